From an optimization exercise on the open Yosys and OpenROAD flow, aimed at small area, a short achievable clock period and few clock cycles per item; shortcuts taken in it are not production practice. RTL that was checked went through simulation tests only; none was proved equivalent to the original. Runs are listed by start time; runs that overlapped did not see each other's results, and the first one shown may already differ from the original design. Not every run is shown, and edits may drop behaviour that the tests do not exercise. For runs 6 and 7, only the layout was checked, not whether the RTL still works.

<file path="flow/config.mk">
export PLATFORM = sky130hd
export DESIGN_NAME = ascon_p_serial_multiround
export DESIGN_NICKNAME = ascon_p_serial_multiround
export VERILOG_FILES = /design/flow/design.v
export SDC_FILE = /design/flow/constraint.sdc
export NUM_CORES = 4
export LEC_CHECK = 0
export CAP_MARGIN = 20
export CORE_MARGIN = 2
export CORE_UTILIZATION = 40
export SLEW_MARGIN = 20
</file>
<file path="flow/design.v">
`timescale 1ns / 1ps
module rotr
    #(parameter BW = 64)
    (
        input [BW - 1:0] val,     
        input [5:0] n_1,          
        input [5:0] n_2,          
        output [BW - 1:0] out
    );
    assign out = ((val >> n_1) | (val << (BW - n_1))) ^ ((val >> n_2) | (val << (BW - n_2)));
endmodule
`timescale 1ns / 1ps
module round_counter (
    input clk,               
    input load,              
    input inc,               
    output reg [3:0] dout,   
    output reg done          
);
    always @(posedge clk) begin
        if (load) begin
            dout <= 0;        
            done <= 0;
        end
        else if (inc && !done) begin
            dout <= dout + 1;        
            if (dout == 4'd11)       
                done <= 1;
        end
    end
endmodule
`timescale 1ns / 1ps
module ascon_p_serial_multiround     
     #(parameter BW = 64) (
         input clk,
         input rstn,
         input en,                        
         input en_inc,                    
         input [2:0] slice_idx,           
         input [BW-1:0] slice_in,         
         output reg [BW-1:0] slice_out,   
         output done                      
     );
    reg [BW-1:0] state [0:4];
    wire [3:0] round;
    wire [BW*5 - 1:0] next_state_w;
    always @(posedge clk or negedge rstn) begin
        if (!rstn) begin
            state[0] <= 0; state[1] <= 0; state[2] <= 0;
            state[3] <= 0; state[4] <= 0;
        end else if (en) begin
            state[slice_idx] <= slice_in;
        end 
        else if (en_inc && !done) begin
            {state[0], state[1], state[2], state[3], state[4]} <= next_state_w;
        end
    end
    wire [BW-1:0] s_rc0, s_rc1, s_rc2, s_rc3, s_rc4;
    wire [BW-1:0] s_p1_0, s_p1_1, s_p1_2, s_p1_3, s_p1_4;
    wire [BW-1:0] t0, t1, t2, t3, t4;
    wire [BW-1:0] s_p2_0, s_p2_1, s_p2_2, s_p2_3, s_p2_4;
    wire [BW-1:0] s_sub_0, s_sub_1, s_sub_2, s_sub_3, s_sub_4;
    wire [BW-1:0] s_q0, s_q1, s_q2, s_q3, s_q4;
    wire [BW-1:0] s_ld_0, s_ld_1, s_ld_2, s_ld_3, s_ld_4;
    assign s_rc0 = state[0];
    assign s_rc1 = state[1];
    assign s_rc2 = state[2] ^ {{56'd0}, (8'd240 - 8'd15 * round)};  
    assign s_rc3 = state[3];
    assign s_rc4 = state[4];
    assign s_p1_0 = s_rc0 ^ s_rc4;
    assign s_p1_4 = s_rc4 ^ s_rc3;
    assign s_p1_2 = s_rc2 ^ s_rc1;
    assign s_p1_1 = s_rc1;
    assign s_p1_3 = s_rc3;
    assign t0 = (~s_p1_0) & s_p1_1;
    assign t1 = (~s_p1_1) & s_p1_2;
    assign t2 = (~s_p1_2) & s_p1_3;
    assign t3 = (~s_p1_3) & s_p1_4;
    assign t4 = (~s_p1_4) & s_p1_0;
    assign s_p2_0 = s_p1_0 ^ t1;
    assign s_p2_1 = s_p1_1 ^ t2;
    assign s_p2_2 = s_p1_2 ^ t3;
    assign s_p2_3 = s_p1_3 ^ t4;
    assign s_p2_4 = s_p1_4 ^ t0;
    assign s_sub_1 = s_p2_1 ^ s_p2_0;
    assign s_sub_0 = s_p2_0 ^ s_p2_4;
    assign s_sub_3 = s_p2_3 ^ s_p2_2;
    assign s_sub_2 = s_p2_2 ^ {BW{1'b1}};
    assign s_sub_4 = s_p2_4;
    assign s_ld_0 = s_sub_0 ^ s_q0;
    assign s_ld_1 = s_sub_1 ^ s_q1;
    assign s_ld_2 = s_sub_2 ^ s_q2;
    assign s_ld_3 = s_sub_3 ^ s_q3;
    assign s_ld_4 = s_sub_4 ^ s_q4;
    assign next_state_w = {s_ld_0, s_ld_1, s_ld_2, s_ld_3, s_ld_4};
    reg [BW-1:0] tmp_out;
    always @(*) begin
        case (slice_idx)
            3'd0: tmp_out = state[0];
            3'd1: tmp_out = state[1];
            3'd2: tmp_out = state[2];
            3'd3: tmp_out = state[3];
            3'd4: tmp_out = state[4];
            default: tmp_out = 0;
        endcase
    end
    always @(posedge clk or negedge rstn) begin
        if (!rstn)
            slice_out <= 'd0;
        else 
            slice_out <= tmp_out;
    end
    round_counter round_ctr (
        .clk(clk),
        .load(!rstn || en),    
        .inc(en_inc),
        .dout(round),
        .done(done)
    );
    rotr ROT0(.val(s_sub_0), .n_1(19), .n_2(28), .out(s_q0));
    rotr ROT1(.val(s_sub_1), .n_1(61), .n_2(39), .out(s_q1));
    rotr ROT2(.val(s_sub_2), .n_1(1),  .n_2(6),  .out(s_q2));
    rotr ROT3(.val(s_sub_3), .n_1(10), .n_2(17), .out(s_q3));
    rotr ROT4(.val(s_sub_4), .n_1(7),  .n_2(41), .out(s_q4));
endmodule
</file>
<file path="flow/run.sh">
#!/bin/bash
# synth_recipe.tcl (not shown) runs the flow's synth.tcl, then flattens the netlist and writes it again
# the make line also repeats each setting of config.mk as NAME=value (left out here)
make -C /OpenROAD-flow-scripts/flow DESIGN_CONFIG=/design/flow/config.mk WORK_HOME=/design/flow/orfs CLKGATE_MAP_FILE= SYNTH_SCRIPT=/design/flow/synth_recipe.tcl finish
</file>
<file path="flow/constraint.sdc">
create_clock -name core_clock -period 4.2 [get_ports {clk}]
set_input_delay 0.8400 -clock core_clock [delete_from_list [all_inputs] [get_ports {clk}]]
set_output_delay 0.8400 -clock core_clock [all_outputs]
set_load 0.01 [all_outputs]
</file>
==> impl_metrics.env, run 1 <==
export IMPL_tritoncts_clock_tree="built"
export IMPL_hpwl_after_detailed_placement_um=111000
export IMPL_cts_root_to_sink_buffers=3
export IMPL_drt_iter0_markers=3613
export IMPL_ant_nets=0
export IMPL_layout_min_cycle_time_ns=4.04
export IMPL_start_kind="register"
export IMPL_grt_remaining_overflow=0
export IMPL_placement_rows=104
export IMPL_drt_pass1_iterations=6
export IMPL_skew_ns=0.0292
export IMPL_yosys_most_used_dff="dfrtp_1"
export IMPL_die_height_um=290
export IMPL_routed_wl_um=146000
export IMPL_first_global_vias=27079
export IMPL_routedWlPerCell_um=29.4
export IMPL_layout_cells_most_common="xnor2_1"
export IMPL_io_pins=136
export IMPL_ys_seq_elements=389
export IMPL_worst_path_max_fanout=5
export IMPL_final_design_area_no_fill_sq_um=37900
export IMPL_yosysSeqAreaShare_pct=29.8
export IMPL_fillerInstances=7830
export IMPL_synth_cell_area_sq_um=32600
export IMPL_timing_max_slew_rel_slack_pct=15.7
export IMPL_final_hold_viol_count=0
export IMPL_postSynth_asyncResetShare_pct=98.7
export IMPL_syn_mean_instance_area_sq_um=8.82
export IMPL_worst_path_stages=17
export IMPL_worst_pin_slew_ns=1.26
export IMPL_yosysUniqueCellTypes=45
export IMPL_crit_path_top_delay_cell="fa_1"
export IMPL_worstHoldPathType="input port to asynchronous set/reset pin"
export IMPL_cts_htree_levels=2
export IMPL_critical_path_n_buffers_inverters=3
export IMPL_cpPeakStageDelay_ns=0.51
export IMPL_clock_insertion_delay_worst_skew_ns=0.63
export IMPL_worst_r2r_startpoint="round_ctr.dout[1]"
export IMPL_die_footprint_sq_um=83900
export IMPL_timing_final_max_slew_violations=0
export IMPL_floorplan_initialDensity_pct=40.4
export IMPL_synth_fp_nets=3919
export IMPL_core_sq_um=80700
export IMPL_min_period_over_period_pct=96.1
export IMPL_placed_cell_area_sq_um=36100
export IMPL_fin_nets=4090
export IMPL_first_pass_grt_wire_length_um=205000
export IMPL_postLayoutCoreUtil_pct=47.0
export IMPL_endpoint_kind="register"
export IMPL_final_cell_mix="xnor2_1 (849), dfrtp_1 (384), nand2_1 (377), xor2_1 (298), o21ai_0 (287)"
export IMPL_run_status="finished clean"
export IMPL_layout_cells_non_filler=4967
export IMPL_worst_r2r_cell_count=17
export IMPL_cts_made_buffers=51
export IMPL_grtUsageTotal_pct=34.4
export IMPL_path_clk_slew_ns=0.06
export IMPL_crit_path_frequent_cell="ha_1"
export IMPL_register_area_sq_um=9720
export IMPL_required_ns=4.69
export IMPL_fp_dieW_um=290
export IMPL_setup_ws_ns=0.165
export IMPL_layout_drive_gt1_share_pct=7.24
export IMPL_dp_cells=4874
export IMPL_post_route_drc_count=0
export IMPL_final_setup_viol_count=0
export IMPL_cts_root_buf="clkbuf_16"
export IMPL_antenna_found_initial=2
export IMPL_io_buffers=135
export IMPL_pin_count_of_the_biggest_net_entering_global_routing=126
export IMPL_critical_path_class="register to register"
export IMPL_cap_violations=0
export IMPL_multi_input_area_sq_um=21800
export IMPL_clock_sinks=389
export IMPL_routed_via_density=5.79
export IMPL_kind_of_cell_with_the_highest_combined_delay_on_the_critical_path="adder cells"
export IMPL_antenna_cells_inserted=0
export IMPL_area_growth_syn_to_layout_pct=16.1
export IMPL_yosysWarningCount=13
export IMPL_via_count=28749
export IMPL_post_place_ws_ns=-0.0702
export IMPL_globalplace_congestion=1.09
export IMPL_critPathArrivalTime_ns=4.53
export IMPL_postSynthCellCount=3699
export IMPL_timing_reg2reg_setup_slack_ns=0.16
export IMPL_max_freq_ghz=0.248
export IMPL_synth_enable_flop_cells=0
export IMPL_regToRegEndpoint="state[3][53]"
export IMPL_timing_critical_path_cells="buf_4 -> ha_1 -> fa_1 -> inv_1 -> ha_1 -> fa_1 -> a21o_1 -> a21oi_1 -> xnor2_1 -> ha_1 -> xnor2_2 -> xnor2_2 -> buf_4 -> xor2_1 -> xnor2_1 -> o21ai_0 -> o21ai_0"
per-stage QoR:
step	hold WS, ns	setup TNS [ns]
floorplan	0.490	0
global placement	0.508	-0.0882
detailed placement	0.515	-0.178
CTS	0.236	0
global route	0.251	-0.140
finish	0.206	0
worst max path at each step:
stage                      startpoint      endpoint  slack, ns
floorplan           round_ctr.dout[2]  state[3][53]       0.03
global placement    round_ctr.dout[2]  state[3][53]      -0.05
detailed placement  round_ctr.dout[2]  state[3][53]      -0.07
CTS                 round_ctr.dout[2]  state[3][51]       0.04
global route        round_ctr.dout[1]   state[3][6]      -0.04
finish              round_ctr.dout[1]  state[3][53]       0.16
synthesized netlist by cell type (2+ instances only):
cell,n,area [sq um]
a31oi_1,24,150
a21oi_1,134,671
mux2i_1,103,1030
o211ai_1,164,1230
xor2_1,301,2640
o21a_1,128,961
fa_1,5,100
ha_1,144,1800
nand2_1,378,1420
buf_1,25,93.8
dfxtp_1,5,100
xnor2_2,8,130
nor2_1,176,661
buf_2,27,135
nor3b_1,3,22.5
a21boi_0,9,67.6
nor2b_1,4,25.0
a21o_1,2,15.0
dfrtp_1,384,9610
o21ai_0,293,1470
o22ai_1,64,400
a22oi_1,63,473
maj3_1,12,120
or3_1,2,12.5
clkbuf_1,121,454
nand3_1,2,10.0
nand2b_1,84,526
inv_1,157,589
nand3b_1,2,15.0
xnor2_1,856,7500
o221ai_1,5,43.8
worst register-to-register path, cell delays in order (launching register included):
cell	delay, ns
dfxtp_2	0.32
buf_4	0.15
ha_1	0.31
fa_1	0.51
inv_1	0.04
ha_1	0.20
fa_1	0.47
a21o_1	0.20
a21oi_1	0.17
xnor2_1	0.16
ha_1	0.29
xnor2_2	0.26
xnor2_2	0.08
buf_4	0.17
xor2_1	0.17
xnor2_1	0.17
o21ai_0	0.16
o21ai_0	0.09
routing by layer:
| metal | wire length [um] | track usage, % |
|---|---|---|
| met1 | 59800 | 46.7 |
| met5 | 16 | 0 |
| met2 | 61000 | 50.5 |
| met4 | 10400 | 20.7 |
| met3 | 14700 | 6.99 |
cell families (layout without fill, tap and decap cells):
kind of cell	count (synthesis)	after routing	share of synthesized area, %
XOR/XNOR	1167	1167	31.6
AO/OA/AOI/OAI	894	894	17.0
AND/OR/NAND/NOR	654	654	8.31
flip-flops	389	389	29.8
buffers and inverters	330	538	3.90
adder cells (fa/ha/maj)	161	161	6.20
multiplexers	104	104	3.23
flip-flops by register name (all words and copies together) (netlist names):
signal	count
state	320
slice_out	64
round_ctr.dout	4
round_ctr.done	1
final cells by class:
| cell class | count | share of cell area [%] |
|---|---|---|
| tap | 1060 | 3.50 |
| timing repair buffer | 291 | 7.22 |
| clock buffer | 74 | 3.97 |
| inverter | 157 | 1.56 |
| multi-input combinational | 2980 | 57.7 |
| sequential | 389 | 25.6 |
| clock inverter | 16 | 0.442 |
what timing repair did:
item,4_1_cts,5_1_grt
hold buffers,0,0
setup buffers,0,3
pin swaps,0,7
endpoints found under the setup margin,4,29
resized for setup,2,22
Testbench counts, summed over its fixed seeds: cycles 6,576, items 384.
Power of run 1 is not shown: default switching activity piles up to over one toggle a cycle in this logic, so the estimate is an artifact.
==> run 2: changes to the inputs <==
==> flow/design.v (replaced) <==
`timescale 1ns / 1ps
module rotr
    #(parameter BW = 64)
    (
        input [BW - 1:0] val,     
        input [5:0] n_1,          
        input [5:0] n_2,          
        output [BW - 1:0] out
    );
    assign out = ((val >> n_1) | (val << (BW - n_1))) ^ ((val >> n_2) | (val << (BW - n_2)));
endmodule
`timescale 1ns / 1ps
module round_counter (
    input            clk,
    input            rstn,
    input            en,       
    input            inc,      
    output reg [3:0] dout,     
    output reg       done,     
    output           adv       
);
    assign adv = rstn & ~en & inc & ~done;
    always @(posedge clk) begin
        if (!rstn || en) begin
            dout <= 4'd0;
            done <= 1'b0;
        end else if (inc && !done) begin
            dout <= dout + 4'd1;
            if (dout == 4'd11)
                done <= 1'b1;
        end
    end
endmodule
`timescale 1ns / 1ps
module ascon_p_serial_multiround     
     #(parameter BW = 64) (
         input clk,
         input rstn,
         input en,                        
         input en_inc,                    
         input [2:0] slice_idx,           
         input [BW-1:0] slice_in,         
         output reg [BW-1:0] slice_out,   
         output done                      
     );
    reg  [BW-1:0] x0, x1, x2, x3, x4;
    wire [3:0]    round;
    wire          adv;
    round_counter round_ctr (
        .clk(clk), .rstn(rstn), .en(en), .inc(en_inc),
        .dout(round), .done(done), .adv(adv)
    );
    wire [BW-1:0] a2 = x2 ^ {56'd0, ~round, round};    
    wire [BW-1:0] b0 = x0 ^ x4;
    wire [BW-1:0] b1 = x1;
    wire [BW-1:0] b2 = a2 ^ x1;
    wire [BW-1:0] b3 = x3;
    wire [BW-1:0] b4 = x4 ^ x3;
    wire [BW-1:0] c0 = b0 ^ (~b1 & b2);
    wire [BW-1:0] c1 = b1 ^ (~b2 & b3);
    wire [BW-1:0] c2 = b2 ^ (~b3 & b4);
    wire [BW-1:0] c3 = b3 ^ (~b4 & b0);
    wire [BW-1:0] c4 = b4 ^ (~b0 & b1);
    wire [BW-1:0] d0 = c0 ^ c4;
    wire [BW-1:0] d1 = c1 ^ c0;
    wire [BW-1:0] d2 = ~c2;
    wire [BW-1:0] d3 = c3 ^ c2;
    wire [BW-1:0] d4 = c4;
    wire [BW-1:0] q0, q1, q2, q3, q4;
    rotr ROT0(.val(d0), .n_1(6'd19), .n_2(6'd28), .out(q0));
    rotr ROT1(.val(d1), .n_1(6'd61), .n_2(6'd39), .out(q1));
    rotr ROT2(.val(d2), .n_1(6'd1),  .n_2(6'd6),  .out(q2));
    rotr ROT3(.val(d3), .n_1(6'd10), .n_2(6'd17), .out(q3));
    rotr ROT4(.val(d4), .n_1(6'd7),  .n_2(6'd41), .out(q4));
    wire [BW-1:0] r0 = d0 ^ q0;
    wire [BW-1:0] r1 = d1 ^ q1;
    wire [BW-1:0] r2 = d2 ^ q2;
    wire [BW-1:0] r3 = d3 ^ q3;
    wire [BW-1:0] r4 = d4 ^ q4;
    wire ld0 = rstn & en & (slice_idx == 3'd0);
    wire ld1 = rstn & en & (slice_idx == 3'd1);
    wire ld2 = rstn & en & (slice_idx == 3'd2);
    wire ld3 = rstn & en & (slice_idx == 3'd3);
    wire ld4 = rstn & en & (slice_idx == 3'd4);
    wire h0  = rstn & ~ld0 & ~adv;
    wire h1  = rstn & ~ld1 & ~adv;
    wire h2  = rstn & ~ld2 & ~adv;
    wire h3  = rstn & ~ld3 & ~adv;
    wire h4  = rstn & ~ld4 & ~adv;
    always @(posedge clk) begin
        x0 <= ({BW{ld0}} & slice_in) | ({BW{adv}} & r0) | ({BW{h0}} & x0);
        x1 <= ({BW{ld1}} & slice_in) | ({BW{adv}} & r1) | ({BW{h1}} & x1);
        x2 <= ({BW{ld2}} & slice_in) | ({BW{adv}} & r2) | ({BW{h2}} & x2);
        x3 <= ({BW{ld3}} & slice_in) | ({BW{adv}} & r3) | ({BW{h3}} & x3);
        x4 <= ({BW{ld4}} & slice_in) | ({BW{adv}} & r4) | ({BW{h4}} & x4);
    end
    wire s0 = (slice_idx == 3'd0);
    wire s1 = (slice_idx == 3'd1);
    wire s2 = (slice_idx == 3'd2);
    wire s3 = (slice_idx == 3'd3);
    wire s4 = (slice_idx == 3'd4);
    always @(posedge clk)
        slice_out <= ({BW{s0}} & x0) | ({BW{s1}} & x1) | ({BW{s2}} & x2)
                   | ({BW{s3}} & x3) | ({BW{s4}} & x4);
endmodule
==> run 2 against run 1 <==
Worst setup slack improved by 1.0 ns. Clock-buffer cell count is 1 higher. Still clean. Non-clock buffer count decreased by 69. Synthesized area decreased by 5.5%. Synthesized cell count is 19% lower. Register-to-register slack improved by 1.0 ns. Global-route usage up 3.4 points. Die area is 5.4% lower.
==> impl_metrics.env, run 2 <==
export IMPL_cts_root_to_sink_buffers=3
export IMPL_synth_fp_nets=3183
export IMPL_via_count=26008
export IMPL_cts_setup_buffers=0
export IMPL_path_clk_slew_ns=0.06
export IMPL_die_height_um=282
export IMPL_min_delay_path_depth=2
export IMPL_skew_ns=0.0154
export IMPL_required_ns=4.74
export IMPL_yosysWarningCount=2
export IMPL_fin_nets=3313
export IMPL_ys_seq_elements=389
export IMPL_antenna_found_initial=11
export IMPL_setup_repair_after_global_routing_missed_its_margin="no"
export IMPL_synth_cell_area_sq_um=30800
export IMPL_worst_pin_slew_ns=1.33
export IMPL_core_sq_um=76100
export IMPL_io_buffers=135
export IMPL_layout_cells_most_common="xnor2_1"
export IMPL_post_synth_top_area_fraction_pct=25.3
export IMPL_finalSetupTns_ns=0
export IMPL_cap_violations=0
export IMPL_postSynthCellCount=2983
export IMPL_global_route_usage_met2_pct=55.8
export IMPL_endpoint_kind="register"
export IMPL_routedWlPerCell_um=36.3
export IMPL_synth_enable_flop_cells=0
export IMPL_synthTopCellsByArea="dfxtp_1 (25%), xnor3_1 (18%), xnor2_1 (13%)"
export IMPL_cts_made_buffers=51
export IMPL_run_status="finished clean"
export IMPL_yosys_cell_count_top_type="xnor2_1"
export IMPL_placement_rows=101
export IMPL_kind_of_cell_with_the_highest_combined_delay_on_the_critical_path="XOR/XNOR gates"
export IMPL_floorplan_initialDensity_pct=40.5
export IMPL_routed_wl_um=152000
export IMPL_timing_hold_worst_start="round_ctr.done"
export IMPL_crit_path_top_delay_cell="xnor2_1"
export IMPL_cts_resized=0
export IMPL_grt_remaining_overflow=0
export IMPL_regToRegEndpoint="x3[13]"
export IMPL_routed_via_density=6.22
export IMPL_max_freq_ghz=0.330
export IMPL_busiest_layer="met2"
export IMPL_post_place_ws_ns=0.639
export IMPL_syn_mean_instance_area_sq_um=10.3
export IMPL_critical_path_n_buffers_inverters=1
export IMPL_first_global_vias=24694
export IMPL_yosysSeqAreaShare_pct=25.3
export IMPL_groute_layer_met1_usage_pct=50.7
export IMPL_pin_count_of_the_biggest_net_entering_global_routing=116
export IMPL_cts_root_buf="clkbuf_16"
export IMPL_use_met3_pct=7.57
export IMPL_timing_final_max_slew_violations=0
export IMPL_fp_dieW_um=282
export IMPL_clock_insertion_delay_worst_skew_ns=0.62
export IMPL_drt_pass1_iterations=5
export IMPL_start_kind="register"
export IMPL_layout_drive_gt1_share_pct=11.4
export IMPL_grtUsageTotal_pct=37.9
export IMPL_timing_critical_path_cells="inv_1 -> ha_1 -> xnor2_1 -> xnor2_1 -> xnor3_1 -> o21ai_1"
export IMPL_hold_buffers=0
export IMPL_worst_r2r_cell_count=6
export IMPL_worstHoldPathType="register to register"
export IMPL_final_hold_viol_count=0
export IMPL_setup_ws_ns=1.17
export IMPL_worst_r2r_startpoint="x1[13]"
export IMPL_layout_cells_non_filler=4183
export IMPL_dp_cells=4090
export IMPL_critPathArrivalTime_ns=3.58
export IMPL_final_cell_mix="xnor2_1 (440), dfxtp_1 (389), a22oi_1 (314), o21ai_1 (292), xnor3_1 (250)"
export IMPL_yosys_most_used_dff="dfxtp_1"
export IMPL_post_route_drc_count=0
export IMPL_cts_htree_levels=2
export IMPL_drt_iter0_markers=3699
export IMPL_ant_nets=0
export IMPL_critical_path_class="register to register"
export IMPL_min_period_over_period_pct=72.3
export IMPL_final_setup_viol_count=0
export IMPL_timing_max_slew_rel_slack_pct=10.4
export IMPL_die_footprint_sq_um=79300
export IMPL_layout_min_cycle_time_ns=3.03
export IMPL_globalplace_congestion=1.04
export IMPL_synth_largest_area_cell="dfxtp_1"
export IMPL_timing_reg2reg_setup_slack_ns=1.17
export IMPL_hpwl_after_detailed_placement_um=113000
export IMPL_tritoncts_clock_tree="built"
export IMPL_clock_sinks=389
export IMPL_worst_path_max_fanout=5
export IMPL_postSynth_asyncResetShare_pct=0
export IMPL_crit_path_frequent_cell="xnor2_1"
export IMPL_yosysUniqueCellTypes=40
export IMPL_area_growth_syn_to_layout_pct=15.3
export IMPL_synth_top_cells_by_count="xnor2_1 (447), dfxtp_1 (389), a22oi_1 (314)"
export IMPL_io_pins=136
export IMPL_first_pass_grt_wire_length_um=206000
export IMPL_hold_path_endpoint="round_ctr.done"
export IMPL_cpPeakStageDelay_ns=1.07
-- run 2: cell count changes after synthesis, sizes merged, moves of 58 or more --
cell | previous run | this run
a221o | 0 | 69
nand2 | 378 | 170
o211ai | 164 | 0
xnor3 | 1 | 250
o21ai | 295 | 353
xor2 | 302 | 104
nand2b | 84 | 4
nor2 | 176 | 56
xnor2 | 864 | 547
dfxtp | 5 | 389
a21oi | 135 | 22
a22oi | 63 | 314
o21a | 128 | 0
dfrtp | 384 | 0
-- run 2: worst min-delay path, cell delays in order, from the launching register on --
cell and delay [ns]:
dfxtp_1 0.36, a41oi_1 0.06, nor2_1 0.08
-- run 2: final cells by class --
cell class	count	area, sq um
clock buffers	75	1500
diodes	4	10.0
well taps	1030	1290
repair buffers	222	2180
inverters	193	724
multi-input cells	2256	21900
flip-flops and latches	389	7790
fillers	7134	40500
clock inverters	14	129
-- run 2: through the flow --
stage | hold WS [ns] | utilization, % | instance area, sq um
after floorplan | 0.490 | - | 30800
after global placement | 0.499 | 44.6 | 33900
after detailed placement | 0.521 | 44.6 | 33900
after CTS | 0.540 | 46.7 | 35500
after global routing | 0.565 | 46.7 | 35600
final | 0.537 | 46.8 | 35600
-- run 2: how the worst max path moves through the flow --
| stage | startpoint | endpoint | slack, ns | depth (start not counted) |
|---|---|---|---|---|
| global placement | rstn | x0[63] | 0.71 | 7 |
| CTS | rstn | x0[50] | 1.28 | 7 |
| floorplan | slice_idx[2] | slice_out[57] | 1.91 | 6 |
| finish | x1[13] | x3[13] | 1.17 | 6 |
| global route | rstn | x0[62] | 1.14 | 7 |
| detailed placement | en | x0[50] | 0.64 | 7 |
-- run 2: routing by layer --
metal  vias to the layer above  part of all wire, %
li1                      10916                    -
met1                     13079                   40
met2                      1647                   42
met3                       362                   10
met4                         4                  7.3
met5                         -                0.018
-- run 2: logic make-up (layout without fill, tap and decap cells) --
kind of cell | count (synthesis) | count (layout) | synth area share (%)
XOR/XNOR | 907 | 907 | 39.8
buffers and inverters | 338 | 504 | 4.16
AO/OA/AOI/OAI | 825 | 825 | 17.7
adder cells (fa/ha/maj) | 193 | 193 | 7.43
flip-flops | 389 | 389 | 25.3
multiplexers | 69 | 69 | 2.24
AND/OR/NAND/NOR | 262 | 262 | 3.40
other | 0 | 4 | 0
Testbench counts for the RTL of run 2, summed over its fixed seeds: cycles 6,576, items 384.
Power of run 2 is left out for the same reason.
==> run 3: changes to the inputs <==
--- a/flow/config.mk
+++ b/flow/config.mk
@@ -10,2 +10,3 @@
 export CORE_UTILIZATION = 40
+export SETUP_SLACK_MARGIN = 1.5
 export SLEW_MARGIN = 20
==> run 3 against run 2 <==
Hold slack barely moved. Non-clock buffer count up 1. Still clean on timing, DRC and antenna. Final cell count about the same. Worst setup slack improved by 0.26 ns. Maximum frequency increased by 9.6%. Register-to-register slack better by 0.26 ns.
==> impl_metrics.env, run 3 <==
export IMPL_run_status="finished clean"
export IMPL_routed_wl_um=153000
export IMPL_routed_via_density=6.23
export IMPL_placement_rows=101
export IMPL_io_buffers=135
export IMPL_ys_seq_elements=389
export IMPL_cts_root_to_sink_buffers=3
export IMPL_synth_enable_flop_cells=0
export IMPL_skew_ns=0.0195
export IMPL_setup_ws_ns=1.43
export IMPL_yosysUniqueCellTypes=40
export IMPL_cap_violations=0
export IMPL_ant_nets=0
export IMPL_grtUsageTotal_pct=38.1
export IMPL_post_synth_top_area_fraction_pct=25.3
export IMPL_layout_min_cycle_time_ns=2.77
export IMPL_antenna_found_initial=14
export IMPL_layout_drive_gt1_share_pct=12.6
export IMPL_worst_r2r_cell_count=6
export IMPL_yosys_cell_count_top_type="xnor2_1"
export IMPL_post_place_ws_ns=0.639
export IMPL_critical_path_class="register to register"
export IMPL_required_ns=4.75
export IMPL_crit_path_top_delay_cell="xnor2_1"
export IMPL_hold_path_endpoint="round_ctr.done"
export IMPL_critical_path_n_buffers_inverters=0
export IMPL_drt_iter0_markers=3790
export IMPL_yosysSeqAreaShare_pct=25.3
export IMPL_cts_root_buf="clkbuf_16"
export IMPL_tritoncts_clock_tree="built"
export IMPL_post_route_drc_count=0
export IMPL_critPathArrivalTime_ns=3.32
export IMPL_crit_path_frequent_cell="xnor2_1"
export IMPL_path_clk_slew_ns=0.06
export IMPL_drt_pass1_iterations=6
export IMPL_area_growth_syn_to_layout_pct=16.5
export IMPL_core_sq_um=76100
export IMPL_yosys_most_used_dff="dfxtp_1"
export IMPL_postLayoutCoreUtil_pct=47.2
export IMPL_timing_critical_path_cells="xnor2_1 -> ha_1 -> xnor2_2 -> xnor2_1 -> xnor3_1 -> o21ai_1"
export IMPL_timing_max_slew_rel_slack_pct=13.5
export IMPL_endpoint_kind="register"
export IMPL_first_global_vias=24753
export IMPL_first_pass_grt_wire_length_um=207000
export IMPL_clock_insertion_delay_worst_skew_ns=0.62
export IMPL_max_freq_ghz=0.361
export IMPL_floorplan_initialDensity_pct=40.5
export IMPL_cts_made_buffers=51
export IMPL_timing_reg2reg_setup_slack_ns=1.43
export IMPL_clock_sinks=389
export IMPL_synthTopCellsByArea="dfxtp_1 (25%), xnor3_1 (18%), xnor2_1 (13%)"
export IMPL_worst_path_stages=6
export IMPL_pin_count_of_the_biggest_net_entering_global_routing=116
export IMPL_synth_fp_nets=3183
export IMPL_min_period_over_period_pct=65.9
export IMPL_cpPeakStageDelay_ns=0.82
export IMPL_hpwl_after_detailed_placement_um=113000
export IMPL_fp_dieW_um=282
export IMPL_fillerInstances=7108
export IMPL_worst_path_max_fanout=4
export IMPL_postSynth_asyncResetShare_pct=0
export IMPL_worst_r2r_startpoint="round_ctr.dout[3]"
export IMPL_fin_nets=3315
export IMPL_via_count=26082
export IMPL_final_hold_viol_count=0
export IMPL_worstHoldPathType="register to register"
export IMPL_worst_pin_slew_ns=1.29
export IMPL_postSynthCellCount=2983
export IMPL_kind_of_cell_with_the_highest_combined_delay_on_the_critical_path="XOR/XNOR gates"
export IMPL_synth_largest_area_cell="dfxtp_1"
export IMPL_setup_repair_after_global_routing_missed_its_margin="no"
export IMPL_cts_htree_levels=2
export IMPL_die_footprint_sq_um=79300
export IMPL_layout_cells_most_common="xnor2_1"
export IMPL_timing_final_max_slew_violations=0
export IMPL_final_setup_viol_count=0
export IMPL_routedWlPerCell_um=36.5
export IMPL_yosysWarningCount=2
export IMPL_start_kind="register"
export IMPL_globalplace_congestion=1.04
export IMPL_hold_buffers=0
export IMPL_finalSetupTns_ns=0
export IMPL_syn_mean_instance_area_sq_um=10.3
export IMPL_grt_remaining_overflow=0
export IMPL_regToRegEndpoint="x3[54]"
export IMPL_synth_cell_area_sq_um=30800
export IMPL_io_pins=136
export IMPL_final_cell_mix="xnor2_1 (405), dfxtp_1 (389), a22oi_1 (314), o21ai_1 (292), xnor3_1 (250)"
export IMPL_min_delay_path_depth=2
export IMPL_synth_top_cells_by_count="xnor2_1 (447), dfxtp_1 (389), a22oi_1 (314)"
export IMPL_die_height_um=282
export IMPL_timing_hold_worst_start="round_ctr.done"
## run 3: cell counts after synthesis
Identical to the previous run, type by type.
## run 3: metal layers
metal | track usage (%) | up-vias | wire length, um
met2 | 55.8 | 1668 | 64400
met3 | 7.52 | 373 | 15900
li1 | - | 10932 | -
met4 | 24.2 | 14 | 11000
met5 | 0 | - | 99
met1 | 51.3 | 13095 | 61200
## run 3: cells by family after synthesis
logic type / Yosys count / share of synthesized area, %
muxes: 69 / 2.24
buffers and inverters: 338 / 4.16
and+or+nand+nor: 262 / 3.40
AOI/OAI and AO/OA: 825 / 17.7
DFF: 389 / 25.3
xor gates and xnor gates: 907 / 39.8
adders and majority gates: 193 / 7.43
## run 3: worst max path at each step
stage / slack, ns / start / endpoint
detailed placement: 0.64 / en / x0[50]
floorplan: 1.91 / slice_idx[2] / slice_out[57]
global placement: 0.71 / rstn / x0[63]
global route: 1.51 / x1[39] / x3[22]
CTS: 1.47 / en_inc / x4[44]
finish: 1.43 / round_ctr.dout[3] / x3[54]
## run 3: area by class of cell
| class | count | area [sq um] | area share (%) |
|---|---|---|---|
| Clock buffer | 75 | 1500 | 4.17 |
| Sequential cell | 389 | 7790 | 21.7 |
| Antenna cell | 6 | 15.0 | 0.0418 |
| Clock inverter | 14 | 129 | 0.359 |
| Timing Repair Buffer | 223 | 2210 | 6.16 |
| Multi-Input combinational cell | 2257 | 22300 | 62.0 |
| Tap cell | 1030 | 1290 | 3.59 |
| Inverter | 193 | 724 | 2.02 |
## run 3: repair_timing
item | in CTS | in global routing
gates cloned | 1 | 0
setup buffers | 0 | 1
pin swaps | 1 | 1
gates resized for setup | 22 | 26
endpoints found under the setup margin | 97 | 162
## run 3: per-stage QoR
step | std cells | hold WS (ns) | cell area (sq um)
after global placement | 4089 | 0.499 | 33900
after global routing | 4182 | 0.564 | 35900
after CTS | 4180 | 0.540 | 35700
final | 4187 | 0.536 | 35900
after floorplan | 2983 | 0.490 | 30800
after detailed placement | 4090 | 0.521 | 33900
## run 3: worst register-to-register path, stage by stage (launching register included)
cell and delay [ns]:
dfxtp_1 0.46, xnor2_1 0.19, ha_1 0.30, xnor2_2 0.24
xnor2_1 0.82, xnor3_1 0.57, o21ai_1 0.12
Power of run 3 is left out for the same reason.
==> run 4: changes to the inputs <==
--- a/flow/config.mk
+++ b/flow/config.mk
@@ -10,3 +10,3 @@
 export CORE_UTILIZATION = 40
-export SETUP_SLACK_MARGIN = 1.5
+export SETUP_SLACK_MARGIN = 2.2
 export SLEW_MARGIN = 20
==> run 4 against run 3 <==
Critical path depth stayed put. Clock-buffer cell count increased by 7. Critical endpoint is now x0[8]. Highest routed layer unchanged. Sequential cell count unchanged. Final cell count is 9.0% higher. Via count is 9.0% higher. Worst setup slack better by 0.65 ns. Register-to-register slack better by 0.65 ns.
==> impl_metrics.env, run 4 <==
export IMPL_final_hold_viol_count=0
export IMPL_worst_path_max_fanout=5
export IMPL_pin_count_of_the_biggest_net_entering_global_routing=83
export IMPL_io_buffers=135
export IMPL_start_kind="register"
export IMPL_syn_mean_instance_area_sq_um=10.3
export IMPL_timing_max_slew_rel_slack_pct=49.6
export IMPL_cts_made_buffers=50
export IMPL_clock_insertion_delay_worst_skew_ns=0.63
export IMPL_synth_compound_area_share_pct=17.7
export IMPL_required_ns=4.75
export IMPL_postSynthCellCount=2983
export IMPL_routed_via_density=6.23
export IMPL_io_pins=136
export IMPL_worst_r2r_cell_count=6
export IMPL_synth_adder_area_share_pct=7.43
export IMPL_via_count=28428
export IMPL_cts_htree_levels=2
export IMPL_cap_violations=0
export IMPL_grt_remaining_overflow=0
export IMPL_main_combinational_cell_family_by_area_after_synthesis="XOR/XNOR gates"
export IMPL_worstHoldPathType="register to register"
export IMPL_antenna_found_initial=9
export IMPL_yosysWarningCount=2
export IMPL_skew_ns=0.0150
export IMPL_synth_fp_nets=3183
export IMPL_run_status="finished clean"
export IMPL_setup_repair_after_global_routing_missed_its_margin="yes"
export IMPL_synthTopCellsByArea="dfxtp_1 (25%), xnor3_1 (18%), xnor2_1 (13%)"
export IMPL_die_height_um=282
export IMPL_layout_cells_most_common="buf_4"
export IMPL_routed_wl_um=163000
export IMPL_fin_nets=3692
export IMPL_post_route_drc_count=0
export IMPL_layout_drive_gt1_share_pct=42.4
export IMPL_min_period_over_period_pct=50.5
export IMPL_path_clk_slew_ns=0.06
export IMPL_area_growth_syn_to_layout_pct=48.7
export IMPL_clock_sinks=389
export IMPL_grtUsageTotal_pct=40.2
export IMPL_synth_mux_area_share_pct=2.24
export IMPL_synth_cell_area_sq_um=30800
export IMPL_post_synth_and_or_nand_nor_area_fraction_pct=3.40
export IMPL_synth_largest_area_cell="dfxtp_1"
export IMPL_worst_pin_slew_ns=0.756
export IMPL_drt_pass1_iterations=8
export IMPL_yosysSeqAreaShare_pct=25.3
export IMPL_finalSetupTns_ns=0
export IMPL_endpoint_kind="register"
export IMPL_hpwl_after_detailed_placement_um=112000
export IMPL_tritoncts_clock_tree="built"
export IMPL_synth_top_cells_by_count="xnor2_1 (447), dfxtp_1 (389), a22oi_1 (314)"
export IMPL_fillerInstances=6045
export IMPL_post_synth_top_area_fraction_pct=25.3
export IMPL_ys_seq_elements=389
export IMPL_yosys_area_share_xor_xnor_pct=39.8
export IMPL_layout_min_cycle_time_ns=2.12
export IMPL_first_pass_grt_wire_length_um=219000
export IMPL_cts_root_buf="clkbuf_16"
export IMPL_core_sq_um=76100
export IMPL_synth_enable_flop_cells=0
export IMPL_timing_final_max_slew_violations=0
export IMPL_critical_path_class="register to register"
export IMPL_globalplace_congestion=1.05
export IMPL_final_cell_mix="buf_4 (324), a22oi_1 (311), o21ai_1 (292), xnor2_1 (231), xnor3_1 (211)"
export IMPL_hold_buffers=0
export IMPL_fp_dieW_um=282
export IMPL_routedWlPerCell_um=35.7
export IMPL_die_footprint_sq_um=79300
export IMPL_final_setup_viol_count=0
export IMPL_yosysUniqueCellTypes=40
export IMPL_drt_iter0_markers=3728
export IMPL_postSynth_asyncResetShare_pct=0
export IMPL_critPathArrivalTime_ns=2.67
export IMPL_first_global_vias=26792
export IMPL_min_delay_path_depth=2
export IMPL_yosys_most_used_dff="dfxtp_1"
export IMPL_ant_nets=0
export IMPL_yosys_cell_count_top_type="xnor2_1"
export IMPL_max_freq_ghz=0.471
export IMPL_cts_root_to_sink_buffers=3
export IMPL_placement_rows=101
export IMPL_floorplan_initialDensity_pct=40.5
==> run 4: cell count changes in the layout (fill, tap and decap cells not counted), moves of 85 or more <==
| cell | previous run | this run |
|---|---|---|
| buf_4 | 70 | 324 |
| dfxtp_1 | 389 | 178 |
| xnor2_1 | 405 | 231 |
| dfxtp_2 | 0 | 164 |
| xnor2_4 | 5 | 169 |
| ha_1 | 129 | 17 |
| ha_4 | 0 | 96 |
| xor2_1 | 97 | 12 |
==> run 4: cell families (layout without fill, tap and decap cells) <==
logic type	after synthesis	in the layout
compound gates	825	825
xor+xnor	907	907
buf+inv	338	885
mux	69	69
fa+ha+maj	193	193
simple gates	262	263
other cells	0	1
flops	389	389
==> run 4: per-layer routing <==
layer / track usage [%] / share of wire [%] / vias up / wire length (um)
met5: 0 / 0.045 / - / 73
met4: 25.4 / 8.6 / 12 / 14000
met3: 8.78 / 12 / 561 / 18900
met2: 60.6 / 43 / 2022 / 69600
met1: 52.3 / 37 / 14182 / 60500
li1: - / - / 11651 / -
==> run 4: what timing repair did <==
action / CTS / global route
resized for setup: 917 / 376
endpoints found under the setup margin: 449 / 273
pin swaps: 272 / 195
buffers inserted: 281 / 106
cloned: 5 / 1
==> run 4: cell type report <==
cell class                      instances  area, sq um  share of cell area [%]
Multi-Input combinational cell       2257        27900                    60.9
Sequential cell                       389         8170                    17.8
Timing Repair Buffer                  601         6120                    13.3
Clock buffer                           82         1550                    3.37
Tap cell                             1030         1290                    2.81
Inverter                              193          729                    1.59
Clock inverter                          9         73.8                   0.161
Antenna cell                            1         2.50                 0.00546
==> run 4: worst max-delay path, cell delays in order, from the launching register on <==
cell and delay (ns):
dfxtp_1 0.43, ha_1 0.31, xor2_1 0.24, xnor2_1 0.18, buf_6 0.17, xnor3_2 0.54
o21ai_1 0.18
==> run 4: per-stage QoR <==
step                utilization (%)  area [sq um]  hold slack (ns)  std cells  worst slack [ns]
finish                         60.3         45900            0.509       4562              2.08
global route                   60.3         45900            0.536       4562              2.01
CTS                            57.0         43300            0.520       4454              2.12
detailed placement             44.7         34000            0.517       4077              1.02
global placement               44.7         34000            0.500       4076              1.07
floorplan                         -         31100            0.490       2983              2.10
==> run 4: worst paths after layout <==
check / from / end / slack (ns)
setup / recovery: x4[8] / x0[8] / 2.08
hold / removal: x3[6] / x3[6] / 0.51
setup reg to reg: x4[8] / x0[8] / 2.08
hold reg to reg: x3[6] / x3[6] / 0.51
Power of run 4 is left out for the same reason.
==> run 5: changes to the inputs <==
--- a/flow/config.mk
+++ b/flow/config.mk
@@ -9,4 +9,4 @@
 export CORE_MARGIN = 2
-export CORE_UTILIZATION = 40
-export SETUP_SLACK_MARGIN = 2.2
+export CORE_UTILIZATION = 70
+export SETUP_SLACK_MARGIN = 2.3
 export SLEW_MARGIN = 20
==> run 5 against run 4 <==
The run now fails in 4_1_cts. Synthesized area unchanged. Synthesized cell count stayed put.
==> impl_metrics.env, run 5 <==
export IMPL_postSynthCellCount=2983
export IMPL_postSynth_asyncResetShare_pct=0
export IMPL_yosysUniqueCellTypes=40
export IMPL_cts_resized=1209
export IMPL_clock_sinks=389
export IMPL_yosys_cell_count_top_type="xnor2_1"
export IMPL_globalplace_congestion=1.25
export IMPL_syn_mean_instance_area_sq_um=10.3
export IMPL_io_pins=136
export IMPL_post_synth_top_area_fraction_pct=25.3
export IMPL_io_buffers=135
export IMPL_yosysSeqAreaShare_pct=25.3
export IMPL_synth_largest_area_cell="dfxtp_1"
export IMPL_yosysWarningCount=2
export IMPL_error_message="[ERROR DPL-0038] Utilization greater than 100%, impossible to legalize"
export IMPL_placement_rows=76
export IMPL_cts_root_buf="clkbuf_16"
export IMPL_floorplan_initialDensity_pct=71.3
export IMPL_synth_enable_flop_cells=0
export IMPL_synth_cell_area_sq_um=30800
export IMPL_cts_made_buffers=45
export IMPL_placed_cell_area_sq_um=33800
export IMPL_cts_root_to_sink_buffers=3
export IMPL_synth_top_cells_by_count="xnor2_1 (447), dfxtp_1 (389), a22oi_1 (314)"
export IMPL_hold_buffers=0
export IMPL_cts_setup_buffers=347
export IMPL_fp_dieW_um=214
export IMPL_flow_stopped_at="4_1_cts"
export IMPL_cts_htree_levels=2
export IMPL_hpwl_after_detailed_placement_um=95800
export IMPL_die_height_um=214
export IMPL_ys_seq_elements=389
export IMPL_run_status="stopped before the end"
export IMPL_synth_fp_nets=3183
export IMPL_yosys_most_used_dff="dfxtp_1"
export IMPL_synthTopCellsByArea="dfxtp_1 (25%), xnor3_1 (18%), xnor2_1 (13%)"
## run 5: worst max-delay path by stage
stage / endpoint / slack [ns] / startpoint / cells past startpoint
after floorplan: x2[13] / 2.18 / slice_idx[2] / 7
after global placement: slice_out[55] / 0.93 / slice_idx[1] / 6
after detailed placement: slice_out[52] / 0.92 / slice_idx[1] / 6
## run 5: per-stage QoR
step	utilization, %	cells	worst slack [ns]
3_3_place_gp	78.1	3608	0.927
2_1_floorplan	-	2983	2.18
3_5_place_dp	78.1	3608	0.921
## run 5: logic make-up after synthesis
family | count (synthesis) | share of synthesized area (%)
xor+xnor | 907 | 39.8
compound gates | 825 | 17.7
flops | 389 | 25.3
buf+inv | 338 | 4.16
simple gates | 262 | 3.40
fa+ha+maj | 193 | 7.43
mux | 69 | 2.24
==> run 6: changes to the inputs <==
==> flow/design.v (replaced) <==
`timescale 1ns / 1ps
module rotr
    #(parameter BW = 64)
    (
        input [BW - 1:0] val,     
        input [5:0] n_1,          
        input [5:0] n_2,          
        output [BW - 1:0] out
    );
    assign out = ((val >> n_1) | (val << (BW - n_1))) ^ ((val >> n_2) | (val << (BW - n_2)));
endmodule
module ascon_xor (input a, input b, output y);
    assign y = a ^ b;
endmodule
module ascon_xnor (input a, input b, output y);
    assign y = ~(a ^ b);
endmodule
module ascon_orn (input a, input b, output y);
    assign y = a | ~b;
endmodule
module ascon_nxt (input ld, input d, input h, input q, input advn, input rn, output n);
    assign n = ~((advn | rn) & ~((ld & d) | (h & q)));
endmodule
module ascon_rd (input [4:0] s, input [4:0] x, output y);
    assign y = |(s & x);
endmodule
`timescale 1ns / 1ps
module round_counter (
    input            clk,
    input            rstn,
    input            en,       
    input            inc,      
    output reg [3:0] dout,     
    output reg       done,     
    output           adv       
);
    assign adv = rstn & ~en & inc & ~done;
    always @(posedge clk) begin
        if (!rstn || en) begin
            dout <= 4'd0;
            done <= 1'b0;
        end else if (inc && !done) begin
            dout <= dout + 4'd1;
            if (dout == 4'd11)
                done <= 1'b1;
        end
    end
endmodule
`timescale 1ns / 1ps
module ascon_p_serial_multiround     
     #(parameter BW = 64) (
         input clk,
         input rstn,
         input en,                        
         input en_inc,                    
         input [2:0] slice_idx,           
         input [BW-1:0] slice_in,         
         output reg [BW-1:0] slice_out,   
         output done                      
     );
    reg  [BW-1:0] x0, x1, x2, x3, x4;
    wire [3:0]    round;
    wire          adv;
    round_counter round_ctr (
        .clk(clk), .rstn(rstn), .en(en), .inc(en_inc),
        .dout(round), .done(done), .adv(adv)
    );
    wire [7:0] rc = {~round, round};
    wire [BW-1:0] b0, b2, b4;             
    wire [BW-1:0] t0, t1, t2, t3, t4;     
    wire [BW-1:0] c0, c1, c3, c4;         
    wire [BW-1:0] d0, d1, d2, d3;         
    wire [BW-1:0] d4 = c4;
    genvar i;
    generate
        for (i = 0; i < BW; i = i + 1) begin : g_sbox
            ascon_xor XB0(.a(x0[i]), .b(x4[i]), .y(b0[i]));
            ascon_xor XB4(.a(x4[i]), .b(x3[i]), .y(b4[i]));
            if (i < 8) begin : g_rc
                wire x2c;
                ascon_xor XRC(.a(x2[i]), .b(rc[i]), .y(x2c));
                ascon_xor XB2(.a(x2c), .b(x1[i]), .y(b2[i]));
            end else begin : g_norc
                ascon_xor XB2(.a(x2[i]), .b(x1[i]), .y(b2[i]));
            end
            ascon_orn A0(.a(x1[i]), .b(b2[i]), .y(t0[i]));
            ascon_orn A1(.a(b2[i]), .b(x3[i]), .y(t1[i]));
            ascon_orn A2(.a(x3[i]), .b(b4[i]), .y(t2[i]));
            ascon_orn A3(.a(b4[i]), .b(b0[i]), .y(t3[i]));
            ascon_orn A4(.a(b0[i]), .b(x1[i]), .y(t4[i]));
            ascon_xnor XC0(.a(b0[i]), .b(t0[i]), .y(c0[i]));
            ascon_xnor XC1(.a(x1[i]), .b(t1[i]), .y(c1[i]));
            ascon_xor  XC2(.a(b2[i]), .b(t2[i]), .y(d2[i]));
            ascon_xnor XC3(.a(x3[i]), .b(t3[i]), .y(c3[i]));
            ascon_xnor XC4(.a(b4[i]), .b(t4[i]), .y(c4[i]));
            ascon_xor  XD0(.a(c0[i]), .b(c4[i]), .y(d0[i]));
            ascon_xor  XD1(.a(c1[i]), .b(c0[i]), .y(d1[i]));
            ascon_xnor XD3(.a(c3[i]), .b(d2[i]), .y(d3[i]));    
        end
    endgenerate
    wire ld0 = rstn & en & (slice_idx == 3'd0);
    wire ld1 = rstn & en & (slice_idx == 3'd1);
    wire ld2 = rstn & en & (slice_idx == 3'd2);
    wire ld3 = rstn & en & (slice_idx == 3'd3);
    wire ld4 = rstn & en & (slice_idx == 3'd4);
    wire h0  = rstn & ~ld0 & ~adv;
    wire h1  = rstn & ~ld1 & ~adv;
    wire h2  = rstn & ~ld2 & ~adv;
    wire h3  = rstn & ~ld3 & ~adv;
    wire h4  = rstn & ~ld4 & ~adv;
    wire advn = ~adv;
    wire [BW-1:0] n0, n1, n2, n3, n4;
    generate
        for (i = 0; i < BW; i = i + 1) begin : g_lin
            wire p0, p1, p2, p3, p4;      
            wire r0, r1, r2, r3, r4;      
            ascon_xor  P0(.a(d0[(i+19)%64]), .b(d0[(i+28)%64]), .y(p0));
            ascon_xor  P1(.a(d1[(i+61)%64]), .b(d1[(i+39)%64]), .y(p1));
            ascon_xor  P2(.a(d2[(i+1)%64]),  .b(d2[(i+6)%64]),  .y(p2));
            ascon_xor  P3(.a(d3[(i+10)%64]), .b(d3[(i+17)%64]), .y(p3));
            ascon_xor  P4(.a(d4[(i+7)%64]),  .b(d4[(i+41)%64]), .y(p4));
            ascon_xnor R0(.a(p0), .b(d0[i]), .y(r0));
            ascon_xnor R1(.a(p1), .b(d1[i]), .y(r1));
            ascon_xnor R2(.a(p2), .b(d2[i]), .y(r2));
            ascon_xnor R3(.a(p3), .b(d3[i]), .y(r3));
            ascon_xnor R4(.a(p4), .b(d4[i]), .y(r4));
            ascon_nxt  N0(.ld(ld0), .d(slice_in[i]), .h(h0), .q(x0[i]), .advn(advn), .rn(r0), .n(n0[i]));
            ascon_nxt  N1(.ld(ld1), .d(slice_in[i]), .h(h1), .q(x1[i]), .advn(advn), .rn(r1), .n(n1[i]));
            ascon_nxt  N2(.ld(ld2), .d(slice_in[i]), .h(h2), .q(x2[i]), .advn(advn), .rn(r2), .n(n2[i]));
            ascon_nxt  N3(.ld(ld3), .d(slice_in[i]), .h(h3), .q(x3[i]), .advn(advn), .rn(r3), .n(n3[i]));
            ascon_nxt  N4(.ld(ld4), .d(slice_in[i]), .h(h4), .q(x4[i]), .advn(advn), .rn(r4), .n(n4[i]));
        end
    endgenerate
    always @(posedge clk) begin
        x0 <= n0; x1 <= n1; x2 <= n2; x3 <= n3; x4 <= n4;
    end
    wire [4:0] sel;
    assign sel[0] = (slice_idx == 3'd0);
    assign sel[1] = (slice_idx == 3'd1);
    assign sel[2] = (slice_idx == 3'd2);
    assign sel[3] = (slice_idx == 3'd3);
    assign sel[4] = (slice_idx == 3'd4);
    wire [BW-1:0] rd;
    generate
        for (i = 0; i < BW; i = i + 1) begin : g_rd
            ascon_rd RD(.s(sel), .x({x4[i], x3[i], x2[i], x1[i], x0[i]}), .y(rd[i]));
        end
    endgenerate
    always @(posedge clk)
        slice_out <= rd;
endmodule
--- a/flow/config.mk
+++ b/flow/config.mk
@@ -9,4 +9,6 @@
 export CORE_MARGIN = 2
-export CORE_UTILIZATION = 70
-export SETUP_SLACK_MARGIN = 2.3
+export CORE_UTILIZATION = 50
+export SETUP_SLACK_MARGIN = 1.8
 export SLEW_MARGIN = 20
+export SYNTH_HIERARCHICAL = 1
+export SYNTH_MINIMUM_KEEP_SIZE = 0
==> run 6 against run 5 <==
Synthesized cell count shrank 1.4%. Synthesized area shrank 12%. The run now finishes clean.
==> impl_metrics.env, run 6 <==
export IMPL_timing_max_slew_rel_slack_pct=44.7
export IMPL_fp_dieW_um=238
export IMPL_layout_cells_most_common="xnor2_1"
export IMPL_tritoncts_clock_tree="built"
export IMPL_cap_violations=0
export IMPL_endpoint_kind="register"
export IMPL_setup_ws_ns=1.64
export IMPL_io_pins=136
export IMPL_postLayoutCoreUtil_pct=69.6
export IMPL_yosysUniqueCellTypes=26
export IMPL_fin_nets=3378
export IMPL_min_period_over_period_pct=60.9
export IMPL_routed_via_density=6.33
export IMPL_skew_ns=0.0203
export IMPL_post_place_ws_ns=0.899
export IMPL_postSynth_asyncResetShare_pct=0
export IMPL_yosys_most_used_dff="dfxtp_1"
export IMPL_grtUsageTotal_pct=43.2
export IMPL_hold_buffers=0
export IMPL_worstHoldPathType="register to register"
export IMPL_die_height_um=238
export IMPL_synth_largest_area_cell="dfxtp_1"
export IMPL_critPathArrivalTime_ns=3.02
export IMPL_worst_path_max_fanout=6
export IMPL_core_sq_um=53900
export IMPL_final_setup_viol_count=0
export IMPL_post_synth_top_area_fraction_pct=28.5
export IMPL_worst_pin_slew_ns=0.830
export IMPL_die_footprint_sq_um=56400
export IMPL_via_count=25552
export IMPL_max_freq_ghz=0.391
export IMPL_setup_repair_after_global_routing_missed_its_margin="yes"
export IMPL_synthTopCellsByArea="dfxtp_1 (29%), xor2_1 (23%), xnor2_1 (21%)"
export IMPL_io_buffers=135
export IMPL_final_hold_viol_count=0
export IMPL_layout_min_cycle_time_ns=2.56
export IMPL_cts_htree_levels=2
export IMPL_ant_nets=0
export IMPL_routedWlPerCell_um=31.5
export IMPL_ys_seq_elements=389
export IMPL_clock_sinks=389
export IMPL_grt_remaining_overflow=0
export IMPL_hpwl_after_detailed_placement_um=86100
export IMPL_placement_rows=85
export IMPL_yosys_cell_count_top_type="xor2_1"
export IMPL_run_status="finished clean"
export IMPL_cts_root_to_sink_buffers=3
export IMPL_drt_pass1_iterations=10
export IMPL_synth_cell_area_sq_um=27300
export IMPL_final_hold_worst_slack_ns=0.528
export IMPL_final_cell_mix="xnor2_1 (488), xor2_1 (448), a22oi_1 (384), dfxtp_1 (380), nand2b_1 (322)"
export IMPL_floorplan_initialDensity_pct=50.6
export IMPL_first_pass_grt_wire_length_um=175000
export IMPL_antenna_found_initial=3
export IMPL_syn_mean_instance_area_sq_um=9.28
export IMPL_pin_count_of_the_biggest_net_entering_global_routing=147
export IMPL_synth_enable_flop_cells=0
export IMPL_path_clk_slew_ns=0.06
export IMPL_routed_wl_um=127000
export IMPL_yosysWarningCount=8
export IMPL_clock_insertion_delay_worst_skew_ns=0.61
export IMPL_drt_iter0_markers=3796
export IMPL_cts_made_buffers=47
export IMPL_globalplace_congestion=1.03
export IMPL_dp_cells=3877
export IMPL_layout_cells_non_filler=4038
export IMPL_synth_fp_nets=3013
export IMPL_post_route_drc_count=0
export IMPL_required_ns=4.66
export IMPL_area_growth_syn_to_layout_pct=37.6
export IMPL_yosysSeqAreaShare_pct=28.5
export IMPL_first_global_vias=23981
export IMPL_timing_final_max_slew_violations=0
export IMPL_critical_path_class="register to register"
export IMPL_start_kind="register"
export IMPL_synth_top_cells_by_count="xor2_1 (713), xnor2_1 (641), dfxtp_1 (389)"
export IMPL_cts_root_buf="clkbuf_16"
export IMPL_layout_drive_gt1_share_pct=21.0
export IMPL_postSynthCellCount=2941
[run 6: cell types whose count changed after synthesis, moves of 69 or more]
cell,before,now
xor2_1,100,713
nand2b_1,4,324
xnor3_1,250,0
xnor2_1,447,641
inv_1,162,7
ha_1,129,1
clkbuf_1,115,0
nand2_1,170,64
xnor2_2,99,0
a22oi_1,314,384
a221o_1,69,0
[run 6: cells by family after synthesis]
kind of cell,share of synthesized area [%]
xor gates and xnor gates,43.5
AOI/OAI and AO/OA,19.0
and+or+nand+nor,8.83
DFF,28.5
buffers and inverters,0.115
muxes,0.0367
adders and majority gates,0.0459
[run 6: timing repair]
item / CTS / global route
resized for setup: 258 / 302
gates cloned: 1 / 0
hold endpoints to repair: 0 / 0
endpoints found under the setup margin: 356 / 242
pin swaps: 27 / 45
buffers inserted: 43 / 32
[run 6: per-stage QoR]
step | cell area, sq um | TNS [ns]
floorplan | 27400 | -79.80
global placement | 30700 | 0
detailed placement | 30700 | 0
CTS | 34700 | 0
global route | 37500 | 0
finish | 37500 | 0
[run 6: area by class of cell]
cell class	count	area, sq um
Sequential cell	389	7810
Tap cell	696	871
Clock buffer	78	1480
Multi-Input combinational cell	2544	24100
Antenna cell	1	2.50
Timing Repair Buffer	317	3210
Clock inverter	6	80.1
Fill cell	4215	16400
Inverter	7	30.0
[run 6: critical path, stage by stage (launching register included)]
cell	delay [ns]
dfxtp_1	0.47
xor2_2	0.30
nand2b_1	0.21
xnor2_4	0.35
xor2_4	0.46
xor2_1	0.20
xnor2_2	0.31
o21ai_1	0.11
[run 6: final timing paths]
path,from,endpoint,slack (ns),cells past startpoint
worst max register to register,x1[13],x0[58],1.64,7
worst min-delay path,round_ctr.done,round_ctr.done,0.53,2
worst min register to register,round_ctr.done,round_ctr.done,0.53,2
worst max-delay path,x1[13],x0[58],1.64,7
[run 6: modules after synthesis (local to each module, per instance)]
module,flip-flops and latches,cell area [sq um]
ascon_p_serial_multiround,384,7850
round_counter,5,220
ascon_rd,0,21.3
ascon_nxt,0,12.5
ascon_xnor,0,8.76
ascon_xor,0,8.76
ascon_orn,0,6.26
[run 6: routing by layer]
layer | vias to the layer above | part of all wire (%) | track usage [%]
li1 | 10802 | - | -
met1 | 12534 | 37 | 57.7
met2 | 1804 | 41 | 62.1
met3 | 412 | 14 | 9.75
met4 | 0 | 8.4 | 29.6
met5 | - | 0 | 0
Power of run 6 is left out for the same reason.
==> run 7: changes to the inputs <==
--- a/flow/config.mk
+++ b/flow/config.mk
@@ -9,4 +9,3 @@
 export CORE_MARGIN = 2
-export CORE_UTILIZATION = 50
-export SETUP_SLACK_MARGIN = 1.8
+export CORE_UTILIZATION = 60
 export SLEW_MARGIN = 20
==> run 7 against run 6 <==
Critical path depth is the same. Sequential cell count did not move. Sequential share of layout area grew 3.4 points. Cell area is 14% lower. Die area fell by 16%. Hold slack gained 0.0057 ns. Synthesized area did not move. First-iteration DRC count increased by 15%. Critical path type unchanged. Highest routed layer is now met5.
==> impl_metrics.env, run 7 <==
export IMPL_final_hold_worst_slack_ns=0.534
export IMPL_cts_root_to_sink_buffers=3
export IMPL_pin_count_of_the_biggest_net_entering_global_routing=86
export IMPL_synth_top_cells_by_count="xor2_1 (713), xnor2_1 (641), dfxtp_1 (389)"
export IMPL_timing_reg2reg_setup_slack_ns=0.99
export IMPL_yosys_most_used_dff="dfxtp_1"
export IMPL_die_height_um=217
export IMPL_final_cell_mix="xor2_1 (713), xnor2_1 (639), dfxtp_1 (389), a22oi_1 (384), nand2b_1 (323)"
export IMPL_cts_htree_levels=2
export IMPL_register_area_sq_um=7790
export IMPL_critical_path_class="register to register"
export IMPL_synth_cell_area_sq_um=27300
export IMPL_hpwl_after_detailed_placement_um=85600
export IMPL_via_count=25675
export IMPL_min_delay_path_depth=2
export IMPL_path_clk_slew_ns=0.06
export IMPL_layout_cells_non_filler=3859
export IMPL_die_footprint_sq_um=47200
export IMPL_finalSetupTns_ns=0
export IMPL_worst_r2r_cell_count=7
export IMPL_routed_wl_um=119000
export IMPL_hold_path_endpoint="slice_out[13]"
export IMPL_io_buffers=135
export IMPL_yosysSeqAreaShare_pct=28.5
export IMPL_max_freq_ghz=0.311
export IMPL_drt_iter0_markers=4357
export IMPL_required_ns=4.67
export IMPL_dp_cells=3770
export IMPL_fin_nets=3291
export IMPL_routed_via_density=6.65
export IMPL_io_pins=136
export IMPL_fp_dieW_um=217
export IMPL_grtUsageTotal_pct=49.2
export IMPL_postSynth_asyncResetShare_pct=0
export IMPL_layout_drive_gt1_share_pct=6.14
export IMPL_final_setup_viol_count=0
export IMPL_hold_buffers=0
export IMPL_worst_r2r_startpoint="x4[3]"
export IMPL_synthTopCellsByArea="dfxtp_1 (29%), xor2_1 (23%), xnor2_1 (21%)"
export IMPL_postSynthCellCount=2941
export IMPL_synth_enable_flop_cells=0
export IMPL_worst_pin_slew_ns=1.25
export IMPL_placement_rows=78
export IMPL_drt_pass1_iterations=9
export IMPL_tritoncts_clock_tree="built"
export IMPL_critPathArrivalTime_ns=3.69
export IMPL_worstHoldPathType="register to register"
export IMPL_yosysUniqueCellTypes=26
export IMPL_worst_path_max_fanout=4
export IMPL_antenna_found_initial=3
export IMPL_ant_nets=0
export IMPL_cts_made_buffers=47
export IMPL_synth_largest_area_cell="dfxtp_1"
export IMPL_globalplace_congestion=1.10
export IMPL_cts_resized=0
export IMPL_start_kind="register"
export IMPL_first_global_vias=24248
export IMPL_yosys_cell_count_top_type="xor2_1"
export IMPL_clock_sinks=389
export IMPL_first_pass_grt_wire_length_um=169000
export IMPL_ys_seq_elements=389
export IMPL_final_hold_viol_count=0
export IMPL_yosysWarningCount=8
export IMPL_postLayoutCoreUtil_pct=71.4
export IMPL_cts_setup_buffers=0
export IMPL_skew_ns=0.0236
export IMPL_cap_violations=0
export IMPL_area_growth_syn_to_layout_pct=18.0
export IMPL_synth_fp_nets=3013
export IMPL_post_synth_top_area_fraction_pct=28.5
export IMPL_grt_remaining_overflow=0
export IMPL_timing_final_max_slew_violations=0
export IMPL_cts_root_buf="clkbuf_16"
export IMPL_clock_insertion_delay_worst_skew_ns=0.61
export IMPL_post_route_drc_count=0
export IMPL_routedWlPerCell_um=31.0
export IMPL_layout_cells_most_common="xor2_1"
export IMPL_setup_repair_after_global_routing_missed_its_margin="no"
export IMPL_layout_min_cycle_time_ns=3.21
export IMPL_min_period_over_period_pct=76.5
export IMPL_timing_hold_worst_start="x2[13]"
export IMPL_core_sq_um=45100
export IMPL_multi_input_area_sq_um=19600
export IMPL_regToRegEndpoint="x0[39]"
export IMPL_fillerInstances=3592
export IMPL_syn_mean_instance_area_sq_um=9.28
export IMPL_timing_max_slew_rel_slack_pct=16.1
export IMPL_run_status="finished clean"
export IMPL_floorplan_initialDensity_pct=60.5
export IMPL_endpoint_kind="register"
[run 7: cell counts after synthesis]
Identical to the previous run, type by type.
[run 7: logic make-up (layout without fill, tap and decap cells)]
group	after synthesis	in the layout	share of synthesized area, %
simple gates	412	412	8.83
fa+ha+maj	1	1	0.0459
flops	389	389	28.5
other cells	0	2	0
compound gates	776	776	19.0
buf+inv	8	324	0.115
mux	1	1	0.0367
xor+xnor	1354	1354	43.5
[run 7: worst max path at each step]
stage,to,startpoint,slack (ns),cells past startpoint
after global placement,x4[56],en,0.83,8
after global routing,x1[10],round_ctr.dout[3],0.98,9
after CTS,x0[39],x4[3],1.17,7
after detailed placement,x4[39],en,0.76,8
final,x0[39],x4[3],0.99,7
after floorplan,x0[0],en,-0.25,4
[run 7: per-module statistics from Yosys (local to each module, per instance)]
module	cells	flops+latches
ascon_rd	3	0
round_counter	23	5
ascon_p_serial_multiround	414	384
ascon_nxt	2	0
ascon_orn	1	0
ascon_xnor	1	0
ascon_xor	1	0
[run 7: worst max-delay path, cell delays in order (launching register included)]
cell      delay (ns)
dfxtp_1         0.43
xor2_1          0.15
nand2b_1        0.18
xnor2_1         0.69
xor2_1          0.77
xor2_1          0.21
xnor2_1         0.53
o21ai_1         0.12
[run 7: metal layers]
layer	global-route usage, %	up-vias	part of all wire (%)
met5	0	-	0.011
li1	-	10852	-
met4	34.4	2	8.9
met1	62.8	12219	36
met2	70.7	2080	40
met3	15.1	522	14
[run 7: area by class of cell]
class	instances	share of cell area (%)
clock inverter	24	0.944
clock buffer	63	4.22
multi-input combinational	2544	61.0
timing repair buffer	230	7.23
antenna	2	0.0155
tap	600	2.33
sequential	389	24.2
inverter	7	0.0933
[run 7: stage by stage]
stage | setup WS, ns | cell area (sq um)
6_report | 0.986 | 32200
5_1_grt | 0.984 | 32200
4_1_cts | 1.17 | 32200
3_5_place_dp | 0.764 | 30500
3_3_place_gp | 0.827 | 30500
2_1_floorplan | -0.249 | 27300
Power of run 7 is left out for the same reason.
==> run 8: changes to the inputs <==
--- a/flow/design.v
+++ b/flow/design.v
@@ -20,2 +20,17 @@
 endmodule
+module ascon_or (input a, input b, output y);
+    assign y = a | b;
+endmodule
+module ascon_muxi (input s, input a, input b, output y);
+    assign y = ~(s ? a : b);
+endmodule
+module ascon_c1 (input x1, input x2, input x3, output y);
+    assign y = x1 ? ~(x3 & x2) : (x3 & ~x2);
+endmodule
+module ascon_c1i (input x1, input x2n, input x3, output y);
+    assign y = x1 ? ~(x3 & ~x2n) : (x3 & x2n);
+endmodule
+module ascon_c3 (input x0, input x3, input x4, output y);
+    assign y = (x3 & x0) | (x3 & ~x4) | (x0 & ~x4);
+endmodule
 module ascon_nxt (input ld, input d, input h, input q, input advn, input rn, output n);
@@ -34,5 +49,7 @@
     output reg       done,     
-    output           adv       
+    output           adv,      
+    output     [3:0] knext     
 );
-    assign adv = rstn & ~en & inc & ~done;
+    assign adv   = rstn & ~en & inc & ~done;
+    assign knext = (dout == 4'd11) ? 4'd0 : dout + 4'd1;
     always @(posedge clk) begin
@@ -62,2 +79,3 @@
     wire [3:0]    round;
+    wire [3:0]    knext;
     wire          adv;
@@ -65,10 +83,6 @@
         .clk(clk), .rstn(rstn), .en(en), .inc(en_inc),
-        .dout(round), .done(done), .adv(adv)
+        .dout(round), .done(done), .adv(adv), .knext(knext)
     );
-    wire [7:0] rc = {~round, round};
-    wire [BW-1:0] b0, b2, b4;             
-    wire [BW-1:0] t0, t1, t2, t3, t4;     
-    wire [BW-1:0] c0, c1, c3, c4;         
-    wire [BW-1:0] d0, d1, d2, d3;         
-    wire [BW-1:0] d4 = c4;
+    wire [7:0] kadd = {knext, knext};     
+    wire [BW-1:0] d0, d1, d2, d3, d4n;    
     genvar i;
@@ -76,24 +90,24 @@
         for (i = 0; i < BW; i = i + 1) begin : g_sbox
-            ascon_xor XB0(.a(x0[i]), .b(x4[i]), .y(b0[i]));
-            ascon_xor XB4(.a(x4[i]), .b(x3[i]), .y(b4[i]));
-            if (i < 8) begin : g_rc
-                wire x2c;
-                ascon_xor XRC(.a(x2[i]), .b(rc[i]), .y(x2c));
-                ascon_xor XB2(.a(x2c), .b(x1[i]), .y(b2[i]));
-            end else begin : g_norc
-                ascon_xor XB2(.a(x2[i]), .b(x1[i]), .y(b2[i]));
+            wire b0, b2, t0n, t2n, c0, c1, c2n, c3, e4, b4;
+            ascon_xor  XB0(.a(x0[i]), .b(x4[i]), .y(b0));
+            ascon_orn  T2 (.a(x3[i]), .b(x4[i]), .y(t2n));           
+            if (i >= 4 && i < 8) begin : g_inv
+                ascon_xnor XB2(.a(x2[i]), .b(x1[i]), .y(b2));
+                ascon_or   T0 (.a(x1[i]), .b(x2[i]), .y(t0n));       
+                ascon_c1i  C1 (.x1(x1[i]), .x2n(x2[i]), .x3(x3[i]), .y(c1));
+            end else begin : g_pos
+                ascon_xor  XB2(.a(x2[i]), .b(x1[i]), .y(b2));
+                ascon_orn  T0 (.a(x1[i]), .b(x2[i]), .y(t0n));       
+                ascon_c1   C1 (.x1(x1[i]), .x2(x2[i]), .x3(x3[i]), .y(c1));
             end
-            ascon_orn A0(.a(x1[i]), .b(b2[i]), .y(t0[i]));
-            ascon_orn A1(.a(b2[i]), .b(x3[i]), .y(t1[i]));
-            ascon_orn A2(.a(x3[i]), .b(b4[i]), .y(t2[i]));
-            ascon_orn A3(.a(b4[i]), .b(b0[i]), .y(t3[i]));
-            ascon_orn A4(.a(b0[i]), .b(x1[i]), .y(t4[i]));
-            ascon_xnor XC0(.a(b0[i]), .b(t0[i]), .y(c0[i]));
-            ascon_xnor XC1(.a(x1[i]), .b(t1[i]), .y(c1[i]));
-            ascon_xor  XC2(.a(b2[i]), .b(t2[i]), .y(d2[i]));
-            ascon_xnor XC3(.a(x3[i]), .b(t3[i]), .y(c3[i]));
-            ascon_xnor XC4(.a(b4[i]), .b(t4[i]), .y(c4[i]));
-            ascon_xor  XD0(.a(c0[i]), .b(c4[i]), .y(d0[i]));
-            ascon_xor  XD1(.a(c1[i]), .b(c0[i]), .y(d1[i]));
-            ascon_xnor XD3(.a(c3[i]), .b(d2[i]), .y(d3[i]));    
+            ascon_xnor XC0(.a(b0), .b(t0n), .y(c0));                 
+            ascon_xor  XC2(.a(b2), .b(t2n), .y(c2n));                
+            ascon_c3   C3 (.x0(x0[i]), .x3(x3[i]), .x4(x4[i]), .y(c3));
+            ascon_xnor XE4(.a(x3[i]), .b(x0[i]), .y(e4));
+            ascon_xor  XB4(.a(x4[i]), .b(x3[i]), .y(b4));
+            ascon_muxi C4 (.s(x1[i]), .a(e4), .b(b4), .y(d4n[i]));   
+            ascon_xnor XD0(.a(c0), .b(d4n[i]), .y(d0[i]));           
+            ascon_xor  XD1(.a(c1), .b(c0), .y(d1[i]));               
+            ascon_xnor XD3(.a(c3), .b(c2n), .y(d3[i]));              
+            assign d2[i] = c2n;                                      
         end
@@ -116,12 +130,18 @@
             wire r0, r1, r2, r3, r4;      
-            ascon_xor  P0(.a(d0[(i+19)%64]), .b(d0[(i+28)%64]), .y(p0));
-            ascon_xor  P1(.a(d1[(i+61)%64]), .b(d1[(i+39)%64]), .y(p1));
-            ascon_xor  P2(.a(d2[(i+1)%64]),  .b(d2[(i+6)%64]),  .y(p2));
-            ascon_xor  P3(.a(d3[(i+10)%64]), .b(d3[(i+17)%64]), .y(p3));
-            ascon_xor  P4(.a(d4[(i+7)%64]),  .b(d4[(i+41)%64]), .y(p4));
-            ascon_xnor R0(.a(p0), .b(d0[i]), .y(r0));
-            ascon_xnor R1(.a(p1), .b(d1[i]), .y(r1));
-            ascon_xnor R2(.a(p2), .b(d2[i]), .y(r2));
-            ascon_xnor R3(.a(p3), .b(d3[i]), .y(r3));
-            ascon_xnor R4(.a(p4), .b(d4[i]), .y(r4));
+            wire e2;
+            ascon_xor  P0(.a(d0[(i+19)%64]),  .b(d0[(i+28)%64]),  .y(p0));
+            ascon_xor  P1(.a(d1[(i+61)%64]),  .b(d1[(i+39)%64]),  .y(p1));
+            ascon_xor  P2(.a(d2[(i+1)%64]),   .b(d2[(i+6)%64]),   .y(p2));
+            ascon_xor  P3(.a(d3[(i+10)%64]),  .b(d3[(i+17)%64]),  .y(p3));
+            ascon_xor  P4(.a(d4n[(i+7)%64]),  .b(d4n[(i+41)%64]), .y(p4));
+            ascon_xnor R0(.a(p0), .b(d0[i]),  .y(r0));
+            ascon_xnor R1(.a(p1), .b(d1[i]),  .y(r1));
+            if (i < 8) begin : g_rc
+                ascon_xor  K2(.a(d2[i]), .b(kadd[i]), .y(e2));
+            end else begin : g_norc
+                assign e2 = d2[i];
+            end
+            ascon_xnor R2(.a(p2), .b(e2),     .y(r2));
+            ascon_xnor R3(.a(p3), .b(d3[i]),  .y(r3));
+            ascon_xor  R4(.a(p4), .b(d4n[i]), .y(r4));              
             ascon_nxt  N0(.ld(ld0), .d(slice_in[i]), .h(h0), .q(x0[i]), .advn(advn), .rn(r0), .n(n0[i]));
==> run 8 against run 7 <==
Maximum frequency is 2.4% higher. Via count is 1.2% lower. Sequential cell count unchanged. Final cell count down 0.75%. Clock skew shrank 0.0036 ns. Utilization shrank 0.49 points. Global-route usage is 0.37 points lower. Synthesized area grew 0.93%. Sequential share of layout area barely moved. Worst setup slack better by 0.076 ns.
==> impl_metrics.env, run 8 <==
export IMPL_io_buffers=135
export IMPL_cts_root_buf="clkbuf_16"
export IMPL_min_delay_path_depth=2
export IMPL_hold_buffers=0
export IMPL_layout_cells_most_common="xor2_1"
export IMPL_required_ns=4.65
export IMPL_syn_mean_instance_area_sq_um=9.36
export IMPL_synth_cell_area_sq_um=27500
export IMPL_drt_pass1_iterations=9
export IMPL_tritoncts_clock_tree="built"
export IMPL_area_growth_syn_to_layout_pct=16.9
export IMPL_min_period_over_period_pct=74.7
export IMPL_routedWlPerCell_um=31.0
export IMPL_max_freq_ghz=0.319
export IMPL_synth_top_cells_by_count="xor2_1 (710), xnor2_1 (517), dfxtp_1 (389)"
export IMPL_layout_drive_gt1_share_pct=7.43
export IMPL_clock_insertion_delay_worst_skew_ns=0.60
export IMPL_floorplan_initialDensity_pct=60.7
export IMPL_cts_root_to_sink_buffers=3
export IMPL_synth_enable_flop_cells=0
export IMPL_synth_largest_area_cell="dfxtp_1"
export IMPL_final_setup_viol_count=0
export IMPL_ys_seq_elements=389
export IMPL_worst_path_max_fanout=7
export IMPL_layout_min_cycle_time_ns=3.14
export IMPL_first_global_vias=23656
export IMPL_cts_resized=0
export IMPL_grt_remaining_overflow=0
export IMPL_start_kind="register"
export IMPL_antenna_found_initial=0
export IMPL_path_clk_slew_ns=0.06
export IMPL_regToRegEndpoint="x0[32]"
export IMPL_cts_htree_levels=2
export IMPL_timing_hold_worst_start="round_ctr.done"
export IMPL_ant_nets=0
export IMPL_postSynth_asyncResetShare_pct=0
export IMPL_yosysWarningCount=8
export IMPL_critical_path_class="register to register"
export IMPL_timing_final_max_slew_violations=0
export IMPL_fin_nets=3267
export IMPL_antenna_cells_inserted=0
export IMPL_worst_r2r_startpoint="x3[60]"
export IMPL_worst_r2r_cell_count=6
export IMPL_cts_setup_buffers=0
export IMPL_hold_path_endpoint="round_ctr.done"
export IMPL_skew_ns=0.0200
export IMPL_routed_via_density=6.62
export IMPL_die_height_um=218
export IMPL_globalplace_congestion=1.08
export IMPL_cts_made_buffers=47
export IMPL_post_route_drc_count=0
export IMPL_final_hold_worst_slack_ns=0.550
export IMPL_grtUsageTotal_pct=48.9
export IMPL_yosys_cell_count_top_type="xor2_1"
export IMPL_first_pass_grt_wire_length_um=169000
export IMPL_fp_dieW_um=218
export IMPL_hpwl_after_detailed_placement_um=84300
export IMPL_yosys_most_used_dff="dfxtp_1"
export IMPL_cap_violations=0
export IMPL_final_hold_viol_count=0
export IMPL_io_pins=136
export IMPL_yosysUniqueCellTypes=37
export IMPL_yosysSeqAreaShare_pct=28.3
export IMPL_fillerInstances=3655
export IMPL_clock_sinks=389
export IMPL_final_cell_mix="xor2_1 (709), xnor2_1 (516), dfxtp_1 (389), a22oi_1 (384), o21ai_1 (320)"
export IMPL_worst_pin_slew_ns=1.26
export IMPL_synth_fp_nets=3015
export IMPL_routed_wl_um=119000
export IMPL_pin_count_of_the_biggest_net_entering_global_routing=65
export IMPL_critPathArrivalTime_ns=3.59
export IMPL_core_sq_um=45400
export IMPL_worstHoldPathType="register to register"
export IMPL_post_synth_top_area_fraction_pct=28.3
export IMPL_postSynthCellCount=2943
export IMPL_endpoint_kind="register"
export IMPL_setup_repair_after_global_routing_missed_its_margin="no"
export IMPL_timing_max_slew_rel_slack_pct=15.4
export IMPL_timing_reg2reg_setup_slack_ns=1.06
export IMPL_synthTopCellsByArea="dfxtp_1 (28%), xor2_1 (23%), xnor2_1 (16%)"
export IMPL_via_count=25366
export IMPL_die_footprint_sq_um=47600
export IMPL_placement_rows=78
export IMPL_run_status="finished clean"
export IMPL_drt_iter0_markers=4664
==> run 8: metal layers <==
layer / part of all wire, % / wire length, um / vias up / GRT usage, %
met5: 0 / 0 / - / 0
met4: 8.8 / 10500 / 0 / 34.5
met3: 14 / 16600 / 477 / 13.1
met2: 41 / 48300 / 1898 / 70.0
met1: 37 / 43500 / 12118 / 63.4
li1: - / - / 10873 / -
==> run 8: cells by family after synthesis <==
group / count (synthesis) / synth area share, %
buffers and inverters: 130 / 1.84
muxes: 130 / 4.80
xor gates and xnor gates: 1227 / 39.0
and+or+nand+nor: 225 / 4.57
AOI/OAI and AO/OA: 777 / 18.8
DFF: 389 / 28.3
adders and majority gates: 65 / 2.66
==> run 8: how the worst max path moves through the flow <==
stage,start,endpoint,slack [ns],cells past startpoint
floorplan,en,x0[0],-0.31,4
global placement,en,x2[7],0.91,8
detailed placement,en,x2[33],0.84,8
CTS,x3[51],x0[32],1.41,6
global route,x3[51],x0[32],1.24,6
finish,x3[60],x0[32],1.06,6
==> run 8: layout make-up <==
cell class              instances  area [sq um]  area share, %
clock buffers                  71          1410           4.38
repair buffers                206          2210           6.87
multi-input cells            2424         19400           60.3
clock inverters                13           140          0.435
well taps                     600           751           2.33
flip-flops and latches        389          7790           24.2
inverters                     127           480           1.49
==> run 8: worst max-delay path, cell delays in order, from the launching register on <==
cell,delay (ns)
dfxtp_1,0.48
xnor2_1,0.11
mux2i_1,0.88
xnor2_1,0.47
xor2_1,0.28
xnor2_1,0.66
o21ai_1,0.11
==> run 8: Yosys stat by module, one instance, submodules excluded <==
module	flops+latches	copies in the design	area, sq um
ascon_rd	0	64	21.3
ascon_p_serial_multiround	384	1	7880
ascon_muxi	0	64	10.0
ascon_xnor	0	516	8.76
ascon_c1i	0	4	15.0
ascon_orn	0	124	6.26
ascon_nxt	0	320	12.5
ascon_c1	0	60	13.8
round_counter	5	1	282
ascon_or	0	4	6.26
ascon_c3	0	64	15.0
ascon_xor	0	708	8.76
==> run 8: per-stage QoR <==
| step | instance area, sq um | setup WS (ns) | cells | setup TNS, ns | util (%) |
|---|---|---|---|---|---|
| final | 32200 | 1.06 | 3830 | 0 | 70.9 |
| after CTS | 32200 | 1.41 | 3830 | 0 | 70.9 |
| after global routing | 32200 | 1.24 | 3830 | 0 | 70.9 |
| after detailed placement | 30600 | 0.837 | 3746 | 0 | 67.5 |
| after floorplan | 27600 | -0.313 | 2943 | -79.96 | - |
| after global placement | 30600 | 0.913 | 3746 | 0 | 67.5 |
Testbench counts for the RTL of run 8, summed over its fixed seeds: cycles 6,576, items 384.
Power of run 8 is left out for the same reason.
==> run 9: changes to the inputs <==
--- a/flow/config.mk
+++ b/flow/config.mk
@@ -9,3 +9,4 @@
 export CORE_MARGIN = 2
-export CORE_UTILIZATION = 60
+export CORE_UTILIZATION = 55
+export SETUP_SLACK_MARGIN = 2.2
 export SLEW_MARGIN = 20
==> run 9 against run 8 <==
Still clean. Global-route usage up 0.43 points. Non-clock buffer count increased by 254. Via count rose by 9.9%. Synthesized area is the same. Highest routed layer unchanged. Final cell count is 8.3% higher. Routed wire length up 17%. Worst setup slack improved by 1.0 ns. Clock skew is 0.0067 ns higher. First-iteration DRC count up 7.4%. Hold slack worse by 0.056 ns. Synthesized cell count stayed put. Critical path type unchanged. Critical endpoint is now x0[17].
==> impl_metrics.env, run 9 <==
export IMPL_kind_of_cell_with_the_highest_combined_delay_on_the_critical_path="XOR/XNOR gates"
export IMPL_placement_rows=81
export IMPL_grt_remaining_overflow=0
export IMPL_synthTopCellsByArea="dfxtp_1 (28%), xor2_1 (23%), xnor2_1 (16%)"
export IMPL_via_count=27883
export IMPL_yosys_cell_count_top_type="xor2_1"
export IMPL_skew_ns=0.0267
export IMPL_fp_dieW_um=228
export IMPL_synth_cell_area_sq_um=27500
export IMPL_crit_path_top_delay_cell="xor2_4"
export IMPL_yosys_most_used_dff="dfxtp_1"
export IMPL_clock_insertion_delay_worst_skew_ns=0.65
export IMPL_tritoncts_clock_tree="built"
export IMPL_synth_enable_flop_cells=0
export IMPL_cap_violations=0
export IMPL_routed_wl_um=139000
export IMPL_critical_path_n_buffers_inverters=1
export IMPL_run_status="finished clean"
export IMPL_postLayoutCoreUtil_pct=83.6
export IMPL_final_hold_viol_count=0
export IMPL_cpPeakStageDelay_ns=0.49
export IMPL_cts_made_buffers=46
export IMPL_drt_pass1_iterations=10
export IMPL_hpwl_after_detailed_placement_um=86900
export IMPL_io_buffers=135
export IMPL_syn_mean_instance_area_sq_um=9.36
export IMPL_worstHoldPathType="register to register"
export IMPL_antenna_found_initial=2
export IMPL_cts_root_to_sink_buffers=3
export IMPL_layout_min_cycle_time_ns=2.14
export IMPL_io_pins=136
export IMPL_ys_seq_elements=389
export IMPL_post_route_drc_count=0
export IMPL_finalSetupTns_ns=0
export IMPL_hold_buffers=0
export IMPL_max_freq_ghz=0.468
export IMPL_final_hold_worst_slack_ns=0.494
export IMPL_area_growth_syn_to_layout_pct=49.2
export IMPL_synth_top_cells_by_count="xor2_1 (710), xnor2_1 (517), dfxtp_1 (389)"
export IMPL_yosysWarningCount=8
export IMPL_start_kind="register"
export IMPL_post_synth_top_area_fraction_pct=28.3
export IMPL_first_global_vias=26118
export IMPL_worst_path_max_fanout=6
export IMPL_postSynth_asyncResetShare_pct=0
export IMPL_grtUsageTotal_pct=49.3
export IMPL_synth_largest_area_cell="dfxtp_1"
export IMPL_path_clk_slew_ns=0.06
export IMPL_clock_sinks=389
export IMPL_pin_count_of_the_biggest_net_entering_global_routing=98
export IMPL_setup_repair_after_global_routing_missed_its_margin="yes"
export IMPL_fin_nets=3521
export IMPL_routed_via_density=6.73
export IMPL_die_footprint_sq_um=51900
export IMPL_post_place_ws_ns=0.936
export IMPL_critical_path_class="register to register"
export IMPL_die_height_um=228
export IMPL_postSynthCellCount=2943
export IMPL_yosysUniqueCellTypes=37
export IMPL_first_pass_grt_wire_length_um=186000
export IMPL_drt_iter0_markers=5010
export IMPL_min_period_over_period_pct=50.9
export IMPL_timing_final_max_slew_violations=0
export IMPL_routedWlPerCell_um=33.5
export IMPL_timing_critical_path_cells="xor2_1 -> mux2i_1 -> buf_4 -> xnor2_4 -> xor2_4 -> xnor2_2 -> o21ai_1"
export IMPL_required_ns=4.71
export IMPL_floorplan_initialDensity_pct=56.0
export IMPL_layout_drive_gt1_share_pct=35.7
export IMPL_cts_htree_levels=2
export IMPL_final_setup_viol_count=0
export IMPL_cts_root_buf="clkbuf_16"
export IMPL_setup_ws_ns=2.06
export IMPL_yosysSeqAreaShare_pct=28.3
export IMPL_worst_pin_slew_ns=0.654
export IMPL_globalplace_congestion=1.03
export IMPL_critPathArrivalTime_ns=2.65
export IMPL_final_cell_mix="xor2_1 (441), a22oi_1 (382), o21ai_1 (320), xnor2_1 (315), buf_4 (244)"
export IMPL_endpoint_kind="register"
export IMPL_synth_fp_nets=3015
export IMPL_ant_nets=0
export IMPL_layout_cells_most_common="xor2_1"
export IMPL_timing_max_slew_rel_slack_pct=56.2
export IMPL_core_sq_um=49200
## run 9: cell counts after synthesis
No cell type changed its count.
## run 9: final timing paths
check	from	end	slack [ns]	cells past startpoint
worst max-delay path	x4[45]	x0[17]	2.06	7
worst min-delay path	round_ctr.done	round_ctr.done	0.49	2
worst max register to register	x4[45]	x0[17]	2.06	7
worst min register to register	round_ctr.done	round_ctr.done	0.49	2
## run 9: tightest hold or removal path: stages (launching register included)
cell and delay (ns):
dfxtp_2 0.34, a21oi_1 0.05, nor2_1 0.07
## run 9: routing by layer
metal | share of wire [%] | vias up | GRT usage [%]
li1 | - | 11206 | -
met3 | 16 | 752 | 17.7
met2 | 41 | 2463 | 69.2
met1 | 33 | 13462 | 60.7
met4 | 10 | 0 | 40.0
met5 | 0 | - | 0
## run 9: Yosys stat by module, one instance, submodules excluded
| module | times used | flops+latches |
|---|---|---|
| ascon_c1 | 60 | 0 |
| ascon_c1i | 4 | 0 |
| ascon_c3 | 64 | 0 |
| ascon_muxi | 64 | 0 |
| ascon_nxt | 320 | 0 |
| ascon_or | 4 | 0 |
| ascon_orn | 124 | 0 |
| ascon_p_serial_multiround | 1 | 384 |
| ascon_rd | 64 | 0 |
| ascon_xnor | 516 | 0 |
| ascon_xor | 708 | 0 |
| round_counter | 1 | 5 |
## run 9: per-stage QoR
stage	area [sq um]	instances
4_1_cts	37700	4044
5_1_grt	41100	4145
6_report	41100	4146
2_1_floorplan	27600	2943
3_3_place_gp	30800	3827
3_5_place_dp	30800	3827
## run 9: final cells by class
class,count,area [sq um]
antenna,1,2.50
clock buffer,77,1480
clock inverter,3,15.0
fill,2698,8080
inverter,127,480
multi-input combinational,2424,25700
sequential,389,8000
tap,664,831
timing repair buffer,460,4550
timing repair inverter,1,5.00
## run 9: logic make-up after synthesis
family	count (synthesis)	share of synthesized area (%)
buffers and inverters	130	1.84
flip-flops	389	28.3
multiplexers	130	4.80
adder cells (fa/ha/maj)	65	2.66
AND/OR/NAND/NOR	225	4.57
AO/OA/AOI/OAI	777	18.8
XOR/XNOR	1227	39.0
## run 9: timing repair
action,4_1_cts,5_1_grt
gates cloned,5,0
pin swaps,120,131
gates resized for setup,716,466
setup buffers,132,101
endpoints found under the setup margin,449,260
Power of run 9 is left out for the same reason.
==> run 10: changes to the inputs <==
--- a/flow/config.mk
+++ b/flow/config.mk
@@ -9,3 +9,3 @@
 export CORE_MARGIN = 2
-export CORE_UTILIZATION = 55
+export CORE_UTILIZATION = 65
 export SETUP_SLACK_MARGIN = 2.2
==> run 10 against run 9 <==
The flow now stops in 5_1_grt. Synthesized cell count stayed put. Synthesized area stayed put.
==> impl_metrics.env, run 10 <==
export IMPL_flow_stopped_at="5_1_grt"
export IMPL_yosys_most_used_dff="dfxtp_1"
export IMPL_cts_htree_levels=2
export IMPL_yosysWarningCount=8
export IMPL_synth_cell_area_sq_um=27500
export IMPL_cts_root_buf="clkbuf_16"
export IMPL_synth_fp_nets=3015
export IMPL_postSynth_asyncResetShare_pct=0
export IMPL_cts_made_buffers=44
export IMPL_synth_largest_area_cell="dfxtp_1"
export IMPL_cts_root_to_sink_buffers=3
export IMPL_synth_enable_flop_cells=0
export IMPL_ys_seq_elements=389
export IMPL_io_buffers=135
export IMPL_post_synth_top_area_fraction_pct=28.3
export IMPL_yosysUniqueCellTypes=37
export IMPL_hpwl_after_detailed_placement_um=81000
export IMPL_pin_count_of_the_biggest_net_entering_global_routing=152
export IMPL_hold_buffers=0
export IMPL_run_status="stopped before the end"
export IMPL_yosys_cell_count_top_type="xor2_1"
export IMPL_globalplace_congestion=1.08
export IMPL_syn_mean_instance_area_sq_um=9.36
export IMPL_yosysSeqAreaShare_pct=28.3
export IMPL_synthTopCellsByArea="dfxtp_1 (28%), xor2_1 (23%), xnor2_1 (16%)"
export IMPL_timing_grt_repair_worst_endpoint="x1[34]$_DFF_P_/D"
export IMPL_error_message="[ERROR DPL-0038] Utilization greater than 100%, impossible to legalize"
export IMPL_floorplan_initialDensity_pct=65.8
export IMPL_placement_rows=75
export IMPL_fp_dieW_um=210
export IMPL_worst_endpoint_kind="register data pin"
export IMPL_synth_top_cells_by_count="xor2_1 (710), xnor2_1 (517), dfxtp_1 (389)"
export IMPL_postSynthCellCount=2943
export IMPL_io_pins=136
export IMPL_die_height_um=210
export IMPL_clock_sinks=389
-- run 10: logic make-up after synthesis --
logic type               after synthesis  synth area share (%)
flip-flops                           389                  28.3
buffers and inverters                130                  1.84
adder cells (fa/ha/maj)               65                  2.66
XOR/XNOR                            1227                  39.0
multiplexers                         130                  4.80
AND/OR/NAND/NOR                      225                  4.57
AO/OA/AOI/OAI                        777                  18.8
-- run 10: how the worst max path moves through the flow --
stage / to / slack, ns / depth (start not counted)
floorplan: x0[0] / -0.25 / 4
global placement: slice_out[24] / 1.09 / 6
detailed placement: x2[27] / 0.98 / 8
CTS: x0[14] / 2.03 / 6
-- run 10: per-stage QoR --
| step | setup slack, ns | instance area [sq um] | util, % | hold slack (ns) | cells |
|---|---|---|---|---|---|
| 4_1_cts | 2.03 | 36700 | 87.7 | 0.498 | 3864 |
| 3_5_place_dp | 0.975 | 30300 | 72.5 | 0.513 | 3671 |
| 3_3_place_gp | 1.09 | 30300 | 72.5 | 0.500 | 3671 |
| 2_1_floorplan | -0.249 | 27600 | - | 0.498 | 2943 |
-- run 10: timing repair --
action                     4_1_cts
pin swaps                       99
setup endpoints to repair      449
gates resized for setup        675
cloned                           4
setup buffers                  112
-- run 10: Yosys stat by module (local to each module, per instance), a selection --
module	area, sq um	times used	flops+latches	cells
ascon_c3	15.0	64	0	2
ascon_nxt	12.5	320	0	2
ascon_muxi	10.0	64	0	1
ascon_or	6.26	4	0	1
ascon_xor	8.76	708	0	1
ascon_p_serial_multiround	7880	1	384	412
ascon_c1i	15.0	4	0	1
==> run 11: changes to the inputs <==
--- a/flow/config.mk
+++ b/flow/config.mk
@@ -9,4 +9,4 @@
 export CORE_MARGIN = 2
-export CORE_UTILIZATION = 65
-export SETUP_SLACK_MARGIN = 2.2
+export CORE_UTILIZATION = 55
+export SETUP_SLACK_MARGIN = 1.9
 export SLEW_MARGIN = 20
==> run 11 against run 10 <==
Now clean on timing, DRC and antenna. Synthesized cell count is the same. Synthesized area unchanged.
==> impl_metrics.env, run 11 <==
export IMPL_run_status="finished clean"
export IMPL_kind_of_cell_with_the_highest_combined_delay_on_the_critical_path="XOR/XNOR gates"
export IMPL_floorplan_initialDensity_pct=56.0
export IMPL_die_footprint_sq_um=51900
export IMPL_final_setup_viol_count=0
export IMPL_core_sq_um=49200
export IMPL_skew_ns=0.0188
export IMPL_placement_rows=81
export IMPL_regToRegEndpoint="x0[22]"
export IMPL_critical_path_class="register to register"
export IMPL_globalplace_congestion=1.03
export IMPL_main_combinational_cell_family_by_area_after_synthesis="XOR/XNOR gates"
export IMPL_dp_cells=3827
export IMPL_cts_root_buf="clkbuf_16"
export IMPL_die_height_um=228
export IMPL_yosys_most_used_dff="dfxtp_1"
export IMPL_setup_repair_after_global_routing_missed_its_margin="yes"
export IMPL_fin_nets=3339
export IMPL_timing_critical_path_cells="xor2_1 -> mux2i_1 -> xnor2_1 -> xor2_1 -> xnor2_1 -> o21ai_1"
export IMPL_clock_insertion_delay_worst_skew_ns=0.62
export IMPL_drt_iter0_markers=4214
export IMPL_pin_count_of_the_biggest_net_entering_global_routing=98
export IMPL_layout_cells_most_common="xor2_1"
export IMPL_max_freq_ghz=0.406
export IMPL_min_period_over_period_pct=58.7
export IMPL_cts_made_buffers=46
export IMPL_synth_adder_area_share_pct=2.66
export IMPL_final_cell_mix="xor2_1 (599), xnor2_1 (434), dfxtp_1 (389), a22oi_1 (383), o21ai_1 (320)"
export IMPL_drt_pass1_iterations=9
export IMPL_required_ns=4.69
export IMPL_worst_r2r_startpoint="x3[50]"
export IMPL_tritoncts_clock_tree="built"
export IMPL_syn_mean_instance_area_sq_um=9.36
export IMPL_first_global_vias=24195
export IMPL_layout_cells_non_filler=3963
export IMPL_timing_reg2reg_setup_slack_ns=1.73
export IMPL_synth_cell_area_sq_um=27500
export IMPL_min_delay_path_depth=2
export IMPL_routedWlPerCell_um=31.9
export IMPL_ys_seq_elements=389
export IMPL_area_growth_syn_to_layout_pct=26.5
export IMPL_endpoint_kind="register"
export IMPL_grt_remaining_overflow=0
export IMPL_layout_min_cycle_time_ns=2.47
export IMPL_timing_final_max_slew_violations=0
export IMPL_postSynthCellCount=2943
export IMPL_synth_largest_area_cell="dfxtp_1"
export IMPL_io_buffers=135
export IMPL_cpPeakStageDelay_ns=0.96
export IMPL_postSynth_asyncResetShare_pct=0
export IMPL_synth_fp_nets=3015
export IMPL_worst_path_max_fanout=7
export IMPL_yosys_cell_count_top_type="xor2_1"
export IMPL_cap_violations=0
export IMPL_synth_compound_area_share_pct=18.8
export IMPL_antenna_found_initial=1
export IMPL_yosysWarningCount=8
export IMPL_final_hold_viol_count=0
export IMPL_synth_enable_flop_cells=0
export IMPL_io_pins=136
export IMPL_cts_htree_levels=2
export IMPL_fillerInstances=3853
export IMPL_worst_pin_slew_ns=1.09
export IMPL_clock_sinks=389
export IMPL_routed_wl_um=126000
export IMPL_via_count=25853
export IMPL_fp_dieW_um=228
export IMPL_routed_via_density=6.52
export IMPL_critPathArrivalTime_ns=2.95
export IMPL_post_route_drc_count=0
export IMPL_cts_root_to_sink_buffers=3
export IMPL_worstHoldPathType="register to register"
export IMPL_timing_hold_worst_start="round_ctr.done"
export IMPL_antenna_cells_inserted=0
export IMPL_worst_r2r_cell_count=6
export IMPL_hold_path_endpoint="round_ctr.done"
export IMPL_start_kind="register"
export IMPL_layout_drive_gt1_share_pct=16.1
export IMPL_first_pass_grt_wire_length_um=173000
export IMPL_synthTopCellsByArea="dfxtp_1 (28%), xor2_1 (23%), xnor2_1 (16%)"
export IMPL_hpwl_after_detailed_placement_um=86900
export IMPL_critical_path_n_buffers_inverters=0
export IMPL_post_synth_top_area_fraction_pct=28.3
export IMPL_ant_nets=0
export IMPL_synth_mux_area_share_pct=4.80
export IMPL_yosysUniqueCellTypes=37
export IMPL_path_clk_slew_ns=0.06
export IMPL_post_synth_and_or_nand_nor_area_fraction_pct=4.57
export IMPL_worst_path_stages=6
export IMPL_synth_top_cells_by_count="xor2_1 (710), xnor2_1 (517), dfxtp_1 (389)"
export IMPL_yosys_area_share_xor_xnor_pct=39.0
export IMPL_yosysSeqAreaShare_pct=28.3
export IMPL_grtUsageTotal_pct=45.7
export IMPL_crit_path_top_delay_cell="xnor2_1"
export IMPL_timing_max_slew_rel_slack_pct=26.8
==> run 11: worst reg2reg max path, cell delays in order, from the launching register on <==
cell and delay, ns:
dfxtp_1 0.47, xor2_1 0.19, mux2i_1 0.28, xnor2_1 0.96
xor2_1 0.23, xnor2_1 0.14, o21ai_1 0.07
==> run 11: worst max-delay path by stage <==
stage | from | to | slack [ns]
6_report | x3[50] | x0[22] | 1.73
5_1_grt | x3[50] | x0[22] | 1.77
4_1_cts | x3[7] | x0[43] | 1.90
3_5_place_dp | en | x4[28] | 0.94
3_3_place_gp | slice_idx[2] | x2[34] | 1.00
2_1_floorplan | en | x0[0] | -0.25
==> run 11: layer usage <==
layer  GRT usage [%]  vias to the layer above  routed length (um)
li1                -                    10913                   -
met1            58.9                    12439               46000
met2            65.6                     1962               51500
met3            13.0                      535               17600
met4            31.9                        4               11100
met5          0.0919                        -                 131
==> run 11: per-module statistics from Yosys, one instance, submodules excluded, a selection <==
module | flip-flops and latches | cells
ascon_p_serial_multiround | 384 | 412
ascon_muxi | 0 | 1
round_counter | 5 | 31
ascon_c3 | 0 | 2
ascon_xor | 0 | 1
ascon_rd | 0 | 3
ascon_c1 | 0 | 2
ascon_or | 0 | 1
ascon_c1i | 0 | 1
ascon_xnor | 0 | 1
==> run 11: final cells by class <==
cell class / count / area (sq um) / area share, %
Inverter: 127 / 480 / 1.38
Sequential cell: 389 / 7790 / 22.4
Timing Repair inverter: 1 / 5.00 / 0.0144
Tap cell: 664 / 831 / 2.38
Multi-Input combinational cell: 2424 / 21200 / 60.9
Timing Repair Buffer: 278 / 3020 / 8.68
Clock inverter: 3 / 15.0 / 0.0431
Clock buffer: 77 / 1480 / 4.25
==> run 11: cells by family (layout without fill, tap and decap cells) <==
family                   Yosys count  count (layout)
XOR/XNOR                        1227            1227
AO/OA/AOI/OAI                    777             777
flip-flops                       389             389
AND/OR/NAND/NOR                  225             225
multiplexers                     130             130
buffers and inverters            130             486
adder cells (fa/ha/maj)           65              65
==> run 11: repair_timing <==
| action | CTS | global route |
|---|---|---|
| pin swaps | 7 | 13 |
| hold buffers | 0 | 0 |
| gates cloned | 2 | 4 |
| hold endpoints to repair | 0 | 0 |
| setup endpoints to repair | 408 | 209 |
| resized for setup | 160 | 154 |
| buffers inserted | 21 | 29 |
==> run 11: metrics by stage <==
step | setup WS [ns] | instance area (sq um) | setup TNS, ns | hold slack (ns) | utilization [%]
floorplan | -0.249 | 27600 | -79.80 | 0.498 | -
global placement | 1.00 | 30800 | 0 | 0.497 | 62.7
detailed placement | 0.936 | 30800 | 0 | 0.528 | 62.7
CTS | 1.90 | 33500 | 0 | 0.538 | 68.1
global route | 1.77 | 34800 | 0 | 0.614 | 70.9
finish | 1.73 | 34800 | 0 | 0.524 | 70.9
Power of run 11 is left out for the same reason.
==> run 12: changes to the inputs <==
--- a/flow/config.mk
+++ b/flow/config.mk
@@ -10,2 +10,4 @@
 export CORE_UTILIZATION = 55
+export CTS_BUF_LIST = sky130_fd_sc_hd__clkbuf_8
+export CTS_CLUSTER_SIZE = 24
 export SETUP_SLACK_MARGIN = 1.9
==> run 12 against run 11 <==
Non-clock buffer count shrank 22. Register-to-register slack about the same. Utilization decreased by 0.54 points. First-iteration DRC count up 5.7%. Critical path depth did not move. Maximum frequency barely moved. Sequential share of layout area increased by 0.18 points. Critical endpoint is now x1[37]. Largest cell class unchanged.
==> impl_metrics.env, run 12 <==
export IMPL_run_status="finished clean"
export IMPL_cap_violations=0
export IMPL_layout_cells_most_common="xor2_1"
export IMPL_synth_fp_nets=3015
export IMPL_final_setup_viol_count=0
export IMPL_tritoncts_clock_tree="built"
export IMPL_yosysWarningCount=8
export IMPL_via_count=25762
export IMPL_drt_iter0_markers=4456
export IMPL_yosys_cell_count_top_type="xor2_1"
export IMPL_final_cell_mix="xor2_1 (601), xnor2_1 (430), dfxtp_1 (388), a22oi_1 (384), o21ai_1 (320)"
export IMPL_post_synth_top_area_fraction_pct=28.3
export IMPL_routed_wl_um=125000
export IMPL_synth_adder_area_share_pct=2.66
export IMPL_skew_ns=0.0266
export IMPL_die_footprint_sq_um=51900
export IMPL_path_clk_slew_ns=0.06
export IMPL_cts_made_buffers=74
export IMPL_globalplace_congestion=1.03
export IMPL_max_freq_ghz=0.406
export IMPL_yosysUniqueCellTypes=37
export IMPL_first_pass_grt_wire_length_um=174000
export IMPL_routed_via_density=6.46
export IMPL_critPathArrivalTime_ns=3.00
export IMPL_register_area_sq_um=7790
export IMPL_cts_root_buf="clkbuf_8"
export IMPL_cts_root_to_sink_buffers=3
export IMPL_multi_input_area_sq_um=21400
export IMPL_clock_sinks=389
export IMPL_worst_r2r_cell_count=6
export IMPL_main_combinational_cell_family_by_area_after_synthesis="XOR/XNOR gates"
export IMPL_synth_cell_area_sq_um=27500
export IMPL_die_height_um=228
export IMPL_placement_rows=81
export IMPL_ant_nets=0
export IMPL_yosys_most_used_dff="dfxtp_1"
export IMPL_endpoint_kind="register"
export IMPL_cts_htree_levels=3
export IMPL_fin_nets=3345
export IMPL_antenna_found_initial=2
export IMPL_io_pins=136
export IMPL_yosys_area_share_xor_xnor_pct=39.0
export IMPL_postSynth_asyncResetShare_pct=0
export IMPL_io_buffers=135
export IMPL_synth_mux_area_share_pct=4.80
export IMPL_routedWlPerCell_um=31.3
export IMPL_grtUsageTotal_pct=46.0
export IMPL_synth_top_cells_by_count="xor2_1 (710), xnor2_1 (517), dfxtp_1 (389)"
export IMPL_area_growth_syn_to_layout_pct=25.6
export IMPL_worst_path_max_fanout=6
export IMPL_grt_remaining_overflow=0
export IMPL_synth_enable_flop_cells=0
export IMPL_core_sq_um=49200
export IMPL_layout_drive_gt1_share_pct=16.5
export IMPL_dp_cells=3827
export IMPL_post_route_drc_count=0
export IMPL_min_delay_path_depth=2
export IMPL_final_hold_viol_count=0
export IMPL_worst_pin_slew_ns=0.801
export IMPL_setup_repair_after_global_routing_missed_its_margin="yes"
export IMPL_floorplan_initialDensity_pct=56.0
export IMPL_timing_final_max_slew_violations=0
export IMPL_start_kind="register"
export IMPL_layout_cells_non_filler=3985
export IMPL_final_hold_worst_slack_ns=0.524
export IMPL_drt_pass1_iterations=10
export IMPL_postSynthCellCount=2943
export IMPL_hpwl_after_detailed_placement_um=86900
export IMPL_fp_dieW_um=228
export IMPL_ys_seq_elements=389
export IMPL_synthTopCellsByArea="dfxtp_1 (28%), xor2_1 (23%), xnor2_1 (16%)"
export IMPL_timing_max_slew_rel_slack_pct=45.0
export IMPL_syn_mean_instance_area_sq_um=9.36
export IMPL_synth_largest_area_cell="dfxtp_1"
export IMPL_required_ns=4.74
export IMPL_finalSetupTns_ns=0
export IMPL_clock_insertion_delay_worst_skew_ns=0.68
export IMPL_pin_count_of_the_biggest_net_entering_global_routing=98
export IMPL_post_synth_and_or_nand_nor_area_fraction_pct=4.57
export IMPL_critical_path_class="register to register"
export IMPL_first_global_vias=24408
export IMPL_worstHoldPathType="register to register"
export IMPL_min_period_over_period_pct=58.7
export IMPL_fillerInstances=3932
export IMPL_layout_min_cycle_time_ns=2.47
export IMPL_yosysSeqAreaShare_pct=28.3
export IMPL_synth_compound_area_share_pct=18.8
-- run 12: cell counts after synthesis --
Identical to the previous run, type by type.
-- run 12: worst paths after layout --
kind                  startpoint             end  slack (ns)
setup / recovery          x1[34]          x1[37]        1.73
hold / removal    round_ctr.done  round_ctr.done        0.52
setup reg to reg          x1[34]          x1[37]        1.73
hold reg to reg   round_ctr.done  round_ctr.done        0.52
-- run 12: worst max-delay path: stages, from the launching register on --
cell      delay (ns)
dfxtp_1         0.40
nand2b_1        0.20
xnor2_1         0.46
xor2_1          0.61
xor2_1          0.42
xnor2_1         0.17
o21ai_1         0.07
-- run 12: routing by layer --
| metal | vias to the layer above | routed length (um) | track usage (%) |
|---|---|---|---|
| met1 | 12460 | 45300 | 59.0 |
| met2 | 1941 | 51800 | 65.5 |
| met5 | - | 13 | 0 |
| met3 | 436 | 17400 | 13.4 |
| met4 | 2 | 10000 | 33.4 |
| li1 | 10923 | - | - |
-- run 12: area by class of cell --
| cell class | count | share of cell area, % |
|---|---|---|
| Antenna cell | 2 | 0.0145 |
| Clock buffer | 93 | 3.70 |
| Multi-Input combinational cell | 2424 | 61.8 |
| Timing Repair Buffer | 256 | 7.69 |
| Clock inverter | 29 | 0.499 |
| Tap cell | 664 | 2.40 |
| Inverter | 127 | 1.39 |
| Sequential cell | 389 | 22.5 |
| Timing Repair inverter | 1 | 0.0145 |
-- run 12: logic make-up after synthesis --
logic type | count (synthesis)
flip-flops | 389
adder cells (fa/ha/maj) | 65
buffers and inverters | 130
AO/OA/AOI/OAI | 777
multiplexers | 130
AND/OR/NAND/NOR | 225
XOR/XNOR | 1227
-- run 12: what timing repair did --
action	CTS	global route
pin swaps	5	11
buffers inserted	18	13
cloned	2	1
gates resized for setup	195	142
endpoints found under the setup margin	449	206
hold buffers	0	0
-- run 12: modules after synthesis (local to each module, per instance), a selection --
module	area, sq um	cells	times used	flip-flops and latches
round_counter	282	31	1	5
ascon_xor	8.76	1	708	0
ascon_c1i	15.0	1	4	0
ascon_xnor	8.76	1	516	0
ascon_orn	6.26	1	124	0
ascon_c1	13.8	2	60	0
ascon_muxi	10.0	1	64	0
-- run 12: metrics by stage --
stage / cell area (sq um) / util (%) / setup WS, ns
global route: 34600 / 70.3 / 1.70
CTS: 33300 / 67.8 / 1.77
detailed placement: 30800 / 62.7 / 0.936
floorplan: 27600 / - / -0.249
global placement: 30800 / 62.7 / 1.00
finish: 34600 / 70.3 / 1.73
Power of run 12 is left out for the same reason.
==> run 13: changes to the inputs <==
--- a/flow/config.mk
+++ b/flow/config.mk
@@ -9,5 +9,4 @@
 export CORE_MARGIN = 2
-export CORE_UTILIZATION = 55
-export CTS_BUF_LIST = sky130_fd_sc_hd__clkbuf_8
-export CTS_CLUSTER_SIZE = 24
+export CORE_UTILIZATION = 50
+export PLACE_DENSITY = 0.72
 export SETUP_SLACK_MARGIN = 1.9
==> run 13 against run 12 <==
Sequential cell count unchanged. Largest cell class unchanged. Hold slack improved by 0.035 ns. Register-to-register slack improved by 0.05 ns. Via count up 0.50%. Critical path type unchanged. Sequential share of layout area fell by 0.28 points. Global-route usage is 2.1 points lower. Clock-buffer cell count is 15 lower. Cell area grew 1.2%.
==> impl_metrics.env, run 13 <==
export IMPL_first_global_vias=24277
export IMPL_required_ns=4.67
export IMPL_layout_cells_non_filler=4009
export IMPL_critPathArrivalTime_ns=2.89
export IMPL_postSynth_asyncResetShare_pct=0
export IMPL_clock_insertion_delay_worst_skew_ns=0.61
export IMPL_core_sq_um=54800
export IMPL_grt_remaining_overflow=0
export IMPL_yosys_most_used_dff="dfxtp_1"
export IMPL_cts_htree_levels=2
export IMPL_globalplace_congestion=1.05
export IMPL_drt_pass1_iterations=10
export IMPL_final_cell_mix="xor2_1 (602), xnor2_1 (421), dfxtp_1 (388), a22oi_1 (384), o21ai_1 (320)"
export IMPL_io_buffers=135
export IMPL_routed_via_density=6.46
export IMPL_final_hold_viol_count=0
export IMPL_fp_dieW_um=239
export IMPL_syn_mean_instance_area_sq_um=9.36
export IMPL_setup_repair_after_global_routing_missed_its_margin="yes"
export IMPL_critical_path_class="register to register"
export IMPL_synth_fp_nets=3015
export IMPL_cpPeakStageDelay_ns=0.49
export IMPL_timing_final_max_slew_violations=0
export IMPL_hpwl_after_detailed_placement_um=89700
export IMPL_cts_root_buf="clkbuf_16"
export IMPL_hold_buffers=0
export IMPL_tritoncts_clock_tree="built"
export IMPL_dp_cells=3867
export IMPL_max_freq_ghz=0.415
export IMPL_yosys_cell_count_top_type="xor2_1"
export IMPL_critical_path_n_buffers_inverters=1
export IMPL_drt_iter0_markers=4688
export IMPL_post_route_drc_count=0
export IMPL_post_synth_top_area_fraction_pct=28.3
export IMPL_layout_min_cycle_time_ns=2.41
export IMPL_worst_pin_slew_ns=0.934
export IMPL_start_kind="register"
export IMPL_clock_sinks=389
export IMPL_yosysUniqueCellTypes=37
export IMPL_final_setup_viol_count=0
export IMPL_run_status="finished clean"
export IMPL_path_clk_slew_ns=0.06
export IMPL_timing_max_slew_rel_slack_pct=37.5
export IMPL_antenna_found_initial=5
export IMPL_worst_r2r_startpoint="x1[28]"
export IMPL_fin_nets=3340
export IMPL_layout_cells_most_common="xor2_1"
export IMPL_antenna_cells_inserted=0
export IMPL_yosysWarningCount=8
export IMPL_via_count=25890
export IMPL_pin_count_of_the_biggest_net_entering_global_routing=116
export IMPL_min_period_over_period_pct=57.4
export IMPL_worstHoldPathType="register to register"
export IMPL_critical_path_startpoint="x1[28]"
export IMPL_timing_hold_worst_start="round_ctr.done"
export IMPL_layout_drive_gt1_share_pct=16.7
export IMPL_kind_of_cell_with_the_highest_combined_delay_on_the_critical_path="XOR/XNOR gates"
export IMPL_register_area_sq_um=7790
export IMPL_grtUsageTotal_pct=43.8
export IMPL_synth_largest_area_cell="dfxtp_1"
export IMPL_synth_cell_area_sq_um=27500
export IMPL_floorplan_initialDensity_pct=50.3
export IMPL_worst_path_max_fanout=6
export IMPL_routed_wl_um=130000
export IMPL_postSynthCellCount=2943
export IMPL_skew_ns=0.0272
export IMPL_yosysSeqAreaShare_pct=28.3
export IMPL_ant_nets=0
export IMPL_timing_critical_path_cells="nand2b_1 -> xnor2_1 -> xor2_1 -> buf_4 -> xor2_1 -> xnor2_1 -> o21ai_1"
export IMPL_io_pins=136
export IMPL_endpoint_kind="register"
export IMPL_placement_rows=86
export IMPL_synthTopCellsByArea="dfxtp_1 (28%), xor2_1 (23%), xnor2_1 (16%)"
export IMPL_area_growth_syn_to_layout_pct=27.1
export IMPL_fillerInstances=4529
export IMPL_routedWlPerCell_um=32.4
export IMPL_synth_enable_flop_cells=0
export IMPL_cts_made_buffers=48
export IMPL_first_pass_grt_wire_length_um=179000
export IMPL_cts_root_to_sink_buffers=3
export IMPL_ys_seq_elements=389
export IMPL_die_footprint_sq_um=57000
export IMPL_crit_path_top_delay_cell="xor2_1"
export IMPL_cap_violations=0
export IMPL_multi_input_area_sq_um=21400
export IMPL_die_height_um=239
export IMPL_synth_top_cells_by_count="xor2_1 (710), xnor2_1 (517), dfxtp_1 (389)"
==> run 13: cell counts after synthesis <==
No cell type changed its count.
==> run 13: metrics by stage <==
stage	util (%)	TNS [ns]	area [sq um]	hold slack [ns]	worst slack (ns)
global placement	56.3	0	30800	0.524	0.852
CTS	61.6	0	33800	0.559	1.80
detailed placement	56.3	0	30800	0.551	0.780
floorplan	-	-79.80	27600	0.498	-0.249
finish	63.9	0	35000	0.558	1.79
global route	63.9	0	35000	0.603	1.74
==> run 13: kinds of logic after synthesis <==
kind of cell	synth area share [%]
AO/OA/AOI/OAI	18.8
XOR/XNOR	39.0
adder cells (fa/ha/maj)	2.66
buffers and inverters	1.84
flip-flops	28.3
multiplexers	4.80
AND/OR/NAND/NOR	4.57
==> run 13: repair_timing <==
item                       in CTS  in global routing
setup endpoints to repair     413                201
gates cloned                    3                  2
buffers inserted               19                 31
gates resized for setup       191                136
pin swaps                       9                 18
==> run 13: worst paths after layout <==
path | endpoint | slack, ns | cells past startpoint
hold / removal | round_ctr.done | 0.56 | 2
setup reg to reg | x1[53] | 1.79 | 7
hold reg to reg | round_ctr.done | 0.56 | 2
setup / recovery | x1[53] | 1.79 | 7
==> run 13: worst register-to-register path: stages, from the launching register on <==
cell and delay (ns):
dfxtp_1 0.39, nand2b_1 0.19, xnor2_1 0.47, xor2_1 0.19
buf_4 0.19, xor2_1 0.50, xnor2_1 0.25, o21ai_1 0.09
==> run 13: modules after synthesis, one instance, submodules excluded, a selection <==
module	copies in the design	flops+latches
ascon_orn	124	0
ascon_p_serial_multiround	1	384
round_counter	1	5
ascon_or	4	0
ascon_xnor	516	0
ascon_c1	60	0
ascon_c1i	4	0
ascon_nxt	320	0
ascon_muxi	64	0
ascon_c3	64	0
ascon_rd	64	0
==> run 13: cell type report <==
cell class	count	area share, %
inverter	127	1.37
timing repair buffer	278	8.37
clock inverter	9	0.214
clock buffer	78	4.19
tap	704	2.52
sequential	389	22.3
multi-input combinational	2424	61.1
==> run 13: metal layers <==
metal  wire length, um  vias to the layer above  global-route usage [%]  share of wire (%)
li1                  -                    10925                       -                  -
met1             47700                    12548                    57.1                 37
met2             52700                     1927                    62.8                 41
met3             17800                      486                    11.2                 14
met4             11500                        4                    31.1                8.9
met5                27                        -                       0              0.021
Power of run 13 is left out for the same reason.
==> run 14: changes to the inputs <==
--- a/flow/config.mk
+++ b/flow/config.mk
@@ -9,6 +9,5 @@
 export CORE_MARGIN = 2
-export CORE_UTILIZATION = 50
-export PLACE_DENSITY = 0.72
+export CORE_UTILIZATION = 55
 export SETUP_SLACK_MARGIN = 1.9
-export SLEW_MARGIN = 20
+export SLEW_MARGIN = 60
 export SYNTH_HIERARCHICAL = 1
==> run 14 against run 13 <==
Clock-buffer cell count stayed put. Maximum frequency hardly changed. Critical path type unchanged. Final cell count is 1.3% lower. Routed wire length is 4.8% lower. Critical endpoint is now x0[1]. Highest routed layer unchanged.
==> impl_metrics.env, run 14 <==
export IMPL_post_synth_top_area_fraction_pct=28.3
export IMPL_start_kind="register"
export IMPL_cts_htree_levels=2
export IMPL_yosysUniqueCellTypes=37
export IMPL_postSynthCellCount=2943
export IMPL_layout_drive_gt1_share_pct=17.3
export IMPL_skew_ns=0.0295
export IMPL_grt_remaining_overflow=0
export IMPL_run_status="finished clean"
export IMPL_tritoncts_clock_tree="built"
export IMPL_timing_final_max_slew_violations=0
export IMPL_routed_wl_um=123000
export IMPL_layout_cells_non_filler=3957
export IMPL_die_footprint_sq_um=51900
export IMPL_final_hold_worst_slack_ns=0.529
export IMPL_synth_top_cells_by_count="xor2_1 (710), xnor2_1 (517), dfxtp_1 (389)"
export IMPL_io_pins=136
export IMPL_yosys_cell_count_top_type="xor2_1"
export IMPL_final_hold_viol_count=0
export IMPL_hold_buffers=0
export IMPL_critical_path_class="register to register"
export IMPL_critPathArrivalTime_ns=2.92
export IMPL_min_period_over_period_pct=57.4
export IMPL_synthTopCellsByArea="dfxtp_1 (28%), xor2_1 (23%), xnor2_1 (16%)"
export IMPL_fp_dieW_um=228
export IMPL_syn_mean_instance_area_sq_um=9.36
export IMPL_dp_cells=3842
export IMPL_placement_rows=81
export IMPL_die_height_um=228
export IMPL_core_sq_um=49200
export IMPL_path_clk_slew_ns=0.06
export IMPL_ys_seq_elements=389
export IMPL_synth_largest_area_cell="dfxtp_1"
export IMPL_antenna_found_initial=3
export IMPL_highest_layer="met5"
export IMPL_first_global_vias=24174
export IMPL_drt_pass1_iterations=9
export IMPL_routedWlPerCell_um=31.2
export IMPL_synth_enable_flop_cells=0
export IMPL_yosysSeqAreaShare_pct=28.3
export IMPL_grtUsageTotal_pct=45.8
export IMPL_cap_violations=0
export IMPL_first_pass_grt_wire_length_um=174000
export IMPL_synth_fp_nets=3015
export IMPL_cts_root_buf="clkbuf_16"
export IMPL_layout_min_cycle_time_ns=2.41
export IMPL_io_buffers=135
export IMPL_worst_path_max_fanout=7
export IMPL_pin_count_of_the_biggest_net_entering_global_routing=98
export IMPL_fin_nets=3327
export IMPL_clock_insertion_delay_worst_skew_ns=0.61
export IMPL_synth_cell_area_sq_um=27500
export IMPL_area_growth_syn_to_layout_pct=27.6
export IMPL_ant_nets=0
export IMPL_cts_root_to_sink_buffers=3
export IMPL_endpoint_kind="register"
export IMPL_finalSetupTns_ns=0
export IMPL_final_cell_mix="xor2_1 (587), xnor2_1 (406), dfxtp_1 (389), a22oi_1 (384), o21ai_1 (320)"
export IMPL_postSynth_asyncResetShare_pct=0
export IMPL_max_freq_ghz=0.415
export IMPL_floorplan_initialDensity_pct=56.0
export IMPL_setup_repair_after_global_routing_missed_its_margin="yes"
export IMPL_globalplace_congestion=1.03
export IMPL_layout_cells_most_common="xor2_1"
export IMPL_wl_met1_um=45000
export IMPL_worst_pin_slew_ns=0.683
export IMPL_met2_length_um=50900
export IMPL_yosys_most_used_dff="dfxtp_1"
export IMPL_drt_iter0_markers=4149
export IMPL_post_route_drc_count=0
export IMPL_yosysWarningCount=8
export IMPL_worstHoldPathType="register to register"
export IMPL_timing_max_slew_rel_slack_pct=54.3
export IMPL_final_setup_viol_count=0
export IMPL_hpwl_after_detailed_placement_um=88100
export IMPL_clock_sinks=389
export IMPL_antenna_cells_inserted=0
export IMPL_required_ns=4.71
export IMPL_cts_made_buffers=46
export IMPL_wl_met3_um=17200
export IMPL_via_count=25785
export IMPL_routed_via_density=6.52
[run 14: cell types whose count changed in the layout (fill, tap and decap cells not counted), moves of 3 or more]
| cell | before | now |
|---|---|---|
| buf_2 | 0 | 5 |
| buf_4 | 103 | 91 |
| buf_8 | 0 | 3 |
| clkdlybuf4s50_1 | 90 | 93 |
| dlygate4sd2_1 | 32 | 29 |
| mux2i_2 | 28 | 18 |
| mux2i_4 | 8 | 16 |
| xnor2_1 | 421 | 406 |
| xnor2_2 | 84 | 98 |
| xor2_1 | 602 | 587 |
| xor2_2 | 98 | 108 |
| xor2_4 | 10 | 15 |
[run 14: cells by family after synthesis]
kind of cell / count (synthesis) / share of synthesized area, %
buffers and inverters: 130 / 1.84
DFF: 389 / 28.3
and+or+nand+nor: 225 / 4.57
muxes: 130 / 4.80
xor gates and xnor gates: 1227 / 39.0
AOI/OAI and AO/OA: 777 / 18.8
adders and majority gates: 65 / 2.66
[run 14: cell type report]
| cell class | instances | area [sq um] |
|---|---|---|
| Multi-Input combinational cell | 2424 | 21700 |
| Fill cell | 3752 | 14000 |
| Inverter | 127 | 480 |
| Clock buffer | 78 | 1480 |
| Sequential cell | 389 | 7790 |
| Timing Repair Buffer | 267 | 2760 |
| Clock inverter | 8 | 71.3 |
| Tap cell | 664 | 831 |
[run 14: modules after synthesis (local to each module, per instance)]
| module | flops+latches | cell area, sq um | copies in the design | cells inside |
|---|---|---|---|---|
| ascon_orn | 0 | 6.26 | 124 | 1 |
| ascon_c3 | 0 | 15.0 | 64 | 2 |
| round_counter | 5 | 282 | 1 | 31 |
| ascon_xnor | 0 | 8.76 | 516 | 1 |
| ascon_c1i | 0 | 15.0 | 4 | 1 |
| ascon_xor | 0 | 8.76 | 708 | 1 |
| ascon_rd | 0 | 21.3 | 64 | 3 |
| ascon_muxi | 0 | 10.0 | 64 | 1 |
| ascon_nxt | 0 | 12.5 | 320 | 2 |
| ascon_c1 | 0 | 13.8 | 60 | 2 |
| ascon_p_serial_multiround | 384 | 7880 | 1 | 412 |
| ascon_or | 0 | 6.26 | 4 | 1 |
[run 14: timing repair]
action                     CTS  global route
gates cloned                 1             0
setup endpoints to repair  411            87
hold endpoints to repair     0             0
buffers inserted             9            18
gates resized for setup     50            50
pin swaps                    4            14
[run 14: routing by layer]
metal,vias up,global-route usage [%]
met3,461,12.7
met5,-,0
met4,6,31.4
li1,10900,-
met2,2004,65.8
met1,12414,59.5
[run 14: stage by stage]
stage,worst slack (ns),instance area (sq um),util [%]
4_1_cts,1.90,34300,69.9
5_1_grt,1.77,35100,71.5
6_report,1.79,35100,71.5
3_3_place_gp,1.00,30800,62.7
3_5_place_dp,0.935,32600,66.3
2_1_floorplan,-0.249,27600,-
[run 14: critical path: stages (launching register included)]
cell and delay (ns):
dfxtp_1 0.50, xor2_1 0.13, mux2i_2 0.51, xnor2_2 0.26
xor2_1 0.48, xnor2_2 0.28, o21ai_1 0.17
[run 14: worst paths after layout]
kind,startpoint,endpoint,slack (ns),depth (start not counted)
max,x3[29],x0[1],1.79,6
min,round_ctr.done,round_ctr.done,0.53,2
max reg2reg,x3[29],x0[1],1.79,6
min reg2reg,round_ctr.done,round_ctr.done,0.53,2
Power of run 14 is left out for the same reason.
==> run 15: changes to the inputs <==
--- a/flow/config.mk
+++ b/flow/config.mk
@@ -9,3 +9,4 @@
 export CORE_MARGIN = 2
-export CORE_UTILIZATION = 55
+export CORE_UTILIZATION = 50
+export PLACE_DENSITY = 0.72
 export SETUP_SLACK_MARGIN = 1.9
==> run 15 against run 14 <==
Non-clock buffer count is 1 higher. Clock skew is 0.0043 ns lower. Register-to-register slack better by 0.02 ns. Hold slack better by 0.041 ns. Largest cell class unchanged. Synthesized area stayed put. Sequential cell count stayed put. Utilization is 7.1 points lower. Global-route usage is 2.0 points lower.
==> impl_metrics.env, run 15 <==
export IMPL_yosys_most_used_dff="dfxtp_1"
export IMPL_area_growth_syn_to_layout_pct=28.2
export IMPL_worst_path_max_fanout=6
export IMPL_synth_cell_area_sq_um=27500
export IMPL_hold_path_endpoint="round_ctr.done"
export IMPL_ant_nets=0
export IMPL_synth_top_cells_by_count="xor2_1 (710), xnor2_1 (517), dfxtp_1 (389)"
export IMPL_routed_via_density=6.46
export IMPL_postSynth_asyncResetShare_pct=0
export IMPL_regToRegEndpoint="x1[34]"
export IMPL_first_pass_grt_wire_length_um=179000
export IMPL_worst_r2r_cell_count=6
export IMPL_final_hold_viol_count=0
export IMPL_max_freq_ghz=0.419
export IMPL_multi_input_area_sq_um=21800
export IMPL_routedWlPerCell_um=31.8
export IMPL_start_kind="register"
export IMPL_final_setup_viol_count=0
export IMPL_critPathArrivalTime_ns=2.88
export IMPL_critical_path_class="register to register"
export IMPL_first_global_vias=24520
export IMPL_placement_rows=86
export IMPL_cts_made_buffers=47
export IMPL_run_status="finished clean"
export IMPL_antenna_found_initial=1
export IMPL_ys_seq_elements=389
export IMPL_setup_repair_after_global_routing_missed_its_margin="yes"
export IMPL_io_pins=136
export IMPL_post_synth_top_area_fraction_pct=28.3
export IMPL_die_footprint_sq_um=57000
export IMPL_worst_pin_slew_ns=0.661
export IMPL_clock_insertion_delay_worst_skew_ns=0.61
export IMPL_synth_enable_flop_cells=0
export IMPL_worstHoldPathType="register to register"
export IMPL_layout_min_cycle_time_ns=2.39
export IMPL_hpwl_after_detailed_placement_um=91600
export IMPL_pin_count_of_the_biggest_net_entering_global_routing=84
export IMPL_layout_drive_gt1_share_pct=17.9
export IMPL_core_sq_um=54800
export IMPL_yosys_cell_count_top_type="xor2_1"
export IMPL_antenna_cells_inserted=0
export IMPL_globalplace_congestion=1.05
export IMPL_tritoncts_clock_tree="built"
export IMPL_worst_r2r_startpoint="x4[31]"
export IMPL_final_cell_mix="xor2_1 (588), xnor2_1 (397), dfxtp_1 (389), a22oi_1 (384), o21ai_1 (320)"
export IMPL_postSynthCellCount=2943
export IMPL_timing_reg2reg_setup_slack_ns=1.81
export IMPL_fillerInstances=4489
export IMPL_dp_cells=3877
export IMPL_cap_violations=0
export IMPL_min_delay_path_depth=2
export IMPL_via_count=25801
export IMPL_synthTopCellsByArea="dfxtp_1 (28%), xor2_1 (23%), xnor2_1 (16%)"
export IMPL_required_ns=4.69
export IMPL_endpoint_kind="register"
export IMPL_grtUsageTotal_pct=43.7
export IMPL_drt_pass1_iterations=9
export IMPL_fp_dieW_um=239
export IMPL_min_period_over_period_pct=56.9
export IMPL_post_place_ws_ns=0.893
export IMPL_floorplan_initialDensity_pct=50.3
export IMPL_timing_final_max_slew_violations=0
export IMPL_fin_nets=3329
export IMPL_timing_hold_worst_start="round_ctr.done"
export IMPL_skew_ns=0.0252
export IMPL_yosysUniqueCellTypes=37
export IMPL_yosysSeqAreaShare_pct=28.3
export IMPL_cts_root_to_sink_buffers=3
export IMPL_syn_mean_instance_area_sq_um=9.36
export IMPL_grt_remaining_overflow=0
export IMPL_setup_ws_ns=1.81
export IMPL_layout_cells_most_common="xor2_1"
export IMPL_clock_sinks=389
export IMPL_register_area_sq_um=7790
export IMPL_routed_wl_um=127000
export IMPL_cts_root_buf="clkbuf_16"
export IMPL_synth_largest_area_cell="dfxtp_1"
export IMPL_drt_iter0_markers=4133
export IMPL_io_buffers=135
export IMPL_layout_cells_non_filler=3997
export IMPL_path_clk_slew_ns=0.06
export IMPL_timing_max_slew_rel_slack_pct=55.7
export IMPL_die_height_um=239
export IMPL_yosysWarningCount=8
export IMPL_synth_fp_nets=3015
export IMPL_cts_htree_levels=2
export IMPL_post_route_drc_count=0
## run 15: cell counts after synthesis
Identical to the previous run, type by type.
## run 15: per-stage QoR
step / TNS [ns] / util, % / cell area [sq um] / hold WS (ns)
floorplan: -79.80 / - / 27600 / 0.498
CTS: 0 / 63.0 / 34500 / 0.554
global route: 0 / 64.4 / 35300 / 0.601
detailed placement: 0 / 59.8 / 32800 / 0.546
global placement: 0 / 56.3 / 30800 / 0.524
finish: 0 / 64.4 / 35300 / 0.570
## run 15: worst max path at each step
stage / start / endpoint / slack (ns) / cells after the start
after floorplan: en / x0[0] / -0.25 / 4
after global placement: en / x2[48] / 0.85 / 8
after detailed placement: en / x2[17] / 0.89 / 9
after CTS: slice_out[56] / slice_out[56] / 1.90 / 1
after global routing: en_inc / x3[34] / 1.83 / 9
final: x4[31] / x1[34] / 1.81 / 6
## run 15: cells by family (layout without fill, tap and decap cells)
kind of cell / count (synthesis) / count (layout) / share of synthesized area [%]
XOR/XNOR: 1227 / 1227 / 39.0
flip-flops: 389 / 389 / 28.3
adder cells (fa/ha/maj): 65 / 65 / 2.66
AO/OA/AOI/OAI: 777 / 777 / 18.8
buffers and inverters: 130 / 480 / 1.84
multiplexers: 130 / 130 / 4.80
AND/OR/NAND/NOR: 225 / 225 / 4.57
## run 15: Yosys stat by module, one instance, submodules excluded
module,flip-flops and latches,times used
ascon_nxt,0,320
ascon_or,0,4
ascon_c3,0,64
ascon_xnor,0,516
round_counter,5,1
ascon_c1,0,60
ascon_c1i,0,4
ascon_muxi,0,64
ascon_p_serial_multiround,384,1
ascon_orn,0,124
ascon_rd,0,64
ascon_xor,0,708
## run 15: cell type report
| type | instances | share of cell area, % |
|---|---|---|
| Clock buffer | 73 | 4.15 |
| Clock inverter | 12 | 0.266 |
| Inverter | 127 | 1.36 |
| Multi-Input combinational cell | 2424 | 61.7 |
| Sequential cell | 389 | 22.1 |
| Tap cell | 704 | 2.50 |
| Timing Repair Buffer | 268 | 7.94 |
## run 15: repair_timing
| action | in CTS | in global routing |
|---|---|---|
| gates resized for setup | 55 | 57 |
| hold buffers | 0 | 0 |
| gates cloned | 1 | 0 |
| setup endpoints to repair | 409 | 100 |
| pin swaps | 4 | 16 |
| buffers inserted | 7 | 27 |
## run 15: metal layers
| metal | part of all wire [%] | up-vias | global-route usage [%] |
|---|---|---|---|
| met3 | 13 | 442 | 11.9 |
| met4 | 8.3 | 2 | 28.2 |
| met1 | 37 | 12543 | 57.4 |
| met5 | 0.010 | - | 0 |
| li1 | - | 10894 | - |
| met2 | 41 | 1920 | 63.2 |
## run 15: critical path, cell delays in order, from the launching register on
cell and delay (ns):
dfxtp_1 0.46, xor2_1 0.12, xnor2_1 0.46, xor2_2 0.42, xor2_1 0.48, xnor2_1 0.23, o21ai_1 0.08
Power of run 15 is left out for the same reason.
==> run 16: changes to the inputs <==
==> flow/flow/run.sh (new file) <==
#!/bin/bash
# Layout flow: the standard ORFS flow (standard.sh, all steps from
# synthesis to the final DEF), with the port buffers made of plain
# sky130_fd_sc_hd__buf_2 cells instead of the delay buffers buffer_ports
# picks by default. Everything ORFS prints goes to run_standard.log here;
# each ORFS step also keeps its own log under orfs/logs/.
set -euo pipefail
export BUFFER_PORTS_ARGS="-buffer_cell sky130_fd_sc_hd__buf_2"
bash standard.sh > run_standard.log 2>&1
==> flow/standard.sh (new file) <==
#!/bin/bash
# synth_recipe.tcl (not shown) runs the flow's synth.tcl, then flattens the netlist and writes it again
# the make line also repeats each setting of config.mk as NAME=value (left out here)
make -C /OpenROAD-flow-scripts/flow DESIGN_CONFIG=/design/flow/config.mk WORK_HOME=/design/flow/orfs CLKGATE_MAP_FILE= SYNTH_SCRIPT=/design/flow/synth_recipe.tcl "${@:-finish}"
removed: flow/run.sh
==> run 16 against run 15 <==
Still clean on timing, DRC and antenna. First-iteration DRC count is 5.5% higher. Global-route usage is 2.8 points lower. Synthesized area stayed put. Critical path depth stayed put. Clock-buffer cell count is 2 lower. Maximum frequency is 0.12% lower. Highest routed layer is now met4.
==> impl_metrics.env, run 16 <==
export IMPL_layout_cells_most_common="xor2_1"
export IMPL_yosysSeqAreaShare_pct=28.3
export IMPL_synth_enable_flop_cells=0
export IMPL_critPathArrivalTime_ns=2.87
export IMPL_endpoint_kind="register"
export IMPL_cpPeakStageDelay_ns=0.55
export IMPL_critical_path_class="register to register"
export IMPL_post_place_ws_ns=1.46
export IMPL_core_sq_um=54800
export IMPL_crit_path_frequent_cell="xor2_1"
export IMPL_io_pins=136
export IMPL_clock_sinks=389
export IMPL_hpwl_after_detailed_placement_um=84600
export IMPL_min_period_over_period_pct=56.9
export IMPL_drt_iter0_markers=4361
export IMPL_crit_path_top_delay_cell="xnor2_2"
export IMPL_cts_made_buffers=47
export IMPL_layout_drive_gt1_share_pct=20.5
export IMPL_final_cell_mix="xor2_1 (596), xnor2_1 (408), dfxtp_1 (389), a22oi_1 (384), o21ai_1 (320)"
export IMPL_worst_r2r_cell_count=6
export IMPL_antenna_found_initial=0
export IMPL_setup_ws_ns=1.81
export IMPL_worst_pin_slew_ns=0.663
export IMPL_routedWlPerCell_um=30.1
export IMPL_layout_min_cycle_time_ns=2.39
export IMPL_die_height_um=239
export IMPL_die_footprint_sq_um=57000
export IMPL_yosysWarningCount=8
export IMPL_ys_seq_elements=389
export IMPL_yosys_most_used_dff="dfxtp_1"
export IMPL_syn_mean_instance_area_sq_um=9.36
export IMPL_grtUsageTotal_pct=40.9
export IMPL_min_delay_path_depth=2
export IMPL_required_ns=4.68
export IMPL_use_met3_pct=10.2
export IMPL_synthTopCellsByArea="dfxtp_1 (28%), xor2_1 (23%), xnor2_1 (16%)"
export IMPL_cap_violations=0
export IMPL_groute_layer_met1_usage_pct=54.8
export IMPL_max_freq_ghz=0.418
export IMPL_path_clk_slew_ns=0.06
export IMPL_synth_top_cells_by_count="xor2_1 (710), xnor2_1 (517), dfxtp_1 (389)"
export IMPL_clock_insertion_delay_worst_skew_ns=0.61
export IMPL_first_pass_grt_wire_length_um=169000
export IMPL_start_kind="register"
export IMPL_drt_pass1_iterations=9
export IMPL_global_route_usage_met2_pct=58.7
export IMPL_timing_final_max_slew_violations=0
export IMPL_synth_fp_nets=3015
export IMPL_skew_ns=0.0165
export IMPL_fin_nets=3298
export IMPL_kind_of_cell_with_the_highest_combined_delay_on_the_critical_path="XOR/XNOR gates"
export IMPL_setup_repair_after_global_routing_missed_its_margin="yes"
export IMPL_post_synth_top_area_fraction_pct=28.3
export IMPL_routed_via_density=6.37
export IMPL_timing_critical_path_cells="xor2_1 -> mux2i_4 -> xnor2_2 -> xor2_1 -> xnor2_1 -> o21ai_1"
export IMPL_globalplace_congestion=1.08
export IMPL_critical_path_n_buffers_inverters=0
export IMPL_post_route_drc_count=0
export IMPL_cts_htree_levels=2
export IMPL_cts_root_buf="clkbuf_16"
export IMPL_postSynth_asyncResetShare_pct=0
export IMPL_tritoncts_clock_tree="built"
export IMPL_final_hold_viol_count=0
export IMPL_timing_max_slew_rel_slack_pct=54.9
export IMPL_worst_path_stages=6
export IMPL_area_growth_syn_to_layout_pct=23.4
export IMPL_pin_count_of_the_biggest_net_entering_global_routing=77
export IMPL_fillerInstances=4606
export IMPL_fp_dieW_um=239
export IMPL_routed_wl_um=119000
export IMPL_cts_root_to_sink_buffers=3
export IMPL_worst_path_max_fanout=7
export IMPL_worstHoldPathType="register to register"
export IMPL_final_setup_viol_count=0
export IMPL_grt_remaining_overflow=0
export IMPL_synth_cell_area_sq_um=27500
export IMPL_antenna_cells_inserted=0
export IMPL_yosysUniqueCellTypes=37
export IMPL_busiest_layer="met2"
export IMPL_placement_rows=86
export IMPL_io_buffers=135
export IMPL_first_global_vias=23233
export IMPL_ant_nets=0
export IMPL_via_count=25239
export IMPL_yosys_cell_count_top_type="xor2_1"
export IMPL_synth_largest_area_cell="dfxtp_1"
export IMPL_postSynthCellCount=2943
export IMPL_floorplan_initialDensity_pct=50.3
export IMPL_run_status="finished clean"
==> run 16: changes by cell type in the layout (fill, tap and decap cells not counted), moves of 15 or more <==
| cell | before | now |
|---|---|---|
| buf_12 | 27 | 12 |
| buf_4 | 98 | 80 |
| dlygate4sd2_1 | 35 | 0 |
| dlymetal6s2s_1 | 21 | 0 |
| buf_2 | 3 | 136 |
| clkdlybuf4s50_1 | 76 | 0 |
==> run 16: what timing repair did <==
action | 4_1_cts | 5_1_grt
buffers inserted | 0 | 12
setup endpoints to repair | 16 | 39
gates resized for setup | 13 | 39
hold buffers | 0 | 0
hold endpoints to repair | 0 | 0
pin swaps | 1 | 9
==> run 16: metal layers <==
| layer | routed length [um] | vias to the layer above | part of all wire [%] |
|---|---|---|---|
| met1 | 44200 | 12118 | 37 |
| met5 | 0 | - | 0 |
| li1 | - | 10835 | - |
| met2 | 49200 | 1858 | 41 |
| met3 | 16100 | 428 | 14 |
| met4 | 9810 | 0 | 8.2 |
==> run 16: modules after synthesis (local to each module, per instance) <==
module,cell area [sq um],flip-flops and latches
ascon_xnor,8.76,0
ascon_xor,8.76,0
round_counter,282,5
ascon_orn,6.26,0
ascon_p_serial_multiround,7880,384
ascon_c3,15.0,0
ascon_muxi,10.0,0
ascon_nxt,12.5,0
ascon_c1,13.8,0
ascon_or,6.26,0
ascon_c1i,15.0,0
ascon_rd,21.3,0
==> run 16: cell type report <==
cell class | count | area, sq um | share of cell area, %
Sequential cell | 389 | 7790 | 22.9
Timing Repair Buffer | 237 | 1660 | 4.88
Inverter | 127 | 480 | 1.41
Clock buffer | 71 | 1420 | 4.18
Tap cell | 704 | 881 | 2.59
Clock inverter | 12 | 160 | 0.471
Multi-Input combinational cell | 2424 | 21600 | 63.6
==> run 16: cells by family after synthesis <==
family	Yosys count	synth area share, %
AO/OA/AOI/OAI	777	18.8
XOR/XNOR	1227	39.0
adder cells (fa/ha/maj)	65	2.66
buffers and inverters	130	1.84
flip-flops	389	28.3
multiplexers	130	4.80
AND/OR/NAND/NOR	225	4.57
==> run 16: path summary, 6_finish.rpt <==
path                                     start             end  slack [ns]
worst max-delay path                    x3[28]           x0[0]        1.81
worst min-delay path            round_ctr.done  round_ctr.done        0.53
worst min register to register  round_ctr.done  round_ctr.done        0.53
worst max register to register          x3[28]           x0[0]        1.81
==> run 16: metrics by stage <==
| stage | setup TNS [ns] | hold slack, ns | instances | cell area (sq um) | util, % |
|---|---|---|---|---|---|
| 3_5_place_dp | 0 | 0.507 | 3869 | 31700 | 57.9 |
| 4_1_cts | 0 | 0.520 | 3952 | 33400 | 60.9 |
| 3_3_place_gp | 0 | 0.520 | 3857 | 30000 | 54.7 |
| 6_report | 0 | 0.534 | 3964 | 34000 | 62.0 |
| 5_1_grt | 0 | 0.549 | 3964 | 34000 | 62.0 |
| 2_1_floorplan | -79.80 | 0.498 | 2943 | 27600 | - |
==> run 16: tightest hold or removal path: stages, from the launching register on <==
cell and delay, ns:
dfxtp_1 0.36, a21oi_1 0.05, nor2_1 0.08
Power of run 16 is left out for the same reason.
==> run 17: changes to the inputs <==
--- a/flow/config.mk
+++ b/flow/config.mk
@@ -11,3 +11,3 @@
 export PLACE_DENSITY = 0.72
-export SETUP_SLACK_MARGIN = 1.9
+export SETUP_SLACK_MARGIN = 2.1
 export SLEW_MARGIN = 60
==> run 17 against run 16 <==
Routed wire length grew 3.5%. Maximum frequency grew 5.4%. Final cell count grew 2.6%. Worst setup slack gained 0.12 ns. Synthesized area is the same. Synthesized cell count is the same. First-iteration DRC count grew 1.6%. Die area is the same. Largest cell class unchanged. Hold slack is essentially flat. Sequential share of layout area shrank 1.7 points. Utilization grew 5.4 points.
==> impl_metrics.env, run 17 <==
export IMPL_clock_sinks=389
export IMPL_critPathArrivalTime_ns=2.75
export IMPL_worstHoldPathType="register to register"
export IMPL_final_cell_mix="xor2_1 (540), a22oi_1 (384), dfxtp_1 (366), xnor2_1 (339), o21ai_1 (320)"
export IMPL_postSynth_asyncResetShare_pct=0
export IMPL_placement_rows=86
export IMPL_antenna_cells_inserted=0
export IMPL_routed_wl_um=124000
export IMPL_grt_remaining_overflow=0
export IMPL_cts_root_buf="clkbuf_16"
export IMPL_yosys_area_share_xor_xnor_pct=39.0
export IMPL_synthTopCellsByArea="dfxtp_1 (28%), xor2_1 (23%), xnor2_1 (16%)"
export IMPL_layout_drive_gt1_share_pct=27.4
export IMPL_drt_pass1_iterations=8
export IMPL_routedWlPerCell_um=30.4
export IMPL_final_hold_viol_count=0
export IMPL_yosysUniqueCellTypes=37
export IMPL_synth_mux_area_share_pct=4.80
export IMPL_run_status="finished clean"
export IMPL_fin_nets=3401
export IMPL_first_pass_grt_wire_length_um=171000
export IMPL_synth_fp_nets=3015
export IMPL_area_growth_syn_to_layout_pct=34.1
export IMPL_setup_repair_after_global_routing_missed_its_margin="yes"
export IMPL_endpoint_kind="register"
export IMPL_postSynthCellCount=2943
export IMPL_cts_made_buffers=47
export IMPL_yosys_cell_count_top_type="xor2_1"
export IMPL_die_height_um=239
export IMPL_min_period_over_period_pct=54.0
export IMPL_synth_top_cells_by_count="xor2_1 (710), xnor2_1 (517), dfxtp_1 (389)"
export IMPL_timing_final_max_slew_violations=0
export IMPL_start_kind="register"
export IMPL_routed_via_density=6.45
export IMPL_synth_cell_area_sq_um=27500
export IMPL_io_pins=136
export IMPL_yosys_most_used_dff="dfxtp_1"
export IMPL_synth_enable_flop_cells=0
export IMPL_clock_insertion_delay_worst_skew_ns=0.61
export IMPL_worst_pin_slew_ns=0.645
export IMPL_io_buffers=135
export IMPL_max_freq_ghz=0.441
export IMPL_yosysSeqAreaShare_pct=28.3
export IMPL_critical_path_class="register to register"
export IMPL_cts_root_to_sink_buffers=3
export IMPL_core_sq_um=54800
export IMPL_die_footprint_sq_um=57000
export IMPL_yosysWarningCount=8
export IMPL_main_combinational_cell_family_by_area_after_synthesis="XOR/XNOR gates"
export IMPL_layout_min_cycle_time_ns=2.27
export IMPL_antenna_found_initial=0
export IMPL_cts_htree_levels=2
export IMPL_required_ns=4.68
export IMPL_final_hold_worst_slack_ns=0.534
export IMPL_post_synth_and_or_nand_nor_area_fraction_pct=4.57
export IMPL_ant_nets=0
export IMPL_worst_path_max_fanout=6
export IMPL_fillerInstances=4121
export IMPL_syn_mean_instance_area_sq_um=9.36
export IMPL_post_synth_top_area_fraction_pct=28.3
export IMPL_globalplace_congestion=1.08
export IMPL_post_place_ws_ns=1.46
export IMPL_hpwl_after_detailed_placement_um=84600
export IMPL_layout_cells_most_common="xor2_1"
export IMPL_skew_ns=0.0177
export IMPL_finalSetupTns_ns=0
export IMPL_synth_largest_area_cell="dfxtp_1"
export IMPL_timing_max_slew_rel_slack_pct=57.0
export IMPL_via_count=26225
export IMPL_setup_ws_ns=1.93
export IMPL_ys_seq_elements=389
export IMPL_drt_iter0_markers=4432
export IMPL_pin_count_of_the_biggest_net_entering_global_routing=77
export IMPL_path_clk_slew_ns=0.06
export IMPL_tritoncts_clock_tree="built"
export IMPL_grtUsageTotal_pct=41.5
export IMPL_fp_dieW_um=239
export IMPL_first_global_vias=23738
export IMPL_final_setup_viol_count=0
export IMPL_synth_adder_area_share_pct=2.66
export IMPL_cap_violations=0
export IMPL_post_route_drc_count=0
export IMPL_synth_compound_area_share_pct=18.8
export IMPL_floorplan_initialDensity_pct=50.3
run 17: changes by cell type in the layout (fill, tap and decap cells not counted), moves of 24 or more:
cell     delta
buf_4      +93
xor2_1     -56
xnor2_1    -69
xor2_2     +32
xor2_4     +24
xnor2_4    +59
run 17: metrics by stage:
stage	util [%]	std cells	cell area, sq um
floorplan	-	2943	27600
global placement	54.7	3857	30000
detailed placement	57.9	3869	31700
CTS	63.5	3994	34800
global route	67.4	4067	36900
finish	67.4	4067	36900
run 17: area by class of cell:
cell class              instances  area, sq um  share of cell area (%)
flip-flops and latches        389         7820                    21.2
clock inverters                12          160                   0.434
inverters                     127          480                    1.30
repair buffers                340         2540                    6.87
well taps                     704          881                    2.39
multi-input cells            2424        23600                    64.0
clock buffers                  71         1420                    3.84
run 17: repair_timing:
| item | 4_1_cts | 5_1_grt |
|---|---|---|
| setup buffers | 42 | 73 |
| pin swaps | 39 | 49 |
| gates resized for setup | 138 | 181 |
| endpoints found under the setup margin | 108 | 262 |
| hold buffers | 0 | 0 |
run 17: cell families after synthesis:
kind of cell             count (synthesis)
multiplexers                           130
AO/OA/AOI/OAI                          777
XOR/XNOR                              1227
adder cells (fa/ha/maj)                 65
buffers and inverters                  130
flip-flops                             389
AND/OR/NAND/NOR                        225
run 17: routing by layer:
metal / GRT usage, % / up-vias / wire (um)
met4: 26.4 / 2 / 10500
met5: 0 / - / 46
met2: 59.9 / 1990 / 50700
met1: 54.8 / 12717 / 44900
li1: - / 11004 / -
met3: 11.2 / 512 / 17300
run 17: path summary, 6_finish.rpt:
path | from | end | slack, ns | depth (start not counted)
worst max register to register | x1[49] | x1[10] | 1.93 | 6
worst min-delay path | round_ctr.done | round_ctr.done | 0.53 | 2
worst max-delay path | x1[49] | x1[10] | 1.93 | 6
worst min register to register | round_ctr.done | round_ctr.done | 0.53 | 2
run 17: modules after synthesis (local to each module, per instance):
module	cells inside	area [sq um]	copies in the design
ascon_p_serial_multiround	412	7880	1
round_counter	31	282	1
ascon_rd	3	21.3	64
ascon_c1i	1	15.0	4
ascon_c3	2	15.0	64
ascon_c1	2	13.8	60
ascon_nxt	2	12.5	320
ascon_muxi	1	10.0	64
ascon_xnor	1	8.76	516
ascon_xor	1	8.76	708
ascon_or	1	6.26	4
ascon_orn	1	6.26	124
run 17: worst max-delay path: stages (launching register included):
cell and delay, ns:
dfxtp_1 0.40, nand2b_1 0.26, xnor2_4 0.39, xor2_4 0.38
xor2_4 0.41, xnor2_2 0.22, o21ai_1 0.10
Power of run 17 is left out for the same reason.
==> run 18: changes to the inputs <==
==> flow/flow/run.sh (replaced) <==
#!/bin/bash
# Layout flow: the standard ORFS flow (standard.sh, all steps from
# synthesis to the final DEF), with two changes:
#  - the port buffers are plain sky130_fd_sc_hd__buf_2 cells instead of the
#    delay buffers buffer_ports picks by default;
#  - after ORFS's global route step has repaired timing, flow/post_grt.tcl
#    runs a second setup repair pass (hook POST_GLOBAL_ROUTE_TCL).
# Everything ORFS prints goes to run_standard.log here; each ORFS step also
# keeps its own log under orfs/logs/.
set -euo pipefail
here=$(pwd)
export BUFFER_PORTS_ARGS="-buffer_cell sky130_fd_sc_hd__buf_2"
export POST_GLOBAL_ROUTE_TCL="$here/flow/post_grt.tcl"
bash standard.sh > run_standard.log 2>&1
==> flow/flow/post_grt.tcl (new file) <==
# Hook run by ORFS at the end of its global route step (POST_GLOBAL_ROUTE_TCL):
# a second setup repair on global-route parasitics, without buffer removal,
# then the same legalisation and incremental global route ORFS runs after
# its own repair.
puts "extra setup repair after global route"
estimate_parasitics -global_routing
report_worst_slack -max
repair_timing -setup -setup_margin $::env(SETUP_SLACK_MARGIN) \
  -sequence "sizeup,swap,buffer,clone,split" -match_cell_footprint -verbose
global_route -start_incremental
detailed_placement
global_route -end_incremental
estimate_parasitics -global_routing
report_worst_slack -max
report_design_area
--- a/flow/config.mk
+++ b/flow/config.mk
@@ -11,3 +11,3 @@
 export PLACE_DENSITY = 0.72
-export SETUP_SLACK_MARGIN = 2.1
+export SETUP_SLACK_MARGIN = 1.9
 export SLEW_MARGIN = 60
==> run 18 against run 17 <==
Still clean on timing, DRC and antenna. Routed wire length down 3.1%. Global-route usage fell by 0.61 points. First-iteration DRC count grew 0.97%.
==> impl_metrics.env, run 18 <==
export IMPL_run_status="finished clean"
export IMPL_required_ns=4.66
export IMPL_final_cell_mix="xor2_1 (595), xnor2_1 (405), dfxtp_1 (389), a22oi_1 (384), o21ai_1 (320)"
export IMPL_synthTopCellsByArea="dfxtp_1 (28%), xor2_1 (23%), xnor2_1 (16%)"
export IMPL_synth_largest_area_cell="dfxtp_1"
export IMPL_critical_path_class="register to register"
export IMPL_globalplace_congestion=1.08
export IMPL_routed_via_density=6.39
export IMPL_synth_fp_nets=3015
export IMPL_first_global_vias=23233
export IMPL_yosysWarningCount=8
export IMPL_ys_seq_elements=389
export IMPL_dp_cells=3869
export IMPL_die_footprint_sq_um=57000
export IMPL_worst_path_max_fanout=6
export IMPL_yosysSeqAreaShare_pct=28.3
export IMPL_fp_dieW_um=239
export IMPL_cts_made_buffers=47
export IMPL_worst_pin_slew_ns=0.689
export IMPL_layout_drive_gt1_share_pct=20.7
export IMPL_io_buffers=135
export IMPL_cpPeakStageDelay_ns=0.58
export IMPL_layout_min_cycle_time_ns=2.43
export IMPL_critPathArrivalTime_ns=2.89
export IMPL_cts_resized=13
export IMPL_post_synth_top_area_fraction_pct=28.3
export IMPL_timing_max_slew_rel_slack_pct=53.1
export IMPL_timing_final_max_slew_violations=0
export IMPL_pin_count_of_the_biggest_net_entering_global_routing=77
export IMPL_yosys_cell_count_top_type="xor2_1"
export IMPL_grtUsageTotal_pct=40.9
export IMPL_cts_root_buf="clkbuf_16"
export IMPL_layout_cells_most_common="xor2_1"
export IMPL_drt_pass1_iterations=9
export IMPL_synth_enable_flop_cells=0
export IMPL_worstHoldPathType="register to register"
export IMPL_start_kind="register"
export IMPL_postSynth_asyncResetShare_pct=0
export IMPL_cts_root_to_sink_buffers=3
export IMPL_timing_critical_path_cells="xor2_1 -> xnor2_1 -> xor2_2 -> xor2_1 -> xnor2_1 -> o21ai_1"
export IMPL_postLayoutCoreUtil_pct=62.2
export IMPL_antenna_found_initial=0
export IMPL_skew_ns=0.0237
export IMPL_io_pins=136
export IMPL_postSynthCellCount=2943
export IMPL_final_setup_viol_count=0
export IMPL_antenna_cells_inserted=0
export IMPL_clock_sinks=389
export IMPL_ant_nets=0
export IMPL_core_sq_um=54800
export IMPL_critical_path_startpoint="x4[23]"
export IMPL_endpoint_kind="register"
export IMPL_clock_insertion_delay_worst_skew_ns=0.61
export IMPL_placement_rows=86
export IMPL_yosys_most_used_dff="dfxtp_1"
export IMPL_cts_htree_levels=2
export IMPL_hold_buffers=0
export IMPL_min_period_over_period_pct=57.9
export IMPL_routedWlPerCell_um=30.2
export IMPL_layout_cells_non_filler=3965
export IMPL_cts_setup_buffers=0
export IMPL_cap_violations=0
export IMPL_register_area_sq_um=7790
export IMPL_max_freq_ghz=0.411
export IMPL_post_route_drc_count=0
export IMPL_area_growth_syn_to_layout_pct=23.8
export IMPL_syn_mean_instance_area_sq_um=9.36
export IMPL_synth_top_cells_by_count="xor2_1 (710), xnor2_1 (517), dfxtp_1 (389)"
export IMPL_drt_iter0_markers=4475
export IMPL_multi_input_area_sq_um=21700
export IMPL_grt_remaining_overflow=0
export IMPL_fillerInstances=4588
export IMPL_floorplan_initialDensity_pct=50.3
export IMPL_crit_path_top_delay_cell="xor2_2"
export IMPL_routed_wl_um=120000
export IMPL_final_hold_viol_count=0
export IMPL_timing_reg2reg_setup_slack_ns=1.77
export IMPL_die_height_um=239
export IMPL_timing_hold_worst_start="round_ctr.done"
export IMPL_worst_r2r_startpoint="x4[23]"
export IMPL_hpwl_after_detailed_placement_um=84600
export IMPL_path_clk_slew_ns=0.06
export IMPL_synth_cell_area_sq_um=27500
export IMPL_tritoncts_clock_tree="built"
export IMPL_yosysUniqueCellTypes=37
export IMPL_first_pass_grt_wire_length_um=169000
export IMPL_fin_nets=3299
export IMPL_via_count=25334
==> run 18: cell counts after synthesis <==
Identical to the previous run, type by type.
==> run 18: final cells by class <==
| cell class | count | share of cell area (%) |
|---|---|---|
| Clock buffer | 71 | 4.16 |
| Multi-Input combinational cell | 2424 | 63.6 |
| Inverter | 127 | 1.41 |
| Sequential cell | 389 | 22.9 |
| Clock inverter | 12 | 0.470 |
| Tap cell | 704 | 2.58 |
| Timing Repair Buffer | 238 | 4.89 |
==> run 18: logic make-up (layout without fill, tap and decap cells) <==
group | count (synthesis) | in the layout | share of synthesized area [%]
compound gates | 777 | 777 | 18.8
xor+xnor | 1227 | 1227 | 39.0
fa+ha+maj | 65 | 65 | 2.66
buf+inv | 130 | 448 | 1.84
flops | 389 | 389 | 28.3
mux | 130 | 130 | 4.80
simple gates | 225 | 225 | 4.57
==> run 18: per-layer routing <==
| metal | vias up | global-route usage [%] | part of all wire (%) |
|---|---|---|---|
| met3 | 406 | 10.2 | 14 |
| li1 | 10845 | - | - |
| met5 | - | 0 | 0 |
| met4 | 0 | 25.9 | 7.9 |
| met2 | 1869 | 58.7 | 42 |
| met1 | 12214 | 54.8 | 37 |
==> run 18: worst max-delay path: cells and delay by family (launching register included) <==
| kind | cells | cell delay, ns |
|---|---|---|
| xor gates and xnor gates | 5 | 1.75 |
| AOI/OAI and AO/OA | 1 | 0.08 |
| DFF | 1 | 0.45 |
==> run 18: worst paths after layout <==
kind                            cells after the start             end
worst max-delay path                                6          x1[26]
worst min-delay path                                2  round_ctr.done
worst max register to register                      6          x1[26]
worst min register to register                      2  round_ctr.done
==> run 18: stage by stage <==
stage	worst slack, ns	TNS (ns)	hold slack, ns	area, sq um
2_1_floorplan	-0.249	-79.80	0.498	27600
3_3_place_gp	1.16	0	0.520	30000
3_5_place_dp	1.46	0	0.507	31700
4_1_cts	1.82	0	0.520	33400
6_report	1.77	0	0.534	34100
==> run 18: per-module statistics from Yosys, one instance, submodules excluded, a selection <==
| module | cell area [sq um] | cells |
|---|---|---|
| ascon_muxi | 10.0 | 1 |
| ascon_orn | 6.26 | 1 |
| ascon_p_serial_multiround | 7880 | 412 |
| ascon_rd | 21.3 | 3 |
| ascon_xnor | 8.76 | 1 |
| ascon_xor | 8.76 | 1 |
Power of run 18 is left out for the same reason.
==> run 19: changes to the inputs <==
==> flow/flow/run.sh (replaced) <==
#!/bin/bash
# Layout flow: the standard ORFS flow (standard.sh, all steps from
# synthesis to the final DEF), with the port buffers made of plain
# sky130_fd_sc_hd__buf_2 cells instead of the delay buffers buffer_ports
# picks by default. Everything ORFS prints goes to run_standard.log here;
# each ORFS step also keeps its own log under orfs/logs/.
set -euo pipefail
export BUFFER_PORTS_ARGS="-buffer_cell sky130_fd_sc_hd__buf_2"
bash standard.sh > run_standard.log 2>&1
--- a/flow/config.mk
+++ b/flow/config.mk
@@ -10,2 +10,4 @@
 export CORE_UTILIZATION = 50
+export CTS_BUF_LIST = sky130_fd_sc_hd__clkbuf_4 sky130_fd_sc_hd__clkbuf_8
+export CTS_CLUSTER_SIZE = 30
 export PLACE_DENSITY = 0.72
removed: flow/flow/post_grt.tcl
==> run 19 against run 18 <==
Highest routed layer unchanged. Sequential cell count is the same. Synthesized area is the same. Utilization shrank 0.050 points. Final cell count grew 1.2%. Cell area is essentially flat. Maximum frequency grew 0.37%. Critical path type unchanged. Register-to-register slack is essentially flat. Worst setup slack gained 0.0090 ns. Clock-buffer cell count grew 50. Critical path depth is the same. Via count grew 0.80%.
==> impl_metrics.env, run 19 <==
export IMPL_run_status="finished clean"
export IMPL_hold_buffers=0
export IMPL_antenna_found_initial=1
export IMPL_crit_path_top_delay_cell="xnor2_1"
export IMPL_synth_enable_flop_cells=0
export IMPL_drt_pass1_iterations=7
export IMPL_ys_seq_elements=389
export IMPL_first_pass_grt_wire_length_um=168000
export IMPL_postSynth_asyncResetShare_pct=0
export IMPL_synth_top_cells_by_count="xor2_1 (710), xnor2_1 (517), dfxtp_1 (389)"
export IMPL_start_kind="register"
export IMPL_cts_root_buf="clkbuf_8"
export IMPL_timing_max_slew_rel_slack_pct=53.2
export IMPL_final_setup_viol_count=0
export IMPL_timing_final_max_slew_violations=0
export IMPL_ant_nets=0
export IMPL_fin_nets=3327
export IMPL_worst_path_max_fanout=7
export IMPL_yosys_cell_count_top_type="xor2_1"
export IMPL_cts_htree_levels=3
export IMPL_required_ns=4.76
export IMPL_multi_input_area_sq_um=21600
export IMPL_pin_count_of_the_biggest_net_entering_global_routing=77
export IMPL_synth_largest_area_cell="dfxtp_1"
export IMPL_die_height_um=239
export IMPL_synth_fp_nets=3015
export IMPL_yosysSeqAreaShare_pct=28.3
export IMPL_regToRegEndpoint="x0[16]"
export IMPL_post_route_drc_count=0
export IMPL_core_sq_um=54800
export IMPL_routedWlPerCell_um=29.9
export IMPL_layout_min_cycle_time_ns=2.42
export IMPL_hold_path_endpoint="x3[43]"
export IMPL_timing_reg2reg_setup_slack_ns=1.78
export IMPL_yosysWarningCount=8
export IMPL_yosysUniqueCellTypes=37
export IMPL_layout_drive_gt1_share_pct=21.8
export IMPL_cap_violations=0
export IMPL_cts_made_buffers=74
export IMPL_synthTopCellsByArea="dfxtp_1 (28%), xor2_1 (23%), xnor2_1 (16%)"
export IMPL_skew_ns=0.0369
export IMPL_max_freq_ghz=0.413
export IMPL_critical_path_class="register to register"
export IMPL_io_pins=136
export IMPL_critPathArrivalTime_ns=2.99
export IMPL_min_delay_path_depth=3
export IMPL_die_footprint_sq_um=57000
export IMPL_synth_cell_area_sq_um=27500
export IMPL_endpoint_kind="register"
export IMPL_syn_mean_instance_area_sq_um=9.36
export IMPL_post_synth_top_area_fraction_pct=28.3
export IMPL_area_growth_syn_to_layout_pct=23.7
export IMPL_path_clk_slew_ns=0.06
export IMPL_fillerInstances=4579
export IMPL_drt_iter0_markers=4110
export IMPL_cts_root_to_sink_buffers=3
export IMPL_cpPeakStageDelay_ns=0.52
export IMPL_first_global_vias=23406
export IMPL_min_period_over_period_pct=57.7
export IMPL_via_count=25536
export IMPL_clock_insertion_delay_worst_skew_ns=0.71
export IMPL_register_area_sq_um=7790
export IMPL_yosys_most_used_dff="dfxtp_1"
export IMPL_floorplan_initialDensity_pct=50.3
export IMPL_timing_critical_path_cells="xor2_1 -> mux2i_4 -> xnor2_1 -> xor2_1 -> xnor2_1 -> o21ai_1"
export IMPL_hpwl_after_detailed_placement_um=84600
export IMPL_placement_rows=86
export IMPL_final_design_area_no_fill_sq_um=34100
export IMPL_tritoncts_clock_tree="built"
export IMPL_clock_sinks=389
export IMPL_worst_r2r_cell_count=6
export IMPL_final_cell_mix="xor2_1 (597), xnor2_1 (414), dfxtp_1 (389), a22oi_1 (384), o21ai_1 (320)"
export IMPL_grtUsageTotal_pct=40.9
export IMPL_placed_cell_area_sq_um=31700
export IMPL_final_hold_viol_count=0
export IMPL_io_buffers=135
export IMPL_setup_repair_after_global_routing_missed_its_margin="yes"
export IMPL_routed_via_density=6.36
export IMPL_timing_hold_worst_start="slice_in[43]"
export IMPL_globalplace_congestion=1.08
export IMPL_fp_dieW_um=239
export IMPL_final_hold_worst_slack_ns=0.440
export IMPL_postSynthCellCount=2943
export IMPL_worstHoldPathType="input port to register"
export IMPL_routed_wl_um=120000
export IMPL_layout_cells_most_common="xor2_1"
export IMPL_worst_r2r_startpoint="x3[35]"
export IMPL_worst_pin_slew_ns=0.698
export IMPL_grt_remaining_overflow=0
run 19: cell types whose count changed in the layout (fill, tap and decap cells not counted), moves of 2 or more:
cell | previous run | this run
clkinv_2 | 8 | 4
clkbuf_16 | 49 | 0
clkbuf_1 | 11 | 0
xor2_1 | 595 | 597
xor2_4 | 13 | 10
xnor2_4 | 8 | 6
xnor2_2 | 104 | 97
clkbuf_8 | 11 | 100
clkbuf_4 | 0 | 21
clkinvlp_4 | 1 | 3
xnor2_1 | 405 | 414
run 19: final cells by class:
type                            instances  share of cell area [%]
Multi-Input combinational cell       2424                    63.3
Sequential cell                       389                    22.9
Timing Repair Buffer                  239                    4.95
Clock buffer                          121                    4.51
Tap cell                              704                    2.59
Inverter                              127                    1.41
Clock inverter                          9                   0.367
Antenna cell                            1                 0.00735
run 19: per-stage QoR:
step / util [%] / instances / setup TNS, ns / worst slack [ns]
after floorplan: - / 2943 / -79.80 / -0.249
after global placement: 54.7 / 3857 / 0 / 1.16
after detailed placement: 57.9 / 3869 / 0 / 1.46
after CTS: 61.1 / 3999 / 0 / 1.81
after global routing: 62.2 / 4014 / 0 / 1.80
final: 62.2 / 4014 / 0 / 1.78
run 19: worst max path at each step:
stage / start / cells past startpoint / end
CTS: x3[31] / 6 / x0[12]
floorplan: en / 4 / x0[0]
global route: x3[35] / 6 / x0[7]
finish: x3[35] / 6 / x0[16]
global placement: en / 7 / x4[45]
detailed placement: en / 8 / x4[32]
run 19: Yosys stat by module, one instance, submodules excluded, excerpt:
| module | area, sq um | flops+latches | cells |
|---|---|---|---|
| ascon_orn | 6.26 | 0 | 1 |
| ascon_c3 | 15.0 | 0 | 2 |
| ascon_muxi | 10.0 | 0 | 1 |
| ascon_c1i | 15.0 | 0 | 1 |
| ascon_xor | 8.76 | 0 | 1 |
| ascon_nxt | 12.5 | 0 | 2 |
| ascon_rd | 21.3 | 0 | 3 |
| ascon_or | 6.26 | 0 | 1 |
| round_counter | 282 | 5 | 31 |
| ascon_p_serial_multiround | 7880 | 384 | 412 |
| ascon_c1 | 13.8 | 0 | 2 |
run 19: kinds of logic after synthesis:
family                     count (synthesis)  synth area share, %
adders and majority gates                 65                 2.66
DFF                                      389                 28.3
muxes                                    130                 4.80
buffers and inverters                    130                 1.84
AOI/OAI and AO/OA                        777                 18.8
and+or+nand+nor                          225                 4.57
xor gates and xnor gates                1227                 39.0
run 19: timing repair:
item,CTS,global route
pin swaps,1,10
setup buffers,0,14
resized for setup,13,31
endpoints found under the setup margin,15,40
run 19: routing by layer:
metal | vias to the layer above | global-route usage, % | wire, um
met5 | - | 0 | 0
met4 | 0 | 28.0 | 9730
met3 | 421 | 10.2 | 16100
met2 | 1917 | 58.0 | 49500
met1 | 12293 | 54.3 | 44600
li1 | 10905 | - | -
run 19: critical path: cells and delay by family (launching register included):
kind	cells	cell delay (ns)
mux	1	0.19
compound gates	1	0.09
xor+xnor	4	1.51
flops	1	0.50
Power of run 19 is left out for the same reason.
==> run 20: changes to the inputs <==
==> flow/flow/run.sh (replaced) <==
#!/bin/bash
set -euo pipefail
here=$(pwd)
export BUFFER_PORTS_ARGS="-buffer_cell sky130_fd_sc_hd__buf_2"
export RC_SCALE=1.2
for step in GLOBAL_PLACE RESIZE CTS GLOBAL_ROUTE; do
  export PRE_${step}_TCL="$here/flow/rc_scaled.tcl"
done
bash standard.sh > run_standard.log 2>&1
==> flow/flow/rc_scaled.tcl (new file) <==
set k $::env(RC_SCALE)
set_layer_rc -layer li1  -capacitance [expr {1.499e-04 * $k}]   -resistance [expr {7.176e-02 * $k}]
set_layer_rc -layer met1 -capacitance [expr {1.72375E-04 * $k}] -resistance [expr {8.929e-04 * $k}]
set_layer_rc -layer met2 -capacitance [expr {1.36233E-04 * $k}] -resistance [expr {8.929e-04 * $k}]
set_layer_rc -layer met3 -capacitance [expr {2.14962E-04 * $k}] -resistance [expr {1.567e-04 * $k}]
set_layer_rc -layer met4 -capacitance [expr {1.48128E-04 * $k}] -resistance [expr {1.567e-04 * $k}]
set_layer_rc -layer met5 -capacitance [expr {1.54087E-04 * $k}] -resistance [expr {1.781e-05 * $k}]
set_wire_rc -signal -layer met1
set_wire_rc -clock -layer met3
puts "wire RC scaled by $k"
--- a/flow/config.mk
+++ b/flow/config.mk
@@ -10,6 +10,4 @@
 export CORE_UTILIZATION = 50
-export CTS_BUF_LIST = sky130_fd_sc_hd__clkbuf_4 sky130_fd_sc_hd__clkbuf_8
-export CTS_CLUSTER_SIZE = 30
 export PLACE_DENSITY = 0.72
-export SETUP_SLACK_MARGIN = 1.9
+export SETUP_SLACK_MARGIN = 1.75
 export SLEW_MARGIN = 60
==> run 20 against run 19 <==
Still clean on timing, DRC and antenna. First-iteration DRC count is 4.2% higher. Hold slack better by 0.080 ns. Die area stayed put. Clock-buffer cell count is 44 lower. Sequential cell count stayed put. Via count hardly changed. Clock skew is 0.0046 ns lower. Critical path type unchanged.
==> impl_metrics.env, run 20 <==
export IMPL_run_status="finished clean"
export IMPL_area_growth_syn_to_layout_pct=25.6
export IMPL_postSynth_asyncResetShare_pct=0
export IMPL_placement_rows=86
export IMPL_cts_htree_levels=2
export IMPL_first_pass_grt_wire_length_um=169000
export IMPL_layout_cells_most_common="xor2_1"
export IMPL_post_place_ws_ns=1.31
export IMPL_kind_of_cell_with_the_highest_combined_delay_on_the_critical_path="XOR/XNOR gates"
export IMPL_final_cell_mix="xor2_1 (595), xnor2_1 (406), dfxtp_1 (389), a22oi_1 (384), o21ai_1 (320)"
export IMPL_routedWlPerCell_um=29.7
export IMPL_regToRegEndpoint="x1[6]"
export IMPL_critical_path_class="register to register"
export IMPL_routed_via_density=6.37
export IMPL_postLayoutCoreUtil_pct=63.1
export IMPL_fp_dieW_um=239
export IMPL_tritoncts_clock_tree="built"
export IMPL_synth_largest_area_cell="dfxtp_1"
export IMPL_pin_count_of_the_biggest_net_entering_global_routing=80
export IMPL_hold_buffers=0
export IMPL_fillerInstances=4519
export IMPL_synthTopCellsByArea="dfxtp_1 (28%), xor2_1 (23%), xnor2_1 (16%)"
export IMPL_final_setup_viol_count=0
export IMPL_post_route_drc_count=0
export IMPL_cap_violations=0
export IMPL_worst_r2r_cell_count=6
export IMPL_routed_wl_um=119000
export IMPL_timing_max_slew_rel_slack_pct=58.2
export IMPL_via_count=25516
export IMPL_worstHoldPathType="input port to register"
export IMPL_critPathArrivalTime_ns=2.83
export IMPL_postSynthCellCount=2943
export IMPL_first_global_vias=23778
export IMPL_ys_seq_elements=389
export IMPL_die_footprint_sq_um=57000
export IMPL_start_kind="register"
export IMPL_min_period_over_period_pct=55.6
export IMPL_max_freq_ghz=0.428
export IMPL_layout_drive_gt1_share_pct=21.4
export IMPL_skew_ns=0.0323
export IMPL_yosys_most_used_dff="dfxtp_1"
export IMPL_timing_critical_path_cells="xor2_1 -> xnor2_1 -> xor2_2 -> xor2_1 -> xnor2_1 -> o21ai_1"
export IMPL_worst_path_max_fanout=6
export IMPL_post_synth_top_area_fraction_pct=28.3
export IMPL_io_buffers=135
export IMPL_timing_hold_worst_start="slice_in[43]"
export IMPL_ant_nets=0
export IMPL_die_height_um=239
export IMPL_timing_final_max_slew_violations=0
export IMPL_globalplace_congestion=1.09
export IMPL_layout_cells_non_filler=4007
export IMPL_cpPeakStageDelay_ns=0.49
export IMPL_grtUsageTotal_pct=40.8
export IMPL_final_hold_viol_count=0
export IMPL_cts_made_buffers=52
export IMPL_yosysSeqAreaShare_pct=28.3
export IMPL_worst_r2r_startpoint="x4[3]"
export IMPL_layout_min_cycle_time_ns=2.34
export IMPL_required_ns=4.69
export IMPL_setup_ws_ns=1.86
export IMPL_finalSetupTns_ns=0
export IMPL_syn_mean_instance_area_sq_um=9.36
export IMPL_critical_path_startpoint="x4[3]"
export IMPL_critical_path_n_buffers_inverters=0
export IMPL_drt_iter0_markers=4283
export IMPL_clock_insertion_delay_worst_skew_ns=0.63
export IMPL_synth_fp_nets=3015
export IMPL_worst_pin_slew_ns=0.625
export IMPL_crit_path_top_delay_cell="xor2_1"
export IMPL_dp_cells=3906
export IMPL_io_pins=136
export IMPL_setup_repair_after_global_routing_missed_its_margin="yes"
export IMPL_yosys_cell_count_top_type="xor2_1"
export IMPL_min_delay_path_depth=3
export IMPL_hpwl_after_detailed_placement_um=85900
export IMPL_hold_path_endpoint="x4[43]"
export IMPL_fin_nets=3331
export IMPL_antenna_found_initial=4
export IMPL_core_sq_um=54800
export IMPL_floorplan_initialDensity_pct=50.3
export IMPL_yosysWarningCount=8
export IMPL_cts_root_to_sink_buffers=3
export IMPL_synth_top_cells_by_count="xor2_1 (710), xnor2_1 (517), dfxtp_1 (389)"
export IMPL_yosysUniqueCellTypes=37
export IMPL_synth_cell_area_sq_um=27500
export IMPL_clock_sinks=389
export IMPL_synth_enable_flop_cells=0
export IMPL_timing_reg2reg_setup_slack_ns=1.86
export IMPL_drt_pass1_iterations=12
export IMPL_grt_remaining_overflow=0
export IMPL_endpoint_kind="register"
export IMPL_path_clk_slew_ns=0.06
export IMPL_cts_root_buf="clkbuf_16"
run 20: per-module statistics from Yosys (local to each module, per instance):
module	flip-flops and latches	copies in the design	cell area (sq um)	cells inside
ascon_c1	0	60	13.8	2
ascon_c1i	0	4	15.0	1
ascon_c3	0	64	15.0	2
ascon_muxi	0	64	10.0	1
ascon_nxt	0	320	12.5	2
ascon_or	0	4	6.26	1
ascon_orn	0	124	6.26	1
ascon_p_serial_multiround	384	1	7880	412
ascon_rd	0	64	21.3	3
ascon_xnor	0	516	8.76	1
ascon_xor	0	708	8.76	1
round_counter	5	1	282	31
run 20: worst max path at each step:
stage | to | slack (ns) | cells after the start
5_1_grt | x3[12] | 1.67 | 7
2_1_floorplan | x0[0] | -0.25 | 4
3_5_place_dp | x1[24] | 1.31 | 8
4_1_cts | x1[4] | 1.77 | 6
3_3_place_gp | x2[45] | 1.27 | 8
6_report | x1[6] | 1.86 | 6
run 20: cell families (layout without fill, tap and decap cells):
kind of cell | count (synthesis) | after routing | share of synthesized area, %
AO/OA/AOI/OAI | 777 | 777 | 18.8
XOR/XNOR | 1227 | 1227 | 39.0
adder cells (fa/ha/maj) | 65 | 65 | 2.66
buffers and inverters | 130 | 486 | 1.84
flip-flops | 389 | 389 | 28.3
multiplexers | 130 | 130 | 4.80
other | 0 | 4 | 0
AND/OR/NAND/NOR | 225 | 225 | 4.57
run 20: layer usage:
layer	vias to the layer above	track usage [%]	wire, um
met5	-	0	0
met4	0	29.9	10800
met3	468	11.4	16400
li1	10914	-	-
met2	1940	57.4	47600
met1	12194	53.1	44400
run 20: tightest hold or removal path, delay by kind of cell:
kind	cells	cell delay [ns]
AO/OA/AOI/OAI	2	0.14
buffers and inverters	1	0.13
run 20: repair_timing:
item,CTS,global route
endpoints found under the setup margin,0,17
setup buffers,0,2
endpoints found under the hold margin,0,0
gates resized for setup,0,11
run 20: stage by stage:
stage | hold WS (ns) | area, sq um
finish | 0.519 | 34600
global route | 0.532 | 34600
CTS | 0.472 | 34100
detailed placement | 0.517 | 32300
global placement | 0.529 | 30300
floorplan | 0.498 | 27600
run 20: layout make-up:
type,count,area (sq um),area share (%)
Tap cell,704,881,2.55
Antenna cell,4,10.0,0.0289
Clock inverter,17,195,0.564
Clock buffer,77,1600,4.62
Multi-Input combinational cell,2424,21600,62.6
Inverter,127,480,1.39
Timing Repair Buffer,265,1990,5.76
Sequential cell,389,7790,22.5
Power of run 20 is left out for the same reason.
==> run 21: changes to the inputs <==
==> flow/flow/run.sh (replaced) <==
#!/bin/bash
# Layout flow: the standard ORFS flow (standard.sh, all steps from
# synthesis to the final DEF), with the port buffers made of plain
# sky130_fd_sc_hd__buf_2 cells instead of the delay buffers buffer_ports
# picks by default. Everything ORFS prints goes to run_standard.log here;
# each ORFS step also keeps its own log under orfs/logs/.
set -euo pipefail
export BUFFER_PORTS_ARGS="-buffer_cell sky130_fd_sc_hd__buf_2"
bash standard.sh > run_standard.log 2>&1
--- a/flow/config.mk
+++ b/flow/config.mk
@@ -10,4 +10,5 @@
 export CORE_UTILIZATION = 50
+export GPL_ROUTABILITY_DRIVEN = 0
 export PLACE_DENSITY = 0.72
-export SETUP_SLACK_MARGIN = 1.75
+export SETUP_SLACK_MARGIN = 1.9
 export SLEW_MARGIN = 60
removed: flow/flow/rc_scaled.tcl
==> run 21 against run 20 <==
Largest cell class unchanged. First-iteration DRC count up 7.3%. Via count up 1.5%. Global-route usage down 0.74 points. Die area unchanged. Clock-buffer cell count down 8. Register-to-register slack worse by 0.42 ns. Highest routed layer is now met5. Cell area down 1.5%. Critical endpoint is now x2[51]. Hold slack better by 0.0025 ns. Clock skew up 0.0047 ns.
==> impl_metrics.env, run 21 <==
export IMPL_postLayoutCoreUtil_pct=62.2
export IMPL_kind_of_cell_with_the_highest_combined_delay_on_the_critical_path="XOR/XNOR gates"
export IMPL_critical_path_startpoint="x1[57]"
export IMPL_hold_buffers=0
export IMPL_worst_path_max_fanout=6
export IMPL_io_buffers=135
export IMPL_routedWlPerCell_um=30.0
export IMPL_setup_ws_ns=1.44
export IMPL_cts_root_buf="clkbuf_16"
export IMPL_ant_nets=0
export IMPL_critical_path_class="register to register"
export IMPL_placement_rows=86
export IMPL_tritoncts_clock_tree="built"
export IMPL_worstHoldPathType="input port to register"
export IMPL_synth_cell_area_sq_um=27500
export IMPL_timing_reg2reg_setup_slack_ns=1.44
export IMPL_worst_r2r_cell_count=5
export IMPL_synth_fp_nets=3015
export IMPL_antenna_cells_inserted=0
export IMPL_final_hold_viol_count=0
export IMPL_floorplan_initialDensity_pct=50.3
export IMPL_final_setup_viol_count=0
export IMPL_fillerInstances=4389
export IMPL_cpPeakStageDelay_ns=1.08
export IMPL_finalSetupTns_ns=0
export IMPL_clock_sinks=389
export IMPL_synth_top_cells_by_count="xor2_1 (710), xnor2_1 (517), dfxtp_1 (389)"
export IMPL_post_synth_top_area_fraction_pct=28.3
export IMPL_cap_violations=0
export IMPL_worst_path_stages=5
export IMPL_io_pins=136
export IMPL_grt_remaining_overflow=0
export IMPL_yosysSeqAreaShare_pct=28.3
export IMPL_die_footprint_sq_um=57000
export IMPL_max_freq_ghz=0.363
export IMPL_crit_path_top_delay_cell="xor2_1"
export IMPL_core_sq_um=54800
export IMPL_worst_r2r_startpoint="x1[57]"
export IMPL_area_growth_syn_to_layout_pct=23.7
export IMPL_first_pass_grt_wire_length_um=166000
export IMPL_post_place_ws_ns=1.28
export IMPL_run_status="finished clean"
export IMPL_setup_repair_after_global_routing_missed_its_margin="yes"
export IMPL_timing_critical_path_cells="xor2_1 -> xor2_2 -> xor2_1 -> xnor2_1 -> o21ai_1"
export IMPL_postSynth_asyncResetShare_pct=0
export IMPL_ys_seq_elements=389
export IMPL_endpoint_kind="register"
export IMPL_critPathCapture="x2[51]"
export IMPL_die_height_um=239
export IMPL_postSynthCellCount=2943
export IMPL_via_count=25902
export IMPL_first_global_vias=23595
export IMPL_layout_cells_non_filler=3946
export IMPL_yosysWarningCount=8
export IMPL_cts_root_to_sink_buffers=3
export IMPL_drt_iter0_markers=4595
export IMPL_antenna_found_initial=0
export IMPL_grtUsageTotal_pct=40.0
export IMPL_skew_ns=0.0370
export IMPL_drt_pass1_iterations=9
export IMPL_start_kind="register"
export IMPL_synth_enable_flop_cells=0
export IMPL_critical_path_n_buffers_inverters=0
export IMPL_pin_count_of_the_biggest_net_entering_global_routing=124
export IMPL_syn_mean_instance_area_sq_um=9.36
export IMPL_worst_pin_slew_ns=1.32
export IMPL_min_period_over_period_pct=65.6
export IMPL_required_ns=4.69
export IMPL_post_route_drc_count=0
export IMPL_timing_max_slew_rel_slack_pct=11.7
export IMPL_routed_wl_um=118000
export IMPL_routed_via_density=6.56
export IMPL_regToRegEndpoint="x2[51]"
export IMPL_timing_final_max_slew_violations=0
export IMPL_layout_min_cycle_time_ns=2.76
export IMPL_clock_insertion_delay_worst_skew_ns=0.63
export IMPL_fin_nets=3280
export IMPL_final_cell_mix="xor2_1 (588), xnor2_1 (398), dfxtp_1 (389), a22oi_1 (384), o21ai_1 (320)"
export IMPL_yosysUniqueCellTypes=37
export IMPL_yosys_most_used_dff="dfxtp_1"
export IMPL_fp_dieW_um=239
export IMPL_layout_drive_gt1_share_pct=20.8
export IMPL_cts_made_buffers=45
export IMPL_yosys_cell_count_top_type="xor2_1"
export IMPL_dp_cells=3843
export IMPL_cts_htree_levels=2
export IMPL_synthTopCellsByArea="dfxtp_1 (28%), xor2_1 (23%), xnor2_1 (16%)"
export IMPL_layout_cells_most_common="xor2_1"
export IMPL_crit_path_frequent_cell="xor2_1"
export IMPL_hpwl_after_detailed_placement_um=80800
export IMPL_critPathArrivalTime_ns=3.25
export IMPL_path_clk_slew_ns=0.07
export IMPL_synth_largest_area_cell="dfxtp_1"
-- run 21: cell counts after synthesis --
No cell type changed its count.
-- run 21: layer usage --
metal	routed length, um	GRT usage (%)	vias to the layer above
li1	-	-	10784
met1	40900	49.9	12326
met2	46300	55.6	2189
met3	19800	16.9	601
met4	11200	27.4	2
met5	94	0.693	-
-- run 21: layout make-up --
type	instances	area (sq um)	share of cell area, %
clock buffers	69	1360	3.98
clock inverters	12	95.1	0.279
inverters	127	480	1.41
multi-input cells	2424	21900	64.3
flip-flops and latches	389	7790	22.9
well taps	704	881	2.59
repair buffers	221	1550	4.55
-- run 21: timing repair --
item	in CTS	in global routing
resized for setup	8	33
gates cloned	0	0
buffers inserted	0	21
pin swaps	2	10
endpoints found under the setup margin	8	34
-- run 21: cells by family (layout without fill, tap and decap cells) --
family,count (synthesis),in the layout,share of synthesized area [%]
xor gates and xnor gates,1227,1227,39.0
AOI/OAI and AO/OA,777,777,18.8
DFF,389,389,28.3
and+or+nand+nor,225,225,4.57
muxes,130,130,4.80
buffers and inverters,130,429,1.84
adders and majority gates,65,65,2.66
-- run 21: per-module statistics from Yosys (local to each module, per instance), a selection --
module | copies in the design | cells | flip-flops and latches | area (sq um)
ascon_xor | 708 | 1 | 0 | 8.76
ascon_c3 | 64 | 2 | 0 | 15.0
ascon_or | 4 | 1 | 0 | 6.26
ascon_xnor | 516 | 1 | 0 | 8.76
ascon_orn | 124 | 1 | 0 | 6.26
ascon_c1 | 60 | 2 | 0 | 13.8
ascon_p_serial_multiround | 1 | 412 | 384 | 7880
-- run 21: worst min path at each step --
stage / startpoint / to / depth (start not counted)
after global placement: round_ctr.done / round_ctr.done / 2
after global routing: slice_in[43] / x2[43] / 3
final: slice_in[43] / x2[43] / 3
after detailed placement: round_ctr.done / round_ctr.done / 2
after floorplan: round_ctr.dout[3] / round_ctr.dout[3] / 2
after CTS: slice_in[43] / x2[43] / 3
-- run 21: through the flow --
| step | instance area (sq um) | hold WS (ns) |
|---|---|---|
| after detailed placement | 31500 | 0.509 |
| final | 34100 | 0.522 |
| after CTS | 33000 | 0.513 |
| after global placement | 29800 | 0.514 |
| after floorplan | 27600 | 0.498 |
| after global routing | 34100 | 0.527 |
-- run 21: worst register-to-register path: stages (launching register included) --
cell and delay (ns):
dfxtp_1 0.47, xor2_1 0.27, xor2_2 0.50, xor2_1 1.08, xnor2_1 0.22, o21ai_1 0.08
Power of run 21 is left out for the same reason.
==> run 22: changes to the inputs <==
--- a/flow/config.mk
+++ b/flow/config.mk
@@ -9,5 +9,4 @@
 export CORE_MARGIN = 2
-export CORE_UTILIZATION = 50
-export GPL_ROUTABILITY_DRIVEN = 0
-export PLACE_DENSITY = 0.72
+export CORE_UTILIZATION = 55
+export PLACE_DENSITY = 0.75
 export SETUP_SLACK_MARGIN = 1.9
==> run 22 against run 21 <==
Highest routed layer is now met4. Die area down 8.9%. Utilization is 7.3 points higher. Final cell count did not move. First-iteration DRC count decreased by 7.1%. Hold slack improved by 0.023 ns. Clock-buffer cell count down 2.
==> impl_metrics.env, run 22 <==
export IMPL_run_status="finished clean"
export IMPL_grt_remaining_overflow=0
export IMPL_cts_made_buffers=46
export IMPL_final_design_area_no_fill_sq_um=34200
export IMPL_first_global_vias=24217
export IMPL_io_pins=136
export IMPL_globalplace_congestion=1.04
export IMPL_timing_final_max_slew_violations=0
export IMPL_synth_largest_area_cell="dfxtp_1"
export IMPL_core_sq_um=49200
export IMPL_antenna_cells_inserted=0
export IMPL_dp_cells=3844
export IMPL_placed_cell_area_sq_um=31700
export IMPL_tritoncts_clock_tree="built"
export IMPL_yosysSeqAreaShare_pct=28.3
export IMPL_clock_insertion_delay_worst_skew_ns=0.60
export IMPL_cts_root_to_sink_buffers=3
export IMPL_grtUsageTotal_pct=46.0
export IMPL_via_count=25829
export IMPL_worst_pin_slew_ns=0.711
export IMPL_syn_mean_instance_area_sq_um=9.36
export IMPL_final_hold_worst_slack_ns=0.544
export IMPL_placement_rows=81
export IMPL_worst_path_max_fanout=7
export IMPL_synth_fp_nets=3015
export IMPL_fillerInstances=3856
export IMPL_cap_violations=0
export IMPL_routed_wl_um=124000
export IMPL_cts_htree_levels=2
export IMPL_hpwl_after_detailed_placement_um=88400
export IMPL_io_buffers=135
export IMPL_min_period_over_period_pct=56.3
export IMPL_pin_count_of_the_biggest_net_entering_global_routing=76
export IMPL_ys_seq_elements=389
export IMPL_start_kind="register"
export IMPL_ant_nets=0
export IMPL_die_footprint_sq_um=51900
export IMPL_first_pass_grt_wire_length_um=175000
export IMPL_hold_buffers=0
export IMPL_timing_max_slew_rel_slack_pct=52.4
export IMPL_synthTopCellsByArea="dfxtp_1 (28%), xor2_1 (23%), xnor2_1 (16%)"
export IMPL_yosys_most_used_dff="dfxtp_1"
export IMPL_synth_cell_area_sq_um=27500
export IMPL_final_hold_viol_count=0
export IMPL_layout_cells_most_common="xor2_1"
export IMPL_drt_iter0_markers=4269
export IMPL_layout_cells_non_filler=3946
export IMPL_fin_nets=3318
export IMPL_max_freq_ghz=0.423
export IMPL_final_cell_mix="xor2_1 (600), xnor2_1 (407), dfxtp_1 (389), a22oi_1 (384), o21ai_1 (320)"
export IMPL_worstHoldPathType="input port to register"
export IMPL_clock_sinks=389
export IMPL_yosysUniqueCellTypes=37
export IMPL_die_height_um=228
export IMPL_floorplan_initialDensity_pct=56.0
export IMPL_synth_top_cells_by_count="xor2_1 (710), xnor2_1 (517), dfxtp_1 (389)"
export IMPL_post_route_drc_count=0
export IMPL_drt_pass1_iterations=9
export IMPL_critPathArrivalTime_ns=2.83
export IMPL_timing_reg2reg_setup_slack_ns=1.83
export IMPL_postSynth_asyncResetShare_pct=0
export IMPL_synth_enable_flop_cells=0
export IMPL_setup_repair_after_global_routing_missed_its_margin="yes"
export IMPL_endpoint_kind="register"
export IMPL_skew_ns=0.0165
export IMPL_post_place_ws_ns=1.29
export IMPL_yosysWarningCount=8
export IMPL_post_synth_top_area_fraction_pct=28.3
export IMPL_routedWlPerCell_um=31.5
export IMPL_layout_drive_gt1_share_pct=20.7
export IMPL_cts_root_buf="clkbuf_16"
export IMPL_postSynthCellCount=2943
export IMPL_final_setup_viol_count=0
export IMPL_fp_dieW_um=228
export IMPL_path_clk_slew_ns=0.06
export IMPL_critical_path_class="register to register"
export IMPL_layout_min_cycle_time_ns=2.37
export IMPL_antenna_found_initial=0
export IMPL_required_ns=4.67
export IMPL_setup_ws_ns=1.83
export IMPL_area_growth_syn_to_layout_pct=24.1
export IMPL_routed_via_density=6.55
export IMPL_yosys_cell_count_top_type="xor2_1"
[run 22: changes by cell type in the layout (fill, tap and decap cells not counted), sizes merged]
cell,delta
buf,+37
bufinv,+6
clkbuf,-2
clkinv,+1
clkinvlp,-1
inv,-1
[run 22: final cells by class]
type / count / area [sq um] / area share (%)
multi-input cells: 2424 / 21600 / 63.3
flip-flops and latches: 389 / 7790 / 22.8
repair buffers: 258 / 1860 / 5.44
clock buffers: 67 / 1320 / 3.87
well taps: 664 / 831 / 2.43
inverters: 127 / 480 / 1.41
clock inverters: 17 / 264 / 0.773
[run 22: path summary, 6_finish.rpt]
kind,cells past startpoint,startpoint,endpoint
worst max-delay path,7,x3[10],x0[46]
worst min-delay path,3,slice_in[50],x3[50]
worst max register to register,7,x3[10],x0[46]
worst min register to register,2,round_ctr.done,round_ctr.done
[run 22: logic make-up (layout without fill, tap and decap cells)]
family                   after synthesis  count (layout)  share of synthesized area, %
adder cells (fa/ha/maj)               65              65                          2.66
buffers and inverters                130             469                          1.84
flip-flops                           389             389                          28.3
XOR/XNOR                            1227            1227                          39.0
AO/OA/AOI/OAI                        777             777                          18.8
AND/OR/NAND/NOR                      225             225                          4.57
multiplexers                         130             130                          4.80
[run 22: what timing repair did]
item | 4_1_cts | 5_1_grt
pin swaps | 0 | 13
endpoints found under the hold margin | 0 | 0
gates cloned | 0 | 0
gates resized for setup | 13 | 40
setup endpoints to repair | 22 | 39
buffers inserted | 1 | 17
[run 22: critical path: stages, from the launching register on]
cell and delay (ns):
dfxtp_1 0.49, xor2_1 0.20, mux2i_1 0.09, buf_4 0.20, xnor2_2 0.52, xor2_1 0.40
xnor2_1 0.25, o21ai_1 0.09
[run 22: modules after synthesis (local to each module, per instance)]
module                     flip-flops and latches  area, sq um
ascon_xnor                                      0         8.76
ascon_orn                                       0         6.26
ascon_muxi                                      0         10.0
ascon_xor                                       0         8.76
ascon_or                                        0         6.26
ascon_c1                                        0         13.8
round_counter                                   5          282
ascon_c3                                        0         15.0
ascon_c1i                                       0         15.0
ascon_nxt                                       0         12.5
ascon_rd                                        0         21.3
ascon_p_serial_multiround                     384         7880
[run 22: per-stage QoR]
step | utilization [%] | TNS [ns]
4_1_cts | 68.1 | 0
3_5_place_dp | 64.6 | 0
2_1_floorplan | - | -79.80
3_3_place_gp | 61.2 | 0
6_report | 69.5 | 0
5_1_grt | 69.5 | 0
[run 22: per-layer routing]
| layer | track usage [%] | wire length (um) | vias up |
|---|---|---|---|
| met5 | 0 | 0 | - |
| met2 | 65.9 | 51000 | 2042 |
| li1 | - | - | 10872 |
| met4 | 31.9 | 10900 | 0 |
| met3 | 12.2 | 17400 | 490 |
| met1 | 60.3 | 45100 | 12425 |
Power of run 22 is left out for the same reason.
==> run 23: changes to the inputs <==
--- a/flow/config.mk
+++ b/flow/config.mk
@@ -7,8 +7,8 @@
 export LEC_CHECK = 0
-export CAP_MARGIN = 20
+export CAP_MARGIN = 40
 export CORE_MARGIN = 2
-export CORE_UTILIZATION = 55
-export PLACE_DENSITY = 0.75
+export CORE_UTILIZATION = 50
+export PLACE_DENSITY = 0.72
 export SETUP_SLACK_MARGIN = 1.9
-export SLEW_MARGIN = 60
+export SLEW_MARGIN = 80
 export SYNTH_HIERARCHICAL = 1
==> run 23 against run 22 <==
Global-route usage increased by 1.2 points. Sequential share of layout area is 3.7 points lower. Still clean on timing, DRC and antenna. Critical path depth rose by 1. Clock skew increased by 0.0027 ns. Hold slack worse by 0.026 ns. Maximum frequency is 6.4% lower. Synthesized cell count is the same. Routed wire length grew 21%. Die area increased by 9.8%.
==> impl_metrics.env, run 23 <==
export IMPL_io_buffers=135
export IMPL_yosys_cell_count_top_type="xor2_1"
export IMPL_post_synth_top_area_fraction_pct=28.3
export IMPL_regToRegEndpoint="x1[16]"
export IMPL_die_height_um=239
export IMPL_layout_cells_most_common="xor2_1"
export IMPL_hold_path_endpoint="round_ctr.done"
export IMPL_final_hold_viol_count=0
export IMPL_post_place_ws_ns=1.46
export IMPL_critical_path_class="register to register"
export IMPL_critical_path_n_buffers_inverters=2
export IMPL_yosysWarningCount=8
export IMPL_timing_reg2reg_setup_slack_ns=1.67
export IMPL_timing_final_max_slew_violations=0
export IMPL_synth_top_cells_by_count="xor2_1 (710), xnor2_1 (517), dfxtp_1 (389)"
export IMPL_endpoint_kind="register"
export IMPL_final_cell_mix="xor2_1 (385), a22oi_1 (384), buf_2 (348), o21ai_1 (320), xnor2_1 (286)"
export IMPL_highest_layer="met5"
export IMPL_critPathArrivalTime_ns=3.01
export IMPL_worstHoldPathType="register to register"
export IMPL_grtUsageTotal_pct=47.2
export IMPL_wl_met1_um=46800
export IMPL_globalplace_congestion=1.08
export IMPL_routed_wl_um=151000
export IMPL_clock_sinks=389
export IMPL_routedWlPerCell_um=34.1
export IMPL_first_global_vias=27910
export IMPL_final_hold_worst_slack_ns=0.519
export IMPL_via_count=30315
export IMPL_setup_repair_after_global_routing_missed_its_margin="yes"
export IMPL_core_sq_um=54800
export IMPL_drt_iter0_markers=6162
export IMPL_synth_fp_nets=3015
export IMPL_drt_pass1_iterations=15
export IMPL_synth_enable_flop_cells=0
export IMPL_wl_met3_um=27100
export IMPL_postSynthCellCount=2943
export IMPL_cap_violations=0
export IMPL_area_growth_syn_to_layout_pct=55.2
export IMPL_synthTopCellsByArea="dfxtp_1 (28%), xor2_1 (23%), xnor2_1 (16%)"
export IMPL_worst_path_max_fanout=6
export IMPL_grt_remaining_overflow=0
export IMPL_met2_length_um=59400
export IMPL_skew_ns=0.0191
export IMPL_run_status="finished clean"
export IMPL_cts_root_to_sink_buffers=3
export IMPL_cts_root_buf="clkbuf_16"
export IMPL_tritoncts_clock_tree="built"
export IMPL_ys_seq_elements=389
export IMPL_placed_cell_area_sq_um=39100
export IMPL_min_delay_path_depth=2
export IMPL_syn_mean_instance_area_sq_um=9.36
export IMPL_yosysSeqAreaShare_pct=28.3
export IMPL_worst_pin_slew_ns=0.588
export IMPL_postSynth_asyncResetShare_pct=0
export IMPL_min_period_over_period_pct=60.1
export IMPL_antenna_found_initial=8
export IMPL_synth_largest_area_cell="dfxtp_1"
export IMPL_die_footprint_sq_um=57000
export IMPL_kind_of_cell_with_the_highest_combined_delay_on_the_critical_path="XOR/XNOR gates"
export IMPL_crit_path_top_delay_cell="xor2_2"
export IMPL_worst_path_stages=8
export IMPL_setup_ws_ns=1.67
export IMPL_layout_min_cycle_time_ns=2.53
export IMPL_routed_via_density=6.84
export IMPL_layout_drive_gt1_share_pct=45.1
export IMPL_clock_insertion_delay_worst_skew_ns=0.62
export IMPL_hpwl_after_detailed_placement_um=99100
export IMPL_fillerInstances=2881
export IMPL_cts_htree_levels=2
export IMPL_first_pass_grt_wire_length_um=195000
export IMPL_floorplan_initialDensity_pct=50.3
export IMPL_required_ns=4.69
export IMPL_io_pins=136
export IMPL_worst_r2r_startpoint="x4[13]"
export IMPL_timing_max_slew_rel_slack_pct=60.8
export IMPL_fin_nets=3761
export IMPL_max_freq_ghz=0.396
export IMPL_timing_hold_worst_start="round_ctr.done"
export IMPL_final_setup_viol_count=0
export IMPL_final_design_area_no_fill_sq_um=42700
export IMPL_synth_cell_area_sq_um=27500
export IMPL_fp_dieW_um=239
export IMPL_finalSetupTns_ns=0
export IMPL_pin_count_of_the_biggest_net_entering_global_routing=46
export IMPL_yosys_most_used_dff="dfxtp_1"
export IMPL_post_route_drc_count=0
export IMPL_cts_made_buffers=46
export IMPL_timing_critical_path_cells="xor2_1 -> xnor2_2 -> buf_1 -> xor2_4 -> clkbuf_4 -> xor2_2 -> xnor2_1 -> o21ai_1"
export IMPL_placement_rows=86
export IMPL_start_kind="register"
export IMPL_path_clk_slew_ns=0.06
export IMPL_cpPeakStageDelay_ns=0.50
export IMPL_worst_r2r_cell_count=8
export IMPL_yosysUniqueCellTypes=37
export IMPL_ant_nets=0
[run 23: cell count changes in the layout (fill, tap and decap cells not counted), sizes merged]
cell / delta
clkinv: -4
clkdlybuf4s15: +26
dlymetal6s2s: +1
buf: +355
diode: +3
clkbuf: +62
bufinv: -1
clkdlybuf4s50: +1
[run 23: worst max-delay path by stage]
stage | start | slack (ns) | end
3_3_place_gp | en | 1.16 | x4[45]
3_5_place_dp | en | 1.46 | x2[9]
2_1_floorplan | en | -0.25 | x0[0]
5_1_grt | x4[10] | 1.68 | x1[35]
4_1_cts | x0[30] | 1.87 | x0[2]
6_report | x4[13] | 1.67 | x1[16]
[run 23: cell families after synthesis]
family / synth area share, %
DFF: 28.3
and+or+nand+nor: 4.57
xor gates and xnor gates: 39.0
adders and majority gates: 2.66
muxes: 4.80
buffers and inverters: 1.84
AOI/OAI and AO/OA: 18.8
[run 23: worst min-delay path: cells and delay by family (launching register included)]
kind	cells	cell delay, ns
simple gates	1	0.08
compound gates	1	0.05
flops	1	0.35
[run 23: modules after synthesis (local to each module, per instance), a selection]
module	times used	flops+latches
ascon_nxt	320	0
ascon_p_serial_multiround	1	384
ascon_xor	708	0
ascon_rd	64	0
ascon_c3	64	0
ascon_or	4	0
ascon_orn	124	0
round_counter	1	5
[run 23: layout make-up]
type	count	area [sq um]	area share, %
diodes	3	7.51	0.0176
multi-input cells	2424	26800	62.7
well taps	704	881	2.06
clock inverters	12	218	0.510
clock buffers	69	1440	3.37
inverters	127	480	1.12
flip-flops and latches	389	8150	19.1
repair buffers	701	4750	11.1
[run 23: per-stage QoR]
| step | instances | util [%] |
|---|---|---|
| finish | 4429 | 78.0 |
| global route | 4427 | 78.0 |
| CTS | 4373 | 74.5 |
| detailed placement | 4291 | 71.3 |
| global placement | 3857 | 54.7 |
| floorplan | 2943 | - |
[run 23: timing repair]
action,4_1_cts,5_1_grt
buffers inserted,1,17
setup endpoints to repair,16,64
gates resized for setup,29,219
hold buffers,0,0
pin swaps,3,21
[run 23: per-layer routing]
layer | up-vias | global-route usage, %
li1 | 11622 | -
met1 | 14338 | 57.1
met2 | 3183 | 66.4
met3 | 1158 | 19.0
met4 | 14 | 37.0
met5 | - | 0
Power of run 23 is left out for the same reason.
==> run 24: changes to the inputs <==
--- a/flow/config.mk
+++ b/flow/config.mk
@@ -7,8 +7,11 @@
 export LEC_CHECK = 0
-export CAP_MARGIN = 40
+export CAP_MARGIN = 20
 export CORE_MARGIN = 2
 export CORE_UTILIZATION = 50
+export CTS_BUF_LIST = sky130_fd_sc_hd__clkbuf_16
+export CTS_CLUSTER_DIAMETER = 60
+export CTS_CLUSTER_SIZE = 20
 export PLACE_DENSITY = 0.72
 export SETUP_SLACK_MARGIN = 1.9
-export SLEW_MARGIN = 80
+export SLEW_MARGIN = 60
 export SYNTH_HIERARCHICAL = 1
==> run 24 against run 23 <==
Still clean on timing, DRC and antenna. Critical path depth shrank 2. Utilization shrank 16 points. Routed wire length shrank 21%. Worst setup slack gained 0.15 ns. Hold slack gained 0.017 ns. Synthesized area is the same. Cell area shrank 21%.
==> impl_metrics.env, run 24 <==
export IMPL_pin_count_of_the_biggest_net_entering_global_routing=77
export IMPL_antenna_found_initial=1
export IMPL_setup_ws_ns=1.82
export IMPL_io_pins=136
export IMPL_ys_seq_elements=389
export IMPL_layout_min_cycle_time_ns=2.38
export IMPL_final_cell_mix="xor2_1 (598), xnor2_1 (409), dfxtp_1 (389), a22oi_1 (384), o21ai_1 (320)"
export IMPL_worst_pin_slew_ns=0.687
export IMPL_fin_nets=3293
export IMPL_tritoncts_clock_tree="built"
export IMPL_post_synth_top_area_fraction_pct=28.3
export IMPL_cts_made_buffers=42
export IMPL_first_pass_grt_wire_length_um=168000
export IMPL_grtUsageTotal_pct=40.7
export IMPL_wl_met3_um=15800
export IMPL_synthTopCellsByArea="dfxtp_1 (28%), xor2_1 (23%), xnor2_1 (16%)"
export IMPL_cts_root_to_sink_buffers=3
export IMPL_placement_rows=86
export IMPL_cap_violations=0
export IMPL_highest_layer="met4"
export IMPL_critPathArrivalTime_ns=2.86
export IMPL_worst_path_max_fanout=7
export IMPL_synth_cell_area_sq_um=27500
export IMPL_postSynthCellCount=2943
export IMPL_timing_max_slew_rel_slack_pct=53.9
export IMPL_hpwl_after_detailed_placement_um=84600
export IMPL_clock_sinks=389
export IMPL_min_period_over_period_pct=56.6
export IMPL_drt_pass1_iterations=9
export IMPL_syn_mean_instance_area_sq_um=9.36
export IMPL_fp_dieW_um=239
export IMPL_synth_largest_area_cell="dfxtp_1"
export IMPL_start_kind="register"
export IMPL_final_setup_viol_count=0
export IMPL_worstHoldPathType="register to register"
export IMPL_critical_path_class="register to register"
export IMPL_final_hold_worst_slack_ns=0.535
export IMPL_dp_cells=3869
export IMPL_timing_final_max_slew_violations=0
export IMPL_floorplan_initialDensity_pct=50.3
export IMPL_die_height_um=239
export IMPL_wl_met1_um=44500
export IMPL_drt_iter0_markers=4269
export IMPL_skew_ns=0.0216
export IMPL_yosysSeqAreaShare_pct=28.3
export IMPL_hold_buffers=0
export IMPL_yosysWarningCount=8
export IMPL_synth_top_cells_by_count="xor2_1 (710), xnor2_1 (517), dfxtp_1 (389)"
export IMPL_run_status="finished clean"
export IMPL_ant_nets=0
export IMPL_cts_htree_levels=2
export IMPL_max_freq_ghz=0.421
export IMPL_final_hold_viol_count=0
export IMPL_via_count=25191
export IMPL_endpoint_kind="register"
export IMPL_routed_wl_um=119000
export IMPL_area_growth_syn_to_layout_pct=23.0
export IMPL_setup_repair_after_global_routing_missed_its_margin="yes"
export IMPL_layout_cells_most_common="xor2_1"
export IMPL_clock_insertion_delay_worst_skew_ns=0.62
export IMPL_io_buffers=135
export IMPL_layout_drive_gt1_share_pct=20.4
export IMPL_die_footprint_sq_um=57000
export IMPL_yosys_cell_count_top_type="xor2_1"
export IMPL_routedWlPerCell_um=30.1
export IMPL_yosysUniqueCellTypes=37
export IMPL_core_sq_um=54800
export IMPL_yosys_most_used_dff="dfxtp_1"
export IMPL_antenna_cells_inserted=0
export IMPL_grt_remaining_overflow=0
export IMPL_synth_fp_nets=3015
export IMPL_routed_via_density=6.37
export IMPL_globalplace_congestion=1.08
export IMPL_layout_cells_non_filler=3957
export IMPL_cts_root_buf="clkbuf_16"
export IMPL_first_global_vias=23151
export IMPL_post_place_ws_ns=1.46
export IMPL_met2_length_um=49400
export IMPL_postSynth_asyncResetShare_pct=0
export IMPL_synth_enable_flop_cells=0
export IMPL_path_clk_slew_ns=0.07
export IMPL_post_route_drc_count=0
export IMPL_required_ns=4.69
[run 24: worst paths after layout]
check,start,to,slack [ns],depth (start not counted)
setup reg to reg,x3[35],x0[7],1.82,6
setup / recovery,x3[35],x0[7],1.82,6
hold / removal,round_ctr.done,round_ctr.done,0.54,2
hold reg to reg,round_ctr.done,round_ctr.done,0.54,2
[run 24: final cells by class]
cell class | count | area [sq um]
multi-input cells | 2424 | 21600
repair buffers | 237 | 1660
clock buffers | 43 | 1080
fillers | 4629 | 20900
well taps | 704 | 881
flip-flops and latches | 389 | 7790
inverters | 127 | 480
clock inverters | 33 | 364
[run 24: cells by family (layout without fill, tap and decap cells)]
kind of cell             count (synthesis)  in the layout  share of synthesized area (%)
AO/OA/AOI/OAI                          777            777                           18.8
XOR/XNOR                              1227           1227                           39.0
adder cells (fa/ha/maj)                 65             65                           2.66
buffers and inverters                  130            440                           1.84
flip-flops                             389            389                           28.3
multiplexers                           130            130                           4.80
AND/OR/NAND/NOR                        225            225                           4.57
[run 24: worst max-delay path, stage by stage (launching register included)]
cell     delay [ns]
dfxtp_1        0.50
xor2_1         0.14
mux2i_2        0.54
xnor2_1        0.36
xor2_1         0.27
xnor2_2        0.35
o21ai_1        0.10
[run 24: per-layer routing]
layer / vias up / global-route usage, %
met3: 410 / 10.4
met1: 12094 / 54.4
li1: 10815 / -
met5: - / 0
met2: 1872 / 58.3
met4: 0 / 26.0
[run 24: per-module statistics from Yosys, one instance, submodules excluded]
module / copies in the design / cell area, sq um / cells inside
ascon_xnor: 516 / 8.76 / 1
ascon_c1i: 4 / 15.0 / 1
ascon_nxt: 320 / 12.5 / 2
ascon_p_serial_multiround: 1 / 7880 / 412
ascon_rd: 64 / 21.3 / 3
ascon_c3: 64 / 15.0 / 2
ascon_muxi: 64 / 10.0 / 1
ascon_or: 4 / 6.26 / 1
ascon_orn: 124 / 6.26 / 1
round_counter: 1 / 282 / 31
ascon_c1: 60 / 13.8 / 2
ascon_xor: 708 / 8.76 / 1
[run 24: repair_timing]
action | CTS | global route
resized for setup | 13 | 35
hold endpoints to repair | 0 | 0
endpoints found under the setup margin | 17 | 42
pin swaps | 1 | 10
buffers inserted | 0 | 12
[run 24: per-stage QoR]
stage / area [sq um] / util (%) / setup TNS, ns
3_3_place_gp: 30000 / 54.7 / 0
3_5_place_dp: 31700 / 57.9 / 0
2_1_floorplan: 27600 / - / -79.80
4_1_cts: 33200 / 60.7 / 0
5_1_grt: 33900 / 61.8 / 0
6_report: 33900 / 61.8 / 0
Power of run 24 is left out for the same reason.
==> run 25: changes to the inputs <==
--- a/flow/config.mk
+++ b/flow/config.mk
@@ -10,5 +10,5 @@
 export CORE_UTILIZATION = 50
-export CTS_BUF_LIST = sky130_fd_sc_hd__clkbuf_16
-export CTS_CLUSTER_DIAMETER = 60
-export CTS_CLUSTER_SIZE = 20
+export CTS_BUF_LIST = sky130_fd_sc_hd__clkbuf_8
+export CTS_CLUSTER_DIAMETER = 50
+export CTS_CLUSTER_SIZE = 16
 export PLACE_DENSITY = 0.72
==> run 25 against run 24 <==
Highest routed layer is now met5. Largest cell class unchanged. Clock-buffer cell count grew 17. Critical path type unchanged. Routed wire length is 0.22% higher. Critical endpoint is now x1[53]. Final cell count rose by 0.76%. Die area stayed put.
==> impl_metrics.env, run 25 <==
export IMPL_timing_reg2reg_setup_slack_ns=1.76
export IMPL_synth_largest_area_cell="dfxtp_1"
export IMPL_placed_cell_area_sq_um=31700
export IMPL_layout_cells_non_filler=3987
export IMPL_antenna_found_initial=2
export IMPL_fillerInstances=4659
export IMPL_io_pins=136
export IMPL_postSynthCellCount=2943
export IMPL_clock_insertion_delay_worst_skew_ns=0.72
export IMPL_floorplan_initialDensity_pct=50.3
export IMPL_yosys_cell_count_top_type="xor2_1"
export IMPL_tritoncts_clock_tree="built"
export IMPL_worst_path_max_fanout=6
export IMPL_io_buffers=135
export IMPL_cts_root_to_sink_buffers=3
export IMPL_yosysUniqueCellTypes=37
export IMPL_cts_root_buf="clkbuf_8"
export IMPL_layout_drive_gt1_share_pct=21.2
export IMPL_routed_wl_um=119000
export IMPL_timing_final_max_slew_violations=0
export IMPL_setup_repair_after_global_routing_missed_its_margin="yes"
export IMPL_cap_violations=0
export IMPL_final_hold_viol_count=0
export IMPL_max_freq_ghz=0.410
export IMPL_synth_top_cells_by_count="xor2_1 (710), xnor2_1 (517), dfxtp_1 (389)"
export IMPL_worst_r2r_startpoint="x1[28]"
export IMPL_routed_via_density=6.36
export IMPL_pin_count_of_the_biggest_net_entering_global_routing=77
export IMPL_post_synth_top_area_fraction_pct=28.3
export IMPL_area_growth_syn_to_layout_pct=22.6
export IMPL_yosysWarningCount=8
export IMPL_min_delay_path_depth=3
export IMPL_grt_remaining_overflow=0
export IMPL_register_area_sq_um=7790
export IMPL_drt_iter0_markers=4145
export IMPL_grtUsageTotal_pct=40.7
export IMPL_final_setup_viol_count=0
export IMPL_cts_htree_levels=2
export IMPL_post_route_drc_count=0
export IMPL_dp_cells=3869
export IMPL_syn_mean_instance_area_sq_um=9.36
export IMPL_regToRegEndpoint="x1[53]"
export IMPL_required_ns=4.79
export IMPL_ant_nets=0
export IMPL_synth_cell_area_sq_um=27500
export IMPL_run_status="finished clean"
export IMPL_first_global_vias=23264
export IMPL_min_period_over_period_pct=58.1
export IMPL_synth_fp_nets=3015
export IMPL_hpwl_after_detailed_placement_um=84600
export IMPL_critical_path_class="register to register"
export IMPL_endpoint_kind="register"
export IMPL_worst_r2r_cell_count=6
export IMPL_final_cell_mix="xor2_1 (598), xnor2_1 (411), dfxtp_1 (389), a22oi_1 (384), o21ai_1 (320)"
export IMPL_skew_ns=0.0271
export IMPL_worst_pin_slew_ns=0.692
export IMPL_path_clk_slew_ns=0.09
export IMPL_multi_input_area_sq_um=21600
export IMPL_worstHoldPathType="input port to register"
export IMPL_layout_min_cycle_time_ns=2.44
export IMPL_ys_seq_elements=389
export IMPL_yosysSeqAreaShare_pct=28.3
export IMPL_setup_ws_ns=1.76
export IMPL_start_kind="register"
export IMPL_globalplace_congestion=1.08
export IMPL_timing_hold_worst_start="slice_in[6]"
export IMPL_fp_dieW_um=239
export IMPL_critPathArrivalTime_ns=3.03
export IMPL_post_place_ws_ns=1.46
export IMPL_via_count=25340
export IMPL_final_design_area_no_fill_sq_um=33800
export IMPL_fin_nets=3308
export IMPL_synthTopCellsByArea="dfxtp_1 (28%), xor2_1 (23%), xnor2_1 (16%)"
export IMPL_final_hold_worst_slack_ns=0.423
export IMPL_cts_made_buffers=55
export IMPL_synth_enable_flop_cells=0
export IMPL_routedWlPerCell_um=30.0
export IMPL_die_height_um=239
export IMPL_placement_rows=86
export IMPL_first_pass_grt_wire_length_um=168000
export IMPL_postSynth_asyncResetShare_pct=0
export IMPL_drt_pass1_iterations=10
export IMPL_layout_cells_most_common="xor2_1"
export IMPL_timing_max_slew_rel_slack_pct=53.5
export IMPL_die_footprint_sq_um=57000
export IMPL_clock_sinks=389
export IMPL_yosys_most_used_dff="dfxtp_1"
export IMPL_core_sq_um=54800
export IMPL_hold_path_endpoint="x4[6]"
-- run 25: cell counts after synthesis --
No cell type changed its count.
-- run 25: worst max path at each step --
stage	from	end	slack, ns	cells past startpoint
2_1_floorplan	en	x0[0]	-0.25	4
3_3_place_gp	en	x4[45]	1.16	7
3_5_place_dp	en	x4[32]	1.46	8
4_1_cts	x3[4]	x0[49]	1.81	6
5_1_grt	x1[28]	x1[53]	1.79	6
6_report	x1[28]	x1[53]	1.76	6
-- run 25: critical path: stages (launching register included) --
cell,delay [ns]
dfxtp_1,0.41
nand2b_1,0.20
xnor2_1,0.58
xor2_2,0.44
xor2_2,0.38
xnor2_1,0.23
o21ai_1,0.09
-- run 25: metal layers --
layer  up-vias  global-route usage [%]  part of all wire [%]
li1      10854                       -                     -
met1     12172                    54.4                    37
met2      1886                    57.8                    41
met3       426                    10.3                    14
met4         2                    27.0                   8.1
met5         -                       0                 0.011
-- run 25: area by class of cell --
type / instances / area share, %
multi-input cells: 2424 / 63.9
flip-flops and latches: 389 / 23.1
repair buffers: 239 / 4.96
well taps: 704 / 2.61
clock buffers: 60 / 2.45
clock inverters: 42 / 1.56
inverters: 127 / 1.42
diodes: 2 / 0.0148
-- run 25: logic make-up after synthesis --
| kind of cell | Yosys count | synth area share (%) |
|---|---|---|
| simple gates | 225 | 4.57 |
| flops | 389 | 28.3 |
| mux | 130 | 4.80 |
| compound gates | 777 | 18.8 |
| xor+xnor | 1227 | 39.0 |
| fa+ha+maj | 65 | 2.66 |
| buf+inv | 130 | 1.84 |
-- run 25: timing repair --
action,CTS,global route
pin swaps,1,10
gates resized for setup,13,32
endpoints found under the hold margin,0,0
endpoints found under the setup margin,15,36
hold buffers,0,0
setup buffers,0,14
-- run 25: metrics by stage --
stage	util, %	setup TNS [ns]
5_1_grt	61.6	0
6_report	61.6	0
3_3_place_gp	54.7	0
2_1_floorplan	-	-79.80
4_1_cts	60.5	0
3_5_place_dp	57.9	0
-- run 25: per-module statistics from Yosys (local to each module, per instance) --
module                     copies in the design  cell area [sq um]
ascon_xor                                   708               8.76
round_counter                                 1                282
ascon_orn                                   124               6.26
ascon_c1                                     60               13.8
ascon_xnor                                  516               8.76
ascon_rd                                     64               21.3
ascon_c1i                                     4               15.0
ascon_or                                      4               6.26
ascon_nxt                                   320               12.5
ascon_muxi                                   64               10.0
ascon_p_serial_multiround                     1               7880
ascon_c3                                     64               15.0
Power of run 25 is left out for the same reason.
==> run 26: changes to the inputs <==
--- a/flow/config.mk
+++ b/flow/config.mk
@@ -10,5 +10,2 @@
 export CORE_UTILIZATION = 50
-export CTS_BUF_LIST = sky130_fd_sc_hd__clkbuf_8
-export CTS_CLUSTER_DIAMETER = 50
-export CTS_CLUSTER_SIZE = 16
 export PLACE_DENSITY = 0.72
@@ -18 +15,2 @@
 export SYNTH_MINIMUM_KEEP_SIZE = 0
+export TNS_END_PERCENT = 30
==> run 26 against run 25 <==
Non-clock buffer count is 9 lower. Maximum frequency rose by 1.4%. Sequential share of layout area fell by 0.16 points. Critical path type unchanged. Cell area up 0.68%. Worst setup slack improved by 0.034 ns. Critical endpoint is now x1[11]. Clock-buffer cell count grew 10. First-iteration DRC count shrank 4.9%.
==> impl_metrics.env, run 26 <==
export IMPL_timing_reg2reg_setup_slack_ns=1.79
export IMPL_io_pins=136
export IMPL_critical_path_class="register to register"
export IMPL_yosys_cell_count_top_type="xor2_1"
export IMPL_worstHoldPathType="register to register"
export IMPL_hold_path_endpoint="round_ctr.done"
export IMPL_first_pass_grt_wire_length_um=170000
export IMPL_layout_drive_gt1_share_pct=20.0
export IMPL_synth_fp_nets=3015
export IMPL_max_freq_ghz=0.416
export IMPL_postSynthCellCount=2943
export IMPL_layout_min_cycle_time_ns=2.41
export IMPL_fillerInstances=4631
export IMPL_setup_repair_after_global_routing_missed_its_margin="yes"
export IMPL_final_cell_mix="xor2_1 (604), xnor2_1 (405), dfxtp_1 (389), a22oi_1 (384), o21ai_1 (320)"
export IMPL_fin_nets=3291
export IMPL_synth_largest_area_cell="dfxtp_1"
export IMPL_fp_dieW_um=239
export IMPL_clock_insertion_delay_worst_skew_ns=0.61
export IMPL_io_buffers=135
export IMPL_required_ns=4.68
export IMPL_routedWlPerCell_um=30.4
export IMPL_synth_top_cells_by_count="xor2_1 (710), xnor2_1 (517), dfxtp_1 (389)"
export IMPL_ant_nets=0
export IMPL_min_delay_path_depth=2
export IMPL_cts_made_buffers=47
export IMPL_cpPeakStageDelay_ns=0.49
export IMPL_synthTopCellsByArea="dfxtp_1 (28%), xor2_1 (23%), xnor2_1 (16%)"
export IMPL_routed_wl_um=120000
export IMPL_drt_pass1_iterations=9
export IMPL_pin_count_of_the_biggest_net_entering_global_routing=82
export IMPL_run_status="finished clean"
export IMPL_post_synth_top_area_fraction_pct=28.3
export IMPL_clock_sinks=389
export IMPL_area_growth_syn_to_layout_pct=23.4
export IMPL_timing_critical_path_cells="nand2b_1 -> xnor2_2 -> xor2_2 -> xor2_2 -> xnor2_1 -> o21ai_1"
export IMPL_cts_root_to_sink_buffers=3
export IMPL_layout_cells_most_common="xor2_1"
export IMPL_tritoncts_clock_tree="built"
export IMPL_regToRegEndpoint="x1[11]"
export IMPL_min_period_over_period_pct=57.3
export IMPL_timing_final_max_slew_violations=0
export IMPL_cts_htree_levels=2
export IMPL_crit_path_frequent_cell="xor2_2"
export IMPL_finalSetupTns_ns=0
export IMPL_placement_rows=86
export IMPL_crit_path_top_delay_cell="xnor2_1"
export IMPL_register_area_sq_um=7790
export IMPL_start_kind="register"
export IMPL_yosysWarningCount=8
export IMPL_first_global_vias=23222
export IMPL_critical_path_n_buffers_inverters=0
export IMPL_cap_violations=0
export IMPL_cts_root_buf="clkbuf_16"
export IMPL_final_design_area_no_fill_sq_um=34000
export IMPL_synth_cell_area_sq_um=27500
export IMPL_placed_cell_area_sq_um=31700
export IMPL_grtUsageTotal_pct=41.5
export IMPL_hold_buffers=0
export IMPL_antenna_found_initial=0
export IMPL_drt_iter0_markers=3942
export IMPL_setup_ws_ns=1.79
export IMPL_worst_r2r_startpoint="x1[8]"
export IMPL_globalplace_congestion=1.07
export IMPL_kind_of_cell_with_the_highest_combined_delay_on_the_critical_path="XOR/XNOR gates"
export IMPL_endpoint_kind="register"
export IMPL_antenna_cells_inserted=0
export IMPL_routed_via_density=6.33
export IMPL_synth_enable_flop_cells=0
export IMPL_die_footprint_sq_um=57000
export IMPL_multi_input_area_sq_um=21500
export IMPL_core_sq_um=54800
export IMPL_worst_r2r_cell_count=6
export IMPL_yosys_most_used_dff="dfxtp_1"
export IMPL_worst_pin_slew_ns=0.671
export IMPL_skew_ns=0.0244
export IMPL_postSynth_asyncResetShare_pct=0
export IMPL_grt_remaining_overflow=0
export IMPL_yosysSeqAreaShare_pct=28.3
export IMPL_worst_path_max_fanout=6
export IMPL_via_count=25070
export IMPL_syn_mean_instance_area_sq_um=9.36
export IMPL_floorplan_initialDensity_pct=50.3
export IMPL_path_clk_slew_ns=0.06
export IMPL_final_setup_viol_count=0
export IMPL_timing_hold_worst_start="round_ctr.done"
export IMPL_die_height_um=239
export IMPL_critPathArrivalTime_ns=2.88
export IMPL_ys_seq_elements=389
export IMPL_final_hold_viol_count=0
export IMPL_post_place_ws_ns=1.45
export IMPL_post_route_drc_count=0
export IMPL_timing_max_slew_rel_slack_pct=54.4
export IMPL_yosysUniqueCellTypes=37
export IMPL_hpwl_after_detailed_placement_um=86100
-- run 26: cell counts after synthesis --
Identical to the previous run, type by type.
-- run 26: metal layers --
metal | global-route usage (%) | vias up | share of wire [%]
li1 | - | 10812 | -
met1 | 54.3 | 12119 | 38
met2 | 59.8 | 1739 | 41
met3 | 11.6 | 398 | 13
met4 | 26.9 | 2 | 7.9
met5 | 0 | - | 0.028
-- run 26: cells by family (layout without fill, tap and decap cells) --
logic type | Yosys count | in the layout | synth area share, %
AO/OA/AOI/OAI | 777 | 777 | 18.8
XOR/XNOR | 1227 | 1227 | 39.0
adder cells (fa/ha/maj) | 65 | 65 | 2.66
buffers and inverters | 130 | 443 | 1.84
flip-flops | 389 | 389 | 28.3
multiplexers | 130 | 130 | 4.80
AND/OR/NAND/NOR | 225 | 225 | 4.57
-- run 26: Yosys stat by module (local to each module, per instance), excerpt --
| module | area [sq um] | flip-flops and latches | cells inside | copies in the design |
|---|---|---|---|---|
| ascon_muxi | 10.0 | 0 | 1 | 64 |
| ascon_xor | 8.76 | 0 | 1 | 708 |
| ascon_xnor | 8.76 | 0 | 1 | 516 |
| ascon_c1 | 13.8 | 0 | 2 | 60 |
| ascon_p_serial_multiround | 7880 | 384 | 412 | 1 |
| ascon_rd | 21.3 | 0 | 3 | 64 |
| ascon_c1i | 15.0 | 0 | 1 | 4 |
| ascon_or | 6.26 | 0 | 1 | 4 |
| ascon_orn | 6.26 | 0 | 1 | 124 |
| ascon_nxt | 12.5 | 0 | 2 | 320 |
| ascon_c3 | 15.0 | 0 | 2 | 64 |
-- run 26: through the flow --
stage	hold slack (ns)	std cells	utilization, %
after floorplan	0.498	2943	-
after global placement	0.536	3853	54.7
after detailed placement	0.517	3867	58.0
after CTS	0.522	3953	61.1
after global routing	0.560	3960	62.1
final	0.516	3960	62.1
-- run 26: worst min-delay path: stages, from the launching register on --
cell and delay [ns]:
dfxtp_1 0.35, a21oi_1 0.06, nor2_1 0.07
-- run 26: layout make-up --
cell class	instances	share of cell area, %
clock buffer	70	4.16
multi-input combinational	2424	63.3
tap	704	2.59
timing repair buffer	230	4.96
clock inverter	16	0.703
sequential	389	22.9
inverter	127	1.41
-- run 26: worst max path at each step --
stage | cells past startpoint | startpoint | to | slack [ns]
finish | 6 | x1[8] | x1[11] | 1.79
global route | 6 | x1[2] | x3[49] | 1.78
CTS | 6 | x4[49] | x1[10] | 1.86
floorplan | 4 | en | x0[0] | -0.25
detailed placement | 8 | en | x4[21] | 1.45
global placement | 8 | en | x4[28] | 1.47
-- run 26: timing repair --
action	4_1_cts	5_1_grt
setup endpoints to repair	13	40
buffers inserted	0	5
resized for setup	5	11
endpoints found under the hold margin	0	0
pin swaps	0	5
Power of run 26 is left out for the same reason.
==> run 27: changes to the inputs <==
--- a/flow/config.mk
+++ b/flow/config.mk
@@ -10,2 +10,5 @@
 export CORE_UTILIZATION = 50
+export CTS_BUF_LIST = sky130_fd_sc_hd__clkbuf_16
+export CTS_CLUSTER_DIAMETER = 85
+export CTS_CLUSTER_SIZE = 25
 export PLACE_DENSITY = 0.72
@@ -15,2 +18 @@
 export SYNTH_MINIMUM_KEEP_SIZE = 0
-export TNS_END_PERCENT = 30
==> run 27 against run 26 <==
Critical path depth is the same. Clock skew barely moved. Maximum frequency rose by 2.3%.
==> impl_metrics.env, run 27 <==
export IMPL_timing_reg2reg_setup_slack_ns=1.85
export IMPL_die_footprint_sq_um=57000
export IMPL_routed_via_density=6.36
export IMPL_yosysUniqueCellTypes=37
export IMPL_required_ns=4.70
export IMPL_layout_drive_gt1_share_pct=19.8
export IMPL_synth_compound_area_share_pct=18.8
export IMPL_synth_fp_nets=3015
export IMPL_cts_root_to_sink_buffers=3
export IMPL_clock_sinks=389
export IMPL_max_freq_ghz=0.425
export IMPL_core_sq_um=54800
export IMPL_global_route_usage_met2_pct=58.2
export IMPL_cap_violations=0
export IMPL_area_growth_syn_to_layout_pct=21.0
export IMPL_final_cell_mix="xor2_1 (595), xnor2_1 (409), dfxtp_1 (389), a22oi_1 (384), o21ai_1 (320)"
export IMPL_critical_path_class="register to register"
export IMPL_via_count=24962
export IMPL_layout_min_cycle_time_ns=2.35
export IMPL_drt_pass1_iterations=10
export IMPL_synthTopCellsByArea="dfxtp_1 (28%), xor2_1 (23%), xnor2_1 (16%)"
export IMPL_regToRegEndpoint="x1[7]"
export IMPL_globalplace_congestion=1.08
export IMPL_setup_repair_after_global_routing_missed_its_margin="yes"
export IMPL_crit_path_top_delay_cell="xor2_2"
export IMPL_synth_cell_area_sq_um=27500
export IMPL_layout_cells_non_filler=3924
export IMPL_final_hold_viol_count=0
export IMPL_hold_path_endpoint="x3[43]"
export IMPL_cts_root_buf="clkbuf_16"
export IMPL_tritoncts_clock_tree="built"
export IMPL_drt_iter0_markers=4235
export IMPL_cts_made_buffers=26
export IMPL_synth_top_cells_by_count="xor2_1 (710), xnor2_1 (517), dfxtp_1 (389)"
export IMPL_hold_buffers=0
export IMPL_fillerInstances=4691
export IMPL_fp_dieW_um=239
export IMPL_timing_hold_worst_start="slice_in[43]"
export IMPL_yosys_cell_count_top_type="xor2_1"
export IMPL_pin_count_of_the_biggest_net_entering_global_routing=77
export IMPL_main_combinational_cell_family_by_area_after_synthesis="XOR/XNOR gates"
export IMPL_routed_wl_um=118000
export IMPL_fin_nets=3273
export IMPL_yosysWarningCount=8
export IMPL_min_delay_path_depth=3
export IMPL_antenna_found_initial=0
export IMPL_setup_ws_ns=1.85
export IMPL_layout_cells_most_common="xor2_1"
export IMPL_worst_pin_slew_ns=0.672
export IMPL_yosys_area_share_xor_xnor_pct=39.0
export IMPL_synth_mux_area_share_pct=4.80
export IMPL_timing_final_max_slew_violations=0
export IMPL_die_height_um=239
export IMPL_min_period_over_period_pct=56.0
export IMPL_use_met3_pct=7.77
export IMPL_io_buffers=135
export IMPL_grtUsageTotal_pct=40.3
export IMPL_first_pass_grt_wire_length_um=167000
export IMPL_postSynth_asyncResetShare_pct=0
export IMPL_yosys_most_used_dff="dfxtp_1"
export IMPL_grt_remaining_overflow=0
export IMPL_synth_largest_area_cell="dfxtp_1"
export IMPL_clock_insertion_delay_worst_skew_ns=0.62
export IMPL_postLayoutCoreUtil_pct=60.8
export IMPL_busiest_layer="met2"
export IMPL_io_pins=136
export IMPL_floorplan_initialDensity_pct=50.3
export IMPL_timing_max_slew_rel_slack_pct=55.0
export IMPL_ant_nets=0
export IMPL_critPathArrivalTime_ns=2.86
export IMPL_post_synth_and_or_nand_nor_area_fraction_pct=4.57
export IMPL_synth_enable_flop_cells=0
export IMPL_post_route_drc_count=0
export IMPL_dp_cells=3869
export IMPL_worstHoldPathType="input port to register"
export IMPL_final_setup_viol_count=0
export IMPL_worst_path_max_fanout=6
export IMPL_yosysSeqAreaShare_pct=28.3
export IMPL_kind_of_cell_with_the_highest_combined_delay_on_the_critical_path="XOR/XNOR gates"
export IMPL_antenna_cells_inserted=0
export IMPL_first_global_vias=22832
export IMPL_placement_rows=86
export IMPL_start_kind="register"
export IMPL_syn_mean_instance_area_sq_um=9.36
export IMPL_worst_r2r_startpoint="x1[4]"
export IMPL_synth_adder_area_share_pct=2.66
export IMPL_cpPeakStageDelay_ns=0.53
export IMPL_cts_htree_levels=1
export IMPL_crit_path_frequent_cell="xnor2_1"
export IMPL_ys_seq_elements=389
export IMPL_timing_critical_path_cells="or2_1 -> xnor2_1 -> xor2_2 -> xor2_1 -> xnor2_1 -> o21ai_1"
export IMPL_critical_path_n_buffers_inverters=0
export IMPL_endpoint_kind="register"
export IMPL_postSynthCellCount=2943
export IMPL_post_synth_top_area_fraction_pct=28.3
export IMPL_routedWlPerCell_um=30.1
export IMPL_hpwl_after_detailed_placement_um=84600
export IMPL_path_clk_slew_ns=0.11
export IMPL_worst_r2r_cell_count=6
export IMPL_groute_layer_met1_usage_pct=55.5
export IMPL_skew_ns=0.0242
export IMPL_run_status="finished clean"
export IMPL_post_place_ws_ns=1.46
-- run 27: cell count changes in the layout (fill, tap and decap cells not counted), sizes merged --
cell and delta:
clkbuf -43, inv +14, bufinv -5, buf +3
clkinv -3, clkinvlp -2
-- run 27: worst max-delay path by stage --
| stage | cells after the start | startpoint | to |
|---|---|---|---|
| after floorplan | 4 | en | x0[0] |
| after global placement | 7 | en | x4[45] |
| after detailed placement | 8 | en | x4[32] |
| after CTS | 6 | x3[31] | x0[12] |
| after global routing | 6 | x4[35] | x1[60] |
| final | 6 | x1[4] | x1[7] |
-- run 27: stage by stage --
stage | cell area [sq um] | setup TNS, ns | hold WS [ns]
after global placement | 30000 | 0 | 0.520
final | 33300 | 0 | 0.519
after CTS | 32700 | 0 | 0.514
after floorplan | 27600 | -79.80 | 0.498
after global routing | 33300 | 0 | 0.531
after detailed placement | 31700 | 0 | 0.507
-- run 27: logic make-up after synthesis --
| kind of cell | Yosys count |
|---|---|
| buffers and inverters | 130 |
| adders and majority gates | 65 |
| AOI/OAI and AO/OA | 777 |
| xor gates and xnor gates | 1227 |
| and+or+nand+nor | 225 |
| DFF | 389 |
| muxes | 130 |
-- run 27: routing by layer --
layer  vias to the layer above  routed length (um)
met4                         0                8950
li1                      10762                   -
met2                      1910               48900
met3                       372               16100
met1                     11918               44300
met5                         -                   0
-- run 27: worst min-delay path, stage by stage --
cell and delay (ns):
buf_2 0.13, a22oi_1 0.07, o21ai_1 0.07
-- run 27: per-module statistics from Yosys, one instance, submodules excluded --
module,cells,flip-flops and latches,times used,area (sq um)
ascon_c1,2,0,60,13.8
ascon_orn,1,0,124,6.26
round_counter,31,5,1,282
ascon_xnor,1,0,516,8.76
ascon_muxi,1,0,64,10.0
ascon_nxt,2,0,320,12.5
ascon_or,1,0,4,6.26
ascon_xor,1,0,708,8.76
ascon_rd,3,0,64,21.3
ascon_p_serial_multiround,412,384,1,7880
ascon_c1i,1,0,4,15.0
ascon_c3,2,0,64,15.0
-- run 27: final cells by class --
| class | count | area (sq um) | area share, % |
|---|---|---|---|
| tap | 704 | 881 | 2.64 |
| clock inverter | 20 | 248 | 0.743 |
| sequential | 389 | 7790 | 23.4 |
| multi-input combinational | 2424 | 21600 | 64.9 |
| clock buffer | 27 | 676 | 2.03 |
| inverter | 127 | 480 | 1.44 |
| timing repair buffer | 233 | 1630 | 4.89 |
-- run 27: what timing repair did --
item | 4_1_cts | 5_1_grt
pin swaps | 0 | 8
endpoints found under the setup margin | 13 | 39
setup buffers | 0 | 8
resized for setup | 11 | 37
Power of run 27 is left out for the same reason.
==> run 28: changes to the inputs <==
--- a/flow/config.mk
+++ b/flow/config.mk
@@ -14,3 +14,3 @@
 export PLACE_DENSITY = 0.72
-export SETUP_SLACK_MARGIN = 1.9
+export SETUP_SLACK_MARGIN = 2.05
 export SLEW_MARGIN = 60
==> run 28 against run 27 <==
Synthesized cell count unchanged. First-iteration DRC count increased by 5.7%. Synthesized area unchanged. Global-route usage increased by 0.44 points. Critical path depth unchanged. Register-to-register slack improved by 0.07 ns. Final cell count increased by 1.6%. Via count increased by 2.8%.
==> impl_metrics.env, run 28 <==
export IMPL_synth_enable_flop_cells=0
export IMPL_path_clk_slew_ns=0.11
export IMPL_hpwl_after_detailed_placement_um=84600
export IMPL_setup_repair_after_global_routing_missed_its_margin="yes"
export IMPL_timing_final_max_slew_violations=0
export IMPL_timing_reg2reg_setup_slack_ns=1.91
export IMPL_regToRegEndpoint="x1[23]"
export IMPL_timing_max_slew_rel_slack_pct=57.0
export IMPL_cts_htree_levels=1
export IMPL_routed_wl_um=121000
export IMPL_cts_root_to_sink_buffers=3
export IMPL_clock_insertion_delay_worst_skew_ns=0.62
export IMPL_placed_cell_area_sq_um=31700
export IMPL_post_synth_top_area_fraction_pct=28.3
export IMPL_yosysSeqAreaShare_pct=28.3
export IMPL_critical_path_class="register to register"
export IMPL_routedWlPerCell_um=30.3
export IMPL_cts_made_buffers=26
export IMPL_hold_buffers=0
export IMPL_routed_via_density=6.44
export IMPL_critPathArrivalTime_ns=2.79
export IMPL_antenna_found_initial=0
export IMPL_io_pins=136
export IMPL_ant_nets=0
export IMPL_start_kind="register"
export IMPL_register_area_sq_um=7800
export IMPL_worst_pin_slew_ns=0.641
export IMPL_required_ns=4.70
export IMPL_layout_min_cycle_time_ns=2.29
export IMPL_ys_seq_elements=389
export IMPL_yosys_most_used_dff="dfxtp_1"
export IMPL_critical_path_startpoint="x1[62]"
export IMPL_final_hold_viol_count=0
export IMPL_via_count=25651
export IMPL_drt_pass1_iterations=8
export IMPL_antenna_cells_inserted=0
export IMPL_area_growth_syn_to_layout_pct=28.2
export IMPL_synthTopCellsByArea="dfxtp_1 (28%), xor2_1 (23%), xnor2_1 (16%)"
export IMPL_final_design_area_no_fill_sq_um=35300
export IMPL_floorplan_initialDensity_pct=50.3
export IMPL_min_delay_path_depth=3
export IMPL_synth_largest_area_cell="dfxtp_1"
export IMPL_placement_rows=86
export IMPL_pin_count_of_the_biggest_net_entering_global_routing=77
export IMPL_synth_top_cells_by_count="xor2_1 (710), xnor2_1 (517), dfxtp_1 (389)"
export IMPL_die_footprint_sq_um=57000
export IMPL_timing_hold_worst_start="slice_in[43]"
export IMPL_layout_cells_most_common="xor2_1"
export IMPL_fillerInstances=4416
export IMPL_skew_ns=0.0282
export IMPL_endpoint_kind="register"
export IMPL_grtUsageTotal_pct=40.7
export IMPL_first_pass_grt_wire_length_um=169000
export IMPL_postSynthCellCount=2943
export IMPL_final_cell_mix="xor2_1 (559), a22oi_1 (384), dfxtp_1 (379), xnor2_1 (357), o21ai_1 (320)"
export IMPL_postSynth_asyncResetShare_pct=0
export IMPL_worstHoldPathType="input port to register"
export IMPL_yosysUniqueCellTypes=37
export IMPL_layout_drive_gt1_share_pct=24.4
export IMPL_hold_path_endpoint="x3[43]"
export IMPL_core_sq_um=54800
export IMPL_fp_dieW_um=239
export IMPL_cts_root_buf="clkbuf_16"
export IMPL_fin_nets=3335
export IMPL_max_freq_ghz=0.437
export IMPL_yosysWarningCount=8
export IMPL_clock_sinks=389
export IMPL_synth_fp_nets=3015
export IMPL_tritoncts_clock_tree="built"
export IMPL_worst_r2r_startpoint="x1[62]"
export IMPL_synth_cell_area_sq_um=27500
export IMPL_grt_remaining_overflow=0
export IMPL_drt_iter0_markers=4476
export IMPL_post_route_drc_count=0
export IMPL_cap_violations=0
export IMPL_yosys_cell_count_top_type="xor2_1"
export IMPL_first_global_vias=23266
export IMPL_die_height_um=239
export IMPL_syn_mean_instance_area_sq_um=9.36
export IMPL_worst_path_max_fanout=6
export IMPL_final_setup_viol_count=0
export IMPL_globalplace_congestion=1.08
export IMPL_multi_input_area_sq_um=23000
export IMPL_run_status="finished clean"
export IMPL_min_period_over_period_pct=54.5
export IMPL_final_hold_worst_slack_ns=0.522
export IMPL_worst_r2r_cell_count=6
export IMPL_io_buffers=135
run 28: cell counts after synthesis:
No cell type changed its count.
run 28: cell families after synthesis:
family,share of synthesized area [%]
and+or+nand+nor,4.57
muxes,4.80
DFF,28.3
buffers and inverters,1.84
adders and majority gates,2.66
AOI/OAI and AO/OA,18.8
xor gates and xnor gates,39.0
run 28: repair_timing:
item | in CTS | in global routing
setup buffers | 27 | 43
gates resized for setup | 90 | 137
setup endpoints to repair | 71 | 146
pin swaps | 24 | 35
run 28: worst max path at each step:
stage                     slack (ns)     end  depth (start not counted)
after floorplan                -0.25   x0[0]                          4
after global placement          1.16  x4[45]                          7
after detailed placement        1.46  x4[32]                          8
after CTS                       1.95  x0[49]                          7
after global routing            1.90  x1[34]                          6
final                           1.91  x1[23]                          6
run 28: per-stage QoR:
| step | util [%] | setup TNS, ns | setup WS (ns) | instances |
|---|---|---|---|---|
| 2_1_floorplan | - | -79.80 | -0.249 | 2943 |
| 6_report | 64.4 | 0 | 1.91 | 3986 |
| 3_5_place_dp | 57.9 | 0 | 1.46 | 3869 |
| 5_1_grt | 64.4 | 0 | 1.90 | 3986 |
| 4_1_cts | 61.4 | 0 | 1.95 | 3943 |
| 3_3_place_gp | 54.7 | 0 | 1.16 | 3857 |
run 28: area by class of cell:
type / count / area share, %
Timing Repair Buffer: 295 / 6.24
Inverter: 127 / 1.36
Clock inverter: 20 / 0.702
Sequential cell: 389 / 22.1
Multi-Input combinational cell: 2424 / 65.2
Clock buffer: 27 / 1.91
Tap cell: 704 / 2.50
run 28: worst max-delay path: stages, from the launching register on:
cell and delay (ns):
dfxtp_1 0.40, nand2b_1 0.18, xnor2_1 0.43, xor2_1 0.52
xor2_1 0.41, xnor2_1 0.18, o21ai_1 0.07
run 28: metal layers:
metal  up-vias  share of wire, %  GRT usage (%)
met5         -                 0              0
met4         0               8.3           26.0
met3       400                14           9.05
met2      1997                41           58.6
met1     12387                37           55.1
li1      10867                 -              -
run 28: per-module statistics from Yosys, one instance, submodules excluded, excerpt:
module / flops+latches / cells / copies in the design
ascon_p_serial_multiround: 384 / 412 / 1
round_counter: 5 / 31 / 1
ascon_c1i: 0 / 1 / 4
ascon_c3: 0 / 2 / 64
ascon_muxi: 0 / 1 / 64
ascon_xor: 0 / 1 / 708
Power of run 28 is left out for the same reason.
==> run 29: changes to the inputs <==
--- a/flow/config.mk
+++ b/flow/config.mk
@@ -14,3 +14,3 @@
 export PLACE_DENSITY = 0.72
-export SETUP_SLACK_MARGIN = 2.05
+export SETUP_SLACK_MARGIN = 1.75
 export SLEW_MARGIN = 60
==> run 29 against run 28 <==
Worst setup slack lost 0.17 ns. Clock skew increased by 0.0023 ns. First-iteration DRC count decreased by 1.6%.
==> impl_metrics.env, run 29 <==
export IMPL_run_status="finished clean"
export IMPL_synth_top_cells_by_count="xor2_1 (710), xnor2_1 (517), dfxtp_1 (389)"
export IMPL_required_ns=4.67
export IMPL_area_growth_syn_to_layout_pct=19.7
export IMPL_fillerInstances=4736
export IMPL_grt_remaining_overflow=0
export IMPL_layout_cells_most_common="xor2_1"
export IMPL_io_buffers=135
export IMPL_ys_seq_elements=389
export IMPL_first_global_vias=22840
export IMPL_antenna_cells_inserted=0
export IMPL_min_period_over_period_pct=58.5
export IMPL_final_cell_mix="xor2_1 (612), xnor2_1 (420), dfxtp_1 (389), a22oi_1 (384), o21ai_1 (320)"
export IMPL_timing_reg2reg_setup_slack_ns=1.74
export IMPL_post_synth_top_area_fraction_pct=28.3
export IMPL_worst_path_max_fanout=6
export IMPL_clock_insertion_delay_worst_skew_ns=0.62
export IMPL_first_pass_grt_wire_length_um=167000
export IMPL_fin_nets=3265
export IMPL_via_count=25014
export IMPL_timing_hold_worst_start="slice_in[49]"
export IMPL_syn_mean_instance_area_sq_um=9.36
export IMPL_postSynth_asyncResetShare_pct=0
export IMPL_synth_enable_flop_cells=0
export IMPL_yosysWarningCount=8
export IMPL_yosys_cell_count_top_type="xor2_1"
export IMPL_postSynthCellCount=2943
export IMPL_hold_path_endpoint="x1[49]"
export IMPL_regToRegEndpoint="x1[53]"
export IMPL_cts_setup_buffers=0
export IMPL_register_area_sq_um=7790
export IMPL_crit_path_frequent_cell="xnor2_1"
export IMPL_finalSetupTns_ns=0
export IMPL_grtUsageTotal_pct=40.2
export IMPL_drt_iter0_markers=4403
export IMPL_placement_rows=86
export IMPL_synthTopCellsByArea="dfxtp_1 (28%), xor2_1 (23%), xnor2_1 (16%)"
export IMPL_worst_r2r_cell_count=6
export IMPL_cts_htree_levels=1
export IMPL_timing_final_max_slew_violations=0
export IMPL_layout_drive_gt1_share_pct=18.7
export IMPL_setup_repair_after_global_routing_missed_its_margin="no"
export IMPL_timing_max_slew_rel_slack_pct=55.0
export IMPL_synth_cell_area_sq_um=27500
export IMPL_cts_root_buf="clkbuf_16"
export IMPL_routedWlPerCell_um=30.1
export IMPL_floorplan_initialDensity_pct=50.3
export IMPL_cap_violations=0
export IMPL_io_pins=136
export IMPL_ant_nets=0
export IMPL_min_delay_path_depth=3
export IMPL_worst_r2r_startpoint="x1[28]"
export IMPL_fp_dieW_um=239
export IMPL_post_route_drc_count=0
export IMPL_yosys_most_used_dff="dfxtp_1"
export IMPL_pin_count_of_the_biggest_net_entering_global_routing=77
export IMPL_antenna_found_initial=0
export IMPL_final_setup_viol_count=0
export IMPL_die_height_um=239
export IMPL_worst_pin_slew_ns=0.662
export IMPL_worstHoldPathType="input port to register"
export IMPL_synth_fp_nets=3015
export IMPL_layout_min_cycle_time_ns=2.46
export IMPL_start_kind="register"
export IMPL_yosysUniqueCellTypes=37
export IMPL_multi_input_area_sq_um=21300
export IMPL_hpwl_after_detailed_placement_um=84600
export IMPL_timing_critical_path_cells="nand2b_1 -> xnor2_1 -> xor2_2 -> xor2_1 -> xnor2_1 -> o21ai_1"
export IMPL_final_hold_viol_count=0
export IMPL_tritoncts_clock_tree="built"
export IMPL_yosysSeqAreaShare_pct=28.3
export IMPL_cpPeakStageDelay_ns=0.54
export IMPL_core_sq_um=54800
export IMPL_cts_made_buffers=26
export IMPL_max_freq_ghz=0.407
export IMPL_critical_path_class="register to register"
export IMPL_synth_largest_area_cell="dfxtp_1"
export IMPL_routed_wl_um=118000
export IMPL_drt_pass1_iterations=9
export IMPL_skew_ns=0.0305
export IMPL_path_clk_slew_ns=0.11
export IMPL_die_footprint_sq_um=57000
export IMPL_critPathArrivalTime_ns=2.93
export IMPL_globalplace_congestion=1.08
export IMPL_cts_root_to_sink_buffers=3
export IMPL_clock_sinks=389
export IMPL_crit_path_top_delay_cell="xor2_1"
export IMPL_endpoint_kind="register"
export IMPL_routed_via_density=6.39
export IMPL_critical_path_startpoint="x1[28]"
==> run 29: cell type report <==
type | count | share of cell area [%]
multi-input combinational | 2424 | 64.7
tap | 704 | 2.67
timing repair buffer | 225 | 4.76
clock buffer | 27 | 2.05
clock inverter | 20 | 0.752
inverter | 127 | 1.46
sequential | 389 | 23.6
==> run 29: routing by layer <==
metal / wire (um) / track usage [%]
met1: 44000 / 54.8
met2: 48800 / 57.8
met3: 16200 / 8.86
met4: 9060 / 24.8
met5: 0 / 0
==> run 29: logic make-up after synthesis <==
logic type	share of synthesized area, %
compound gates	18.8
fa+ha+maj	2.66
buf+inv	1.84
flops	28.3
xor+xnor	39.0
mux	4.80
simple gates	4.57
==> run 29: worst max path at each step <==
stage | endpoint
global placement | x4[45]
finish | x1[53]
global route | x1[53]
floorplan | x0[0]
detailed placement | x4[32]
CTS | x0[49]
==> run 29: critical path, delay by kind of cell (launching register included) <==
kind                      cells  cell delay (ns)
AOI/OAI and AO/OA             1             0.09
xor gates and xnor gates      4             1.61
and+or+nand+nor               1             0.20
DFF                           1             0.41
==> run 29: stage by stage <==
stage	area, sq um	hold slack, ns	instances	util (%)	setup WS, ns
after global routing	33000	0.531	3916	60.2	1.75
after detailed placement	31700	0.507	3869	57.9	1.46
final	33000	0.524	3916	60.2	1.74
after floorplan	27600	0.498	2943	-	-0.249
after global placement	30000	0.520	3857	54.7	1.16
after CTS	32600	0.514	3916	59.6	1.77
==> run 29: modules after synthesis, one instance, submodules excluded <==
module,flip-flops and latches,cells,times used
ascon_c3,0,2,64
ascon_p_serial_multiround,384,412,1
ascon_xnor,0,1,516
ascon_orn,0,1,124
ascon_rd,0,3,64
ascon_c1i,0,1,4
ascon_c1,0,2,60
ascon_or,0,1,4
ascon_muxi,0,1,64
round_counter,5,31,1
ascon_xor,0,1,708
ascon_nxt,0,2,320
==> run 29: timing repair <==
item,4_1_cts,5_1_grt
resized for setup,0,3
hold buffers,0,0
endpoints found under the setup margin,0,3
Power of run 29 is left out for the same reason.
==> run 30: changes to the inputs <==
--- a/flow/config.mk
+++ b/flow/config.mk
@@ -13,4 +13,5 @@
 export CTS_CLUSTER_SIZE = 25
+export GPL_TIMING_DRIVEN = 0
 export PLACE_DENSITY = 0.72
-export SETUP_SLACK_MARGIN = 1.75
+export SETUP_SLACK_MARGIN = 1.9
 export SLEW_MARGIN = 60
==> run 30 against run 29 <==
First-iteration DRC count is 3.0% higher. Clock-buffer cell count grew 2. Critical path type unchanged. Via count increased by 3.8%. Die area did not move. Non-clock buffer count grew 86. Clock skew down 0.0098 ns. Cell area rose by 6.5%. Hold slack worse by 0.016 ns. Critical path depth stayed put. Critical endpoint is now x0[42]. Routed wire length rose by 1.4%.
==> impl_metrics.env, run 30 <==
export IMPL_placement_rows=86
export IMPL_yosysSeqAreaShare_pct=28.3
export IMPL_cts_made_buffers=28
export IMPL_highest_layer="met5"
export IMPL_cts_htree_levels=1
export IMPL_post_route_drc_count=0
export IMPL_wl_met1_um=41700
export IMPL_skew_ns=0.0206
export IMPL_final_hold_viol_count=0
export IMPL_layout_drive_gt1_share_pct=23.3
export IMPL_setup_repair_after_global_routing_missed_its_margin="yes"
export IMPL_fp_dieW_um=239
export IMPL_drt_pass1_iterations=10
export IMPL_syn_mean_instance_area_sq_um=9.36
export IMPL_worst_r2r_cell_count=6
export IMPL_yosysUniqueCellTypes=37
export IMPL_cts_root_to_sink_buffers=3
export IMPL_crit_path_top_delay_cell="xor2_1"
export IMPL_cpPeakStageDelay_ns=0.58
export IMPL_required_ns=4.71
export IMPL_first_global_vias=23856
export IMPL_layout_cells_non_filler=4010
export IMPL_routed_via_density=6.48
export IMPL_timing_critical_path_cells="xor2_1 -> mux2i_4 -> xnor2_2 -> xor2_1 -> xnor2_1 -> o21ai_1"
export IMPL_first_pass_grt_wire_length_um=169000
export IMPL_yosysWarningCount=8
export IMPL_critical_path_startpoint="x3[6]"
export IMPL_area_growth_syn_to_layout_pct=27.5
export IMPL_critPathCapture="x0[42]"
export IMPL_globalplace_congestion=1.09
export IMPL_worst_path_max_fanout=7
export IMPL_max_freq_ghz=0.411
export IMPL_yosys_area_share_xor_xnor_pct=39.0
export IMPL_met2_length_um=48300
export IMPL_synth_top_cells_by_count="xor2_1 (710), xnor2_1 (517), dfxtp_1 (389)"
export IMPL_worstHoldPathType="input port to register"
export IMPL_io_pins=136
export IMPL_synth_adder_area_share_pct=2.66
export IMPL_timing_hold_worst_start="slice_in[4]"
export IMPL_grt_remaining_overflow=0
export IMPL_finalSetupTns_ns=0
export IMPL_path_clk_slew_ns=0.09
export IMPL_yosys_most_used_dff="dfxtp_1"
export IMPL_io_buffers=132
export IMPL_synth_enable_flop_cells=0
export IMPL_min_delay_path_depth=3
export IMPL_synth_cell_area_sq_um=27500
export IMPL_core_sq_um=54800
export IMPL_fin_nets=3353
export IMPL_worst_r2r_startpoint="x3[6]"
export IMPL_post_synth_and_or_nand_nor_area_fraction_pct=4.57
export IMPL_clock_insertion_delay_worst_skew_ns=0.63
export IMPL_antenna_found_initial=5
export IMPL_final_cell_mix="xor2_1 (571), xnor2_1 (405), dfxtp_1 (389), a22oi_1 (384), o21ai_1 (320)"
export IMPL_routed_wl_um=120000
export IMPL_regToRegEndpoint="x0[42]"
export IMPL_timing_max_slew_rel_slack_pct=54.1
export IMPL_routedWlPerCell_um=29.8
export IMPL_tritoncts_clock_tree="built"
export IMPL_critical_path_class="register to register"
export IMPL_worst_pin_slew_ns=0.686
export IMPL_critPathArrivalTime_ns=2.94
export IMPL_postSynth_asyncResetShare_pct=0
export IMPL_die_height_um=239
export IMPL_min_period_over_period_pct=57.9
export IMPL_endpoint_kind="register"
export IMPL_cap_violations=0
export IMPL_synthTopCellsByArea="dfxtp_1 (28%), xor2_1 (23%), xnor2_1 (16%)"
export IMPL_floorplan_initialDensity_pct=50.3
export IMPL_synth_compound_area_share_pct=18.8
export IMPL_run_status="finished clean"
export IMPL_postSynthCellCount=2943
export IMPL_hpwl_after_detailed_placement_um=92300
export IMPL_clock_sinks=389
export IMPL_ys_seq_elements=389
export IMPL_cts_root_buf="clkbuf_16"
export IMPL_post_synth_top_area_fraction_pct=28.3
export IMPL_final_hold_worst_slack_ns=0.509
export IMPL_wl_met3_um=18200
export IMPL_synth_mux_area_share_pct=4.80
export IMPL_layout_cells_most_common="xor2_1"
export IMPL_drt_iter0_markers=4533
export IMPL_grtUsageTotal_pct=40.6
export IMPL_via_count=25971
export IMPL_final_design_area_no_fill_sq_um=35100
export IMPL_timing_reg2reg_setup_slack_ns=1.77
export IMPL_placed_cell_area_sq_um=32800
export IMPL_synth_fp_nets=3015
export IMPL_dp_cells=3919
export IMPL_final_setup_viol_count=0
export IMPL_yosys_cell_count_top_type="xor2_1"
export IMPL_main_combinational_cell_family_by_area_after_synthesis="XOR/XNOR gates"
export IMPL_layout_min_cycle_time_ns=2.43
export IMPL_pin_count_of_the_biggest_net_entering_global_routing=25
export IMPL_timing_final_max_slew_violations=0
export IMPL_synth_largest_area_cell="dfxtp_1"
export IMPL_die_footprint_sq_um=57000
export IMPL_ant_nets=0
export IMPL_crit_path_frequent_cell="xor2_1"
export IMPL_start_kind="register"
-- run 30: cell counts after synthesis --
Identical to the previous run, type by type.
-- run 30: layout make-up --
type,count,area [sq um]
antenna,3,7.51
buffer,3,42.5
clock buffer,29,726
clock inverter,23,284
fill,4306,19700
inverter,127,480
multi-input combinational,2424,22300
sequential,389,7790
tap,704,881
timing repair buffer,308,2550
-- run 30: how the worst min path moves through the flow --
stage / to
after floorplan: round_ctr.dout[3]
after global placement: round_ctr.done
after detailed placement: round_ctr.done
after CTS: x4[4]
after global routing: x0[49]
final: x4[4]
-- run 30: critical path, delay by kind of cell (launching register included) --
kind | cells | cell delay [ns]
multiplexers | 1 | 0.21
XOR/XNOR | 4 | 1.53
AO/OA/AOI/OAI | 1 | 0.08
flip-flops | 1 | 0.50
-- run 30: logic make-up after synthesis --
logic type,Yosys count
XOR/XNOR,1227
AO/OA/AOI/OAI,777
flip-flops,389
AND/OR/NAND/NOR,225
buffers and inverters,130
multiplexers,130
adder cells (fa/ha/maj),65
-- run 30: per-layer routing --
layer / up-vias / global-route usage [%]
li1: 10937 / -
met1: 12294 / 50.7
met2: 2211 / 56.5
met3: 523 / 14.9
met4: 6 / 30.9
met5: - / 0
-- run 30: repair_timing --
item,4_1_cts,5_1_grt
endpoints found under the hold margin,0,0
setup buffers,5,31
pin swaps,5,20
hold buffers,0,0
resized for setup,11,42
endpoints found under the setup margin,81,52
-- run 30: stage by stage --
step,utilization (%),worst slack (ns)
floorplan,-,-0.249
global placement,53.2,-4.87
detailed placement,60.0,0.887
CTS,62.0,1.90
global route,64.1,1.84
finish,64.1,1.77
-- run 30: per-module statistics from Yosys, one instance, submodules excluded --
module	copies in the design	area, sq um	cells	flops+latches
ascon_or	4	6.26	1	0
ascon_xnor	516	8.76	1	0
ascon_c3	64	15.0	2	0
round_counter	1	282	31	5
ascon_orn	124	6.26	1	0
ascon_c1	60	13.8	2	0
ascon_nxt	320	12.5	2	0
ascon_xor	708	8.76	1	0
ascon_p_serial_multiround	1	7880	412	384
ascon_c1i	4	15.0	1	0
ascon_muxi	64	10.0	1	0
ascon_rd	64	21.3	3	0
Power of run 30 is left out for the same reason.
==> run 31: changes to the inputs <==
==> flow/flow/run.sh (replaced) <==
#!/bin/bash
# Layout flow: the standard ORFS flow (standard.sh, all steps from
# synthesis to the final DEF), with two changes:
#  - the port buffers are plain sky130_fd_sc_hd__buf_2 cells instead of the
#    delay buffers buffer_ports picks by default;
#  - before global placement the state flip-flops are resized from dfxtp_1
#    to dfxtp_2 (flow/upsize_state_ff.tcl, ORFS hook PRE_GLOBAL_PLACE_TCL).
# Everything ORFS prints goes to run_standard.log here; each ORFS step also
# keeps its own log under orfs/logs/.
set -euo pipefail
here=$(pwd)
export BUFFER_PORTS_ARGS="-buffer_cell sky130_fd_sc_hd__buf_2"
export PRE_GLOBAL_PLACE_TCL="$here/flow/upsize_state_ff.tcl"
bash standard.sh > run_standard.log 2>&1
==> flow/flow/upsize_state_ff.tcl (new file) <==
# Hook run by ORFS at the start of its global placement step
# (PRE_GLOBAL_PLACE_TCL): the state flip-flops x0..x4 each drive the S-box of
# their bit slice as well as the read and hold logic, so they start as
# sky130_fd_sc_hd__dfxtp_2 instead of dfxtp_1 (same cell type, stronger drive).
set n 0
foreach inst [get_cells -filter "ref_name == sky130_fd_sc_hd__dfxtp_1"] {
  if {[string match {x[0-4]*} [get_full_name $inst]]} {
    replace_cell $inst sky130_fd_sc_hd__dfxtp_2
    incr n
  }
}
puts "state flip-flops resized to dfxtp_2: $n"
--- a/flow/config.mk
+++ b/flow/config.mk
@@ -13,3 +13,2 @@
 export CTS_CLUSTER_SIZE = 25
-export GPL_TIMING_DRIVEN = 0
 export PLACE_DENSITY = 0.72
==> run 31 against run 30 <==
Still clean on timing, DRC and antenna. Worst setup slack better by 0.032 ns. Routed wire length increased by 4.3%. Global-route usage rose by 1.9 points. Critical path depth up 1. Sequential cell count unchanged. Die area is the same. Via count shrank 2.6%. Register-to-register slack improved by 0.03 ns. Maximum frequency increased by 1.3%. Clock skew fell by 0.00061 ns. Hold slack worse by 0.0028 ns. Cell area shrank 4.0%. Critical endpoint is now x1[41]. Largest cell class unchanged. Highest routed layer unchanged.
==> impl_metrics.env, run 31 <==
export IMPL_timing_max_slew_rel_slack_pct=54.2
export IMPL_final_setup_viol_count=0
export IMPL_io_buffers=135
export IMPL_routed_wl_um=125000
export IMPL_layout_min_cycle_time_ns=2.40
export IMPL_area_growth_syn_to_layout_pct=22.4
export IMPL_hpwl_after_detailed_placement_um=90400
export IMPL_critPathArrivalTime_ns=2.90
export IMPL_die_height_um=239
export IMPL_routed_via_density=6.44
export IMPL_antenna_found_initial=1
export IMPL_synth_top_cells_by_count="xor2_1 (710), xnor2_1 (517), dfxtp_1 (389)"
export IMPL_fp_dieW_um=239
export IMPL_worstHoldPathType="input port to register"
export IMPL_ant_nets=0
export IMPL_cts_htree_levels=1
export IMPL_clock_insertion_delay_worst_skew_ns=0.63
export IMPL_start_kind="register"
export IMPL_final_cell_mix="xor2_1 (602), xnor2_1 (408), a22oi_1 (384), o21ai_1 (320), dfxtp_2 (320)"
export IMPL_cts_root_buf="clkbuf_16"
export IMPL_placed_cell_area_sq_um=32200
export IMPL_placement_rows=86
export IMPL_worst_pin_slew_ns=0.684
export IMPL_final_design_area_no_fill_sq_um=33700
export IMPL_tritoncts_clock_tree="built"
export IMPL_io_pins=136
export IMPL_layout_drive_gt1_share_pct=29.4
export IMPL_critical_path_class="register to register"
export IMPL_fin_nets=3271
export IMPL_floorplan_initialDensity_pct=50.3
export IMPL_critical_path_startpoint="x4[16]"
export IMPL_timing_final_max_slew_violations=0
export IMPL_post_synth_top_area_fraction_pct=28.3
export IMPL_via_count=25287
export IMPL_layout_cells_most_common="xor2_1"
export IMPL_synth_largest_area_cell="dfxtp_1"
export IMPL_synth_fp_nets=3015
export IMPL_yosys_cell_count_top_type="xor2_1"
export IMPL_clock_sinks=389
export IMPL_timing_hold_worst_start="slice_in[8]"
export IMPL_post_route_drc_count=0
export IMPL_grt_remaining_overflow=0
export IMPL_yosysSeqAreaShare_pct=28.3
export IMPL_required_ns=4.70
export IMPL_cts_root_to_sink_buffers=3
export IMPL_drt_iter0_markers=4209
export IMPL_synth_enable_flop_cells=0
export IMPL_final_hold_viol_count=0
export IMPL_syn_mean_instance_area_sq_um=9.36
export IMPL_antenna_cells_inserted=0
export IMPL_path_clk_slew_ns=0.10
export IMPL_cap_violations=0
export IMPL_first_global_vias=23486
export IMPL_globalplace_congestion=1.10
export IMPL_ys_seq_elements=389
export IMPL_min_period_over_period_pct=57.1
export IMPL_max_freq_ghz=0.417
export IMPL_yosys_most_used_dff="dfxtp_1"
export IMPL_yosysWarningCount=8
export IMPL_routedWlPerCell_um=31.8
export IMPL_postSynthCellCount=2943
export IMPL_pin_count_of_the_biggest_net_entering_global_routing=93
export IMPL_endpoint_kind="register"
export IMPL_synth_cell_area_sq_um=27500
export IMPL_worst_r2r_startpoint="x4[16]"
export IMPL_drt_pass1_iterations=9
export IMPL_worst_path_max_fanout=6
export IMPL_skew_ns=0.0200
export IMPL_core_sq_um=54800
export IMPL_first_pass_grt_wire_length_um=174000
export IMPL_run_status="finished clean"
export IMPL_yosysUniqueCellTypes=37
export IMPL_final_hold_worst_slack_ns=0.506
export IMPL_setup_repair_after_global_routing_missed_its_margin="yes"
export IMPL_cts_made_buffers=28
export IMPL_synthTopCellsByArea="dfxtp_1 (28%), xor2_1 (23%), xnor2_1 (16%)"
export IMPL_die_footprint_sq_um=57000
export IMPL_postSynth_asyncResetShare_pct=0
export IMPL_hold_buffers=0
export IMPL_grtUsageTotal_pct=42.4
run 31: cell counts after synthesis:
Identical to the previous run, type by type.
run 31: Yosys stat by module, one instance, submodules excluded, excerpt:
module,flops+latches,copies in the design
ascon_c3,0,64
ascon_muxi,0,64
ascon_c1,0,60
ascon_nxt,0,320
ascon_rd,0,64
ascon_p_serial_multiround,384,1
round_counter,5,1
ascon_orn,0,124
ascon_or,0,4
ascon_c1i,0,4
ascon_xnor,0,516
run 31: cell families (layout without fill, tap and decap cells):
family,Yosys count,after routing,synth area share [%]
fa+ha+maj,65,65,2.66
buf+inv,130,407,1.84
xor+xnor,1227,1227,39.0
mux,130,130,4.80
simple gates,225,225,4.57
compound gates,777,777,18.8
flops,389,389,28.3
run 31: stage by stage:
step | util (%) | setup TNS, ns | instances | worst slack, ns
after floorplan | - | -79.80 | 2943 | -0.249
after global placement | 55.5 | 0 | 3860 | 1.31
after detailed placement | 58.8 | 0 | 3868 | 1.32
after CTS | 60.6 | 0 | 3919 | 1.92
after global routing | 61.5 | 0 | 3924 | 1.83
final | 61.5 | 0 | 3924 | 1.80
run 31: final cells by class:
type | count | area (sq um)
multi-input combinational | 2424 | 21600
fill | 4546 | 21100
sequential | 389 | 8190
timing repair buffer | 229 | 1590
tap | 704 | 881
clock buffer | 29 | 726
inverter | 127 | 480
clock inverter | 22 | 249
run 31: worst paths after layout:
path / end / slack (ns) / depth (start not counted)
setup / recovery: x1[41] / 1.80 / 7
hold / removal: x0[8] / 0.51 / 3
setup reg to reg: x1[41] / 1.80 / 7
hold reg to reg: round_ctr.done / 0.53 / 2
run 31: what timing repair did:
action / CTS / global route
hold endpoints to repair: 0 / 0
resized for setup: 5 / 16
endpoints found under the setup margin: 5 / 44
pin swaps: 0 / 2
setup buffers: 0 / 4
run 31: worst max-delay path: stages, from the launching register on:
cell and delay, ns:
dfxtp_2 0.37, xor2_1 0.18, xnor2_1 0.38, xor2_2 0.49, buf_4 0.23, xor2_1 0.09, xnor2_1 0.43, o21ai_1 0.09
run 31: routing by layer:
metal	vias to the layer above	global-route usage [%]	routed length [um]
met5	-	0	14
met4	2	25.9	9760
met3	408	10.2	16800
met2	1879	61.8	51400
met1	12243	56.6	46800
li1	10755	-	-
Power of run 31 is left out for the same reason.
==> run 32: changes to the inputs <==
--- a/flow/config.mk
+++ b/flow/config.mk
@@ -14,3 +14,3 @@
 export PLACE_DENSITY = 0.72
-export SETUP_SLACK_MARGIN = 1.9
+export SETUP_SLACK_MARGIN = 1.8
 export SLEW_MARGIN = 60
==> run 32 against run 31 <==
Global-route usage about the same. Critical path depth decreased by 1. Largest cell class unchanged. Sequential cell count unchanged. Clock skew increased by 0.0063 ns. Maximum frequency decreased by 1.3%. Critical endpoint is now x1[3].
==> impl_metrics.env, run 32 <==
export IMPL_placement_rows=86
export IMPL_post_place_ws_ns=1.32
export IMPL_cts_setup_buffers=0
export IMPL_globalplace_congestion=1.10
export IMPL_final_cell_mix="xor2_1 (608), xnor2_1 (412), a22oi_1 (384), o21ai_1 (320), dfxtp_2 (320)"
export IMPL_final_setup_viol_count=0
export IMPL_endpoint_kind="register"
export IMPL_floorplan_initialDensity_pct=50.3
export IMPL_required_ns=4.70
export IMPL_area_growth_syn_to_layout_pct=21.7
export IMPL_postSynthCellCount=2943
export IMPL_post_route_drc_count=0
export IMPL_min_period_over_period_pct=57.8
export IMPL_hold_buffers=0
export IMPL_timing_critical_path_cells="xor2_1 -> xnor2_1 -> xor2_2 -> xor2_1 -> xnor2_1 -> o21ai_1"
export IMPL_final_hold_viol_count=0
export IMPL_via_count=25470
export IMPL_setup_ws_ns=1.77
export IMPL_tritoncts_clock_tree="built"
export IMPL_io_buffers=135
export IMPL_synth_top_cells_by_count="xor2_1 (710), xnor2_1 (517), dfxtp_1 (389)"
export IMPL_crit_path_top_delay_cell="xnor2_1"
export IMPL_yosysWarningCount=8
export IMPL_postSynth_asyncResetShare_pct=0
export IMPL_setup_repair_after_global_routing_missed_its_margin="yes"
export IMPL_first_global_vias=23495
export IMPL_min_delay_path_depth=3
export IMPL_cap_violations=0
export IMPL_postLayoutCoreUtil_pct=61.2
export IMPL_antenna_found_initial=1
export IMPL_ant_nets=0
export IMPL_die_height_um=239
export IMPL_first_pass_grt_wire_length_um=175000
export IMPL_cts_root_to_sink_buffers=3
export IMPL_io_pins=136
export IMPL_finalSetupTns_ns=0
export IMPL_path_clk_slew_ns=0.11
export IMPL_cts_resized=0
export IMPL_yosys_cell_count_top_type="xor2_1"
export IMPL_critPathArrivalTime_ns=2.93
export IMPL_clock_sinks=389
export IMPL_synth_fp_nets=3015
export IMPL_fin_nets=3266
export IMPL_synth_enable_flop_cells=0
export IMPL_timing_final_max_slew_violations=0
export IMPL_layout_min_cycle_time_ns=2.43
export IMPL_worst_r2r_cell_count=6
export IMPL_pin_count_of_the_biggest_net_entering_global_routing=93
export IMPL_drt_iter0_markers=4233
export IMPL_start_kind="register"
export IMPL_post_synth_top_area_fraction_pct=28.3
export IMPL_cpPeakStageDelay_ns=0.57
export IMPL_worst_pin_slew_ns=0.692
export IMPL_fp_dieW_um=239
export IMPL_run_status="finished clean"
export IMPL_skew_ns=0.0264
export IMPL_grtUsageTotal_pct=42.4
export IMPL_synthTopCellsByArea="dfxtp_1 (28%), xor2_1 (23%), xnor2_1 (16%)"
export IMPL_clock_insertion_delay_worst_skew_ns=0.63
export IMPL_synth_cell_area_sq_um=27500
export IMPL_layout_cells_most_common="xor2_1"
export IMPL_cts_htree_levels=1
export IMPL_yosysSeqAreaShare_pct=28.3
export IMPL_layout_cells_non_filler=3919
export IMPL_die_footprint_sq_um=57000
export IMPL_max_freq_ghz=0.412
export IMPL_dp_cells=3868
export IMPL_layout_drive_gt1_share_pct=29.0
export IMPL_cts_made_buffers=28
export IMPL_antenna_cells_inserted=0
export IMPL_routedWlPerCell_um=31.7
export IMPL_yosys_most_used_dff="dfxtp_1"
export IMPL_critical_path_class="register to register"
export IMPL_worstHoldPathType="input port to register"
export IMPL_routed_via_density=6.50
export IMPL_hpwl_after_detailed_placement_um=90400
export IMPL_ys_seq_elements=389
export IMPL_yosysUniqueCellTypes=37
export IMPL_worst_path_max_fanout=6
export IMPL_grt_remaining_overflow=0
export IMPL_timing_max_slew_rel_slack_pct=53.5
export IMPL_synth_largest_area_cell="dfxtp_1"
export IMPL_syn_mean_instance_area_sq_um=9.36
export IMPL_drt_pass1_iterations=12
export IMPL_routed_wl_um=124000
export IMPL_cts_root_buf="clkbuf_16"
export IMPL_core_sq_um=54800
[run 32: cell counts after synthesis]
No cell type changed its count.
[run 32: routing by layer]
layer	track usage, %	vias up	part of all wire [%]
met3	10.1	404	14
met1	56.9	12341	37
met5	0	-	0.011
met4	25.0	2	7.6
met2	61.9	1957	41
li1	-	10766	-
[run 32: kinds of logic after synthesis]
family | count (synthesis) | synth area share, %
buffers and inverters | 130 | 1.84
AO/OA/AOI/OAI | 777 | 18.8
XOR/XNOR | 1227 | 39.0
adder cells (fa/ha/maj) | 65 | 2.66
flip-flops | 389 | 28.3
AND/OR/NAND/NOR | 225 | 4.57
multiplexers | 130 | 4.80
[run 32: Yosys stat by module, one instance, submodules excluded]
module / cells / area (sq um)
ascon_c1: 2 / 13.8
ascon_c1i: 1 / 15.0
ascon_c3: 2 / 15.0
ascon_muxi: 1 / 10.0
ascon_nxt: 2 / 12.5
ascon_or: 1 / 6.26
ascon_orn: 1 / 6.26
ascon_p_serial_multiround: 412 / 7880
ascon_rd: 3 / 21.3
ascon_xnor: 1 / 8.76
ascon_xor: 1 / 8.76
round_counter: 31 / 282
[run 32: worst max-delay path: cells and delay by family (launching register included)]
| family | cells | cell delay (ns) |
|---|---|---|
| xor gates and xnor gates | 5 | 1.83 |
| DFF | 1 | 0.37 |
| AOI/OAI and AO/OA | 1 | 0.10 |
[run 32: worst paths after layout]
check,from,endpoint,slack [ns]
worst max-delay path,x4[42],x1[3],1.77
worst min-delay path,slice_in[56],x2[56],0.51
worst max register to register,x4[42],x1[3],1.77
worst min register to register,round_ctr.done,round_ctr.done,0.53
[run 32: through the flow]
step	hold WS [ns]	cell area (sq um)
4_1_cts	0.494	33200
2_1_floorplan	0.498	27600
6_report	0.506	33500
5_1_grt	0.523	33500
3_5_place_dp	0.513	32200
3_3_place_gp	0.522	30400
[run 32: layout make-up]
type                            instances  area [sq um]
Inverter                              127           480
Fill cell                            4569         21300
Sequential cell                       389          8190
Multi-Input combinational cell       2424         21400
Timing Repair Buffer                  224          1530
Tap cell                              704           881
Clock inverter                         22           249
Clock buffer                           29           726
Power of run 32 is left out for the same reason.
==> run 33: changes to the inputs <==
==> flow/run.sh (new file) <==
#!/bin/bash
# synth_recipe.tcl (not shown) runs the flow's synth.tcl, then flattens the netlist and writes it again
# the make line also repeats each setting of config.mk as NAME=value (left out here)
make -C /OpenROAD-flow-scripts/flow DESIGN_CONFIG=/design/flow/config.mk WORK_HOME=/design/flow/orfs CLKGATE_MAP_FILE= SYNTH_SCRIPT=/design/flow/synth_recipe.tcl finish
--- a/flow/config.mk
+++ b/flow/config.mk
@@ -14,3 +14,3 @@
 export PLACE_DENSITY = 0.72
-export SETUP_SLACK_MARGIN = 1.8
+export SETUP_SLACK_MARGIN = 1.9
 export SLEW_MARGIN = 60
removed: flow/flow/run.sh
removed: flow/flow/upsize_state_ff.tcl
removed: flow/standard.sh
==> run 33 against run 32 <==
Worst setup slack improved by 0.10 ns. Die area is the same. Still clean on timing, DRC and antenna. Synthesized cell count stayed put. Largest cell class unchanged.
==> impl_metrics.env, run 33 <==
export IMPL_run_status="finished clean"
export IMPL_via_count=25434
export IMPL_worst_path_max_fanout=6
export IMPL_critical_path_class="register to register"
export IMPL_ant_nets=0
export IMPL_post_synth_top_area_fraction_pct=28.3
export IMPL_hold_buffers=0
export IMPL_placed_cell_area_sq_um=32800
export IMPL_routed_wl_um=126000
export IMPL_grt_remaining_overflow=0
export IMPL_ys_seq_elements=389
export IMPL_routedWlPerCell_um=31.9
export IMPL_path_clk_slew_ns=0.10
export IMPL_cts_htree_levels=1
export IMPL_synth_largest_area_cell="dfxtp_1"
export IMPL_first_pass_grt_wire_length_um=178000
export IMPL_synth_enable_flop_cells=0
export IMPL_layout_cells_non_filler=3958
export IMPL_final_setup_viol_count=0
export IMPL_start_kind="register"
export IMPL_worst_pin_slew_ns=0.657
export IMPL_synthTopCellsByArea="dfxtp_1 (28%), xor2_1 (23%), xnor2_1 (16%)"
export IMPL_dp_cells=3877
export IMPL_first_global_vias=24256
export IMPL_clock_sinks=389
export IMPL_placement_rows=86
export IMPL_cts_root_to_sink_buffers=3
export IMPL_worstHoldPathType="register to register"
export IMPL_cts_made_buffers=26
export IMPL_syn_mean_instance_area_sq_um=9.36
export IMPL_yosysUniqueCellTypes=37
export IMPL_final_cell_mix="xor2_1 (590), xnor2_1 (395), dfxtp_1 (386), a22oi_1 (383), o21ai_1 (320)"
export IMPL_grtUsageTotal_pct=43.2
export IMPL_synth_cell_area_sq_um=27500
export IMPL_postSynthCellCount=2943
export IMPL_skew_ns=0.0288
export IMPL_final_design_area_no_fill_sq_um=34600
export IMPL_cts_root_buf="clkbuf_16"
export IMPL_io_pins=136
export IMPL_antenna_found_initial=3
export IMPL_pin_count_of_the_biggest_net_entering_global_routing=84
export IMPL_drt_pass1_iterations=10
export IMPL_layout_drive_gt1_share_pct=17.1
export IMPL_floorplan_initialDensity_pct=50.3
export IMPL_required_ns=4.69
export IMPL_layout_cells_most_common="xor2_1"
export IMPL_worst_r2r_startpoint="x4[35]"
export IMPL_critical_path_startpoint="x4[35]"
export IMPL_fin_nets=3304
export IMPL_synth_fp_nets=3015
export IMPL_postSynth_asyncResetShare_pct=0
export IMPL_drt_iter0_markers=4025
export IMPL_fillerInstances=4554
export IMPL_layout_min_cycle_time_ns=2.33
export IMPL_critPathArrivalTime_ns=2.81
export IMPL_area_growth_syn_to_layout_pct=25.8
export IMPL_timing_max_slew_rel_slack_pct=55.9
export IMPL_post_route_drc_count=0
export IMPL_min_delay_path_depth=2
export IMPL_die_footprint_sq_um=57000
export IMPL_synth_top_cells_by_count="xor2_1 (710), xnor2_1 (517), dfxtp_1 (389)"
export IMPL_yosys_most_used_dff="dfxtp_1"
export IMPL_cap_violations=0
export IMPL_final_hold_worst_slack_ns=0.574
export IMPL_fp_dieW_um=239
export IMPL_globalplace_congestion=1.05
export IMPL_worst_r2r_cell_count=7
export IMPL_core_sq_um=54800
export IMPL_yosysSeqAreaShare_pct=28.3
export IMPL_timing_final_max_slew_violations=0
export IMPL_timing_hold_worst_start="round_ctr.done"
export IMPL_tritoncts_clock_tree="built"
export IMPL_clock_insertion_delay_worst_skew_ns=0.62
export IMPL_yosysWarningCount=8
export IMPL_die_height_um=239
export IMPL_min_period_over_period_pct=55.4
export IMPL_final_hold_viol_count=0
export IMPL_max_freq_ghz=0.430
export IMPL_hpwl_after_detailed_placement_um=91600
export IMPL_yosys_cell_count_top_type="xor2_1"
export IMPL_routed_via_density=6.43
export IMPL_io_buffers=135
export IMPL_endpoint_kind="register"
export IMPL_setup_repair_after_global_routing_missed_its_margin="yes"
[run 33: timing repair]
action	in CTS	in global routing
pin swaps	5	18
setup buffers	5	25
endpoints found under the setup margin	424	92
cloned	1	0
resized for setup	75	56
[run 33: Yosys stat by module (local to each module, per instance)]
| module | cell area (sq um) | flip-flops and latches |
|---|---|---|
| ascon_rd | 21.3 | 0 |
| round_counter | 282 | 5 |
| ascon_or | 6.26 | 0 |
| ascon_c1i | 15.0 | 0 |
| ascon_xor | 8.76 | 0 |
| ascon_nxt | 12.5 | 0 |
| ascon_c3 | 15.0 | 0 |
| ascon_orn | 6.26 | 0 |
| ascon_c1 | 13.8 | 0 |
| ascon_xnor | 8.76 | 0 |
| ascon_muxi | 10.0 | 0 |
| ascon_p_serial_multiround | 7880 | 384 |
[run 33: per-stage QoR]
stage | worst slack (ns) | TNS (ns) | utilization (%)
CTS | 1.90 | 0 | 61.8
floorplan | -0.249 | -79.80 | -
finish | 1.87 | 0 | 63.3
global placement | 0.852 | 0 | 56.3
detailed placement | 0.893 | 0 | 59.8
global route | 1.83 | 0 | 63.2
[run 33: cell type report]
type                    instances  area (sq um)  area share, %
diodes                          2          5.00         0.0144
well taps                     704           881           2.54
clock buffers                  27           676           1.95
repair buffers                264          2740           7.91
inverters                     127           480           1.39
clock inverters                21           229          0.661
multi-input cells            2424         21800           63.0
flip-flops and latches        389          7790           22.5
[run 33: cell families (layout without fill, tap and decap cells)]
| family | count (synthesis) | after routing | synth area share, % |
|---|---|---|---|
| AOI/OAI and AO/OA | 777 | 777 | 18.8 |
| xor gates and xnor gates | 1227 | 1227 | 39.0 |
| adders and majority gates | 65 | 65 | 2.66 |
| buffers and inverters | 130 | 439 | 1.84 |
| DFF | 389 | 389 | 28.3 |
| muxes | 130 | 130 | 4.80 |
| other | 0 | 2 | 0 |
| and+or+nand+nor | 225 | 225 | 4.57 |
[run 33: metal layers]
metal	GRT usage [%]	wire length (um)	up-vias	share of wire, %
met5	0	13	-	0.010
met4	28.5	10700	2	8.5
met3	11.6	16400	446	13
met2	62.2	51900	1860	41
met1	56.8	47300	12299	37
li1	-	-	10827	-
[run 33: path summary, 6_finish.rpt]
| check | end | slack (ns) |
|---|---|---|
| max | x1[60] | 1.87 |
| min | round_ctr.done | 0.57 |
| max reg2reg | x1[60] | 1.87 |
| min reg2reg | round_ctr.done | 0.57 |
[run 33: worst max-delay path, stage by stage (launching register included)]
cell and delay, ns:
dfxtp_1 0.38, xor2_1 0.19, xnor2_1 0.53, xor2_2 0.25, buf_12 0.16, xor2_1 0.37, xnor2_1 0.23, o21ai_1 0.08
Power of run 33 is left out for the same reason.
==> run 34: changes to the inputs <==
==> flow/flow/run.sh (new file) <==
#!/bin/bash
# Layout flow: the standard ORFS flow (standard.sh, all steps from
# synthesis to the final DEF), with the port buffers made of plain
# sky130_fd_sc_hd__buf_2 cells instead of the delay buffers buffer_ports
# picks by default. Everything ORFS prints goes to run_standard.log here;
# each ORFS step also keeps its own log under orfs/logs/.
set -euo pipefail
export BUFFER_PORTS_ARGS="-buffer_cell sky130_fd_sc_hd__buf_2"
bash standard.sh > run_standard.log 2>&1
==> flow/standard.sh (new file) <==
#!/bin/bash
# synth_recipe.tcl (not shown) runs the flow's synth.tcl, then flattens the netlist and writes it again
# the make line also repeats each setting of config.mk as NAME=value (left out here)
make -C /OpenROAD-flow-scripts/flow DESIGN_CONFIG=/design/flow/config.mk WORK_HOME=/design/flow/orfs CLKGATE_MAP_FILE= SYNTH_SCRIPT=/design/flow/synth_recipe.tcl "${@:-finish}"
--- a/flow/config.mk
+++ b/flow/config.mk
@@ -15,3 +15,3 @@
 export SETUP_SLACK_MARGIN = 1.9
-export SLEW_MARGIN = 60
+export SLEW_MARGIN = 40
 export SYNTH_HIERARCHICAL = 1
removed: flow/run.sh
==> run 34 against run 33 <==
Clock skew grew 0.012 ns. Synthesized area stayed put. Routed wire length fell by 6.1%. Highest routed layer unchanged. Hold slack worse by 0.068 ns. First-iteration DRC count is 8.0% higher. Sequential cell count unchanged. Utilization fell by 3.1 points. Via count down 1.3%. Critical path depth decreased by 1. Cell area is 4.9% lower. Maximum frequency down 5.6%. Synthesized cell count did not move. Critical endpoint is now x0[3].
==> impl_metrics.env, run 34 <==
export IMPL_run_status="finished clean"
export IMPL_timing_max_slew_rel_slack_pct=42.1
export IMPL_grt_remaining_overflow=0
export IMPL_hpwl_after_detailed_placement_um=83200
export IMPL_routedWlPerCell_um=30.1
export IMPL_synth_cell_area_sq_um=27500
export IMPL_antenna_cells_inserted=0
export IMPL_final_hold_viol_count=0
export IMPL_timing_critical_path_cells="xnor2_1 -> mux2i_1 -> xnor2_2 -> xor2_1 -> xnor2_2 -> o21ai_1"
export IMPL_die_footprint_sq_um=57000
export IMPL_globalplace_congestion=1.08
export IMPL_regToRegEndpoint="x0[3]"
export IMPL_post_synth_and_or_nand_nor_area_fraction_pct=4.57
export IMPL_drt_pass1_iterations=12
export IMPL_die_height_um=239
export IMPL_crit_path_frequent_cell="xnor2_2"
export IMPL_layout_drive_gt1_share_pct=18.8
export IMPL_worst_path_max_fanout=7
export IMPL_routed_wl_um=119000
export IMPL_placed_cell_area_sq_um=30200
export IMPL_synthTopCellsByArea="dfxtp_1 (28%), xor2_1 (23%), xnor2_1 (16%)"
export IMPL_synth_mux_area_share_pct=4.80
export IMPL_busiest_layer="met2"
export IMPL_tritoncts_clock_tree="built"
export IMPL_timing_reg2reg_setup_slack_ns=1.73
export IMPL_setup_repair_after_global_routing_missed_its_margin="yes"
export IMPL_crit_path_top_delay_cell="mux2i_1"
export IMPL_clock_insertion_delay_worst_skew_ns=0.64
export IMPL_yosys_most_used_dff="dfxtp_1"
export IMPL_critical_path_class="register to register"
export IMPL_min_delay_path_depth=3
export IMPL_antenna_found_initial=1
export IMPL_layout_cells_most_common="xor2_1"
export IMPL_synth_adder_area_share_pct=2.66
export IMPL_area_growth_syn_to_layout_pct=19.6
export IMPL_drt_iter0_markers=4346
export IMPL_cts_htree_levels=1
export IMPL_pin_count_of_the_biggest_net_entering_global_routing=185
export IMPL_io_pins=136
export IMPL_hold_buffers=0
export IMPL_grtUsageTotal_pct=40.2
export IMPL_start_kind="register"
export IMPL_via_count=25105
export IMPL_worst_r2r_startpoint="x3[22]"
export IMPL_post_synth_top_area_fraction_pct=28.3
export IMPL_cts_root_to_sink_buffers=3
export IMPL_cpPeakStageDelay_ns=0.57
export IMPL_critPathArrivalTime_ns=2.96
export IMPL_synth_fp_nets=3015
export IMPL_fp_dieW_um=239
export IMPL_use_met3_pct=9.23
export IMPL_yosys_cell_count_top_type="xor2_1"
export IMPL_syn_mean_instance_area_sq_um=9.36
export IMPL_post_route_drc_count=0
export IMPL_final_setup_viol_count=0
export IMPL_core_sq_um=54800
export IMPL_final_design_area_no_fill_sq_um=32900
export IMPL_dp_cells=3857
export IMPL_synth_largest_area_cell="dfxtp_1"
export IMPL_timing_hold_worst_start="slice_in[45]"
export IMPL_worst_r2r_cell_count=6
export IMPL_final_cell_mix="xor2_1 (610), xnor2_1 (433), dfxtp_1 (389), a22oi_1 (384), o21ai_1 (320)"
export IMPL_cts_root_buf="clkbuf_16"
export IMPL_io_buffers=135
export IMPL_cts_made_buffers=27
export IMPL_yosys_area_share_xor_xnor_pct=39.0
export IMPL_floorplan_initialDensity_pct=50.3
export IMPL_main_combinational_cell_family_by_area_after_synthesis="XOR/XNOR gates"
export IMPL_yosysUniqueCellTypes=37
export IMPL_ant_nets=0
export IMPL_skew_ns=0.0406
export IMPL_ys_seq_elements=389
export IMPL_cap_violations=0
export IMPL_first_global_vias=22676
export IMPL_postSynthCellCount=2943
export IMPL_max_freq_ghz=0.405
export IMPL_hold_path_endpoint="x3[45]"
export IMPL_fin_nets=3284
export IMPL_timing_final_max_slew_violations=0
export IMPL_first_pass_grt_wire_length_um=166000
export IMPL_layout_min_cycle_time_ns=2.47
export IMPL_yosysSeqAreaShare_pct=28.3
export IMPL_required_ns=4.70
export IMPL_path_clk_slew_ns=0.11
export IMPL_min_period_over_period_pct=58.7
export IMPL_endpoint_kind="register"
export IMPL_yosysWarningCount=8
export IMPL_clock_sinks=389
export IMPL_kind_of_cell_with_the_highest_combined_delay_on_the_critical_path="XOR/XNOR gates"
export IMPL_worstHoldPathType="input port to register"
export IMPL_finalSetupTns_ns=0
export IMPL_critical_path_n_buffers_inverters=0
export IMPL_placement_rows=86
export IMPL_groute_layer_met1_usage_pct=54.3
export IMPL_synth_top_cells_by_count="xor2_1 (710), xnor2_1 (517), dfxtp_1 (389)"
export IMPL_synth_enable_flop_cells=0
export IMPL_layout_cells_non_filler=3935
export IMPL_global_route_usage_met2_pct=58.6
export IMPL_synth_compound_area_share_pct=18.8
export IMPL_routed_via_density=6.38
export IMPL_postSynth_asyncResetShare_pct=0
export IMPL_worst_pin_slew_ns=0.866
[run 34: per-module statistics from Yosys (local to each module, per instance)]
| module | cells | copies in the design | flip-flops and latches |
|---|---|---|---|
| round_counter | 31 | 1 | 5 |
| ascon_c1i | 1 | 4 | 0 |
| ascon_p_serial_multiround | 412 | 1 | 384 |
| ascon_c1 | 2 | 60 | 0 |
| ascon_orn | 1 | 124 | 0 |
| ascon_nxt | 2 | 320 | 0 |
| ascon_rd | 3 | 64 | 0 |
| ascon_muxi | 1 | 64 | 0 |
| ascon_or | 1 | 4 | 0 |
| ascon_xnor | 1 | 516 | 0 |
| ascon_c3 | 2 | 64 | 0 |
| ascon_xor | 1 | 708 | 0 |
[run 34: layer usage]
metal,vias up,routed length (um)
li1,10787,-
met2,1818,49100
met4,2,8710
met3,374,16400
met1,12124,44400
met5,-,8
[run 34: worst max path at each step]
stage / slack (ns) / from / to / cells after the start
final: 1.73 / x3[22] / x0[3] / 6
after global routing: 1.76 / x3[22] / x0[3] / 6
after CTS: 1.74 / x3[31] / x0[3] / 6
after detailed placement: 1.14 / en / x1[56] / 7
after global placement: 1.16 / en / x4[45] / 7
after floorplan: -0.25 / en / x0[0] / 4
[run 34: area by class of cell]
type,count,area [sq um]
clock buffer,27,676
fill,4797,21800
clock inverter,21,275
inverter,127,480
timing repair buffer,243,1680
multi-input combinational,2424,21200
sequential,389,7790
tap,704,881
[run 34: worst register-to-register path: cells and delay by family (launching register included)]
kind / cells / cell delay (ns)
DFF: 1 / 0.53
AOI/OAI and AO/OA: 1 / 0.09
muxes: 1 / 0.57
xor gates and xnor gates: 4 / 1.13
[run 34: metrics by stage]
stage | utilization, % | hold slack (ns) | worst slack [ns]
finish | 60.1 | 0.506 | 1.73
global route | 60.1 | 0.533 | 1.76
CTS | 58.2 | 0.508 | 1.74
detailed placement | 55.0 | 0.507 | 1.14
global placement | 54.7 | 0.520 | 1.16
floorplan | - | 0.498 | -0.249
[run 34: repair_timing]
| item | CTS | global route |
|---|---|---|
| setup buffers | 1 | 27 |
| endpoints found under the setup margin | 139 | 175 |
| pin swaps | 1 | 14 |
| resized for setup | 118 | 103 |
[run 34: logic make-up (layout without fill, tap and decap cells)]
family,count (synthesis),after routing
buf+inv,130,418
fa+ha+maj,65,65
mux,130,130
flops,389,389
xor+xnor,1227,1227
simple gates,225,225
compound gates,777,777
Power of run 34 is left out for the same reason.
==> run 35: changes to the inputs <==
--- a/flow/flow/run.sh
+++ b/flow/flow/run.sh
@@ -8,2 +8,3 @@
 export BUFFER_PORTS_ARGS="-buffer_cell sky130_fd_sc_hd__buf_2"
+export SETUP_MOVE_SEQUENCE="sizeup,swap,buffer"
 bash standard.sh > run_standard.log 2>&1
--- a/flow/config.mk
+++ b/flow/config.mk
@@ -15,3 +15,3 @@
 export SETUP_SLACK_MARGIN = 1.9
-export SLEW_MARGIN = 40
+export SLEW_MARGIN = 60
 export SYNTH_HIERARCHICAL = 1
==> run 35 against run 34 <==
Routed wire length down 0.34%. Global-route usage increased by 0.14 points. Synthesized area did not move. Hold slack better by 0.014 ns. Cell area up 1.2%. Register-to-register slack better by 0.11 ns. Worst setup slack better by 0.11 ns. Synthesized cell count did not move. First-iteration DRC count decreased by 2.6%. Critical endpoint is now x1[7].
==> impl_metrics.env, run 35 <==
export IMPL_routedWlPerCell_um=30.1
export IMPL_tritoncts_clock_tree="built"
export IMPL_required_ns=4.70
export IMPL_endpoint_kind="register"
export IMPL_cts_root_buf="clkbuf_16"
export IMPL_layout_min_cycle_time_ns=2.35
export IMPL_final_hold_viol_count=0
export IMPL_synth_mux_area_share_pct=4.80
export IMPL_max_freq_ghz=0.425
export IMPL_start_kind="register"
export IMPL_yosysUniqueCellTypes=37
export IMPL_path_clk_slew_ns=0.11
export IMPL_worstHoldPathType="input port to register"
export IMPL_die_height_um=239
export IMPL_grtUsageTotal_pct=40.3
export IMPL_yosys_cell_count_top_type="xor2_1"
export IMPL_yosys_area_share_xor_xnor_pct=39.0
export IMPL_clock_insertion_delay_worst_skew_ns=0.62
export IMPL_worst_r2r_cell_count=6
export IMPL_post_synth_and_or_nand_nor_area_fraction_pct=4.57
export IMPL_cts_htree_levels=1
export IMPL_layout_cells_most_common="xor2_1"
export IMPL_io_buffers=135
export IMPL_placement_rows=86
export IMPL_layout_drive_gt1_share_pct=19.8
export IMPL_area_growth_syn_to_layout_pct=21.0
export IMPL_die_footprint_sq_um=57000
export IMPL_fp_dieW_um=239
export IMPL_worst_pin_slew_ns=0.672
export IMPL_synth_top_cells_by_count="xor2_1 (710), xnor2_1 (517), dfxtp_1 (389)"
export IMPL_globalplace_congestion=1.08
export IMPL_pin_count_of_the_biggest_net_entering_global_routing=77
export IMPL_io_pins=136
export IMPL_core_sq_um=54800
export IMPL_min_delay_path_depth=3
export IMPL_yosysSeqAreaShare_pct=28.3
export IMPL_drt_iter0_markers=4235
export IMPL_routed_via_density=6.36
export IMPL_postSynthCellCount=2943
export IMPL_yosys_most_used_dff="dfxtp_1"
export IMPL_hpwl_after_detailed_placement_um=84600
export IMPL_yosysWarningCount=8
export IMPL_timing_max_slew_rel_slack_pct=55.0
export IMPL_synth_enable_flop_cells=0
export IMPL_synthTopCellsByArea="dfxtp_1 (28%), xor2_1 (23%), xnor2_1 (16%)"
export IMPL_antenna_cells_inserted=0
export IMPL_main_combinational_cell_family_by_area_after_synthesis="XOR/XNOR gates"
export IMPL_synth_adder_area_share_pct=2.66
export IMPL_clock_sinks=389
export IMPL_cts_made_buffers=26
export IMPL_drt_pass1_iterations=10
export IMPL_grt_remaining_overflow=0
export IMPL_first_global_vias=22832
export IMPL_cap_violations=0
export IMPL_setup_repair_after_global_routing_missed_its_margin="yes"
export IMPL_synth_fp_nets=3015
export IMPL_final_setup_viol_count=0
export IMPL_postSynth_asyncResetShare_pct=0
export IMPL_min_period_over_period_pct=56.0
export IMPL_timing_reg2reg_setup_slack_ns=1.85
export IMPL_antenna_found_initial=0
export IMPL_worst_path_max_fanout=6
export IMPL_fin_nets=3273
export IMPL_floorplan_initialDensity_pct=50.3
export IMPL_timing_final_max_slew_violations=0
export IMPL_syn_mean_instance_area_sq_um=9.36
export IMPL_synth_compound_area_share_pct=18.8
export IMPL_postLayoutCoreUtil_pct=60.8
export IMPL_first_pass_grt_wire_length_um=167000
export IMPL_cts_root_to_sink_buffers=3
export IMPL_post_route_drc_count=0
export IMPL_routed_wl_um=118000
export IMPL_ant_nets=0
export IMPL_ys_seq_elements=389
export IMPL_synth_largest_area_cell="dfxtp_1"
export IMPL_via_count=24962
export IMPL_critical_path_class="register to register"
export IMPL_run_status="finished clean"
export IMPL_final_cell_mix="xor2_1 (595), xnor2_1 (409), dfxtp_1 (389), a22oi_1 (384), o21ai_1 (320)"
export IMPL_skew_ns=0.0242
export IMPL_critPathArrivalTime_ns=2.86
export IMPL_synth_cell_area_sq_um=27500
export IMPL_post_synth_top_area_fraction_pct=28.3
==> run 35: worst max-delay path: stages, from the launching register on <==
cell,delay (ns)
dfxtp_1,0.41
or2_1,0.25
xnor2_1,0.41
xor2_2,0.53
xor2_1,0.37
xnor2_1,0.19
o21ai_1,0.08
==> run 35: worst paths after layout <==
kind	startpoint	to
setup / recovery	x1[4]	x1[7]
hold / removal	slice_in[43]	x3[43]
setup reg to reg	x1[4]	x1[7]
hold reg to reg	round_ctr.done	round_ctr.done
==> run 35: layout make-up <==
| cell class | instances | area, sq um |
|---|---|---|
| Tap cell | 704 | 881 |
| Clock inverter | 20 | 248 |
| Sequential cell | 389 | 7790 |
| Multi-Input combinational cell | 2424 | 21600 |
| Clock buffer | 27 | 676 |
| Fill cell | 4691 | 21400 |
| Timing Repair Buffer | 233 | 1630 |
| Inverter | 127 | 480 |
==> run 35: through the flow <==
stage / std cells / setup slack [ns] / instance area [sq um] / hold WS (ns) / TNS (ns)
after floorplan: 2943 / -0.249 / 27600 / 0.498 / -79.80
after global placement: 3857 / 1.16 / 30000 / 0.520 / 0
after detailed placement: 3869 / 1.46 / 31700 / 0.507 / 0
after CTS: 3916 / 1.83 / 32700 / 0.514 / 0
after global routing: 3924 / 1.83 / 33300 / 0.531 / 0
final: 3924 / 1.85 / 33300 / 0.519 / 0
==> run 35: logic make-up after synthesis <==
logic type      after synthesis
simple gates                225
fa+ha+maj                    65
flops                       389
compound gates              777
buf+inv                     130
xor+xnor                   1227
mux                         130
==> run 35: repair_timing <==
item,CTS,global route
pin swaps,0,8
hold buffers,0,0
setup endpoints to repair,13,39
gates resized for setup,11,37
cloned,0,0
setup buffers,0,8
==> run 35: Yosys stat by module (local to each module, per instance), a selection <==
module                     cell area, sq um  flip-flops and latches
ascon_muxi                             10.0                       0
ascon_c3                               15.0                       0
ascon_xnor                             8.76                       0
ascon_p_serial_multiround              7880                     384
ascon_xor                              8.76                       0
round_counter                           282                       5
ascon_or                               6.26                       0
ascon_rd                               21.3                       0
ascon_c1                               13.8                       0
==> run 35: routing by layer <==
layer	part of all wire, %	vias to the layer above	track usage [%]
met5	0	-	0
met4	7.6	0	24.3
met2	41	1910	58.2
met3	14	372	7.77
met1	37	11918	55.5
li1	-	10762	-
Power of run 35 is left out for the same reason.
==> run 36: changes to the inputs <==
--- a/flow/flow/run.sh
+++ b/flow/flow/run.sh
@@ -8,3 +8,2 @@
 export BUFFER_PORTS_ARGS="-buffer_cell sky130_fd_sc_hd__buf_2"
-export SETUP_MOVE_SEQUENCE="sizeup,swap,buffer"
 bash standard.sh > run_standard.log 2>&1
--- a/flow/config.mk
+++ b/flow/config.mk
@@ -9,3 +9,3 @@
 export CORE_MARGIN = 2
-export CORE_UTILIZATION = 50
+export CORE_UTILIZATION = 45
 export CTS_BUF_LIST = sky130_fd_sc_hd__clkbuf_16
==> run 36 against run 35 <==
Cell area increased by 1.0%. Critical path depth stayed put. Clock-buffer cell count did not move. First-iteration DRC count down 4.2%. Critical path type unchanged. Register-to-register slack worse by 0.03 ns. Clock skew down 0.0060 ns. Maximum frequency is 1.2% lower. Largest cell class unchanged. Utilization shrank 5.2 points. Synthesized cell count unchanged. Final cell count grew 1.9%. Die area grew 11%.
==> impl_metrics.env, run 36 <==
export IMPL_synth_largest_area_cell="dfxtp_1"
export IMPL_first_pass_grt_wire_length_um=166000
export IMPL_drt_iter0_markers=4059
export IMPL_worst_pin_slew_ns=0.703
export IMPL_yosysWarningCount=8
export IMPL_io_pins=136
export IMPL_post_synth_top_area_fraction_pct=28.3
export IMPL_final_hold_viol_count=0
export IMPL_cts_root_buf="clkbuf_16"
export IMPL_pin_count_of_the_biggest_net_entering_global_routing=86
export IMPL_yosysUniqueCellTypes=37
export IMPL_routedWlPerCell_um=29.6
export IMPL_path_clk_slew_ns=0.10
export IMPL_min_period_over_period_pct=56.7
export IMPL_synthTopCellsByArea="dfxtp_1 (28%), xor2_1 (23%), xnor2_1 (16%)"
export IMPL_run_status="finished clean"
export IMPL_yosys_most_used_dff="dfxtp_1"
export IMPL_synth_cell_area_sq_um=27500
export IMPL_layout_cells_most_common="xor2_1"
export IMPL_endpoint_kind="register"
export IMPL_routed_via_density=6.31
export IMPL_ant_nets=0
export IMPL_layout_min_cycle_time_ns=2.38
export IMPL_final_hold_worst_slack_ns=0.536
export IMPL_clock_insertion_delay_worst_skew_ns=0.61
export IMPL_drt_pass1_iterations=9
export IMPL_skew_ns=0.0182
export IMPL_synth_enable_flop_cells=0
export IMPL_cts_htree_levels=1
export IMPL_critPathArrivalTime_ns=2.86
export IMPL_finalSetupTns_ns=0
export IMPL_post_route_drc_count=0
export IMPL_setup_repair_after_global_routing_missed_its_margin="yes"
export IMPL_die_footprint_sq_um=63200
export IMPL_final_cell_mix="xor2_1 (591), xnor2_1 (395), dfxtp_1 (389), a22oi_1 (384), o21ai_1 (320)"
export IMPL_grtUsageTotal_pct=36.0
export IMPL_hpwl_after_detailed_placement_um=84900
export IMPL_worst_r2r_cell_count=6
export IMPL_synth_top_cells_by_count="xor2_1 (710), xnor2_1 (517), dfxtp_1 (389)"
export IMPL_start_kind="register"
export IMPL_first_global_vias=23088
export IMPL_area_growth_syn_to_layout_pct=22.3
export IMPL_placement_rows=90
export IMPL_critical_path_class="register to register"
export IMPL_tritoncts_clock_tree="built"
export IMPL_hold_buffers=0
export IMPL_clock_sinks=389
export IMPL_postSynthCellCount=2943
export IMPL_max_freq_ghz=0.420
export IMPL_fp_dieW_um=251
export IMPL_via_count=25252
export IMPL_globalplace_congestion=1.05
export IMPL_ys_seq_elements=389
export IMPL_timing_final_max_slew_violations=0
export IMPL_worstHoldPathType="input port to register"
export IMPL_die_height_um=251
export IMPL_cap_violations=0
export IMPL_synth_fp_nets=3015
export IMPL_fin_nets=3272
export IMPL_cts_made_buffers=27
export IMPL_routed_wl_um=119000
export IMPL_cts_root_to_sink_buffers=3
export IMPL_antenna_found_initial=2
export IMPL_required_ns=4.68
export IMPL_syn_mean_instance_area_sq_um=9.36
export IMPL_grt_remaining_overflow=0
export IMPL_postLayoutCoreUtil_pct=55.7
export IMPL_io_buffers=135
export IMPL_yosys_cell_count_top_type="xor2_1"
export IMPL_postSynth_asyncResetShare_pct=0
export IMPL_layout_drive_gt1_share_pct=20.4
export IMPL_worst_path_max_fanout=6
export IMPL_timing_max_slew_rel_slack_pct=52.9
export IMPL_min_delay_path_depth=3
export IMPL_core_sq_um=60500
export IMPL_final_setup_viol_count=0
export IMPL_floorplan_initialDensity_pct=45.5
export IMPL_yosysSeqAreaShare_pct=28.3
## run 36: changes by cell type in the layout (fill, tap and decap cells not counted), moves of 3 or more
| cell | previous run | this run |
|---|---|---|
| buf_12 | 12 | 17 |
| mux2i_1 | 83 | 80 |
| xor2_1 | 595 | 591 |
| xnor2_2 | 101 | 115 |
| inv_12 | 3 | 0 |
| buf_4 | 76 | 67 |
| xnor2_1 | 409 | 395 |
| mux2i_4 | 24 | 29 |
## run 36: metal layers
metal | GRT usage, % | routed length (um)
met2 | 52.3 | 49600
met3 | 10.3 | 15800
met1 | 46.8 | 44300
met5 | 0 | 26
met4 | 22.7 | 8760
## run 36: area by class of cell
cell class                 count  area [sq um]
sequential                   389          7790
fill                        5293         26800
antenna                        1          2.50
multi-input combinational   2424         21800
inverter                     127           480
timing repair buffer         231          1690
clock buffer                  27           676
clock inverter                19           206
tap                          782           978
## run 36: cell families (layout without fill, tap and decap cells)
group,count (synthesis),after routing,share of synthesized area [%]
flops,389,389,28.3
xor+xnor,1227,1227,39.0
buf+inv,130,404,1.84
fa+ha+maj,65,65,2.66
compound gates,777,777,18.8
mux,130,130,4.80
other cells,0,1,0
simple gates,225,225,4.57
## run 36: critical path, cell delays in order (launching register included)
cell and delay [ns]:
dfxtp_1 0.41, nand2b_1 0.20, xnor2_1 0.37, xor2_2 0.43, xor2_1 0.51, xnor2_1 0.24, o21ai_1 0.08
## run 36: timing repair
item	in CTS	in global routing
setup endpoints to repair	11	37
buffers inserted	10	11
gates cloned	0	0
pin swaps	5	10
gates resized for setup	10	35
## run 36: final timing paths
check	startpoint	endpoint	slack [ns]
setup / recovery	x1[3]	x1[6]	1.82
hold / removal	slice_in[58]	x3[58]	0.54
setup reg to reg	x1[3]	x1[6]	1.82
hold reg to reg	round_ctr.done	round_ctr.done	0.54
## run 36: modules after synthesis, one instance, submodules excluded
module / flip-flops and latches / cell area (sq um)
ascon_c1: 0 / 13.8
ascon_c1i: 0 / 15.0
ascon_c3: 0 / 15.0
ascon_muxi: 0 / 10.0
ascon_nxt: 0 / 12.5
ascon_or: 0 / 6.26
ascon_orn: 0 / 6.26
ascon_p_serial_multiround: 384 / 7880
ascon_rd: 0 / 21.3
ascon_xnor: 0 / 8.76
ascon_xor: 0 / 8.76
round_counter: 5 / 282
## run 36: through the flow
stage | setup WS (ns) | area (sq um) | instances
after CTS | 1.91 | 32900 | 3987
final | 1.82 | 33700 | 4000
after global placement | 1.21 | 30000 | 3916
after detailed placement | 1.39 | 31800 | 3931
after floorplan | -0.249 | 27600 | 2943
after global routing | 1.84 | 33700 | 3999
Power of run 36 is left out for the same reason.
==> run 37: changes to the inputs <==
--- a/flow/config.mk
+++ b/flow/config.mk
@@ -9,3 +9,3 @@
 export CORE_MARGIN = 2
-export CORE_UTILIZATION = 45
+export CORE_UTILIZATION = 60
 export CTS_BUF_LIST = sky130_fd_sc_hd__clkbuf_16
==> run 37 against run 36 <==
Synthesized cell count unchanged. Critical endpoint is now x1[54]. Synthesized area unchanged. Global-route usage up 12 points. Still clean on timing, DRC and antenna. Routed wire length down 0.96%.
==> impl_metrics.env, run 37 <==
export IMPL_dp_cells=3751
export IMPL_clock_sinks=389
export IMPL_worst_pin_slew_ns=0.677
export IMPL_grtUsageTotal_pct=47.8
export IMPL_cts_root_to_sink_buffers=3
export IMPL_cap_violations=0
export IMPL_die_height_um=218
export IMPL_core_sq_um=45400
export IMPL_postSynth_asyncResetShare_pct=0
export IMPL_routed_via_density=6.71
export IMPL_final_hold_viol_count=0
export IMPL_critPathArrivalTime_ns=2.88
export IMPL_layout_cells_most_common="xor2_1"
export IMPL_final_setup_viol_count=0
export IMPL_synthTopCellsByArea="dfxtp_1 (28%), xor2_1 (23%), xnor2_1 (16%)"
export IMPL_io_pins=136
export IMPL_wl_met3_um=17400
export IMPL_yosysUniqueCellTypes=37
export IMPL_via_count=25670
export IMPL_ant_nets=0
export IMPL_pin_count_of_the_biggest_net_entering_global_routing=108
export IMPL_layout_cells_non_filler=3828
export IMPL_post_synth_top_area_fraction_pct=28.3
export IMPL_globalplace_congestion=1.12
export IMPL_post_route_drc_count=0
export IMPL_placement_rows=78
export IMPL_floorplan_initialDensity_pct=60.7
export IMPL_fillerInstances=3396
export IMPL_setup_repair_after_global_routing_missed_its_margin="yes"
export IMPL_cts_made_buffers=27
export IMPL_endpoint_kind="register"
export IMPL_synth_fp_nets=3015
export IMPL_synth_cell_area_sq_um=27500
export IMPL_timing_reg2reg_setup_slack_ns=1.81
export IMPL_drt_pass1_iterations=9
export IMPL_cts_root_buf="clkbuf_16"
export IMPL_fp_dieW_um=218
export IMPL_skew_ns=0.0287
export IMPL_yosysWarningCount=8
export IMPL_wl_met1_um=41800
export IMPL_layout_min_cycle_time_ns=2.39
export IMPL_area_growth_syn_to_layout_pct=21.4
export IMPL_syn_mean_instance_area_sq_um=9.36
export IMPL_final_cell_mix="xor2_1 (586), xnor2_1 (419), dfxtp_1 (388), a22oi_1 (384), o21ai_1 (320)"
export IMPL_synth_largest_area_cell="dfxtp_1"
export IMPL_yosysSeqAreaShare_pct=28.3
export IMPL_required_ns=4.69
export IMPL_start_kind="register"
export IMPL_postSynthCellCount=2943
export IMPL_first_pass_grt_wire_length_um=165000
export IMPL_grt_remaining_overflow=0
export IMPL_cts_htree_levels=1
export IMPL_io_buffers=135
export IMPL_critical_path_class="register to register"
export IMPL_run_status="finished clean"
export IMPL_timing_final_max_slew_violations=0
export IMPL_worstHoldPathType="input port to register"
export IMPL_yosys_cell_count_top_type="xor2_1"
export IMPL_synth_top_cells_by_count="xor2_1 (710), xnor2_1 (517), dfxtp_1 (389)"
export IMPL_first_global_vias=23714
export IMPL_synth_enable_flop_cells=0
export IMPL_drt_iter0_markers=4352
export IMPL_hold_buffers=0
export IMPL_ys_seq_elements=389
export IMPL_met2_length_um=47900
export IMPL_hpwl_after_detailed_placement_um=83800
export IMPL_worst_path_max_fanout=6
export IMPL_antenna_found_initial=3
export IMPL_fin_nets=3278
export IMPL_timing_max_slew_rel_slack_pct=54.6
export IMPL_yosys_most_used_dff="dfxtp_1"
export IMPL_min_period_over_period_pct=56.9
export IMPL_die_footprint_sq_um=47600
export IMPL_routedWlPerCell_um=30.7
export IMPL_tritoncts_clock_tree="built"
export IMPL_routed_wl_um=117000
export IMPL_max_freq_ghz=0.418
export IMPL_layout_drive_gt1_share_pct=20.1
export IMPL_path_clk_slew_ns=0.11
export IMPL_clock_insertion_delay_worst_skew_ns=0.62
export IMPL_highest_layer="met5"
run 37: through the flow:
stage	cell area, sq um	setup WS, ns	TNS (ns)	util (%)	hold slack, ns
detailed placement	31500	1.36	0	69.3	0.539
global route	33400	1.81	0	73.6	0.542
CTS	32500	1.91	0	71.6	0.509
floorplan	27600	-0.249	-79.80	-	0.498
global placement	29800	1.36	0	65.6	0.515
finish	33400	1.81	0	73.6	0.515
run 37: path summary, 6_finish.rpt:
| path | start | cells past startpoint | to |
|---|---|---|---|
| max | x1[29] | 6 | x1[54] |
| min | slice_in[48] | 3 | x2[48] |
| max reg2reg | x1[29] | 6 | x1[54] |
| min reg2reg | round_ctr.dout[3] | 2 | round_ctr.dout[3] |
run 37: layer usage:
layer  vias up  GRT usage (%)
met5         -              0
met4         4           31.8
met3       505           14.7
met2      2063           68.5
met1     12325           61.7
li1      10773              -
run 37: layout make-up:
class                      count  area, sq um  area share (%)
sequential                   389         7790            23.3
multi-input combinational   2424        21700            64.9
tap                          600          751            2.25
antenna                        1         2.50         0.00749
timing repair buffer         237         1760            5.26
clock buffer                  27          676            2.02
clock inverter                23          290           0.869
inverter                     127          480            1.44
run 37: per-module statistics from Yosys, one instance, submodules excluded, excerpt:
module                     area [sq um]  copies in the design  cells
ascon_xnor                         8.76                   516      1
ascon_or                           6.26                     4      1
ascon_p_serial_multiround          7880                     1    412
round_counter                       282                     1     31
ascon_nxt                          12.5                   320      2
ascon_orn                          6.26                   124      1
ascon_c1i                          15.0                     4      1
ascon_rd                           21.3                    64      3
ascon_muxi                         10.0                    64      1
run 37: cell families (layout without fill, tap and decap cells):
family,after synthesis,count (layout),share of synthesized area [%]
AO/OA/AOI/OAI,777,777,18.8
XOR/XNOR,1227,1227,39.0
adder cells (fa/ha/maj),65,65,2.66
buffers and inverters,130,414,1.84
flip-flops,389,389,28.3
multiplexers,130,130,4.80
other,0,1,0
AND/OR/NAND/NOR,225,225,4.57
run 37: worst max-delay path, cell delays in order (launching register included):
cell and delay [ns]:
dfxtp_1 0.42, nand2b_1 0.20, xnor2_1 0.46, xor2_2 0.43, xor2_1 0.46, xnor2_1 0.20, o21ai_1 0.08
run 37: what timing repair did:
item                       4_1_cts  5_1_grt
setup endpoints to repair       11       59
buffers inserted                 3       22
gates resized for setup          9       35
pin swaps                        4       11
Power of run 37 is left out for the same reason.

==> re-timing with driven ports <==
The results above use ideal ports. As a check the final layouts listed here were re-extracted and re-timed, cells and wires unchanged.
Step 1 (the two cells are an assumption about what drives the block):
set clk [get_ports {clk}]
set_driving_cell -lib_cell sky130_fd_sc_hd__clkbuf_16 $clk
set_driving_cell -lib_cell sky130_fd_sc_hd__buf_2 [delete_from_list [all_inputs] $clk]
Step 2 adds t to the input delays and takes it off the output delays; t is the mean of the earliest and latest rising clock arrival at the registers after step 1. Input paths then give back, and output paths get back, about the clock's delay inside the block.
Three values: ideal, step 1, step 2; two values: the first two.
run	t (ns)	setup slack, ns	worst hold slack (ns)
run 1	0.685	0.165 / 0.165 / 0.165	0.206 / 0.183 / 0.533
run 2	0.676	1.165 / 1.165 / 0.574	0.537 / 0.537 / 0.537
run 3	0.679	1.430 / 1.430 / 0.893	0.536 / 0.536 / 0.536
run 4	0.693	2.078 / 2.078 / 1.526	0.509 / 0.509 / 0.509
run 6	0.671	1.643 / 1.643 / 1.197	0.528 / 0.528 / 0.528
run 7	0.662	0.986 / 0.986 / 0.703	0.534 / 0.534 / 0.534
run 8	0.653	1.061 / 1.061 / 0.753	0.550 / 0.550 / 0.550
run 9	0.696	2.062 / 2.062 / 1.503	0.494 / 0.494 / 0.494
run 11	0.675	1.734 / 1.734 / 1.331	0.524 / 0.524 / 0.524
run 12	0.724	1.735 / 1.735 / 1.229	0.524 / 0.524 / 0.524
run 13	0.657	1.790 / 1.790 / 1.324	0.558 / 0.558 / 0.558
run 14	0.654	1.790 / 1.790 / 1.291	0.529 / 0.529 / 0.529
run 15	0.667	1.812 / 1.812 / 1.282	0.570 / 0.570 / 0.570
run 16	0.667	1.809 / 1.809 / 1.415	0.534 / 0.500 / 0.534
run 17	0.669	1.932 / 1.932 / 1.521	0.534 / 0.498 / 0.534
run 18	0.667	1.770 / 1.770 / 1.401	0.534 / 0.496 / 0.534
run 19	0.758	1.779 / 1.779 / 1.405	0.440 / 0.397 / 0.533
run 20	0.674	1.864 / 1.864 / 1.297	0.519 / 0.486 / 0.538
run 21	0.676	1.443 / 1.443 / 1.341	0.522 / 0.479 / 0.528
run 22	0.651	1.835 / 1.835 / 1.368	0.544 / 0.511 / 0.546
run 23	0.677	1.674 / 1.674 / 1.389	0.519 / 0.493 / 0.519
run 24	0.663	1.823 / 1.823 / 1.424	0.535 / 0.492 / 0.535
run 25	0.767	1.760 / 1.760 / 1.434	0.423 / 0.382 / 0.538
run 26	0.665	1.794 / 1.794 / 1.395	0.516 / 0.495 / 0.516
run 27	0.671	1.847 / 1.847 / 1.406	0.519 / 0.481 / 0.541
run 28	0.671	1.913 / 1.913 / 1.525	0.522 / 0.480 / 0.541
run 29	0.667	1.744 / 1.744 / 1.413	0.524 / 0.482 / 0.541
run 30	0.680	1.770 / 1.770 / 1.279	0.509 / 0.471 / 0.528
run 31	0.688	1.802 / 1.802 / 1.373	0.506 / 0.472 / 0.527
run 32	0.684	1.771 / 1.771 / 1.294	0.506 / 0.475 / 0.527
run 33	0.665	1.872 / 1.868 / 1.358	0.574 / 0.574 / 0.574
run 34	0.680	1.733 / 1.733 / 1.385	0.506 / 0.466 / 0.536
run 35	0.671	1.847 / 1.847 / 1.406	0.519 / 0.481 / 0.541
run 36	0.669	1.818 / 1.818 / 1.302	0.536 / 0.493 / 0.540
run 37	0.665	1.809 / 1.809 / 1.392	0.515 / 0.484 / 0.555
After both steps setup and hold are still met in every run listed. The setup slack of run 2, which loses most, moves by 0.000 ns with the drivers and by -0.591 ns with both steps.
